What follows belongs to an exercise in optimizing a design on an open flow for small area; a production flow would make more cautious choices.
RTL that was checked went through simulation tests only; none was proved equivalent to the original.
The runs stand in the order in which they began. Some may have run side by side, so a run need not build on the results above it, and the first need not be the original design.
Some runs may be left out. An edit can pass the tests and still lose a function that they never use.
No functional check of the RTL was part of runs 2, 3, 7, 8, 13 to 17 and 20.

File: design/flow/run.sh
#!/bin/bash
# synth_recipe.tcl (not shown) runs the flow's synth.tcl, then flattens the netlist and writes it again
# the make line also repeats each setting of config.mk as NAME=value (left out here)
make -C /OpenROAD-flow-scripts/flow DESIGN_CONFIG=/design/flow/config.mk WORK_HOME=/design/flow/orfs CLKGATE_MAP_FILE= SYNTH_SCRIPT=/design/flow/synth_recipe.tcl finish
File: design/flow/design.v
module cordiciter(input clk,input signed  [15:0] Xin,input signed  [15:0] Yin,input   [15:0] Zin,input signed[15:0] prev_angle,output reg [15:0] Xout,output reg [15:0] Yout,output reg [15:0] Zout,input [2:0] i);
always @(posedge clk)
begin
    Xout<=Zin[15]? Xin+(Yin>>>i) : Xin-(Yin>>>i);
    Yout<=Zin[15]? Yin-(Xin>>>i) : Yin+(Xin>>>i);
    Zout<=Zin[15]? Zin+prev_angle : Zin-prev_angle;
end
endmodule
module Cordic(input clk,input signed  [15:0] Xin, input signed  [15:0] Yin, input  [15:0]  angle, output reg signed  [15:0]Xout, output reg signed  [15:0]Yout);
   localparam signed [17:0] allcosmulfactor = 18'sd40108;
   wire[15:0] Xi[0:7];  
   reg[15:0] x;
   assign Xi[0]=x;
   wire[15:0] Yi[0:7];  
   reg[15:0] y;
   assign Yi[0]=y;
   wire[15:0] Z[0:7];  
   reg[15:0] z;
   assign Z[0]=z;   
   wire signed [15:0]Xf;
   wire signed [15:0]Yf;
   wire [15:0] angle_rotated_total;
   wire [15:0] angles [0:7];
	assign angles[0] = 16'b0010000000000000; 
   assign angles[1] = 16'b0001001011100100; 
   assign angles[2] = 16'b0000100111111011; 
   assign angles[3] = 16'b0000010100010001; 
   assign angles[4] = 16'b0000001010001011;
   assign angles[5] = 16'b0000000101000101;
   assign angles[6] = 16'b0000000010100010;
   assign angles[7] = 16'b0000000001010001;
   cordiciter c0(clk,Xi[0],Yi[0],Z[0],angles[0],Xi[1],Yi[1],Z[1],3'd0);
   cordiciter c1(clk,Xi[1],Yi[1],Z[1],angles[1],Xi[2],Yi[2],Z[2],3'd1);
   cordiciter c2(clk,Xi[2],Yi[2],Z[2],angles[2],Xi[3],Yi[3],Z[3],3'd2);
   cordiciter c3(clk,Xi[3],Yi[3],Z[3],angles[3],Xi[4],Yi[4],Z[4],3'd3);
   cordiciter c4(clk,Xi[4],Yi[4],Z[4],angles[4],Xi[5],Yi[5],Z[5],3'd4);
   cordiciter c5(clk,Xi[5],Yi[5],Z[5],angles[5],Xi[6],Yi[6],Z[6],3'd5);
   cordiciter c6(clk,Xi[6],Yi[6],Z[6],angles[6],Xi[7],Yi[7],Z[7],3'd6);
   cordiciter c7(clk,Xi[7],Yi[7],Z[7],angles[7],Xf,Yf,angle_rotated_total,3'd7);
   wire signed [33:0] xout_scaled = Xf*allcosmulfactor + 34'sd32768;
   wire signed [33:0] yout_scaled = Yf*allcosmulfactor + 34'sd32768;
   always @(posedge clk)
   begin
      case (angle[15:14])
      2'b00:  
         begin
            x<=Xin;
            y<=Yin;
            z<=angle;
         end
      2'b01:  
         begin
            x<=-Yin;
            y<=Xin;
            z<={2'b00,angle[13:0]};
         end
      2'b10:  
         begin
            x<=-Xin;
            y<=-Yin;
            z<={2'b00,angle[13:0]};
         end
      2'b11:  
         begin
            x<=Yin;
            y<=-Xin;
            z<={2'b00,angle[13:0]};
         end
   endcase
   Xout<=xout_scaled[31:16];
   Yout<=yout_scaled[31:16];
   end
endmodule
File: design/flow/config.mk
export PLATFORM = sky130hd
export DESIGN_NAME = Cordic
export DESIGN_NICKNAME = Cordic
export VERILOG_FILES = /design/flow/design.v
export SDC_FILE = /design/flow/constraint.sdc
export NUM_CORES = 4
export LEC_CHECK = 0
export CAP_MARGIN = 20
export CORE_MARGIN = 2
export CORE_UTILIZATION = 40
export SLEW_MARGIN = 20
File: design/flow/constraint.sdc
create_clock -name core_clock -period 7.0 [get_ports {clk}]
set_input_delay 1.4000 -clock core_clock [delete_from_list [all_inputs] [get_ports {clk}]]
set_output_delay 1.4000 -clock core_clock [all_outputs]
set_load 0.01 [all_outputs]
==> results of run 1 <==
layout make-up:
type / instances / area share (%)
multi-input combinational: 2970 / 62.68
sequential: 431 / 21.30
inverter: 648 / 6.006
tap: 1186 / 3.664
clock buffer: 65 / 3.426
timing repair buffer: 92 / 2.187
clock inverter: 28 / 0.7291
path summary, 6_finish.rpt:
kind,from,depth (start not counted),to,slack [ns]
max,c7.Xout[15],19,Xout[14],0.66
min,c0.Zout[0],0,c1.Zout[0],0.33
max reg2reg,c7.Xout[15],19,Xout[14],0.66
min reg2reg,c0.Zout[0],0,c1.Zout[0],0.33
per-layer routing:
metal  vias up  global-route usage [%]  part of all wire [%]
met3       134                   2.226                   3.0
met1     12331                   18.62                    42
met4         0                   6.635                   4.0
li1      13924                       -                     -
met5         -                       0                     0
met2       356                   30.46                    51
Yosys cell counts, types with 12 or more instances:
| cell type | count | area share (%) |
|---|---|---|
| a211oi_1 | 14 | 0.29 |
| a21boi_0 | 22 | 0.45 |
| a21o_1 | 74 | 1.5 |
| a21oi_1 | 340 | 4.6 |
| a31o_2 | 12 | 0.29 |
| a31oi_1 | 17 | 0.29 |
| and2_1 | 15 | 0.26 |
| and3_1 | 12 | 0.20 |
| clkbuf_1 | 59 | 0.60 |
| dfxtp_1 | 431 | 24 |
| fa_1 | 199 | 11 |
| ha_1 | 586 | 20 |
| inv_1 | 646 | 6.6 |
| mux2i_1 | 29 | 0.79 |
| nand2_1 | 139 | 1.4 |
| nand2b_1 | 24 | 0.41 |
| nand3_1 | 40 | 0.55 |
| nand4_1 | 12 | 0.20 |
| nor2_1 | 299 | 3.1 |
| nor2b_1 | 42 | 0.72 |
| nor3_1 | 90 | 1.2 |
| nor4_1 | 28 | 0.48 |
| o21a_1 | 15 | 0.31 |
| o21ai_0 | 151 | 2.1 |
| o21bai_1 | 88 | 1.8 |
| o31ai_1 | 14 | 0.29 |
| o41ai_1 | 17 | 0.41 |
| or3_1 | 30 | 0.51 |
| xnor2_1 | 355 | 8.5 |
| xor2_1 | 163 | 3.9 |
metrics by stage:
| step | std cells | utilization (%) |
|---|---|---|
| 2_1_floorplan | 4118 | - |
| 3_3_place_gp | 5327 | 42.54 |
| 3_5_place_dp | 5327 | 42.54 |
| 4_1_cts | 5420 | 44.39 |
| 5_1_grt | 5420 | 44.39 |
| 6_report | 5420 | 44.39 |
cell families (layout without fill, tap and decap cells):
group,count (synthesis),in the layout,synth area share [%]
AOI/OAI and AO/OA,848,848,14.56
xor gates and xnor gates,520,520,12.47
adders and majority gates,786,786,30.86
buffers and inverters,717,833,7.339
DFF,431,431,23.51
muxes,41,41,1.220
other,1,2,0.01022
and+or+nand+nor,773,773,10.04
==> run_results.csv, run 1 <==
group,metric,value,unit
clock_tree,clock_sinks,431,
worst_setup_path,worstPathCellList,"ha_1, fa_1, inv_1, fa_1, fa_1, fa_1, inv_1, fa_1, inv_1, ha_1, nand4_1, o21ai_0, nor2_1, xnor2_2, nand4b_4, nor4_2, a2111oi_0, a311oi_1, nand2_1",
timing,tns,0,ns
worst_setup_path,arrival,6.86,ns
global_route,gr-total-overflow,0,
global_route,track_usage,16.34,%
cells_and_area,multi_input_area,25390,sq um
timing,fmax,157.8,MHz
timing,setup_viol,0,
floorplanning,die_x,306.9,um
cells_and_area,layout_common_cells,"inv_1, ha_1, dfxtp_1, xnor2_1, a21oi_1",
clock_tree,path_clk_slew,0.06,ns
worst_setup_path,cp-end-kind,"flop",
cells_and_area,diodes,0,
worst_setup_path,cp_slowest_cell,"dfxtp_1",
drt,firstDrtPassIters,5,
place,dp_hpwl,63270,um
global_route,grt_pass1_wl,127700,um
yosys,synthCells,4117,
floorplanning,die_y,306.9,um
global_route,grt_pass1_vias,26581,
yosys,yosysWarnings,2,
worst_setup_path,crit_required,7.52,ns
yosys,synth_area,36710,sq um
cells_and_area,fillers,8836,
global_route,grt_max_degree,62,
floorplanning,pin_count,81,
worst_setup_path,worstSetupPathType,"reg -> reg",
worst_setup_path,crit_family,"adder cells",
timing,finalWorstPathRequiredPeriod,6.338,ns
floorplanning,core,91250,sq um
timing,rsz0062_at_grt,"no",
clock_tree,cts_buffers,50,
clock_tree,hold_buffers,0,
hold_path,holdCritPathClass,"reg -> reg",
floorplanning,start_util,40.23,%
drt,wl_per_cell,13.97,um
clock_tree,clockBufferDepth,3,
floorplanning,die_area,94200,sq um
clock_tree,cts_tree,"built",
clock_tree,htreeDepth,2,
clock_tree,cts_resized,0,
worst_setup_path,worst-path-max-fanout,13,
yosys,synth-seq-cells,431,
drt,vias_per_cell,4.935,
cells_and_area,final_common_cell,"inv_1",
job,maxCapViolations,0,
drt,vias,26745,
yosys,async_flop_share,0,%
yosys,synth_edf_count,0,
drt,ant_nets,0,
yosys,yosysSeqAreaShare,23.51,%
timing,finalCritPeriodShare,90.54,%
cells_and_area,fin_nets,5027,
place,place_ws,0.6753,ns
cells_and_area,postLayoutCellArea,40500,sq um
global_route,antenna_found_initial,0,
yosys,synth-main-ff-cell,"dfxtp_1",
clock_tree,clock-root-buffer,"clkbuf_16",
drt,wl,75700,um
worst_setup_path,cp_common_cell,"fa_1",
place,place_congestion,0.8934,
timing,finalHoldViolCount,0,
worst_setup_path,path_buf_inv,3,
worst_setup_path,start_kind,"flop",
clock_tree,post-cts-setup-buffer-count,0,
timing,fin_skew,0.02760,ns
worst_setup_path,worst_path_largest_cell_delay,0.63,ns
drt,drc,0,
outcome,status,"finished clean",
timing,hold_ws,0.3272,ns
place,placed_cell_area,38820,sq um
place,port-buffer-count,80,
drt,drt_iter0_drc,1072,
floorplanning,rows,111,
timing,tightest_slew,0.8722,ns
timing,postLayoutSetupSlackWorst,0.6620,ns
timing,final_max_slew_viol_count,0,
cells_and_area,area_delta_synth_final,10.34,%
cells_and_area,regArea,8628,sq um
timing,max-slew-margin-rel,41.86,%
clock_tree,worstSkewPairLatency,0.63,ns
cells_and_area,drive_above_1_share,3.755,%
yosys,ys_types,89,
yosys,synth.avg_cell_area,8.916,sq um
Power of run 1 is not shown: default switching activity piles up to over one toggle a cycle in this logic, so the estimate is an artifact.
==> run 2, diff against run 1 <==
==> design/flow/design.v (replaced) <==
module Cordic(input clk, input signed [15:0] Xin, input signed [15:0] Yin, input [15:0] angle,
              output reg signed [15:0] Xout, output reg signed [15:0] Yout);
   function [31:0] radd;
      input [31:0] a;
      input [31:0] b;
      input        cin;
      integer k;
      reg c;
      begin
         c = cin;
         for (k = 0; k < 32; k = k + 1) begin
            radd[k] = a[k] ^ b[k] ^ c;
            c = (a[k] & b[k]) | (a[k] & c) | (b[k] & c);
         end
      end
   endfunction
   function [31:0] iter;
      input [15:0] x;
      input [15:0] y;
      input        neg;
      input [2:0]  sh;
      reg [15:0] xs, ys, xn, yn;
      begin
         xs = $signed(x) >>> sh;
         ys = $signed(y) >>> sh;
         xn = radd({16'd0, x}, {16'd0, ys ^ {16{~neg}}}, ~neg);
         yn = radd({16'd0, y}, {16'd0, xs ^ {16{neg}}}, neg);
         iter = {xn, yn};
      end
   endfunction
   function [15:0] scale;
      input [15:0] v;
      reg [31:0] xe, t1, t, vv, u;
      begin
         xe = {{16{v[15]}}, v};
         t1 = radd(xe, xe << 2, 1'b0);
         t  = radd(t1, xe << 5, 1'b0);
         vv = radd(t << 4, ~t, 1'b1);
         u  = radd(t << 8, vv, 1'b0);
         u  = radd(u, 32'd8192, 1'b0);
         scale = u[29:14];
      end
   endfunction
   localparam [15:0] A1 = 16'h12e4, A2 = 16'h09fb, A3 = 16'h0511, A4 = 16'h028b,
                     A5 = 16'h0145, A6 = 16'h00a2, A7 = 16'h0051;
   function [15:0] zstep;
      input [15:0] z;    
      input [15:0] a;
      begin
         zstep = radd({16'd0, z}, {16'd0, z[15] ? a : (~a + 16'd1)}, 1'b0);
      end
   endfunction
   reg [15:0] x0, y0;
   reg [15:0] a0;
   always @(posedge clk) begin
      x0 <= Xin; y0 <= Yin; a0 <= angle;
   end
   wire [15:0] nx0 = -x0;
   wire [15:0] ny0 = -y0;
   reg  [15:0] xq, yq;
   always @* begin
      case (a0[15:14])
         2'd0: begin xq = x0;  yq = y0;  end
         2'd1: begin xq = ny0; yq = x0;  end
         2'd2: begin xq = nx0; yq = ny0; end
         default: begin xq = y0; yq = nx0; end
      endcase
   end
   wire [31:0] it0 = iter(xq, yq, 1'b0, 3'd0);
   wire [15:0] z1 = {{3{~a0[13]}}, a0[12:0]};
   wire [31:0] it1 = iter(it0[31:16], it0[15:0], z1[15], 3'd1);
   wire [15:0] z2 = zstep(z1, A1);
   wire [15:0] z3 = zstep(z2, A2);
   wire [15:0] z4 = zstep(z3, A3);
   reg [15:0] x2, y2;
   reg        d2, d3;
   reg [11:0] z4r;
   always @(posedge clk) begin
      x2 <= it1[31:16]; y2 <= it1[15:0];
      d2 <= z2[15]; d3 <= z3[15]; z4r <= z4[11:0];
   end
   wire [31:0] it2 = iter(x2, y2, d2, 3'd2);
   wire [15:0] z4e = {{4{z4r[11]}}, z4r};
   wire [15:0] z5 = zstep(z4e, A4);
   wire [15:0] z6 = zstep(z5, A5);
   wire [15:0] z7 = zstep(z6, A6);
   reg [15:0] x3, y3;
   reg [4:0]  dd3;    
   always @(posedge clk) begin
      x3 <= it2[31:16]; y3 <= it2[15:0];
      dd3 <= {z7[15], z6[15], z5[15], z4e[15], d3};
   end
   wire [31:0] it3 = iter(x3, y3, dd3[0], 3'd3);
   reg [15:0] x4, y4; reg [3:0] dd4;
   always @(posedge clk) begin x4 <= it3[31:16]; y4 <= it3[15:0]; dd4 <= dd3[4:1]; end
   wire [31:0] it4 = iter(x4, y4, dd4[0], 3'd4);
   reg [15:0] x5, y5; reg [2:0] dd5;
   always @(posedge clk) begin x5 <= it4[31:16]; y5 <= it4[15:0]; dd5 <= dd4[3:1]; end
   wire [31:0] it5 = iter(x5, y5, dd5[0], 3'd5);
   reg [15:0] x6, y6; reg [1:0] dd6;
   always @(posedge clk) begin x6 <= it5[31:16]; y6 <= it5[15:0]; dd6 <= dd5[2:1]; end
   wire [31:0] it6 = iter(x6, y6, dd6[0], 3'd6);
   reg [15:0] x7, y7; reg dd7;
   always @(posedge clk) begin x7 <= it6[31:16]; y7 <= it6[15:0]; dd7 <= dd6[1]; end
   wire [31:0] it7 = iter(x7, y7, dd7, 3'd7);
   reg [15:0] x8, y8;
   always @(posedge clk) begin x8 <= it7[31:16]; y8 <= it7[15:0]; end
   reg [15:0] x9, y9;
   always @(posedge clk) begin x9 <= x8; y9 <= y8; end
   always @(posedge clk) begin
      Xout <= scale(x9);
      Yout <= scale(y9);
   end
endmodule
==> run_results.csv, run 2 <==
group,metric,value,unit
outcome,status,"failed layout checks",
outcome,check-failures,"negative setup slack",
yosys,async_flop_share,0,%
worst_setup_path,arrival,12.62,ns
timing,postLayoutSetupSlackWorst,-5.125,ns
drt,wl,39260,um
timing,rsz0062_at_grt,"yes",
yosys,yosys.area_share.simple,3.518,%
yosys,synth.avg_cell_area,11.28,sq um
yosys,synthMuxAreaShare,2.368,%
drt,vias_per_cell,4.240,
global_route,grt_pass1_vias,14470,
hold_path,holdCritPathClass,"reg -> reg",
clock_tree,hold_buffers,0,
worst_setup_path,rr_worst_depth,39,
floorplanning,rows,86,
floorplanning,die_x,240.1,um
timing,max-slew-margin-rel,32.46,%
cells_and_area,layout_common_cells,"inv_1, dfxtp_1, buf_4, fa_1, fa_2",
clock_tree,worstSkewPairLatency,0.56,ns
clock_tree,clockBufferDepth,3,
timing,finalWorstPathRequiredPeriod,12.12,ns
yosys,synthTopCellsByArea,"fa_1, dfxtp_1, inv_1",
yosys,synth_common_cells,"inv_1, fa_1, dfxtp_1",
yosys,synth.most_common_cell,"inv_1",
drt,drc,0,
drt,firstDrtPassIters,4,
place,port-buffer-count,80,
yosys,synth_area,22300,sq um
worst_setup_path,start_kind,"flop",
job,maxCapViolations,0,
worst_setup_path,crit_required,7.49,ns
worst_setup_path,cp_common_cell,"fa_2",
clock_tree,cts_buffers,43,
global_route,track_usage,14.53,%
clock_tree,cts_tree,"built",
worst_setup_path,worst-path-max-fanout,2,
yosys,synth-main-ff-cell,"dfxtp_1",
place,place_congestion,0.8349,
yosys,synth_compound_area_share,3.574,%
timing,finalCritPeriodShare,173.2,%
clock_tree,path_clk_slew,0.06,ns
drt,ant_nets,0,
floorplanning,start_util,40.47,%
yosys,synth_largest_area_cell,"fa_1",
global_route,grt_max_degree,37,
cells_and_area,final_common_cell,"inv_1",
timing,finalHoldViolCount,0,
drt,drt_iter0_drc,405,
worst_setup_path,cp-end-kind,"flop",
cells_and_area,diodes,0,
yosys,synthXorXnorAreaFrac,9.309,%
timing,fin_skew,0.02498,ns
yosys,synth_edf_count,0,
worst_setup_path,worstSetupPathType,"reg -> reg",
drt,vias,13080,
clock_tree,clock-root-buffer,"clkbuf_16",
clock_tree,clock_sinks,365,
timing,fmax,82.48,MHz
timing,tns,-107.14,ns
floorplanning,die_area,57650,sq um
cells_and_area,fillers,4907,
yosys,synthAdderAreaFrac,38.15,%
timing,setup_viol,49,
cells_and_area,utilization,51.44,%
worst_setup_path,worst_path_largest_cell_delay,0.59,ns
yosys,yosysWarnings,1,
floorplanning,pin_count,81,
timing,final_max_slew_viol_count,0,
cells_and_area,fin_nets,2800,
yosys,synth_top_area_share,34.30,%
global_route,antenna_found_initial,0,
global_route,gr-total-overflow,0,
hold_path,whs_path_depth,0,
timing,tightest_slew,1.006,ns
floorplanning,core,55090,sq um
global_route,grt_pass1_wl,67210,um
floorplanning,die_y,240.1,um
yosys,ys_types,61,
yosys,synth_top_family_by_area,"adder cells",
drt,wl_per_cell,12.72,um
cells_and_area,drive_above_1_share,29.95,%
clock_tree,htreeDepth,2,
place,dp_hpwl,32150,um
worst_setup_path,cp_slowest_cell,"fa_2",
yosys,yosysSeqAreaShare,32.77,%
cells_and_area,area_delta_synth_final,27.09,%
yosys,synthCells,1976,
yosys,synth-seq-cells,365,
run 2: cell type report:
cell class	count	area [sq um]	area share, %
clock buffers	62	1271	4.486
repair buffers	335	2768	9.766
multi-input cells	1001	13700	48.34
flip-flops and latches	365	7338	25.90
clock inverters	14	205.2	0.7241
well taps	748	935.9	3.303
inverters	560	2121	7.484
run 2: kinds of logic after synthesis:
| family | count (synthesis) |
|---|---|
| simple gates | 154 |
| flops | 365 |
| buf+inv | 610 |
| compound gates | 122 |
| mux | 36 |
| xor+xnor | 237 |
| fa+ha+maj | 452 |
run 2: critical path: cells and delay by family (launching register included):
family | cells | cell delay [ns]
flops | 1 | 0.35
buf+inv | 5 | 0.23
xor+xnor | 3 | 0.44
fa+ha+maj | 31 | 11.08
run 2: final timing paths:
kind | startpoint | end | slack, ns
max | x9[0] | Xout[15] | -5.12
max reg2reg | x9[0] | Xout[15] | -5.12
min | x8[8] | x9[8] | 0.32
min reg2reg | x8[8] | x9[8] | 0.32
run 2: through the flow:
stage | hold WS [ns] | setup slack, ns | instances | cell area [sq um]
final | 0.3195 | -5.125 | 3085 | 28340
after detailed placement | 0.3120 | -5.254 | 2974 | 26060
after global routing | 0.3237 | -5.494 | 3085 | 28340
after CTS | 0.3200 | -5.149 | 3081 | 28020
after global placement | 0.3104 | -5.097 | 2974 | 26060
after floorplan | 0.3089 | -5.018 | 1976 | 22910
run 2: layer usage:
layer	GRT usage (%)	up-vias	routed length (um)
li1	-	6434	-
met1	16.39	6428	15400
met2	27.61	163	21620
met3	2.239	55	1224
met4	5.101	0	1018
met5	0	-	0
run 2: what timing repair did:
action | in CTS | in global routing
setup endpoints to repair | 52 | 54
hold endpoints to repair | 0 | 0
pin swaps | 45 | 23
setup buffers | 31 | 5
resized for setup | 59 | 71
Power of run 2 is left out for the same reason.
==> run 3, diff against run 2 <==
==> design/flow/design.v (replaced) <==
module Cordic(input clk, input signed [15:0] Xin, input signed [15:0] Yin, input [15:0] angle,
              output reg signed [15:0] Xout, output reg signed [15:0] Yout);
   function [15:0] radd;
      input [15:0] a;
      input [15:0] b;
      input        cin;
      integer k;
      reg c;
      begin
         c = cin;
         for (k = 0; k < 16; k = k + 1) begin
            radd[k] = a[k] ^ b[k] ^ c;
            c = (a[k] & b[k]) | (a[k] & c) | (b[k] & c);
         end
      end
   endfunction
   function [31:0] iter;
      input [15:0] x;
      input [15:0] y;
      input        neg;
      input [2:0]  sh;
      reg [15:0] xs, ys;
      begin
         xs = $signed(x) >>> sh;
         ys = $signed(y) >>> sh;
         iter = {radd(x, ys ^ {16{~neg}}, ~neg), radd(y, xs ^ {16{neg}}, neg)};
      end
   endfunction
   function [15:0] scale;
      input [15:0] v;
      reg [31:0] xe, t, u;
      begin
         xe = {{16{v[15]}}, v};
         t = xe + (xe << 2) + (xe << 5);
         u = (t << 8) + (t << 4) - t + 32'd8192;
         scale = u[29:14];
      end
   endfunction
   localparam signed [15:0] A1 = 16'sh12e4, A2 = 16'sh09fb, A3 = 16'sh0511, A4 = 16'sh028b,
                            A5 = 16'sh0145, A6 = 16'sh00a2, A7 = 16'sh0051;
   wire signed [15:0] z1 = {{3{~angle[13]}}, angle[12:0]};    
   wire signed [15:0] z2 = z1[15] ? z1 + A1 : z1 - A1;
   wire signed [15:0] z3 = z2[15] ? z2 + A2 : z2 - A2;
   wire signed [15:0] z4 = z3[15] ? z3 + A3 : z3 - A3;
   reg [15:0] x0, y0;
   reg [1:0]  q0;
   reg [3:1]  d0;
   reg [11:0] z4r;       
   always @(posedge clk) begin
      x0 <= Xin; y0 <= Yin; q0 <= angle[15:14];
      d0 <= {z3[15], z2[15], z1[15]};
      z4r <= z4[11:0];
   end
   wire signed [15:0] z4e = {{4{z4r[11]}}, z4r};
   wire signed [15:0] z5 = z4e[15] ? z4e + A4 : z4e - A4;
   wire signed [15:0] z6 = z5[15] ? z5 + A5 : z5 - A5;
   wire signed [15:0] z7 = z6[15] ? z6 + A6 : z6 - A6;
   wire [15:0] ny0 = radd(~y0, 16'd0, 1'b1);
   wire mx = q0[1] ^ q0[0];      
   wire my = ~q0[1];             
   wire mxy = q0[1];             
   wire myy = q0[1] ^ q0[0];     
   wire [15:0] x1n = radd(x0 ^ {16{mx}},  my  ? ny0 : y0, mx);
   wire [15:0] y1n = radd(x0 ^ {16{mxy}}, myy ? ny0 : y0, mxy);
   reg [15:0] x1, y1;
   reg [7:1]  d1;
   always @(posedge clk) begin
      x1 <= ~x1n; y1 <= ~y1n; d1 <= {z7[15], z6[15], z5[15], z4e[15], d0};
   end
   wire [31:0] it1 = iter(~x1, ~y1, d1[1], 3'd1);
   reg [15:0] x2, y2; reg [7:2] d2;
   always @(posedge clk) begin x2 <= ~it1[31:16]; y2 <= ~it1[15:0]; d2 <= d1[7:2]; end
   wire [31:0] it2 = iter(~x2, ~y2, d2[2], 3'd2);
   reg [15:0] x3, y3; reg [7:3] d3;
   always @(posedge clk) begin x3 <= ~it2[31:16]; y3 <= ~it2[15:0]; d3 <= d2[7:3]; end
   wire [31:0] it3 = iter(~x3, ~y3, d3[3], 3'd3);
   reg [15:0] x4, y4; reg [7:4] d4;
   always @(posedge clk) begin x4 <= ~it3[31:16]; y4 <= ~it3[15:0]; d4 <= d3[7:4]; end
   wire [31:0] it4 = iter(~x4, ~y4, d4[4], 3'd4);
   reg [15:0] x5, y5; reg [7:5] d5;
   always @(posedge clk) begin x5 <= ~it4[31:16]; y5 <= ~it4[15:0]; d5 <= d4[7:5]; end
   wire [31:0] it5 = iter(~x5, ~y5, d5[5], 3'd5);
   reg [15:0] x6, y6; reg [7:6] d6;
   always @(posedge clk) begin x6 <= ~it5[31:16]; y6 <= ~it5[15:0]; d6 <= d5[7:6]; end
   wire [31:0] it6 = iter(~x6, ~y6, d6[6], 3'd6);
   reg [15:0] x7, y7; reg d7;
   always @(posedge clk) begin x7 <= ~it6[31:16]; y7 <= ~it6[15:0]; d7 <= d6[7]; end
   wire [31:0] it7 = iter(~x7, ~y7, d7, 3'd7);
   reg [15:0] x8, y8;
   always @(posedge clk) begin x8 <= ~it7[31:16]; y8 <= ~it7[15:0]; end
   always @(posedge clk) begin
      Xout <= scale(~x8);
      Yout <= scale(~y8);
   end
endmodule
==> run_results.csv, run 3 <==
group,metric,value,unit
timing,setup_viol,0,
yosys,synth_edf_count,0,
worst_setup_path,crit_required,7.43,ns
drt,vias,12992,
yosys,synth-seq-cells,365,
place,dp_hpwl,31640,um
clock_tree,path_clk_slew,0.06,ns
clock_tree,cts_tree,"built",
cells_and_area,final_common_cell,"dfxtp_1",
timing,fin_skew,0.03768,ns
global_route,track_usage,13.30,%
drt,firstDrtPassIters,4,
timing,hold_ws,0.3129,ns
floorplanning,die_x,242.2,um
worst_setup_path,worstSetupPathType,"reg -> reg",
yosys,synth-main-ff-cell,"dfxtp_1",
global_route,grt_busiest_layer,"met2",
clock_tree,clock-root-buffer,"clkbuf_16",
drt,wl_per_cell,13.09,um
clock_tree,clock_sinks,365,
floorplanning,core,56280,sq um
worst_setup_path,path_buf_inv,0,
cells_and_area,area_delta_synth_final,16.34,%
yosys,async_flop_share,0,%
global_route,antenna_found_initial,0,
clock_tree,worstSkewPairLatency,0.59,ns
hold_path,holdCritPathClass,"reg -> reg",
yosys,synthCells,1914,
cells_and_area,drive_above_1_share,8.630,%
yosys,synth_common_cells,"dfxtp_1, fa_1, ha_1",
clock_tree,cts_buffers,43,
yosys,yosysWarnings,1,
timing,fmax,148.0,MHz
yosys,synth_area,22690,sq um
worst_setup_path,worstPathCellList,"mux2_2, fa_1, fa_1, fa_1, fa_1, fa_1, fa_1, fa_1, fa_1, fa_1, fa_1, fa_1, fa_1, fa_1, fa_1, xor2_1",
global_route,grtUsageMet2,26.42,%
outcome,status,"finished clean",
yosys,yosysSeqAreaShare,32.21,%
timing,final_max_slew_viol_count,0,
clock_tree,clockBufferDepth,3,
worst_setup_path,cp_common_cell,"fa_1",
floorplanning,die_y,242.2,um
timing,rsz0062_at_grt,"yes",
timing,postLayoutSetupSlackWorst,0.2439,ns
floorplanning,rows,87,
yosys,synth_largest_area_cell,"dfxtp_1",
drt,ant_nets,0,
yosys,synth.most_common_cell,"dfxtp_1",
timing,tightest_slew,1.054,ns
timing,finalCritPeriodShare,96.52,%
timing,finalHoldViolCount,0,
global_route,grt_max_degree,36,
place,port-buffer-count,80,
timing,tns,0,ns
cells_and_area,layout_common_cells,"dfxtp_1, fa_1, ha_1, xnor2_1, inv_1",
timing,finalWorstPathRequiredPeriod,6.756,ns
worst_setup_path,cp_slowest_cell,"dfxtp_1",
floorplanning,die_area,58640,sq um
drt,drc,0,
global_route,grt_pass1_wl,65310,um
worst_setup_path,arrival,7.18,ns
worst_setup_path,crit_family,"adder cells",
cells_and_area,diodes,0,
worst_setup_path,cp-end-kind,"flop",
drt,drt_iter0_drc,354,
drt,vias_per_cell,4.535,
cells_and_area,utilization,46.90,%
global_route,met3_usage,2.060,%
drt,wl,37510,um
yosys,ys_types,59,
cells_and_area,fin_nets,2650,
yosys,synth_top_area_share,32.21,%
global_route,gr-total-overflow,0,
floorplanning,start_util,40.31,%
worst_setup_path,start_kind,"flop",
place,place_ws,-0.7750,ns
yosys,synthTopCellsByArea,"dfxtp_1, fa_1, ha_1",
place,place_congestion,0.8072,
global_route,grt_pass1_vias,14427,
timing,max-slew-margin-rel,29.52,%
global_route,use_met1,14.14,%
worst_setup_path,worst-path-max-fanout,3,
worst_setup_path,worst_path_largest_cell_delay,0.44,ns
job,maxCapViolations,0,
floorplanning,pin_count,81,
yosys,synth.avg_cell_area,11.85,sq um
clock_tree,htreeDepth,2,
[run 3: cell count changes in the layout (fill, tap and decap cells not counted), moves of 37 or more]
cell	change
inv_1	-290
ha_1	+208
buf_4	-183
fa_2	-180
inv_2	-87
fa_1	+85
xnor2_1	+84
a21oi_1	+55
a21o_1	+37
[run 3: routing by layer]
| layer | up-vias | part of all wire, % |
|---|---|---|
| met4 | 0 | 2.5 |
| met2 | 123 | 55 |
| met1 | 6232 | 40 |
| met5 | - | 0 |
| li1 | 6584 | - |
| met3 | 53 | 2.7 |
[run 3: timing repair]
action                     CTS  global route
gates resized for setup      3            21
pin swaps                    0             5
setup buffers                0             2
hold buffers                 0             0
setup endpoints to repair    4             9
cloned                       0             0
[run 3: worst paths after layout]
check | cells after the start | slack, ns | to | start
worst min register to register | 0 | 0.31 | d5[5] | d4[5]
worst max-delay path | 16 | 0.24 | x8[15] | y7[7]
worst min-delay path | 0 | 0.31 | d5[5] | d4[5]
worst max register to register | 16 | 0.24 | x8[15] | y7[7]
[run 3: area by class of cell]
class                   instances  area, sq um
clock inverters                18        252.7
fillers                      5044        29880
clock buffers                  59         1226
multi-input cells            1344        14700
flip-flops and latches        365         7311
repair buffers                146         1299
well taps                     756        945.9
inverters                     177        664.4
[run 3: kinds of logic after synthesis]
kind of cell	Yosys count	synth area share [%]
adder cells (fa/ha/maj)	524	38.39
multiplexers	31	1.412
XOR/XNOR	338	13.16
buffers and inverters	205	3.392
AND/OR/NAND/NOR	189	4.009
flip-flops	365	32.21
AO/OA/AOI/OAI	262	7.423
[run 3: worst reg2reg max path, delay by kind of cell (launching register included)]
family / cells / cell delay, ns
XOR/XNOR: 1 / 0.18
adder cells (fa/ha/maj): 14 / 5.61
multiplexers: 1 / 0.38
flip-flops: 1 / 0.44
[run 3: metrics by stage]
step / std cells / area [sq um]
6_report: 2865 / 26390
5_1_grt: 2865 / 26390
3_5_place_dp: 2786 / 24840
2_1_floorplan: 1914 / 22710
4_1_cts: 2863 / 26320
3_3_place_gp: 2786 / 24840
Power of run 3 is left out for the same reason.
==> run 4, diff against run 3 <==
--- a/design/flow/design.v
+++ b/design/flow/design.v
@@ -19,10 +19,13 @@
       input [15:0] y;
       input        neg;
       input [2:0]  sh;
+      reg signed [15:0] xv, yv;
       reg [15:0] xs, ys;
       begin
-         xs = $signed(x) >>> sh;
-         ys = $signed(y) >>> sh;
+         xv = x;
+         yv = y;
+         xs = xv >>> sh;
+         ys = yv >>> sh;
          iter = {radd(x, ys ^ {16{~neg}}, ~neg), radd(y, xs ^ {16{neg}}, neg)};
       end
    endfunction
==> run_results.csv, run 4 <==
group,metric,value,unit
outcome,status,"finished clean",
clock_tree,path_clk_slew,0.06,ns
worst_setup_path,arrival,7.27,ns
worst_setup_path,crit_family,"adder cells",
hold_path,worstHoldStart,"d5[7]",
global_route,gr-total-overflow,0,
cells_and_area,final_common_cell,"dfxtp_1",
clock_tree,clockBufferDepth,3,
global_route,met3_usage,2.206,%
yosys,synthTopCellsByArea,"dfxtp_1, fa_1, ha_1",
timing,final_max_slew_viol_count,0,
clock_tree,htreeDepth,2,
hold_path,holdCritPathClass,"reg -> reg",
yosys,synth_top_area_share,31.63,%
cells_and_area,area_delta_synth_final,14.63,%
timing,tightest_slew,1.019,ns
place,port-buffer-count,80,
timing,hold_ws,0.3235,ns
floorplanning,die_y,244.3,um
yosys,synthCells,1980,
yosys,synth-seq-cells,365,
global_route,grt_max_degree,38,
hold_path,whs_path_depth,0,
worst_setup_path,start_kind,"flop",
yosys,async_flop_share,0,%
clock_tree,cts_buffers,42,
timing,rsz0062_at_grt,"no",
clock_tree,worstSkewPairLatency,0.59,ns
clock_tree,post-cts-setup-buffer-count,0,
worst_setup_path,crit_required,7.51,ns
timing,max-slew-margin-rel,31.61,%
clock_tree,cts_tree,"built",
global_route,track_usage,13.33,%
place,placed_cell_area,24990,sq um
cells_and_area,multi_input_area,15050,sq um
timing,fin_skew,0.04102,ns
worst_setup_path,r2r-end,"x1[15]",
worst_setup_path,cp-end-kind,"flop",
worst_setup_path,worstPathCellList,"inv_1, ha_1, mux2i_1, fa_2, fa_1, fa_1, fa_1, fa_1, fa_1, fa_1, fa_1, fa_2, fa_1, fa_1, fa_1, fa_2, fa_2, xnor2_2, xnor2_1, xnor2_1",
yosys,synth.avg_cell_area,11.67,sq um
hold_path,min_to,"d6[7]",
yosys,synth_edf_count,0,
global_route,use_met1,14.91,%
cells_and_area,fillers,5251,
timing,fmax,147.9,MHz
cells_and_area,postLayoutCellArea,26480,sq um
drt,ant_nets,0,
yosys,synth_area,23100,sq um
cells_and_area,diodes,0,
timing,finalHoldViolCount,0,
worst_setup_path,reg2reg_from,"y0[1]",
yosys,yosysWarnings,1,
clock_tree,clock-root-buffer,"clkbuf_16",
cells_and_area,layout_common_cells,"dfxtp_1, fa_1, ha_1, xnor2_1, inv_1",
yosys,synth_largest_area_cell,"dfxtp_1",
worst_setup_path,rr_worst_depth,20,
drt,drc,0,
yosys,ys_types,74,
drt,wl_per_cell,13.36,um
job,maxCapViolations,0,
global_route,grt_pass1_wl,66720,um
timing,finalWorstPathRequiredPeriod,6.760,ns
clock_tree,clock_sinks,365,
floorplanning,die_x,244.3,um
worst_setup_path,worstSetupPathType,"reg -> reg",
drt,firstDrtPassIters,4,
worst_setup_path,worst_path_largest_cell_delay,0.40,ns
place,dp_hpwl,32560,um
floorplanning,start_util,40.27,%
worst_setup_path,reg2reg_slack,0.24,ns
global_route,grt_pass1_vias,14721,
floorplanning,rows,88,
floorplanning,die_area,59690,sq um
drt,vias_per_cell,4.643,
cells_and_area,regArea,7310,sq um
worst_setup_path,path_buf_inv,1,
place,place_congestion,0.8339,
global_route,grt_busiest_layer,"met2",
drt,wl,38760,um
cells_and_area,fin_nets,2676,
worst_setup_path,cp_slowest_cell,"fa_1",
timing,finalCritPeriodShare,96.58,%
yosys,synth.most_common_cell,"dfxtp_1",
cells_and_area,drive_above_1_share,6.742,%
yosys,synth-main-ff-cell,"dfxtp_1",
worst_setup_path,cp_common_cell,"fa_1",
floorplanning,pin_count,81,
worst_setup_path,worst-path-max-fanout,2,
yosys,synth_common_cells,"dfxtp_1, fa_1, ha_1",
timing,setup_viol,0,
global_route,grtUsageMet2,25.43,%
floorplanning,core,57370,sq um
drt,drt_iter0_drc,360,
global_route,antenna_found_initial,0,
yosys,yosysSeqAreaShare,31.63,%
drt,vias,13470,
-- run 4: changes by cell type after synthesis, moves of 4 or more --
cell       delta
o21bai_1      -5
a31oi_1       +6
o31ai_1       +4
nor3_1       +13
o22ai_1       +4
nor2_1       +17
a21o_1        -6
nand2_1      +13
o41ai_1       +4
nor2b_1       -4
o21a_1        -4
xnor2_1       -5
o2111ai_1     +5
-- run 4: layout make-up --
| type | instances | area share (%) |
|---|---|---|
| Clock buffer | 57 | 4.484 |
| Clock inverter | 20 | 1.068 |
| Multi-Input combinational cell | 1407 | 56.85 |
| Timing Repair Buffer | 109 | 3.860 |
| Inverter | 178 | 2.523 |
| Tap cell | 765 | 3.614 |
| Sequential cell | 365 | 27.60 |
-- run 4: how the worst max path moves through the flow --
stage	from	to	slack, ns	cells past startpoint
3_3_place_gp	angle[13]	z4r[11]	-0.002	26
4_1_cts	q0[0]	x1[15]	0.006	19
6_report	y0[1]	x1[15]	0.24	20
3_5_place_dp	angle[13]	z4r[11]	-0.18	26
5_1_grt	y0[1]	x1[15]	0.01	20
2_1_floorplan	q0[1]	x1[15]	-0.06	21
-- run 4: routing by layer --
layer | part of all wire, % | routed length, um
met5 | 0 | 0
met4 | 3.1 | 1214
met2 | 53 | 20350
met1 | 42 | 16180
met3 | 2.6 | 1009
-- run 4: metrics by stage --
| step | utilization (%) | cells | setup slack (ns) | setup TNS [ns] |
|---|---|---|---|---|
| final | 46.16 | 2901 | 0.2396 | 0 |
| after global routing | 46.16 | 2901 | 0.01016 | 0 |
| after CTS | 46.12 | 2901 | 0.005807 | 0 |
| after detailed placement | 43.56 | 2824 | -0.1785 | -0.1785 |
| after global placement | 43.56 | 2824 | -0.002295 | -0.002295 |
| after floorplan | - | 1980 | -0.05608 | -0.05608 |
-- run 4: what timing repair did --
action                     in CTS  in global routing
gates resized for setup         0                  7
hold buffers                    0                  0
setup endpoints to repair       0                  2
-- run 4: logic make-up after synthesis --
group / count (synthesis) / synth area share [%]
flops: 365 / 31.63
mux: 34 / 1.516
buf+inv: 208 / 3.379
fa+ha+maj: 524 / 37.71
xor+xnor: 333 / 12.84
compound gates: 286 / 8.221
simple gates: 230 / 4.712
Power of run 4 is left out for the same reason.
==> run 5, diff against run 4 <==
--- a/design/flow/config.mk
+++ b/design/flow/config.mk
@@ -7,5 +7,7 @@
 export LEC_CHECK = 0
 export CAP_MARGIN = 20
 export CORE_MARGIN = 2
-export CORE_UTILIZATION = 40
+export CORE_UTILIZATION = 70
+export CTS_BUF_LIST = sky130_fd_sc_hd__clkbuf_2 sky130_fd_sc_hd__clkbuf_4
+export PLACE_DENSITY = 0.8
 export SLEW_MARGIN = 20
==> run_results.csv, run 5 <==
group,metric,value,unit
clock_tree,clock-root-buffer,"clkbuf_4",
yosys,yosysWarnings,1,
global_route,grt_pass1_wl,69360,um
yosys,synthMuxAreaShare,1.516,%
global_route,grt_max_degree,39,
worst_setup_path,crit_required,7.60,ns
clock_tree,clockBufferDepth,3,
timing,rsz0062_at_grt,"yes",
yosys,synthTopCellsByArea,"dfxtp_1, fa_1, ha_1",
job,maxCapViolations,0,
yosys,async_flop_share,0,%
hold_path,holdCritPathClass,"reg -> reg",
place,dp.cells,2498,
floorplanning,rows,66,
yosys,synth-main-ff-cell,"dfxtp_1",
worst_setup_path,arrival,7.39,ns
timing,finalWorstPathRequiredPeriod,6.787,ns
drt,firstDrtPassIters,5,
drt,drt_iter0_drc,434,
timing,fmax,147.3,MHz
cells_and_area,layout_common_cells,"dfxtp_1, fa_1, ha_1, xnor2_1, inv_1",
timing,fin_skew,0.08224,ns
worst_setup_path,rr_worst_depth,19,
floorplanning,pin_count,81,
yosys,synth_top_family_by_area,"adder cells",
worst_setup_path,start_kind,"flop",
floorplanning,core,32540,sq um
yosys,synthAdderAreaFrac,37.71,%
global_route,antenna_found_initial,2,
timing,finalHoldViolCount,0,
yosys,synth_area,23100,sq um
yosys,synth.most_common_cell,"dfxtp_1",
yosys,synth_common_cells,"dfxtp_1, fa_1, ha_1",
yosys,synthXorXnorAreaFrac,12.84,%
global_route,grtUsageMet2,47.52,%
timing,max-slew-margin-rel,42.56,%
timing,tightest_slew,0.8555,ns
timing,final_max_slew_viol_count,0,
drt,wl_per_cell,14.92,um
yosys,synth_largest_area_cell,"dfxtp_1",
hold_path,whs_path_depth,0,
place,place_congestion,0.8377,
yosys,ys_types,74,
drt,wl,39820,um
cells_and_area,drive_above_1_share,9.753,%
drt,ant_nets,0,
global_route,grt_busiest_layer,"met2",
clock_tree,cts_tree,"built",
floorplanning,die_area,34470,sq um
place,dp_hpwl,32120,um
cells_and_area,fin_nets,2722,
yosys,synth_top_area_share,31.63,%
clock_tree,hold_buffers,0,
global_route,track_usage,25.10,%
cells_and_area,fillers,2032,
yosys,synthCells,1980,
cells_and_area,final_cells,2668,
drt,vias_per_cell,5.301,
clock_tree,path_clk_slew,0.07,ns
global_route,gr-total-overflow,0,
worst_setup_path,reg2reg_slack,0.21,ns
place,port-buffer-count,80,
yosys,synth_edf_count,0,
yosys,yosysSeqAreaShare,31.63,%
worst_setup_path,worstSetupEndpoint,"x1[15]",
drt,vias,14144,
global_route,grt_pass1_vias,15393,
cells_and_area,area_delta_synth_final,11.92,%
global_route,use_met1,27.90,%
drt,drc,0,
cells_and_area,final_common_cell,"dfxtp_1",
yosys,synth.avg_cell_area,11.67,sq um
timing,finalCritPeriodShare,96.96,%
clock_tree,htreeDepth,3,
worst_setup_path,worstSetupPathType,"reg -> reg",
worst_setup_path,crit_path_start,"q0[1]",
worst_setup_path,worst-path-max-fanout,5,
yosys,yosys.area_share.simple,4.712,%
yosys,synth_compound_area_share,8.221,%
clock_tree,clock_sinks,365,
yosys,synth-seq-cells,365,
floorplanning,die_x,185.7,um
clock_tree,worstSkewPairLatency,0.79,ns
worst_setup_path,cp-end-kind,"flop",
floorplanning,die_y,185.7,um
clock_tree,cts_buffers,91,
worst_setup_path,r2r-end,"x1[15]",
worst_setup_path,reg2reg_from,"q0[1]",
outcome,status,"finished clean",
global_route,met3_usage,4.617,%
floorplanning,start_util,71.00,%
timing,setup_viol,0,
## run 5: how the worst min path moves through the flow
stage	startpoint	end	slack (ns)
floorplan	d0[1]	d1[1]	0.31
global placement	d1[5]	d2[5]	0.31
detailed placement	d1[3]	d2[3]	0.31
CTS	d4[6]	d5[6]	0.29
global route	d2[3]	d3[3]	0.28
finish	d2[3]	d3[3]	0.30
## run 5: through the flow
| step | instance area, sq um | hold slack (ns) | worst slack, ns | TNS (ns) | util [%] |
|---|---|---|---|---|---|
| final | 25860 | 0.3004 | 0.2128 | 0 | 79.47 |
| after global routing | 25860 | 0.2820 | -0.007142 | -0.01165 | 79.47 |
| after CTS | 25820 | 0.2950 | 0.003807 | 0 | 79.35 |
| after detailed placement | 24560 | 0.3121 | -0.2272 | -0.2515 | 75.49 |
| after global placement | 24560 | 0.3121 | 0.03381 | 0 | 75.49 |
| after floorplan | 23110 | 0.3096 | -0.05608 | -0.05608 | - |
## run 5: cells by family after synthesis
| group | after synthesis |
|---|---|
| AOI/OAI and AO/OA | 286 |
| xor gates and xnor gates | 333 |
| adders and majority gates | 524 |
| buffers and inverters | 208 |
| DFF | 365 |
| muxes | 34 |
| and+or+nand+nor | 230 |
## run 5: worst max-delay path, stage by stage, from the launching register on
cell and delay, ns:
dfxtp_2 0.44, xor2_4 0.24, xnor2_1 0.12, fa_1 0.45, fa_1 0.39, fa_1 0.40, fa_1 0.39, fa_1 0.40
fa_1 0.39, fa_2 0.36, fa_1 0.39, fa_1 0.40, fa_1 0.40, fa_2 0.36, fa_2 0.35, fa_1 0.41
fa_2 0.37, xnor2_2 0.15, xnor2_1 0.14, xnor2_1 0.13
## run 5: routing by layer
layer | up-vias | part of all wire (%)
li1 | 6980 | -
met1 | 6815 | 39
met2 | 248 | 54
met3 | 99 | 3.7
met4 | 2 | 3.1
met5 | - | 0.033
## run 5: repair_timing
item	CTS	global route
setup endpoints to repair	1	3
hold endpoints to repair	0	0
gates cloned	0	0
setup buffers	0	0
resized for setup	1	7
## run 5: final cells by class
| type | count | area, sq um | share of cell area, % |
|---|---|---|---|
| Multi-Input combinational cell | 1407 | 15070 | 58.28 |
| Sequential cell | 365 | 7310 | 28.27 |
| Timing Repair Buffer | 106 | 1003 | 3.881 |
| Clock buffer | 128 | 960.9 | 3.716 |
| Inverter | 178 | 668.1 | 2.584 |
| Tap cell | 442 | 553.0 | 2.139 |
| Clock inverter | 41 | 289.0 | 1.118 |
| Antenna cell | 1 | 2.502 | 0.009678 |
Power of run 5 is left out for the same reason.
==> run 6, diff against run 5 <==
==> design/flow/config.mk (replaced) <==
export PLATFORM = sky130hd
export DESIGN_NAME = Cordic
export DESIGN_NICKNAME = Cordic
export VERILOG_FILES = /design/flow/design.v
export SDC_FILE = /design/flow/constraint.sdc
export NUM_CORES = 4
export LEC_CHECK = 0
export CAP_MARGIN = 20
export CORE_MARGIN = 2
export CORE_UTILIZATION = 60
export CTS_BUF_LIST = sky130_fd_sc_hd__clkbuf_4
export SLEW_MARGIN = 20
==> run_results.csv, run 6 <==
group,metric,value,unit
outcome,status,"finished clean",
worst_setup_path,crit_required,7.69,ns
hold_path,whs_path_depth,0,
global_route,gr-total-overflow,0,
worst_setup_path,reg2reg_slack,0.25,ns
place,dp.cells,2575,
yosys,synth-main-ff-cell,"dfxtp_1",
floorplanning,rows,71,
worst_setup_path,reg2reg_from,"q0[0]",
clock_tree,clock-root-buffer,"clkbuf_4",
timing,finalWorstPathRequiredPeriod,6.752,ns
clock_tree,htreeDepth,3,
timing,tightest_slew,1.029,ns
yosys,synth_common_cells,"dfxtp_1, fa_1, ha_1",
yosys,synth_edf_count,0,
yosys,synth_top_area_share,31.63,%
cells_and_area,area_delta_synth_final,12.26,%
place,port-buffer-count,80,
cells_and_area,fillers,2926,
yosys,ys_types,74,
global_route,grt_max_degree,28,
cells_and_area,utilization,68.69,%
job,maxCapViolations,0,
floorplanning,die_y,200.2,um
timing,fmax,148.1,MHz
place,placed_cell_area,24710,sq um
timing,finalCritPeriodShare,96.46,%
floorplanning,die_area,40090,sq um
timing,max-slew-margin-rel,30.91,%
floorplanning,pin_count,81,
clock_tree,clockBufferDepth,3,
yosys,synth-seq-cells,365,
hold_path,worstHoldStart,"d5[7]",
timing,final_max_slew_viol_count,0,
clock_tree,path_clk_slew,0.06,ns
worst_setup_path,arrival,7.44,ns
yosys,synthTopCellsByArea,"dfxtp_1, fa_1, ha_1",
worst_setup_path,worst_path_largest_cell_delay,0.44,ns
clock_tree,worstSkewPairLatency,0.77,ns
timing,tns,0,ns
clock_tree,cts_buffers,96,
global_route,track_usage,20.54,%
drt,wl_per_cell,14.16,um
clock_tree,clock_sinks,365,
worst_setup_path,cp_slowest_cell,"fa_1",
yosys,synth_area,23100,sq um
yosys,synth_largest_area_cell,"dfxtp_1",
cells_and_area,final_common_cell,"dfxtp_1",
worst_setup_path,cp-end-kind,"flop",
worst_setup_path,worstPathCellList,"xor2_4, xnor2_1, fa_1, fa_1, fa_1, fa_1, fa_1, fa_1, fa_2, fa_1, fa_1, fa_1, fa_1, fa_1, fa_2, fa_2, xnor2_2, xnor2_1, xnor2_1",
timing,finalHoldViolCount,0,
cells_and_area,drive_above_1_share,10.09,%
yosys,synth.most_common_cell,"dfxtp_1",
worst_setup_path,start_kind,"flop",
global_route,antenna_found_initial,1,
worst_setup_path,worst-path-max-fanout,4,
floorplanning,die_x,200.2,um
drt,vias_per_cell,5.082,
drt,wl,38840,um
cells_and_area,fin_nets,2735,
hold_path,min_to,"d6[7]",
worst_setup_path,crit_family,"adder cells",
drt,ant_nets,0,
drt,drt_iter0_drc,343,
worst_setup_path,path_buf_inv,0,
yosys,yosysWarnings,1,
timing,fin_skew,0.04661,ns
yosys,synth.avg_cell_area,11.67,sq um
floorplanning,start_util,61.19,%
cells_and_area,layout_common_cells,"dfxtp_1, fa_1, ha_1, xnor2_1, inv_1",
drt,firstDrtPassIters,4,
yosys,synthCells,1980,
worst_setup_path,r2r-end,"x1[15]",
worst_setup_path,cp_common_cell,"fa_1",
cells_and_area,final_cells,2743,
timing,setup_viol,0,
yosys,async_flop_share,0,%
place,dp_hpwl,32370,um
worst_setup_path,rr_worst_depth,19,
cells_and_area,postLayoutCellArea,25930,sq um
yosys,yosysSeqAreaShare,31.63,%
worst_setup_path,worstSetupPathType,"reg -> reg",
clock_tree,post-cts-setup-buffer-count,0,
clock_tree,cts_tree,"built",
hold_path,holdCritPathClass,"reg -> reg",
floorplanning,core,37760,sq um
timing,rsz0062_at_grt,"no",
place,place_congestion,0.8409,
drt,drc,0,
global_route,grt_pass1_vias,15250,
global_route,grt_pass1_wl,67630,um
drt,vias,13941,
-- run 6: changes by cell type in the layout (fill, tap and decap cells not counted), moves of 2 or more --
cell	previous run	this run
clkinv_1	26	21
bufinv_16	4	2
clkbuf_4	128	133
clkinv_2	8	6
inv_2	1	3
buf_4	25	34
-- run 6: cell type report --
class,count,area (sq um),area share (%)
sequential,365,7312,28.19
clock buffer,133,998.5,3.850
timing repair buffer,114,1056,4.072
inverter,178,668.1,2.576
clock inverter,34,206.4,0.7960
antenna,1,2.502,0.009649
multi-input combinational,1407,15050,58.04
tap,511,639.4,2.465
-- run 6: repair_timing --
item                                    CTS  global route
endpoints found under the setup margin    1             2
hold buffers                              0             0
resized for setup                         1             6
gates cloned                              0             0
pin swaps                                 0             2
-- run 6: routing by layer --
layer,track usage (%),part of all wire (%),vias up
met2,40.14,55,194
met4,8.529,2.8,0
met3,3.580,3.0,68
met5,0,0,-
met1,21.45,39,6687
li1,-,-,6992
-- run 6: cells by family after synthesis --
family,synth area share (%)
adder cells (fa/ha/maj),37.71
XOR/XNOR,12.84
buffers and inverters,3.379
flip-flops,31.63
AND/OR/NAND/NOR,4.712
AO/OA/AOI/OAI,8.221
multiplexers,1.516
-- run 6: worst max path at each step --
stage	startpoint	to	slack, ns	depth (start not counted)
floorplan	q0[1]	x1[15]	-0.06	21
global placement	angle[2]	z4r[11]	0.08	26
detailed placement	angle[2]	z4r[11]	-0.25	26
CTS	q0[0]	x1[15]	0.04	19
global route	q0[0]	x1[15]	0.01	19
finish	q0[0]	x1[15]	0.25	19
-- run 6: per-stage QoR --
step	hold WS, ns	setup slack, ns
2_1_floorplan	0.3096	-0.05608
3_3_place_gp	0.3101	0.07606
3_5_place_dp	0.3121	-0.2473
4_1_cts	0.3227	0.03784
5_1_grt	0.3274	0.01292
6_report	0.3220	0.2481
Power of run 6 is left out for the same reason.
==> run 7, diff against run 6 <==
==> design/flow/design.v (replaced) <==
module cordic_fa(input a, input b, input c, output s, output co);
   assign s = a ^ b ^ c;
   assign co = (a & b) | (a & c) | (b & c);
endmodule
module cordic_ha(input a, input b, output s, output co);
   assign s = a ^ b;
   assign co = a & b;
endmodule
module cordic_rca #(parameter N = 16) (input [N-1:0] a, input [N-1:0] b, input ci, output [N-1:0] s);
   wire [N:0] c;
   assign c[0] = ci;
   genvar k;
   generate for (k = 0; k < N; k = k + 1) begin : gb
      cordic_fa u (.a(a[k]), .b(b[k]), .c(c[k]), .s(s[k]), .co(c[k+1]));
   end endgenerate
endmodule
module cordic_inc #(parameter N = 16) (input [N-1:0] a, input ci, output [N-1:0] s);
   wire [N:0] c;
   assign c[0] = ci;
   genvar k;
   generate for (k = 0; k < N; k = k + 1) begin : gb
      cordic_ha u (.a(a[k]), .b(c[k]), .s(s[k]), .co(c[k+1]));
   end endgenerate
endmodule
module cordic_zstep #(parameter N = 14, parameter [15:0] A = 16'h0, parameter L = 0)
                     (input [N-1:0] z, input neg, output [N-1:0] zn);
   localparam [15:0] NA = ~A + 16'd1;
   wire [N:0] c;
   genvar k;
   generate
      if (L > 0) begin : lo
         assign zn[L-1:0] = z[L-1:0];
      end
      assign zn[L] = ~z[L];
      assign c[L+1] = z[L];
      for (k = L + 1; k < N; k = k + 1) begin : gb
         if (A[k] == 1'b0 && NA[k] == 1'b0) begin : h0
            cordic_ha u (.a(z[k]), .b(c[k]), .s(zn[k]), .co(c[k+1]));
         end else if (A[k] == 1'b1 && NA[k] == 1'b1) begin : h1
            cordic_fa u (.a(z[k]), .b(1'b1), .c(c[k]), .s(zn[k]), .co(c[k+1]));
         end else if (A[k] == 1'b1) begin : fp
            cordic_fa u (.a(z[k]), .b(neg), .c(c[k]), .s(zn[k]), .co(c[k+1]));
         end else begin : fn
            cordic_fa u (.a(z[k]), .b(~neg), .c(c[k]), .s(zn[k]), .co(c[k+1]));
         end
      end
   endgenerate
endmodule
module cordic_maj(input a, input b, input c, output y);
   assign y = (a & b) | (a & c) | (b & c);
endmodule
module cordic_ha1(input a, input b, output s, output co);
   assign s = ~(a ^ b);
   assign co = a | b;
endmodule
module cordic_scale(input [15:0] v, output [15:0] o);
   wire [15:0] u = {~v[15], v[14:0]};
   wire [15:0] w = {v[15], ~v[14:0]};
   wire s1, c2; cordic_fa f2 (.a(u[0]), .b(u[2]), .c(w[5]), .s(s1), .co(c2));
   wire s3, c4; cordic_fa f4 (.a(u[1]), .b(u[3]), .c(w[6]), .s(s3), .co(c4));
   wire s5, c6; cordic_fa f6 (.a(u[2]), .b(u[4]), .c(w[7]), .s(s5), .co(c6));
   wire s7, c8; cordic_ha h8 (.a(u[10]), .b(u[12]), .s(s7), .co(c8));
   wire s9, c10; cordic_fa f10 (.a(u[3]), .b(u[5]), .c(w[8]), .s(s9), .co(c10));
   wire s11, c12; cordic_ha h12 (.a(u[11]), .b(u[13]), .s(s11), .co(c12));
   wire s13, c14; cordic_fa f14 (.a(u[4]), .b(u[6]), .c(w[9]), .s(s13), .co(c14));
   wire s15, c16; cordic_fa f16 (.a(w[0]), .b(u[3]), .c(u[5]), .s(s15), .co(c16));
   wire s17, c18; cordic_fa f18 (.a(w[1]), .b(u[4]), .c(u[6]), .s(s17), .co(c18));
   wire s19, c20; cordic_fa f20 (.a(w[2]), .b(u[5]), .c(u[7]), .s(s19), .co(c20));
   wire s21, c22; cordic_fa f22 (.a(u[0]), .b(w[3]), .c(u[6]), .s(s21), .co(c22));
   wire s23, c24; cordic_ha h24 (.a(u[8]), .b(u[9]), .s(s23), .co(c24));
   wire s25, c26; cordic_fa f26 (.a(u[1]), .b(w[4]), .c(u[7]), .s(s25), .co(c26));
   wire s27, c28; cordic_fa f28 (.a(u[9]), .b(u[10]), .c(w[12]), .s(s27), .co(c28));
   wire s29, c30; cordic_fa f30 (.a(u[8]), .b(u[10]), .c(u[11]), .s(s29), .co(c30));
   wire s31, c32; cordic_ha1 f32 (.a(w[13]), .b(s1), .s(s31), .co(c32));
   wire s33, c34; cordic_fa f34 (.a(u[9]), .b(u[11]), .c(u[12]), .s(s33), .co(c34));
   wire s35, c36; cordic_fa f36 (.a(w[14]), .b(s3), .c(c2), .s(s35), .co(c36));
   wire s37, c38; cordic_ha1 f38 (.a(u[13]), .b(w[15]), .s(s37), .co(c38));
   wire s39, c40; cordic_fa f40 (.a(s5), .b(s7), .c(c4), .s(s39), .co(c40));
   wire s41, c42; cordic_ha1 f42 (.a(u[14]), .b(s9), .s(s41), .co(c42));
   wire s43, c44; cordic_fa f44 (.a(s11), .b(c6), .c(c8), .s(s43), .co(c44));
   wire s45, c46; cordic_fa f46 (.a(u[12]), .b(u[14]), .c(u[15]), .s(s45), .co(c46));
   wire s47, c48; cordic_fa f48 (.a(s13), .b(c10), .c(c12), .s(s47), .co(c48));
   wire s49, c50; cordic_fa f50 (.a(u[5]), .b(u[7]), .c(w[10]), .s(s49), .co(c50));
   wire s51, c52; cordic_fa f52 (.a(u[13]), .b(u[15]), .c(c14), .s(s51), .co(c52));
   wire s53, c54; cordic_fa f54 (.a(u[6]), .b(u[8]), .c(w[11]), .s(s53), .co(c54));
   wire s55; assign s55 = ~u[14];
   wire s57, c58; cordic_fa f58 (.a(u[7]), .b(u[9]), .c(w[12]), .s(s57), .co(c58));
   wire s59, c60; cordic_ha h60 (.a(u[8]), .b(u[10]), .s(s59), .co(c60));
   wire s61, c62; cordic_ha h62 (.a(u[9]), .b(u[11]), .s(s61), .co(c62));
   wire s63, c64; cordic_ha h64 (.a(u[0]), .b(u[2]), .s(s63), .co(c64));
   wire s65, c66; cordic_fa f66 (.a(u[1]), .b(u[3]), .c(u[4]), .s(s65), .co(c66));
   wire s67, c68; cordic_fa f68 (.a(u[2]), .b(u[4]), .c(u[5]), .s(s67), .co(c68));
   wire s69, c70; cordic_ha1 f70 (.a(u[6]), .b(w[8]), .s(s69), .co(c70));
   wire s71, c72; cordic_fa f72 (.a(u[7]), .b(w[9]), .c(s17), .s(s71), .co(c72));
   wire s73, c74; cordic_fa f74 (.a(u[8]), .b(w[10]), .c(s19), .s(s73), .co(c74));
   wire s75, c76; cordic_fa f76 (.a(w[11]), .b(s21), .c(s23), .s(s75), .co(c76));
   wire s77, c78; cordic_fa f78 (.a(s25), .b(s27), .c(c22), .s(s77), .co(c78));
   wire s79, c80; cordic_fa f80 (.a(s29), .b(s31), .c(c26), .s(s79), .co(c80));
   wire s81, c82; cordic_fa f82 (.a(s33), .b(s35), .c(c30), .s(s81), .co(c82));
   wire s83, c84; cordic_fa f84 (.a(s37), .b(s39), .c(c34), .s(s83), .co(c84));
   wire s85, c86; cordic_fa f86 (.a(s41), .b(s43), .c(c38), .s(s85), .co(c86));
   wire s87, c88; cordic_fa f88 (.a(s45), .b(s47), .c(c42), .s(s87), .co(c88));
   wire s89, c90; cordic_fa f90 (.a(s49), .b(s51), .c(c46), .s(s89), .co(c90));
   wire s91, c92; cordic_fa f92 (.a(s53), .b(s55), .c(c50), .s(s91), .co(c92));
   wire s93, c94; cordic_fa f94 (.a(u[15]), .b(s57), .c(c54), .s(s93), .co(c94));
   wire s95, c96; cordic_ha1 f96 (.a(w[13]), .b(s59), .s(s95), .co(c96));
   wire s97, c98; cordic_ha1 f98 (.a(w[14]), .b(s61), .s(s97), .co(c98));
   wire s99, c100; cordic_fa f100 (.a(u[10]), .b(u[12]), .c(w[15]), .s(s99), .co(c100));
   wire s101, c102; cordic_ha h102 (.a(u[11]), .b(u[13]), .s(s101), .co(c102));
   wire s103, c104; cordic_ha h104 (.a(u[12]), .b(u[14]), .s(s103), .co(c104));
   wire s105, c106; cordic_ha h106 (.a(u[0]), .b(u[1]), .s(s105), .co(c106));
   wire s107, c108; cordic_fa f108 (.a(u[1]), .b(u[2]), .c(w[4]), .s(s107), .co(c108));
   wire s109, c110; cordic_fa f110 (.a(u[3]), .b(w[5]), .c(s63), .s(s109), .co(c110));
   wire s111, c112; cordic_fa f112 (.a(w[6]), .b(s65), .c(c64), .s(s111), .co(c112));
   wire s113, c114; cordic_fa f114 (.a(w[7]), .b(s67), .c(c66), .s(s113), .co(c114));
   wire s115, c116; cordic_fa f116 (.a(s15), .b(s69), .c(c68), .s(s115), .co(c116));
   wire s117, c118; cordic_fa f118 (.a(c16), .b(s71), .c(c70), .s(s117), .co(c118));
   wire s119, c120; cordic_fa f120 (.a(c18), .b(s73), .c(c72), .s(s119), .co(c120));
   wire s121, c122; cordic_fa f122 (.a(c20), .b(s75), .c(c74), .s(s121), .co(c122));
   wire s123, c124; cordic_fa f124 (.a(c24), .b(s77), .c(c76), .s(s123), .co(c124));
   wire s125, c126; cordic_fa f126 (.a(c28), .b(s79), .c(c78), .s(s125), .co(c126));
   wire s127, c128; cordic_fa f128 (.a(c32), .b(s81), .c(c80), .s(s127), .co(c128));
   wire s129, c130; cordic_fa f130 (.a(c36), .b(s83), .c(c82), .s(s129), .co(c130));
   wire s131, c132; cordic_fa f132 (.a(c40), .b(s85), .c(c84), .s(s131), .co(c132));
   wire s133, c134; cordic_fa f134 (.a(c44), .b(s87), .c(c86), .s(s133), .co(c134));
   wire s135, c136; cordic_fa f136 (.a(c48), .b(s89), .c(c88), .s(s135), .co(c136));
   wire s137, c138; cordic_fa f138 (.a(c52), .b(s91), .c(c90), .s(s137), .co(c138));
   wire s139, c140; cordic_fa f140 (.a(u[14]), .b(s93), .c(c92), .s(s139), .co(c140));
   wire s141, c142; cordic_fa f142 (.a(c58), .b(s95), .c(c94), .s(s141), .co(c142));
   wire s143, c144; cordic_fa f144 (.a(c60), .b(s97), .c(c96), .s(s143), .co(c144));
   wire s145, c146; cordic_fa f146 (.a(c62), .b(s99), .c(c98), .s(s145), .co(c146));
   wire s147, c148; cordic_ha1 f148 (.a(s101), .b(c100), .s(s147), .co(c148));
   wire s149, c150; cordic_ha1 f150 (.a(s103), .b(c102), .s(s149), .co(c150));
   wire s151, c152; cordic_fa f152 (.a(u[13]), .b(u[15]), .c(c104), .s(s151), .co(c152));
   wire s153; assign s153 = ~u[14];
   wire k155; cordic_maj m155 (.a(w[0]), .b(1'b1), .c(1'b0), .y(k155));
   wire k156 = w[1] & k155;
   wire k157; cordic_maj m157 (.a(u[0]), .b(w[2]), .c(k156), .y(k157));
   wire k158; cordic_maj m158 (.a(w[3]), .b(s105), .c(k157), .y(k158));
   wire k159; cordic_maj m159 (.a(s107), .b(c106), .c(k158), .y(k159));
   wire k160; cordic_maj m160 (.a(s109), .b(c108), .c(k159), .y(k160));
   wire k161; cordic_maj m161 (.a(s111), .b(c110), .c(k160), .y(k161));
   wire k162; cordic_maj m162 (.a(s113), .b(c112), .c(k161), .y(k162));
   wire k163; cordic_maj m163 (.a(s115), .b(c114), .c(k162), .y(k163));
   wire k164; cordic_maj m164 (.a(s117), .b(c116), .c(k163), .y(k164));
   wire k165; cordic_maj m165 (.a(s119), .b(c118), .c(k164), .y(k165));
   wire k166; cordic_maj m166 (.a(s121), .b(c120), .c(k165), .y(k166));
   wire k167; cordic_maj m167 (.a(s123), .b(c122), .c(k166), .y(k167));
   wire k168; cordic_maj m168 (.a(s125), .b(c124), .c(k167), .y(k168));
   wire t169, r170; cordic_fa g170 (.a(s127), .b(c126), .c(1'b0), .s(t169), .co(r170));
   wire t171, r172; cordic_fa g172 (.a(s129), .b(c128), .c(r170), .s(t171), .co(r172));
   wire t173, r174; cordic_fa g174 (.a(s131), .b(c130), .c(r172), .s(t173), .co(r174));
   wire t175, r176; cordic_fa g176 (.a(s133), .b(c132), .c(r174), .s(t175), .co(r176));
   wire t177, r178; cordic_fa g178 (.a(s135), .b(c134), .c(r176), .s(t177), .co(r178));
   wire t179, r180; cordic_fa g180 (.a(s137), .b(c136), .c(r178), .s(t179), .co(r180));
   wire t181, r182; cordic_fa g182 (.a(s139), .b(c138), .c(r180), .s(t181), .co(r182));
   wire t183, r184; cordic_fa g184 (.a(s141), .b(c140), .c(r182), .s(t183), .co(r184));
   wire t185, r186; cordic_fa g186 (.a(s127), .b(c126), .c(1'b1), .s(t185), .co(r186));
   wire t187, r188; cordic_fa g188 (.a(s129), .b(c128), .c(r186), .s(t187), .co(r188));
   wire t189, r190; cordic_fa g190 (.a(s131), .b(c130), .c(r188), .s(t189), .co(r190));
   wire t191, r192; cordic_fa g192 (.a(s133), .b(c132), .c(r190), .s(t191), .co(r192));
   wire t193, r194; cordic_fa g194 (.a(s135), .b(c134), .c(r192), .s(t193), .co(r194));
   wire t195, r196; cordic_fa g196 (.a(s137), .b(c136), .c(r194), .s(t195), .co(r196));
   wire t197, r198; cordic_fa g198 (.a(s139), .b(c138), .c(r196), .s(t197), .co(r198));
   wire t199, r200; cordic_fa g200 (.a(s141), .b(c140), .c(r198), .s(t199), .co(r200));
   wire q201 = k168 ? r200 : r184;
   wire t202, r203; cordic_fa g203 (.a(s143), .b(c142), .c(1'b0), .s(t202), .co(r203));
   wire t204, r205; cordic_fa g205 (.a(s145), .b(c144), .c(r203), .s(t204), .co(r205));
   wire t206, r207; cordic_fa g207 (.a(s147), .b(c146), .c(r205), .s(t206), .co(r207));
   wire t208, r209; cordic_fa g209 (.a(s149), .b(c148), .c(r207), .s(t208), .co(r209));
   wire t210, r211; cordic_fa g211 (.a(s151), .b(c150), .c(r209), .s(t210), .co(r211));
   wire t212, r213; cordic_fa g213 (.a(s153), .b(c152), .c(r211), .s(t212), .co(r213));
   wire t214, r215; cordic_fa g215 (.a(u[15]), .b(u[14]), .c(r213), .s(t214), .co(r215));
   wire t216, r217; cordic_fa g217 (.a(1'b1), .b(1'b0), .c(r215), .s(t216), .co(r217));
   wire t218, r219; cordic_fa g219 (.a(s143), .b(c142), .c(1'b1), .s(t218), .co(r219));
   wire t220, r221; cordic_fa g221 (.a(s145), .b(c144), .c(r219), .s(t220), .co(r221));
   wire t222, r223; cordic_fa g223 (.a(s147), .b(c146), .c(r221), .s(t222), .co(r223));
   wire t224, r225; cordic_fa g225 (.a(s149), .b(c148), .c(r223), .s(t224), .co(r225));
   wire t226, r227; cordic_fa g227 (.a(s151), .b(c150), .c(r225), .s(t226), .co(r227));
   wire t228, r229; cordic_fa g229 (.a(s153), .b(c152), .c(r227), .s(t228), .co(r229));
   wire t230, r231; cordic_fa g231 (.a(u[15]), .b(u[14]), .c(r229), .s(t230), .co(r231));
   wire t232, r233; cordic_fa g233 (.a(1'b1), .b(1'b0), .c(r231), .s(t232), .co(r233));
   wire q234 = q201 ? r233 : r217;
   assign o = {(q201 ? t232 : t216), (q201 ? t230 : t214), (q201 ? t228 : t212), (q201 ? t226 : t210), (q201 ? t224 : t208), (q201 ? t222 : t206), (q201 ? t220 : t204), (q201 ? t218 : t202), (k168 ? t199 : t183), (k168 ? t197 : t181), (k168 ? t195 : t179), (k168 ? t193 : t177), (k168 ? t191 : t175), (k168 ? t189 : t173), (k168 ? t187 : t171), (k168 ? t185 : t169)};
endmodule
module Cordic(input clk, input signed [15:0] Xin, input signed [15:0] Yin, input [15:0] angle,
              output reg signed [15:0] Xout, output reg signed [15:0] Yout);
   reg [15:0] x0, y0;
   reg [1:0]  q0;
   reg [13:0] a0;
   always @(posedge clk) begin
      x0 <= Xin; y0 <= Yin; q0 <= angle[15:14]; a0 <= angle[13:0];
   end
   wire [15:0] ny0;                                  
   assign ny0[0] = y0[0];
   cordic_inc #(15) negy (.a(~y0[15:1]), .ci(~y0[0]), .s(ny0[15:1]));
   wire mx  = q0[1] ^ q0[0];     
   wire my  = ~q0[1];            
   wire mxy = q0[1];             
   wire myy = q0[1] ^ q0[0];     
   wire [15:0] x1n, y1n;
   cordic_rca #(16) addx1 (.a(x0 ^ {16{mx}}),  .b(my  ? ny0 : y0), .ci(mx),  .s(x1n));
   cordic_rca #(16) addy1 (.a(x0 ^ {16{mxy}}), .b(myy ? ny0 : y0), .ci(mxy), .s(y1n));
   wire [13:0] z1 = {~a0[13], a0[12:0]};            
   wire [13:0] z2n;                                  
   cordic_zstep #(14, 16'h12e4, 2) zs1 (.z(z1), .neg(z1[13]), .zn(z2n));
   reg [15:0] x1, y1;
   reg        d1;
   reg [13:0] z2;
   always @(posedge clk) begin
      x1 <= x1n; y1 <= y1n; d1 <= z1[13]; z2 <= z2n;
   end
   wire [15:0] x2n, y2n;
   cordic_rca #(16) ax1 (.a(x1), .b({{1{y1[15]}}, y1[15:1]} ^ {16{~d1}}), .ci(~d1), .s(x2n));
   cordic_rca #(16) ay1 (.a(y1), .b({{1{x1[15]}}, x1[15:1]} ^ {16{d1}}),  .ci(d1),  .s(y2n));
   wire [12:0] z3n;                                  
   cordic_zstep #(13, 16'h09fb, 0) zs2 (.z(z2[12:0]), .neg(z2[13]), .zn(z3n));
   reg [15:0] x2, y2; reg d2; reg [12:0] z3;
   always @(posedge clk) begin
      x2 <= x2n; y2 <= y2n; d2 <= z2[13]; z3 <= z3n;
   end
   wire [15:0] x3n, y3n;
   cordic_rca #(16) ax2 (.a(x2), .b({{2{y2[15]}}, y2[15:2]} ^ {16{~d2}}), .ci(~d2), .s(x3n));
   cordic_rca #(16) ay2 (.a(y2), .b({{2{x2[15]}}, x2[15:2]} ^ {16{d2}}),  .ci(d2),  .s(y3n));
   wire [11:0] z4n;                                  
   cordic_zstep #(12, 16'h0511, 0) zs3 (.z(z3[11:0]), .neg(z3[12]), .zn(z4n));
   reg [15:0] x3, y3; reg d3; reg [11:0] z4;
   always @(posedge clk) begin
      x3 <= x3n; y3 <= y3n; d3 <= z3[12]; z4 <= z4n;
   end
   wire [15:0] x4n, y4n;
   cordic_rca #(16) ax3 (.a(x3), .b({{3{y3[15]}}, y3[15:3]} ^ {16{~d3}}), .ci(~d3), .s(x4n));
   cordic_rca #(16) ay3 (.a(y3), .b({{3{x3[15]}}, x3[15:3]} ^ {16{d3}}),  .ci(d3),  .s(y4n));
   wire [10:0] z5n;                                  
   cordic_zstep #(11, 16'h028b, 0) zs4 (.z(z4[10:0]), .neg(z4[11]), .zn(z5n));
   reg [15:0] x4, y4; reg d4; reg [10:0] z5;
   always @(posedge clk) begin
      x4 <= x4n; y4 <= y4n; d4 <= z4[11]; z5 <= z5n;
   end
   wire [15:0] x5n, y5n;
   cordic_rca #(16) ax4 (.a(x4), .b({{4{y4[15]}}, y4[15:4]} ^ {16{~d4}}), .ci(~d4), .s(x5n));
   cordic_rca #(16) ay4 (.a(y4), .b({{4{x4[15]}}, x4[15:4]} ^ {16{d4}}),  .ci(d4),  .s(y5n));
   wire [9:0] z6n;                                   
   cordic_zstep #(10, 16'h0145, 0) zs5 (.z(z5[9:0]), .neg(z5[10]), .zn(z6n));
   reg [15:0] x5, y5; reg d5; reg [9:0] z6;
   always @(posedge clk) begin
      x5 <= x5n; y5 <= y5n; d5 <= z5[10]; z6 <= z6n;
   end
   wire [15:0] x6n, y6n;
   cordic_rca #(16) ax5 (.a(x5), .b({{5{y5[15]}}, y5[15:5]} ^ {16{~d5}}), .ci(~d5), .s(x6n));
   cordic_rca #(16) ay5 (.a(y5), .b({{5{x5[15]}}, x5[15:5]} ^ {16{d5}}),  .ci(d5),  .s(y6n));
   wire [8:0] z7n;                                   
   cordic_zstep #(9, 16'h00a2, 1) zs6 (.z(z6[8:0]), .neg(z6[9]), .zn(z7n));
   reg [15:0] x6, y6; reg [7:6] d6;
   always @(posedge clk) begin
      x6 <= x6n; y6 <= y6n; d6 <= {z7n[8], z6[9]};
   end
   wire [15:0] x7n, y7n;
   cordic_rca #(16) ax6 (.a(x6), .b({{6{y6[15]}}, y6[15:6]} ^ {16{~d6[6]}}), .ci(~d6[6]), .s(x7n));
   cordic_rca #(16) ay6 (.a(y6), .b({{6{x6[15]}}, x6[15:6]} ^ {16{d6[6]}}),  .ci(d6[6]),  .s(y7n));
   reg [15:0] x7, y7; reg d7;
   always @(posedge clk) begin x7 <= x7n; y7 <= y7n; d7 <= d6[7]; end
   wire [15:0] x8n, y8n;
   cordic_rca #(16) ax7 (.a(x7), .b({{7{y7[15]}}, y7[15:7]} ^ {16{~d7}}), .ci(~d7), .s(x8n));
   cordic_rca #(16) ay7 (.a(y7), .b({{7{x7[15]}}, x7[15:7]} ^ {16{d7}}),  .ci(d7),  .s(y8n));
   reg [15:0] x8, y8;
   always @(posedge clk) begin x8 <= x8n; y8 <= y8n; end
   wire [15:0] xs8, ys8;
   cordic_scale scx (.v(x8), .o(xs8));
   cordic_scale scy (.v(y8), .o(ys8));
   always @(posedge clk) begin
      Xout <= xs8;
      Yout <= ys8;
   end
endmodule
--- a/design/flow/config.mk
+++ b/design/flow/config.mk
@@ -7,6 +7,6 @@
 export LEC_CHECK = 0
 export CAP_MARGIN = 20
 export CORE_MARGIN = 2
-export CORE_UTILIZATION = 60
-export CTS_BUF_LIST = sky130_fd_sc_hd__clkbuf_4
+export CORE_UTILIZATION = 40
 export SLEW_MARGIN = 20
+export SYNTH_HIERARCHICAL = 1
==> run_results.csv, run 7 <==
group,metric,value,unit
outcome,status,"finished clean",
drt,vias,9744,
timing,fin_skew,0.04735,ns
cells_and_area,final_cells,2354,
floorplanning,die_area,57370,sq um
hold_path,holdCritPathClass,"reg -> reg",
timing,fmax,146.8,MHz
floorplanning,rows,86,
cells_and_area,layout_common_cells,"fa_1, dfxtp_1, inv_1, xor2_1, fa_2",
worst_setup_path,worstSetupPathType,"reg -> reg",
worst_setup_path,reg2reg_from,"y7[7]",
drt,drc,0,
clock_tree,clock_sinks,403,
global_route,gr-total-overflow,0,
timing,finalWorstPathRequiredPeriod,6.810,ns
worst_setup_path,r2r-end,"x8[15]",
worst_setup_path,crit_required,7.43,ns
clock_tree,post-cts-setup-buffer-count,0,
place,port-buffer-count,80,
worst_setup_path,cp-end-kind,"flop",
yosys,synthCells,1408,
worst_setup_path,worstPathCellList,"xnor2_1, fa_1, fa_1, fa_1, fa_2, fa_2, fa_1, fa_2, fa_2, fa_1, fa_1, fa_1, fa_1, fa_1, fa_1, fa_1, fa_1",
clock_tree,worstSkewPairLatency,0.59,ns
place,place_congestion,0.8417,
worst_setup_path,reg2reg_slack,0.19,ns
timing,final_max_slew_viol_count,0,
hold_path,min_to,"d7",
drt,ant_nets,0,
worst_setup_path,start_kind,"flop",
clock_tree,clock-root-buffer,"clkbuf_16",
worst_setup_path,arrival,7.24,ns
cells_and_area,final_common_cell,"fa_1",
drt,wl,31720,um
clock_tree,cts_tree,"built",
timing,setup_viol,0,
yosys,synth_area,22190,sq um
clock_tree,clockBufferDepth,3,
drt,firstDrtPassIters,4,
global_route,track_usage,12.47,%
cells_and_area,area_delta_synth_final,17.36,%
timing,tightest_slew,1.007,ns
cells_and_area,fin_nets,2163,
drt,vias_per_cell,4.139,
clock_tree,cts_buffers,47,
place,dp_hpwl,26600,um
floorplanning,core,54990,sq um
clock_tree,hold_buffers,0,
cells_and_area,utilization,47.36,%
floorplanning,pin_count,81,
floorplanning,die_y,239.5,um
drt,wl_per_cell,13.47,um
global_route,antenna_found_initial,0,
yosys,yosysWarnings,7,
cells_and_area,diodes,0,
timing,finalHoldViolCount,0,
worst_setup_path,cp_slowest_cell,"fa_1",
clock_tree,path_clk_slew,0.06,ns
worst_setup_path,worst_path_largest_cell_delay,0.44,ns
worst_setup_path,worst-path-max-fanout,2,
timing,finalCritPeriodShare,97.28,%
hold_path,worstHoldStart,"d6[7]",
job,maxCapViolations,0,
place,dp.cells,2268,
hold_path,whs_path_depth,0,
floorplanning,die_x,239.5,um
cells_and_area,drive_above_1_share,20.30,%
global_route,grt_pass1_vias,11965,
clock_tree,htreeDepth,2,
global_route,grt_max_degree,29,
yosys,synth.avg_cell_area,15.76,sq um
timing,max-slew-margin-rel,32.36,%
worst_setup_path,rr_worst_depth,17,
drt,drt_iter0_drc,204,
global_route,grt_pass1_wl,57070,um
floorplanning,start_util,40.36,%
worst_setup_path,cp_common_cell,"fa_1",
==> run 7: what timing repair did <==
action / CTS / global route
resized for setup: 32 / 68
hold endpoints to repair: 0 / 0
setup endpoints to repair: 16 / 16
==> run 7: metal layers <==
metal  vias to the layer above  part of all wire, %  GRT usage (%)
met1                      5032                   37          13.30
met2                       120                   56          24.02
met5                         -                    0              0
met4                         0                  3.1          4.678
met3                        61                  3.5          2.455
li1                       4531                    -              -
==> run 7: worst max path at each step <==
stage | cells after the start | startpoint | end
after global routing | 17 | y6[6] | x7[15]
after CTS | 17 | y6[6] | x7[15]
final | 17 | y7[7] | x8[15]
after floorplan | 20 | q0[1] | x1[15]
after global placement | 18 | q0[1] | x1[15]
after detailed placement | 17 | d4 | y5[15]
==> run 7: cell type report <==
cell class	count	area, sq um
tap	748	935.9
multi-input combinational	858	13740
timing repair buffer	128	1169
clock inverter	21	261.5
inverter	131	491.7
clock buffer	65	1354
sequential	403	8090
fill	4789	28940
==> run 7: through the flow <==
stage	area (sq um)	hold WS, ns	TNS (ns)	worst slack (ns)
finish	26040	0.3244	0	0.1901
global route	26040	0.3395	-0.006723	-0.006723
CTS	25870	0.3275	0	0.008278
detailed placement	24180	0.3158	-0.9503	-0.1232
global placement	24180	0.3143	-0.2252	-0.06635
floorplan	22370	0.3096	-0.1007	-0.03510
==> run 7: critical path: cells and delay by family (launching register included) <==
family | cells | cell delay [ns]
xor gates and xnor gates | 1 | 0.14
adders and majority gates | 16 | 6.18
DFF | 1 | 0.35
Power of run 7 is left out for the same reason.
==> run 8, diff against run 7 <==
--- a/design/flow/config.mk
+++ b/design/flow/config.mk
@@ -7,6 +7,9 @@
 export LEC_CHECK = 0
 export CAP_MARGIN = 20
 export CORE_MARGIN = 2
-export CORE_UTILIZATION = 40
+export CORE_UTILIZATION = 60
+export CTS_BUF_LIST = sky130_fd_sc_hd__clkbuf_16
+export CTS_CLUSTER_DIAMETER = 60
+export CTS_CLUSTER_SIZE = 24
 export SLEW_MARGIN = 20
 export SYNTH_HIERARCHICAL = 1
==> run_results.csv, run 8 <==
group,metric,value,unit
cells_and_area,fillers,2567,
drt,wl_met1,11330,um
yosys,synthCells,1408,
timing,fin_skew,0.02365,ns
timing,rsz0062_at_grt,"no",
worst_setup_path,rr_worst_depth,17,
worst_setup_path,worstSetupEndpoint,"x4[15]",
drt,vias_per_cell,4.745,
clock_tree,path_clk_slew,0.08,ns
yosys,synth.avg_cell_area,15.76,sq um
worst_setup_path,worst-path-max-fanout,2,
cells_and_area,fin_nets,2154,
timing,final_max_slew_viol_count,0,
worst_setup_path,reg2reg_from,"y3[3]",
cells_and_area,diodes,0,
global_route,grt_pass1_vias,11811,
worst_setup_path,start_kind,"flop",
drt,met3_length,939,um
yosys,synth_area,22190,sq um
place,port-buffer-count,80,
outcome,status,"finished clean",
clock_tree,clock_sinks,403,
clock_tree,worstSkewPairLatency,0.55,ns
worst_setup_path,r2r-end,"x4[15]",
job,maxCapViolations,0,
worst_setup_path,worstSetupPathType,"reg -> reg",
cells_and_area,final_common_cell,"fa_1",
place,dp_hpwl,27010,um
drt,vias,9747,
global_route,antenna_found_initial,0,
worst_setup_path,cp-end-kind,"flop",
drt,topRoutingLayerUsed,"met4",
worst_setup_path,crit_path_start,"y3[3]",
worst_setup_path,arrival,7.26,ns
global_route,gr-total-overflow,0,
global_route,grt_max_degree,29,
hold_path,holdCritPathClass,"reg -> reg",
drt,wl_per_cell,15.52,um
clock_tree,post-cts-setup-buffer-count,0,
timing,finalHoldViolCount,0,
floorplanning,pin_count,81,
place,dp.cells,1991,
drt,wl,31890,um
floorplanning,die_area,38540,sq um
timing,tightest_slew,1.027,ns
clock_tree,clock-root-buffer,"clkbuf_16",
drt,dr_wl_met2,18570,um
cells_and_area,drive_above_1_share,19.92,%
place,place_congestion,0.8540,
cells_and_area,final_cells,2054,
timing,finalCritPeriodShare,97.47,%
hold_path,whs_path_depth,0,
clock_tree,clockBufferDepth,3,
clock_tree,hold_buffers,0,
yosys,yosysWarnings,7,
floorplanning,rows,70,
drt,firstDrtPassIters,4,
drt,drt_iter0_drc,212,
global_route,track_usage,18.79,%
cells_and_area,utilization,69.50,%
worst_setup_path,crit_required,7.43,ns
timing,max-slew-margin-rel,31.29,%
place,placed_cell_area,23850,sq um
drt,drc,0,
clock_tree,cts_tree,"built",
timing,setup_viol,0,
floorplanning,die_x,196.3,um
floorplanning,start_util,60.76,%
floorplanning,die_y,196.3,um
timing,finalWorstPathRequiredPeriod,6.823,ns
clock_tree,htreeDepth,2,
floorplanning,core,36520,sq um
clock_tree,cts_buffers,35,
worst_setup_path,reg2reg_slack,0.18,ns
drt,ant_nets,0,
cells_and_area,postLayoutCellArea,25380,sq um
timing,fmax,146.6,MHz
cells_and_area,layout_common_cells,"fa_1, dfxtp_1, inv_1, xor2_1, fa_2",
cells_and_area,area_delta_synth_final,14.40,%
global_route,grt_pass1_wl,56200,um
==> run 8: worst min-delay path by stage <==
stage	to	slack, ns	from
after floorplan	d7	0.31	d6[7]
after global placement	d7	0.31	d6[7]
after detailed placement	z2[1]	0.31	a0[1]
after CTS	z2[1]	0.34	a0[1]
after global routing	z2[0]	0.34	a0[0]
final	z2[0]	0.33	a0[0]
==> run 8: layer usage <==
layer  vias to the layer above  GRT usage [%]
met2                       118          36.73
li1                       4507              -
met5                         -              0
met4                         0          7.239
met3                        58          2.854
met1                      5064          20.23
==> run 8: final cells by class <==
class	instances	area, sq um	area share [%]
multi-input combinational	858	13760	54.20
tap	468	585.6	2.307
clock buffer	37	925.9	3.647
timing repair buffer	131	1187	4.678
clock inverter	26	345.3	1.360
inverter	131	491.7	1.937
sequential	403	8090	31.87
==> run 8: stage by stage <==
step	TNS (ns)	hold slack, ns	worst slack, ns
2_1_floorplan	-0.1007	0.3096	-0.03510
3_3_place_gp	-0.4355	0.3120	-0.06683
3_5_place_dp	-1.195	0.3135	-0.1552
4_1_cts	0	0.3361	0.006433
5_1_grt	0	0.3384	0.002866
6_report	0	0.3321	0.1768
==> run 8: what timing repair did <==
| action | 4_1_cts | 5_1_grt |
|---|---|---|
| hold endpoints to repair | 0 | 0 |
| setup endpoints to repair | 16 | 16 |
| pin swaps | 0 | 0 |
| gates resized for setup | 38 | 66 |
==> run 8: worst max-delay path, cell delays in order, from the launching register on <==
cell,delay [ns]
dfxtp_1,0.35
xnor2_1,0.16
fa_2,0.37
fa_2,0.37
fa_1,0.40
fa_1,0.40
fa_2,0.36
fa_2,0.38
fa_1,0.40
fa_2,0.37
fa_1,0.39
fa_1,0.40
fa_1,0.40
fa_1,0.41
fa_1,0.40
fa_2,0.35
fa_1,0.38
fa_1,0.43
Power of run 8 is left out for the same reason.
==> run 9, diff against run 8 <==
--- a/design/flow/design.v
+++ b/design/flow/design.v
@@ -12,14 +12,6 @@
    genvar k;
    generate for (k = 0; k < N; k = k + 1) begin : gb
       cordic_fa u (.a(a[k]), .b(b[k]), .c(c[k]), .s(s[k]), .co(c[k+1]));
-   end endgenerate
-endmodule
-module cordic_inc #(parameter N = 16) (input [N-1:0] a, input ci, output [N-1:0] s);
-   wire [N:0] c;
-   assign c[0] = ci;
-   genvar k;
-   generate for (k = 0; k < N; k = k + 1) begin : gb
-      cordic_ha u (.a(a[k]), .b(c[k]), .s(s[k]), .co(c[k+1]));
    end endgenerate
 endmodule
 module cordic_zstep #(parameter N = 14, parameter [15:0] A = 16'h0, parameter L = 0)
@@ -49,10 +41,6 @@
 module cordic_maj(input a, input b, input c, output y);
    assign y = (a & b) | (a & c) | (b & c);
 endmodule
-module cordic_ha1(input a, input b, output s, output co);
-   assign s = ~(a ^ b);
-   assign co = a | b;
-endmodule
 module cordic_scale(input [15:0] v, output [15:0] o);
    wire [15:0] u = {~v[15], v[14:0]};
    wire [15:0] w = {v[15], ~v[14:0]};
@@ -71,12 +59,12 @@
    wire s25, c26; cordic_fa f26 (.a(u[1]), .b(w[4]), .c(u[7]), .s(s25), .co(c26));
    wire s27, c28; cordic_fa f28 (.a(u[9]), .b(u[10]), .c(w[12]), .s(s27), .co(c28));
    wire s29, c30; cordic_fa f30 (.a(u[8]), .b(u[10]), .c(u[11]), .s(s29), .co(c30));
-   wire s31, c32; cordic_ha1 f32 (.a(w[13]), .b(s1), .s(s31), .co(c32));
+   wire s31, c32; cordic_fa f32 (.a(w[13]), .b(s1), .c(1'b1), .s(s31), .co(c32));
    wire s33, c34; cordic_fa f34 (.a(u[9]), .b(u[11]), .c(u[12]), .s(s33), .co(c34));
    wire s35, c36; cordic_fa f36 (.a(w[14]), .b(s3), .c(c2), .s(s35), .co(c36));
-   wire s37, c38; cordic_ha1 f38 (.a(u[13]), .b(w[15]), .s(s37), .co(c38));
+   wire s37, c38; cordic_fa f38 (.a(u[13]), .b(w[15]), .c(1'b1), .s(s37), .co(c38));
    wire s39, c40; cordic_fa f40 (.a(s5), .b(s7), .c(c4), .s(s39), .co(c40));
-   wire s41, c42; cordic_ha1 f42 (.a(u[14]), .b(s9), .s(s41), .co(c42));
+   wire s41, c42; cordic_fa f42 (.a(u[14]), .b(s9), .c(1'b1), .s(s41), .co(c42));
    wire s43, c44; cordic_fa f44 (.a(s11), .b(c6), .c(c8), .s(s43), .co(c44));
    wire s45, c46; cordic_fa f46 (.a(u[12]), .b(u[14]), .c(u[15]), .s(s45), .co(c46));
    wire s47, c48; cordic_fa f48 (.a(s13), .b(c10), .c(c12), .s(s47), .co(c48));
@@ -90,7 +78,7 @@
    wire s63, c64; cordic_ha h64 (.a(u[0]), .b(u[2]), .s(s63), .co(c64));
    wire s65, c66; cordic_fa f66 (.a(u[1]), .b(u[3]), .c(u[4]), .s(s65), .co(c66));
    wire s67, c68; cordic_fa f68 (.a(u[2]), .b(u[4]), .c(u[5]), .s(s67), .co(c68));
-   wire s69, c70; cordic_ha1 f70 (.a(u[6]), .b(w[8]), .s(s69), .co(c70));
+   wire s69, c70; cordic_fa f70 (.a(u[6]), .b(w[8]), .c(1'b1), .s(s69), .co(c70));
    wire s71, c72; cordic_fa f72 (.a(u[7]), .b(w[9]), .c(s17), .s(s71), .co(c72));
    wire s73, c74; cordic_fa f74 (.a(u[8]), .b(w[10]), .c(s19), .s(s73), .co(c74));
    wire s75, c76; cordic_fa f76 (.a(w[11]), .b(s21), .c(s23), .s(s75), .co(c76));
@@ -103,8 +91,8 @@
    wire s89, c90; cordic_fa f90 (.a(s49), .b(s51), .c(c46), .s(s89), .co(c90));
    wire s91, c92; cordic_fa f92 (.a(s53), .b(s55), .c(c50), .s(s91), .co(c92));
    wire s93, c94; cordic_fa f94 (.a(u[15]), .b(s57), .c(c54), .s(s93), .co(c94));
-   wire s95, c96; cordic_ha1 f96 (.a(w[13]), .b(s59), .s(s95), .co(c96));
-   wire s97, c98; cordic_ha1 f98 (.a(w[14]), .b(s61), .s(s97), .co(c98));
+   wire s95, c96; cordic_fa f96 (.a(w[13]), .b(s59), .c(1'b1), .s(s95), .co(c96));
+   wire s97, c98; cordic_fa f98 (.a(w[14]), .b(s61), .c(1'b1), .s(s97), .co(c98));
    wire s99, c100; cordic_fa f100 (.a(u[10]), .b(u[12]), .c(w[15]), .s(s99), .co(c100));
    wire s101, c102; cordic_ha h102 (.a(u[11]), .b(u[13]), .s(s101), .co(c102));
    wire s103, c104; cordic_ha h104 (.a(u[12]), .b(u[14]), .s(s103), .co(c104));
@@ -129,59 +117,58 @@
    wire s141, c142; cordic_fa f142 (.a(c58), .b(s95), .c(c94), .s(s141), .co(c142));
    wire s143, c144; cordic_fa f144 (.a(c60), .b(s97), .c(c96), .s(s143), .co(c144));
    wire s145, c146; cordic_fa f146 (.a(c62), .b(s99), .c(c98), .s(s145), .co(c146));
-   wire s147, c148; cordic_ha1 f148 (.a(s101), .b(c100), .s(s147), .co(c148));
-   wire s149, c150; cordic_ha1 f150 (.a(s103), .b(c102), .s(s149), .co(c150));
+   wire s147, c148; cordic_fa f148 (.a(s101), .b(c100), .c(1'b1), .s(s147), .co(c148));
+   wire s149, c150; cordic_fa f150 (.a(s103), .b(c102), .c(1'b1), .s(s149), .co(c150));
    wire s151, c152; cordic_fa f152 (.a(u[13]), .b(u[15]), .c(c104), .s(s151), .co(c152));
    wire s153; assign s153 = ~u[14];
-   wire k155; cordic_maj m155 (.a(w[0]), .b(1'b1), .c(1'b0), .y(k155));
-   wire k156 = w[1] & k155;
-   wire k157; cordic_maj m157 (.a(u[0]), .b(w[2]), .c(k156), .y(k157));
-   wire k158; cordic_maj m158 (.a(w[3]), .b(s105), .c(k157), .y(k158));
-   wire k159; cordic_maj m159 (.a(s107), .b(c106), .c(k158), .y(k159));
-   wire k160; cordic_maj m160 (.a(s109), .b(c108), .c(k159), .y(k160));
-   wire k161; cordic_maj m161 (.a(s111), .b(c110), .c(k160), .y(k161));
-   wire k162; cordic_maj m162 (.a(s113), .b(c112), .c(k161), .y(k162));
-   wire k163; cordic_maj m163 (.a(s115), .b(c114), .c(k162), .y(k163));
-   wire k164; cordic_maj m164 (.a(s117), .b(c116), .c(k163), .y(k164));
-   wire k165; cordic_maj m165 (.a(s119), .b(c118), .c(k164), .y(k165));
-   wire k166; cordic_maj m166 (.a(s121), .b(c120), .c(k165), .y(k166));
-   wire k167; cordic_maj m167 (.a(s123), .b(c122), .c(k166), .y(k167));
-   wire k168; cordic_maj m168 (.a(s125), .b(c124), .c(k167), .y(k168));
-   wire t169, r170; cordic_fa g170 (.a(s127), .b(c126), .c(1'b0), .s(t169), .co(r170));
-   wire t171, r172; cordic_fa g172 (.a(s129), .b(c128), .c(r170), .s(t171), .co(r172));
-   wire t173, r174; cordic_fa g174 (.a(s131), .b(c130), .c(r172), .s(t173), .co(r174));
-   wire t175, r176; cordic_fa g176 (.a(s133), .b(c132), .c(r174), .s(t175), .co(r176));
-   wire t177, r178; cordic_fa g178 (.a(s135), .b(c134), .c(r176), .s(t177), .co(r178));
-   wire t179, r180; cordic_fa g180 (.a(s137), .b(c136), .c(r178), .s(t179), .co(r180));
-   wire t181, r182; cordic_fa g182 (.a(s139), .b(c138), .c(r180), .s(t181), .co(r182));
-   wire t183, r184; cordic_fa g184 (.a(s141), .b(c140), .c(r182), .s(t183), .co(r184));
-   wire t185, r186; cordic_fa g186 (.a(s127), .b(c126), .c(1'b1), .s(t185), .co(r186));
-   wire t187, r188; cordic_fa g188 (.a(s129), .b(c128), .c(r186), .s(t187), .co(r188));
-   wire t189, r190; cordic_fa g190 (.a(s131), .b(c130), .c(r188), .s(t189), .co(r190));
-   wire t191, r192; cordic_fa g192 (.a(s133), .b(c132), .c(r190), .s(t191), .co(r192));
-   wire t193, r194; cordic_fa g194 (.a(s135), .b(c134), .c(r192), .s(t193), .co(r194));
-   wire t195, r196; cordic_fa g196 (.a(s137), .b(c136), .c(r194), .s(t195), .co(r196));
-   wire t197, r198; cordic_fa g198 (.a(s139), .b(c138), .c(r196), .s(t197), .co(r198));
-   wire t199, r200; cordic_fa g200 (.a(s141), .b(c140), .c(r198), .s(t199), .co(r200));
-   wire q201 = k168 ? r200 : r184;
-   wire t202, r203; cordic_fa g203 (.a(s143), .b(c142), .c(1'b0), .s(t202), .co(r203));
-   wire t204, r205; cordic_fa g205 (.a(s145), .b(c144), .c(r203), .s(t204), .co(r205));
-   wire t206, r207; cordic_fa g207 (.a(s147), .b(c146), .c(r205), .s(t206), .co(r207));
-   wire t208, r209; cordic_fa g209 (.a(s149), .b(c148), .c(r207), .s(t208), .co(r209));
-   wire t210, r211; cordic_fa g211 (.a(s151), .b(c150), .c(r209), .s(t210), .co(r211));
-   wire t212, r213; cordic_fa g213 (.a(s153), .b(c152), .c(r211), .s(t212), .co(r213));
-   wire t214, r215; cordic_fa g215 (.a(u[15]), .b(u[14]), .c(r213), .s(t214), .co(r215));
-   wire t216, r217; cordic_fa g217 (.a(1'b1), .b(1'b0), .c(r215), .s(t216), .co(r217));
-   wire t218, r219; cordic_fa g219 (.a(s143), .b(c142), .c(1'b1), .s(t218), .co(r219));
-   wire t220, r221; cordic_fa g221 (.a(s145), .b(c144), .c(r219), .s(t220), .co(r221));
-   wire t222, r223; cordic_fa g223 (.a(s147), .b(c146), .c(r221), .s(t222), .co(r223));
-   wire t224, r225; cordic_fa g225 (.a(s149), .b(c148), .c(r223), .s(t224), .co(r225));
-   wire t226, r227; cordic_fa g227 (.a(s151), .b(c150), .c(r225), .s(t226), .co(r227));
-   wire t228, r229; cordic_fa g229 (.a(s153), .b(c152), .c(r227), .s(t228), .co(r229));
-   wire t230, r231; cordic_fa g231 (.a(u[15]), .b(u[14]), .c(r229), .s(t230), .co(r231));
-   wire t232, r233; cordic_fa g233 (.a(1'b1), .b(1'b0), .c(r231), .s(t232), .co(r233));
-   wire q234 = q201 ? r233 : r217;
-   assign o = {(q201 ? t232 : t216), (q201 ? t230 : t214), (q201 ? t228 : t212), (q201 ? t226 : t210), (q201 ? t224 : t208), (q201 ? t222 : t206), (q201 ? t220 : t204), (q201 ? t218 : t202), (k168 ? t199 : t183), (k168 ? t197 : t181), (k168 ? t195 : t179), (k168 ? t193 : t177), (k168 ? t191 : t175), (k168 ? t189 : t173), (k168 ? t187 : t171), (k168 ? t185 : t169)};
+   wire k155 = w[1] & w[0];
+   wire k156; cordic_maj m156 (.a(u[0]), .b(w[2]), .c(k155), .y(k156));
+   wire k157; cordic_maj m157 (.a(w[3]), .b(s105), .c(k156), .y(k157));
+   wire k158; cordic_maj m158 (.a(s107), .b(c106), .c(k157), .y(k158));
+   wire k159; cordic_maj m159 (.a(s109), .b(c108), .c(k158), .y(k159));
+   wire k160; cordic_maj m160 (.a(s111), .b(c110), .c(k159), .y(k160));
+   wire k161; cordic_maj m161 (.a(s113), .b(c112), .c(k160), .y(k161));
+   wire k162; cordic_maj m162 (.a(s115), .b(c114), .c(k161), .y(k162));
+   wire k163; cordic_maj m163 (.a(s117), .b(c116), .c(k162), .y(k163));
+   wire k164; cordic_maj m164 (.a(s119), .b(c118), .c(k163), .y(k164));
+   wire k165; cordic_maj m165 (.a(s121), .b(c120), .c(k164), .y(k165));
+   wire k166; cordic_maj m166 (.a(s123), .b(c122), .c(k165), .y(k166));
+   wire k167; cordic_maj m167 (.a(s125), .b(c124), .c(k166), .y(k167));
+   wire t168, r169; cordic_ha g169 (.a(s127), .b(c126), .s(t168), .co(r169));
+   wire t170, r171; cordic_fa g171 (.a(s129), .b(c128), .c(r169), .s(t170), .co(r171));
+   wire t172, r173; cordic_fa g173 (.a(s131), .b(c130), .c(r171), .s(t172), .co(r173));
+   wire t174, r175; cordic_fa g175 (.a(s133), .b(c132), .c(r173), .s(t174), .co(r175));
+   wire t176, r177; cordic_fa g177 (.a(s135), .b(c134), .c(r175), .s(t176), .co(r177));
+   wire t178, r179; cordic_fa g179 (.a(s137), .b(c136), .c(r177), .s(t178), .co(r179));
+   wire t180, r181; cordic_fa g181 (.a(s139), .b(c138), .c(r179), .s(t180), .co(r181));
+   wire t182, r183; cordic_fa g183 (.a(s141), .b(c140), .c(r181), .s(t182), .co(r183));
+   wire t184, r185; cordic_fa g185 (.a(s127), .b(c126), .c(1'b1), .s(t184), .co(r185));
+   wire t186, r187; cordic_fa g187 (.a(s129), .b(c128), .c(r185), .s(t186), .co(r187));
+   wire t188, r189; cordic_fa g189 (.a(s131), .b(c130), .c(r187), .s(t188), .co(r189));
+   wire t190, r191; cordic_fa g191 (.a(s133), .b(c132), .c(r189), .s(t190), .co(r191));
+   wire t192, r193; cordic_fa g193 (.a(s135), .b(c134), .c(r191), .s(t192), .co(r193));
+   wire t194, r195; cordic_fa g195 (.a(s137), .b(c136), .c(r193), .s(t194), .co(r195));
+   wire t196, r197; cordic_fa g197 (.a(s139), .b(c138), .c(r195), .s(t196), .co(r197));
+   wire t198, r199; cordic_fa g199 (.a(s141), .b(c140), .c(r197), .s(t198), .co(r199));
+   wire q200 = k167 ? r199 : r183;
+   wire t201, r202; cordic_ha g202 (.a(s143), .b(c142), .s(t201), .co(r202));
+   wire t203, r204; cordic_fa g204 (.a(s145), .b(c144), .c(r202), .s(t203), .co(r204));
+   wire t205, r206; cordic_fa g206 (.a(s147), .b(c146), .c(r204), .s(t205), .co(r206));
+   wire t207, r208; cordic_fa g208 (.a(s149), .b(c148), .c(r206), .s(t207), .co(r208));
+   wire t209, r210; cordic_fa g210 (.a(s151), .b(c150), .c(r208), .s(t209), .co(r210));
+   wire t211, r212; cordic_fa g212 (.a(s153), .b(c152), .c(r210), .s(t211), .co(r212));
+   wire t213, r214; cordic_fa g214 (.a(u[15]), .b(u[14]), .c(r212), .s(t213), .co(r214));
+   wire t215, r216; cordic_fa g216 (.a(1'b1), .b(1'b0), .c(r214), .s(t215), .co(r216));
+   wire t217, r218; cordic_fa g218 (.a(s143), .b(c142), .c(1'b1), .s(t217), .co(r218));
+   wire t219, r220; cordic_fa g220 (.a(s145), .b(c144), .c(r218), .s(t219), .co(r220));
+   wire t221, r222; cordic_fa g222 (.a(s147), .b(c146), .c(r220), .s(t221), .co(r222));
+   wire t223, r224; cordic_fa g224 (.a(s149), .b(c148), .c(r222), .s(t223), .co(r224));
+   wire t225, r226; cordic_fa g226 (.a(s151), .b(c150), .c(r224), .s(t225), .co(r226));
+   wire t227, r228; cordic_fa g228 (.a(s153), .b(c152), .c(r226), .s(t227), .co(r228));
+   wire t229, r230; cordic_fa g230 (.a(u[15]), .b(u[14]), .c(r228), .s(t229), .co(r230));
+   wire t231, r232; cordic_fa g232 (.a(1'b1), .b(1'b0), .c(r230), .s(t231), .co(r232));
+   wire q233 = q200 ? r232 : r216;
+   assign o = {(q200 ? t231 : t215), (q200 ? t229 : t213), (q200 ? t227 : t211), (q200 ? t225 : t209), (q200 ? t223 : t207), (q200 ? t221 : t205), (q200 ? t219 : t203), (q200 ? t217 : t201), (k167 ? t198 : t182), (k167 ? t196 : t180), (k167 ? t194 : t178), (k167 ? t192 : t176), (k167 ? t190 : t174), (k167 ? t188 : t172), (k167 ? t186 : t170), (k167 ? t184 : t168)};
 endmodule
 module Cordic(input clk, input signed [15:0] Xin, input signed [15:0] Yin, input [15:0] angle,
               output reg signed [15:0] Xout, output reg signed [15:0] Yout);
@@ -191,16 +178,19 @@
    always @(posedge clk) begin
       x0 <= Xin; y0 <= Yin; q0 <= angle[15:14]; a0 <= angle[13:0];
    end
-   wire [15:0] ny0;                                  
-   assign ny0[0] = y0[0];
-   cordic_inc #(15) negy (.a(~y0[15:1]), .ci(~y0[0]), .s(ny0[15:1]));
+   wire [15:0] low1;                                 
+   assign low1[0] = 1'b0;
+   genvar k;
+   generate for (k = 1; k < 16; k = k + 1) begin : gl
+      assign low1[k] = low1[k-1] | y0[k-1];
+   end endgenerate
    wire mx  = q0[1] ^ q0[0];     
    wire my  = ~q0[1];            
    wire mxy = q0[1];             
    wire myy = q0[1] ^ q0[0];     
    wire [15:0] x1n, y1n;
-   cordic_rca #(16) addx1 (.a(x0 ^ {16{mx}}),  .b(my  ? ny0 : y0), .ci(mx),  .s(x1n));
-   cordic_rca #(16) addy1 (.a(x0 ^ {16{mxy}}), .b(myy ? ny0 : y0), .ci(mxy), .s(y1n));
+   cordic_rca #(16) addx1 (.a(x0 ^ {16{mx}}),  .b(y0 ^ ({16{my}} & low1)), .ci(mx),  .s(x1n));
+   cordic_rca #(16) addy1 (.a(x0 ^ {16{mxy}}), .b(y0 ^ ({16{myy}} & low1)), .ci(mxy), .s(y1n));
    wire [13:0] z1 = {~a0[13], a0[12:0]};            
    wire [13:0] z2n;                                  
    cordic_zstep #(14, 16'h12e4, 2) zs1 (.z(z1), .neg(z1[13]), .zn(z2n));
==> run_results.csv, run 9 <==
group,metric,value,unit
outcome,status,"finished clean",
global_route,antenna_found_initial,0,
worst_setup_path,cp_slowest_cell,"fa_1",
floorplanning,die_x,194.6,um
worst_setup_path,start_kind,"flop",
timing,finalWorstPathRequiredPeriod,6.833,ns
floorplanning,core,35660,sq um
worst_setup_path,worst-path-max-fanout,4,
cells_and_area,drive_above_1_share,17.80,%
timing,max-slew-margin-rel,34.73,%
cells_and_area,fin_nets,2092,
drt,drc,0,
worst_setup_path,cp_common_cell,"fa_1",
timing,fin_skew,0.01249,ns
timing,setup_viol,0,
hold_path,whs_path_depth,0,
drt,firstDrtPassIters,6,
hold_path,holdCritPathClass,"reg -> reg",
yosys,yosysWarnings,7,
timing,tightest_slew,0.9757,ns
floorplanning,die_area,37880,sq um
cells_and_area,fillers,2450,
cells_and_area,layout_common_cells,"fa_1, dfxtp_1, xor2_1, xnor2_1, fa_2",
clock_tree,path_clk_slew,0.07,ns
global_route,grt_pass1_vias,11608,
yosys,synth.avg_cell_area,16.07,sq um
clock_tree,cts_buffers,36,
clock_tree,clock_sinks,403,
place,place_congestion,0.8596,
clock_tree,clockBufferDepth,3,
cells_and_area,diodes,0,
worst_setup_path,arrival,7.25,ns
clock_tree,cts_tree,"built",
floorplanning,rows,69,
floorplanning,start_util,61.16,%
place,dp_hpwl,25970,um
worst_setup_path,rr_worst_depth,17,
job,maxCapViolations,0,
worst_setup_path,cp-end-kind,"flop",
clock_tree,worstSkewPairLatency,0.55,ns
timing,final_max_slew_viol_count,0,
place,port-buffer-count,80,
worst_setup_path,worstSetupPathType,"reg -> reg",
cells_and_area,final_common_cell,"fa_1",
clock_tree,clock-root-buffer,"clkbuf_16",
clock_tree,hold_buffers,0,
cells_and_area,utilization,70.03,%
yosys,synthCells,1357,
timing,fmax,146.3,MHz
clock_tree,post-cts-setup-buffer-count,0,
global_route,grt_max_degree,29,
global_route,grt_pass1_wl,54230,um
floorplanning,die_y,194.6,um
drt,ant_nets,0,
clock_tree,htreeDepth,2,
drt,drt_iter0_drc,109,
cells_and_area,final_cells,2000,
drt,wl,30800,um
floorplanning,pin_count,81,
cells_and_area,area_delta_synth_final,14.51,%
drt,wl_per_cell,15.40,um
global_route,track_usage,18.26,%
worst_setup_path,worstPathCellList,"xnor2_1, fa_1, fa_1, fa_1, fa_2, fa_2, fa_1, fa_2, fa_1, fa_1, fa_1, fa_1, fa_1, fa_1, fa_2, fa_2, fa_1",
yosys,synth_area,21810,sq um
global_route,gr-total-overflow,0,
timing,finalHoldViolCount,0,
worst_setup_path,reg2reg_slack,0.17,ns
place,dp.cells,1936,
drt,vias,9603,
drt,vias_per_cell,4.802,
worst_setup_path,crit_required,7.42,ns
timing,finalCritPeriodShare,97.62,%
worst_setup_path,worst_path_largest_cell_delay,0.43,ns
run 9: cell types whose count changed in the layout (fill, tap and decap cells not counted), moves of 4 or more:
cell	previous run	this run
a21oi_1	0	8
a31oi_1	0	4
buf_4	50	45
conb_1	20	28
fa_1	398	411
ha_1	49	22
inv_1	131	57
inv_8	9	2
mux2_2	53	32
mux2_4	9	0
nor2_1	0	22
xnor2_1	83	109
xor2_1	114	119
run 9: worst paths after layout:
check	startpoint	to
setup / recovery	d4	x5[15]
hold / removal	d6[7]	d7
setup reg to reg	d4	x5[15]
hold reg to reg	d6[7]	d7
run 9: per-stage QoR:
step	area, sq um	hold WS [ns]	setup slack [ns]	TNS, ns
finish	24970	0.3257	0.1668	0
global route	24970	0.3335	-0.003188	-0.003188
CTS	24780	0.3321	-0.02265	-0.02265
detailed placement	23510	0.3135	-0.2138	-0.9623
global placement	23510	0.3118	-0.1389	-0.4322
floorplan	22080	0.3096	-0.01673	-0.01673
run 9: layout make-up:
type                       instances  area [sq um]  area share, %
clock buffer                      37         925.9          3.708
clock inverter                    27         276.5          1.107
inverter                          54         202.7         0.8118
multi-input combinational        892         13750          55.07
sequential                       403          8088          32.39
tap                              461         576.8          2.310
timing repair buffer             126          1150          4.605
run 9: worst max-delay path, delay by kind of cell (launching register included):
family     cells  cell delay, ns
fa+ha+maj     16            6.21
flops          1            0.35
xor+xnor       1            0.14
run 9: per-layer routing:
layer | vias up | part of all wire, % | global-route usage, % | wire [um]
li1 | 4395 | - | - | -
met1 | 5039 | 35 | 19.27 | 10810
met2 | 115 | 59 | 35.98 | 18090
met3 | 54 | 2.7 | 2.863 | 843
met4 | 0 | 3.4 | 7.265 | 1049
met5 | - | 0 | 0 | 0
run 9: what timing repair did:
item,in CTS,in global routing
pin swaps,0,1
setup endpoints to repair,15,16
gates resized for setup,30,72
Power of run 9 is left out for the same reason.
==> run 10, diff against run 9 <==
--- a/design/flow/config.mk
+++ b/design/flow/config.mk
@@ -7,9 +7,10 @@
 export LEC_CHECK = 0
 export CAP_MARGIN = 20
 export CORE_MARGIN = 2
-export CORE_UTILIZATION = 60
+export CORE_UTILIZATION = 70
 export CTS_BUF_LIST = sky130_fd_sc_hd__clkbuf_16
-export CTS_CLUSTER_DIAMETER = 60
-export CTS_CLUSTER_SIZE = 24
+export CTS_CLUSTER_DIAMETER = 70
+export CTS_CLUSTER_SIZE = 32
+export PLACE_DENSITY = 0.75
 export SLEW_MARGIN = 20
 export SYNTH_HIERARCHICAL = 1
==> run_results.csv, run 10 <==
group,metric,value,unit
floorplanning,pin_count,81,
timing,tightest_slew,0.9674,ns
clock_tree,clock-root-buffer,"clkbuf_16",
worst_setup_path,worst-path-max-fanout,3,
place,dp_hpwl,25630,um
clock_tree,post-cts-setup-buffer-count,0,
hold_path,holdCritPathClass,"reg -> reg",
place,placed_cell_area,23440,sq um
worst_setup_path,start_kind,"flop",
floorplanning,rows,64,
clock_tree,path_clk_slew,0.09,ns
cells_and_area,diodes,0,
yosys,synth.avg_cell_area,16.07,sq um
timing,max-slew-margin-rel,35.29,%
worst_setup_path,worstPathCellList,"buf_4, xnor2_1, fa_1, fa_1, fa_2, fa_2, fa_1, fa_2, fa_2, fa_2, fa_1, fa_1, fa_2, fa_2, fa_1, fa_1, fa_2, fa_1",
place,place_ws,-0.1966,ns
worst_setup_path,cp-end-kind,"flop",
drt,vias_per_cell,5.001,
place,port-buffer-count,80,
cells_and_area,postLayoutCellArea,24740,sq um
drt,drt_iter0_drc,184,
global_route,grt_pass1_vias,11813,
worst_setup_path,worstSetupPathType,"reg -> reg",
drt,wl_per_cell,16.16,um
yosys,yosysWarnings,7,
cells_and_area,layout_common_cells,"fa_1, dfxtp_1, xor2_1, xnor2_1, fa_2",
cells_and_area,area_delta_synth_final,13.47,%
timing,finalWorstPathRequiredPeriod,6.820,ns
yosys,synth_area,21810,sq um
job,maxCapViolations,0,
cells_and_area,drive_above_1_share,17.94,%
global_route,gr-total-overflow,0,
drt,ant_nets,0,
cells_and_area,fin_nets,2086,
floorplanning,start_util,71.10,%
drt,vias,9616,
drt,drc,0,
floorplanning,die_y,180.5,um
cells_and_area,final_common_cell,"fa_1",
global_route,track_usage,21.40,%
cells_and_area,final_cells,1923,
clock_tree,cts_tree,"built",
cells_and_area,utilization,80.68,%
timing,finalHoldViolCount,0,
worst_setup_path,crit_required,7.43,ns
timing,fin_skew,0.01619,ns
timing,finalCritPeriodShare,97.42,%
place,dp.cells,1874,
clock_tree,htreeDepth,1,
floorplanning,core,30670,sq um
global_route,grt_pass1_wl,55260,um
yosys,synthCells,1357,
outcome,status,"finished clean",
clock_tree,worstSkewPairLatency,0.56,ns
clock_tree,clockBufferDepth,3,
timing,final_max_slew_viol_count,0,
clock_tree,clock_sinks,403,
timing,setup_viol,0,
cells_and_area,fillers,1683,
timing,fmax,146.6,MHz
drt,firstDrtPassIters,4,
floorplanning,die_x,180.5,um
drt,wl,31070,um
clock_tree,hold_buffers,0,
global_route,grt_max_degree,30,
worst_setup_path,arrival,7.25,ns
worst_setup_path,cp_slowest_cell,"fa_1",
floorplanning,die_area,32580,sq um
timing,postLayoutSetupSlackWorst,0.1805,ns
place,place_congestion,0.8615,
worst_setup_path,worst_path_largest_cell_delay,0.44,ns
global_route,antenna_found_initial,0,
clock_tree,cts_buffers,27,
run 10: path summary, 6_finish.rpt:
| check | startpoint | endpoint | slack (ns) | cells past startpoint |
|---|---|---|---|---|
| setup / recovery | d7 | x8[15] | 0.18 | 18 |
| hold / removal | a0[1] | z2[1] | 0.33 | 0 |
| setup reg to reg | d7 | x8[15] | 0.18 | 18 |
| hold reg to reg | a0[1] | z2[1] | 0.33 | 0 |
run 10: metal layers:
layer	vias up	global-route usage, %	wire, um
met5	-	0	0
met2	112	43.83	18910
li1	4390	-	-
met3	45	2.466	805
met1	5069	23.05	10570
met4	0	5.290	779
run 10: critical path, delay by kind of cell, from the launching register on:
kind | cells | cell delay, ns
xor+xnor | 1 | 0.14
fa+ha+maj | 16 | 6.04
buf+inv | 1 | 0.15
flops | 1 | 0.36
run 10: through the flow:
stage / hold slack, ns / TNS, ns
after floorplan: 0.3096 / -0.01673
after global placement: 0.3113 / -0.2709
after detailed placement: 0.3147 / -1.078
after CTS: 0.3326 / 0
after global routing: 0.3441 / -0.002207
final: 0.3319 / 0
run 10: final cells by class:
cell class / count / area, sq um / share of cell area [%]
Clock buffer: 27 / 675.6 / 2.731
Clock inverter: 22 / 340.3 / 1.375
Inverter: 54 / 202.7 / 0.8192
Multi-Input combinational cell: 892 / 13770 / 55.64
Sequential cell: 403 / 8083 / 32.67
Tap cell: 396 / 495.5 / 2.002
Timing Repair Buffer: 129 / 1180 / 4.768
run 10: what timing repair did:
item                                    4_1_cts  5_1_grt
endpoints found under the hold margin         0        0
gates resized for setup                      40       70
pin swaps                                     1        1
endpoints found under the setup margin       16       16
Power of run 10 is left out for the same reason.
==> run 11, diff against run 10 <==
==> design/flow/flow/run.sh (new file) <==
#!/bin/bash
# The standard layout (standard synthesis included), except that the port
# buffers use the smallest buffer cell. ORFS keeps each step's log under
# orfs/logs/; the make output goes to standard.log.
set -euo pipefail
export BUFFER_PORTS_ARGS="-buffer_cell sky130_fd_sc_hd__buf_1"
bash standard.sh > standard.log 2>&1
==> design/flow/standard.sh (new file) <==
#!/bin/bash
# synth_recipe.tcl (not shown) runs the flow's synth.tcl, then flattens the netlist and writes it again
# the make line also repeats each setting of config.mk as NAME=value (left out here)
make -C /OpenROAD-flow-scripts/flow DESIGN_CONFIG=/design/flow/config.mk WORK_HOME=/design/flow/orfs CLKGATE_MAP_FILE= SYNTH_SCRIPT=/design/flow/synth_recipe.tcl "${@:-finish}"
removed: design/flow/run.sh
==> run_results.csv, run 11 <==
group,metric,value,unit
outcome,status,"finished clean",
floorplanning,die_area,32580,sq um
yosys,synthCells,1357,
place,dp_hpwl,25340,um
cells_and_area,final_common_cell,"fa_1",
global_route,grt_pass1_wl,54350,um
timing,fmax,145.8,MHz
drt,vias,9627,
hold_path,whs_path_depth,0,
cells_and_area,utilization,79.15,%
place,place_congestion,0.8522,
place,place_ws,-0.1504,ns
place,port-buffer-count,80,
clock_tree,post-cts-setup-buffer-count,0,
global_route,antenna_found_initial,0,
yosys,synth_area,21810,sq um
hold_path,holdCritPathClass,"reg -> reg",
timing,finalWorstPathRequiredPeriod,6.861,ns
yosys,synth.avg_cell_area,16.07,sq um
global_route,grt_pass1_vias,11471,
worst_setup_path,crit_required,7.48,ns
worst_setup_path,cp_slowest_cell,"fa_1",
worst_setup_path,worst-path-max-fanout,3,
place,dp.cells,1869,
cells_and_area,area_delta_synth_final,11.33,%
clock_tree,clockBufferDepth,3,
worst_setup_path,crit_path_start,"q0[1]",
timing,hold_ws,0.3265,ns
drt,ant_nets,0,
global_route,gr-total-overflow,0,
clock_tree,htreeDepth,1,
clock_tree,cts_buffers,31,
floorplanning,core,30670,sq um
drt,drt_iter0_drc,219,
cells_and_area,fillers,1756,
timing,max-slew-margin-rel,32.75,%
drt,firstDrtPassIters,4,
worst_setup_path,worstPathCellList,"xor2_1, fa_1, fa_1, fa_1, fa_1, fa_2, fa_2, fa_1, fa_2, fa_2, fa_1, fa_2, fa_1, fa_2, fa_1, fa_1, fa_1",
drt,vias_per_cell,4.996,
worst_setup_path,cp-end-kind,"flop",
floorplanning,start_util,71.10,%
clock_tree,worstSkewPairLatency,0.59,ns
worst_setup_path,worst_path_largest_cell_delay,0.45,ns
floorplanning,die_x,180.5,um
job,maxCapViolations,0,
clock_tree,path_clk_slew,0.08,ns
cells_and_area,diodes,0,
timing,setup_viol,0,
timing,final_max_slew_viol_count,0,
drt,drc,0,
cells_and_area,multi_input_area,13750,sq um
global_route,grt_max_degree,29,
drt,wl_per_cell,16.08,um
worst_setup_path,start_kind,"flop",
hold_path,worstHoldStart,"d6[7]",
floorplanning,pin_count,81,
cells_and_area,layout_common_cells,"fa_1, dfxtp_1, xor2_1, xnor2_1, fa_2",
clock_tree,clock_sinks,403,
floorplanning,die_y,180.5,um
drt,wl,30990,um
clock_tree,clock-root-buffer,"clkbuf_16",
cells_and_area,final_cells,1927,
floorplanning,rows,64,
cells_and_area,regArea,8088,sq um
timing,postLayoutSetupSlackWorst,0.1392,ns
cells_and_area,fin_nets,2085,
worst_setup_path,worstSetupPathType,"reg -> reg",
timing,finalHoldViolCount,0,
worst_setup_path,arrival,7.34,ns
clock_tree,hold_buffers,0,
timing,tightest_slew,1.002,ns
cells_and_area,drive_above_1_share,17.70,%
clock_tree,cts_tree,"built",
worst_setup_path,cp_common_cell,"fa_1",
worst_setup_path,rr_worst_depth,17,
timing,finalCritPeriodShare,98.01,%
yosys,yosysWarnings,7,
worst_setup_path,reg2reg_from,"q0[1]",
timing,fin_skew,0.02142,ns
global_route,track_usage,21.04,%
==> run 11: path summary, 6_finish.rpt <==
kind,to,slack [ns]
max,y1[15],0.14
min reg2reg,d7,0.33
max reg2reg,y1[15],0.14
min,d7,0.33
==> run 11: stage by stage <==
stage / TNS [ns] / area [sq um]
after detailed placement: -0.8363 / 22900
after global placement: -0.2871 / 22900
after floorplan: -0.01673 / 22080
final: 0 / 24280
after global routing: -0.02519 / 24280
after CTS: 0 / 24090
==> run 11: final cells by class <==
type | count | area share [%]
clock buffer | 31 | 3.196
clock inverter | 27 | 1.345
inverter | 54 | 0.8350
multi-input combinational | 892 | 56.64
sequential | 403 | 33.32
tap | 396 | 2.041
timing repair buffer | 124 | 2.629
==> run 11: worst max-delay path: cells and delay by family (launching register included) <==
kind	cells	cell delay [ns]
xor+xnor	1	0.19
fa+ha+maj	16	6.18
flops	1	0.36
==> run 11: layer usage <==
metal	share of wire [%]	vias to the layer above	track usage [%]	wire length [um]
met5	0	-	0	0
met4	3.4	0	5.677	1052
met3	2.3	63	2.365	724
met2	59	127	42.31	18350
met1	35	5048	23.24	10860
li1	-	4389	-	-
==> run 11: what timing repair did <==
action,4_1_cts,5_1_grt
pin swaps,1,1
cloned,0,0
gates resized for setup,35,70
setup endpoints to repair,16,16
Power of run 11 is left out for the same reason.
==> run 12, diff against run 11 <==
==> design/flow/flow/run.sh (replaced) <==
#!/bin/bash
# The standard layout (standard synthesis included), except that the port
# buffers use the smallest buffer cell and clock tree synthesis adds no dummy
# loads. ORFS keeps each step's log under orfs/logs/; the make output goes to
# standard.log.
set -euo pipefail
export BUFFER_PORTS_ARGS="-buffer_cell sky130_fd_sc_hd__buf_1"
export CTS_ARGS="-sink_clustering_enable -repair_clock_nets -dont_use_dummy_load -buf_list sky130_fd_sc_hd__clkbuf_16 -sink_clustering_size 32 -sink_clustering_max_diameter 70"
bash standard.sh > standard.log 2>&1
==> run_results.csv, run 12 <==
group,metric,value,unit
outcome,status,"finished clean",
global_route,grt_pass1_vias,11457,
worst_setup_path,cp_common_cell,"fa_1",
worst_setup_path,path_buf_inv,0,
cells_and_area,utilization,78.12,%
cells_and_area,final_common_cell,"fa_1",
worst_setup_path,start_kind,"flop",
drt,firstDrtPassIters,4,
worst_setup_path,cp_slowest_cell,"fa_1",
worst_setup_path,worstSetupPathType,"reg -> reg",
worst_setup_path,r2r-end,"y5[15]",
drt,drt_iter0_drc,197,
worst_setup_path,cp_num_cells,17,
floorplanning,start_util,71.10,%
timing,tightest_slew,0.9953,ns
hold_path,holdCritPathClass,"reg -> reg",
worst_setup_path,worstSetupEndpoint,"y5[15]",
floorplanning,pin_count,81,
timing,finalCritPeriodShare,97.48,%
worst_setup_path,crit_required,7.46,ns
cells_and_area,diodes,0,
timing,setup_viol,0,
worst_setup_path,worstPathCellList,"xor2_1, fa_1, fa_1, fa_1, fa_2, fa_2, fa_1, fa_2, fa_2, fa_2, fa_1, fa_1, fa_1, fa_1, fa_1, fa_1, fa_1",
yosys,synthCells,1357,
timing,max-slew-margin-rel,33.17,%
worst_setup_path,worst-path-max-fanout,4,
clock_tree,worstSkewPairLatency,0.59,ns
clock_tree,path_clk_slew,0.07,ns
clock_tree,post-cts-setup-buffer-count,0,
worst_setup_path,rr_worst_depth,17,
cells_and_area,fillers,1797,
global_route,track_usage,20.90,%
place,dp_hpwl,25340,um
timing,final_max_slew_viol_count,0,
drt,drc,0,
drt,wl_per_cell,16.16,um
drt,vias_per_cell,5.037,
drt,ant_nets,0,
worst_setup_path,arrival,7.28,ns
clock_tree,htreeDepth,1,
cells_and_area,multi_input_area,13760,sq um
cells_and_area,layout_common_cells,"fa_1, dfxtp_1, xor2_1, xnor2_1, fa_2",
global_route,grt_pass1_wl,54110,um
job,maxCapViolations,0,
worst_setup_path,crit_path_start,"d4",
global_route,grt_max_degree,29,
global_route,antenna_found_initial,0,
floorplanning,die_y,180.5,um
yosys,synth.avg_cell_area,16.07,sq um
clock_tree,clock-root-buffer,"clkbuf_16",
global_route,gr-total-overflow,0,
timing,finalWorstPathRequiredPeriod,6.823,ns
worst_setup_path,reg2reg_from,"d4",
drt,vias,9570,
clock_tree,cts_buffers,31,
place,place_congestion,0.8522,
yosys,synth_area,21810,sq um
clock_tree,clock_sinks,403,
worst_setup_path,cp-end-kind,"flop",
yosys,yosysWarnings,7,
cells_and_area,fin_nets,2085,
floorplanning,rows,64,
floorplanning,die_area,32580,sq um
timing,rsz0062_at_grt,"no",
clock_tree,cts_tree,"built",
timing,finalHoldViolCount,0,
cells_and_area,area_delta_synth_final,9.875,%
worst_setup_path,worst_path_largest_cell_delay,0.43,ns
place,port-buffer-count,80,
drt,wl,30700,um
worst_setup_path,crit_family,"adder cells",
timing,fmax,146.6,MHz
floorplanning,die_x,180.5,um
timing,fin_skew,0.05091,ns
cells_and_area,drive_above_1_share,16.56,%
cells_and_area,regArea,8087,sq um
worst_setup_path,reg2reg_slack,0.18,ns
floorplanning,core,30670,sq um
clock_tree,clockBufferDepth,3,
-- run 12: layout make-up --
class	instances	share of cell area, %
Timing Repair Buffer	124	2.679
Multi-Input combinational cell	892	57.42
Sequential cell	403	33.75
Tap cell	396	2.068
Clock buffer	31	3.238
Inverter	54	0.8460
-- run 12: worst min path at each step --
stage          startpoint     to  slack, ns  cells after the start
4_1_cts             d6[7]     d7       0.33                      0
2_1_floorplan       d6[7]     d7       0.31                      0
5_1_grt             d6[7]     d7       0.35                      0
3_3_place_gp        a0[0]  z2[0]       0.31                      0
3_5_place_dp        d6[7]     d7       0.31                      0
6_report            d6[7]     d7       0.32                      0
-- run 12: per-layer routing --
| metal | global-route usage, % | part of all wire, % | up-vias |
|---|---|---|---|
| met1 | 23.00 | 35 | 5041 |
| met5 | 0 | 0 | - |
| met2 | 42.38 | 60 | 111 |
| met4 | 5.161 | 3.2 | 0 |
| li1 | - | - | 4357 |
| met3 | 2.304 | 2.2 | 61 |
-- run 12: repair_timing --
item / in CTS / in global routing
hold buffers: 0 / 0
pin swaps: 1 / 2
gates resized for setup: 34 / 74
endpoints found under the setup margin: 16 / 16
-- run 12: stage by stage --
step                      worst slack (ns)  area, sq um  TNS [ns]  hold slack, ns  cells
after floorplan                   -0.01673        22080  -0.01673          0.3096   1381
after detailed placement           -0.1504        22900   -0.8363          0.3121   1869
after global routing             0.0003038        23960         0          0.3502   1900
after CTS                        0.0001790        23760         0          0.3266   1900
final                               0.1766        23960         0          0.3248   1900
after global placement             -0.1099        22900   -0.2871          0.3113   1869
Power of run 12 is left out for the same reason.
==> run 13, diff against run 12 <==
--- a/design/flow/design.v
+++ b/design/flow/design.v
@@ -172,11 +172,15 @@
 endmodule
 module Cordic(input clk, input signed [15:0] Xin, input signed [15:0] Yin, input [15:0] angle,
               output reg signed [15:0] Xout, output reg signed [15:0] Yout);
+   wire [13:0] z1 = {~angle[13], angle[12:0]};      
+   wire [13:0] z2n;                                  
+   cordic_zstep #(14, 16'h12e4, 2) zs1 (.z(z1), .neg(z1[13]), .zn(z2n));
    reg [15:0] x0, y0;
    reg [1:0]  q0;
-   reg [13:0] a0;
-   always @(posedge clk) begin
-      x0 <= Xin; y0 <= Yin; q0 <= angle[15:14]; a0 <= angle[13:0];
+   reg        d1;
+   reg [13:0] z2;
+   always @(posedge clk) begin
+      x0 <= Xin; y0 <= Yin; q0 <= angle[15:14]; d1 <= z1[13]; z2 <= z2n;
    end
    wire [15:0] low1;                                 
    assign low1[0] = 1'b0;
@@ -191,68 +195,65 @@
    wire [15:0] x1n, y1n;
    cordic_rca #(16) addx1 (.a(x0 ^ {16{mx}}),  .b(y0 ^ ({16{my}} & low1)), .ci(mx),  .s(x1n));
    cordic_rca #(16) addy1 (.a(x0 ^ {16{mxy}}), .b(y0 ^ ({16{myy}} & low1)), .ci(mxy), .s(y1n));
-   wire [13:0] z1 = {~a0[13], a0[12:0]};            
-   wire [13:0] z2n;                                  
-   cordic_zstep #(14, 16'h12e4, 2) zs1 (.z(z1), .neg(z1[13]), .zn(z2n));
-   reg [15:0] x1, y1;
-   reg        d1;
-   reg [13:0] z2;
-   always @(posedge clk) begin
-      x1 <= x1n; y1 <= y1n; d1 <= z1[13]; z2 <= z2n;
-   end
-   wire [15:0] x2n, y2n;
-   cordic_rca #(16) ax1 (.a(x1), .b({{1{y1[15]}}, y1[15:1]} ^ {16{~d1}}), .ci(~d1), .s(x2n));
-   cordic_rca #(16) ay1 (.a(y1), .b({{1{x1[15]}}, x1[15:1]} ^ {16{d1}}),  .ci(d1),  .s(y2n));
    wire [12:0] z3n;                                  
    cordic_zstep #(13, 16'h09fb, 0) zs2 (.z(z2[12:0]), .neg(z2[13]), .zn(z3n));
-   reg [15:0] x2, y2; reg d2; reg [12:0] z3;
-   always @(posedge clk) begin
-      x2 <= x2n; y2 <= y2n; d2 <= z2[13]; z3 <= z3n;
-   end
-   wire [15:0] x3n, y3n;
-   cordic_rca #(16) ax2 (.a(x2), .b({{2{y2[15]}}, y2[15:2]} ^ {16{~d2}}), .ci(~d2), .s(x3n));
-   cordic_rca #(16) ay2 (.a(y2), .b({{2{x2[15]}}, x2[15:2]} ^ {16{d2}}),  .ci(d2),  .s(y3n));
+   reg [15:0] x1, y1;
+   reg [2:1]  d1r;
+   reg [12:0] z3;
+   always @(posedge clk) begin
+      x1 <= x1n; y1 <= y1n; d1r <= {z2[13], d1}; z3 <= z3n;
+   end
+   wire [15:0] x2n, y2n;
+   cordic_rca #(16) ax1 (.a(x1), .b({{1{y1[15]}}, y1[15:1]} ^ {16{~d1r[1]}}), .ci(~d1r[1]), .s(x2n));
+   cordic_rca #(16) ay1 (.a(y1), .b({{1{x1[15]}}, x1[15:1]} ^ {16{d1r[1]}}),  .ci(d1r[1]),  .s(y2n));
    wire [11:0] z4n;                                  
    cordic_zstep #(12, 16'h0511, 0) zs3 (.z(z3[11:0]), .neg(z3[12]), .zn(z4n));
-   reg [15:0] x3, y3; reg d3; reg [11:0] z4;
-   always @(posedge clk) begin
-      x3 <= x3n; y3 <= y3n; d3 <= z3[12]; z4 <= z4n;
-   end
-   wire [15:0] x4n, y4n;
-   cordic_rca #(16) ax3 (.a(x3), .b({{3{y3[15]}}, y3[15:3]} ^ {16{~d3}}), .ci(~d3), .s(x4n));
-   cordic_rca #(16) ay3 (.a(y3), .b({{3{x3[15]}}, x3[15:3]} ^ {16{d3}}),  .ci(d3),  .s(y4n));
+   reg [15:0] x2, y2; reg [3:2] d2r; reg [11:0] z4;
+   always @(posedge clk) begin
+      x2 <= x2n; y2 <= y2n; d2r <= {z3[12], d1r[2]}; z4 <= z4n;
+   end
+   wire [15:0] x3n, y3n;
+   cordic_rca #(16) ax2 (.a(x2), .b({{2{y2[15]}}, y2[15:2]} ^ {16{~d2r[2]}}), .ci(~d2r[2]), .s(x3n));
+   cordic_rca #(16) ay2 (.a(y2), .b({{2{x2[15]}}, x2[15:2]} ^ {16{d2r[2]}}),  .ci(d2r[2]),  .s(y3n));
    wire [10:0] z5n;                                  
    cordic_zstep #(11, 16'h028b, 0) zs4 (.z(z4[10:0]), .neg(z4[11]), .zn(z5n));
-   reg [15:0] x4, y4; reg d4; reg [10:0] z5;
-   always @(posedge clk) begin
-      x4 <= x4n; y4 <= y4n; d4 <= z4[11]; z5 <= z5n;
-   end
-   wire [15:0] x5n, y5n;
-   cordic_rca #(16) ax4 (.a(x4), .b({{4{y4[15]}}, y4[15:4]} ^ {16{~d4}}), .ci(~d4), .s(x5n));
-   cordic_rca #(16) ay4 (.a(y4), .b({{4{x4[15]}}, x4[15:4]} ^ {16{d4}}),  .ci(d4),  .s(y5n));
+   reg [15:0] x3, y3; reg [4:3] d3r; reg [10:0] z5;
+   always @(posedge clk) begin
+      x3 <= x3n; y3 <= y3n; d3r <= {z4[11], d2r[3]}; z5 <= z5n;
+   end
+   wire [15:0] x4n, y4n;
+   cordic_rca #(16) ax3 (.a(x3), .b({{3{y3[15]}}, y3[15:3]} ^ {16{~d3r[3]}}), .ci(~d3r[3]), .s(x4n));
+   cordic_rca #(16) ay3 (.a(y3), .b({{3{x3[15]}}, x3[15:3]} ^ {16{d3r[3]}}),  .ci(d3r[3]),  .s(y4n));
    wire [9:0] z6n;                                   
    cordic_zstep #(10, 16'h0145, 0) zs5 (.z(z5[9:0]), .neg(z5[10]), .zn(z6n));
-   reg [15:0] x5, y5; reg d5; reg [9:0] z6;
-   always @(posedge clk) begin
-      x5 <= x5n; y5 <= y5n; d5 <= z5[10]; z6 <= z6n;
-   end
-   wire [15:0] x6n, y6n;
-   cordic_rca #(16) ax5 (.a(x5), .b({{5{y5[15]}}, y5[15:5]} ^ {16{~d5}}), .ci(~d5), .s(x6n));
-   cordic_rca #(16) ay5 (.a(y5), .b({{5{x5[15]}}, x5[15:5]} ^ {16{d5}}),  .ci(d5),  .s(y6n));
+   reg [15:0] x4, y4; reg [5:4] d4r; reg [9:0] z6;
+   always @(posedge clk) begin
+      x4 <= x4n; y4 <= y4n; d4r <= {z5[10], d3r[4]}; z6 <= z6n;
+   end
+   wire [15:0] x5n, y5n;
+   cordic_rca #(16) ax4 (.a(x4), .b({{4{y4[15]}}, y4[15:4]} ^ {16{~d4r[4]}}), .ci(~d4r[4]), .s(x5n));
+   cordic_rca #(16) ay4 (.a(y4), .b({{4{x4[15]}}, x4[15:4]} ^ {16{d4r[4]}}),  .ci(d4r[4]),  .s(y5n));
    wire [8:0] z7n;                                   
    cordic_zstep #(9, 16'h00a2, 1) zs6 (.z(z6[8:0]), .neg(z6[9]), .zn(z7n));
-   reg [15:0] x6, y6; reg [7:6] d6;
-   always @(posedge clk) begin
-      x6 <= x6n; y6 <= y6n; d6 <= {z7n[8], z6[9]};
+   reg [15:0] x5, y5; reg [7:5] d5r;
+   always @(posedge clk) begin
+      x5 <= x5n; y5 <= y5n; d5r <= {z7n[8], z6[9], d4r[5]};
+   end
+   wire [15:0] x6n, y6n;
+   cordic_rca #(16) ax5 (.a(x5), .b({{5{y5[15]}}, y5[15:5]} ^ {16{~d5r[5]}}), .ci(~d5r[5]), .s(x6n));
+   cordic_rca #(16) ay5 (.a(y5), .b({{5{x5[15]}}, x5[15:5]} ^ {16{d5r[5]}}),  .ci(d5r[5]),  .s(y6n));
+   reg [15:0] x6, y6; reg [7:6] d6r;
+   always @(posedge clk) begin
+      x6 <= x6n; y6 <= y6n; d6r <= d5r[7:6];
    end
    wire [15:0] x7n, y7n;
-   cordic_rca #(16) ax6 (.a(x6), .b({{6{y6[15]}}, y6[15:6]} ^ {16{~d6[6]}}), .ci(~d6[6]), .s(x7n));
-   cordic_rca #(16) ay6 (.a(y6), .b({{6{x6[15]}}, x6[15:6]} ^ {16{d6[6]}}),  .ci(d6[6]),  .s(y7n));
-   reg [15:0] x7, y7; reg d7;
-   always @(posedge clk) begin x7 <= x7n; y7 <= y7n; d7 <= d6[7]; end
+   cordic_rca #(16) ax6 (.a(x6), .b({{6{y6[15]}}, y6[15:6]} ^ {16{~d6r[6]}}), .ci(~d6r[6]), .s(x7n));
+   cordic_rca #(16) ay6 (.a(y6), .b({{6{x6[15]}}, x6[15:6]} ^ {16{d6r[6]}}),  .ci(d6r[6]),  .s(y7n));
+   reg [15:0] x7, y7; reg d7r;
+   always @(posedge clk) begin x7 <= x7n; y7 <= y7n; d7r <= d6r[7]; end
    wire [15:0] x8n, y8n;
-   cordic_rca #(16) ax7 (.a(x7), .b({{7{y7[15]}}, y7[15:7]} ^ {16{~d7}}), .ci(~d7), .s(x8n));
-   cordic_rca #(16) ay7 (.a(y7), .b({{7{x7[15]}}, x7[15:7]} ^ {16{d7}}),  .ci(d7),  .s(y8n));
+   cordic_rca #(16) ax7 (.a(x7), .b({{7{y7[15]}}, y7[15:7]} ^ {16{~d7r}}), .ci(~d7r), .s(x8n));
+   cordic_rca #(16) ay7 (.a(y7), .b({{7{x7[15]}}, x7[15:7]} ^ {16{d7r}}),  .ci(d7r),  .s(y8n));
    reg [15:0] x8, y8;
    always @(posedge clk) begin x8 <= x8n; y8 <= y8n; end
    wire [15:0] xs8, ys8;
==> run_results.csv, run 13 <==
group,metric,value,unit
hold_path,worstHoldStart,"d3r[4]",
clock_tree,clockBufferDepth,3,
clock_tree,worstSkewPairLatency,0.55,ns
clock_tree,post-cts-setup-buffer-count,0,
timing,fin_skew,0.04185,ns
drt,ant_nets,0,
worst_setup_path,cp_common_cell,"fa_1",
timing,tightest_slew,0.9501,ns
worst_setup_path,start_kind,"flop",
global_route,antenna_found_initial,0,
yosys,synth_area,21670,sq um
cells_and_area,diodes,0,
timing,max-slew-margin-rel,36.44,%
cells_and_area,fin_nets,2077,
place,port-buffer-count,80,
drt,wl_per_cell,16.05,um
worst_setup_path,cp_slowest_cell,"fa_1",
worst_setup_path,worstPathCellList,"xnor2_1, fa_1, fa_1, fa_1, fa_1, fa_1, fa_2, fa_1, fa_2, fa_1, fa_1, fa_1, fa_1, fa_2, fa_1, fa_2, fa_1",
floorplanning,die_area,32370,sq um
clock_tree,clock-root-buffer,"clkbuf_16",
worst_setup_path,cp-end-kind,"flop",
floorplanning,pin_count,81,
drt,drt_iter0_drc,179,
cells_and_area,area_delta_synth_final,9.367,%
clock_tree,cts_buffers,25,
clock_tree,path_clk_slew,0.10,ns
worst_setup_path,crit_required,7.42,ns
timing,finalWorstPathRequiredPeriod,6.831,ns
cells_and_area,fillers,1790,
global_route,grt_pass1_wl,52630,um
global_route,track_usage,20.51,%
floorplanning,die_x,179.9,um
hold_path,holdCritPathClass,"reg -> reg",
place,place_congestion,0.8400,
drt,drc,0,
outcome,status,"finished clean",
worst_setup_path,arrival,7.25,ns
global_route,grt_max_degree,32,
floorplanning,die_y,179.9,um
timing,finalHoldViolCount,0,
worst_setup_path,worst-path-max-fanout,5,
cells_and_area,drive_above_1_share,16.51,%
yosys,synth.avg_cell_area,16.05,sq um
drt,firstDrtPassIters,4,
drt,wl,30360,um
worst_setup_path,worst_path_largest_cell_delay,0.43,ns
clock_tree,clock_sinks,396,
timing,hold_ws,0.3043,ns
timing,finalCritPeriodShare,97.59,%
yosys,yosysWarnings,7,
timing,setup_viol,0,
place,dp.cells,1867,
cells_and_area,layout_common_cells,"fa_1, dfxtp_1, xor2_1, xnor2_1, fa_2",
worst_setup_path,reg2reg_slack,0.17,ns
cells_and_area,final_common_cell,"fa_1",
drt,vias,9508,
clock_tree,cts_tree,"built",
yosys,synthCells,1350,
timing,final_max_slew_viol_count,0,
cells_and_area,final_cells,1892,
clock_tree,htreeDepth,1,
global_route,gr-total-overflow,0,
drt,vias_per_cell,5.025,
timing,fmax,146.4,MHz
global_route,grt_pass1_vias,11413,
place,dp_hpwl,25320,um
worst_setup_path,reg2reg_from,"d7r",
floorplanning,rows,64,
floorplanning,core,30510,sq um
floorplanning,start_util,71.01,%
worst_setup_path,crit_path_start,"d7r",
job,maxCapViolations,0,
worst_setup_path,worstSetupPathType,"reg -> reg",
==> run 13: cell count changes in the layout (fill, tap and decap cells not counted), sizes merged <==
cell,before,now
buf,124,129
dfxtp,403,396
clkbuf,31,25
==> run 13: per-layer routing <==
layer | vias to the layer above | global-route usage [%] | share of wire (%)
met1 | 5034 | 21.63 | 34
met4 | 0 | 4.813 | 2.3
met3 | 42 | 2.229 | 2.4
met2 | 100 | 42.71 | 61
li1 | 4332 | - | -
met5 | - | 0 | 0
==> run 13: timing repair <==
item / CTS / global route
hold buffers: 0 / 0
gates cloned: 0 / 0
endpoints found under the setup margin: 16 / 16
resized for setup: 37 / 67
==> run 13: area by class of cell <==
cell class                 count  area, sq um  share of cell area [%]
multi-input combinational    892        13760                   58.06
timing repair buffer         129        668.1                   2.820
tap                          396        495.5                   2.091
clock buffer                  25        625.6                   2.640
inverter                      54        202.7                  0.8554
sequential                   396         7946                   33.54
==> run 13: stage by stage <==
stage               area [sq um]  TNS (ns)  setup slack, ns  util (%)
floorplan                  21940  -0.01673         -0.01673         -
detailed placement         22810   -0.9985          -0.1607     74.75
CTS                        23510         0        0.0001790     77.07
global placement           22810   -0.3313          -0.1159     74.75
global route               23700  -0.01142        -0.007780     77.67
finish                     23700         0           0.1687     77.67
==> run 13: final timing paths <==
kind | endpoint | cells past startpoint
worst max-delay path | x8[15] | 17
worst min-delay path | d4r[4] | 0
worst max register to register | x8[15] | 17
worst min register to register | d4r[4] | 0
==> run 13: critical path: cells and delay by family, from the launching register on <==
| family | cells | cell delay (ns) |
|---|---|---|
| xor gates and xnor gates | 1 | 0.14 |
| DFF | 1 | 0.38 |
| adders and majority gates | 16 | 6.19 |
Power of run 13 is left out for the same reason.
==> run 14, diff against run 13 <==
--- a/design/flow/design.v
+++ b/design/flow/design.v
@@ -37,6 +37,23 @@
          end
       end
    endgenerate
+endmodule
+module cordic_zsign #(parameter N = 11, parameter [15:0] P = 16'h0, parameter [15:0] M = 16'h0)
+                     (input [N-1:0] z, input neg, output s);
+   reg c;
+   reg b;
+   integer k;
+   always @* begin
+      c = 1'b0;
+      for (k = 0; k < N - 1; k = k + 1) begin
+         if (P[k] == M[k]) b = P[k];
+         else b = P[k] ? neg : ~neg;
+         c = (z[k] & b) | (z[k] & c) | (b & c);
+      end
+      if (P[N-1] == M[N-1]) b = P[N-1];
+      else b = P[N-1] ? neg : ~neg;
+   end
+   assign s = z[N-1] ^ b ^ c;
 endmodule
 module cordic_maj(input a, input b, input c, output y);
    assign y = (a & b) | (a & c) | (b & c);
@@ -224,20 +241,20 @@
    wire [15:0] x4n, y4n;
    cordic_rca #(16) ax3 (.a(x3), .b({{3{y3[15]}}, y3[15:3]} ^ {16{~d3r[3]}}), .ci(~d3r[3]), .s(x4n));
    cordic_rca #(16) ay3 (.a(y3), .b({{3{x3[15]}}, x3[15:3]} ^ {16{d3r[3]}}),  .ci(d3r[3]),  .s(y4n));
-   wire [9:0] z6n;                                   
-   cordic_zstep #(10, 16'h0145, 0) zs5 (.z(z5[9:0]), .neg(z5[10]), .zn(z6n));
-   reg [15:0] x4, y4; reg [5:4] d4r; reg [9:0] z6;
-   always @(posedge clk) begin
-      x4 <= x4n; y4 <= y4n; d4r <= {z5[10], d3r[4]}; z6 <= z6n;
+   wire d6n, d7m, d7p;
+   cordic_zsign #(11, 16'h0145, 16'hfebb) zg6 (.z(z5), .neg(z5[10]), .s(d6n));
+   cordic_zsign #(11, 16'h00a3, 16'hfe19) zg7m (.z(z5), .neg(z5[10]), .s(d7m));   
+   cordic_zsign #(11, 16'h01e7, 16'hff5d) zg7p (.z(z5), .neg(z5[10]), .s(d7p));   
+   reg [15:0] x4, y4; reg [7:4] d4r;
+   always @(posedge clk) begin
+      x4 <= x4n; y4 <= y4n; d4r <= {d6n ? d7p : d7m, d6n, z5[10], d3r[4]};
    end
    wire [15:0] x5n, y5n;
    cordic_rca #(16) ax4 (.a(x4), .b({{4{y4[15]}}, y4[15:4]} ^ {16{~d4r[4]}}), .ci(~d4r[4]), .s(x5n));
    cordic_rca #(16) ay4 (.a(y4), .b({{4{x4[15]}}, x4[15:4]} ^ {16{d4r[4]}}),  .ci(d4r[4]),  .s(y5n));
-   wire [8:0] z7n;                                   
-   cordic_zstep #(9, 16'h00a2, 1) zs6 (.z(z6[8:0]), .neg(z6[9]), .zn(z7n));
    reg [15:0] x5, y5; reg [7:5] d5r;
    always @(posedge clk) begin
-      x5 <= x5n; y5 <= y5n; d5r <= {z7n[8], z6[9], d4r[5]};
+      x5 <= x5n; y5 <= y5n; d5r <= d4r[7:5];
    end
    wire [15:0] x6n, y6n;
    cordic_rca #(16) ax5 (.a(x5), .b({{5{y5[15]}}, y5[15:5]} ^ {16{~d5r[5]}}), .ci(~d5r[5]), .s(x6n));
==> design/flow/flow/run.sh (replaced) <==
#!/bin/bash
# The standard layout (standard synthesis included), except that the port
# buffers use the smallest buffer cell and clock tree synthesis adds no dummy
# loads. ORFS keeps each step's log under orfs/logs/; the make output goes to
# standard.log.
set -euo pipefail
export BUFFER_PORTS_ARGS="-buffer_cell sky130_fd_sc_hd__buf_1"
export CTS_ARGS="-sink_clustering_enable -repair_clock_nets -dont_use_dummy_load -buf_list sky130_fd_sc_hd__clkbuf_8 -sink_clustering_size 20 -sink_clustering_max_diameter 90"
bash standard.sh > standard.log 2>&1
==> run_results.csv, run 14 <==
group,metric,value,unit
worst_setup_path,worstPathCellList,"xor2_1, fa_1, fa_1, fa_1, fa_1, fa_2, fa_2, fa_2, fa_2, fa_1, fa_2, fa_1, fa_2, fa_1, fa_1, fa_1, fa_1",
timing,max-slew-margin-rel,32.57,%
clock_tree,htreeDepth,1,
yosys,synth_top_area_share,45.98,%
drt,vias_per_cell,5.080,
worst_setup_path,cp-end-kind,"flop",
worst_setup_path,cp_common_cell,"fa_1",
floorplanning,start_util,70.58,%
worst_setup_path,cp_slowest_cell,"fa_1",
place,place_congestion,0.8397,
global_route,antenna_found_initial,0,
drt,vias,9637,
floorplanning,die_area,32020,sq um
global_route,track_usage,20.53,%
worst_setup_path,worstSetupPathType,"reg -> reg",
clock_tree,clock-root-buffer,"clkbuf_8",
timing,finalWorstPathRequiredPeriod,6.847,ns
yosys,synthXorXnorAreaFrac,9.567,%
drt,firstDrtPassIters,4,
cells_and_area,regArea,7809,sq um
outcome,status,"finished clean",
place,port-buffer-count,80,
yosys,synthAdderAreaFrac,48.53,%
cells_and_area,final_common_cell,"fa_1",
yosys,async_flop_share,0,%
global_route,gr-total-overflow,0,
cells_and_area,multi_input_area,13650,sq um
global_route,grt_pass1_vias,11182,
floorplanning,core,30350,sq um
yosys,synth-seq-cells,389,
cells_and_area,fin_nets,2066,
clock_tree,cts_buffers,23,
worst_setup_path,start_kind,"flop",
floorplanning,die_y,178.9,um
yosys,ys_types,38,
floorplanning,rows,64,
worst_setup_path,path_buf_inv,0,
cells_and_area,diodes,0,
worst_setup_path,arrival,7.29,ns
clock_tree,post-cts-setup-buffer-count,0,
timing,fin_skew,0.04553,ns
global_route,grt_max_degree,29,
floorplanning,die_x,178.9,um
floorplanning,pin_count,81,
global_route,grt_pass1_wl,50790,um
yosys,synthTopCellsByArea,"fa_1, dfxtp_1, xor2_1",
cells_and_area,layout_common_cells,"fa_1, dfxtp_1, xor2_1, xnor2_1, fa_2",
timing,setup_viol,0,
yosys,synth_compound_area_share,0.8644,%
clock_tree,path_clk_slew,0.11,ns
worst_setup_path,worst-path-max-fanout,5,
timing,finalHoldViolCount,0,
yosys,yosys.area_share.simple,1.051,%
cells_and_area,fillers,1871,
cells_and_area,area_delta_synth_final,7.996,%
clock_tree,clockBufferDepth,3,
yosys,synth_common_cells,"fa_1, dfxtp_1, xor2_1",
yosys,synth_largest_area_cell,"fa_1",
worst_setup_path,crit_required,7.45,ns
yosys,yosysSeqAreaShare,36.35,%
yosys,synth_top_family_by_area,"adder cells",
drt,drc,0,
yosys,synth.avg_cell_area,15.79,sq um
worst_setup_path,crit_family,"adder cells",
cells_and_area,drive_above_1_share,16.39,%
yosys,synth_area,21420,sq um
cells_and_area,utilization,76.23,%
timing,final_max_slew_viol_count,0,
drt,wl,29870,um
drt,ant_nets,0,
worst_setup_path,worst_path_largest_cell_delay,0.43,ns
yosys,synth_edf_count,0,
clock_tree,hold_buffers,0,
yosys,synth.most_common_cell,"fa_1",
drt,wl_per_cell,15.75,um
drt,drt_iter0_drc,297,
timing,hold_ws,0.3332,ns
timing,finalCritPeriodShare,97.81,%
place,dp_hpwl,25720,um
hold_path,holdCritPathClass,"reg -> reg",
yosys,synth-main-ff-cell,"dfxtp_1",
yosys,synthMuxAreaShare,1.945,%
job,maxCapViolations,0,
yosys,synthCells,1357,
yosys,yosysWarnings,10,
clock_tree,worstSkewPairLatency,0.59,ns
timing,fmax,146.1,MHz
clock_tree,clock_sinks,389,
timing,tightest_slew,1.004,ns
clock_tree,cts_tree,"built",
==> run 14: per-stage QoR <==
stage	worst slack [ns]	TNS [ns]	cells	instance area, sq um
3_5_place_dp	-0.1733	-1.119	1874	22560
3_3_place_gp	-0.1199	-0.3454	1874	22560
5_1_grt	-0.006812	-0.006812	1897	23130
6_report	0.1532	0	1897	23130
2_1_floorplan	-0.01673	-0.01673	1381	21690
4_1_cts	0.002436	0	1897	22970
==> run 14: final timing paths <==
kind	start	slack (ns)	end	depth (start not counted)
hold / removal	d6r[7]	0.33	d7r	0
setup reg to reg	d2r[2]	0.15	y3[15]	17
hold reg to reg	d6r[7]	0.33	d7r	0
setup / recovery	d2r[2]	0.15	y3[15]	17
==> run 14: timing repair <==
action | 4_1_cts | 5_1_grt
endpoints found under the setup margin | 16 | 16
gates resized for setup | 41 | 60
endpoints found under the hold margin | 0 | 0
==> run 14: routing by layer <==
layer	vias to the layer above	track usage [%]	wire length, um
met1	5064	20.92	10260
met2	120	42.53	17910
met4	0	6.741	1009
li1	4391	-	-
met3	62	2.226	694
met5	-	0	0
==> run 14: final cells by class <==
class	instances	share of cell area, %
Tap cell	396	2.142
Clock buffer	23	1.368
Multi-Input combinational cell	908	59.00
Timing Repair Buffer	129	2.888
Inverter	52	0.8437
Sequential cell	389	33.75
==> run 14: logic make-up (layout without fill, tap and decap cells) <==
kind of cell | count (synthesis) | in the layout
fa+ha+maj | 538 | 538
flops | 389 | 389
xor+xnor | 234 | 234
buf+inv | 84 | 204
simple gates | 44 | 44
mux | 35 | 35
compound gates | 29 | 29
other cells | 4 | 28
==> run 14: modules after synthesis (local to each module, per instance), a selection <==
module | area [sq um] | times used
Cordic | 10200 | 1
cordic_fa | 20.02 | 492
cordic_ha | 12.51 | 22
cordic_maj | 11.26 | 24
cordic_scale | 285.3 | 2
Power of run 14 is left out for the same reason.
==> run 15, diff against run 14 <==
==> design/flow/flow/run.sh (replaced) <==
#!/bin/bash
# The standard layout (standard synthesis included), except that the port
# buffers use the smallest buffer cell and clock tree synthesis adds no dummy
# loads. ORFS keeps each step's log under orfs/logs/; the make output goes to
# standard.log.
set -euo pipefail
export BUFFER_PORTS_ARGS="-buffer_cell sky130_fd_sc_hd__buf_1"
export CTS_ARGS="-sink_clustering_enable -repair_clock_nets -dont_use_dummy_load -buf_list sky130_fd_sc_hd__clkbuf_16 -sink_clustering_size 32 -sink_clustering_max_diameter 70"
bash standard.sh > standard.log 2>&1
==> run_results.csv, run 15 <==
group,metric,value,unit
drt,drc,0,
drt,topRoutingLayerUsed,"met4",
worst_setup_path,arrival,7.31,ns
clock_tree,cts_tree,"built",
cells_and_area,drive_above_1_share,16.77,%
global_route,gr-total-overflow,0,
yosys,synthCells,1357,
timing,finalWorstPathRequiredPeriod,6.872,ns
drt,drt_iter0_drc,229,
floorplanning,die_area,32020,sq um
floorplanning,rows,64,
outcome,status,"finished clean",
timing,finalCritPeriodShare,98.17,%
worst_setup_path,worstPathCellList,"buf_4, xnor2_1, fa_1, fa_1, fa_1, fa_1, fa_2, fa_2, fa_2, fa_2, fa_1, fa_2, fa_2, fa_1, fa_1, fa_1, fa_2, fa_1",
place,place_congestion,0.8397,
drt,met3_length,663,um
cells_and_area,diodes,0,
job,maxCapViolations,0,
yosys,synth_top_area_share,45.98,%
yosys,yosysSeqAreaShare,36.35,%
yosys,synth_largest_area_cell,"fa_1",
drt,vias,9695,
timing,hold_ws,0.3272,ns
floorplanning,start_util,70.58,%
clock_tree,cts_resized,42,
yosys,synth-seq-cells,389,
cells_and_area,area_delta_synth_final,9.485,%
yosys,synth_common_cells,"fa_1, dfxtp_1, xor2_1",
yosys,synth-main-ff-cell,"dfxtp_1",
drt,ant_nets,0,
yosys,synth.most_common_cell,"fa_1",
worst_setup_path,cp_common_cell,"fa_1",
worst_setup_path,cp-end-kind,"flop",
drt,wl_met1,10350,um
place,dp_hpwl,25720,um
clock_tree,hold_buffers,0,
global_route,antenna_found_initial,0,
yosys,synth_area,21420,sq um
yosys,synthTopCellsByArea,"fa_1, dfxtp_1, xor2_1",
cells_and_area,utilization,77.28,%
drt,wl,30320,um
drt,dr_wl_met2,18330,um
drt,firstDrtPassIters,4,
timing,setup_viol,0,
yosys,async_flop_share,0,%
cells_and_area,final_common_cell,"fa_1",
floorplanning,die_y,178.9,um
worst_setup_path,start_kind,"flop",
hold_path,holdCritPathClass,"reg -> reg",
floorplanning,core,30350,sq um
yosys,yosysWarnings,10,
global_route,grt_pass1_wl,51320,um
worst_setup_path,worstSetupPathType,"reg -> reg",
timing,max-slew-margin-rel,32.56,%
clock_tree,clock_sinks,389,
yosys,synth.avg_cell_area,15.79,sq um
cells_and_area,fin_nets,2068,
timing,tightest_slew,1.004,ns
global_route,grt_pass1_vias,11342,
place,port-buffer-count,80,
clock_tree,worstSkewPairLatency,0.56,ns
drt,vias_per_cell,5.105,
timing,fin_skew,0.06144,ns
global_route,track_usage,20.71,%
timing,finalHoldViolCount,0,
floorplanning,die_x,178.9,um
worst_setup_path,worst_path_largest_cell_delay,0.43,ns
drt,wl_per_cell,15.97,um
timing,final_max_slew_viol_count,0,
clock_tree,clockBufferDepth,3,
global_route,grt_max_degree,32,
clock_tree,htreeDepth,1,
clock_tree,cts_buffers,25,
cells_and_area,layout_common_cells,"fa_1, dfxtp_1, xor2_1, xnor2_1, fa_2",
clock_tree,clock-root-buffer,"clkbuf_16",
worst_setup_path,worst-path-max-fanout,4,
clock_tree,path_clk_slew,0.09,ns
worst_setup_path,crit_required,7.44,ns
yosys,ys_types,38,
worst_setup_path,cp_slowest_cell,"fa_1",
floorplanning,pin_count,81,
timing,fmax,145.5,MHz
yosys,synth_edf_count,0,
timing,tns,0,ns
clock_tree,post-cts-setup-buffer-count,0,
run 15: cell counts after synthesis:
No cell type changed its count.
run 15: path summary, 6_finish.rpt:
check        startpoint      to  slack (ns)  cells past startpoint
max                 d7r  x8[15]        0.13                     18
min reg2reg      d3r[4]  d4r[4]        0.33                      0
max reg2reg         d7r  x8[15]        0.13                     18
min              d3r[4]  d4r[4]        0.33                      0
run 15: area by class of cell:
cell class | instances | area [sq um]
tap | 396 | 495.5
clock buffer | 25 | 625.6
timing repair buffer | 129 | 671.9
multi-input combinational | 908 | 13660
fill | 1827 | 6895
inverter | 52 | 195.2
sequential | 389 | 7807
run 15: critical path: cells and delay by family, from the launching register on:
family | cells | cell delay (ns)
XOR/XNOR | 1 | 0.14
adder cells (fa/ha/maj) | 16 | 6.09
buffers and inverters | 1 | 0.14
flip-flops | 1 | 0.36
run 15: layer usage:
layer | global-route usage (%) | vias up
met5 | 0 | -
met4 | 6.504 | 0
met3 | 2.120 | 61
met2 | 43.04 | 123
met1 | 21.19 | 5110
li1 | - | 4401
run 15: per-module statistics from Yosys (local to each module, per instance), excerpt:
module	flip-flops and latches	area [sq um]
cordic_scale	0	285.3
Cordic	389	10200
cordic_fa	0	20.02
cordic_maj	0	11.26
cordic_ha	0	12.51
run 15: per-stage QoR:
| stage | cell area [sq um] | setup slack [ns] | std cells |
|---|---|---|---|
| 4_1_cts | 23280 | 0.001560 | 1899 |
| 3_3_place_gp | 22560 | -0.1199 | 1874 |
| 6_report | 23450 | 0.1282 | 1899 |
| 2_1_floorplan | 21690 | -0.01673 | 1381 |
| 5_1_grt | 23450 | -0.03113 | 1899 |
| 3_5_place_dp | 22560 | -0.1733 | 1874 |
run 15: cells by family (layout without fill, tap and decap cells):
| logic type | Yosys count | count (layout) | share of synthesized area (%) |
|---|---|---|---|
| compound gates | 29 | 29 | 0.8644 |
| fa+ha+maj | 538 | 538 | 48.53 |
| buf+inv | 84 | 206 | 1.624 |
| xor+xnor | 234 | 234 | 9.567 |
| simple gates | 44 | 44 | 1.051 |
| flops | 389 | 389 | 36.35 |
| mux | 35 | 35 | 1.945 |
| other cells | 4 | 28 | 0.07007 |
Power of run 15 is left out for the same reason.
==> run 16, diff against run 15 <==
--- a/design/flow/design.v
+++ b/design/flow/design.v
@@ -175,17 +175,17 @@
    wire t209, r210; cordic_fa g210 (.a(s151), .b(c150), .c(r208), .s(t209), .co(r210));
    wire t211, r212; cordic_fa g212 (.a(s153), .b(c152), .c(r210), .s(t211), .co(r212));
    wire t213, r214; cordic_fa g214 (.a(u[15]), .b(u[14]), .c(r212), .s(t213), .co(r214));
-   wire t215, r216; cordic_fa g216 (.a(1'b1), .b(1'b0), .c(r214), .s(t215), .co(r216));
-   wire t217, r218; cordic_fa g218 (.a(s143), .b(c142), .c(1'b1), .s(t217), .co(r218));
-   wire t219, r220; cordic_fa g220 (.a(s145), .b(c144), .c(r218), .s(t219), .co(r220));
-   wire t221, r222; cordic_fa g222 (.a(s147), .b(c146), .c(r220), .s(t221), .co(r222));
-   wire t223, r224; cordic_fa g224 (.a(s149), .b(c148), .c(r222), .s(t223), .co(r224));
-   wire t225, r226; cordic_fa g226 (.a(s151), .b(c150), .c(r224), .s(t225), .co(r226));
-   wire t227, r228; cordic_fa g228 (.a(s153), .b(c152), .c(r226), .s(t227), .co(r228));
-   wire t229, r230; cordic_fa g230 (.a(u[15]), .b(u[14]), .c(r228), .s(t229), .co(r230));
-   wire t231, r232; cordic_fa g232 (.a(1'b1), .b(1'b0), .c(r230), .s(t231), .co(r232));
-   wire q233 = q200 ? r232 : r216;
-   assign o = {(q200 ? t231 : t215), (q200 ? t229 : t213), (q200 ? t227 : t211), (q200 ? t225 : t209), (q200 ? t223 : t207), (q200 ? t221 : t205), (q200 ? t219 : t203), (q200 ? t217 : t201), (k167 ? t198 : t182), (k167 ? t196 : t180), (k167 ? t194 : t178), (k167 ? t192 : t176), (k167 ? t190 : t174), (k167 ? t188 : t172), (k167 ? t186 : t170), (k167 ? t184 : t168)};
+   wire t215 = ~r214;
+   wire t216, r217; cordic_fa g217 (.a(s143), .b(c142), .c(1'b1), .s(t216), .co(r217));
+   wire t218, r219; cordic_fa g219 (.a(s145), .b(c144), .c(r217), .s(t218), .co(r219));
+   wire t220, r221; cordic_fa g221 (.a(s147), .b(c146), .c(r219), .s(t220), .co(r221));
+   wire t222, r223; cordic_fa g223 (.a(s149), .b(c148), .c(r221), .s(t222), .co(r223));
+   wire t224, r225; cordic_fa g225 (.a(s151), .b(c150), .c(r223), .s(t224), .co(r225));
+   wire t226, r227; cordic_fa g227 (.a(s153), .b(c152), .c(r225), .s(t226), .co(r227));
+   wire t228, r229; cordic_fa g229 (.a(u[15]), .b(u[14]), .c(r227), .s(t228), .co(r229));
+   wire t230 = ~r229;
+   wire q231 = q200 ? r229 : r214;
+   assign o = {(q200 ? t230 : t215), (q200 ? t228 : t213), (q200 ? t226 : t211), (q200 ? t224 : t209), (q200 ? t222 : t207), (q200 ? t220 : t205), (q200 ? t218 : t203), (q200 ? t216 : t201), (k167 ? t198 : t182), (k167 ? t196 : t180), (k167 ? t194 : t178), (k167 ? t192 : t176), (k167 ? t190 : t174), (k167 ? t188 : t172), (k167 ? t186 : t170), (k167 ? t184 : t168)};
 endmodule
 module Cordic(input clk, input signed [15:0] Xin, input signed [15:0] Yin, input [15:0] angle,
               output reg signed [15:0] Xout, output reg signed [15:0] Yout);
==> design/flow/flow/run.sh (replaced) <==
#!/bin/bash
# The standard layout (standard synthesis included), except that the port
# buffers use the smallest buffer cell and clock tree synthesis adds no dummy
# loads. ORFS keeps each step's log under orfs/logs/; the make output goes to
# standard.log.
set -euo pipefail
export BUFFER_PORTS_ARGS="-buffer_cell sky130_fd_sc_hd__buf_1"
export CTS_ARGS="-sink_clustering_enable -repair_clock_nets -dont_use_dummy_load -buf_list sky130_fd_sc_hd__clkbuf_8 -sink_clustering_size 18 -sink_clustering_max_diameter 80"
bash standard.sh > standard.log 2>&1
==> design/flow/config.mk (replaced) <==
export PLATFORM = sky130hd
export DESIGN_NAME = Cordic
export DESIGN_NICKNAME = Cordic
export VERILOG_FILES = /design/flow/design.v
export SDC_FILE = /design/flow/constraint.sdc
export NUM_CORES = 4
export LEC_CHECK = 0
export CAP_MARGIN = 5
export CORE_MARGIN = 2
export CORE_UTILIZATION = 70
export GPL_TIMING_DRIVEN = 0
export PLACE_DENSITY = 0.75
export SLEW_MARGIN = 5
export SYNTH_HIERARCHICAL = 1
==> run_results.csv, run 16 <==
group,metric,value,unit
cells_and_area,area_delta_synth_final,9.285,%
job,maxCapViolations,0,
yosys,synth_largest_area_cell,"fa_1",
yosys,synth_edf_count,0,
yosys,ys_types,39,
timing,fin_skew,0.03606,ns
cells_and_area,multi_input_area,13710,sq um
drt,wl_per_cell,16.99,um
yosys,synth.most_common_cell,"fa_1",
timing,finalHoldViolCount,0,
floorplanning,start_util,71.59,%
worst_setup_path,start_kind,"flop",
yosys,async_flop_share,0,%
drt,vias,9657,
worst_setup_path,arrival,7.32,ns
place,dp.cells,1837,
drt,ant_nets,0,
clock_tree,cts_buffers,26,
floorplanning,die_area,31890,sq um
clock_tree,clock-root-buffer,"clkbuf_8",
timing,finalWorstPathRequiredPeriod,6.850,ns
hold_path,holdCritPathClass,"reg -> reg",
worst_setup_path,rr_worst_depth,19,
timing,finalCritPeriodShare,97.86,%
clock_tree,cts_tree,"built",
floorplanning,die_y,178.6,um
yosys,synth-main-ff-cell,"dfxtp_1",
yosys,synth_top_area_share,45.80,%
yosys,synth-seq-cells,389,
global_route,gr-total-overflow,0,
worst_setup_path,worstSetupPathType,"reg -> reg",
timing,tightest_slew,1.165,ns
cells_and_area,final_cells,1875,
clock_tree,htreeDepth,1,
yosys,synth.avg_cell_area,15.79,sq um
drt,drc,0,
floorplanning,pin_count,81,
cells_and_area,final_common_cell,"dfxtp_1",
worst_setup_path,r2r-end,"x8[15]",
clock_tree,worstSkewPairLatency,0.58,ns
worst_setup_path,worst-path-max-fanout,10,
place,dp_hpwl,26320,um
yosys,synthCells,1351,
yosys,synthTopCellsByArea,"fa_1, dfxtp_1, xor2_1",
yosys,yosysWarnings,10,
global_route,grt_pass1_vias,11572,
worst_setup_path,crit_required,7.47,ns
timing,fmax,146.0,MHz
worst_setup_path,reg2reg_slack,0.15,ns
worst_setup_path,reg2reg_from,"d7r",
place,port-buffer-count,78,
cells_and_area,layout_common_cells,"dfxtp_1, fa_1, fa_2, xor2_1, xnor2_1",
drt,wl,31850,um
global_route,track_usage,21.97,%
global_route,grt_pass1_wl,53670,um
timing,setup_viol,0,
global_route,antenna_found_initial,0,
outcome,status,"finished clean",
floorplanning,rows,63,
cells_and_area,regArea,7805,sq um
hold_path,worstHoldStart,"d6r[7]",
drt,drt_iter0_drc,277,
timing,final_max_slew_viol_count,0,
worst_setup_path,cp-end-kind,"flop",
clock_tree,clockBufferDepth,3,
cells_and_area,fin_nets,2046,
clock_tree,hold_buffers,0,
cells_and_area,fillers,1725,
clock_tree,path_clk_slew,0.11,ns
drt,vias_per_cell,5.150,
clock_tree,clock_sinks,389,
place,place_congestion,0.8799,
yosys,synth_area,21330,sq um
worst_setup_path,crit_path_start,"d7r",
cells_and_area,diodes,0,
floorplanning,core,29800,sq um
yosys,yosysSeqAreaShare,36.51,%
floorplanning,die_x,178.6,um
yosys,synth_common_cells,"fa_1, dfxtp_1, xor2_1",
cells_and_area,drive_above_1_share,20.94,%
global_route,grt_max_degree,19,
timing,max-slew-margin-rel,21.75,%
drt,firstDrtPassIters,4,
worst_setup_path,worstSetupEndpoint,"x8[15]",
-- run 16: changes by cell type after synthesis --
cell,delta
conb_1,-2
mux2_2,-2
fa_1,-4
mux2i_1,+2
-- run 16: timing repair --
action / CTS / global route
gates resized for setup: 122 / 66
endpoints found under the setup margin: 25 / 30
buffers inserted: 10 / 2
pin swaps: 1 / 0
-- run 16: worst min path at each step --
stage / to / slack (ns) / cells after the start
final: d7r / 0.33 / 0
after global routing: d4r[4] / 0.34 / 0
after CTS: d7r / 0.33 / 0
after detailed placement: d4r[4] / 0.31 / 0
after global placement: d5r[7] / 0.31 / 0
after floorplan: d1r[1] / 0.31 / 0
-- run 16: per-layer routing --
layer	vias to the layer above	part of all wire, %	track usage (%)
li1	4383	-	-
met1	5086	33	22.09
met4	0	3.1	6.606
met3	59	2.5	2.451
met5	-	0	0
met2	129	61	46.09
-- run 16: worst max-delay path, cell delays in order, from the launching register on --
cell      delay, ns
dfxtp_2        0.34
clkbuf_8       0.14
buf_8          0.14
xnor2_1        0.15
fa_1           0.42
fa_2           0.35
fa_1           0.39
fa_2           0.36
fa_2           0.35
fa_1           0.39
fa_2           0.37
fa_2           0.37
fa_2           0.36
fa_2           0.35
fa_2           0.35
fa_2           0.35
fa_1           0.38
fa_1           0.40
fa_2           0.36
fa_1           0.43
-- run 16: layout make-up --
cell class	count	share of cell area, %
inverters	52	0.8373
well taps	390	2.093
flip-flops and latches	389	33.48
plain buffers	32	1.610
multi-input cells	896	58.80
repair buffers	90	1.642
clock buffers	26	1.535
-- run 16: Yosys stat by module, one instance, submodules excluded, excerpt --
module	times used	cells	area [sq um]	flops+latches
cordic_ha	22	1	12.51	0
cordic_scale	2	36	280.3	0
cordic_maj	24	1	11.26	0
cordic_fa	488	1	20.02	0
Cordic	1	704	10200	389
-- run 16: logic make-up (layout without fill, tap and decap cells) --
family / count (synthesis) / in the layout / synth area share, %
adders and majority gates: 534 / 534 / 48.35
DFF: 389 / 389 / 36.51
xor gates and xnor gates: 234 / 234 / 9.608
buffers and inverters: 84 / 200 / 1.631
and+or+nand+nor: 44 / 44 / 1.056
muxes: 35 / 35 / 1.941
AOI/OAI and AO/OA: 29 / 29 / 0.8681
other: 2 / 20 / 0.03521
-- run 16: through the flow --
step | cell area, sq um | setup WS (ns) | TNS (ns) | utilization [%] | hold slack (ns)
global route | 23310 | -0.01153 | -0.02572 | 78.24 | 0.3385
CTS | 23120 | 0.002460 | 0 | 77.60 | 0.3309
detailed placement | 22360 | -0.5046 | -5.850 | 75.04 | 0.3121
finish | 23310 | 0.1501 | 0 | 78.24 | 0.3285
global placement | 22360 | -0.4708 | -4.877 | 75.04 | 0.3111
floorplan | 21580 | -0.01673 | -0.01673 | - | 0.3096
Power of run 16 is left out for the same reason.
==> run 17, diff against run 16 <==
--- a/design/flow/config.mk
+++ b/design/flow/config.mk
@@ -8,7 +8,6 @@
 export CAP_MARGIN = 5
 export CORE_MARGIN = 2
 export CORE_UTILIZATION = 70
-export GPL_TIMING_DRIVEN = 0
 export PLACE_DENSITY = 0.75
 export SLEW_MARGIN = 5
 export SYNTH_HIERARCHICAL = 1
==> run_results.csv, run 17 <==
group,metric,value,unit
yosys,async_flop_share,0,%
floorplanning,die_y,178.6,um
yosys,yosysSeqAreaShare,36.51,%
yosys,synth-main-ff-cell,"dfxtp_1",
drt,vias_per_cell,5.097,
floorplanning,die_area,31890,sq um
drt,wl,29660,um
worst_setup_path,reg2reg_slack,0.18,ns
worst_setup_path,r2r-end,"y1[15]",
cells_and_area,drive_above_1_share,16.44,%
drt,drt_iter0_drc,208,
timing,rsz0062_at_grt,"no",
floorplanning,pin_count,81,
yosys,synth_largest_area_cell,"fa_1",
clock_tree,clockBufferDepth,3,
worst_setup_path,crit_path_start,"q0[1]",
worst_setup_path,reg2reg_from,"q0[1]",
hold_path,whs_path_depth,0,
yosys,synth_common_cells,"fa_1, dfxtp_1, xor2_1",
drt,vias,9583,
yosys,synth_top_area_share,45.80,%
global_route,grt_pass1_vias,11280,
drt,drc,0,
worst_setup_path,arrival,7.27,ns
yosys,synth_area,21330,sq um
yosys,synthXorXnorAreaFrac,9.608,%
global_route,antenna_found_initial,0,
clock_tree,cts_buffers,25,
yosys,synthTopCellsByArea,"fa_1, dfxtp_1, xor2_1",
clock_tree,htreeDepth,1,
yosys,yosys.area_share.simple,1.056,%
clock_tree,hold_buffers,0,
hold_path,worstHoldStart,"d5r[6]",
hold_path,holdCritPathClass,"reg -> reg",
place,place_congestion,0.8376,
global_route,grt_max_degree,29,
cells_and_area,diodes,0,
worst_setup_path,worst_path_largest_cell_delay,0.42,ns
timing,finalHoldViolCount,0,
timing,finalWorstPathRequiredPeriod,6.823,ns
global_route,track_usage,20.70,%
yosys,synthAdderAreaFrac,48.35,%
yosys,synthMuxAreaShare,1.941,%
worst_setup_path,crit_family,"adder cells",
worst_setup_path,worstPathCellList,"xor2_1, fa_2, fa_1, fa_1, fa_1, fa_2, fa_1, fa_1, fa_2, fa_2, fa_1, fa_2, fa_1, fa_2, fa_2, fa_1, fa_1",
yosys,synthCells,1351,
yosys,synth.avg_cell_area,15.79,sq um
timing,fin_skew,0.02727,ns
cells_and_area,fin_nets,2051,
worst_setup_path,cp_common_cell,"fa_1",
outcome,status,"finished clean",
place,place_ws,-0.1744,ns
cells_and_area,area_delta_synth_final,7.948,%
yosys,synth_top_family_by_area,"adder cells",
worst_setup_path,path_buf_inv,0,
clock_tree,post-cts-setup-buffer-count,0,
global_route,grt_pass1_wl,51190,um
worst_setup_path,cp_num_cells,17,
yosys,synth-seq-cells,389,
worst_setup_path,crit_required,7.45,ns
timing,fmax,146.6,MHz
worst_setup_path,worst-path-max-fanout,3,
worst_setup_path,start_kind,"flop",
worst_setup_path,rr_worst_depth,17,
yosys,synth_edf_count,0,
clock_tree,path_clk_slew,0.10,ns
worst_setup_path,cp-end-kind,"flop",
hold_path,min_to,"d6r[6]",
worst_setup_path,worstSetupPathType,"reg -> reg",
floorplanning,rows,63,
yosys,synth_compound_area_share,0.8681,%
drt,ant_nets,0,
clock_tree,clock-root-buffer,"clkbuf_8",
timing,tightest_slew,1.152,ns
floorplanning,start_util,71.59,%
timing,setup_viol,0,
drt,firstDrtPassIters,6,
global_route,gr-total-overflow,0,
timing,postLayoutSetupSlackWorst,0.1773,ns
timing,max-slew-margin-rel,22.64,%
timing,final_max_slew_viol_count,0,
drt,wl_per_cell,15.78,um
timing,finalCritPeriodShare,97.47,%
clock_tree,cts_tree,"built",
worst_setup_path,cp_slowest_cell,"fa_1",
place,dp_hpwl,25640,um
floorplanning,die_x,178.6,um
cells_and_area,final_common_cell,"fa_1",
yosys,ys_types,39,
cells_and_area,layout_common_cells,"fa_1, dfxtp_1, xor2_1, xnor2_1, fa_2",
clock_tree,worstSkewPairLatency,0.58,ns
floorplanning,core,29800,sq um
yosys,yosysWarnings,10,
job,maxCapViolations,0,
place,port-buffer-count,80,
clock_tree,clock_sinks,389,
yosys,synth.most_common_cell,"fa_1",
[run 17: changes by cell type in the layout (fill, tap and decap cells not counted), moves of 2 or more]
cell and change:
dfxtp_4 +2, buf_8 -5, clkbuf_1 -2, buf_12 -2
clkbuf_8 -12, buf_2 -3, buf_4 +31, fa_2 -70
buf_1 +2, buf_6 -4, fa_1 +70, dfxtp_2 -2
[run 17: per-layer routing]
metal | wire length [um] | share of wire [%] | track usage [%]
met1 | 10110 | 34 | 21.47
met2 | 17940 | 60 | 42.86
met3 | 682 | 2.3 | 2.259
met4 | 924 | 3.1 | 6.064
met5 | 0 | 0 | 0
[run 17: layout make-up]
class | count | area (sq um)
inverter | 52 | 195.2
tap | 390 | 488.0
multi-input combinational | 896 | 13530
fill | 1836 | 6769
sequential | 389 | 7810
clock buffer | 25 | 344.1
timing repair buffer | 128 | 664.4
[run 17: per-module statistics from Yosys (local to each module, per instance), a selection]
module,copies in the design,cells
cordic_scale,2,36
Cordic,1,704
cordic_ha,22,1
cordic_maj,24,1
cordic_fa,488,1
[run 17: kinds of logic after synthesis]
logic type / after synthesis
AO/OA/AOI/OAI: 29
adder cells (fa/ha/maj): 534
XOR/XNOR: 234
other: 2
flip-flops: 389
multiplexers: 35
AND/OR/NAND/NOR: 44
buffers and inverters: 84
[run 17: how the worst max path moves through the flow]
stage              to  slack [ns]
2_1_floorplan  x4[15]       -0.02
3_3_place_gp   x1[15]       -0.11
3_5_place_dp   y1[15]       -0.17
4_1_cts        x3[15]      0.0009
5_1_grt        y1[15]       0.002
6_report       y1[15]        0.18
[run 17: per-stage QoR]
stage	util (%)	instances	area [sq um]	hold slack [ns]	setup TNS, ns
final	77.28	1880	23030	0.3322	0
after global routing	77.28	1880	23030	0.3428	0
after CTS	76.72	1880	22860	0.3330	0
after detailed placement	75.30	1855	22440	0.3121	-0.9313
after global placement	75.30	1855	22440	0.3123	-0.3224
after floorplan	-	1369	21580	0.3096	-0.01673
[run 17: worst reg2reg max path, cell delays in order (launching register included)]
cell and delay (ns):
dfxtp_4 0.37, xor2_1 0.19, fa_2 0.41, fa_1 0.40
fa_1 0.40, fa_1 0.39, fa_2 0.36, fa_1 0.39
fa_1 0.40, fa_2 0.36, fa_2 0.35, fa_1 0.39
fa_2 0.37, fa_1 0.41, fa_2 0.36, fa_2 0.36
fa_1 0.39, fa_1 0.42
[run 17: timing repair]
action | 4_1_cts | 5_1_grt
resized for setup | 37 | 67
endpoints found under the setup margin | 16 | 16
endpoints found under the hold margin | 0 | 0
Power of run 17 is left out for the same reason.
==> run 18, diff against run 17 <==
--- a/design/flow/design.v
+++ b/design/flow/design.v
@@ -138,54 +138,90 @@
    wire s149, c150; cordic_fa f150 (.a(s103), .b(c102), .c(1'b1), .s(s149), .co(c150));
    wire s151, c152; cordic_fa f152 (.a(u[13]), .b(u[15]), .c(c104), .s(s151), .co(c152));
    wire s153; assign s153 = ~u[14];
-   wire k155 = w[1] & w[0];
-   wire k156; cordic_maj m156 (.a(u[0]), .b(w[2]), .c(k155), .y(k156));
-   wire k157; cordic_maj m157 (.a(w[3]), .b(s105), .c(k156), .y(k157));
-   wire k158; cordic_maj m158 (.a(s107), .b(c106), .c(k157), .y(k158));
-   wire k159; cordic_maj m159 (.a(s109), .b(c108), .c(k158), .y(k159));
-   wire k160; cordic_maj m160 (.a(s111), .b(c110), .c(k159), .y(k160));
-   wire k161; cordic_maj m161 (.a(s113), .b(c112), .c(k160), .y(k161));
-   wire k162; cordic_maj m162 (.a(s115), .b(c114), .c(k161), .y(k162));
-   wire k163; cordic_maj m163 (.a(s117), .b(c116), .c(k162), .y(k163));
-   wire k164; cordic_maj m164 (.a(s119), .b(c118), .c(k163), .y(k164));
-   wire k165; cordic_maj m165 (.a(s121), .b(c120), .c(k164), .y(k165));
-   wire k166; cordic_maj m166 (.a(s123), .b(c122), .c(k165), .y(k166));
-   wire k167; cordic_maj m167 (.a(s125), .b(c124), .c(k166), .y(k167));
-   wire t168, r169; cordic_ha g169 (.a(s127), .b(c126), .s(t168), .co(r169));
-   wire t170, r171; cordic_fa g171 (.a(s129), .b(c128), .c(r169), .s(t170), .co(r171));
-   wire t172, r173; cordic_fa g173 (.a(s131), .b(c130), .c(r171), .s(t172), .co(r173));
-   wire t174, r175; cordic_fa g175 (.a(s133), .b(c132), .c(r173), .s(t174), .co(r175));
-   wire t176, r177; cordic_fa g177 (.a(s135), .b(c134), .c(r175), .s(t176), .co(r177));
-   wire t178, r179; cordic_fa g179 (.a(s137), .b(c136), .c(r177), .s(t178), .co(r179));
-   wire t180, r181; cordic_fa g181 (.a(s139), .b(c138), .c(r179), .s(t180), .co(r181));
-   wire t182, r183; cordic_fa g183 (.a(s141), .b(c140), .c(r181), .s(t182), .co(r183));
-   wire t184, r185; cordic_fa g185 (.a(s127), .b(c126), .c(1'b1), .s(t184), .co(r185));
-   wire t186, r187; cordic_fa g187 (.a(s129), .b(c128), .c(r185), .s(t186), .co(r187));
-   wire t188, r189; cordic_fa g189 (.a(s131), .b(c130), .c(r187), .s(t188), .co(r189));
-   wire t190, r191; cordic_fa g191 (.a(s133), .b(c132), .c(r189), .s(t190), .co(r191));
-   wire t192, r193; cordic_fa g193 (.a(s135), .b(c134), .c(r191), .s(t192), .co(r193));
-   wire t194, r195; cordic_fa g195 (.a(s137), .b(c136), .c(r193), .s(t194), .co(r195));
-   wire t196, r197; cordic_fa g197 (.a(s139), .b(c138), .c(r195), .s(t196), .co(r197));
-   wire t198, r199; cordic_fa g199 (.a(s141), .b(c140), .c(r197), .s(t198), .co(r199));
-   wire q200 = k167 ? r199 : r183;
-   wire t201, r202; cordic_ha g202 (.a(s143), .b(c142), .s(t201), .co(r202));
-   wire t203, r204; cordic_fa g204 (.a(s145), .b(c144), .c(r202), .s(t203), .co(r204));
-   wire t205, r206; cordic_fa g206 (.a(s147), .b(c146), .c(r204), .s(t205), .co(r206));
-   wire t207, r208; cordic_fa g208 (.a(s149), .b(c148), .c(r206), .s(t207), .co(r208));
-   wire t209, r210; cordic_fa g210 (.a(s151), .b(c150), .c(r208), .s(t209), .co(r210));
-   wire t211, r212; cordic_fa g212 (.a(s153), .b(c152), .c(r210), .s(t211), .co(r212));
-   wire t213, r214; cordic_fa g214 (.a(u[15]), .b(u[14]), .c(r212), .s(t213), .co(r214));
-   wire t215 = ~r214;
-   wire t216, r217; cordic_fa g217 (.a(s143), .b(c142), .c(1'b1), .s(t216), .co(r217));
-   wire t218, r219; cordic_fa g219 (.a(s145), .b(c144), .c(r217), .s(t218), .co(r219));
-   wire t220, r221; cordic_fa g221 (.a(s147), .b(c146), .c(r219), .s(t220), .co(r221));
-   wire t222, r223; cordic_fa g223 (.a(s149), .b(c148), .c(r221), .s(t222), .co(r223));
-   wire t224, r225; cordic_fa g225 (.a(s151), .b(c150), .c(r223), .s(t224), .co(r225));
-   wire t226, r227; cordic_fa g227 (.a(s153), .b(c152), .c(r225), .s(t226), .co(r227));
-   wire t228, r229; cordic_fa g229 (.a(u[15]), .b(u[14]), .c(r227), .s(t228), .co(r229));
-   wire t230 = ~r229;
-   wire q231 = q200 ? r229 : r214;
-   assign o = {(q200 ? t230 : t215), (q200 ? t228 : t213), (q200 ? t226 : t211), (q200 ? t224 : t209), (q200 ? t222 : t207), (q200 ? t220 : t205), (q200 ? t218 : t203), (q200 ? t216 : t201), (k167 ? t198 : t182), (k167 ? t196 : t180), (k167 ? t194 : t178), (k167 ? t192 : t176), (k167 ? t190 : t174), (k167 ? t188 : t172), (k167 ? t186 : t170), (k167 ? t184 : t168)};
+   wire g168 = u[0] & w[2];
+   wire p169 = u[0] | w[2];
+   wire g170 = w[3] & s105;
+   wire p171 = w[3] | s105;
+   wire g172 = s107 & c106;
+   wire p173 = s107 | c106;
+   wire g174 = s109 & c108;
+   wire p175 = s109 | c108;
+   wire g176 = s111 & c110;
+   wire p177 = s111 | c110;
+   wire g178 = s113 & c112;
+   wire p179 = s113 | c112;
+   wire g180 = s115 & c114;
+   wire p181 = s115 | c114;
+   wire g182 = s117 & c116;
+   wire p183 = s117 | c116;
+   wire g184 = s119 & c118;
+   wire p185 = s119 | c118;
+   wire g186 = s121 & c120;
+   wire p187 = s121 | c120;
+   wire g188 = s123 & c122;
+   wire p189 = s123 | c122;
+   wire g190 = s125 & c124;
+   wire p191 = s125 | c124;
+   wire g192 = 1'b0 | (w[1] & w[0]);
+   wire p193 = w[1] & 1'b1;
+   wire g194 = g170 | (p171 & g168);
+   wire p195 = p171 & p169;
+   wire g196 = g194 | (p195 & g192);
+   wire p197 = p195 & p193;
+   wire g198 = g174 | (p175 & g172);
+   wire p199 = p175 & p173;
+   wire g200 = g176 | (p177 & g198);
+   wire p201 = p177 & p199;
+   wire g202 = g200 | (p201 & g196);
+   wire p203 = p201 & p197;
+   wire g204 = g180 | (p181 & g178);
+   wire p205 = p181 & p179;
+   wire g206 = g184 | (p185 & g182);
+   wire p207 = p185 & p183;
+   wire g208 = g206 | (p207 & g204);
+   wire p209 = p207 & p205;
+   wire g210 = g188 | (p189 & g186);
+   wire p211 = p189 & p187;
+   wire g212 = g190 | (p191 & g210);
+   wire p213 = p191 & p211;
+   wire g214 = g212 | (p213 & g208);
+   wire p215 = p213 & p209;
+   wire g216 = g214 | (p215 & g202);
+   wire p217 = p215 & p203;
+   wire t218, r219; cordic_fa g219 (.a(s127), .b(c126), .c(g216), .s(t218), .co(r219));
+   wire t220, r221; cordic_fa g221 (.a(s129), .b(c128), .c(r219), .s(t220), .co(r221));
+   wire t222, r223; cordic_fa g223 (.a(s131), .b(c130), .c(r221), .s(t222), .co(r223));
+   wire t224, r225; cordic_fa g225 (.a(s133), .b(c132), .c(r223), .s(t224), .co(r225));
+   wire t226, r227; cordic_fa g227 (.a(s135), .b(c134), .c(r225), .s(t226), .co(r227));
+   wire t228, r229; cordic_fa g229 (.a(s137), .b(c136), .c(r227), .s(t228), .co(r229));
+   wire t230, r231; cordic_fa g231 (.a(s139), .b(c138), .c(r229), .s(t230), .co(r231));
+   wire t232, r233; cordic_fa g233 (.a(s141), .b(c140), .c(r231), .s(t232), .co(r233));
+   wire t234, r235; cordic_fa g235 (.a(s143), .b(c142), .c(r233), .s(t234), .co(r235));
+   wire t236, r237; cordic_fa g237 (.a(s145), .b(c144), .c(r235), .s(t236), .co(r237));
+   wire t238, r239; cordic_fa g239 (.a(s147), .b(c146), .c(r237), .s(t238), .co(r239));
+   wire t240, r241; cordic_fa g241 (.a(s149), .b(c148), .c(r239), .s(t240), .co(r241));
+   wire t242, r243; cordic_fa g243 (.a(s151), .b(c150), .c(r241), .s(t242), .co(r243));
+   wire t244, r245; cordic_fa g245 (.a(s153), .b(c152), .c(r243), .s(t244), .co(r245));
+   wire t246, r247; cordic_fa g247 (.a(u[15]), .b(u[14]), .c(r245), .s(t246), .co(r247));
+   wire t248 = ~r247;
+   wire t249, r250; cordic_ha g250 (.a(s143), .b(c142), .s(t249), .co(r250));
+   wire t251, r252; cordic_fa g252 (.a(s145), .b(c144), .c(r250), .s(t251), .co(r252));
+   wire t253, r254; cordic_fa g254 (.a(s147), .b(c146), .c(r252), .s(t253), .co(r254));
+   wire t255, r256; cordic_fa g256 (.a(s149), .b(c148), .c(r254), .s(t255), .co(r256));
+   wire t257, r258; cordic_fa g258 (.a(s151), .b(c150), .c(r256), .s(t257), .co(r258));
+   wire t259, r260; cordic_fa g260 (.a(s153), .b(c152), .c(r258), .s(t259), .co(r260));
+   wire t261, r262; cordic_fa g262 (.a(u[15]), .b(u[14]), .c(r260), .s(t261), .co(r262));
+   wire t263 = ~r262;
+   wire t264, r265; cordic_fa g265 (.a(s143), .b(c142), .c(1'b1), .s(t264), .co(r265));
+   wire t266, r267; cordic_fa g267 (.a(s145), .b(c144), .c(r265), .s(t266), .co(r267));
+   wire t268, r269; cordic_fa g269 (.a(s147), .b(c146), .c(r267), .s(t268), .co(r269));
+   wire t270, r271; cordic_fa g271 (.a(s149), .b(c148), .c(r269), .s(t270), .co(r271));
+   wire t272, r273; cordic_fa g273 (.a(s151), .b(c150), .c(r271), .s(t272), .co(r273));
+   wire t274, r275; cordic_fa g275 (.a(s153), .b(c152), .c(r273), .s(t274), .co(r275));
+   wire t276, r277; cordic_fa g277 (.a(u[15]), .b(u[14]), .c(r275), .s(t276), .co(r277));
+   wire t278 = ~r277;
+   wire q279 = r233 ? r277 : r262;
+   assign o = {(r233 ? t278 : t263), (r233 ? t276 : t261), (r233 ? t274 : t259), (r233 ? t272 : t257), (r233 ? t270 : t255), (r233 ? t268 : t253), (r233 ? t266 : t251), (r233 ? t264 : t249), t232, t230, t228, t226, t224, t222, t220, t218};
 endmodule
 module Cordic(input clk, input signed [15:0] Xin, input signed [15:0] Yin, input [15:0] angle,
               output reg signed [15:0] Xout, output reg signed [15:0] Yout);
==> run_results.csv, run 18 <==
group,metric,value,unit
timing,max-slew-margin-rel,27.41,%
global_route,track_usage,21.35,%
cells_and_area,drive_above_1_share,14.17,%
cells_and_area,final_common_cell,"fa_1",
timing,fin_skew,0.02256,ns
clock_tree,post-cts-setup-buffer-count,0,
drt,vias_per_cell,5.134,
timing,finalWorstPathRequiredPeriod,6.834,ns
drt,met3_length,878,um
floorplanning,rows,63,
global_route,antenna_found_initial,0,
place,placed_cell_area,22020,sq um
drt,vias,9646,
timing,final_max_slew_viol_count,0,
timing,setup_viol,0,
floorplanning,core,29560,sq um
drt,dr_wl_met2,17840,um
worst_setup_path,worst-path-max-fanout,3,
clock_tree,cts_buffers,25,
timing,postLayoutSetupSlackWorst,0.1659,ns
cells_and_area,postLayoutCellArea,22600,sq um
hold_path,holdCritPathClass,"reg -> reg",
yosys,yosysSeqAreaShare,37.09,%
global_route,grt_pass1_vias,11141,
yosys,synth_edf_count,0,
worst_setup_path,worstSetupPathType,"reg -> reg",
global_route,grt_pass1_wl,51830,um
cells_and_area,diodes,0,
job,maxCapViolations,0,
timing,tightest_slew,1.085,ns
yosys,ys_types,47,
drt,drt_iter0_drc,278,
global_route,gr-total-overflow,0,
clock_tree,clockBufferDepth,3,
yosys,synthCells,1363,
cells_and_area,fin_nets,2034,
drt,wl,30230,um
yosys,synth_common_cells,"fa_1, dfxtp_1, xor2_1",
drt,firstDrtPassIters,4,
yosys,synth.most_common_cell,"fa_1",
clock_tree,cts_resized,37,
floorplanning,die_x,177.2,um
worst_setup_path,crit_required,7.45,ns
clock_tree,clock-root-buffer,"clkbuf_8",
place,dp_hpwl,25890,um
worst_setup_path,arrival,7.28,ns
drt,ant_nets,0,
place,port-buffer-count,80,
yosys,synth.avg_cell_area,15.40,sq um
clock_tree,cts_tree,"built",
clock_tree,path_clk_slew,0.10,ns
drt,drc,0,
yosys,synth_area,21000,sq um
timing,fmax,146.3,MHz
outcome,status,"finished clean",
cells_and_area,layout_common_cells,"fa_1, dfxtp_1, xor2_1, xnor2_1, fa_2",
yosys,synth-main-ff-cell,"dfxtp_1",
yosys,synth_largest_area_cell,"fa_1",
yosys,synth_top_area_share,45.19,%
cells_and_area,fillers,1859,
clock_tree,clock_sinks,389,
floorplanning,start_util,71.03,%
drt,wl_per_cell,16.09,um
worst_setup_path,start_kind,"flop",
yosys,yosysWarnings,10,
clock_tree,hold_buffers,0,
floorplanning,die_area,31400,sq um
floorplanning,die_y,177.2,um
floorplanning,pin_count,81,
yosys,async_flop_share,0,%
global_route,grt_max_degree,29,
yosys,synthTopCellsByArea,"fa_1, dfxtp_1, xor2_1",
timing,finalHoldViolCount,0,
place,place_congestion,0.8619,
place,place_ws,-0.1804,ns
clock_tree,worstSkewPairLatency,0.58,ns
drt,wl_met1,10480,um
clock_tree,htreeDepth,1,
worst_setup_path,cp-end-kind,"flop",
yosys,synth-seq-cells,389,
timing,finalCritPeriodShare,97.63,%
cells_and_area,area_delta_synth_final,7.639,%
drt,topRoutingLayerUsed,"met4",
-- run 18: cell count changes after synthesis, moves of 4 or more --
| cell | delta |
|---|---|
| nor2_1 | +10 |
| a31oi_1 | +6 |
| mux2_2 | -16 |
| a21oi_1 | +6 |
| fa_1 | -14 |
| maj3_2 | -24 |
| buf_4 | +16 |
| o22a_1 | +4 |
-- run 18: logic make-up (layout without fill, tap and decap cells) --
group / count (synthesis) / after routing / synth area share [%]
simple gates: 64 / 64 / 1.561
flops: 389 / 389 / 37.09
fa+ha+maj: 494 / 494 / 46.39
mux: 17 / 17 / 0.8998
buf+inv: 100 / 210 / 2.169
other cells: 2 / 18 / 0.03577
compound gates: 63 / 63 / 2.098
xor+xnor: 234 / 234 / 9.761
-- run 18: layout make-up --
class	count	area (sq um)	area share, %
clock buffers	25	344.1	1.522
inverters	52	195.2	0.8636
multi-input cells	890	13070	57.81
flip-flops and latches	389	7806	34.54
well taps	390	488.0	2.159
repair buffers	133	701.9	3.106
-- run 18: per-stage QoR --
| step | hold WS [ns] | setup TNS (ns) | cells | util, % |
|---|---|---|---|---|
| after floorplan | 0.3096 | -0.01673 | 1379 | - |
| after global placement | 0.3127 | -0.3140 | 1854 | 74.50 |
| after detailed placement | 0.3132 | -0.8491 | 1854 | 74.50 |
| after CTS | 0.3351 | 0 | 1879 | 75.93 |
| after global routing | 0.3396 | -0.02716 | 1879 | 76.46 |
| final | 0.3318 | 0 | 1879 | 76.46 |
-- run 18: per-module statistics from Yosys (local to each module, per instance), excerpt --
module	copies in the design	cells inside	flops+latches	area (sq um)
cordic_scale	2	62	0	400.4
cordic_fa	474	1	0	20.02
Cordic	1	704	389	10200
cordic_ha	20	1	0	12.51
-- run 18: worst paths after layout --
path / to / cells past startpoint / slack, ns / start
worst min-delay path: d3r[3] / 0 / 0.33 / d2r[3]
worst min register to register: d3r[3] / 0 / 0.33 / d2r[3]
worst max-delay path: x1[15] / 18 / 0.17 / q0[1]
worst max register to register: x1[15] / 18 / 0.17 / q0[1]
-- run 18: routing by layer --
layer | vias to the layer above | global-route usage [%]
met5 | - | 0
met4 | 0 | 7.541
met3 | 56 | 2.491
met2 | 156 | 43.03
met1 | 5035 | 22.50
li1 | 4399 | -
-- run 18: critical path, stage by stage, from the launching register on --
cell     delay, ns
dfxtp_4       0.38
xnor2_4       0.13
xnor2_1       0.17
fa_2          0.41
fa_2          0.35
fa_2          0.35
fa_2          0.35
fa_2          0.35
fa_2          0.35
fa_1          0.40
fa_2          0.36
fa_1          0.39
fa_2          0.36
fa_1          0.40
fa_1          0.40
fa_1          0.40
fa_2          0.36
fa_1          0.39
fa_1          0.43
Power of run 18 is left out for the same reason.
==> run 19, diff against run 18 <==
--- a/design/flow/config.mk
+++ b/design/flow/config.mk
@@ -7,7 +7,7 @@
 export LEC_CHECK = 0
 export CAP_MARGIN = 5
 export CORE_MARGIN = 2
-export CORE_UTILIZATION = 70
-export PLACE_DENSITY = 0.75
+export CORE_UTILIZATION = 80
+export PLACE_DENSITY = 0.85
 export SLEW_MARGIN = 5
 export SYNTH_HIERARCHICAL = 1
==> run_results.csv, run 19 <==
group,metric,value,unit
outcome,status,"finished clean",
yosys,ys_types,47,
timing,fmax,145.8,MHz
worst_setup_path,reg2reg_from,"d2r[2]",
cells_and_area,diodes,0,
global_route,met3_usage,2.526,%
yosys,synth_area,21000,sq um
floorplanning,start_util,81.03,%
floorplanning,die_x,166.0,um
floorplanning,die_y,166.0,um
yosys,yosysSeqAreaShare,37.09,%
cells_and_area,layout_common_cells,"fa_1, dfxtp_1, xor2_1, xnor2_1, fa_2",
cells_and_area,fillers,1169,
worst_setup_path,path_buf_inv,0,
worst_setup_path,worstSetupEndpoint,"y3[15]",
yosys,synthCells,1363,
worst_setup_path,crit_path_start,"d2r[2]",
worst_setup_path,worst-path-max-fanout,5,
timing,tightest_slew,1.124,ns
drt,vias,9881,
clock_tree,cts_tree,"built",
floorplanning,pin_count,81,
worst_setup_path,cp_slowest_cell,"fa_1",
yosys,synthTopCellsByArea,"fa_1, dfxtp_1, xor2_1",
worst_setup_path,cp_num_cells,17,
place,place_congestion,0.8824,
job,maxCapViolations,0,
floorplanning,rows,59,
worst_setup_path,start_kind,"flop",
drt,drc,0,
worst_setup_path,reg2reg_slack,0.14,ns
global_route,grt_pass1_wl,56070,um
drt,firstDrtPassIters,5,
yosys,yosysWarnings,10,
yosys,synth_edf_count,0,
drt,wl,34090,um
place,dp_hpwl,27560,um
timing,postLayoutSetupSlackWorst,0.1393,ns
global_route,grt_max_degree,29,
drt,vias_per_cell,5.444,
global_route,track_usage,26.01,%
worst_setup_path,worstSetupPathType,"reg -> reg",
yosys,synth_top_area_share,45.19,%
floorplanning,core,25910,sq um
global_route,grt_busiest_layer,"met2",
worst_setup_path,cp-end-kind,"flop",
cells_and_area,final_common_cell,"fa_1",
cells_and_area,drive_above_1_share,14.05,%
yosys,async_flop_share,0,%
worst_setup_path,crit_family,"adder cells",
worst_setup_path,crit_required,7.48,ns
clock_tree,cts_buffers,25,
drt,ant_nets,0,
worst_setup_path,r2r-end,"y3[15]",
yosys,synth-main-ff-cell,"dfxtp_1",
yosys,synth_largest_area_cell,"fa_1",
worst_setup_path,arrival,7.34,ns
timing,setup_viol,0,
global_route,grtUsageMet2,53.62,%
cells_and_area,fin_nets,2025,
global_route,use_met1,27.18,%
clock_tree,clock_sinks,389,
global_route,gr-total-overflow,0,
yosys,synth.most_common_cell,"fa_1",
worst_setup_path,rr_worst_depth,17,
cells_and_area,area_delta_synth_final,7.145,%
worst_setup_path,worstPathCellList,"xor2_1, fa_1, fa_2, fa_1, fa_1, fa_2, fa_2, fa_1, fa_1, fa_1, fa_2, fa_2, fa_1, fa_1, fa_2, fa_1, fa_1",
floorplanning,die_area,27560,sq um
timing,finalCritPeriodShare,98.01,%
clock_tree,htreeDepth,1,
drt,wl_per_cell,18.78,um
drt,drt_iter0_drc,371,
clock_tree,clock-root-buffer,"clkbuf_8",
yosys,synth-seq-cells,389,
timing,max-slew-margin-rel,24.51,%
worst_setup_path,worst_path_largest_cell_delay,0.42,ns
global_route,antenna_found_initial,0,
timing,finalWorstPathRequiredPeriod,6.861,ns
worst_setup_path,cp_common_cell,"fa_1",
place,port-buffer-count,80,
clock_tree,post-cts-setup-buffer-count,0,
global_route,grt_pass1_vias,11841,
hold_path,holdCritPathClass,"reg -> reg",
timing,final_max_slew_viol_count,0,
clock_tree,clockBufferDepth,3,
clock_tree,path_clk_slew,0.10,ns
clock_tree,worstSkewPairLatency,0.60,ns
yosys,synth.avg_cell_area,15.40,sq um
place,place_ws,-0.2441,ns
timing,finalHoldViolCount,0,
yosys,synth_common_cells,"fa_1, dfxtp_1, xor2_1",
timing,fin_skew,0.04852,ns
-- run 19: cell counts after synthesis --
Identical to the previous run, type by type.
-- run 19: kinds of logic after synthesis --
group	synth area share (%)
AOI/OAI and AO/OA	2.098
buffers and inverters	2.169
muxes	0.8998
xor gates and xnor gates	9.761
adders and majority gates	46.39
other	0.03577
and+or+nand+nor	1.561
DFF	37.09
-- run 19: through the flow --
stage | instances | utilization, % | instance area, sq um | hold WS, ns | TNS [ns]
floorplan | 1379 | - | 21240 | 0.3096 | -0.01673
global placement | 1790 | 84.42 | 21870 | 0.3121 | -0.1958
detailed placement | 1790 | 84.42 | 21870 | 0.3121 | -1.869
CTS | 1815 | 86.19 | 22330 | 0.3323 | 0
global route | 1815 | 86.82 | 22500 | 0.3371 | -0.03149
finish | 1815 | 86.82 | 22500 | 0.3316 | 0
-- run 19: final cells by class --
cell class	count	area [sq um]	share of cell area, %
Multi-Input combinational cell	890	13090	58.19
Sequential cell	389	7812	34.73
Timing Repair Buffer	124	634.4	2.820
Tap cell	335	419.2	1.863
Clock buffer	25	344.1	1.529
Inverter	52	195.2	0.8676
-- run 19: worst min-delay path by stage --
stage / end / depth (start not counted) / startpoint
floorplan: d1r[1] / 0 / d1
global placement: d5r[7] / 0 / d4r[7]
detailed placement: d5r[5] / 0 / d4r[5]
CTS: d5r[5] / 0 / d4r[5]
global route: d5r[5] / 0 / d4r[5]
finish: d5r[5] / 0 / d4r[5]
-- run 19: repair_timing --
action	CTS	global route
hold buffers	0	0
setup endpoints to repair	15	16
pin swaps	1	1
resized for setup	45	64
-- run 19: metal layers --
metal | wire (um) | share of wire [%] | vias to the layer above
met5 | 0 | 0 | -
met3 | 835 | 2.4 | 85
met4 | 1405 | 4.1 | 0
met1 | 11330 | 33 | 5245
met2 | 20520 | 60 | 176
li1 | - | - | 4375
-- run 19: per-module statistics from Yosys (local to each module, per instance), a selection --
module | copies in the design | cell area [sq um] | flops+latches | cells inside
cordic_fa | 474 | 20.02 | 0 | 1
Cordic | 1 | 10200 | 389 | 704
cordic_scale | 2 | 400.4 | 0 | 62
cordic_ha | 20 | 12.51 | 0 | 1
Power of run 19 is left out for the same reason.
==> run 20, diff against run 19 <==
--- a/design/flow/design.v
+++ b/design/flow/design.v
@@ -246,8 +246,18 @@
    wire mxy = q0[1];             
    wire myy = q0[1] ^ q0[0];     
    wire [15:0] x1n, y1n;
-   cordic_rca #(16) addx1 (.a(x0 ^ {16{mx}}),  .b(y0 ^ ({16{my}} & low1)), .ci(mx),  .s(x1n));
-   cordic_rca #(16) addy1 (.a(x0 ^ {16{mxy}}), .b(y0 ^ ({16{myy}} & low1)), .ci(mxy), .s(y1n));
+   wire [15:0] addx1_a = y0 ^ ({16{my}} & low1);
+   wire [15:0] addx1_b = x0;
+   wire addx1_s = mx;
+   assign x1n[0] = addx1_a[0] ^ addx1_b[0];
+   cordic_rca #(15) addx1 (.a(addx1_a[15:1]), .b(addx1_b[15:1] ^ {15{addx1_s}}),
+                     .ci(addx1_s ? (addx1_a[0] | ~addx1_b[0]) : (addx1_a[0] & addx1_b[0])), .s(x1n[15:1]));
+   wire [15:0] addy1_a = y0 ^ ({16{myy}} & low1);
+   wire [15:0] addy1_b = x0;
+   wire addy1_s = mxy;
+   assign y1n[0] = addy1_a[0] ^ addy1_b[0];
+   cordic_rca #(15) addy1 (.a(addy1_a[15:1]), .b(addy1_b[15:1] ^ {15{addy1_s}}),
+                     .ci(addy1_s ? (addy1_a[0] | ~addy1_b[0]) : (addy1_a[0] & addy1_b[0])), .s(y1n[15:1]));
    wire [12:0] z3n;                                  
    cordic_zstep #(13, 16'h09fb, 0) zs2 (.z(z2[12:0]), .neg(z2[13]), .zn(z3n));
    reg [15:0] x1, y1;
@@ -257,8 +267,18 @@
       x1 <= x1n; y1 <= y1n; d1r <= {z2[13], d1}; z3 <= z3n;
    end
    wire [15:0] x2n, y2n;
-   cordic_rca #(16) ax1 (.a(x1), .b({{1{y1[15]}}, y1[15:1]} ^ {16{~d1r[1]}}), .ci(~d1r[1]), .s(x2n));
-   cordic_rca #(16) ay1 (.a(y1), .b({{1{x1[15]}}, x1[15:1]} ^ {16{d1r[1]}}),  .ci(d1r[1]),  .s(y2n));
+   wire [15:0] ax1_a = x1;
+   wire [15:0] ax1_b = {{1{y1[15]}}, y1[15:1]};
+   wire ax1_s = ~d1r[1];
+   assign x2n[0] = ax1_a[0] ^ ax1_b[0];
+   cordic_rca #(15) ax1 (.a(ax1_a[15:1]), .b(ax1_b[15:1] ^ {15{ax1_s}}),
+                     .ci(ax1_s ? (ax1_a[0] | ~ax1_b[0]) : (ax1_a[0] & ax1_b[0])), .s(x2n[15:1]));
+   wire [15:0] ay1_a = y1;
+   wire [15:0] ay1_b = {{1{x1[15]}}, x1[15:1]};
+   wire ay1_s = d1r[1];
+   assign y2n[0] = ay1_a[0] ^ ay1_b[0];
+   cordic_rca #(15) ay1 (.a(ay1_a[15:1]), .b(ay1_b[15:1] ^ {15{ay1_s}}),
+                     .ci(ay1_s ? (ay1_a[0] | ~ay1_b[0]) : (ay1_a[0] & ay1_b[0])), .s(y2n[15:1]));
    wire [11:0] z4n;                                  
    cordic_zstep #(12, 16'h0511, 0) zs3 (.z(z3[11:0]), .neg(z3[12]), .zn(z4n));
    reg [15:0] x2, y2; reg [3:2] d2r; reg [11:0] z4;
@@ -266,8 +286,18 @@
       x2 <= x2n; y2 <= y2n; d2r <= {z3[12], d1r[2]}; z4 <= z4n;
    end
    wire [15:0] x3n, y3n;
-   cordic_rca #(16) ax2 (.a(x2), .b({{2{y2[15]}}, y2[15:2]} ^ {16{~d2r[2]}}), .ci(~d2r[2]), .s(x3n));
-   cordic_rca #(16) ay2 (.a(y2), .b({{2{x2[15]}}, x2[15:2]} ^ {16{d2r[2]}}),  .ci(d2r[2]),  .s(y3n));
+   wire [15:0] ax2_a = x2;
+   wire [15:0] ax2_b = {{2{y2[15]}}, y2[15:2]};
+   wire ax2_s = ~d2r[2];
+   assign x3n[0] = ax2_a[0] ^ ax2_b[0];
+   cordic_rca #(15) ax2 (.a(ax2_a[15:1]), .b(ax2_b[15:1] ^ {15{ax2_s}}),
+                     .ci(ax2_s ? (ax2_a[0] | ~ax2_b[0]) : (ax2_a[0] & ax2_b[0])), .s(x3n[15:1]));
+   wire [15:0] ay2_a = y2;
+   wire [15:0] ay2_b = {{2{x2[15]}}, x2[15:2]};
+   wire ay2_s = d2r[2];
+   assign y3n[0] = ay2_a[0] ^ ay2_b[0];
+   cordic_rca #(15) ay2 (.a(ay2_a[15:1]), .b(ay2_b[15:1] ^ {15{ay2_s}}),
+                     .ci(ay2_s ? (ay2_a[0] | ~ay2_b[0]) : (ay2_a[0] & ay2_b[0])), .s(y3n[15:1]));
    wire [10:0] z5n;                                  
    cordic_zstep #(11, 16'h028b, 0) zs4 (.z(z4[10:0]), .neg(z4[11]), .zn(z5n));
    reg [15:0] x3, y3; reg [4:3] d3r; reg [10:0] z5;
@@ -275,8 +305,18 @@
       x3 <= x3n; y3 <= y3n; d3r <= {z4[11], d2r[3]}; z5 <= z5n;
    end
    wire [15:0] x4n, y4n;
-   cordic_rca #(16) ax3 (.a(x3), .b({{3{y3[15]}}, y3[15:3]} ^ {16{~d3r[3]}}), .ci(~d3r[3]), .s(x4n));
-   cordic_rca #(16) ay3 (.a(y3), .b({{3{x3[15]}}, x3[15:3]} ^ {16{d3r[3]}}),  .ci(d3r[3]),  .s(y4n));
+   wire [15:0] ax3_a = x3;
+   wire [15:0] ax3_b = {{3{y3[15]}}, y3[15:3]};
+   wire ax3_s = ~d3r[3];
+   assign x4n[0] = ax3_a[0] ^ ax3_b[0];
+   cordic_rca #(15) ax3 (.a(ax3_a[15:1]), .b(ax3_b[15:1] ^ {15{ax3_s}}),
+                     .ci(ax3_s ? (ax3_a[0] | ~ax3_b[0]) : (ax3_a[0] & ax3_b[0])), .s(x4n[15:1]));
+   wire [15:0] ay3_a = y3;
+   wire [15:0] ay3_b = {{3{x3[15]}}, x3[15:3]};
+   wire ay3_s = d3r[3];
+   assign y4n[0] = ay3_a[0] ^ ay3_b[0];
+   cordic_rca #(15) ay3 (.a(ay3_a[15:1]), .b(ay3_b[15:1] ^ {15{ay3_s}}),
+                     .ci(ay3_s ? (ay3_a[0] | ~ay3_b[0]) : (ay3_a[0] & ay3_b[0])), .s(y4n[15:1]));
    wire d6n, d7m, d7p;
    cordic_zsign #(11, 16'h0145, 16'hfebb) zg6 (.z(z5), .neg(z5[10]), .s(d6n));
    cordic_zsign #(11, 16'h00a3, 16'hfe19) zg7m (.z(z5), .neg(z5[10]), .s(d7m));   
@@ -286,27 +326,67 @@
       x4 <= x4n; y4 <= y4n; d4r <= {d6n ? d7p : d7m, d6n, z5[10], d3r[4]};
    end
    wire [15:0] x5n, y5n;
-   cordic_rca #(16) ax4 (.a(x4), .b({{4{y4[15]}}, y4[15:4]} ^ {16{~d4r[4]}}), .ci(~d4r[4]), .s(x5n));
-   cordic_rca #(16) ay4 (.a(y4), .b({{4{x4[15]}}, x4[15:4]} ^ {16{d4r[4]}}),  .ci(d4r[4]),  .s(y5n));
+   wire [15:0] ax4_a = x4;
+   wire [15:0] ax4_b = {{4{y4[15]}}, y4[15:4]};
+   wire ax4_s = ~d4r[4];
+   assign x5n[0] = ax4_a[0] ^ ax4_b[0];
+   cordic_rca #(15) ax4 (.a(ax4_a[15:1]), .b(ax4_b[15:1] ^ {15{ax4_s}}),
+                     .ci(ax4_s ? (ax4_a[0] | ~ax4_b[0]) : (ax4_a[0] & ax4_b[0])), .s(x5n[15:1]));
+   wire [15:0] ay4_a = y4;
+   wire [15:0] ay4_b = {{4{x4[15]}}, x4[15:4]};
+   wire ay4_s = d4r[4];
+   assign y5n[0] = ay4_a[0] ^ ay4_b[0];
+   cordic_rca #(15) ay4 (.a(ay4_a[15:1]), .b(ay4_b[15:1] ^ {15{ay4_s}}),
+                     .ci(ay4_s ? (ay4_a[0] | ~ay4_b[0]) : (ay4_a[0] & ay4_b[0])), .s(y5n[15:1]));
    reg [15:0] x5, y5; reg [7:5] d5r;
    always @(posedge clk) begin
       x5 <= x5n; y5 <= y5n; d5r <= d4r[7:5];
    end
    wire [15:0] x6n, y6n;
-   cordic_rca #(16) ax5 (.a(x5), .b({{5{y5[15]}}, y5[15:5]} ^ {16{~d5r[5]}}), .ci(~d5r[5]), .s(x6n));
-   cordic_rca #(16) ay5 (.a(y5), .b({{5{x5[15]}}, x5[15:5]} ^ {16{d5r[5]}}),  .ci(d5r[5]),  .s(y6n));
+   wire [15:0] ax5_a = x5;
+   wire [15:0] ax5_b = {{5{y5[15]}}, y5[15:5]};
+   wire ax5_s = ~d5r[5];
+   assign x6n[0] = ax5_a[0] ^ ax5_b[0];
+   cordic_rca #(15) ax5 (.a(ax5_a[15:1]), .b(ax5_b[15:1] ^ {15{ax5_s}}),
+                     .ci(ax5_s ? (ax5_a[0] | ~ax5_b[0]) : (ax5_a[0] & ax5_b[0])), .s(x6n[15:1]));
+   wire [15:0] ay5_a = y5;
+   wire [15:0] ay5_b = {{5{x5[15]}}, x5[15:5]};
+   wire ay5_s = d5r[5];
+   assign y6n[0] = ay5_a[0] ^ ay5_b[0];
+   cordic_rca #(15) ay5 (.a(ay5_a[15:1]), .b(ay5_b[15:1] ^ {15{ay5_s}}),
+                     .ci(ay5_s ? (ay5_a[0] | ~ay5_b[0]) : (ay5_a[0] & ay5_b[0])), .s(y6n[15:1]));
    reg [15:0] x6, y6; reg [7:6] d6r;
    always @(posedge clk) begin
       x6 <= x6n; y6 <= y6n; d6r <= d5r[7:6];
    end
    wire [15:0] x7n, y7n;
-   cordic_rca #(16) ax6 (.a(x6), .b({{6{y6[15]}}, y6[15:6]} ^ {16{~d6r[6]}}), .ci(~d6r[6]), .s(x7n));
-   cordic_rca #(16) ay6 (.a(y6), .b({{6{x6[15]}}, x6[15:6]} ^ {16{d6r[6]}}),  .ci(d6r[6]),  .s(y7n));
+   wire [15:0] ax6_a = x6;
+   wire [15:0] ax6_b = {{6{y6[15]}}, y6[15:6]};
+   wire ax6_s = ~d6r[6];
+   assign x7n[0] = ax6_a[0] ^ ax6_b[0];
+   cordic_rca #(15) ax6 (.a(ax6_a[15:1]), .b(ax6_b[15:1] ^ {15{ax6_s}}),
+                     .ci(ax6_s ? (ax6_a[0] | ~ax6_b[0]) : (ax6_a[0] & ax6_b[0])), .s(x7n[15:1]));
+   wire [15:0] ay6_a = y6;
+   wire [15:0] ay6_b = {{6{x6[15]}}, x6[15:6]};
+   wire ay6_s = d6r[6];
+   assign y7n[0] = ay6_a[0] ^ ay6_b[0];
+   cordic_rca #(15) ay6 (.a(ay6_a[15:1]), .b(ay6_b[15:1] ^ {15{ay6_s}}),
+                     .ci(ay6_s ? (ay6_a[0] | ~ay6_b[0]) : (ay6_a[0] & ay6_b[0])), .s(y7n[15:1]));
    reg [15:0] x7, y7; reg d7r;
    always @(posedge clk) begin x7 <= x7n; y7 <= y7n; d7r <= d6r[7]; end
    wire [15:0] x8n, y8n;
-   cordic_rca #(16) ax7 (.a(x7), .b({{7{y7[15]}}, y7[15:7]} ^ {16{~d7r}}), .ci(~d7r), .s(x8n));
-   cordic_rca #(16) ay7 (.a(y7), .b({{7{x7[15]}}, x7[15:7]} ^ {16{d7r}}),  .ci(d7r),  .s(y8n));
+   wire [15:0] ax7_a = x7;
+   wire [15:0] ax7_b = {{7{y7[15]}}, y7[15:7]};
+   wire ax7_s = ~d7r;
+   assign x8n[0] = ax7_a[0] ^ ax7_b[0];
+   cordic_rca #(15) ax7 (.a(ax7_a[15:1]), .b(ax7_b[15:1] ^ {15{ax7_s}}),
+                     .ci(ax7_s ? (ax7_a[0] | ~ax7_b[0]) : (ax7_a[0] & ax7_b[0])), .s(x8n[15:1]));
+   wire [15:0] ay7_a = y7;
+   wire [15:0] ay7_b = {{7{x7[15]}}, x7[15:7]};
+   wire ay7_s = d7r;
+   assign y8n[0] = ay7_a[0] ^ ay7_b[0];
+   cordic_rca #(15) ay7 (.a(ay7_a[15:1]), .b(ay7_b[15:1] ^ {15{ay7_s}}),
+                     .ci(ay7_s ? (ay7_a[0] | ~ay7_b[0]) : (ay7_a[0] & ay7_b[0])), .s(y8n[15:1]));
    reg [15:0] x8, y8;
    always @(posedge clk) begin x8 <= x8n; y8 <= y8n; end
    wire [15:0] xs8, ys8;
--- a/design/flow/config.mk
+++ b/design/flow/config.mk
@@ -7,7 +7,7 @@
 export LEC_CHECK = 0
 export CAP_MARGIN = 5
 export CORE_MARGIN = 2
-export CORE_UTILIZATION = 80
-export PLACE_DENSITY = 0.85
+export CORE_UTILIZATION = 70
+export PLACE_DENSITY = 0.75
 export SLEW_MARGIN = 5
 export SYNTH_HIERARCHICAL = 1
==> run_results.csv, run 20 <==
group,metric,value,unit
cells_and_area,drive_above_1_share,8.521,%
yosys,synth.avg_cell_area,15.28,sq um
floorplanning,die_y,176.4,um
worst_setup_path,crit_required,7.46,ns
yosys,synth_largest_area_cell,"fa_1",
place,port-buffer-count,80,
yosys,synth_edf_count,0,
place,dp.cells,1830,
yosys,synth_top_area_share,44.09,%
worst_setup_path,worstSetupPathType,"reg -> reg",
worst_setup_path,arrival,7.28,ns
cells_and_area,layout_common_cells,"fa_1, dfxtp_1, xor2_1, xnor2_1, buf_1",
timing,tightest_slew,1.080,ns
cells_and_area,fin_nets,1996,
worst_setup_path,worst-path-max-fanout,3,
timing,finalWorstPathRequiredPeriod,6.824,ns
job,maxCapViolations,0,
place,place_congestion,0.8679,
global_route,antenna_found_initial,0,
global_route,track_usage,21.16,%
clock_tree,clock_sinks,388,
global_route,gr-total-overflow,0,
worst_setup_path,start_kind,"flop",
hold_path,holdCritPathClass,"reg -> reg",
drt,wl_per_cell,16.02,um
clock_tree,worstSkewPairLatency,0.58,ns
clock_tree,path_clk_slew,0.10,ns
yosys,yosysSeqAreaShare,37.35,%
cells_and_area,diodes,0,
cells_and_area,fillers,1935,
floorplanning,pin_count,81,
timing,setup_viol,0,
cells_and_area,final_cells,1857,
drt,ant_nets,0,
drt,firstDrtPassIters,4,
clock_tree,cts_tree,"built",
clock_tree,htreeDepth,1,
drt,drc,0,
timing,finalHoldViolCount,0,
timing,fmax,146.6,MHz
drt,vias,9528,
outcome,status,"finished clean",
floorplanning,die_area,31100,sq um
yosys,yosysWarnings,10,
yosys,synth-main-ff-cell,"dfxtp_1",
cells_and_area,final_common_cell,"fa_1",
worst_setup_path,cp-end-kind,"flop",
timing,fin_skew,0.04122,ns
clock_tree,clockBufferDepth,3,
timing,rsz0062_at_grt,"yes",
yosys,synth_common_cells,"fa_1, dfxtp_1, xor2_1",
timing,final_max_slew_viol_count,0,
global_route,grt_pass1_wl,51470,um
yosys,ys_types,48,
place,dp_hpwl,25420,um
drt,vias_per_cell,5.131,
clock_tree,clock-root-buffer,"clkbuf_8",
global_route,grt_pass1_vias,11077,
yosys,synth.most_common_cell,"fa_1",
timing,max-slew-margin-rel,27.73,%
global_route,grt_max_degree,29,
yosys,synthTopCellsByArea,"fa_1, dfxtp_1, xor2_1",
floorplanning,start_util,70.55,%
floorplanning,die_x,176.4,um
floorplanning,rows,63,
timing,finalCritPeriodShare,97.48,%
yosys,async_flop_share,0,%
cells_and_area,area_delta_synth_final,6.202,%
clock_tree,cts_buffers,26,
yosys,synth-seq-cells,388,
worst_setup_path,reg2reg_slack,0.18,ns
floorplanning,core,29480,sq um
yosys,synthCells,1361,
drt,wl,29760,um
yosys,synth_area,20800,sq um
drt,drt_iter0_drc,246,
==> run 20: cell count changes after synthesis, sizes merged, moves of 7 or more <==
cell	previous run	this run
xnor2	112	104
inv	52	44
nand2	6	13
mux2	15	24
o21ai	6	13
xor2	122	130
fa	474	458
==> run 20: area by class of cell <==
class                      count  area [sq um]  share of cell area (%)
multi-input combinational    897         12730                   57.63
inverter                      44         165.2                  0.7477
sequential                   388          7796                   35.30
timing repair buffer         112         551.8                   2.498
clock buffer                  26         357.8                   1.620
tap                          390         488.0                   2.209
==> run 20: what timing repair did <==
item | in CTS | in global routing
hold buffers | 0 | 0
buffers inserted | 0 | 1
gates resized for setup | 3 | 36
endpoints found under the setup margin | 1 | 12
pin swaps | 0 | 1
==> run 20: cell families (layout without fill, tap and decap cells) <==
group                      count (synthesis)  in the layout  synth area share, %
buffers and inverters                     92            182                2.058
DFF                                      388            388                37.35
and+or+nand+nor                           71             71                1.733
other                                      2             18              0.03611
muxes                                     26             26                1.396
AOI/OAI and AO/OA                         70             70                2.286
adders and majority gates                478            478                45.29
xor gates and xnor gates                 234            234                9.854
==> run 20: final timing paths <==
kind / start / cells after the start / to
worst max-delay path: q0[1] / 18 / y1[15]
worst min-delay path: d4r[5] / 0 / d5r[5]
worst max register to register: q0[1] / 18 / y1[15]
worst min register to register: d4r[5] / 0 / d5r[5]
==> run 20: critical path: stages, from the launching register on <==
cell and delay (ns):
dfxtp_4 0.37, xor2_2 0.19, nand2_1 0.09, xnor2_1 0.16, fa_1 0.45, fa_1 0.39
fa_1 0.39, fa_1 0.40, fa_1 0.40, fa_1 0.40, fa_1 0.40, fa_2 0.36
fa_2 0.35, fa_1 0.39, fa_2 0.36, fa_1 0.38, fa_1 0.39, fa_1 0.40
fa_1 0.45
==> run 20: metrics by stage <==
step / setup WS (ns) / utilization [%] / setup TNS [ns] / hold WS (ns) / area [sq um]
2_1_floorplan: 0.007790 / - / 0 / 0.3096 / 20880
3_5_place_dp: -0.01745 / 73.35 / -0.01745 / 0.3121 / 21620
3_3_place_gp: 0.04175 / 73.35 / 0 / 0.3111 / 21620
4_1_cts: 0.007248 / 74.60 / 0 / 0.3305 / 21990
5_1_grt: -0.04088 / 74.92 / -0.04088 / 0.3456 / 22090
6_report: 0.1764 / 74.92 / 0 / 0.3255 / 22090
==> run 20: Yosys stat by module (local to each module, per instance), excerpt <==
module	cells inside	area (sq um)
Cordic	718	10320
cordic_ha	1	12.51
cordic_fa	1	20.02
cordic_scale	62	400.4
==> run 20: per-layer routing <==
metal	share of wire, %	track usage [%]	vias up
li1	-	-	4374
met1	34	22.44	4930
met2	59	42.94	165
met3	3.1	2.519	59
met4	3.4	6.784	0
met5	0	0	-
Power of run 20 is left out for the same reason.
==> run 21, diff against run 20 <==
--- a/design/flow/design.v
+++ b/design/flow/design.v
@@ -6,13 +6,19 @@
    assign s = a ^ b;
    assign co = a & b;
 endmodule
+module cordic_xor(input a, input b, output y);
+   assign y = a ^ b;
+endmodule
 module cordic_rca #(parameter N = 16) (input [N-1:0] a, input [N-1:0] b, input ci, output [N-1:0] s);
    wire [N:0] c;
+   wire t;
    assign c[0] = ci;
    genvar k;
-   generate for (k = 0; k < N; k = k + 1) begin : gb
+   generate for (k = 0; k < N - 1; k = k + 1) begin : gb
       cordic_fa u (.a(a[k]), .b(b[k]), .c(c[k]), .s(s[k]), .co(c[k+1]));
    end endgenerate
+   cordic_xor xt (.a(a[N-1]), .b(b[N-1]), .y(t));
+   cordic_xor xs (.a(t), .b(c[N-1]), .y(s[N-1]));
 endmodule
 module cordic_zstep #(parameter N = 14, parameter [15:0] A = 16'h0, parameter L = 0)
                      (input [N-1:0] z, input neg, output [N-1:0] zn);
==> run_results.csv, run 21 <==
group,metric,value,unit
yosys,synth_edf_count,0,
clock_tree,clock-root-buffer,"clkbuf_8",
cells_and_area,final_common_cell,"fa_1",
place,port-buffer-count,80,
drt,ant_nets,0,
yosys,ys_types,48,
timing,finalHoldViolCount,0,
cells_and_area,regArea,7772,sq um
yosys,yosysWarnings,10,
timing,finalCritPeriodShare,96.53,%
clock_tree,htreeDepth,1,
place,place_congestion,0.8848,
global_route,grt_pass1_vias,11248,
timing,rsz0062_at_grt,"no",
job,maxCapViolations,0,
yosys,synth.avg_cell_area,15.07,sq um
clock_tree,cts_tree,"built",
floorplanning,start_util,70.60,%
yosys,synth-seq-cells,388,
global_route,gr-total-overflow,0,
worst_setup_path,reg2reg_slack,0.24,ns
global_route,track_usage,21.38,%
clock_tree,clockBufferDepth,3,
floorplanning,rows,63,
global_route,grt_pass1_wl,51730,um
drt,drc,0,
floorplanning,die_x,176.2,um
worst_setup_path,worstSetupPathType,"reg -> reg",
global_route,antenna_found_initial,0,
cells_and_area,drive_above_1_share,6.671,%
timing,setup_viol,0,
floorplanning,pin_count,81,
global_route,grt_max_degree,29,
outcome,status,"finished clean",
cells_and_area,final_cells,1874,
timing,tns,0,ns
drt,drt_iter0_drc,299,
floorplanning,die_area,31050,sq um
yosys,synth_top_area_share,42.63,%
worst_setup_path,arrival,7.22,ns
clock_tree,clock_sinks,388,
cells_and_area,diodes,0,
cells_and_area,fin_nets,1997,
timing,finalWorstPathRequiredPeriod,6.757,ns
timing,final_max_slew_viol_count,0,
timing,fmax,148.0,MHz
cells_and_area,layout_common_cells,"fa_1, dfxtp_1, xor2_1, xnor2_1, buf_1",
worst_setup_path,crit_required,7.46,ns
drt,wl_per_cell,15.92,um
drt,vias,9511,
clock_tree,cts_buffers,26,
yosys,synth.most_common_cell,"fa_1",
yosys,synthCells,1377,
clock_tree,hold_buffers,0,
place,dp.cells,1848,
yosys,yosysSeqAreaShare,37.42,%
yosys,synthTopCellsByArea,"fa_1, dfxtp_1, xor2_1",
cells_and_area,multi_input_area,12640,sq um
timing,tightest_slew,1.169,ns
cells_and_area,fillers,1919,
timing,fin_skew,0.04536,ns
drt,vias_per_cell,5.075,
worst_setup_path,worst-path-max-fanout,3,
yosys,synth-main-ff-cell,"dfxtp_1",
hold_path,holdCritPathClass,"reg -> reg",
cells_and_area,area_delta_synth_final,5.835,%
worst_setup_path,start_kind,"flop",
timing,max-slew-margin-rel,21.81,%
floorplanning,core,29400,sq um
yosys,synth_largest_area_cell,"fa_1",
drt,wl,29830,um
clock_tree,worstSkewPairLatency,0.58,ns
floorplanning,die_y,176.2,um
clock_tree,path_clk_slew,0.10,ns
drt,firstDrtPassIters,4,
yosys,synth_common_cells,"fa_1, dfxtp_1, xor2_1",
yosys,synth_area,20760,sq um
worst_setup_path,cp-end-kind,"flop",
yosys,async_flop_share,0,%
place,dp_hpwl,25390,um
[run 21: layer usage]
metal | global-route usage (%) | share of wire, % | up-vias | wire (um)
li1 | - | - | 4434 | -
met3 | 2.326 | 2.7 | 80 | 805
met1 | 22.87 | 34 | 4833 | 10270
met5 | 0 | 0 | - | 0
met4 | 8.437 | 4.3 | 0 | 1276
met2 | 42.60 | 59 | 164 | 17470
[run 21: logic make-up after synthesis]
group	count (synthesis)	share of synthesized area, %
compound gates	70	2.290
mux	26	1.398
fa+ha+maj	462	43.83
other cells	2	0.03618
simple gates	71	1.736
buf+inv	92	2.061
xor+xnor	266	11.22
flops	388	37.42
[run 21: stage by stage]
stage / setup slack [ns] / hold slack, ns / util [%] / area, sq um
global placement: 0.2561 / 0.3115 / 73.46 / 21600
global route: 0.005585 / 0.3392 / 74.72 / 21970
CTS: 0.2029 / 0.3312 / 74.68 / 21960
finish: 0.2431 / 0.3303 / 74.72 / 21970
floorplan: 0.07531 / 0.3096 / - / 20820
detailed placement: 0.2264 / 0.3128 / 73.46 / 21600
[run 21: area by class of cell]
cell class,instances,area share [%]
multi-input cells,913,57.52
flip-flops and latches,388,35.38
repair buffers,113,2.495
well taps,390,2.221
clock buffers,26,1.629
inverters,44,0.7518
[run 21: worst max-delay path, cell delays in order, from the launching register on]
cell     delay [ns]
dfxtp_1        0.41
mux2_2         0.37
fa_1           0.39
fa_1           0.41
fa_1           0.41
fa_1           0.42
fa_1           0.40
fa_1           0.40
fa_1           0.39
fa_1           0.46
fa_1           0.42
fa_1           0.40
fa_1           0.39
fa_1           0.39
fa_1           0.39
fa_1           0.40
xor2_1         0.18
[run 21: timing repair]
item / 4_1_cts / 5_1_grt
resized for setup: 0 / 4
buffers inserted: 0 / 0
endpoints found under the setup margin: 0 / 1
[run 21: per-module statistics from Yosys, one instance, submodules excluded, excerpt]
module / cell area, sq um / times used / flops+latches / cells
Cordic: 10320 / 1 / 388 / 718
cordic_fa: 20.02 / 442 / 0 / 1
cordic_ha: 12.51 / 20 / 0 / 1
cordic_scale: 400.4 / 2 / 0 / 62
cordic_xor: 8.758 / 32 / 0 / 1
[run 21: final timing paths]
path           from      to  depth (start not counted)
max           x5[5]  y6[15]                         16
min          d5r[7]  d6r[7]                          0
max reg2reg   x5[5]  y6[15]                         16
min reg2reg  d5r[7]  d6r[7]                          0
Power of run 21 is left out for the same reason.
==> run 22, diff against run 21 <==
==> design/flow/flow/run.sh (replaced) <==
#!/bin/bash
# The standard layout (standard synthesis included), except that the port
# buffers use the smallest buffer cell and clock tree synthesis adds no dummy
# loads. ORFS keeps each step's log under orfs/logs/; the make output goes to
# standard.log.
set -euo pipefail
export BUFFER_PORTS_ARGS="-buffer_cell sky130_fd_sc_hd__buf_1"
export CTS_ARGS="-sink_clustering_enable -repair_clock_nets -dont_use_dummy_load -buf_list sky130_fd_sc_hd__clkbuf_8 -sink_clustering_size 20 -sink_clustering_max_diameter 90"
bash standard.sh > standard.log 2>&1
--- a/design/flow/config.mk
+++ b/design/flow/config.mk
@@ -5,9 +5,9 @@
 export SDC_FILE = /design/flow/constraint.sdc
 export NUM_CORES = 4
 export LEC_CHECK = 0
-export CAP_MARGIN = 5
+export CAP_MARGIN = 0
 export CORE_MARGIN = 2
 export CORE_UTILIZATION = 70
 export PLACE_DENSITY = 0.75
-export SLEW_MARGIN = 5
+export SLEW_MARGIN = 0
 export SYNTH_HIERARCHICAL = 1
==> run_results.csv, run 22 <==
group,metric,value,unit
outcome,status,"finished clean",
worst_setup_path,crit_family,"adder cells",
yosys,synthTopCellsByArea,"fa_1, dfxtp_1, xor2_1",
cells_and_area,fillers,1909,
yosys,synth_area,20760,sq um
yosys,synth_largest_area_cell,"fa_1",
cells_and_area,final_common_cell,"fa_1",
drt,firstDrtPassIters,4,
global_route,grt_pass1_vias,11234,
yosys,synth_common_cells,"fa_1, dfxtp_1, xor2_1",
clock_tree,clockBufferDepth,3,
clock_tree,path_clk_slew,0.12,ns
timing,finalWorstPathRequiredPeriod,6.744,ns
worst_setup_path,cp-end-kind,"flop",
worst_setup_path,worst-path-max-fanout,3,
yosys,synth_compound_area_share,2.291,%
worst_setup_path,worst_path_largest_cell_delay,0.46,ns
cells_and_area,diodes,0,
yosys,yosysSeqAreaShare,37.42,%
worst_setup_path,path_buf_inv,0,
place,place_congestion,0.8848,
floorplanning,core,29400,sq um
floorplanning,rows,63,
cells_and_area,multi_input_area,12640,sq um
drt,vias_per_cell,5.082,
yosys,synthCells,1377,
yosys,synth-main-ff-cell,"dfxtp_1",
yosys,synth_top_area_share,42.63,%
yosys,synth.most_common_cell,"fa_1",
worst_setup_path,start_kind,"flop",
yosys,ys_types,48,
drt,ant_nets,0,
clock_tree,htreeDepth,1,
global_route,met3_usage,2.412,%
drt,drc,0,
cells_and_area,layout_common_cells,"fa_1, dfxtp_1, xor2_1, xnor2_1, buf_1",
place,port-buffer-count,80,
timing,fmax,148.3,MHz
worst_setup_path,reg2reg_slack,0.26,ns
global_route,gr-total-overflow,0,
global_route,grt_busiest_layer,"met2",
worst_setup_path,cp_common_cell,"fa_1",
timing,finalHoldViolCount,0,
cells_and_area,fin_nets,1994,
clock_tree,worstSkewPairLatency,0.56,ns
hold_path,holdCritPathClass,"reg -> reg",
global_route,grt_max_degree,29,
drt,wl,29730,um
job,maxCapViolations,0,
floorplanning,pin_count,81,
global_route,use_met1,22.80,%
worst_setup_path,crit_required,7.45,ns
timing,tns,0,ns
clock_tree,cts_buffers,23,
cells_and_area,regArea,7771,sq um
drt,wl_per_cell,15.89,um
global_route,track_usage,21.39,%
yosys,synth_edf_count,0,
drt,drt_iter0_drc,369,
floorplanning,die_y,176.2,um
yosys,synthMuxAreaShare,1.398,%
yosys,synth.avg_cell_area,15.07,sq um
cells_and_area,drive_above_1_share,6.415,%
floorplanning,die_area,31050,sq um
clock_tree,clock-root-buffer,"clkbuf_8",
global_route,grt_pass1_wl,51800,um
clock_tree,clock_sinks,388,
yosys,synthXorXnorAreaFrac,11.22,%
floorplanning,die_x,176.2,um
place,dp_hpwl,25390,um
clock_tree,cts_tree,"built",
timing,final_max_slew_viol_count,0,
timing,fin_skew,0.02289,ns
worst_setup_path,worstPathCellList,"mux2_2, fa_1, fa_1, fa_1, fa_1, fa_1, fa_1, fa_1, fa_1, fa_1, fa_1, fa_1, fa_1, fa_1, fa_1, xor2_1",
yosys,synthAdderAreaFrac,43.83,%
timing,setup_viol,0,
global_route,antenna_found_initial,0,
yosys,synth-seq-cells,388,
yosys,async_flop_share,0,%
clock_tree,post-cts-setup-buffer-count,0,
floorplanning,start_util,70.60,%
global_route,grtUsageMet2,43.09,%
timing,max-slew-margin-rel,21.67,%
worst_setup_path,arrival,7.20,ns
timing,tightest_slew,1.171,ns
timing,hold_ws,0.3168,ns
worst_setup_path,cp_slowest_cell,"fa_1",
cells_and_area,area_delta_synth_final,5.630,%
yosys,yosys.area_share.simple,1.736,%
drt,vias,9509,
timing,finalCritPeriodShare,96.34,%
yosys,synth_top_family_by_area,"adder cells",
worst_setup_path,worstSetupPathType,"reg -> reg",
yosys,yosysWarnings,10,
-- run 22: cell counts after synthesis --
Identical to the previous run, type by type.
-- run 22: worst reg2reg max path, cell delays in order, from the launching register on --
cell and delay, ns:
dfxtp_1 0.41, mux2_2 0.37, fa_1 0.39, fa_1 0.42, fa_1 0.41, fa_1 0.42
fa_1 0.40, fa_1 0.40, fa_1 0.39, fa_1 0.46, fa_1 0.42, fa_1 0.40
fa_1 0.39, fa_1 0.39, fa_1 0.39, fa_1 0.40, xor2_1 0.18
-- run 22: cells by family after synthesis --
group | Yosys count
other | 2
AO/OA/AOI/OAI | 70
multiplexers | 26
adder cells (fa/ha/maj) | 462
buffers and inverters | 92
XOR/XNOR | 266
flip-flops | 388
AND/OR/NAND/NOR | 71
-- run 22: routing by layer --
layer | vias up | part of all wire [%]
met4 | 0 | 3.8
met1 | 4841 | 34
met3 | 78 | 3.0
met2 | 158 | 59
li1 | 4432 | -
met5 | - | 0
-- run 22: per-stage QoR --
stage,cell area (sq um),util (%),instances,setup slack (ns)
after CTS,21910,74.54,1871,0.1992
final,21930,74.57,1871,0.2564
after global placement,21600,73.46,1848,0.2561
after detailed placement,21600,73.46,1848,0.2264
after global routing,21930,74.57,1871,-0.006939
after floorplan,20820,-,1393,0.07531
-- run 22: final timing paths --
| path | from | endpoint | cells past startpoint |
|---|---|---|---|
| max | x5[5] | y6[15] | 16 |
| max reg2reg | x5[5] | y6[15] | 16 |
| min | d1r[2] | d2r[2] | 0 |
| min reg2reg | d1r[2] | d2r[2] | 0 |
-- run 22: repair_timing --
action | CTS | global route
hold buffers | 0 | 0
endpoints found under the setup margin | 0 | 1
resized for setup | 0 | 3
-- run 22: area by class of cell --
class	instances	share of cell area [%]
inverter	44	0.7533
tap	390	2.226
timing repair buffer	113	2.499
sequential	388	35.44
clock buffer	23	1.444
multi-input combinational	913	57.64
-- run 22: Yosys stat by module (local to each module, per instance), excerpt --
| module | flops+latches | cells inside | cell area, sq um | times used |
|---|---|---|---|---|
| cordic_scale | 0 | 62 | 400.4 | 2 |
| cordic_ha | 0 | 1 | 12.51 | 20 |
| Cordic | 388 | 718 | 10320 | 1 |
| cordic_fa | 0 | 1 | 20.02 | 442 |
| cordic_xor | 0 | 1 | 8.758 | 32 |
Power of run 22 is left out for the same reason.
==> run 23, diff against run 22 <==
==> design/flow/flow/run.sh (replaced) <==
#!/bin/bash
# The standard layout (standard synthesis included), except that the port
# buffers use the smallest buffer cell and clock tree synthesis adds no dummy
# loads. ORFS keeps each step's log under orfs/logs/; the make output goes to
# standard.log.
set -euo pipefail
export BUFFER_PORTS_ARGS="-buffer_cell sky130_fd_sc_hd__buf_1"
export CTS_ARGS="-sink_clustering_enable -repair_clock_nets -dont_use_dummy_load -buf_list sky130_fd_sc_hd__clkbuf_8 -sink_clustering_size 18 -sink_clustering_max_diameter 80"
bash standard.sh > standard.log 2>&1
==> run_results.csv, run 23 <==
group,metric,value,unit
cells_and_area,fillers,1919,
clock_tree,post-cts-setup-buffer-count,0,
drt,vias,9511,
place,place_congestion,0.8848,
worst_setup_path,worstSetupEndpoint,"y6[15]",
yosys,ys_types,48,
clock_tree,hold_buffers,0,
timing,finalWorstPathRequiredPeriod,6.757,ns
clock_tree,clock-root-buffer,"clkbuf_8",
drt,drc,0,
worst_setup_path,reg2reg_from,"x5[5]",
timing,fin_skew,0.04536,ns
yosys,synth-main-ff-cell,"dfxtp_1",
worst_setup_path,reg2reg_slack,0.24,ns
drt,ant_nets,0,
place,port-buffer-count,80,
timing,setup_viol,0,
drt,drt_iter0_drc,299,
timing,fmax,148.0,MHz
global_route,grt_pass1_wl,51730,um
drt,wl,29830,um
floorplanning,pin_count,81,
yosys,yosysSeqAreaShare,37.42,%
floorplanning,start_util,70.60,%
floorplanning,die_area,31050,sq um
timing,hold_ws,0.3303,ns
outcome,status,"finished clean",
yosys,synth_area,20760,sq um
yosys,synth.avg_cell_area,15.07,sq um
cells_and_area,layout_common_cells,"fa_1, dfxtp_1, xor2_1, xnor2_1, buf_1",
clock_tree,clock_sinks,388,
timing,tightest_slew,1.169,ns
global_route,grt_max_degree,29,
global_route,gr-total-overflow,0,
cells_and_area,drive_above_1_share,6.671,%
timing,final_max_slew_viol_count,0,
hold_path,holdCritPathClass,"reg -> reg",
worst_setup_path,arrival,7.22,ns
cells_and_area,fin_nets,1997,
place,dp_hpwl,25390,um
worst_setup_path,cp-end-kind,"flop",
cells_and_area,diodes,0,
timing,tns,0,ns
global_route,track_usage,21.38,%
floorplanning,die_x,176.2,um
worst_setup_path,crit_path_start,"x5[5]",
timing,rsz0062_at_grt,"no",
cells_and_area,postLayoutCellArea,21970,sq um
worst_setup_path,crit_required,7.46,ns
hold_path,whs_path_depth,0,
worst_setup_path,worst-path-max-fanout,3,
global_route,antenna_found_initial,0,
drt,wl_per_cell,15.92,um
yosys,synth.most_common_cell,"fa_1",
drt,vias_per_cell,5.075,
clock_tree,worstSkewPairLatency,0.58,ns
clock_tree,htreeDepth,1,
yosys,yosysWarnings,10,
yosys,synthTopCellsByArea,"fa_1, dfxtp_1, xor2_1",
yosys,synth_edf_count,0,
yosys,synth_top_area_share,42.63,%
cells_and_area,regArea,7772,sq um
job,maxCapViolations,0,
worst_setup_path,r2r-end,"y6[15]",
yosys,async_flop_share,0,%
worst_setup_path,rr_worst_depth,16,
drt,firstDrtPassIters,4,
floorplanning,die_y,176.2,um
cells_and_area,area_delta_synth_final,5.835,%
global_route,grt_pass1_vias,11248,
floorplanning,rows,63,
worst_setup_path,start_kind,"flop",
timing,postLayoutSetupSlackWorst,0.2431,ns
clock_tree,cts_resized,0,
cells_and_area,final_common_cell,"fa_1",
clock_tree,cts_buffers,26,
place,place_ws,0.2264,ns
clock_tree,clockBufferDepth,3,
timing,finalCritPeriodShare,96.53,%
timing,finalHoldViolCount,0,
cells_and_area,multi_input_area,12640,sq um
worst_setup_path,worstSetupPathType,"reg -> reg",
floorplanning,core,29400,sq um
timing,max-slew-margin-rel,21.81,%
yosys,synth_common_cells,"fa_1, dfxtp_1, xor2_1",
yosys,synth_largest_area_cell,"fa_1",
clock_tree,cts_tree,"built",
yosys,synthCells,1377,
clock_tree,path_clk_slew,0.10,ns
yosys,synth-seq-cells,388,
place,placed_cell_area,21600,sq um
-- run 23: cell counts after synthesis --
Identical to the previous run, type by type.
-- run 23: worst min-delay path by stage --
stage,startpoint,endpoint
after floorplan,d1,d1r[1]
after detailed placement,d6r[7],d7r
after CTS,d6r[7],d7r
after global placement,d4r[6],d5r[6]
final,d5r[7],d6r[7]
after global routing,d4r[6],d5r[6]
-- run 23: through the flow --
step | utilization, % | instances
floorplan | - | 1393
global placement | 73.46 | 1848
detailed placement | 73.46 | 1848
CTS | 74.68 | 1874
global route | 74.72 | 1874
finish | 74.72 | 1874
-- run 23: cell families (layout without fill, tap and decap cells) --
| group | count (synthesis) | count (layout) | share of synthesized area (%) |
|---|---|---|---|
| adder cells (fa/ha/maj) | 462 | 462 | 43.83 |
| flip-flops | 388 | 388 | 37.42 |
| XOR/XNOR | 266 | 266 | 11.22 |
| buffers and inverters | 92 | 183 | 2.061 |
| AND/OR/NAND/NOR | 71 | 71 | 1.736 |
| AO/OA/AOI/OAI | 70 | 70 | 2.290 |
| multiplexers | 26 | 26 | 1.398 |
| other | 2 | 18 | 0.03618 |
-- run 23: worst max-delay path, stage by stage (launching register included) --
cell,delay (ns)
dfxtp_1,0.41
mux2_2,0.37
fa_1,0.39
fa_1,0.41
fa_1,0.41
fa_1,0.42
fa_1,0.40
fa_1,0.40
fa_1,0.39
fa_1,0.46
fa_1,0.42
fa_1,0.40
fa_1,0.39
fa_1,0.39
fa_1,0.39
fa_1,0.40
xor2_1,0.18
-- run 23: per-module statistics from Yosys (local to each module, per instance), a selection --
| module | times used | cells inside |
|---|---|---|
| cordic_fa | 442 | 1 |
| cordic_scale | 2 | 62 |
| cordic_ha | 20 | 1 |
| Cordic | 1 | 718 |
| cordic_xor | 32 | 1 |
-- run 23: layout make-up --
type,instances,share of cell area [%]
inverters,44,0.7518
well taps,390,2.221
multi-input cells,913,57.52
clock buffers,26,1.629
flip-flops and latches,388,35.38
repair buffers,113,2.495
-- run 23: layer usage --
layer	vias to the layer above	track usage, %	part of all wire [%]	routed length, um
met3	80	2.326	2.7	805
met4	0	8.437	4.3	1276
met5	-	0	0	0
met1	4833	22.87	34	10270
met2	164	42.60	59	17470
li1	4434	-	-	-
Power of run 23 is left out for the same reason.
==> run 24, diff against run 23 <==
--- a/design/flow/config.mk
+++ b/design/flow/config.mk
@@ -8,6 +8,7 @@
 export CAP_MARGIN = 0
 export CORE_MARGIN = 2
 export CORE_UTILIZATION = 70
+export GPL_TIMING_DRIVEN = 0
 export PLACE_DENSITY = 0.75
 export SLEW_MARGIN = 0
 export SYNTH_HIERARCHICAL = 1
==> run_results.csv, run 24 <==
group,metric,value,unit
outcome,status,"finished clean",
clock_tree,worstSkewPairLatency,0.60,ns
floorplanning,pin_count,81,
clock_tree,hold_buffers,0,
clock_tree,cts_buffers,25,
cells_and_area,layout_common_cells,"fa_1, dfxtp_1, xor2_1, xnor2_1, buf_1",
drt,dr_wl_met2,18960,um
worst_setup_path,worst-path-max-fanout,10,
drt,vias,9653,
yosys,synth_area,20760,sq um
timing,fmax,147.1,MHz
yosys,synth_top_area_share,42.63,%
drt,wl_met1,9995,um
yosys,synthTopCellsByArea,"fa_1, dfxtp_1, xor2_1",
timing,finalHoldViolCount,0,
timing,max-slew-margin-rel,18.74,%
timing,rsz0062_at_grt,"yes",
cells_and_area,postLayoutCellArea,22060,sq um
worst_setup_path,worstSetupPathType,"reg -> reg",
floorplanning,die_x,176.2,um
worst_setup_path,cp_common_cell,"fa_1",
floorplanning,die_area,31050,sq um
drt,drc,0,
worst_setup_path,reg2reg_from,"d4r[4]",
drt,wl_per_cell,16.39,um
global_route,track_usage,21.93,%
clock_tree,clock-root-buffer,"clkbuf_8",
global_route,grt_pass1_vias,11343,
worst_setup_path,crit_required,7.46,ns
timing,hold_ws,0.3286,ns
worst_setup_path,r2r-end,"x5[15]",
floorplanning,die_y,176.2,um
floorplanning,core,29400,sq um
timing,postLayoutSetupSlackWorst,0.2009,ns
global_route,antenna_found_initial,0,
drt,vias_per_cell,5.132,
yosys,synthCells,1377,
yosys,synth_largest_area_cell,"fa_1",
worst_setup_path,rr_worst_depth,17,
place,dp_hpwl,26500,um
worst_setup_path,crit_path_start,"d4r[4]",
timing,tightest_slew,1.210,ns
place,place_ws,-0.7157,ns
timing,finalWorstPathRequiredPeriod,6.799,ns
yosys,synth.most_common_cell,"fa_1",
worst_setup_path,reg2reg_slack,0.20,ns
drt,drt_iter0_drc,292,
place,placed_cell_area,21600,sq um
yosys,synth_common_cells,"fa_1, dfxtp_1, xor2_1",
yosys,ys_types,48,
cells_and_area,fin_nets,2004,
clock_tree,clockBufferDepth,3,
floorplanning,start_util,70.60,%
worst_setup_path,worst_path_largest_cell_delay,0.45,ns
clock_tree,cts_tree,"built",
drt,met3_length,916,um
floorplanning,rows,63,
yosys,async_flop_share,0,%
timing,final_max_slew_viol_count,0,
drt,topRoutingLayerUsed,"met4",
drt,ant_nets,0,
global_route,grt_pass1_wl,52850,um
worst_setup_path,cp_slowest_cell,"dfxtp_2",
yosys,synth.avg_cell_area,15.07,sq um
place,place_congestion,0.8469,
yosys,yosysSeqAreaShare,37.42,%
worst_setup_path,cp-end-kind,"flop",
yosys,synth_edf_count,0,
timing,fin_skew,0.03966,ns
clock_tree,path_clk_slew,0.10,ns
global_route,gr-total-overflow,0,
cells_and_area,diodes,0,
timing,finalCritPeriodShare,97.13,%
worst_setup_path,worstPathCellList,"clkbuf_4, o21ai_0, fa_1, fa_1, fa_1, fa_1, fa_1, fa_1, fa_1, fa_1, fa_1, fa_1, fa_1, fa_1, fa_1, fa_1, xor2_1",
worst_setup_path,worstSetupEndpoint,"x5[15]",
cells_and_area,area_delta_synth_final,6.293,%
hold_path,holdCritPathClass,"reg -> reg",
yosys,yosysWarnings,10,
yosys,synth-seq-cells,388,
place,port-buffer-count,78,
drt,wl,30820,um
timing,setup_viol,0,
drt,firstDrtPassIters,4,
job,maxCapViolations,0,
yosys,synth-main-ff-cell,"dfxtp_1",
clock_tree,clock_sinks,388,
cells_and_area,final_common_cell,"fa_1",
clock_tree,htreeDepth,1,
global_route,grt_max_degree,19,
worst_setup_path,start_kind,"flop",
cells_and_area,drive_above_1_share,7.713,%
worst_setup_path,arrival,7.26,ns
## run 24: changes by cell type in the layout (fill, tap and decap cells not counted), moves of 3 or more
cell     change
buf_4        -6
dfxtp_1      -7
dfxtp_4      +3
buf_6        +4
buf_2        +5
dfxtp_2      +4
## run 24: cells by family after synthesis
logic type	synth area share, %
fa+ha+maj	43.83
buf+inv	2.061
compound gates	2.290
flops	37.42
xor+xnor	11.22
simple gates	1.736
mux	1.398
other cells	0.03618
## run 24: per-stage QoR
stage	util [%]	TNS [ns]	std cells
after floorplan	-	0	1393
after global placement	73.46	-6.163	1861
after detailed placement	73.46	-7.153	1861
after CTS	74.78	0	1882
after global routing	75.04	-0.05793	1881
final	75.04	0	1881
## run 24: per-module statistics from Yosys, one instance, submodules excluded, excerpt
module	times used	flip-flops and latches	cell area, sq um
Cordic	1	388	10320
cordic_fa	442	0	20.02
cordic_ha	20	0	12.51
cordic_scale	2	0	400.4
cordic_xor	32	0	8.758
## run 24: timing repair
| action | in CTS | in global routing |
|---|---|---|
| endpoints found under the setup margin | 26 | 34 |
| pin swaps | 1 | 0 |
| cloned | 0 | 0 |
| gates resized for setup | 26 | 41 |
| buffers inserted | 1 | 0 |
## run 24: routing by layer
layer  up-vias  global-route usage (%)
met1      4981                   21.45
met2       154                   46.41
li1       4454                       -
met5         -                       0
met3        64                   2.713
met4         0                   6.887
## run 24: critical path: cells and delay by family (launching register included)
kind | cells | cell delay, ns
fa+ha+maj | 14 | 5.60
flops | 1 | 0.45
buf+inv | 1 | 0.30
xor+xnor | 1 | 0.16
compound gates | 1 | 0.14
## run 24: worst min path at each step
stage                       from      to  depth (start not counted)
after floorplan               d1  d1r[1]                          0
after global placement    d5r[7]  d6r[7]                          0
after detailed placement  d5r[7]  d6r[7]                          0
after CTS                     d1  d1r[1]                          0
after global routing      d1r[2]  d2r[2]                          0
final                         d1  d1r[1]                          0
## run 24: area by class of cell
class | count | area (sq um)
Buffer | 42 | 312.8
Multi-Input combinational cell | 913 | 12660
Timing Repair Buffer | 79 | 300.3
Inverter | 44 | 165.2
Sequential cell | 388 | 7789
Clock buffer | 25 | 344.1
Tap cell | 390 | 488.0
Fill cell | 1915 | 7338
Power of run 24 is left out for the same reason.
==> run 25, diff against run 24 <==
--- a/design/flow/design.v
+++ b/design/flow/design.v
@@ -9,6 +9,12 @@
 module cordic_xor(input a, input b, output y);
    assign y = a ^ b;
 endmodule
+module cordic_xnor(input a, input b, output y);
+   assign y = ~(a ^ b);
+endmodule
+module cordic_or(input a, input b, output y);
+   assign y = a | b;
+endmodule
 module cordic_rca #(parameter N = 16) (input [N-1:0] a, input [N-1:0] b, input ci, output [N-1:0] s);
    wire [N:0] c;
    wire t;
@@ -32,7 +38,9 @@
       assign zn[L] = ~z[L];
       assign c[L+1] = z[L];
       for (k = L + 1; k < N; k = k + 1) begin : gb
-         if (A[k] == 1'b0 && NA[k] == 1'b0) begin : h0
+         if (k == N - 1) begin : top
+            assign zn[k] = z[k] ^ c[k] ^ (A[k] == NA[k] ? A[k] : (A[k] ? neg : ~neg));
+         end else if (A[k] == 1'b0 && NA[k] == 1'b0) begin : h0
             cordic_ha u (.a(z[k]), .b(c[k]), .s(zn[k]), .co(c[k+1]));
          end else if (A[k] == 1'b1 && NA[k] == 1'b1) begin : h1
             cordic_fa u (.a(z[k]), .b(1'b1), .c(c[k]), .s(zn[k]), .co(c[k+1]));
@@ -82,12 +90,12 @@
    wire s25, c26; cordic_fa f26 (.a(u[1]), .b(w[4]), .c(u[7]), .s(s25), .co(c26));
    wire s27, c28; cordic_fa f28 (.a(u[9]), .b(u[10]), .c(w[12]), .s(s27), .co(c28));
    wire s29, c30; cordic_fa f30 (.a(u[8]), .b(u[10]), .c(u[11]), .s(s29), .co(c30));
-   wire s31, c32; cordic_fa f32 (.a(w[13]), .b(s1), .c(1'b1), .s(s31), .co(c32));
+   wire s31, c32; cordic_xnor f32 (.a(w[13]), .b(s1), .y(s31)); cordic_or o32 (.a(w[13]), .b(s1), .y(c32));
    wire s33, c34; cordic_fa f34 (.a(u[9]), .b(u[11]), .c(u[12]), .s(s33), .co(c34));
    wire s35, c36; cordic_fa f36 (.a(w[14]), .b(s3), .c(c2), .s(s35), .co(c36));
-   wire s37, c38; cordic_fa f38 (.a(u[13]), .b(w[15]), .c(1'b1), .s(s37), .co(c38));
+   wire s37, c38; cordic_xnor f38 (.a(u[13]), .b(w[15]), .y(s37)); cordic_or o38 (.a(u[13]), .b(w[15]), .y(c38));
    wire s39, c40; cordic_fa f40 (.a(s5), .b(s7), .c(c4), .s(s39), .co(c40));
-   wire s41, c42; cordic_fa f42 (.a(u[14]), .b(s9), .c(1'b1), .s(s41), .co(c42));
+   wire s41, c42; cordic_xnor f42 (.a(u[14]), .b(s9), .y(s41)); cordic_or o42 (.a(u[14]), .b(s9), .y(c42));
    wire s43, c44; cordic_fa f44 (.a(s11), .b(c6), .c(c8), .s(s43), .co(c44));
    wire s45, c46; cordic_fa f46 (.a(u[12]), .b(u[14]), .c(u[15]), .s(s45), .co(c46));
    wire s47, c48; cordic_fa f48 (.a(s13), .b(c10), .c(c12), .s(s47), .co(c48));
@@ -101,7 +109,7 @@
    wire s63, c64; cordic_ha h64 (.a(u[0]), .b(u[2]), .s(s63), .co(c64));
    wire s65, c66; cordic_fa f66 (.a(u[1]), .b(u[3]), .c(u[4]), .s(s65), .co(c66));
    wire s67, c68; cordic_fa f68 (.a(u[2]), .b(u[4]), .c(u[5]), .s(s67), .co(c68));
-   wire s69, c70; cordic_fa f70 (.a(u[6]), .b(w[8]), .c(1'b1), .s(s69), .co(c70));
+   wire s69, c70; cordic_xnor f70 (.a(u[6]), .b(w[8]), .y(s69)); cordic_or o70 (.a(u[6]), .b(w[8]), .y(c70));
    wire s71, c72; cordic_fa f72 (.a(u[7]), .b(w[9]), .c(s17), .s(s71), .co(c72));
    wire s73, c74; cordic_fa f74 (.a(u[8]), .b(w[10]), .c(s19), .s(s73), .co(c74));
    wire s75, c76; cordic_fa f76 (.a(w[11]), .b(s21), .c(s23), .s(s75), .co(c76));
@@ -114,8 +122,8 @@
    wire s89, c90; cordic_fa f90 (.a(s49), .b(s51), .c(c46), .s(s89), .co(c90));
    wire s91, c92; cordic_fa f92 (.a(s53), .b(s55), .c(c50), .s(s91), .co(c92));
    wire s93, c94; cordic_fa f94 (.a(u[15]), .b(s57), .c(c54), .s(s93), .co(c94));
-   wire s95, c96; cordic_fa f96 (.a(w[13]), .b(s59), .c(1'b1), .s(s95), .co(c96));
-   wire s97, c98; cordic_fa f98 (.a(w[14]), .b(s61), .c(1'b1), .s(s97), .co(c98));
+   wire s95, c96; cordic_xnor f96 (.a(w[13]), .b(s59), .y(s95)); cordic_or o96 (.a(w[13]), .b(s59), .y(c96));
+   wire s97, c98; cordic_xnor f98 (.a(w[14]), .b(s61), .y(s97)); cordic_or o98 (.a(w[14]), .b(s61), .y(c98));
    wire s99, c100; cordic_fa f100 (.a(u[10]), .b(u[12]), .c(w[15]), .s(s99), .co(c100));
    wire s101, c102; cordic_ha h102 (.a(u[11]), .b(u[13]), .s(s101), .co(c102));
    wire s103, c104; cordic_ha h104 (.a(u[12]), .b(u[14]), .s(s103), .co(c104));
@@ -140,8 +148,8 @@
    wire s141, c142; cordic_fa f142 (.a(c58), .b(s95), .c(c94), .s(s141), .co(c142));
    wire s143, c144; cordic_fa f144 (.a(c60), .b(s97), .c(c96), .s(s143), .co(c144));
    wire s145, c146; cordic_fa f146 (.a(c62), .b(s99), .c(c98), .s(s145), .co(c146));
-   wire s147, c148; cordic_fa f148 (.a(s101), .b(c100), .c(1'b1), .s(s147), .co(c148));
-   wire s149, c150; cordic_fa f150 (.a(s103), .b(c102), .c(1'b1), .s(s149), .co(c150));
+   wire s147, c148; cordic_xnor f148 (.a(s101), .b(c100), .y(s147)); cordic_or o148 (.a(s101), .b(c100), .y(c148));
+   wire s149, c150; cordic_xnor f150 (.a(s103), .b(c102), .y(s149)); cordic_or o150 (.a(s103), .b(c102), .y(c150));
    wire s151, c152; cordic_fa f152 (.a(u[13]), .b(u[15]), .c(c104), .s(s151), .co(c152));
    wire s153; assign s153 = ~u[14];
    wire g168 = u[0] & w[2];
@@ -218,7 +226,7 @@
    wire t259, r260; cordic_fa g260 (.a(s153), .b(c152), .c(r258), .s(t259), .co(r260));
    wire t261, r262; cordic_fa g262 (.a(u[15]), .b(u[14]), .c(r260), .s(t261), .co(r262));
    wire t263 = ~r262;
-   wire t264, r265; cordic_fa g265 (.a(s143), .b(c142), .c(1'b1), .s(t264), .co(r265));
+   wire t264, r265; cordic_xnor g265 (.a(s143), .b(c142), .y(t264)); cordic_or o265 (.a(s143), .b(c142), .y(r265));
    wire t266, r267; cordic_fa g267 (.a(s145), .b(c144), .c(r265), .s(t266), .co(r267));
    wire t268, r269; cordic_fa g269 (.a(s147), .b(c146), .c(r267), .s(t268), .co(r269));
    wire t270, r271; cordic_fa g271 (.a(s149), .b(c148), .c(r269), .s(t270), .co(r271));
==> design/flow/config.mk (replaced) <==
export PLATFORM = sky130hd
export DESIGN_NAME = Cordic
export DESIGN_NICKNAME = Cordic
export VERILOG_FILES = /design/flow/design.v
export SDC_FILE = /design/flow/constraint.sdc
export NUM_CORES = 4
export LEC_CHECK = 0
export CAP_MARGIN = 5
export CORE_MARGIN = 2
export CORE_UTILIZATION = 70
export PLACE_DENSITY = 0.75
export SLEW_MARGIN = 5
export SYNTH_HIERARCHICAL = 1
==> run_results.csv, run 25 <==
group,metric,value,unit
timing,finalCritPeriodShare,95.59,%
place,place_congestion,0.8647,
clock_tree,worstSkewPairLatency,0.58,ns
yosys,synth_top_area_share,40.68,%
floorplanning,start_util,71.63,%
floorplanning,pin_count,81,
worst_setup_path,arrival,7.16,ns
drt,firstDrtPassIters,4,
clock_tree,clockBufferDepth,3,
clock_tree,clock_sinks,388,
place,port-buffer-count,80,
cells_and_area,layout_common_cells,"fa_1, dfxtp_1, xor2_1, xnor2_1, buf_1",
drt,wl_met1,10380,um
cells_and_area,final_cells,1861,
yosys,synth-main-ff-cell,"dfxtp_1",
worst_setup_path,worst-path-max-fanout,5,
timing,finalHoldViolCount,0,
drt,drt_iter0_drc,317,
yosys,synth_edf_count,0,
global_route,track_usage,20.89,%
clock_tree,post-cts-setup-buffer-count,0,
yosys,synth_area,20670,sq um
place,placed_cell_area,21400,sq um
worst_setup_path,cp-end-kind,"flop",
global_route,grt_pass1_vias,10939,
yosys,synth_largest_area_cell,"fa_1",
drt,dr_wl_met2,16670,um
drt,vias,9483,
job,maxCapViolations,0,
clock_tree,cts_tree,"built",
timing,max-slew-margin-rel,19.37,%
cells_and_area,fin_nets,1968,
timing,fin_skew,0.04221,ns
yosys,synth_compound_area_share,2.300,%
yosys,synthAdderAreaFrac,41.89,%
worst_setup_path,start_kind,"flop",
yosys,yosys.area_share.simple,2.288,%
drt,wl,28970,um
timing,fmax,149.4,MHz
floorplanning,die_x,175.8,um
floorplanning,rows,62,
yosys,synth.avg_cell_area,14.84,sq um
cells_and_area,postLayoutCellArea,21770,sq um
clock_tree,htreeDepth,1,
timing,finalWorstPathRequiredPeriod,6.691,ns
yosys,synthXorXnorAreaFrac,12.47,%
drt,vias_per_cell,5.096,
timing,tns,0,ns
yosys,synthCells,1393,
cells_and_area,fillers,1857,
cells_and_area,drive_above_1_share,6.229,%
clock_tree,cts_buffers,25,
global_route,gr-total-overflow,0,
worst_setup_path,worstSetupPathType,"reg -> reg",
drt,met3_length,764,um
yosys,yosysWarnings,10,
global_route,grt_max_degree,29,
yosys,synth-seq-cells,388,
yosys,yosysSeqAreaShare,37.58,%
place,dp.cells,1836,
yosys,async_flop_share,0,%
drt,topRoutingLayerUsed,"met4",
drt,wl_per_cell,15.57,um
floorplanning,die_area,30920,sq um
clock_tree,clock-root-buffer,"clkbuf_8",
yosys,synth.most_common_cell,"fa_1",
global_route,antenna_found_initial,0,
yosys,synth_common_cells,"fa_1, dfxtp_1, xor2_1",
yosys,synthMuxAreaShare,1.404,%
timing,tightest_slew,1.201,ns
cells_and_area,final_common_cell,"fa_1",
timing,setup_viol,0,
global_route,grt_pass1_wl,50860,um
timing,final_max_slew_viol_count,0,
outcome,status,"finished clean",
yosys,synth_top_family_by_area,"adder cells",
cells_and_area,area_delta_synth_final,5.327,%
cells_and_area,diodes,0,
drt,drc,0,
hold_path,holdCritPathClass,"reg -> reg",
drt,ant_nets,0,
yosys,synthTopCellsByArea,"fa_1, dfxtp_1, xor2_1",
floorplanning,die_y,175.8,um
yosys,ys_types,49,
floorplanning,core,28860,sq um
clock_tree,path_clk_slew,0.10,ns
place,dp_hpwl,24510,um
worst_setup_path,crit_required,7.46,ns
[run 25: per-stage QoR]
stage | worst slack (ns) | hold slack [ns] | util [%]
finish | 0.3085 | 0.3345 | 75.44
global route | -0.03392 | 0.3435 | 75.44
CTS | 0.2059 | 0.3360 | 75.34
global placement | 0.2542 | 0.3118 | 74.15
detailed placement | 0.2358 | 0.3121 | 74.15
floorplan | 0.07531 | 0.3096 | -
[run 25: what timing repair did]
item / CTS / global route
hold endpoints to repair: 0 / 0
gates resized for setup: 0 / 6
hold buffers: 0 / 0
setup endpoints to repair: 0 / 2
[run 25: layout make-up]
| type | count | area [sq um] | area share, % |
|---|---|---|---|
| repair buffers | 107 | 506.7 | 2.328 |
| flip-flops and latches | 388 | 7771 | 35.70 |
| clock buffers | 25 | 344.1 | 1.580 |
| well taps | 384 | 480.5 | 2.207 |
| inverters | 44 | 165.2 | 0.7586 |
| multi-input cells | 913 | 12500 | 57.43 |
[run 25: layer usage]
metal | track usage [%] | vias up
met5 | 0 | -
met4 | 7.645 | 0
met3 | 2.338 | 65
met2 | 41.35 | 151
met1 | 22.81 | 4801
li1 | - | 4466
[run 25: cell families (layout without fill, tap and decap cells)]
logic type | Yosys count | count (layout)
xor gates and xnor gates | 288 | 288
AOI/OAI and AO/OA | 70 | 70
adders and majority gates | 440 | 440
muxes | 26 | 26
DFF | 388 | 388
buffers and inverters | 92 | 176
and+or+nand+nor | 89 | 89
[run 25: worst paths after layout]
check | from | end | slack [ns] | cells after the start
worst max register to register | q0[1] | x1[15] | 0.31 | 18
worst min register to register | d2r[3] | d3r[3] | 0.33 | 0
worst max-delay path | q0[1] | x1[15] | 0.31 | 18
worst min-delay path | d2r[3] | d3r[3] | 0.33 | 0
[run 25: critical path, stage by stage (launching register included)]
cell	delay (ns)
dfxtp_1	0.35
buf_4	0.18
nand2b_1	0.16
xnor2_1	0.16
fa_1	0.45
fa_1	0.39
fa_1	0.40
fa_1	0.39
fa_1	0.40
fa_1	0.41
fa_2	0.36
fa_1	0.38
fa_1	0.40
fa_1	0.40
fa_1	0.40
fa_1	0.40
fa_1	0.40
fa_1	0.39
xor2_1	0.16
[run 25: Yosys stat by module, one instance, submodules excluded, a selection]
module        cells  times used  flops+latches  cell area [sq um]
cordic_xor        1          32              0              8.758
cordic_scale     61           2              0              396.6
cordic_ha         1          20              0              12.51
cordic_fa         1         420              0              20.02
cordic_xnor       1          18              0              8.758
Cordic          718           1            388              10320
cordic_or         1          18              0              6.256
Power of run 25 is left out for the same reason.
==> run 26, diff against run 25 <==
--- a/design/flow/config.mk
+++ b/design/flow/config.mk
@@ -7,7 +7,7 @@
 export LEC_CHECK = 0
 export CAP_MARGIN = 5
 export CORE_MARGIN = 2
-export CORE_UTILIZATION = 70
-export PLACE_DENSITY = 0.75
+export CORE_UTILIZATION = 80
+export PLACE_DENSITY = 0.85
 export SLEW_MARGIN = 5
 export SYNTH_HIERARCHICAL = 1
==> run_results.csv, run 26 <==
group,metric,value,unit
timing,setup_viol,0,
yosys,synth_area,20670,sq um
clock_tree,clock_sinks,388,
place,place_congestion,0.8926,
worst_setup_path,arrival,7.26,ns
job,maxCapViolations,0,
clock_tree,htreeDepth,1,
timing,tns,0,ns
global_route,grt_pass1_wl,53320,um
cells_and_area,diodes,0,
cells_and_area,drive_above_1_share,6.229,%
yosys,synth_top_area_share,40.68,%
worst_setup_path,worst_path_largest_cell_delay,0.43,ns
place,dp_hpwl,26540,um
drt,vias_per_cell,5.402,
clock_tree,clockBufferDepth,3,
timing,postLayoutSetupSlackWorst,0.2019,ns
clock_tree,clock-root-buffer,"clkbuf_8",
drt,wl,31740,um
timing,tightest_slew,1.121,ns
floorplanning,start_util,81.85,%
timing,rsz0062_at_grt,"no",
global_route,grt_max_degree,29,
worst_setup_path,cp-end-kind,"flop",
yosys,synthTopCellsByArea,"fa_1, dfxtp_1, xor2_1",
cells_and_area,utilization,85.89,%
worst_setup_path,worstSetupPathType,"reg -> reg",
place,place_ws,0.1734,ns
floorplanning,rows,58,
cells_and_area,area_delta_synth_final,4.939,%
floorplanning,die_y,164.7,um
clock_tree,path_clk_slew,0.10,ns
yosys,synth_edf_count,0,
worst_setup_path,worstPathCellList,"buf_4, xnor2_2, xnor2_1, fa_1, fa_1, fa_1, fa_1, fa_1, fa_1, fa_1, fa_1, fa_1, fa_1, fa_1, fa_1, fa_1, fa_1, xor2_1",
timing,finalWorstPathRequiredPeriod,6.798,ns
clock_tree,cts_tree,"built",
yosys,ys_types,49,
cells_and_area,final_common_cell,"fa_1",
yosys,synth.avg_cell_area,14.84,sq um
drt,vias,9762,
floorplanning,die_x,164.7,um
yosys,synth-seq-cells,388,
worst_setup_path,cp_common_cell,"fa_1",
drt,firstDrtPassIters,4,
timing,final_max_slew_viol_count,0,
global_route,gr-total-overflow,0,
cells_and_area,layout_common_cells,"fa_1, dfxtp_1, xor2_1, xnor2_1, buf_1",
global_route,grt_pass1_vias,11481,
floorplanning,core,25250,sq um
timing,finalHoldViolCount,0,
timing,fin_skew,0.03233,ns
yosys,yosysSeqAreaShare,37.58,%
drt,ant_nets,0,
worst_setup_path,crit_required,7.47,ns
global_route,track_usage,25.92,%
global_route,antenna_found_initial,0,
place,port-buffer-count,80,
drt,drt_iter0_drc,323,
yosys,synth-main-ff-cell,"dfxtp_1",
floorplanning,pin_count,81,
worst_setup_path,start_kind,"flop",
clock_tree,cts_buffers,25,
yosys,synth_common_cells,"fa_1, dfxtp_1, xor2_1",
outcome,status,"finished clean",
timing,fmax,147.1,MHz
yosys,synth.most_common_cell,"fa_1",
worst_setup_path,worst-path-max-fanout,5,
worst_setup_path,crit_family,"adder cells",
cells_and_area,fin_nets,1968,
drt,wl_per_cell,17.57,um
clock_tree,worstSkewPairLatency,0.57,ns
floorplanning,die_area,27140,sq um
timing,finalCritPeriodShare,97.12,%
yosys,async_flop_share,0,%
worst_setup_path,cp_slowest_cell,"fa_1",
timing,max-slew-margin-rel,25.00,%
yosys,synthCells,1393,
drt,drc,0,
yosys,yosysWarnings,10,
yosys,synth_largest_area_cell,"fa_1",
worst_setup_path,path_buf_inv,1,
clock_tree,post-cts-setup-buffer-count,0,
hold_path,holdCritPathClass,"reg -> reg",
timing,hold_ws,0.3349,ns
==> run 26: cell families after synthesis <==
kind of cell	synth area share (%)
adders and majority gates	41.89
AOI/OAI and AO/OA	2.300
DFF	37.58
xor gates and xnor gates	12.47
and+or+nand+nor	2.288
muxes	1.404
buffers and inverters	2.070
==> run 26: final cells by class <==
class | instances | area, sq um
clock buffer | 25 | 344.1
timing repair buffer | 107 | 503.0
inverter | 44 | 165.2
sequential | 388 | 7769
multi-input combinational | 913 | 12500
tap | 330 | 412.9
fill | 1211 | 3563
==> run 26: metrics by stage <==
stage / area, sq um / instances
2_1_floorplan: 20670 / 1393
3_3_place_gp: 21330 / 1782
3_5_place_dp: 21330 / 1782
4_1_cts: 21670 / 1807
5_1_grt: 21690 / 1807
6_report: 21690 / 1807
==> run 26: layer usage <==
metal,global-route usage (%),routed length (um)
met5,0,0
met4,11.54,1486
met3,2.938,911
met2,52.66,18700
met1,26.08,10650
==> run 26: path summary, 6_finish.rpt <==
check	from	end	slack [ns]	cells past startpoint
setup / recovery	q0[1]	x1[15]	0.20	18
hold / removal	d2r[3]	d3r[3]	0.33	0
setup reg to reg	q0[1]	x1[15]	0.20	18
hold reg to reg	d2r[3]	d3r[3]	0.33	0
==> run 26: repair_timing <==
| item | in CTS | in global routing |
|---|---|---|
| resized for setup | 0 | 2 |
| hold buffers | 0 | 0 |
| setup endpoints to repair | 0 | 1 |
==> run 26: per-module statistics from Yosys, one instance, submodules excluded, a selection <==
module	cells	times used	cell area, sq um	flip-flops and latches
cordic_xnor	1	18	8.758	0
Cordic	718	1	10320	388
cordic_ha	1	20	12.51	0
cordic_xor	1	32	8.758	0
cordic_fa	1	420	20.02	0
cordic_or	1	18	6.256	0
cordic_scale	61	2	396.6	0
Power of run 26 is left out for the same reason.
==> run 27, diff against run 26 <==
==> design/flow/flow/run.sh (replaced) <==
#!/bin/bash
# The standard layout (standard synthesis included), except that the port
# buffers use the smallest buffer cell and clock tree synthesis adds no dummy
# loads. ORFS keeps each step's log under orfs/logs/; the make output goes to
# standard.log.
set -euo pipefail
export BUFFER_PORTS_ARGS="-buffer_cell sky130_fd_sc_hd__buf_1"
export CTS_ARGS="-sink_clustering_enable -repair_clock_nets -dont_use_dummy_load -buf_list sky130_fd_sc_hd__clkbuf_8 -sink_clustering_size 20 -sink_clustering_max_diameter 90"
bash standard.sh > standard.log 2>&1
==> design/flow/config.mk (replaced) <==
export PLATFORM = sky130hd
export DESIGN_NAME = Cordic
export DESIGN_NICKNAME = Cordic
export VERILOG_FILES = /design/flow/design.v
export SDC_FILE = /design/flow/constraint.sdc
export NUM_CORES = 4
export LEC_CHECK = 0
export CAP_MARGIN = 0
export CORE_MARGIN = 2
export CORE_UTILIZATION = 70
export PLACE_DENSITY = 0.75
export SLEW_MARGIN = 0
export SYNTH_HIERARCHICAL = 1
==> run_results.csv, run 27 <==
group,metric,value,unit
outcome,status,"finished clean",
cells_and_area,drive_above_1_share,6.034,%
worst_setup_path,worst_path_largest_cell_delay,0.44,ns
timing,setup_viol,0,
cells_and_area,fin_nets,1966,
hold_path,worstHoldStart,"d1",
clock_tree,hold_buffers,0,
global_route,grt_busiest_layer,"met2",
cells_and_area,area_delta_synth_final,5.097,%
drt,vias,9483,
timing,final_max_slew_viol_count,0,
yosys,synth_area,20670,sq um
timing,fin_skew,0.04876,ns
yosys,yosysWarnings,10,
cells_and_area,final_common_cell,"fa_1",
clock_tree,cts_buffers,23,
global_route,met3_usage,2.706,%
timing,finalWorstPathRequiredPeriod,6.676,ns
worst_setup_path,worstPathCellList,"xor2_2, nand2_1, xnor2_1, fa_1, fa_1, fa_1, fa_1, fa_1, fa_1, fa_1, fa_1, fa_1, fa_1, fa_1, fa_1, fa_1, fa_1, xor2_1",
clock_tree,cts_tree,"built",
place,port-buffer-count,80,
drt,drt_iter0_drc,291,
clock_tree,post-cts-setup-buffer-count,0,
global_route,antenna_found_initial,0,
worst_setup_path,cp_slowest_cell,"fa_1",
global_route,use_met1,22.49,%
clock_tree,clockBufferDepth,3,
timing,finalHoldViolCount,0,
worst_setup_path,reg2reg_from,"q0[0]",
global_route,track_usage,20.77,%
worst_setup_path,arrival,7.13,ns
yosys,synth_edf_count,0,
worst_setup_path,cp-end-kind,"flop",
floorplanning,start_util,71.63,%
clock_tree,clock-root-buffer,"clkbuf_8",
timing,finalCritPeriodShare,95.37,%
place,dp_hpwl,24510,um
yosys,yosysSeqAreaShare,37.58,%
yosys,synth_top_area_share,40.68,%
global_route,grt_pass1_wl,50710,um
clock_tree,clock_sinks,388,
drt,wl,28740,um
yosys,synthTopCellsByArea,"fa_1, dfxtp_1, xor2_1",
floorplanning,rows,62,
worst_setup_path,cp_common_cell,"fa_1",
worst_setup_path,crit_path_start,"q0[0]",
clock_tree,path_clk_slew,0.11,ns
cells_and_area,diodes,0,
timing,tightest_slew,1.158,ns
drt,drc,0,
yosys,synth-main-ff-cell,"dfxtp_1",
global_route,gr-total-overflow,0,
cells_and_area,layout_common_cells,"fa_1, dfxtp_1, xor2_1, xnor2_1, buf_1",
yosys,synth.avg_cell_area,14.84,sq um
yosys,synth-seq-cells,388,
timing,fmax,149.8,MHz
floorplanning,die_y,175.8,um
global_route,grt_pass1_vias,10896,
place,place_congestion,0.8647,
yosys,synthCells,1393,
worst_setup_path,crit_required,7.45,ns
hold_path,holdCritPathClass,"reg -> reg",
yosys,synth.most_common_cell,"fa_1",
floorplanning,pin_count,81,
floorplanning,core,28860,sq um
worst_setup_path,start_kind,"flop",
clock_tree,worstSkewPairLatency,0.56,ns
timing,postLayoutSetupSlackWorst,0.3238,ns
place,place_ws,0.2358,ns
drt,ant_nets,0,
global_route,grt_max_degree,29,
worst_setup_path,worst-path-max-fanout,3,
timing,tns,0,ns
clock_tree,htreeDepth,1,
floorplanning,die_x,175.8,um
timing,rsz0062_at_grt,"no",
yosys,async_flop_share,0,%
yosys,ys_types,49,
drt,wl_per_cell,15.46,um
worst_setup_path,worstSetupPathType,"reg -> reg",
clock_tree,cts_resized,0,
timing,max-slew-margin-rel,22.26,%
drt,firstDrtPassIters,4,
global_route,grtUsageMet2,41.60,%
yosys,synth_common_cells,"fa_1, dfxtp_1, xor2_1",
job,maxCapViolations,0,
yosys,synth_largest_area_cell,"fa_1",
drt,vias_per_cell,5.101,
floorplanning,die_area,30920,sq um
[run 27: cell counts after synthesis]
No cell type changed its count.
[run 27: kinds of logic (layout without fill, tap and decap cells)]
group | count (synthesis) | in the layout | synth area share (%)
fa+ha+maj | 440 | 440 | 41.89
flops | 388 | 388 | 37.58
xor+xnor | 288 | 288 | 12.47
buf+inv | 92 | 174 | 2.070
simple gates | 89 | 89 | 2.288
compound gates | 70 | 70 | 2.300
mux | 26 | 26 | 1.404
[run 27: final cells by class]
cell class | instances | area [sq um]
well taps | 384 | 480.5
clock buffers | 23 | 316.6
inverters | 44 | 165.2
flip-flops and latches | 388 | 7769
fillers | 1857 | 7134
multi-input cells | 913 | 12490
repair buffers | 107 | 503.0
[run 27: per-module statistics from Yosys (local to each module, per instance), a selection]
module	cells inside	flops+latches
cordic_scale	61	0
cordic_xor	1	0
cordic_fa	1	0
cordic_ha	1	0
Cordic	718	388
cordic_or	1	0
cordic_xnor	1	0
[run 27: layer usage]
| metal | routed length [um] | share of wire [%] |
|---|---|---|
| met5 | 0 | 0 |
| met4 | 918 | 3.2 |
| met3 | 873 | 3.0 |
| met2 | 16640 | 58 |
| met1 | 10300 | 36 |
[run 27: path summary, 6_finish.rpt]
| check | to | slack, ns | cells past startpoint |
|---|---|---|---|
| setup reg to reg | y1[15] | 0.32 | 18 |
| hold / removal | d1r[1] | 0.28 | 0 |
| setup / recovery | y1[15] | 0.32 | 18 |
| hold reg to reg | d1r[1] | 0.28 | 0 |
[run 27: worst max-delay path: cells and delay by family, from the launching register on]
family                   cells  cell delay [ns]
AND/OR/NAND/NOR              1             0.09
flip-flops                   1             0.40
XOR/XNOR                     3             0.51
adder cells (fa/ha/maj)     14             5.59
[run 27: per-stage QoR]
stage | instance area [sq um] | util (%) | hold slack (ns) | cells
after floorplan | 20670 | - | 0.3096 | 1393
after global placement | 21400 | 74.15 | 0.3118 | 1836
after detailed placement | 21400 | 74.15 | 0.3121 | 1836
after CTS | 21710 | 75.25 | 0.2695 | 1859
after global routing | 21720 | 75.28 | 0.2712 | 1859
final | 21720 | 75.28 | 0.2776 | 1859
Power of run 27 is left out for the same reason.
==> run 28, diff against run 27 <==
--- a/design/flow/design.v
+++ b/design/flow/design.v
@@ -39,7 +39,9 @@
       assign c[L+1] = z[L];
       for (k = L + 1; k < N; k = k + 1) begin : gb
          if (k == N - 1) begin : top
-            assign zn[k] = z[k] ^ c[k] ^ (A[k] == NA[k] ? A[k] : (A[k] ? neg : ~neg));
+            wire t;
+            cordic_xor xt (.a(z[k]), .b(A[k] ? neg : ~neg), .y(t));
+            cordic_xor xs (.a(t), .b(c[k]), .y(zn[k]));
          end else if (A[k] == 1'b0 && NA[k] == 1'b0) begin : h0
             cordic_ha u (.a(z[k]), .b(c[k]), .s(zn[k]), .co(c[k+1]));
          end else if (A[k] == 1'b1 && NA[k] == 1'b1) begin : h1
==> design/flow/flow/run.sh (replaced) <==
#!/bin/bash
# The standard layout (standard synthesis included), except that the port
# buffers use the smallest buffer cell and clock tree synthesis adds no dummy
# loads. ORFS keeps each step's log under orfs/logs/; the make output goes to
# standard.log.
set -euo pipefail
export BUFFER_PORTS_ARGS="-buffer_cell sky130_fd_sc_hd__buf_1"
export CTS_ARGS="-sink_clustering_enable -repair_clock_nets -dont_use_dummy_load -buf_list sky130_fd_sc_hd__clkbuf_8 -sink_clustering_size 18 -sink_clustering_max_diameter 80"
bash standard.sh > standard.log 2>&1
--- a/design/flow/config.mk
+++ b/design/flow/config.mk
@@ -5,9 +5,9 @@
 export SDC_FILE = /design/flow/constraint.sdc
 export NUM_CORES = 4
 export LEC_CHECK = 0
-export CAP_MARGIN = 0
+export CAP_MARGIN = 5
 export CORE_MARGIN = 2
 export CORE_UTILIZATION = 70
 export PLACE_DENSITY = 0.75
-export SLEW_MARGIN = 0
+export SLEW_MARGIN = 5
 export SYNTH_HIERARCHICAL = 1
==> run_results.csv, run 28 <==
group,metric,value,unit
worst_setup_path,worstSetupEndpoint,"y5[15]",
floorplanning,start_util,71.56,%
clock_tree,clock-root-buffer,"clkbuf_8",
worst_setup_path,arrival,7.14,ns
timing,finalCritPeriodShare,95.40,%
clock_tree,clockBufferDepth,3,
global_route,gr-total-overflow,0,
yosys,async_flop_share,0,%
worst_setup_path,rr_worst_depth,16,
yosys,synthCells,1397,
timing,rsz0062_at_grt,"no",
place,port-buffer-count,80,
yosys,synth_largest_area_cell,"fa_1",
yosys,synth-seq-cells,388,
timing,tns,0,ns
timing,setup_viol,0,
timing,max-slew-margin-rel,30.83,%
floorplanning,die_area,30890,sq um
global_route,track_usage,21.25,%
cells_and_area,drive_above_1_share,6.081,%
yosys,synth-main-ff-cell,"dfxtp_1",
clock_tree,hold_buffers,0,
clock_tree,worstSkewPairLatency,0.57,ns
drt,wl,29380,um
yosys,synth.most_common_cell,"fa_1",
worst_setup_path,cp_slowest_cell,"dfxtp_1",
drt,ant_nets,0,
worst_setup_path,crit_family,"adder cells",
clock_tree,path_clk_slew,0.10,ns
clock_tree,clock_sinks,388,
worst_setup_path,crit_path_start,"x4[4]",
drt,drc,0,
timing,fin_skew,0.03225,ns
worst_setup_path,path_buf_inv,0,
timing,finalWorstPathRequiredPeriod,6.678,ns
worst_setup_path,crit_required,7.47,ns
yosys,synth.avg_cell_area,14.78,sq um
worst_setup_path,cp_num_cells,16,
cells_and_area,layout_common_cells,"fa_1, dfxtp_1, xor2_1, xnor2_1, buf_1",
cells_and_area,area_delta_synth_final,5.199,%
drt,vias,9520,
place,dp_hpwl,24980,um
floorplanning,pin_count,81,
yosys,synthTopCellsByArea,"fa_1, dfxtp_1, xor2_1",
yosys,synth_common_cells,"fa_1, dfxtp_1, xor2_1",
floorplanning,core,28860,sq um
yosys,yosysSeqAreaShare,37.62,%
yosys,synth_area,20650,sq um
timing,tightest_slew,1.034,ns
global_route,grt_pass1_wl,51680,um
floorplanning,rows,62,
job,maxCapViolations,0,
clock_tree,cts_buffers,25,
clock_tree,cts_tree,"built",
floorplanning,die_x,175.8,um
clock_tree,htreeDepth,1,
timing,fmax,149.7,MHz
global_route,grt_pass1_vias,11279,
worst_setup_path,reg2reg_from,"x4[4]",
global_route,grt_max_degree,29,
cells_and_area,diodes,0,
worst_setup_path,cp-end-kind,"flop",
worst_setup_path,reg2reg_slack,0.32,ns
timing,final_max_slew_viol_count,0,
worst_setup_path,worstSetupPathType,"reg -> reg",
cells_and_area,fin_nets,1971,
drt,wl_per_cell,15.76,um
worst_setup_path,worst-path-max-fanout,3,
yosys,synth_top_area_share,40.72,%
worst_setup_path,start_kind,"flop",
yosys,yosysWarnings,10,
floorplanning,die_y,175.8,um
yosys,synth_edf_count,0,
worst_setup_path,r2r-end,"y5[15]",
drt,firstDrtPassIters,4,
place,place_congestion,0.8743,
worst_setup_path,worst_path_largest_cell_delay,0.42,ns
yosys,ys_types,48,
worst_setup_path,worstPathCellList,"mux2_2, fa_1, fa_1, fa_1, fa_1, fa_1, fa_1, fa_1, fa_1, fa_1, fa_1, fa_1, fa_1, fa_1, fa_1, xor2_1",
drt,drt_iter0_drc,278,
drt,vias_per_cell,5.107,
cells_and_area,final_common_cell,"fa_1",
timing,finalHoldViolCount,0,
global_route,antenna_found_initial,0,
hold_path,holdCritPathClass,"reg -> reg",
worst_setup_path,cp_common_cell,"fa_1",
outcome,status,"finished clean",
run 28: cell types whose count changed after synthesis, sizes merged:
| cell | delta |
|---|---|
| xor2 | +8 |
| xnor3 | -4 |
run 28: timing repair:
item / 4_1_cts / 5_1_grt
setup endpoints to repair: 0 / 1
gates resized for setup: 0 / 2
setup buffers: 0 / 0
run 28: how the worst min path moves through the flow:
| stage | start | end | slack (ns) | cells after the start |
|---|---|---|---|---|
| after floorplan | d1 | d1r[1] | 0.31 | 0 |
| after global placement | d4r[7] | d5r[7] | 0.31 | 0 |
| after detailed placement | d4r[7] | d5r[7] | 0.31 | 0 |
| after CTS | d4r[7] | d5r[7] | 0.34 | 0 |
| after global routing | d3r[4] | d4r[4] | 0.34 | 0 |
| final | d3r[4] | d4r[4] | 0.33 | 0 |
run 28: layout make-up:
cell class	instances	area, sq um
sequential	388	7769
fill	1898	7134
inverter	44	165.2
multi-input combinational	917	12470
timing repair buffer	106	495.5
tap	384	480.5
clock buffer	25	344.1
run 28: cells by family (layout without fill, tap and decap cells):
kind of cell	count (synthesis)	count (layout)	synth area share, %
adders and majority gates	440	440	41.93
AOI/OAI and AO/OA	70	70	2.302
muxes	26	26	1.406
buffers and inverters	92	175	2.072
and+or+nand+nor	89	89	2.290
xor gates and xnor gates	292	292	12.38
DFF	388	388	37.62
run 28: modules after synthesis (local to each module, per instance), a selection:
module	cell area, sq um	cells inside	flip-flops and latches	copies in the design
cordic_ha	12.51	1	0	20
cordic_or	6.256	1	0	18
cordic_fa	20.02	1	0	420
Cordic	10320	718	388	1
cordic_scale	396.6	61	0	2
cordic_xnor	8.758	1	0	18
cordic_xor	8.758	1	0	40
run 28: stage by stage:
stage	instances	utilization (%)	setup slack (ns)	instance area, sq um	hold slack [ns]
global route	1864	75.28	0.04666	21720	0.3430
CTS	1864	75.25	0.2007	21710	0.3372
detailed placement	1839	74.05	0.2131	21370	0.3128
finish	1864	75.28	0.3217	21720	0.3341
floorplan	1397	-	0.07531	20650	0.3096
global placement	1839	74.05	0.2654	21370	0.3108
run 28: routing by layer:
layer  global-route usage (%)  share of wire (%)
met1                    22.35                 35
met2                    43.52                 59
met3                    2.554                2.8
met4                    6.336                3.0
met5                        0                  0
Power of run 28 is left out for the same reason.

## re-timing with driven ports
No port has a modelled driver above. Below, the same layouts with a new extraction and two added sets of constraints. Step 1, drivers: a clkbuf_16 drives clk and a buf_2 each remaining input, both assumed. Step 2, shift: input delay + t, output delay - t, t = (earliest + latest rising clock arrival at the registers) / 2. This alone moves slack from input paths to output paths. Three values: no drivers, after step 1, after step 2; two values: the first two.
run	t (ns)	setup slack, ns	pins driven straight from the clock port
run 1	0.676	0.662 / 0.662 / 0.662	1
run 2	0.609	-5.125 / -5.125 / -5.125	1
run 3	0.623	0.244 / 0.244 / -0.197	1
run 4	0.624	0.240 / 0.240 / -0.254	1
run 5	0.798	0.213 / 0.213 / -0.298	1
run 6	0.795	0.248 / 0.248 / -0.296	1
run 7	0.627	0.190 / 0.190 / 0.190	1
run 8	0.589	0.177 / 0.177 / 0.177	1
run 9	0.594	0.167 / 0.167 / 0.167	1
run 10	0.609	0.180 / 0.180 / 0.180	1
run 11	0.635	0.139 / 0.139 / 0.139	1
run 12	0.603	0.177 / 0.177 / 0.177	1
run 13	0.578	0.169 / 0.169 / 0.169	1
run 14	0.620	0.153 / 0.153 / 0.153	1
run 15	0.586	0.128 / 0.128 / 0.128	1
run 16	0.610	0.150 / 0.150 / 0.150	1
run 17	0.616	0.177 / 0.177 / 0.177	1
run 18	0.613	0.166 / 0.166 / 0.166	1
run 19	0.618	0.139 / 0.139 / 0.139	1
run 20	0.603	0.176 / 0.176 / 0.176	1
run 21	0.607	0.243 / 0.243 / 0.243	1
run 22	0.595	0.256 / 0.256 / 0.256	1
run 23	0.607	0.243 / 0.243 / 0.243	1
run 24	0.627	0.201 / 0.201 / 0.201	1
run 25	0.601	0.309 / 0.309 / 0.309	1
run 26	0.606	0.202 / 0.202 / 0.202	1
run 27	0.584	0.324 / 0.324 / 0.324	1
run 28	0.609	0.322 / 0.322 / 0.322	1
With both steps, setup timing fails in run 3, run 4, run 5 and run 6, where it was met with ideal ports. The setup slack of run 6, which loses most, moves by 0.000 ns with the drivers and by -0.544 ns with both steps.
